From an optimization exercise on the open Yosys and OpenROAD flow, aimed at small area; shortcuts taken in it are not production practice.
RTL that was checked went through simulation tests only; none was proved equivalent to the original.
Runs are listed by start time; runs that overlapped did not see each other's results, and the first one shown may already differ from the original design.
The series may have gaps, and a smaller design here may also do less where the tests do not look.
No functional check of the RTL was part of runs 2 to 4, 12, 13, 18, 19, 25 and 27 to 29.
The clock port is modelled as an ideal driver; clocking choices that lean on that would not hold on a real chip.

## config.mk

```make
export PLATFORM = sky130hd
export DESIGN_NAME = cordic_dds
export DESIGN_NICKNAME = cordic_dds
export VERILOG_FILES = /design/flow/design.v
export SDC_FILE = /design/flow/constraint.sdc
export NUM_CORES = 4
export LEC_CHECK = 0
export CAP_MARGIN = 20
export CORE_MARGIN = 2
export CORE_UTILIZATION = 40
export SLEW_MARGIN = 20
```

## constraint.sdc

```tcl
create_clock -name core_clock -period 5.0 [get_ports {clk}]
set_input_delay 1.0000 -clock core_clock [delete_from_list [all_inputs] [get_ports {clk}]]
set_output_delay 1.0000 -clock core_clock [all_outputs]
set_load 0.01 [all_outputs]
```

## design.v

```verilog
module cordic_dds # (
   parameter DW = 16,                
   parameter PIPE_DEPTH = 14,        
   parameter limP = 16'h4dba         
)
( 
   sin_o, cos_o, err_o,
   clk, phase_i
);
   input             clk;
   input [DW-1:0]    phase_i;        
   output [DW:0]     sin_o, cos_o;   
   output [DW:0]     err_o;          
   reg [DW:0] cos_r, sin_o_r;
   reg [DW:0] x[PIPE_DEPTH:0];
   reg [DW:0] y[PIPE_DEPTH:0];
   reg [DW:0] z[PIPE_DEPTH:0];
   reg [1:0] quadrant [PIPE_DEPTH:0];
   wire [DW:0] atan_rom[PIPE_DEPTH:0];
   assign atan_rom[0] = 8189;
   assign atan_rom[1] = 4834;
   assign atan_rom[2] = 2554;
   assign atan_rom[3] = 1296;
   assign atan_rom[4] = 650;
   assign atan_rom[5] = 325;
   assign atan_rom[6] = 162;
   assign atan_rom[7] = 81;
   assign atan_rom[8] = 40;
   assign atan_rom[9] = 20;
   assign atan_rom[10] = 10;
   assign atan_rom[11] = 5;
   assign atan_rom[12] = 2;
   assign atan_rom[13] = 1;
   assign atan_rom[14] = 0;
   always @ (posedge clk) begin  
      x[0] <= {1'b0, limP};
      y[0] <= 0;
      z[0] <= {3'b0, phase_i[DW-1-2:0]};  
   end
   always @ (posedge clk) begin  
      x[1] <= x[0] - y[0];
      y[1] <= x[0] + y[0];
      z[1] <= z[0] - atan_rom[0];  
   end
   generate
      genvar k;
      for(k=1; k<PIPE_DEPTH; k=k+1) begin
         always @ (posedge clk) begin
            if (z[k][DW]) begin  
               x[k+1] <= x[k] + {{k{y[k][DW]}},y[k][DW:k]};  
               y[k+1] <= y[k] - {{k{x[k][DW]}},x[k][DW:k]};  
               z[k+1] <= z[k] + atan_rom[k];
            end else begin
               x[k+1] <= x[k] - {{k{y[k][DW]}},y[k][DW:k]};
               y[k+1] <= y[k] + {{k{x[k][DW]}},x[k][DW:k]};
               z[k+1] <= z[k] - atan_rom[k];
            end
         end
      end
   endgenerate
   always @ (posedge clk) begin
      quadrant[0] <= phase_i[DW-1:DW-2];
   end
   generate
      genvar j;
      for(j=0; j<PIPE_DEPTH; j=j+1) begin
         always @ (posedge clk) begin
            quadrant[j+1] <= quadrant[j];
         end
      end
   endgenerate
   always @ (posedge clk)
      case(quadrant[PIPE_DEPTH])
         2'b00: begin
            cos_r <= x[PIPE_DEPTH];  
            sin_o_r <= y[PIPE_DEPTH];  
         end
         2'b01: begin
            cos_r <= ~(y[PIPE_DEPTH]) + 1'b1;  
            sin_o_r <= x[PIPE_DEPTH];  
         end
         2'b10: begin
            cos_r <= ~(x[PIPE_DEPTH]) + 1'b1;  
            sin_o_r <= ~(y[PIPE_DEPTH]) + 1'b1;  
         end
         2'b11: begin
            cos_r <= y[PIPE_DEPTH];  
            sin_o_r <= ~(x[PIPE_DEPTH]) + 1'b1;  
         end
      endcase
   assign cos_o = cos_r;
   assign sin_o = sin_o_r;
   assign err_o = z[PIPE_DEPTH];
endmodule
```

## run.sh

```bash
#!/bin/bash
# synth_recipe.tcl (not shown) runs the flow's synth.tcl, then flattens the netlist and writes it again
# the make line also repeats each setting of config.mk as NAME=value (left out here)
make -C /OpenROAD-flow-scripts/flow DESIGN_CONFIG=/design/flow/config.mk WORK_HOME=/design/flow/orfs CLKGATE_MAP_FILE= SYNTH_SCRIPT=/design/flow/synth_recipe.tcl finish
```

==> impl_metrics.py, run 1 <==
metrics = {
    "floorplanning": {
        "chipWidth_um": 334.5,
        "fp-row-count": 121,
        "core_area_um2": 108600,
        "initial_utilization_pct": 40.24,
        "die_height_um": 334.5,
        "floorplan.die_area_um2": 111900,
        "io_pins": 68,
    },
    "clock_tree": {
        "cts.sink_count": 718,
        "post_cts_repair_setup_buffers": 0,
        "cts-root-buf": "sky130_fd_sc_hd__clkbuf_16",
        "clock_tree.htree_level_count": 3,
        "cts_buffer_depth": 3,
        "cts_tree": "yes",
        "clk_latency_ns": 0.65,
        "holdBufCountCts": 0,
        "post_cts_resize_count": 0,
        "numCtsBuffers": 85,
        "clkTransAtPathRegs_ns": 0.06,
    },
    "sta": {
        "fin_crit_ns": 3.866,
        "count_of_final_max_slew_check_failures": 0,
        "setup_violations_final": 0,
        "max_slew.worst_pin.slew_ns": 1.014,
        "finClkSkew_ns": 0.02802,
        "final_min_period_over_clock_period_pct": 77.31,
        "final_hold_viol_count": 0,
        "grt_setup_unrepaired": "no",
        "maxSlewHeadroom_pct": 32.40,
        "final.hold.worst_slack_ns": 0.3084,
        "fmax_mhz": 258.7,
        "setup_total_negative_slack_ns": 0,
    },
    "synth": {
        "post_synthesis_instance_total": 4873,
        "syn-num-nets": 5522,
        "yosys_register_bits": 718,
        "sequential_to_total_area_share_from_yosys_stat_pct": 32.90,
        "synth.avg_cell_area_um2": 8.964,
        "ys_warn_count": 5,
        "synth_enable_flop_cells": 0,
        "postSynth.topFlopCell": "sky130_fd_sc_hd__dfxtp_1",
        "synthDistinctLibCells": 69,
        "async_reset_ff_share_pct": 0,
        "mappedNetlistArea_um2": 43680,
    },
    "routing": {
        "num_vias": 33330,
        "avgRoutedWirePerCell_um": 14.71,
        "post_drt_via_cell_ratio": 5.159,
        "drt_pre_antenna_iters": 5,
        "remaining_drcs": 0,
        "ant_nets": 0,
        "detail_route.iter0.violations": 1441,
        "route.final.wire_length_mm": 95.02,
    },
    "grt": {
        "antenna_found_initial": 0,
        "grt_pass1_vias": 32160,
        "global_route.overflow_total": 0,
        "grt_pass1_wl_mm": 157.7,
        "grt.total_usage_pct": 16.86,
        "pin_count_of_the_biggest_net_entering_global_routing": 65,
    },
    "critical_path": {
        "worst-endpoint-required_ns": 5.53,
        "arrival_time_at_the_worst_endpoint_ns": 4.40,
        "cp-startpoint": "z[11][16]$_DFF_P_",
        "timing.critical_path.fanout_max": 28,
        "regToRegStartpoint": "z[11][16]$_DFF_P_",
        "setup.worst_path.end_class": "register",
        "worst_setup_path_start_kind": "register",
        "setup.worst_path.class": "register to register",
    },
    "layout": {
        "antenna_cells_inserted": 0,
        "flow.area_growth_from_synthesis_pct": 12.04,
        "fin_area_um2": 48940,
        "fin_nets": 5630,
        "drive_gt1_share_pct": 4.102,
    },
    "placed_design": {
        "routabilityCongestion": 0.8793,
        "postPlaceCellArea_um2": 46010,
        "dpl.hpwl_mm": 75.23,
        "place.port_buffers": 67,
    },
    "worst_hold_path": {
        "hold_class": "register to register",
        "min_from": "quadrant[9][1]$_DFF_P_",
    },
    "run_status": {
        "run_status": "complete, no violations",
    },
    "job": {
        "max_cap_viols": 0,
    },
}
## kinds of logic (layout without fill, tap and decap cells)
group | after synthesis | count (layout) | synth area share [%]
xor+xnor | 660 | 660 | 13.23
fa+ha+maj | 632 | 632 | 18.70
flops | 718 | 718 | 32.90
mux | 44 | 44 | 1.117
simple gates | 1099 | 1099 | 11.70
buf+inv | 352 | 525 | 3.025
compound gates | 1368 | 1368 | 19.32
## synth_stat cells, types with 12 or more instances
library cell | number | area share [%]
sky130_fd_sc_hd__buf_1 | 14 | 0.12
sky130_fd_sc_hd__nor2b_1 | 48 | 0.69
sky130_fd_sc_hd__a31oi_1 | 50 | 0.72
sky130_fd_sc_hd__a21boi_0 | 12 | 0.21
sky130_fd_sc_hd__o41ai_1 | 16 | 0.32
sky130_fd_sc_hd__o21ai_0 | 279 | 3.2
sky130_fd_sc_hd__mux2_2 | 18 | 0.46
sky130_fd_sc_hd__or4_1 | 14 | 0.24
sky130_fd_sc_hd__clkbuf_1 | 47 | 0.40
sky130_fd_sc_hd__a21oi_1 | 495 | 5.7
sky130_fd_sc_hd__a211oi_1 | 40 | 0.69
sky130_fd_sc_hd__nor4_1 | 24 | 0.34
sky130_fd_sc_hd__or2_2 | 16 | 0.23
sky130_fd_sc_hd__or3_1 | 25 | 0.36
sky130_fd_sc_hd__nor3b_1 | 13 | 0.22
sky130_fd_sc_hd__a311oi_1 | 12 | 0.24
sky130_fd_sc_hd__inv_1 | 284 | 2.4
sky130_fd_sc_hd__nor2_1 | 406 | 3.5
sky130_fd_sc_hd__nand2_1 | 227 | 2.0
sky130_fd_sc_hd__and2_1 | 13 | 0.19
sky130_fd_sc_hd__mux2i_1 | 24 | 0.55
sky130_fd_sc_hd__a21o_1 | 189 | 3.2
sky130_fd_sc_hd__dfxtp_1 | 718 | 33
sky130_fd_sc_hd__fa_1 | 35 | 1.6
sky130_fd_sc_hd__xor2_1 | 218 | 4.4
sky130_fd_sc_hd__nand4_1 | 24 | 0.34
sky130_fd_sc_hd__o21bai_1 | 62 | 1.1
sky130_fd_sc_hd__o21a_1 | 72 | 1.2
sky130_fd_sc_hd__nand2b_1 | 63 | 0.90
sky130_fd_sc_hd__ha_1 | 597 | 17
sky130_fd_sc_hd__o31ai_1 | 24 | 0.41
sky130_fd_sc_hd__o211ai_1 | 15 | 0.26
sky130_fd_sc_hd__xnor2_1 | 442 | 8.9
sky130_fd_sc_hd__nand3_1 | 73 | 0.84
sky130_fd_sc_hd__and3_1 | 27 | 0.39
sky130_fd_sc_hd__nor3_1 | 116 | 1.3
## flip-flops by register name (all words and copies together) (netlist names)
signal and flops:
sin_o_r 17, x 203, cos_r 17, y 201, z 250, quadrant 30
## path summary, 6_finish.rpt
kind                             endpoint  slack, ns  cells past startpoint
setup / recovery        x[12][16]$_DFF_P_       1.13                     11
setup reg to reg        x[12][16]$_DFF_P_       1.13                     11
hold / removal    quadrant[10][1]$_DFF_P_       0.31                      0
hold reg to reg   quadrant[10][1]$_DFF_P_       0.31                      0
## critical path, cell delays in order (launching register included)
cell and delay (ns):
sky130_fd_sc_hd__dfxtp_1 0.74, sky130_fd_sc_hd__inv_1 0.61, sky130_fd_sc_hd__nor2_1 0.37, sky130_fd_sc_hd__a21oi_1 0.11
sky130_fd_sc_hd__ha_1 0.28, sky130_fd_sc_hd__or2_2 0.31, sky130_fd_sc_hd__nor4_1 0.45, sky130_fd_sc_hd__o21ai_0 0.18
sky130_fd_sc_hd__a31oi_1 0.32, sky130_fd_sc_hd__o21ai_0 0.15, sky130_fd_sc_hd__a21oi_1 0.18, sky130_fd_sc_hd__xnor2_1 0.08
## routing by layer
layer	up-vias	track usage, %	share of wire [%]
li1	17500	-	-
met1	15190	19.67	44
met2	467	31.53	50
met3	169	2.261	3.0
met4	0	5.444	2.8
met5	-	0	0
## metrics by stage
| step | instances | setup WS [ns] | utilization [%] |
|---|---|---|---|
| 3_3_place_gp | 6308 | 1.230 | 42.38 |
| 4_1_cts | 6460 | 1.157 | 45.09 |
| 3_5_place_dp | 6308 | 1.156 | 42.38 |
| 6_report | 6460 | 1.134 | 45.09 |
| 2_1_floorplan | 4873 | 1.498 | - |
| 5_1_grt | 6460 | 0.7599 | 45.09 |
## cell usage in the layout, fill, tap and decap left out, types with 14 or more instances in the layout
cell type                         synthesis  final
sky130_fd_sc_hd__a211oi_1                40     40
sky130_fd_sc_hd__mux2_2                  18     18
sky130_fd_sc_hd__o21a_1                  72     72
sky130_fd_sc_hd__or2_2                   16     16
sky130_fd_sc_hd__o21ai_0                279    279
sky130_fd_sc_hd__nand2_1                227    227
sky130_fd_sc_hd__dfxtp_1                718    717
sky130_fd_sc_hd__nand4_1                 24     24
sky130_fd_sc_hd__a21o_1                 189    189
sky130_fd_sc_hd__nor3_1                 116    116
sky130_fd_sc_hd__fa_1                    35     35
sky130_fd_sc_hd__or4_1                   14     14
sky130_fd_sc_hd__inv_1                  284    284
sky130_fd_sc_hd__clkdlybuf4s50_1          0     67
sky130_fd_sc_hd__nand3_1                 73     73
sky130_fd_sc_hd__nor2_1                 406    406
sky130_fd_sc_hd__o211ai_1                15     15
sky130_fd_sc_hd__nand2b_1                63     63
sky130_fd_sc_hd__o21bai_1                62     62
sky130_fd_sc_hd__a21oi_1                495    495
sky130_fd_sc_hd__clkinv_2                 0     14
sky130_fd_sc_hd__nor4_1                  24     24
sky130_fd_sc_hd__a31oi_1                 50     50
sky130_fd_sc_hd__xnor2_1                442    442
sky130_fd_sc_hd__nor2b_1                 48     48
sky130_fd_sc_hd__and3_1                  27     27
sky130_fd_sc_hd__o41ai_1                 16     16
sky130_fd_sc_hd__xor2_1                 218    218
sky130_fd_sc_hd__o31ai_1                 24     24
sky130_fd_sc_hd__clkbuf_16                0     86
sky130_fd_sc_hd__ha_1                   597    597
sky130_fd_sc_hd__mux2i_1                 24     24
sky130_fd_sc_hd__or3_1                   25     25
sky130_fd_sc_hd__buf_4                    0     15
## layout make-up
type                            count  area [um2]
Tap cell                         1414        1769
Fill cell                       10490       59610
Clock inverter                     45       614.3
Sequential cell                   718       14380
Timing Repair Buffer               82       783.3
Inverter                          291        1092
Multi-Input combinational cell   3803       27990
Clock buffer                      107        2321
Power of run 1 is left out: the tool's default activity adds up to more than one toggle a clock period on the data nets, which glitch-free logic cannot reach.
==> run 2: changes to the inputs <==
==> design.v (replaced) <==
module cordic_dds (clk, phase_i, sin_o, cos_o, err_o);
   input         clk;
   input  [15:0] phase_i;
   output [16:0] sin_o, cos_o, err_o;
   reg [1:0] q [0:14];
   always @(posedge clk) q[0] <= phase_i[15:14];
   genvar g;
   generate for (g = 1; g < 15; g = g + 1) begin : qp
      always @(posedge clk) q[g] <= q[g-1];
   end endgenerate
   reg [13:0] z0;
   always @(posedge clk) z0 <= phase_i[13:0];
   reg [14:0] z1;
   reg [13:0] z2;
   reg [12:0] z3;
   reg [11:0] z4;
   reg [10:0] z5;
   reg [9:0] z6;
   reg [8:0] z7;
   reg [7:0] z8;
   reg [6:0] z9;
   reg [5:0] z10;
   reg [4:0] z11;
   reg [3:0] z12;
   reg [3:0] z13;
   reg [2:0] z14;
   always @(posedge clk) z1 <= {1'b0, z0} - 15'd8189;
   always @(posedge clk) z2 <= z1[14] ? z1[13:0] + 14'd4834 : z1[13:0] - 14'd4834;
   always @(posedge clk) z3 <= z2[13] ? z2[12:0] + 13'd2554 : z2[12:0] - 13'd2554;
   always @(posedge clk) z4 <= z3[12] ? z3[11:0] + 12'd1296 : z3[11:0] - 12'd1296;
   always @(posedge clk) z5 <= z4[11] ? z4[10:0] + 11'd650 : z4[10:0] - 11'd650;
   always @(posedge clk) z6 <= z5[10] ? z5[9:0] + 10'd325 : z5[9:0] - 10'd325;
   always @(posedge clk) z7 <= z6[9] ? z6[8:0] + 9'd162 : z6[8:0] - 9'd162;
   always @(posedge clk) z8 <= z7[8] ? z7[7:0] + 8'd81 : z7[7:0] - 8'd81;
   always @(posedge clk) z9 <= z8[7] ? z8[6:0] + 7'd40 : z8[6:0] - 7'd40;
   always @(posedge clk) z10 <= z9[6] ? z9[5:0] + 6'd20 : z9[5:0] - 6'd20;
   always @(posedge clk) z11 <= z10[5] ? z10[4:0] + 5'd10 : z10[4:0] - 5'd10;
   always @(posedge clk) z12 <= z11[4] ? z11[3:0] + 4'd5 : z11[3:0] - 4'd5;
   always @(posedge clk) z13 <= z12[3] ? z12[3:0] + 4'd2 : z12[3:0] - 4'd2;
   always @(posedge clk) z14 <= z13[3] ? z13[2:0] + 3'd1 : z13[2:0] - 3'd1;
   assign err_o = {{14{z14[2]}}, z14};
   reg d1_2; always @(posedge clk) d1_2 <= z1[14];
   reg d1_3; always @(posedge clk) d1_3 <= d1_2;
   reg d1_4; always @(posedge clk) d1_4 <= d1_3;
   reg d1_5; always @(posedge clk) d1_5 <= d1_4;
   reg d1_6; always @(posedge clk) d1_6 <= d1_5;
   reg d1_7; always @(posedge clk) d1_7 <= d1_6;
   reg d2_3; always @(posedge clk) d2_3 <= z2[13];
   reg d2_4; always @(posedge clk) d2_4 <= d2_3;
   reg d2_5; always @(posedge clk) d2_5 <= d2_4;
   reg d2_6; always @(posedge clk) d2_6 <= d2_5;
   reg d2_7; always @(posedge clk) d2_7 <= d2_6;
   reg d3_4; always @(posedge clk) d3_4 <= z3[12];
   reg d3_5; always @(posedge clk) d3_5 <= d3_4;
   reg d3_6; always @(posedge clk) d3_6 <= d3_5;
   reg d3_7; always @(posedge clk) d3_7 <= d3_6;
   reg d4_5; always @(posedge clk) d4_5 <= z4[11];
   reg d4_6; always @(posedge clk) d4_6 <= d4_5;
   reg d4_7; always @(posedge clk) d4_7 <= d4_6;
   reg d5_6; always @(posedge clk) d5_6 <= z5[10];
   reg d5_7; always @(posedge clk) d5_7 <= d5_6;
   reg d6_7; always @(posedge clk) d6_7 <= z6[9];
   reg d7_8; always @(posedge clk) d7_8 <= z7[8];
   reg d8_9; always @(posedge clk) d8_9 <= z8[7];
   reg d9_10; always @(posedge clk) d9_10 <= z9[6];
   reg d10_11; always @(posedge clk) d10_11 <= z10[5];
   reg d11_12; always @(posedge clk) d11_12 <= z11[4];
   reg d12_13; always @(posedge clk) d12_13 <= z12[3];
   reg d13_14; always @(posedge clk) d13_14 <= z13[3];
   wire [5:0] tsel = {d6_7, d5_7, d4_7, d3_7, d2_7, d1_7};
   wire [15:0] tx, ty;
   wire [63:0] tx_t0 = 64'b1010011111110111101100111011110110100111111101111011001110111101;
   assign tx[0] = tx_t0[tsel];
   wire [63:0] tx_t1 = 64'b0011110011001101011000011001010100101111111000010110011101110011;
   assign tx[1] = tx_t1[tsel];
   wire [63:0] tx_t2 = 64'b0001001111111001000001111111000101111011110110110001110101010011;
   assign tx[2] = tx_t2[tsel];
   wire [63:0] tx_t3 = 64'b0100001010111111011110001010111100000010111100010100100000010101;
   assign tx[3] = tx_t3[tsel];
   wire [63:0] tx_t4 = 64'b0111110010011111011010100001011100100000111011110100010001010101;
   assign tx[4] = tx_t4[tsel];
   wire [63:0] tx_t5 = 64'b0010101110001101000111011101001100000111101100110000001100011011;
   assign tx[5] = tx_t5[tsel];
   wire [63:0] tx_t6 = 64'b1110101110101110100110111000001010010001111001001000101111001100;
   assign tx[6] = tx_t6[tsel];
   wire [63:0] tx_t7 = 64'b1110001110111101100000011101011110100111111100111011111110011101;
   assign tx[7] = tx_t7[tsel];
   wire [63:0] tx_t8 = 64'b1101110110010011100100011111111111111101100101011101101110111111;
   assign tx[8] = tx_t8[tsel];
   wire [63:0] tx_t9 = 64'b1101111110110001111110111011101110111101100100111101001111010001;
   assign tx[9] = tx_t9[tsel];
   wire [63:0] tx_t10 = 64'b1001100110011100111111111011010010101100110010101010100111100000;
   assign tx[10] = tx_t10[tsel];
   wire [63:0] tx_t11 = 64'b1110101010001001100111011111111111001110110010111001110110111111;
   assign tx[11] = tx_t11[tsel];
   wire [63:0] tx_t12 = 64'b1110100011111100111111011000101011101100101111101111110110001010;
   assign tx[12] = tx_t12[tsel];
   wire [63:0] tx_t13 = 64'b1011101010101110101011111010110010111110101011001010111110101100;
   assign tx[13] = tx_t13[tsel];
   wire [63:0] tx_t14 = 64'b1110111011101010111010111110101011101010111010101110101111101010;
   assign tx[14] = tx_t14[tsel];
   wire [63:0] tx_t15 = 64'b0000000000000000000000010000000000000000000000000000000100000000;
   assign tx[15] = tx_t15[tsel];
   wire [63:0] ty_t0 = 64'b1011110111001100111011111110010010111101110011001110111111100100;
   assign ty[0] = ty_t0[tsel];
   wire [63:0] ty_t1 = 64'b0100111011100111000001111111010100101001100001110011001100111101;
   assign ty[1] = ty_t1[tsel];
   wire [63:0] ty_t2 = 64'b1100101010111000110110111101111010001111111000001001111111001000;
   assign ty[2] = ty_t2[tsel];
   wire [63:0] ty_t3 = 64'b0010100000010010000011110100000001110101000111100111110101000010;
   assign ty[3] = ty_t3[tsel];
   wire [63:0] ty_t4 = 64'b0010101000100011011101110000010101101000010101110111100100111111;
   assign ty[4] = ty_t4[tsel];
   wire [63:0] ty_t5 = 64'b1101100011000001110011011110000111001011101110011011000111010101;
   assign ty[5] = ty_t5[tsel];
   wire [63:0] ty_t6 = 64'b1011001111010001101001111000100111000001110110011111010111010111;
   assign ty[6] = ty_t6[tsel];
   wire [63:0] ty_t7 = 64'b1011100111111100110011111110010011101011100000001011110111000110;
   assign ty[7] = ty_t7[tsel];
   wire [63:0] ty_t8 = 64'b1111110111011011101010011011111111111111100010011100100110111011;
   assign ty[8] = ty_t8[tsel];
   wire [63:0] ty_t9 = 64'b1000101111001011110010011011110111011101110111111000110111111011;
   assign ty[9] = ty_t9[tsel];
   wire [63:0] ty_t10 = 64'b1000011110010101110100110011010110101101111111111011100110011001;
   assign ty[10] = ty_t10[tsel];
   wire [63:0] ty_t11 = 64'b0111110110111001010100110111001101111111101110010001000101010111;
   assign ty[11] = ty_t11[tsel];
   wire [63:0] ty_t12 = 64'b0101000110111111011111010011011101010001101111110011111100010111;
   assign ty[12] = ty_t12[tsel];
   wire [63:0] ty_t13 = 64'b0011010111110101001101010111110100110101111101010111010101011101;
   assign ty[13] = ty_t13[tsel];
   wire [63:0] ty_t14 = 64'b0101011111010111010101110101011101010111110101110101011101110111;
   assign ty[14] = ty_t14[tsel];
   wire [63:0] ty_t15 = 64'b0000000010000000000000000000000000000000100000000000000000000000;
   assign ty[15] = ty_t15[tsel];
   reg [15:0] xr8, yr8;
   always @(posedge clk) begin xr8 <= tx; yr8 <= ty; end
   wire [16:0] wy7 = {(yr8[15] & yr8[14]), yr8};
   wire [16:0] wx7 = {(xr8[15] & xr8[14]), xr8};
   wire [15:0] sy7 = $signed(wy7) >>> 7;
   wire [15:0] sx7 = $signed(wx7) >>> 7;
   wire nd7 = ~d7_8;
   wire [15:0] nx8;
   wire [15:0] u1_b = sy7 ^ {16{nd7}};
   wire [15:0] u1_p = xr8 ^ u1_b, u1_g = xr8 & u1_b;
   wire u1_0_G = u1_g[1] | (u1_p[1] & (u1_g[0] | (u1_p[0] & nd7)));
   wire u1_1_G = u1_g[3] | (u1_p[3] & u1_g[2]);
   wire u1_1_P = u1_p[3] & u1_p[2];
   wire u1_2_G = u1_g[5] | (u1_p[5] & u1_g[4]);
   wire u1_2_P = u1_p[5] & u1_p[4];
   wire u1_3_G = u1_g[7] | (u1_p[7] & u1_g[6]);
   wire u1_3_P = u1_p[7] & u1_p[6];
   wire u1_4_G = u1_g[9] | (u1_p[9] & u1_g[8]);
   wire u1_4_P = u1_p[9] & u1_p[8];
   wire u1_5_G = u1_g[11] | (u1_p[11] & u1_g[10]);
   wire u1_5_P = u1_p[11] & u1_p[10];
   wire u1_6_G = u1_g[13] | (u1_p[13] & u1_g[12]);
   wire u1_6_P = u1_p[13] & u1_p[12];
   wire u1_7_G = u1_g[15] | (u1_p[15] & u1_g[14]);
   wire u1_7_P = u1_p[15] & u1_p[14];
   wire u1_8_G = u1_1_G | (u1_1_P & u1_0_G);
   wire u1_9_G = u1_3_G | (u1_3_P & u1_2_G);
   wire u1_9_P = u1_3_P & u1_2_P;
   wire u1_10_G = u1_5_G | (u1_5_P & u1_4_G);
   wire u1_10_P = u1_5_P & u1_4_P;
   wire u1_11_G = u1_7_G | (u1_7_P & u1_6_G);
   wire u1_11_P = u1_7_P & u1_6_P;
   wire u1_12_G = u1_9_G | (u1_9_P & u1_8_G);
   wire u1_13_G = u1_11_G | (u1_11_P & u1_10_G);
   wire u1_13_P = u1_11_P & u1_10_P;
   wire u1_14_G = u1_13_G | (u1_13_P & u1_12_G);
   wire u1_15_G = u1_10_G | (u1_10_P & u1_12_G);
   wire u1_16_G = u1_2_G | (u1_2_P & u1_8_G);
   wire u1_17_G = u1_4_G | (u1_4_P & u1_12_G);
   wire u1_18_G = u1_6_G | (u1_6_P & u1_15_G);
   wire u1_19_G = u1_g[2] | (u1_p[2] & u1_0_G);
   wire u1_20_G = u1_g[4] | (u1_p[4] & u1_8_G);
   wire u1_21_G = u1_g[6] | (u1_p[6] & u1_16_G);
   wire u1_22_G = u1_g[8] | (u1_p[8] & u1_12_G);
   wire u1_23_G = u1_g[10] | (u1_p[10] & u1_17_G);
   wire u1_24_G = u1_g[12] | (u1_p[12] & u1_15_G);
   wire u1_25_G = u1_g[14] | (u1_p[14] & u1_18_G);
   assign nx8 = u1_p ^ {u1_25_G, u1_18_G, u1_24_G, u1_15_G, u1_23_G, u1_17_G, u1_22_G, u1_12_G, u1_21_G, u1_16_G, u1_20_G, u1_8_G, u1_19_G, u1_0_G, (u1_g[0] | (u1_p[0] & nd7)), nd7};
   wire [15:0] ny8;
   wire [15:0] u2_b = sx7 ^ {16{d7_8}};
   wire [15:0] u2_p = yr8 ^ u2_b, u2_g = yr8 & u2_b;
   wire u2_0_G = u2_g[1] | (u2_p[1] & (u2_g[0] | (u2_p[0] & d7_8)));
   wire u2_1_G = u2_g[3] | (u2_p[3] & u2_g[2]);
   wire u2_1_P = u2_p[3] & u2_p[2];
   wire u2_2_G = u2_g[5] | (u2_p[5] & u2_g[4]);
   wire u2_2_P = u2_p[5] & u2_p[4];
   wire u2_3_G = u2_g[7] | (u2_p[7] & u2_g[6]);
   wire u2_3_P = u2_p[7] & u2_p[6];
   wire u2_4_G = u2_g[9] | (u2_p[9] & u2_g[8]);
   wire u2_4_P = u2_p[9] & u2_p[8];
   wire u2_5_G = u2_g[11] | (u2_p[11] & u2_g[10]);
   wire u2_5_P = u2_p[11] & u2_p[10];
   wire u2_6_G = u2_g[13] | (u2_p[13] & u2_g[12]);
   wire u2_6_P = u2_p[13] & u2_p[12];
   wire u2_7_G = u2_g[15] | (u2_p[15] & u2_g[14]);
   wire u2_7_P = u2_p[15] & u2_p[14];
   wire u2_8_G = u2_1_G | (u2_1_P & u2_0_G);
   wire u2_9_G = u2_3_G | (u2_3_P & u2_2_G);
   wire u2_9_P = u2_3_P & u2_2_P;
   wire u2_10_G = u2_5_G | (u2_5_P & u2_4_G);
   wire u2_10_P = u2_5_P & u2_4_P;
   wire u2_11_G = u2_7_G | (u2_7_P & u2_6_G);
   wire u2_11_P = u2_7_P & u2_6_P;
   wire u2_12_G = u2_9_G | (u2_9_P & u2_8_G);
   wire u2_13_G = u2_11_G | (u2_11_P & u2_10_G);
   wire u2_13_P = u2_11_P & u2_10_P;
   wire u2_14_G = u2_13_G | (u2_13_P & u2_12_G);
   wire u2_15_G = u2_10_G | (u2_10_P & u2_12_G);
   wire u2_16_G = u2_2_G | (u2_2_P & u2_8_G);
   wire u2_17_G = u2_4_G | (u2_4_P & u2_12_G);
   wire u2_18_G = u2_6_G | (u2_6_P & u2_15_G);
   wire u2_19_G = u2_g[2] | (u2_p[2] & u2_0_G);
   wire u2_20_G = u2_g[4] | (u2_p[4] & u2_8_G);
   wire u2_21_G = u2_g[6] | (u2_p[6] & u2_16_G);
   wire u2_22_G = u2_g[8] | (u2_p[8] & u2_12_G);
   wire u2_23_G = u2_g[10] | (u2_p[10] & u2_17_G);
   wire u2_24_G = u2_g[12] | (u2_p[12] & u2_15_G);
   wire u2_25_G = u2_g[14] | (u2_p[14] & u2_18_G);
   assign ny8 = u2_p ^ {u2_25_G, u2_18_G, u2_24_G, u2_15_G, u2_23_G, u2_17_G, u2_22_G, u2_12_G, u2_21_G, u2_16_G, u2_20_G, u2_8_G, u2_19_G, u2_0_G, (u2_g[0] | (u2_p[0] & d7_8)), d7_8};
   reg [15:0] xr9, yr9;
   always @(posedge clk) begin xr9 <= nx8; yr9 <= ny8; end
   wire [16:0] wy8 = {1'b0, yr9};
   wire [16:0] wx8 = {1'b0, xr9};
   wire [15:0] sy8 = $signed(wy8) >>> 8;
   wire [15:0] sx8 = $signed(wx8) >>> 8;
   wire nd8 = ~d8_9;
   wire [15:0] nx9;
   wire [15:0] u3_b = sy8 ^ {16{nd8}};
   wire [15:0] u3_p = xr9 ^ u3_b, u3_g = xr9 & u3_b;
   wire u3_0_G = u3_g[1] | (u3_p[1] & (u3_g[0] | (u3_p[0] & nd8)));
   wire u3_1_G = u3_g[3] | (u3_p[3] & u3_g[2]);
   wire u3_1_P = u3_p[3] & u3_p[2];
   wire u3_2_G = u3_g[5] | (u3_p[5] & u3_g[4]);
   wire u3_2_P = u3_p[5] & u3_p[4];
   wire u3_3_G = u3_g[7] | (u3_p[7] & u3_g[6]);
   wire u3_3_P = u3_p[7] & u3_p[6];
   wire u3_4_G = u3_g[9] | (u3_p[9] & u3_g[8]);
   wire u3_4_P = u3_p[9] & u3_p[8];
   wire u3_5_G = u3_g[11] | (u3_p[11] & u3_g[10]);
   wire u3_5_P = u3_p[11] & u3_p[10];
   wire u3_6_G = u3_g[13] | (u3_p[13] & u3_g[12]);
   wire u3_6_P = u3_p[13] & u3_p[12];
   wire u3_7_G = u3_g[15] | (u3_p[15] & u3_g[14]);
   wire u3_7_P = u3_p[15] & u3_p[14];
   wire u3_8_G = u3_1_G | (u3_1_P & u3_0_G);
   wire u3_9_G = u3_3_G | (u3_3_P & u3_2_G);
   wire u3_9_P = u3_3_P & u3_2_P;
   wire u3_10_G = u3_5_G | (u3_5_P & u3_4_G);
   wire u3_10_P = u3_5_P & u3_4_P;
   wire u3_11_G = u3_7_G | (u3_7_P & u3_6_G);
   wire u3_11_P = u3_7_P & u3_6_P;
   wire u3_12_G = u3_9_G | (u3_9_P & u3_8_G);
   wire u3_13_G = u3_11_G | (u3_11_P & u3_10_G);
   wire u3_13_P = u3_11_P & u3_10_P;
   wire u3_14_G = u3_13_G | (u3_13_P & u3_12_G);
   wire u3_15_G = u3_10_G | (u3_10_P & u3_12_G);
   wire u3_16_G = u3_2_G | (u3_2_P & u3_8_G);
   wire u3_17_G = u3_4_G | (u3_4_P & u3_12_G);
   wire u3_18_G = u3_6_G | (u3_6_P & u3_15_G);
   wire u3_19_G = u3_g[2] | (u3_p[2] & u3_0_G);
   wire u3_20_G = u3_g[4] | (u3_p[4] & u3_8_G);
   wire u3_21_G = u3_g[6] | (u3_p[6] & u3_16_G);
   wire u3_22_G = u3_g[8] | (u3_p[8] & u3_12_G);
   wire u3_23_G = u3_g[10] | (u3_p[10] & u3_17_G);
   wire u3_24_G = u3_g[12] | (u3_p[12] & u3_15_G);
   wire u3_25_G = u3_g[14] | (u3_p[14] & u3_18_G);
   assign nx9 = u3_p ^ {u3_25_G, u3_18_G, u3_24_G, u3_15_G, u3_23_G, u3_17_G, u3_22_G, u3_12_G, u3_21_G, u3_16_G, u3_20_G, u3_8_G, u3_19_G, u3_0_G, (u3_g[0] | (u3_p[0] & nd8)), nd8};
   wire [15:0] ny9;
   wire [15:0] u4_b = sx8 ^ {16{d8_9}};
   wire [15:0] u4_p = yr9 ^ u4_b, u4_g = yr9 & u4_b;
   wire u4_0_G = u4_g[1] | (u4_p[1] & (u4_g[0] | (u4_p[0] & d8_9)));
   wire u4_1_G = u4_g[3] | (u4_p[3] & u4_g[2]);
   wire u4_1_P = u4_p[3] & u4_p[2];
   wire u4_2_G = u4_g[5] | (u4_p[5] & u4_g[4]);
   wire u4_2_P = u4_p[5] & u4_p[4];
   wire u4_3_G = u4_g[7] | (u4_p[7] & u4_g[6]);
   wire u4_3_P = u4_p[7] & u4_p[6];
   wire u4_4_G = u4_g[9] | (u4_p[9] & u4_g[8]);
   wire u4_4_P = u4_p[9] & u4_p[8];
   wire u4_5_G = u4_g[11] | (u4_p[11] & u4_g[10]);
   wire u4_5_P = u4_p[11] & u4_p[10];
   wire u4_6_G = u4_g[13] | (u4_p[13] & u4_g[12]);
   wire u4_6_P = u4_p[13] & u4_p[12];
   wire u4_7_G = u4_g[15] | (u4_p[15] & u4_g[14]);
   wire u4_7_P = u4_p[15] & u4_p[14];
   wire u4_8_G = u4_1_G | (u4_1_P & u4_0_G);
   wire u4_9_G = u4_3_G | (u4_3_P & u4_2_G);
   wire u4_9_P = u4_3_P & u4_2_P;
   wire u4_10_G = u4_5_G | (u4_5_P & u4_4_G);
   wire u4_10_P = u4_5_P & u4_4_P;
   wire u4_11_G = u4_7_G | (u4_7_P & u4_6_G);
   wire u4_11_P = u4_7_P & u4_6_P;
   wire u4_12_G = u4_9_G | (u4_9_P & u4_8_G);
   wire u4_13_G = u4_11_G | (u4_11_P & u4_10_G);
   wire u4_13_P = u4_11_P & u4_10_P;
   wire u4_14_G = u4_13_G | (u4_13_P & u4_12_G);
   wire u4_15_G = u4_10_G | (u4_10_P & u4_12_G);
   wire u4_16_G = u4_2_G | (u4_2_P & u4_8_G);
   wire u4_17_G = u4_4_G | (u4_4_P & u4_12_G);
   wire u4_18_G = u4_6_G | (u4_6_P & u4_15_G);
   wire u4_19_G = u4_g[2] | (u4_p[2] & u4_0_G);
   wire u4_20_G = u4_g[4] | (u4_p[4] & u4_8_G);
   wire u4_21_G = u4_g[6] | (u4_p[6] & u4_16_G);
   wire u4_22_G = u4_g[8] | (u4_p[8] & u4_12_G);
   wire u4_23_G = u4_g[10] | (u4_p[10] & u4_17_G);
   wire u4_24_G = u4_g[12] | (u4_p[12] & u4_15_G);
   wire u4_25_G = u4_g[14] | (u4_p[14] & u4_18_G);
   assign ny9 = u4_p ^ {u4_25_G, u4_18_G, u4_24_G, u4_15_G, u4_23_G, u4_17_G, u4_22_G, u4_12_G, u4_21_G, u4_16_G, u4_20_G, u4_8_G, u4_19_G, u4_0_G, (u4_g[0] | (u4_p[0] & d8_9)), d8_9};
   reg [15:0] xr10, yr10;
   always @(posedge clk) begin xr10 <= nx9; yr10 <= ny9; end
   wire [16:0] wy9 = {1'b0, yr10};
   wire [16:0] wx9 = {1'b0, xr10};
   wire [15:0] sy9 = $signed(wy9) >>> 9;
   wire [15:0] sx9 = $signed(wx9) >>> 9;
   wire nd9 = ~d9_10;
   wire [15:0] nx10;
   wire [15:0] u5_b = sy9 ^ {16{nd9}};
   wire [15:0] u5_p = xr10 ^ u5_b, u5_g = xr10 & u5_b;
   wire u5_0_G = u5_g[1] | (u5_p[1] & (u5_g[0] | (u5_p[0] & nd9)));
   wire u5_1_G = u5_g[3] | (u5_p[3] & u5_g[2]);
   wire u5_1_P = u5_p[3] & u5_p[2];
   wire u5_2_G = u5_g[5] | (u5_p[5] & u5_g[4]);
   wire u5_2_P = u5_p[5] & u5_p[4];
   wire u5_3_G = u5_g[7] | (u5_p[7] & u5_g[6]);
   wire u5_3_P = u5_p[7] & u5_p[6];
   wire u5_4_G = u5_g[9] | (u5_p[9] & u5_g[8]);
   wire u5_4_P = u5_p[9] & u5_p[8];
   wire u5_5_G = u5_g[11] | (u5_p[11] & u5_g[10]);
   wire u5_5_P = u5_p[11] & u5_p[10];
   wire u5_6_G = u5_g[13] | (u5_p[13] & u5_g[12]);
   wire u5_6_P = u5_p[13] & u5_p[12];
   wire u5_7_G = u5_g[15] | (u5_p[15] & u5_g[14]);
   wire u5_7_P = u5_p[15] & u5_p[14];
   wire u5_8_G = u5_1_G | (u5_1_P & u5_0_G);
   wire u5_9_G = u5_3_G | (u5_3_P & u5_2_G);
   wire u5_9_P = u5_3_P & u5_2_P;
   wire u5_10_G = u5_5_G | (u5_5_P & u5_4_G);
   wire u5_10_P = u5_5_P & u5_4_P;
   wire u5_11_G = u5_7_G | (u5_7_P & u5_6_G);
   wire u5_11_P = u5_7_P & u5_6_P;
   wire u5_12_G = u5_9_G | (u5_9_P & u5_8_G);
   wire u5_13_G = u5_11_G | (u5_11_P & u5_10_G);
   wire u5_13_P = u5_11_P & u5_10_P;
   wire u5_14_G = u5_13_G | (u5_13_P & u5_12_G);
   wire u5_15_G = u5_10_G | (u5_10_P & u5_12_G);
   wire u5_16_G = u5_2_G | (u5_2_P & u5_8_G);
   wire u5_17_G = u5_4_G | (u5_4_P & u5_12_G);
   wire u5_18_G = u5_6_G | (u5_6_P & u5_15_G);
   wire u5_19_G = u5_g[2] | (u5_p[2] & u5_0_G);
   wire u5_20_G = u5_g[4] | (u5_p[4] & u5_8_G);
   wire u5_21_G = u5_g[6] | (u5_p[6] & u5_16_G);
   wire u5_22_G = u5_g[8] | (u5_p[8] & u5_12_G);
   wire u5_23_G = u5_g[10] | (u5_p[10] & u5_17_G);
   wire u5_24_G = u5_g[12] | (u5_p[12] & u5_15_G);
   wire u5_25_G = u5_g[14] | (u5_p[14] & u5_18_G);
   assign nx10 = u5_p ^ {u5_25_G, u5_18_G, u5_24_G, u5_15_G, u5_23_G, u5_17_G, u5_22_G, u5_12_G, u5_21_G, u5_16_G, u5_20_G, u5_8_G, u5_19_G, u5_0_G, (u5_g[0] | (u5_p[0] & nd9)), nd9};
   wire [15:0] ny10;
   wire [15:0] u6_b = sx9 ^ {16{d9_10}};
   wire [15:0] u6_p = yr10 ^ u6_b, u6_g = yr10 & u6_b;
   wire u6_0_G = u6_g[1] | (u6_p[1] & (u6_g[0] | (u6_p[0] & d9_10)));
   wire u6_1_G = u6_g[3] | (u6_p[3] & u6_g[2]);
   wire u6_1_P = u6_p[3] & u6_p[2];
   wire u6_2_G = u6_g[5] | (u6_p[5] & u6_g[4]);
   wire u6_2_P = u6_p[5] & u6_p[4];
   wire u6_3_G = u6_g[7] | (u6_p[7] & u6_g[6]);
   wire u6_3_P = u6_p[7] & u6_p[6];
   wire u6_4_G = u6_g[9] | (u6_p[9] & u6_g[8]);
   wire u6_4_P = u6_p[9] & u6_p[8];
   wire u6_5_G = u6_g[11] | (u6_p[11] & u6_g[10]);
   wire u6_5_P = u6_p[11] & u6_p[10];
   wire u6_6_G = u6_g[13] | (u6_p[13] & u6_g[12]);
   wire u6_6_P = u6_p[13] & u6_p[12];
   wire u6_7_G = u6_g[15] | (u6_p[15] & u6_g[14]);
   wire u6_7_P = u6_p[15] & u6_p[14];
   wire u6_8_G = u6_1_G | (u6_1_P & u6_0_G);
   wire u6_9_G = u6_3_G | (u6_3_P & u6_2_G);
   wire u6_9_P = u6_3_P & u6_2_P;
   wire u6_10_G = u6_5_G | (u6_5_P & u6_4_G);
   wire u6_10_P = u6_5_P & u6_4_P;
   wire u6_11_G = u6_7_G | (u6_7_P & u6_6_G);
   wire u6_11_P = u6_7_P & u6_6_P;
   wire u6_12_G = u6_9_G | (u6_9_P & u6_8_G);
   wire u6_13_G = u6_11_G | (u6_11_P & u6_10_G);
   wire u6_13_P = u6_11_P & u6_10_P;
   wire u6_14_G = u6_13_G | (u6_13_P & u6_12_G);
   wire u6_15_G = u6_10_G | (u6_10_P & u6_12_G);
   wire u6_16_G = u6_2_G | (u6_2_P & u6_8_G);
   wire u6_17_G = u6_4_G | (u6_4_P & u6_12_G);
   wire u6_18_G = u6_6_G | (u6_6_P & u6_15_G);
   wire u6_19_G = u6_g[2] | (u6_p[2] & u6_0_G);
   wire u6_20_G = u6_g[4] | (u6_p[4] & u6_8_G);
   wire u6_21_G = u6_g[6] | (u6_p[6] & u6_16_G);
   wire u6_22_G = u6_g[8] | (u6_p[8] & u6_12_G);
   wire u6_23_G = u6_g[10] | (u6_p[10] & u6_17_G);
   wire u6_24_G = u6_g[12] | (u6_p[12] & u6_15_G);
   wire u6_25_G = u6_g[14] | (u6_p[14] & u6_18_G);
   assign ny10 = u6_p ^ {u6_25_G, u6_18_G, u6_24_G, u6_15_G, u6_23_G, u6_17_G, u6_22_G, u6_12_G, u6_21_G, u6_16_G, u6_20_G, u6_8_G, u6_19_G, u6_0_G, (u6_g[0] | (u6_p[0] & d9_10)), d9_10};
   reg [15:0] xr11, yr11;
   always @(posedge clk) begin xr11 <= nx10; yr11 <= ny10; end
   wire [16:0] wy10 = {1'b0, yr11};
   wire [16:0] wx10 = {1'b0, xr11};
   wire [15:0] sy10 = $signed(wy10) >>> 10;
   wire [15:0] sx10 = $signed(wx10) >>> 10;
   wire nd10 = ~d10_11;
   wire [15:0] nx11;
   wire [15:0] u7_b = sy10 ^ {16{nd10}};
   wire [15:0] u7_p = xr11 ^ u7_b, u7_g = xr11 & u7_b;
   wire u7_0_G = u7_g[1] | (u7_p[1] & (u7_g[0] | (u7_p[0] & nd10)));
   wire u7_1_G = u7_g[3] | (u7_p[3] & u7_g[2]);
   wire u7_1_P = u7_p[3] & u7_p[2];
   wire u7_2_G = u7_g[5] | (u7_p[5] & u7_g[4]);
   wire u7_2_P = u7_p[5] & u7_p[4];
   wire u7_3_G = u7_g[7] | (u7_p[7] & u7_g[6]);
   wire u7_3_P = u7_p[7] & u7_p[6];
   wire u7_4_G = u7_g[9] | (u7_p[9] & u7_g[8]);
   wire u7_4_P = u7_p[9] & u7_p[8];
   wire u7_5_G = u7_g[11] | (u7_p[11] & u7_g[10]);
   wire u7_5_P = u7_p[11] & u7_p[10];
   wire u7_6_G = u7_g[13] | (u7_p[13] & u7_g[12]);
   wire u7_6_P = u7_p[13] & u7_p[12];
   wire u7_7_G = u7_g[15] | (u7_p[15] & u7_g[14]);
   wire u7_7_P = u7_p[15] & u7_p[14];
   wire u7_8_G = u7_1_G | (u7_1_P & u7_0_G);
   wire u7_9_G = u7_3_G | (u7_3_P & u7_2_G);
   wire u7_9_P = u7_3_P & u7_2_P;
   wire u7_10_G = u7_5_G | (u7_5_P & u7_4_G);
   wire u7_10_P = u7_5_P & u7_4_P;
   wire u7_11_G = u7_7_G | (u7_7_P & u7_6_G);
   wire u7_11_P = u7_7_P & u7_6_P;
   wire u7_12_G = u7_9_G | (u7_9_P & u7_8_G);
   wire u7_13_G = u7_11_G | (u7_11_P & u7_10_G);
   wire u7_13_P = u7_11_P & u7_10_P;
   wire u7_14_G = u7_13_G | (u7_13_P & u7_12_G);
   wire u7_15_G = u7_10_G | (u7_10_P & u7_12_G);
   wire u7_16_G = u7_2_G | (u7_2_P & u7_8_G);
   wire u7_17_G = u7_4_G | (u7_4_P & u7_12_G);
   wire u7_18_G = u7_6_G | (u7_6_P & u7_15_G);
   wire u7_19_G = u7_g[2] | (u7_p[2] & u7_0_G);
   wire u7_20_G = u7_g[4] | (u7_p[4] & u7_8_G);
   wire u7_21_G = u7_g[6] | (u7_p[6] & u7_16_G);
   wire u7_22_G = u7_g[8] | (u7_p[8] & u7_12_G);
   wire u7_23_G = u7_g[10] | (u7_p[10] & u7_17_G);
   wire u7_24_G = u7_g[12] | (u7_p[12] & u7_15_G);
   wire u7_25_G = u7_g[14] | (u7_p[14] & u7_18_G);
   assign nx11 = u7_p ^ {u7_25_G, u7_18_G, u7_24_G, u7_15_G, u7_23_G, u7_17_G, u7_22_G, u7_12_G, u7_21_G, u7_16_G, u7_20_G, u7_8_G, u7_19_G, u7_0_G, (u7_g[0] | (u7_p[0] & nd10)), nd10};
   wire [15:0] ny11;
   wire [15:0] u8_b = sx10 ^ {16{d10_11}};
   wire [15:0] u8_p = yr11 ^ u8_b, u8_g = yr11 & u8_b;
   wire u8_0_G = u8_g[1] | (u8_p[1] & (u8_g[0] | (u8_p[0] & d10_11)));
   wire u8_1_G = u8_g[3] | (u8_p[3] & u8_g[2]);
   wire u8_1_P = u8_p[3] & u8_p[2];
   wire u8_2_G = u8_g[5] | (u8_p[5] & u8_g[4]);
   wire u8_2_P = u8_p[5] & u8_p[4];
   wire u8_3_G = u8_g[7] | (u8_p[7] & u8_g[6]);
   wire u8_3_P = u8_p[7] & u8_p[6];
   wire u8_4_G = u8_g[9] | (u8_p[9] & u8_g[8]);
   wire u8_4_P = u8_p[9] & u8_p[8];
   wire u8_5_G = u8_g[11] | (u8_p[11] & u8_g[10]);
   wire u8_5_P = u8_p[11] & u8_p[10];
   wire u8_6_G = u8_g[13] | (u8_p[13] & u8_g[12]);
   wire u8_6_P = u8_p[13] & u8_p[12];
   wire u8_7_G = u8_g[15] | (u8_p[15] & u8_g[14]);
   wire u8_7_P = u8_p[15] & u8_p[14];
   wire u8_8_G = u8_1_G | (u8_1_P & u8_0_G);
   wire u8_9_G = u8_3_G | (u8_3_P & u8_2_G);
   wire u8_9_P = u8_3_P & u8_2_P;
   wire u8_10_G = u8_5_G | (u8_5_P & u8_4_G);
   wire u8_10_P = u8_5_P & u8_4_P;
   wire u8_11_G = u8_7_G | (u8_7_P & u8_6_G);
   wire u8_11_P = u8_7_P & u8_6_P;
   wire u8_12_G = u8_9_G | (u8_9_P & u8_8_G);
   wire u8_13_G = u8_11_G | (u8_11_P & u8_10_G);
   wire u8_13_P = u8_11_P & u8_10_P;
   wire u8_14_G = u8_13_G | (u8_13_P & u8_12_G);
   wire u8_15_G = u8_10_G | (u8_10_P & u8_12_G);
   wire u8_16_G = u8_2_G | (u8_2_P & u8_8_G);
   wire u8_17_G = u8_4_G | (u8_4_P & u8_12_G);
   wire u8_18_G = u8_6_G | (u8_6_P & u8_15_G);
   wire u8_19_G = u8_g[2] | (u8_p[2] & u8_0_G);
   wire u8_20_G = u8_g[4] | (u8_p[4] & u8_8_G);
   wire u8_21_G = u8_g[6] | (u8_p[6] & u8_16_G);
   wire u8_22_G = u8_g[8] | (u8_p[8] & u8_12_G);
   wire u8_23_G = u8_g[10] | (u8_p[10] & u8_17_G);
   wire u8_24_G = u8_g[12] | (u8_p[12] & u8_15_G);
   wire u8_25_G = u8_g[14] | (u8_p[14] & u8_18_G);
   assign ny11 = u8_p ^ {u8_25_G, u8_18_G, u8_24_G, u8_15_G, u8_23_G, u8_17_G, u8_22_G, u8_12_G, u8_21_G, u8_16_G, u8_20_G, u8_8_G, u8_19_G, u8_0_G, (u8_g[0] | (u8_p[0] & d10_11)), d10_11};
   reg [15:0] xr12, yr12;
   always @(posedge clk) begin xr12 <= nx11; yr12 <= ny11; end
   wire [16:0] wy11 = {1'b0, yr12};
   wire [16:0] wx11 = {1'b0, xr12};
   wire [15:0] sy11 = $signed(wy11) >>> 11;
   wire [15:0] sx11 = $signed(wx11) >>> 11;
   wire nd11 = ~d11_12;
   wire [15:0] nx12;
   wire [15:0] u9_b = sy11 ^ {16{nd11}};
   wire [15:0] u9_p = xr12 ^ u9_b, u9_g = xr12 & u9_b;
   wire u9_0_G = u9_g[1] | (u9_p[1] & (u9_g[0] | (u9_p[0] & nd11)));
   wire u9_1_G = u9_g[3] | (u9_p[3] & u9_g[2]);
   wire u9_1_P = u9_p[3] & u9_p[2];
   wire u9_2_G = u9_g[5] | (u9_p[5] & u9_g[4]);
   wire u9_2_P = u9_p[5] & u9_p[4];
   wire u9_3_G = u9_g[7] | (u9_p[7] & u9_g[6]);
   wire u9_3_P = u9_p[7] & u9_p[6];
   wire u9_4_G = u9_g[9] | (u9_p[9] & u9_g[8]);
   wire u9_4_P = u9_p[9] & u9_p[8];
   wire u9_5_G = u9_g[11] | (u9_p[11] & u9_g[10]);
   wire u9_5_P = u9_p[11] & u9_p[10];
   wire u9_6_G = u9_g[13] | (u9_p[13] & u9_g[12]);
   wire u9_6_P = u9_p[13] & u9_p[12];
   wire u9_7_G = u9_g[15] | (u9_p[15] & u9_g[14]);
   wire u9_7_P = u9_p[15] & u9_p[14];
   wire u9_8_G = u9_1_G | (u9_1_P & u9_0_G);
   wire u9_9_G = u9_3_G | (u9_3_P & u9_2_G);
   wire u9_9_P = u9_3_P & u9_2_P;
   wire u9_10_G = u9_5_G | (u9_5_P & u9_4_G);
   wire u9_10_P = u9_5_P & u9_4_P;
   wire u9_11_G = u9_7_G | (u9_7_P & u9_6_G);
   wire u9_11_P = u9_7_P & u9_6_P;
   wire u9_12_G = u9_9_G | (u9_9_P & u9_8_G);
   wire u9_13_G = u9_11_G | (u9_11_P & u9_10_G);
   wire u9_13_P = u9_11_P & u9_10_P;
   wire u9_14_G = u9_13_G | (u9_13_P & u9_12_G);
   wire u9_15_G = u9_10_G | (u9_10_P & u9_12_G);
   wire u9_16_G = u9_2_G | (u9_2_P & u9_8_G);
   wire u9_17_G = u9_4_G | (u9_4_P & u9_12_G);
   wire u9_18_G = u9_6_G | (u9_6_P & u9_15_G);
   wire u9_19_G = u9_g[2] | (u9_p[2] & u9_0_G);
   wire u9_20_G = u9_g[4] | (u9_p[4] & u9_8_G);
   wire u9_21_G = u9_g[6] | (u9_p[6] & u9_16_G);
   wire u9_22_G = u9_g[8] | (u9_p[8] & u9_12_G);
   wire u9_23_G = u9_g[10] | (u9_p[10] & u9_17_G);
   wire u9_24_G = u9_g[12] | (u9_p[12] & u9_15_G);
   wire u9_25_G = u9_g[14] | (u9_p[14] & u9_18_G);
   assign nx12 = u9_p ^ {u9_25_G, u9_18_G, u9_24_G, u9_15_G, u9_23_G, u9_17_G, u9_22_G, u9_12_G, u9_21_G, u9_16_G, u9_20_G, u9_8_G, u9_19_G, u9_0_G, (u9_g[0] | (u9_p[0] & nd11)), nd11};
   wire [15:0] ny12;
   wire [15:0] u10_b = sx11 ^ {16{d11_12}};
   wire [15:0] u10_p = yr12 ^ u10_b, u10_g = yr12 & u10_b;
   wire u10_0_G = u10_g[1] | (u10_p[1] & (u10_g[0] | (u10_p[0] & d11_12)));
   wire u10_1_G = u10_g[3] | (u10_p[3] & u10_g[2]);
   wire u10_1_P = u10_p[3] & u10_p[2];
   wire u10_2_G = u10_g[5] | (u10_p[5] & u10_g[4]);
   wire u10_2_P = u10_p[5] & u10_p[4];
   wire u10_3_G = u10_g[7] | (u10_p[7] & u10_g[6]);
   wire u10_3_P = u10_p[7] & u10_p[6];
   wire u10_4_G = u10_g[9] | (u10_p[9] & u10_g[8]);
   wire u10_4_P = u10_p[9] & u10_p[8];
   wire u10_5_G = u10_g[11] | (u10_p[11] & u10_g[10]);
   wire u10_5_P = u10_p[11] & u10_p[10];
   wire u10_6_G = u10_g[13] | (u10_p[13] & u10_g[12]);
   wire u10_6_P = u10_p[13] & u10_p[12];
   wire u10_7_G = u10_g[15] | (u10_p[15] & u10_g[14]);
   wire u10_7_P = u10_p[15] & u10_p[14];
   wire u10_8_G = u10_1_G | (u10_1_P & u10_0_G);
   wire u10_9_G = u10_3_G | (u10_3_P & u10_2_G);
   wire u10_9_P = u10_3_P & u10_2_P;
   wire u10_10_G = u10_5_G | (u10_5_P & u10_4_G);
   wire u10_10_P = u10_5_P & u10_4_P;
   wire u10_11_G = u10_7_G | (u10_7_P & u10_6_G);
   wire u10_11_P = u10_7_P & u10_6_P;
   wire u10_12_G = u10_9_G | (u10_9_P & u10_8_G);
   wire u10_13_G = u10_11_G | (u10_11_P & u10_10_G);
   wire u10_13_P = u10_11_P & u10_10_P;
   wire u10_14_G = u10_13_G | (u10_13_P & u10_12_G);
   wire u10_15_G = u10_10_G | (u10_10_P & u10_12_G);
   wire u10_16_G = u10_2_G | (u10_2_P & u10_8_G);
   wire u10_17_G = u10_4_G | (u10_4_P & u10_12_G);
   wire u10_18_G = u10_6_G | (u10_6_P & u10_15_G);
   wire u10_19_G = u10_g[2] | (u10_p[2] & u10_0_G);
   wire u10_20_G = u10_g[4] | (u10_p[4] & u10_8_G);
   wire u10_21_G = u10_g[6] | (u10_p[6] & u10_16_G);
   wire u10_22_G = u10_g[8] | (u10_p[8] & u10_12_G);
   wire u10_23_G = u10_g[10] | (u10_p[10] & u10_17_G);
   wire u10_24_G = u10_g[12] | (u10_p[12] & u10_15_G);
   wire u10_25_G = u10_g[14] | (u10_p[14] & u10_18_G);
   assign ny12 = u10_p ^ {u10_25_G, u10_18_G, u10_24_G, u10_15_G, u10_23_G, u10_17_G, u10_22_G, u10_12_G, u10_21_G, u10_16_G, u10_20_G, u10_8_G, u10_19_G, u10_0_G, (u10_g[0] | (u10_p[0] & d11_12)), d11_12};
   reg [15:0] xr13, yr13;
   always @(posedge clk) begin xr13 <= nx12; yr13 <= ny12; end
   wire [16:0] wy12 = {(yr13[15] & yr13[14]), yr13};
   wire [16:0] wx12 = {(xr13[15] & xr13[14]), xr13};
   wire [15:0] sy12 = $signed(wy12) >>> 12;
   wire [15:0] sx12 = $signed(wx12) >>> 12;
   wire nd12 = ~d12_13;
   wire [15:0] nx13;
   wire [15:0] u11_b = sy12 ^ {16{nd12}};
   wire [15:0] u11_p = xr13 ^ u11_b, u11_g = xr13 & u11_b;
   wire u11_0_G = u11_g[1] | (u11_p[1] & (u11_g[0] | (u11_p[0] & nd12)));
   wire u11_1_G = u11_g[3] | (u11_p[3] & u11_g[2]);
   wire u11_1_P = u11_p[3] & u11_p[2];
   wire u11_2_G = u11_g[5] | (u11_p[5] & u11_g[4]);
   wire u11_2_P = u11_p[5] & u11_p[4];
   wire u11_3_G = u11_g[7] | (u11_p[7] & u11_g[6]);
   wire u11_3_P = u11_p[7] & u11_p[6];
   wire u11_4_G = u11_g[9] | (u11_p[9] & u11_g[8]);
   wire u11_4_P = u11_p[9] & u11_p[8];
   wire u11_5_G = u11_g[11] | (u11_p[11] & u11_g[10]);
   wire u11_5_P = u11_p[11] & u11_p[10];
   wire u11_6_G = u11_g[13] | (u11_p[13] & u11_g[12]);
   wire u11_6_P = u11_p[13] & u11_p[12];
   wire u11_7_G = u11_g[15] | (u11_p[15] & u11_g[14]);
   wire u11_7_P = u11_p[15] & u11_p[14];
   wire u11_8_G = u11_1_G | (u11_1_P & u11_0_G);
   wire u11_9_G = u11_3_G | (u11_3_P & u11_2_G);
   wire u11_9_P = u11_3_P & u11_2_P;
   wire u11_10_G = u11_5_G | (u11_5_P & u11_4_G);
   wire u11_10_P = u11_5_P & u11_4_P;
   wire u11_11_G = u11_7_G | (u11_7_P & u11_6_G);
   wire u11_11_P = u11_7_P & u11_6_P;
   wire u11_12_G = u11_9_G | (u11_9_P & u11_8_G);
   wire u11_13_G = u11_11_G | (u11_11_P & u11_10_G);
   wire u11_13_P = u11_11_P & u11_10_P;
   wire u11_14_G = u11_13_G | (u11_13_P & u11_12_G);
   wire u11_15_G = u11_10_G | (u11_10_P & u11_12_G);
   wire u11_16_G = u11_2_G | (u11_2_P & u11_8_G);
   wire u11_17_G = u11_4_G | (u11_4_P & u11_12_G);
   wire u11_18_G = u11_6_G | (u11_6_P & u11_15_G);
   wire u11_19_G = u11_g[2] | (u11_p[2] & u11_0_G);
   wire u11_20_G = u11_g[4] | (u11_p[4] & u11_8_G);
   wire u11_21_G = u11_g[6] | (u11_p[6] & u11_16_G);
   wire u11_22_G = u11_g[8] | (u11_p[8] & u11_12_G);
   wire u11_23_G = u11_g[10] | (u11_p[10] & u11_17_G);
   wire u11_24_G = u11_g[12] | (u11_p[12] & u11_15_G);
   wire u11_25_G = u11_g[14] | (u11_p[14] & u11_18_G);
   assign nx13 = u11_p ^ {u11_25_G, u11_18_G, u11_24_G, u11_15_G, u11_23_G, u11_17_G, u11_22_G, u11_12_G, u11_21_G, u11_16_G, u11_20_G, u11_8_G, u11_19_G, u11_0_G, (u11_g[0] | (u11_p[0] & nd12)), nd12};
   wire [15:0] ny13;
   wire [15:0] u12_b = sx12 ^ {16{d12_13}};
   wire [15:0] u12_p = yr13 ^ u12_b, u12_g = yr13 & u12_b;
   wire u12_0_G = u12_g[1] | (u12_p[1] & (u12_g[0] | (u12_p[0] & d12_13)));
   wire u12_1_G = u12_g[3] | (u12_p[3] & u12_g[2]);
   wire u12_1_P = u12_p[3] & u12_p[2];
   wire u12_2_G = u12_g[5] | (u12_p[5] & u12_g[4]);
   wire u12_2_P = u12_p[5] & u12_p[4];
   wire u12_3_G = u12_g[7] | (u12_p[7] & u12_g[6]);
   wire u12_3_P = u12_p[7] & u12_p[6];
   wire u12_4_G = u12_g[9] | (u12_p[9] & u12_g[8]);
   wire u12_4_P = u12_p[9] & u12_p[8];
   wire u12_5_G = u12_g[11] | (u12_p[11] & u12_g[10]);
   wire u12_5_P = u12_p[11] & u12_p[10];
   wire u12_6_G = u12_g[13] | (u12_p[13] & u12_g[12]);
   wire u12_6_P = u12_p[13] & u12_p[12];
   wire u12_7_G = u12_g[15] | (u12_p[15] & u12_g[14]);
   wire u12_7_P = u12_p[15] & u12_p[14];
   wire u12_8_G = u12_1_G | (u12_1_P & u12_0_G);
   wire u12_9_G = u12_3_G | (u12_3_P & u12_2_G);
   wire u12_9_P = u12_3_P & u12_2_P;
   wire u12_10_G = u12_5_G | (u12_5_P & u12_4_G);
   wire u12_10_P = u12_5_P & u12_4_P;
   wire u12_11_G = u12_7_G | (u12_7_P & u12_6_G);
   wire u12_11_P = u12_7_P & u12_6_P;
   wire u12_12_G = u12_9_G | (u12_9_P & u12_8_G);
   wire u12_13_G = u12_11_G | (u12_11_P & u12_10_G);
   wire u12_13_P = u12_11_P & u12_10_P;
   wire u12_14_G = u12_13_G | (u12_13_P & u12_12_G);
   wire u12_15_G = u12_10_G | (u12_10_P & u12_12_G);
   wire u12_16_G = u12_2_G | (u12_2_P & u12_8_G);
   wire u12_17_G = u12_4_G | (u12_4_P & u12_12_G);
   wire u12_18_G = u12_6_G | (u12_6_P & u12_15_G);
   wire u12_19_G = u12_g[2] | (u12_p[2] & u12_0_G);
   wire u12_20_G = u12_g[4] | (u12_p[4] & u12_8_G);
   wire u12_21_G = u12_g[6] | (u12_p[6] & u12_16_G);
   wire u12_22_G = u12_g[8] | (u12_p[8] & u12_12_G);
   wire u12_23_G = u12_g[10] | (u12_p[10] & u12_17_G);
   wire u12_24_G = u12_g[12] | (u12_p[12] & u12_15_G);
   wire u12_25_G = u12_g[14] | (u12_p[14] & u12_18_G);
   assign ny13 = u12_p ^ {u12_25_G, u12_18_G, u12_24_G, u12_15_G, u12_23_G, u12_17_G, u12_22_G, u12_12_G, u12_21_G, u12_16_G, u12_20_G, u12_8_G, u12_19_G, u12_0_G, (u12_g[0] | (u12_p[0] & d12_13)), d12_13};
   reg [15:0] xr14, yr14;
   always @(posedge clk) begin xr14 <= nx13; yr14 <= ny13; end
   wire [16:0] X13 = {(xr14[15] & xr14[14]), xr14};
   wire [16:0] Y13 = {(yr14[15] & yr14[14]), yr14};
   wire [16:0] a13 = $signed(Y13) >>> 13;   
   wire [16:0] b13 = $signed(X13) >>> 13;   
   wire d13 = d13_14;
   wire [16:0] ta = d13 ? a13 : -a13;       
   wire [16:0] tb = d13 ? -b13 : b13;       
   wire [1:0] qq = q[14];
   wire cP = qq[0];
   wire cN = qq[1] ^ qq[0];
   wire sP = ~qq[0];
   wire sN = qq[1];
   wire [16:0] cA = cP ? Y13 : X13;
   wire [16:0] cT = cP ? tb : ta;
   wire [16:0] sA = sP ? Y13 : X13;
   wire [16:0] sT = sP ? tb : ta;
   reg [16:0] cos_r, sin_r;
   always @(posedge clk) begin
      cos_r <= (cA ^ {17{cN}}) + (cN ? -cT : cT) + {16'd0, cN};
      sin_r <= (sA ^ {17{sN}}) + (sN ? -sT : sT) + {16'd0, sN};
   end
   assign cos_o = cos_r;
   assign sin_o = sin_r;
endmodule
==> run 2 against run 1 <==
  * Non-clock buffer count up 8
  * Critical path type unchanged
  * Still clean on timing, DRC and antenna
  * Clock-buffer cell count shrank 50
  * Largest cell class unchanged
  * Maximum frequency is 8.2% lower
  * Hold slack better by 0.013 ns
  * Clock skew up 0.011 ns
==> impl_metrics.py, run 2 <==
metrics = {
    "routing": {
        "avgRoutedWirePerCell_um": 15.39,
        "ant_nets": 0,
        "route.final.wire_length_mm": 54.73,
        "detail_route.iter0.violations": 932,
        "drt_pre_antenna_iters": 7,
        "remaining_drcs": 0,
        "post_drt_via_cell_ratio": 5.073,
        "num_vias": 18050,
    },
    "floorplanning": {
        "io_pins": 68,
        "chipWidth_um": 255.8,
        "floorplan.die_area_um2": 65430,
        "die_height_um": 255.8,
        "core_area_um2": 62850,
        "fp-row-count": 92,
        "initial_utilization_pct": 40.35,
    },
    "sta": {
        "final_hold_viol_count": 0,
        "final_min_period_over_clock_period_pct": 84.17,
        "max_slew.worst_pin.slew_ns": 0.8269,
        "setup_violations_final": 0,
        "maxSlewHeadroom_pct": 44.88,
        "fmax_mhz": 237.6,
        "fin_crit_ns": 4.209,
        "finClkSkew_ns": 0.03878,
        "final.hold.worst_slack_ns": 0.3218,
        "count_of_final_max_slew_check_failures": 0,
        "setup_total_negative_slack_ns": 0,
        "grt_setup_unrepaired": "no",
    },
    "critical_path": {
        "setup.worst_path.class": "register to register",
        "arrival_time_at_the_worst_endpoint_ns": 4.68,
        "worst-endpoint-required_ns": 5.47,
        "worst_setup_path_start_kind": "register",
        "cp-startpoint": "xr14[15]$_DFF_P_",
        "timing.critical_path.fanout_max": 11,
        "setup.worst_path.end_class": "register",
        "regToRegStartpoint": "xr14[15]$_DFF_P_",
    },
    "job": {
        "max_cap_viols": 0,
    },
    "clock_tree": {
        "post_cts_repair_setup_buffers": 0,
        "cts-root-buf": "sky130_fd_sc_hd__clkbuf_16",
        "cts.sink_count": 451,
        "clkTransAtPathRegs_ns": 0.06,
        "holdBufCountCts": 0,
        "numCtsBuffers": 49,
        "clock_tree.htree_level_count": 2,
        "cts_buffer_depth": 3,
        "post_cts_resize_count": 0,
        "clk_latency_ns": 0.61,
        "cts_tree": "yes",
    },
    "synth": {
        "sequential_to_total_area_share_from_yosys_stat_pct": 35.60,
        "synth_enable_flop_cells": 0,
        "yosys_register_bits": 451,
        "synthDistinctLibCells": 82,
        "post_synthesis_instance_total": 2626,
        "synth.avg_cell_area_um2": 9.658,
        "yosys-top-cells-count": "451 x sky130_fd_sc_hd__dfxtp_1, 281 x sky130_fd_sc_hd__inv_1, 270 x sky130_fd_sc_hd__ha_1",
        "async_reset_ff_share_pct": 0,
        "yosysMostFrequentCell": "sky130_fd_sc_hd__dfxtp_1",
        "netlist_top_cells_area": "sky130_fd_sc_hd__dfxtp_1 36%, sky130_fd_sc_hd__ha_1 13%, sky130_fd_sc_hd__fa_1 8.8%",
        "syn-num-nets": 3024,
        "mappedNetlistArea_um2": 25360,
        "postSynth.topFlopCell": "sky130_fd_sc_hd__dfxtp_1",
        "synthDominantAreaCellType": "sky130_fd_sc_hd__dfxtp_1",
        "yosysTopAreaCellShare_pct": 35.60,
        "ys_warn_count": 2,
    },
    "run_status": {
        "run_status": "complete, no violations",
    },
    "placed_design": {
        "dpl.hpwl_mm": 42.10,
        "place.port_buffers": 67,
        "routabilityCongestion": 0.8966,
    },
    "grt": {
        "global_route.overflow_total": 0,
        "grt.total_usage_pct": 16.78,
        "pin_count_of_the_biggest_net_entering_global_routing": 87,
        "grt_pass1_vias": 18410,
        "antenna_found_initial": 0,
        "grt_pass1_wl_mm": 90.55,
    },
    "worst_hold_path": {
        "min_from": "z12[0]$_DFF_P_",
        "hold_class": "register to register",
    },
    "layout": {
        "layout.cells.most_common": "sky130_fd_sc_hd__dfxtp_1",
        "biggestRegsByFlops": "q (30), cos_r (17), sin_r (17)",
        "drive_gt1_share_pct": 5.496,
        "antenna_cells_inserted": 0,
        "nFillCells": 5979,
        "fin_nets": 3069,
        "post-route-util_pct": 45.57,
        "largest_register_ff_count": 30,
        "layout.cells.most_common_list": "446 x sky130_fd_sc_hd__dfxtp_1, 281 x sky130_fd_sc_hd__inv_1, 270 x sky130_fd_sc_hd__ha_1",
        "register_with_the_highest_flop_count": "q",
        "flow.area_growth_from_synthesis_pct": 12.92,
    },
}
-- run 2: metrics by stage --
step / setup slack [ns] / cells / instance area (um2)
final: 0.7913 / 3557 / 28640
after global routing: 0.4266 / 3557 / 28640
after CTS: 0.7772 / 3557 / 28640
after detailed placement: 0.7911 / 3466 / 26820
after global placement: 0.7988 / 3466 / 26820
after floorplan: 1.050 / 2626 / 25360
-- run 2: cell families after synthesis --
logic type	count (synthesis)	share of synthesized area (%)
compound gates	597	15.04
simple gates	477	8.954
flops	451	35.60
fa+ha+maj	381	22.08
buf+inv	379	5.969
xor+xnor	300	10.36
mux	41	1.998
-- run 2: worst max-delay path, cell delays in order (launching register included) --
cell	delay (ns)
sky130_fd_sc_hd__dfxtp_1	0.42
sky130_fd_sc_hd__or3_1	0.40
sky130_fd_sc_hd__ha_1	0.30
sky130_fd_sc_hd__mux4_2	0.54
sky130_fd_sc_hd__nand2_1	0.16
sky130_fd_sc_hd__o21ai_0	0.14
sky130_fd_sc_hd__xnor2_1	0.19
sky130_fd_sc_hd__ha_1	0.35
sky130_fd_sc_hd__and2_1	0.19
sky130_fd_sc_hd__a221o_1	0.37
sky130_fd_sc_hd__o32ai_1	0.36
sky130_fd_sc_hd__o21ai_2	0.14
sky130_fd_sc_hd__a21oi_1	0.26
sky130_fd_sc_hd__nor3_1	0.09
sky130_fd_sc_hd__nand3b_1	0.15
-- run 2: layout make-up --
cell class | instances | area [um2] | share of cell area (%)
Tap cell | 846 | 1059 | 3.696
Inverter | 283 | 1062 | 3.709
Multi-Input combinational cell | 1796 | 14820 | 51.75
Sequential cell | 451 | 9035 | 31.55
Clock buffer | 57 | 1296 | 4.526
Timing Repair Buffer | 90 | 843.3 | 2.945
Clock inverter | 34 | 524.3 | 1.831
-- run 2: final timing paths --
check,end,cells after the start,slack (ns)
worst max register to register,sin_r[15]$_DFF_P_,14,0.79
worst min-delay path,z13[0]$_DFF_P_,0,0.32
worst min register to register,z13[0]$_DFF_P_,0,0.32
worst max-delay path,sin_r[15]$_DFF_P_,14,0.79
-- run 2: metal layers --
layer	vias up	share of wire (%)	GRT usage, %
li1	9000	-	-
met1	8539	39	17.85
met2	353	53	31.98
met3	154	3.6	2.713
met4	0	4.8	8.073
met5	-	0	0
Power of run 2 is left out for the same reason.
==> run 3: changes to the inputs <==
--- a/config.mk
+++ b/config.mk
@@ -10,2 +10,3 @@
 export CORE_UTILIZATION = 40
+export CTS_BUF_LIST = sky130_fd_sc_hd__clkbuf_4
 export SLEW_MARGIN = 20
==> run 3 against run 2 <==
  * Critical endpoint unchanged
  * Critical path type unchanged
  * Core utilization is 0.49 points lower
  * Cell count rose by 3.2%
  * Final area decreased by 1.1%
==> impl_metrics.py, run 3 <==
metrics = {
    "routing": {
        "num_vias": 18400,
        "detail_route.iter0.violations": 886,
        "drt_pre_antenna_iters": 5,
        "route.final.wire_length_mm": 55.23,
        "post_drt_via_cell_ratio": 5.010,
        "remaining_drcs": 0,
        "ant_nets": 0,
        "avgRoutedWirePerCell_um": 15.04,
    },
    "critical_path": {
        "timing.reg2reg.worst_path_depth": 18,
        "critical-path-top-cell-by-count": "sky130_fd_sc_hd__ha_1",
        "worst-endpoint-required_ns": 5.70,
        "setup.worst_path.end_class": "register",
        "timing.critical_path.fanout_max": 9,
        "worst_path_cell_chain": "inv_1 -> ha_1 -> mux2i_1 -> and2_1 -> a21oi_1 -> inv_1 -> ha_1 -> nand2_1 -> o21ai_0 -> xnor2_1 -> ha_1 -> and2_1 -> a221o_1 -> o32ai_1 -> o21ai_2 -> a21oi_1 -> nor3_1 -> nand3b_1",
        "critPathTopFamily": "compound AO/OA/AOI/OAI gates",
        "crit_path_cell_count": 18,
        "arrival_time_at_the_worst_endpoint_ns": 4.93,
        "worst-path-buf-inv": 2,
        "setup.worst_path.class": "register to register",
        "worst_path_max_delay_cell": "sky130_fd_sc_hd__dfxtp_1",
        "worst_setup_path_start_kind": "register",
        "reg2reg_setup_slack_ns": 0.77,
        "critical-path-max-stage-delay_ns": 0.49,
    },
    "sta": {
        "maxSlewHeadroom_pct": 43.86,
        "fmax_mhz": 236.7,
        "setup_total_negative_slack_ns": 0,
        "final_hold_viol_count": 0,
        "max_slew.worst_pin.slew_ns": 0.8420,
        "grt_setup_unrepaired": "no",
        "finClkSkew_ns": 0.05808,
        "final_min_period_over_clock_period_pct": 84.50,
        "fin_crit_ns": 4.225,
        "count_of_final_max_slew_check_failures": 0,
        "setup_violations_final": 0,
    },
    "synth": {
        "postSynth.topFlopCell": "sky130_fd_sc_hd__dfxtp_1",
        "synthDistinctLibCells": 82,
        "yosysMostFrequentCell": "sky130_fd_sc_hd__dfxtp_1",
        "yosysTopAreaCellShare_pct": 35.60,
        "synthDominantAreaCellType": "sky130_fd_sc_hd__dfxtp_1",
        "syn-num-nets": 3024,
        "post_synthesis_instance_total": 2626,
        "mappedNetlistArea_um2": 25360,
        "netlist_top_cells_area": "sky130_fd_sc_hd__dfxtp_1 36%, sky130_fd_sc_hd__ha_1 13%, sky130_fd_sc_hd__fa_1 8.8%",
        "synth_enable_flop_cells": 0,
        "sequential_to_total_area_share_from_yosys_stat_pct": 35.60,
        "yosys_register_bits": 451,
        "ys_warn_count": 2,
        "synth.avg_cell_area_um2": 9.658,
        "yosys-top-cells-count": "451 x sky130_fd_sc_hd__dfxtp_1, 281 x sky130_fd_sc_hd__inv_1, 270 x sky130_fd_sc_hd__ha_1",
        "async_reset_ff_share_pct": 0,
    },
    "grt": {
        "global_route.overflow_total": 0,
        "grt_pass1_vias": 19030,
        "grt.total_usage_pct": 17.01,
        "antenna_found_initial": 1,
        "grt_pass1_wl_mm": 91.79,
        "pin_count_of_the_biggest_net_entering_global_routing": 87,
    },
    "layout": {
        "ff_latch_area_um2": 9035,
        "layout.cells.most_common_list": "446 x sky130_fd_sc_hd__dfxtp_1, 281 x sky130_fd_sc_hd__inv_1, 270 x sky130_fd_sc_hd__ha_1",
        "multiInputGateArea_um2": 14820,
        "nFillCells": 6087,
        "drive_gt1_share_pct": 8.743,
        "largest_register_ff_count": 30,
        "flow.area_growth_from_synthesis_pct": 11.71,
        "biggestRegsByFlops": "q (30), cos_r (17), sin_r (17)",
        "layout.cells.most_common": "sky130_fd_sc_hd__dfxtp_1",
        "fin_nets": 3140,
        "register_with_the_highest_flop_count": "q",
    },
    "worst_hold_path": {
        "hold-path-cell-count": 0,
        "hold_class": "register to register",
    },
    "clock_tree": {
        "cts_buffer_depth": 3,
        "cts-root-buf": "sky130_fd_sc_hd__clkbuf_4",
        "cts.sink_count": 451,
        "post_cts_resize_count": 0,
        "numCtsBuffers": 120,
        "clock_tree.htree_level_count": 3,
        "holdBufCountCts": 0,
        "clkTransAtPathRegs_ns": 0.07,
        "post_cts_repair_setup_buffers": 0,
        "cts_tree": "yes",
        "clk_latency_ns": 0.87,
    },
    "floorplanning": {
        "initial_utilization_pct": 40.35,
        "io_pins": 68,
        "fp-row-count": 92,
        "chipWidth_um": 255.8,
        "die_height_um": 255.8,
        "floorplan.die_area_um2": 65430,
        "core_area_um2": 62850,
    },
    "run_status": {
        "run_status": "complete, no violations",
    },
    "job": {
        "max_cap_viols": 0,
    },
    "placed_design": {
        "place.port_buffers": 67,
        "dpl.hpwl_mm": 42.10,
        "routabilityCongestion": 0.8966,
    },
}
==> run 3: changes by cell type in the layout (fill, tap and decap cells not counted), moves of 2 or more <==
cell                         before  now
sky130_fd_sc_hd__clkinv_1         1   21
sky130_fd_sc_hd__clkinvlp_4       5    0
sky130_fd_sc_hd__clkbuf_4         0  173
sky130_fd_sc_hd__clkbuf_16       49    0
sky130_fd_sc_hd__clkbuf_1         4    0
sky130_fd_sc_hd__clkbuf_8         4    0
sky130_fd_sc_hd__clkinv_4         3    1
sky130_fd_sc_hd__bufinv_16       11    1
sky130_fd_sc_hd__clkinv_2        11    4
==> run 3: path summary, 6_finish.rpt <==
kind                          from           endpoint
setup / recovery  xr14[14]$_DFF_P_  sin_r[15]$_DFF_P_
hold / removal     q[7][1]$_DFF_P_    q[8][1]$_DFF_P_
setup reg to reg  xr14[14]$_DFF_P_  sin_r[15]$_DFF_P_
hold reg to reg    q[7][1]$_DFF_P_    q[8][1]$_DFF_P_
==> run 3: cell families after synthesis <==
logic type / after synthesis / share of synthesized area (%)
AOI/OAI and AO/OA: 597 / 15.04
xor gates and xnor gates: 300 / 10.36
adders and majority gates: 381 / 22.08
buffers and inverters: 379 / 5.969
DFF: 451 / 35.60
muxes: 41 / 1.998
and+or+nand+nor: 477 / 8.954
==> run 3: final cells by class <==
type / count / area share [%]
Clock buffer: 173 / 4.584
Inverter: 283 / 3.750
Timing Repair Buffer: 90 / 2.977
Antenna cell: 1 / 0.008833
Sequential cell: 451 / 31.89
Tap cell: 846 / 3.736
Multi-Input combinational cell: 1796 / 52.31
Clock inverter: 32 / 0.7464
==> run 3: layer usage <==
metal / vias to the layer above / track usage, % / part of all wire (%)
li1: 9211 / - / -
met3: 162 / 2.951 / 3.8
met2: 399 / 32.00 / 53
met1: 8623 / 17.59 / 38
met5: - / 0 / 0
met4: 0 / 10.09 / 5.0
==> run 3: through the flow <==
step           cells  area (um2)  hold WS, ns  setup WS (ns)  util (%)
6_report        3672       28330       0.3149         0.7749     45.08
5_1_grt         3672       28330       0.3298         0.4032     45.08
4_1_cts         3671       28330       0.3135         0.7531     45.07
2_1_floorplan   2626       25360       0.3096          1.050         -
3_5_place_dp    3466       26820       0.3121         0.7911     42.67
3_3_place_gp    3466       26820       0.3096         0.7988     42.67
Power of run 3 is left out for the same reason.
==> run 4: changes to the inputs <==
--- a/design.v
+++ b/design.v
@@ -41,3 +41,3 @@
    assign err_o = {{14{z14[2]}}, z14};
-   reg d1_2; always @(posedge clk) d1_2 <= z1[14];
+   reg d1_2; always @(posedge clk) d1_2 <= (z1[14] ^ q[1][0]);
    reg d1_3; always @(posedge clk) d1_3 <= d1_2;
@@ -47,3 +47,3 @@
    reg d1_7; always @(posedge clk) d1_7 <= d1_6;
-   reg d2_3; always @(posedge clk) d2_3 <= z2[13];
+   reg d2_3; always @(posedge clk) d2_3 <= (z2[13] ^ q[2][0]);
    reg d2_4; always @(posedge clk) d2_4 <= d2_3;
@@ -52,3 +52,3 @@
    reg d2_7; always @(posedge clk) d2_7 <= d2_6;
-   reg d3_4; always @(posedge clk) d3_4 <= z3[12];
+   reg d3_4; always @(posedge clk) d3_4 <= (z3[12] ^ q[3][0]);
    reg d3_5; always @(posedge clk) d3_5 <= d3_4;
@@ -56,15 +56,15 @@
    reg d3_7; always @(posedge clk) d3_7 <= d3_6;
-   reg d4_5; always @(posedge clk) d4_5 <= z4[11];
+   reg d4_5; always @(posedge clk) d4_5 <= (z4[11] ^ q[4][0]);
    reg d4_6; always @(posedge clk) d4_6 <= d4_5;
    reg d4_7; always @(posedge clk) d4_7 <= d4_6;
-   reg d5_6; always @(posedge clk) d5_6 <= z5[10];
+   reg d5_6; always @(posedge clk) d5_6 <= (z5[10] ^ q[5][0]);
    reg d5_7; always @(posedge clk) d5_7 <= d5_6;
-   reg d6_7; always @(posedge clk) d6_7 <= z6[9];
-   reg d7_8; always @(posedge clk) d7_8 <= z7[8];
-   reg d8_9; always @(posedge clk) d8_9 <= z8[7];
-   reg d9_10; always @(posedge clk) d9_10 <= z9[6];
-   reg d10_11; always @(posedge clk) d10_11 <= z10[5];
-   reg d11_12; always @(posedge clk) d11_12 <= z11[4];
-   reg d12_13; always @(posedge clk) d12_13 <= z12[3];
-   reg d13_14; always @(posedge clk) d13_14 <= z13[3];
+   reg d6_7; always @(posedge clk) d6_7 <= (z6[9] ^ q[6][0]);
+   reg d7_8; always @(posedge clk) d7_8 <= (z7[8] ^ q[7][0]);
+   reg d8_9; always @(posedge clk) d8_9 <= (z8[7] ^ q[8][0]);
+   reg d9_10; always @(posedge clk) d9_10 <= (z9[6] ^ q[9][0]);
+   reg d10_11; always @(posedge clk) d10_11 <= (z10[5] ^ q[10][0]);
+   reg d11_12; always @(posedge clk) d11_12 <= (z11[4] ^ q[11][0]);
+   reg d12_13; always @(posedge clk) d12_13 <= (z12[3] ^ q[12][0]);
+   reg d13_14; always @(posedge clk) d13_14 <= (z13[3] ^ q[13][0]);
    wire [5:0] tsel = {d6_7, d5_7, d4_7, d3_7, d2_7, d1_7};
@@ -141,3 +141,4 @@
    wire [15:0] sx7 = $signed(wx7) >>> 7;
-   wire nd7 = ~d7_8;
+   wire dd7 = d7_8;
+   wire nd7 = ~dd7;
    wire [15:0] nx8;
@@ -184,5 +185,5 @@
    wire [15:0] ny8;
-   wire [15:0] u2_b = sx7 ^ {16{d7_8}};
+   wire [15:0] u2_b = sx7 ^ {16{dd7}};
    wire [15:0] u2_p = yr8 ^ u2_b, u2_g = yr8 & u2_b;
-   wire u2_0_G = u2_g[1] | (u2_p[1] & (u2_g[0] | (u2_p[0] & d7_8)));
+   wire u2_0_G = u2_g[1] | (u2_p[1] & (u2_g[0] | (u2_p[0] & dd7)));
    wire u2_1_G = u2_g[3] | (u2_p[3] & u2_g[2]);
@@ -223,3 +224,3 @@
    wire u2_25_G = u2_g[14] | (u2_p[14] & u2_18_G);
-   assign ny8 = u2_p ^ {u2_25_G, u2_18_G, u2_24_G, u2_15_G, u2_23_G, u2_17_G, u2_22_G, u2_12_G, u2_21_G, u2_16_G, u2_20_G, u2_8_G, u2_19_G, u2_0_G, (u2_g[0] | (u2_p[0] & d7_8)), d7_8};
+   assign ny8 = u2_p ^ {u2_25_G, u2_18_G, u2_24_G, u2_15_G, u2_23_G, u2_17_G, u2_22_G, u2_12_G, u2_21_G, u2_16_G, u2_20_G, u2_8_G, u2_19_G, u2_0_G, (u2_g[0] | (u2_p[0] & dd7)), dd7};
    reg [15:0] xr9, yr9;
@@ -230,3 +231,4 @@
    wire [15:0] sx8 = $signed(wx8) >>> 8;
-   wire nd8 = ~d8_9;
+   wire dd8 = d8_9;
+   wire nd8 = ~dd8;
    wire [15:0] nx9;
@@ -273,5 +275,5 @@
    wire [15:0] ny9;
-   wire [15:0] u4_b = sx8 ^ {16{d8_9}};
+   wire [15:0] u4_b = sx8 ^ {16{dd8}};
    wire [15:0] u4_p = yr9 ^ u4_b, u4_g = yr9 & u4_b;
-   wire u4_0_G = u4_g[1] | (u4_p[1] & (u4_g[0] | (u4_p[0] & d8_9)));
+   wire u4_0_G = u4_g[1] | (u4_p[1] & (u4_g[0] | (u4_p[0] & dd8)));
    wire u4_1_G = u4_g[3] | (u4_p[3] & u4_g[2]);
@@ -312,3 +314,3 @@
    wire u4_25_G = u4_g[14] | (u4_p[14] & u4_18_G);
-   assign ny9 = u4_p ^ {u4_25_G, u4_18_G, u4_24_G, u4_15_G, u4_23_G, u4_17_G, u4_22_G, u4_12_G, u4_21_G, u4_16_G, u4_20_G, u4_8_G, u4_19_G, u4_0_G, (u4_g[0] | (u4_p[0] & d8_9)), d8_9};
+   assign ny9 = u4_p ^ {u4_25_G, u4_18_G, u4_24_G, u4_15_G, u4_23_G, u4_17_G, u4_22_G, u4_12_G, u4_21_G, u4_16_G, u4_20_G, u4_8_G, u4_19_G, u4_0_G, (u4_g[0] | (u4_p[0] & dd8)), dd8};
    reg [15:0] xr10, yr10;
@@ -319,3 +321,4 @@
    wire [15:0] sx9 = $signed(wx9) >>> 9;
-   wire nd9 = ~d9_10;
+   wire dd9 = d9_10;
+   wire nd9 = ~dd9;
    wire [15:0] nx10;
@@ -362,5 +365,5 @@
    wire [15:0] ny10;
-   wire [15:0] u6_b = sx9 ^ {16{d9_10}};
+   wire [15:0] u6_b = sx9 ^ {16{dd9}};
    wire [15:0] u6_p = yr10 ^ u6_b, u6_g = yr10 & u6_b;
-   wire u6_0_G = u6_g[1] | (u6_p[1] & (u6_g[0] | (u6_p[0] & d9_10)));
+   wire u6_0_G = u6_g[1] | (u6_p[1] & (u6_g[0] | (u6_p[0] & dd9)));
    wire u6_1_G = u6_g[3] | (u6_p[3] & u6_g[2]);
@@ -401,3 +404,3 @@
    wire u6_25_G = u6_g[14] | (u6_p[14] & u6_18_G);
-   assign ny10 = u6_p ^ {u6_25_G, u6_18_G, u6_24_G, u6_15_G, u6_23_G, u6_17_G, u6_22_G, u6_12_G, u6_21_G, u6_16_G, u6_20_G, u6_8_G, u6_19_G, u6_0_G, (u6_g[0] | (u6_p[0] & d9_10)), d9_10};
+   assign ny10 = u6_p ^ {u6_25_G, u6_18_G, u6_24_G, u6_15_G, u6_23_G, u6_17_G, u6_22_G, u6_12_G, u6_21_G, u6_16_G, u6_20_G, u6_8_G, u6_19_G, u6_0_G, (u6_g[0] | (u6_p[0] & dd9)), dd9};
    reg [15:0] xr11, yr11;
@@ -408,3 +411,4 @@
    wire [15:0] sx10 = $signed(wx10) >>> 10;
-   wire nd10 = ~d10_11;
+   wire dd10 = d10_11;
+   wire nd10 = ~dd10;
    wire [15:0] nx11;
@@ -451,5 +455,5 @@
    wire [15:0] ny11;
-   wire [15:0] u8_b = sx10 ^ {16{d10_11}};
+   wire [15:0] u8_b = sx10 ^ {16{dd10}};
    wire [15:0] u8_p = yr11 ^ u8_b, u8_g = yr11 & u8_b;
-   wire u8_0_G = u8_g[1] | (u8_p[1] & (u8_g[0] | (u8_p[0] & d10_11)));
+   wire u8_0_G = u8_g[1] | (u8_p[1] & (u8_g[0] | (u8_p[0] & dd10)));
    wire u8_1_G = u8_g[3] | (u8_p[3] & u8_g[2]);
@@ -490,3 +494,3 @@
    wire u8_25_G = u8_g[14] | (u8_p[14] & u8_18_G);
-   assign ny11 = u8_p ^ {u8_25_G, u8_18_G, u8_24_G, u8_15_G, u8_23_G, u8_17_G, u8_22_G, u8_12_G, u8_21_G, u8_16_G, u8_20_G, u8_8_G, u8_19_G, u8_0_G, (u8_g[0] | (u8_p[0] & d10_11)), d10_11};
+   assign ny11 = u8_p ^ {u8_25_G, u8_18_G, u8_24_G, u8_15_G, u8_23_G, u8_17_G, u8_22_G, u8_12_G, u8_21_G, u8_16_G, u8_20_G, u8_8_G, u8_19_G, u8_0_G, (u8_g[0] | (u8_p[0] & dd10)), dd10};
    reg [15:0] xr12, yr12;
@@ -497,3 +501,4 @@
    wire [15:0] sx11 = $signed(wx11) >>> 11;
-   wire nd11 = ~d11_12;
+   wire dd11 = d11_12;
+   wire nd11 = ~dd11;
    wire [15:0] nx12;
@@ -540,5 +545,5 @@
    wire [15:0] ny12;
-   wire [15:0] u10_b = sx11 ^ {16{d11_12}};
+   wire [15:0] u10_b = sx11 ^ {16{dd11}};
    wire [15:0] u10_p = yr12 ^ u10_b, u10_g = yr12 & u10_b;
-   wire u10_0_G = u10_g[1] | (u10_p[1] & (u10_g[0] | (u10_p[0] & d11_12)));
+   wire u10_0_G = u10_g[1] | (u10_p[1] & (u10_g[0] | (u10_p[0] & dd11)));
    wire u10_1_G = u10_g[3] | (u10_p[3] & u10_g[2]);
@@ -579,3 +584,3 @@
    wire u10_25_G = u10_g[14] | (u10_p[14] & u10_18_G);
-   assign ny12 = u10_p ^ {u10_25_G, u10_18_G, u10_24_G, u10_15_G, u10_23_G, u10_17_G, u10_22_G, u10_12_G, u10_21_G, u10_16_G, u10_20_G, u10_8_G, u10_19_G, u10_0_G, (u10_g[0] | (u10_p[0] & d11_12)), d11_12};
+   assign ny12 = u10_p ^ {u10_25_G, u10_18_G, u10_24_G, u10_15_G, u10_23_G, u10_17_G, u10_22_G, u10_12_G, u10_21_G, u10_16_G, u10_20_G, u10_8_G, u10_19_G, u10_0_G, (u10_g[0] | (u10_p[0] & dd11)), dd11};
    reg [15:0] xr13, yr13;
@@ -586,3 +591,4 @@
    wire [15:0] sx12 = $signed(wx12) >>> 12;
-   wire nd12 = ~d12_13;
+   wire dd12 = d12_13;
+   wire nd12 = ~dd12;
    wire [15:0] nx13;
@@ -629,5 +635,5 @@
    wire [15:0] ny13;
-   wire [15:0] u12_b = sx12 ^ {16{d12_13}};
+   wire [15:0] u12_b = sx12 ^ {16{dd12}};
    wire [15:0] u12_p = yr13 ^ u12_b, u12_g = yr13 & u12_b;
-   wire u12_0_G = u12_g[1] | (u12_p[1] & (u12_g[0] | (u12_p[0] & d12_13)));
+   wire u12_0_G = u12_g[1] | (u12_p[1] & (u12_g[0] | (u12_p[0] & dd12)));
    wire u12_1_G = u12_g[3] | (u12_p[3] & u12_g[2]);
@@ -668,3 +674,3 @@
    wire u12_25_G = u12_g[14] | (u12_p[14] & u12_18_G);
-   assign ny13 = u12_p ^ {u12_25_G, u12_18_G, u12_24_G, u12_15_G, u12_23_G, u12_17_G, u12_22_G, u12_12_G, u12_21_G, u12_16_G, u12_20_G, u12_8_G, u12_19_G, u12_0_G, (u12_g[0] | (u12_p[0] & d12_13)), d12_13};
+   assign ny13 = u12_p ^ {u12_25_G, u12_18_G, u12_24_G, u12_15_G, u12_23_G, u12_17_G, u12_22_G, u12_12_G, u12_21_G, u12_16_G, u12_20_G, u12_8_G, u12_19_G, u12_0_G, (u12_g[0] | (u12_p[0] & dd12)), dd12};
    reg [15:0] xr14, yr14;
@@ -673,20 +679,13 @@
    wire [16:0] Y13 = {(yr14[15] & yr14[14]), yr14};
-   wire [16:0] a13 = $signed(Y13) >>> 13;   
-   wire [16:0] b13 = $signed(X13) >>> 13;   
+   wire [3:0] a13 = Y13[16:13];   
+   wire [3:0] b13 = X13[16:13];
    wire d13 = d13_14;
-   wire [16:0] ta = d13 ? a13 : -a13;       
-   wire [16:0] tb = d13 ? -b13 : b13;       
-   wire [1:0] qq = q[14];
-   wire cP = qq[0];
-   wire cN = qq[1] ^ qq[0];
-   wire sP = ~qq[0];
-   wire sN = qq[1];
-   wire [16:0] cA = cP ? Y13 : X13;
-   wire [16:0] cT = cP ? tb : ta;
-   wire [16:0] sA = sP ? Y13 : X13;
-   wire [16:0] sT = sP ? tb : ta;
+   wire cN = q[14][1] ^ q[14][0];
+   wire sN = q[14][1];
+   wire [4:0] ta = (d13 ? {a13[3], a13} : -{a13[3], a13}) - {4'd0, cN};
+   wire [4:0] tb = (d13 ? -{b13[3], b13} : {b13[3], b13}) - {4'd0, sN};
    reg [16:0] cos_r, sin_r;
    always @(posedge clk) begin
-      cos_r <= (cA ^ {17{cN}}) + (cN ? -cT : cT) + {16'd0, cN};
-      sin_r <= (sA ^ {17{sN}}) + (sN ? -sT : sT) + {16'd0, sN};
+      cos_r <= {17{cN}} ^ (X13 + {{12{ta[4]}}, ta});
+      sin_r <= {17{sN}} ^ (Y13 + {{12{tb[4]}}, tb});
    end
--- a/config.mk
+++ b/config.mk
@@ -10,3 +10,5 @@
 export CORE_UTILIZATION = 40
-export CTS_BUF_LIST = sky130_fd_sc_hd__clkbuf_4
+export CTS_BUF_LIST = sky130_fd_sc_hd__clkbuf_16
+export CTS_CLUSTER_DIAMETER = 120
+export CTS_CLUSTER_SIZE = 25
 export SLEW_MARGIN = 20
==> run 4 against run 3 <==
  * Global-route usage is 1.4 points lower
  * Area after synthesis decreased by 3.6%
  * Setup slack improved by 0.20 ns
  * Hold slack better by 0.014 ns
  * Still clean on timing, DRC and antenna
  * Highest routed layer unchanged
  * Maximum frequency increased by 4.9%
  * Critical path type unchanged
==> impl_metrics.py, run 4 <==
metrics = {
    "synth": {
        "syn-num-nets": 2878,
        "synth.avg_cell_area_um2": 9.859,
        "yosys_register_bits": 451,
        "ys_warn_count": 2,
        "async_reset_ff_share_pct": 0,
        "yosysTopAreaCellShare_pct": 36.93,
        "synthDominantAreaCellType": "sky130_fd_sc_hd__dfxtp_1",
        "sequential_to_total_area_share_from_yosys_stat_pct": 36.93,
        "netlist_top_cells_area": "sky130_fd_sc_hd__dfxtp_1 37%, sky130_fd_sc_hd__ha_1 14%, sky130_fd_sc_hd__fa_1 9.1%",
        "synth_enable_flop_cells": 0,
        "mappedNetlistArea_um2": 24450,
        "post_synthesis_instance_total": 2480,
        "synthDistinctLibCells": 67,
        "postSynth.topFlopCell": "sky130_fd_sc_hd__dfxtp_1",
        "yosys-top-cells-count": "451 x sky130_fd_sc_hd__dfxtp_1, 270 x sky130_fd_sc_hd__ha_1, 234 x sky130_fd_sc_hd__inv_1",
        "yosysMostFrequentCell": "sky130_fd_sc_hd__dfxtp_1",
    },
    "routing": {
        "num_vias": 16760,
        "drt_pre_antenna_iters": 5,
        "ant_nets": 0,
        "route.final.wire_length_mm": 48.89,
        "remaining_drcs": 0,
        "avgRoutedWirePerCell_um": 14.85,
        "detail_route.iter0.violations": 839,
        "post_drt_via_cell_ratio": 5.092,
    },
    "sta": {
        "fmax_mhz": 248.4,
        "final_hold_viol_count": 0,
        "maxSlewHeadroom_pct": 35.12,
        "setup_total_negative_slack_ns": 0,
        "finClkSkew_ns": 0.04040,
        "fin_crit_ns": 4.026,
        "grt_setup_unrepaired": "no",
        "finalWorstSetupSlack_ns": 0.9741,
        "setup_violations_final": 0,
        "final_min_period_over_clock_period_pct": 80.52,
        "count_of_final_max_slew_check_failures": 0,
        "max_slew.worst_pin.slew_ns": 0.9722,
    },
    "critical_path": {
        "regToRegStartpoint": "xr14[14]$_DFF_P_",
        "setup.worst_path.class": "register to register",
        "worst_setup_path_start_kind": "register",
        "critical-path-max-stage-delay_ns": 0.54,
        "timing.critical_path.fanout_max": 10,
        "worst-endpoint-required_ns": 5.45,
        "critical-path-top-cell-by-count": "sky130_fd_sc_hd__ha_1",
        "setup.worst_path.end_class": "register",
        "arrival_time_at_the_worst_endpoint_ns": 4.47,
        "worst_path_max_delay_cell": "sky130_fd_sc_hd__o221ai_1",
        "cp-startpoint": "xr14[14]$_DFF_P_",
        "worst_path_cell_chain": "inv_1 -> ha_1 -> mux2i_1 -> ha_1 -> a22oi_1 -> o221ai_1 -> buf_4 -> ha_1 -> nor2_1 -> o21ai_0 -> o21ai_1 -> nor4_1 -> o221ai_1 -> xnor2_1",
    },
    "layout": {
        "layout.cells.most_common": "sky130_fd_sc_hd__dfxtp_1",
        "antenna_cells_inserted": 0,
        "flow.area_growth_from_synthesis_pct": 8.326,
        "register_with_the_highest_flop_count": "q",
        "drive_gt1_share_pct": 2.669,
        "biggestRegsByFlops": "q (30), cos_r (17), sin_r (17)",
        "fin_nets": 2906,
        "largest_register_ff_count": 30,
        "layout.cells.most_common_list": "447 x sky130_fd_sc_hd__dfxtp_1, 270 x sky130_fd_sc_hd__ha_1, 236 x sky130_fd_sc_hd__inv_1",
    },
    "worst_hold_path": {
        "min_from": "d1_3$_DFF_P_",
        "hold_class": "register to register",
    },
    "clock_tree": {
        "post_cts_resize_count": 0,
        "post_cts_repair_setup_buffers": 0,
        "cts_tree": "yes",
        "clkTransAtPathRegs_ns": 0.10,
        "holdBufCountCts": 0,
        "cts_buffer_depth": 3,
        "numCtsBuffers": 22,
        "cts-root-buf": "sky130_fd_sc_hd__clkbuf_16",
        "clock_tree.htree_level_count": 1,
        "cts.sink_count": 451,
        "clk_latency_ns": 0.57,
    },
    "floorplanning": {
        "die_height_um": 251.2,
        "io_pins": 68,
        "core_area_um2": 60360,
        "fp-row-count": 90,
        "floorplan.die_area_um2": 63120,
        "initial_utilization_pct": 40.51,
        "chipWidth_um": 251.2,
    },
    "grt": {
        "antenna_found_initial": 0,
        "grt_pass1_vias": 17030,
        "grt_pass1_wl_mm": 82.08,
        "pin_count_of_the_biggest_net_entering_global_routing": 94,
        "grt.total_usage_pct": 15.59,
        "global_route.overflow_total": 0,
    },
    "job": {
        "max_cap_viols": 0,
    },
    "run_status": {
        "run_status": "complete, no violations",
    },
    "placed_design": {
        "pre_cts_ws_ns": 1.053,
        "dpl.hpwl_mm": 37.34,
        "place.port_buffers": 67,
        "routabilityCongestion": 0.8830,
    },
}
==> run 4: routing by layer <==
metal | routed length [um] | GRT usage (%) | vias to the layer above
met5 | 0 | 0 | -
met4 | 1457 | 5.306 | 0
met3 | 1700 | 1.688 | 99
met2 | 25930 | 30.61 | 325
met1 | 19800 | 17.25 | 7896
li1 | - | - | 8444
==> run 4: cell type report <==
| class | instances | area, um2 |
|---|---|---|
| clock buffers | 22 | 550.5 |
| clock inverters | 4 | 53.80 |
| fillers | 5676 | 33870 |
| inverters | 236 | 885.9 |
| multi-input cells | 1708 | 14150 |
| flip-flops and latches | 451 | 9036 |
| well taps | 782 | 978.4 |
| repair buffers | 89 | 835.8 |
==> run 4: worst paths after layout <==
path	end	slack, ns	cells past startpoint
setup / recovery	sin_r[16]$_DFF_P_	0.97	14
hold / removal	d1_4$_DFF_P_	0.33	0
hold reg to reg	d1_4$_DFF_P_	0.33	0
setup reg to reg	sin_r[16]$_DFF_P_	0.97	14
==> run 4: cell families after synthesis <==
family | count (synthesis) | synth area share, %
compound gates | 531 | 13.84
buf+inv | 321 | 5.220
xor+xnor | 312 | 11.25
flops | 451 | 36.93
fa+ha+maj | 381 | 22.90
mux | 17 | 0.9006
simple gates | 467 | 8.955
==> run 4: critical path: cells and delay by family (launching register included) <==
| family | cells | cell delay (ns) |
|---|---|---|
| AO/OA/AOI/OAI | 5 | 1.22 |
| XOR/XNOR | 1 | 0.18 |
| adder cells (fa/ha/maj) | 3 | 0.77 |
| buffers and inverters | 2 | 0.41 |
| flip-flops | 1 | 0.51 |
| multiplexers | 1 | 0.23 |
| AND/OR/NAND/NOR | 2 | 0.59 |
==> run 4: per-stage QoR <==
stage | instance area (um2) | cells | hold WS, ns | util, %
after CTS | 26490 | 3292 | 0.3327 | 43.88
after global placement | 25880 | 3266 | 0.3104 | 42.88
after detailed placement | 25880 | 3266 | 0.3121 | 42.88
after global routing | 26490 | 3292 | 0.3400 | 43.88
after floorplan | 24450 | 2480 | 0.3096 | -
final | 26490 | 3292 | 0.3288 | 43.88
Power of run 4 is left out for the same reason.
==> run 5: changes to the inputs <==
--- a/design.v
+++ b/design.v
@@ -139,4 +139,4 @@
    wire [16:0] wx7 = {(xr8[15] & xr8[14]), xr8};
-   wire [15:0] sy7 = $signed(wy7) >>> 7;
-   wire [15:0] sx7 = $signed(wx7) >>> 7;
+   wire [15:0] sy7 = {{6{wy7[16]}}, wy7[16:7]};   
+   wire [15:0] sx7 = {{6{wx7[16]}}, wx7[16:7]};   
    wire dd7 = d7_8;
@@ -229,4 +229,4 @@
    wire [16:0] wx8 = {1'b0, xr9};
-   wire [15:0] sy8 = $signed(wy8) >>> 8;
-   wire [15:0] sx8 = $signed(wx8) >>> 8;
+   wire [15:0] sy8 = {{7{wy8[16]}}, wy8[16:8]};   
+   wire [15:0] sx8 = {{7{wx8[16]}}, wx8[16:8]};   
    wire dd8 = d8_9;
@@ -319,4 +319,4 @@
    wire [16:0] wx9 = {1'b0, xr10};
-   wire [15:0] sy9 = $signed(wy9) >>> 9;
-   wire [15:0] sx9 = $signed(wx9) >>> 9;
+   wire [15:0] sy9 = {{8{wy9[16]}}, wy9[16:9]};   
+   wire [15:0] sx9 = {{8{wx9[16]}}, wx9[16:9]};   
    wire dd9 = d9_10;
@@ -409,4 +409,4 @@
    wire [16:0] wx10 = {1'b0, xr11};
-   wire [15:0] sy10 = $signed(wy10) >>> 10;
-   wire [15:0] sx10 = $signed(wx10) >>> 10;
+   wire [15:0] sy10 = {{9{wy10[16]}}, wy10[16:10]};   
+   wire [15:0] sx10 = {{9{wx10[16]}}, wx10[16:10]};   
    wire dd10 = d10_11;
@@ -499,4 +499,4 @@
    wire [16:0] wx11 = {1'b0, xr12};
-   wire [15:0] sy11 = $signed(wy11) >>> 11;
-   wire [15:0] sx11 = $signed(wx11) >>> 11;
+   wire [15:0] sy11 = {{10{wy11[16]}}, wy11[16:11]};   
+   wire [15:0] sx11 = {{10{wx11[16]}}, wx11[16:11]};   
    wire dd11 = d11_12;
@@ -589,4 +589,4 @@
    wire [16:0] wx12 = {(xr13[15] & xr13[14]), xr13};
-   wire [15:0] sy12 = $signed(wy12) >>> 12;
-   wire [15:0] sx12 = $signed(wx12) >>> 12;
+   wire [15:0] sy12 = {{11{wy12[16]}}, wy12[16:12]};   
+   wire [15:0] sx12 = {{11{wx12[16]}}, wx12[16:12]};   
    wire dd12 = d12_13;
@@ -686,6 +686,91 @@
    wire [4:0] tb = (d13 ? -{b13[3], b13} : {b13[3], b13}) - {4'd0, sN};
+   wire [16:0] tax = {{12{ta[4]}}, ta}, tbx = {{12{tb[4]}}, tb};
+   wire [16:0] cs;
+   wire [16:0] u13_b = tax ^ {17{1'b0}};
+   wire [16:0] u13_p = X13 ^ u13_b, u13_g = X13 & u13_b;
+   wire u13_0_G = u13_g[1] | (u13_p[1] & (u13_g[0] | (u13_p[0] & 1'b0)));
+   wire u13_1_G = u13_g[3] | (u13_p[3] & u13_g[2]);
+   wire u13_1_P = u13_p[3] & u13_p[2];
+   wire u13_2_G = u13_g[5] | (u13_p[5] & u13_g[4]);
+   wire u13_2_P = u13_p[5] & u13_p[4];
+   wire u13_3_G = u13_g[7] | (u13_p[7] & u13_g[6]);
+   wire u13_3_P = u13_p[7] & u13_p[6];
+   wire u13_4_G = u13_g[9] | (u13_p[9] & u13_g[8]);
+   wire u13_4_P = u13_p[9] & u13_p[8];
+   wire u13_5_G = u13_g[11] | (u13_p[11] & u13_g[10]);
+   wire u13_5_P = u13_p[11] & u13_p[10];
+   wire u13_6_G = u13_g[13] | (u13_p[13] & u13_g[12]);
+   wire u13_6_P = u13_p[13] & u13_p[12];
+   wire u13_7_G = u13_g[15] | (u13_p[15] & u13_g[14]);
+   wire u13_7_P = u13_p[15] & u13_p[14];
+   wire u13_8_G = u13_1_G | (u13_1_P & u13_0_G);
+   wire u13_9_G = u13_3_G | (u13_3_P & u13_2_G);
+   wire u13_9_P = u13_3_P & u13_2_P;
+   wire u13_10_G = u13_5_G | (u13_5_P & u13_4_G);
+   wire u13_10_P = u13_5_P & u13_4_P;
+   wire u13_11_G = u13_7_G | (u13_7_P & u13_6_G);
+   wire u13_11_P = u13_7_P & u13_6_P;
+   wire u13_12_G = u13_9_G | (u13_9_P & u13_8_G);
+   wire u13_13_G = u13_11_G | (u13_11_P & u13_10_G);
+   wire u13_13_P = u13_11_P & u13_10_P;
+   wire u13_14_G = u13_13_G | (u13_13_P & u13_12_G);
+   wire u13_15_G = u13_10_G | (u13_10_P & u13_12_G);
+   wire u13_16_G = u13_2_G | (u13_2_P & u13_8_G);
+   wire u13_17_G = u13_4_G | (u13_4_P & u13_12_G);
+   wire u13_18_G = u13_6_G | (u13_6_P & u13_15_G);
+   wire u13_19_G = u13_g[2] | (u13_p[2] & u13_0_G);
+   wire u13_20_G = u13_g[4] | (u13_p[4] & u13_8_G);
+   wire u13_21_G = u13_g[6] | (u13_p[6] & u13_16_G);
+   wire u13_22_G = u13_g[8] | (u13_p[8] & u13_12_G);
+   wire u13_23_G = u13_g[10] | (u13_p[10] & u13_17_G);
+   wire u13_24_G = u13_g[12] | (u13_p[12] & u13_15_G);
+   wire u13_25_G = u13_g[14] | (u13_p[14] & u13_18_G);
+   wire u13_26_G = u13_g[16] | (u13_p[16] & u13_14_G);
+   assign cs = u13_p ^ {u13_14_G, u13_25_G, u13_18_G, u13_24_G, u13_15_G, u13_23_G, u13_17_G, u13_22_G, u13_12_G, u13_21_G, u13_16_G, u13_20_G, u13_8_G, u13_19_G, u13_0_G, (u13_g[0] | (u13_p[0] & 1'b0)), 1'b0};
+   wire [16:0] ss;
+   wire [16:0] u14_b = tbx ^ {17{1'b0}};
+   wire [16:0] u14_p = Y13 ^ u14_b, u14_g = Y13 & u14_b;
+   wire u14_0_G = u14_g[1] | (u14_p[1] & (u14_g[0] | (u14_p[0] & 1'b0)));
+   wire u14_1_G = u14_g[3] | (u14_p[3] & u14_g[2]);
+   wire u14_1_P = u14_p[3] & u14_p[2];
+   wire u14_2_G = u14_g[5] | (u14_p[5] & u14_g[4]);
+   wire u14_2_P = u14_p[5] & u14_p[4];
+   wire u14_3_G = u14_g[7] | (u14_p[7] & u14_g[6]);
+   wire u14_3_P = u14_p[7] & u14_p[6];
+   wire u14_4_G = u14_g[9] | (u14_p[9] & u14_g[8]);
+   wire u14_4_P = u14_p[9] & u14_p[8];
+   wire u14_5_G = u14_g[11] | (u14_p[11] & u14_g[10]);
+   wire u14_5_P = u14_p[11] & u14_p[10];
+   wire u14_6_G = u14_g[13] | (u14_p[13] & u14_g[12]);
+   wire u14_6_P = u14_p[13] & u14_p[12];
+   wire u14_7_G = u14_g[15] | (u14_p[15] & u14_g[14]);
+   wire u14_7_P = u14_p[15] & u14_p[14];
+   wire u14_8_G = u14_1_G | (u14_1_P & u14_0_G);
+   wire u14_9_G = u14_3_G | (u14_3_P & u14_2_G);
+   wire u14_9_P = u14_3_P & u14_2_P;
+   wire u14_10_G = u14_5_G | (u14_5_P & u14_4_G);
+   wire u14_10_P = u14_5_P & u14_4_P;
+   wire u14_11_G = u14_7_G | (u14_7_P & u14_6_G);
+   wire u14_11_P = u14_7_P & u14_6_P;
+   wire u14_12_G = u14_9_G | (u14_9_P & u14_8_G);
+   wire u14_13_G = u14_11_G | (u14_11_P & u14_10_G);
+   wire u14_13_P = u14_11_P & u14_10_P;
+   wire u14_14_G = u14_13_G | (u14_13_P & u14_12_G);
+   wire u14_15_G = u14_10_G | (u14_10_P & u14_12_G);
+   wire u14_16_G = u14_2_G | (u14_2_P & u14_8_G);
+   wire u14_17_G = u14_4_G | (u14_4_P & u14_12_G);
+   wire u14_18_G = u14_6_G | (u14_6_P & u14_15_G);
+   wire u14_19_G = u14_g[2] | (u14_p[2] & u14_0_G);
+   wire u14_20_G = u14_g[4] | (u14_p[4] & u14_8_G);
+   wire u14_21_G = u14_g[6] | (u14_p[6] & u14_16_G);
+   wire u14_22_G = u14_g[8] | (u14_p[8] & u14_12_G);
+   wire u14_23_G = u14_g[10] | (u14_p[10] & u14_17_G);
+   wire u14_24_G = u14_g[12] | (u14_p[12] & u14_15_G);
+   wire u14_25_G = u14_g[14] | (u14_p[14] & u14_18_G);
+   wire u14_26_G = u14_g[16] | (u14_p[16] & u14_14_G);
+   assign ss = u14_p ^ {u14_14_G, u14_25_G, u14_18_G, u14_24_G, u14_15_G, u14_23_G, u14_17_G, u14_22_G, u14_12_G, u14_21_G, u14_16_G, u14_20_G, u14_8_G, u14_19_G, u14_0_G, (u14_g[0] | (u14_p[0] & 1'b0)), 1'b0};
    reg [16:0] cos_r, sin_r;
    always @(posedge clk) begin
-      cos_r <= {17{cN}} ^ (X13 + {{12{ta[4]}}, ta});
-      sin_r <= {17{sN}} ^ (Y13 + {{12{tb[4]}}, tb});
+      cos_r <= {17{cN}} ^ cs;
+      sin_r <= {17{sN}} ^ ss;
    end
--- a/config.mk
+++ b/config.mk
@@ -10,5 +10,2 @@
 export CORE_UTILIZATION = 40
-export CTS_BUF_LIST = sky130_fd_sc_hd__clkbuf_16
-export CTS_CLUSTER_DIAMETER = 120
-export CTS_CLUSTER_SIZE = 25
 export SLEW_MARGIN = 20
==> run 5 against run 4 <==
  * Clock-buffer cell count is 54 higher
  * Highest routed layer unchanged
  * Hold slack worse by 0.0061 ns
  * Routed wire length fell by 0.69%
  * Cell count increased by 2.8%
  * Critical endpoint is now cos_r[15]$_DFF_P_
  * Non-clock buffer count grew 5
  * Still clean on timing, DRC and antenna
  * Synthesized cell count grew 0.93%
  * Register-to-register slack lost 0.56 ns
  * Clock skew down 0.022 ns
  * Die area grew 0.75%
  * Maximum frequency decreased by 12%
==> impl_metrics.py, run 5 <==
metrics = {
    "layout": {
        "layout.cells.most_common": "sky130_fd_sc_hd__dfxtp_1",
        "flow.area_growth_from_synthesis_pct": 12.21,
        "nFillCells": 5638,
        "largest_register_ff_count": 30,
        "register_with_the_highest_flop_count": "q",
        "biggestRegsByFlops": "q (30), cos_r (17), sin_r (17)",
        "drive_gt1_share_pct": 5.073,
        "fin_nets": 2970,
        "layout.cells.most_common_list": "448 x sky130_fd_sc_hd__dfxtp_1, 318 x sky130_fd_sc_hd__inv_1, 265 x sky130_fd_sc_hd__ha_1",
        "antenna_cells_inserted": 0,
    },
    "synth": {
        "synth_enable_flop_cells": 0,
        "synth-xor-area-share_pct": 10.63,
        "synth.avg_cell_area_um2": 9.844,
        "ys_warn_count": 2,
        "async_reset_ff_share_pct": 0,
        "yosys-top-cells-count": "451 x sky130_fd_sc_hd__dfxtp_1, 319 x sky130_fd_sc_hd__inv_1, 265 x sky130_fd_sc_hd__ha_1",
        "combinational_family_with_the_most_area_after_synthesis": "adder cells",
        "mappedNetlistArea_um2": 24640,
        "yosys_register_bits": 451,
        "post_synthesis_instance_total": 2503,
        "synthDominantAreaCellType": "sky130_fd_sc_hd__dfxtp_1",
        "muxShareOfSynthArea_pct": 0.8582,
        "synth_compound_gate_area_share_pct": 13.53,
        "synthDistinctLibCells": 73,
        "netlist_top_cells_area": "sky130_fd_sc_hd__dfxtp_1 37%, sky130_fd_sc_hd__ha_1 13%, sky130_fd_sc_hd__fa_1 10%",
        "yosysTopAreaCellShare_pct": 36.64,
        "yosysMostFrequentCell": "sky130_fd_sc_hd__dfxtp_1",
        "synth-adder-area-share_pct": 23.61,
        "syn-num-nets": 2910,
        "postSynth.topFlopCell": "sky130_fd_sc_hd__dfxtp_1",
        "sequential_to_total_area_share_from_yosys_stat_pct": 36.64,
        "post_synth_and_or_nand_nor_area_fraction_pct": 7.886,
    },
    "floorplanning": {
        "fp-row-count": 90,
        "io_pins": 68,
        "die_height_um": 252.2,
        "initial_utilization_pct": 40.67,
        "floorplan.die_area_um2": 63600,
        "core_area_um2": 60580,
        "chipWidth_um": 252.2,
    },
    "routing": {
        "ant_nets": 0,
        "remaining_drcs": 0,
        "avgRoutedWirePerCell_um": 14.35,
        "route.final.wire_length_mm": 48.55,
        "post_drt_via_cell_ratio": 4.995,
        "detail_route.iter0.violations": 805,
        "num_vias": 16900,
        "drt_pre_antenna_iters": 6,
    },
    "sta": {
        "setup_violations_final": 0,
        "max_slew.worst_pin.slew_ns": 0.7633,
        "final_hold_viol_count": 0,
        "fmax_mhz": 218.0,
        "grt_setup_unrepaired": "no",
        "setup_total_negative_slack_ns": 0,
        "maxSlewHeadroom_pct": 49.11,
        "final_min_period_over_clock_period_pct": 91.73,
        "count_of_final_max_slew_check_failures": 0,
        "fin_crit_ns": 4.586,
        "finClkSkew_ns": 0.01842,
    },
    "clock_tree": {
        "clock_tree.htree_level_count": 2,
        "numCtsBuffers": 50,
        "cts.sink_count": 451,
        "clk_latency_ns": 0.59,
        "cts_tree": "yes",
        "cts-root-buf": "sky130_fd_sc_hd__clkbuf_16",
        "clkTransAtPathRegs_ns": 0.06,
        "holdBufCountCts": 0,
        "cts_buffer_depth": 3,
    },
    "critical_path": {
        "setup.worst_path.end_class": "register",
        "worst_setup_path_start_kind": "register",
        "setup.worst_path.class": "register to register",
        "worst_path_cell_chain": "inv_1 -> ha_1 -> mux2i_1 -> ha_1 -> nor2b_1 -> o22ai_1 -> o21ai_1 -> clkinvlp_4 -> buf_4 -> ha_1 -> o211ai_1 -> a21oi_1 -> o21ai_0 -> o21a_1 -> o21bai_1 -> a21oi_1 -> fa_1 -> xor2_1 -> xnor2_1",
        "arrival_time_at_the_worst_endpoint_ns": 5.05,
        "worst_path_max_delay_cell": "sky130_fd_sc_hd__o21ai_1",
        "worst-endpoint-required_ns": 5.46,
        "timing.critical_path.fanout_max": 12,
        "critical-path-max-stage-delay_ns": 0.52,
        "critical-path-top-cell-by-count": "sky130_fd_sc_hd__ha_1",
    },
    "placed_design": {
        "place.port_buffers": 67,
        "dpl.hpwl_mm": 36.93,
        "routabilityCongestion": 0.8688,
    },
    "worst_hold_path": {
        "hold_class": "register to register",
    },
    "grt": {
        "pin_count_of_the_biggest_net_entering_global_routing": 63,
        "grt.total_usage_pct": 15.59,
        "grt_pass1_wl_mm": 81.76,
        "antenna_found_initial": 0,
        "grt_pass1_vias": 17260,
        "global_route.overflow_total": 0,
    },
    "run_status": {
        "run_status": "complete, no violations",
    },
    "job": {
        "max_cap_viols": 0,
    },
}
==> run 5: changes by cell type after synthesis, moves of 14 or more <==
cell,before,now
sky130_fd_sc_hd__inv_1,234,319
sky130_fd_sc_hd__buf_2,9,40
sky130_fd_sc_hd__nand2b_1,26,40
sky130_fd_sc_hd__nand2_1,138,161
sky130_fd_sc_hd__fa_1,111,125
sky130_fd_sc_hd__clkbuf_1,48,20
sky130_fd_sc_hd__nor2_1,140,82
sky130_fd_sc_hd__xor2_1,115,93
==> run 5: path summary, 6_finish.rpt <==
| kind | from | end | slack, ns | depth (start not counted) |
|---|---|---|---|---|
| setup reg to reg | yr14[14]$_DFF_P_ | cos_r[15]$_DFF_P_ | 0.41 | 19 |
| hold / removal | q[8][1]$_DFF_P_ | q[9][1]$_DFF_P_ | 0.32 | 0 |
| setup / recovery | yr14[14]$_DFF_P_ | cos_r[15]$_DFF_P_ | 0.41 | 19 |
| hold reg to reg | q[8][1]$_DFF_P_ | q[9][1]$_DFF_P_ | 0.32 | 0 |
==> run 5: per-layer routing <==
layer	GRT usage, %	vias up	share of wire [%]
met5	0	-	0
li1	-	8461	-
met3	2.297	120	4.0
met2	29.93	367	52
met4	7.371	0	4.2
met1	16.62	7956	40
==> run 5: repair_timing <==
action,4_1_cts,5_1_grt
setup endpoints to repair,0,1
setup buffers,0,6
gates resized for setup,0,1
==> run 5: critical path: cells and delay by family, from the launching register on <==
family / cells / cell delay [ns]
buffers and inverters: 3 / 0.55
DFF: 1 / 0.49
muxes: 1 / 0.09
xor gates and xnor gates: 2 / 0.30
and+or+nand+nor: 1 / 0.17
adders and majority gates: 4 / 1.29
AOI/OAI and AO/OA: 8 / 1.56
==> run 5: cell type report <==
type | count | area (um2) | share of cell area (%)
clock inverters | 15 | 178.9 | 0.6472
inverters | 321 | 1209 | 4.372
multi-input cells | 1645 | 13930 | 50.37
flip-flops and latches | 451 | 9032 | 32.67
clock buffers | 76 | 1449 | 5.241
repair buffers | 94 | 873.3 | 3.159
well taps | 782 | 978.4 | 3.539
==> run 5: stage by stage <==
| stage | instances | setup WS (ns) | area, um2 | hold WS, ns | utilization [%] |
|---|---|---|---|---|---|
| 3_3_place_gp | 3287 | 0.5223 | 25970 | 0.3100 | 42.87 |
| 2_1_floorplan | 2503 | 0.8407 | 24640 | 0.3096 | - |
| 6_report | 3384 | 0.4136 | 27650 | 0.3228 | 45.63 |
| 4_1_cts | 3378 | 0.3192 | 27600 | 0.3232 | 45.55 |
| 5_1_grt | 3384 | 0.08788 | 27650 | 0.3285 | 45.63 |
| 3_5_place_dp | 3287 | 0.3397 | 25970 | 0.3121 | 42.87 |
==> run 5: logic make-up (layout without fill, tap and decap cells) <==
logic type | Yosys count | after routing
XOR/XNOR | 297 | 297
multiplexers | 16 | 16
AO/OA/AOI/OAI | 523 | 523
adder cells (fa/ha/maj) | 390 | 390
flip-flops | 451 | 451
buffers and inverters | 407 | 506
AND/OR/NAND/NOR | 419 | 419
Power of run 5 is left out for the same reason.
==> run 6: changes to the inputs <==
--- a/config.mk
+++ b/config.mk
@@ -10,2 +10,5 @@
 export CORE_UTILIZATION = 40
+export CTS_BUF_LIST = sky130_fd_sc_hd__clkbuf_16
+export CTS_CLUSTER_DIAMETER = 80
+export CTS_CLUSTER_SIZE = 35
 export SLEW_MARGIN = 20
==> run 6 against run 5 <==
  * Still clean
  * First-iteration DRC count grew 9.7%
  * Setup slack gained 0.0074 ns
  * Core utilization shrank 1.0 points
  * Via count shrank 1.4%
  * Sequential share of layout area grew 0.77 points
  * Area after synthesis is the same
  * Clock-buffer cell count shrank 49
  * Cell count shrank 1.2%
  * Global-route usage shrank 0.44 points
  * Final area shrank 2.3%
==> impl_metrics.py, run 6 <==
metrics = {
    "routing": {
        "route.final.wire_length_mm": 47.75,
        "remaining_drcs": 0,
        "avgRoutedWirePerCell_um": 14.28,
        "detail_route.iter0.violations": 883,
        "ant_nets": 0,
        "num_vias": 16670,
        "drt_pre_antenna_iters": 5,
        "post_drt_via_cell_ratio": 4.985,
    },
    "sta": {
        "fin_crit_ns": 4.579,
        "final_hold_viol_count": 0,
        "count_of_final_max_slew_check_failures": 0,
        "setup_violations_final": 0,
        "grt_setup_unrepaired": "no",
        "fmax_mhz": 218.4,
        "finClkSkew_ns": 0.02613,
        "setup_total_negative_slack_ns": 0,
        "final_min_period_over_clock_period_pct": 91.58,
        "maxSlewHeadroom_pct": 48.57,
        "max_slew.worst_pin.slew_ns": 0.7714,
    },
    "layout": {
        "largest_register_ff_count": 30,
        "nFillCells": 5685,
        "layout.cells.most_common": "sky130_fd_sc_hd__dfxtp_1",
        "flow.area_growth_from_synthesis_pct": 9.634,
        "post-route-util_pct": 44.59,
        "antenna_cells_inserted": 0,
        "drive_gt1_share_pct": 4.100,
        "multiInputGateArea_um2": 13930,
        "biggestRegsByFlops": "q (30), cos_r (17), sin_r (17)",
        "register_with_the_highest_flop_count": "q",
        "final_instance_count_without_filler_cells": 3343,
        "fin_nets": 2947,
        "layout.cells.most_common_list": "448 x sky130_fd_sc_hd__dfxtp_1, 319 x sky130_fd_sc_hd__inv_1, 265 x sky130_fd_sc_hd__ha_1",
        "ff_latch_area_um2": 9032,
    },
    "synth": {
        "mappedNetlistArea_um2": 24640,
        "yosys_register_bits": 451,
        "syn-num-nets": 2910,
        "yosys-top-cells-count": "451 x sky130_fd_sc_hd__dfxtp_1, 319 x sky130_fd_sc_hd__inv_1, 265 x sky130_fd_sc_hd__ha_1",
        "postSynth.topFlopCell": "sky130_fd_sc_hd__dfxtp_1",
        "synthDistinctLibCells": 73,
        "ys_warn_count": 2,
        "synth.avg_cell_area_um2": 9.844,
        "sequential_to_total_area_share_from_yosys_stat_pct": 36.64,
        "yosysTopAreaCellShare_pct": 36.64,
        "post_synthesis_instance_total": 2503,
        "netlist_top_cells_area": "sky130_fd_sc_hd__dfxtp_1 37%, sky130_fd_sc_hd__ha_1 13%, sky130_fd_sc_hd__fa_1 10%",
        "yosysMostFrequentCell": "sky130_fd_sc_hd__dfxtp_1",
        "synth_enable_flop_cells": 0,
        "synthDominantAreaCellType": "sky130_fd_sc_hd__dfxtp_1",
        "async_reset_ff_share_pct": 0,
    },
    "clock_tree": {
        "clkTransAtPathRegs_ns": 0.10,
        "clk_latency_ns": 0.60,
        "cts-root-buf": "sky130_fd_sc_hd__clkbuf_16",
        "numCtsBuffers": 27,
        "holdBufCountCts": 0,
        "cts_buffer_depth": 3,
        "cts.sink_count": 451,
        "clock_tree.htree_level_count": 1,
        "cts_tree": "yes",
    },
    "floorplanning": {
        "die_height_um": 252.2,
        "io_pins": 68,
        "floorplan.die_area_um2": 63600,
        "fp-row-count": 90,
        "core_area_um2": 60580,
        "chipWidth_um": 252.2,
        "initial_utilization_pct": 40.67,
    },
    "placed_design": {
        "routabilityCongestion": 0.8688,
        "dpl.hpwl_mm": 36.93,
        "place.detailed.instances": 3287,
        "place.port_buffers": 67,
    },
    "critical_path": {
        "worst-endpoint-required_ns": 5.49,
        "setup.worst_path.end_class": "register",
        "setup.worst_path.class": "register to register",
        "worst_setup_path_start_kind": "register",
        "arrival_time_at_the_worst_endpoint_ns": 5.07,
        "timing.critical_path.fanout_max": 12,
    },
    "grt": {
        "global_route.overflow_total": 0,
        "antenna_found_initial": 0,
        "pin_count_of_the_biggest_net_entering_global_routing": 63,
        "grt_pass1_wl_mm": 80.34,
        "grt.total_usage_pct": 15.15,
        "grt_pass1_vias": 16910,
    },
    "worst_hold_path": {
        "hold_class": "register to register",
    },
    "run_status": {
        "run_status": "complete, no violations",
    },
    "job": {
        "max_cap_viols": 0,
    },
}
-- run 6: cell count changes in the layout (fill, tap and decap cells not counted), moves of 2 or more --
cell                        before  now
sky130_fd_sc_hd__inv_8           0    7
sky130_fd_sc_hd__clkinv_4        0    2
sky130_fd_sc_hd__clkinv_8        1    3
sky130_fd_sc_hd__clkbuf_16      50   27
sky130_fd_sc_hd__inv_12          0    3
sky130_fd_sc_hd__clkinv_2        9    0
sky130_fd_sc_hd__clkbuf_1       16    0
sky130_fd_sc_hd__clkbuf_8       10    0
-- run 6: logic make-up after synthesis --
kind of cell	synth area share [%]
flip-flops	36.64
multiplexers	0.8582
AND/OR/NAND/NOR	7.887
adder cells (fa/ha/maj)	23.61
XOR/XNOR	10.63
buffers and inverters	6.835
AO/OA/AOI/OAI	13.53
-- run 6: path summary, 6_finish.rpt --
check / from / to / slack (ns) / depth (start not counted)
max: yr14[14]$_DFF_P_ / cos_r[15]$_DFF_P_ / 0.42 / 19
min: z6[0]$_DFF_P_ / z7[0]$_DFF_P_ / 0.32 / 0
min reg2reg: z6[0]$_DFF_P_ / z7[0]$_DFF_P_ / 0.32 / 0
max reg2reg: yr14[14]$_DFF_P_ / cos_r[15]$_DFF_P_ / 0.42 / 19
-- run 6: per-layer routing --
layer	vias to the layer above	part of all wire [%]	GRT usage [%]
met4	0	4.0	5.664
met5	-	0	0
met3	99	3.3	1.596
li1	8396	-	-
met2	329	52	29.74
met1	7842	40	16.59
-- run 6: repair_timing --
item / in CTS / in global routing
setup endpoints to repair: 0 / 1
setup buffers: 0 / 6
gates resized for setup: 0 / 1
-- run 6: final cells by class --
cell class / instances / share of cell area (%)
Multi-Input combinational cell: 1645 / 51.55
Sequential cell: 451 / 33.44
Inverter: 321 / 4.474
Tap cell: 782 / 3.622
Timing Repair Buffer: 94 / 3.233
Clock buffer: 27 / 2.501
Clock inverter: 23 / 1.177
-- run 6: per-stage QoR --
step           hold WS (ns)  area (um2)  worst slack (ns)
3_3_place_gp         0.3100       25970            0.5223
5_1_grt              0.3403       27010           0.08732
4_1_cts              0.3192       26960            0.3301
6_report             0.3160       27010            0.4210
3_5_place_dp         0.3121       25970            0.3397
2_1_floorplan        0.3096       24640            0.8407
-- run 6: worst max-delay path: stages (launching register included) --
cell                         delay (ns)
sky130_fd_sc_hd__dfxtp_1           0.50
sky130_fd_sc_hd__inv_1             0.15
sky130_fd_sc_hd__ha_1              0.30
sky130_fd_sc_hd__mux2i_1           0.09
sky130_fd_sc_hd__ha_1              0.27
sky130_fd_sc_hd__nor2b_1           0.17
sky130_fd_sc_hd__o22ai_1           0.11
sky130_fd_sc_hd__o21ai_1           0.51
sky130_fd_sc_hd__clkinvlp_4        0.19
sky130_fd_sc_hd__buf_4             0.21
sky130_fd_sc_hd__ha_1              0.34
sky130_fd_sc_hd__o211ai_1          0.10
sky130_fd_sc_hd__a21oi_1           0.16
sky130_fd_sc_hd__o21ai_0           0.16
sky130_fd_sc_hd__o21a_1            0.24
sky130_fd_sc_hd__o21bai_1          0.17
sky130_fd_sc_hd__a21oi_1           0.11
sky130_fd_sc_hd__fa_1              0.38
sky130_fd_sc_hd__xor2_1            0.18
sky130_fd_sc_hd__xnor2_1           0.12
Power of run 6 is left out for the same reason.
==> run 7: changes to the inputs <==
--- a/config.mk
+++ b/config.mk
@@ -9,6 +9,6 @@
 export CORE_MARGIN = 2
-export CORE_UTILIZATION = 40
+export CORE_UTILIZATION = 60
 export CTS_BUF_LIST = sky130_fd_sc_hd__clkbuf_16
-export CTS_CLUSTER_DIAMETER = 80
-export CTS_CLUSTER_SIZE = 35
+export CTS_CLUSTER_DIAMETER = 100
+export CTS_CLUSTER_SIZE = 30
 export SLEW_MARGIN = 20
==> run 7 against run 6 <==
  * Still clean
  * Setup slack improved by 0.048 ns
  * Flip-flop and latch count unchanged
  * Critical path depth fell by 3
  * Via count fell by 0.68%
  * Maximum frequency is 1.1% higher
  * First-iteration DRC count shrank 10%
==> impl_metrics.py, run 7 <==
metrics = {
    "routing": {
        "drt_pre_antenna_iters": 6,
        "route.final.wire_length_mm": 46.52,
        "ant_nets": 0,
        "avgRoutedWirePerCell_um": 15.19,
        "post_drt_via_cell_ratio": 5.406,
        "remaining_drcs": 0,
        "num_vias": 16550,
        "detail_route.iter0.violations": 794,
    },
    "synth": {
        "post_synthesis_instance_total": 2503,
        "yosys_register_bits": 451,
        "synth_enable_flop_cells": 0,
        "yosys-top-cells-count": "451 x sky130_fd_sc_hd__dfxtp_1, 319 x sky130_fd_sc_hd__inv_1, 265 x sky130_fd_sc_hd__ha_1",
        "synthDominantAreaCellType": "sky130_fd_sc_hd__dfxtp_1",
        "mappedNetlistArea_um2": 24640,
        "postSynth.topFlopCell": "sky130_fd_sc_hd__dfxtp_1",
        "yosysMostFrequentCell": "sky130_fd_sc_hd__dfxtp_1",
        "synthDistinctLibCells": 73,
        "async_reset_ff_share_pct": 0,
        "synth.avg_cell_area_um2": 9.844,
        "yosysTopAreaCellShare_pct": 36.64,
        "syn-num-nets": 2910,
        "sequential_to_total_area_share_from_yosys_stat_pct": 36.64,
        "netlist_top_cells_area": "sky130_fd_sc_hd__dfxtp_1 37%, sky130_fd_sc_hd__ha_1 13%, sky130_fd_sc_hd__fa_1 10%",
        "ys_warn_count": 2,
    },
    "layout": {
        "layout.cells.most_common_list": "448 x sky130_fd_sc_hd__dfxtp_1, 320 x sky130_fd_sc_hd__inv_1, 265 x sky130_fd_sc_hd__ha_1",
        "register_with_the_highest_flop_count": "q",
        "fin_nets": 2934,
        "biggestRegsByFlops": "q (30), cos_r (17), sin_r (17)",
        "fin_area_um2": 26200,
        "flow.area_growth_from_synthesis_pct": 6.322,
        "layout.cells.most_common": "sky130_fd_sc_hd__dfxtp_1",
        "drive_gt1_share_pct": 2.887,
        "largest_register_ff_count": 30,
    },
    "clock_tree": {
        "post_cts_resize_count": 0,
        "cts_tree": "yes",
        "holdBufCountCts": 0,
        "numCtsBuffers": 19,
        "cts_buffer_depth": 3,
        "cts.sink_count": 451,
        "clock_tree.htree_level_count": 1,
        "clk_latency_ns": 0.56,
        "clkTransAtPathRegs_ns": 0.11,
        "post_cts_repair_setup_buffers": 0,
        "cts-root-buf": "sky130_fd_sc_hd__clkbuf_16",
    },
    "grt": {
        "grt_pass1_vias": 16710,
        "global_route.overflow_total": 0,
        "antenna_found_initial": 0,
        "pin_count_of_the_biggest_net_entering_global_routing": 83,
        "grt_pass1_wl_mm": 78.23,
        "grt.total_usage_pct": 22.46,
    },
    "critical_path": {
        "timing.critical_path.fanout_max": 16,
        "setup.worst_path.end_class": "register",
        "setup.worst_path.class": "register to register",
        "cp-startpoint": "xr14[14]$_DFF_P_",
        "worst_setup_path_start_kind": "register",
        "worst-endpoint-required_ns": 5.43,
        "arrival_time_at_the_worst_endpoint_ns": 4.96,
        "regToRegStartpoint": "xr14[14]$_DFF_P_",
    },
    "placed_design": {
        "place.port_buffers": 67,
        "postPlaceCellArea_um2": 25670,
        "dpl.hpwl_mm": 36.51,
        "routabilityCongestion": 0.9418,
    },
    "sta": {
        "maxSlewHeadroom_pct": 48.33,
        "final_hold_viol_count": 0,
        "final_min_period_over_clock_period_pct": 90.61,
        "grt_setup_unrepaired": "no",
        "setup_total_negative_slack_ns": 0,
        "fin_crit_ns": 4.531,
        "final.hold.worst_slack_ns": 0.3324,
        "count_of_final_max_slew_check_failures": 0,
        "fmax_mhz": 220.7,
        "finClkSkew_ns": 0.01724,
        "setup_violations_final": 0,
        "max_slew.worst_pin.slew_ns": 0.7751,
    },
    "floorplanning": {
        "fp-row-count": 74,
        "floorplan.die_area_um2": 42700,
        "die_height_um": 206.6,
        "initial_utilization_pct": 60.62,
        "io_pins": 68,
        "core_area_um2": 40650,
        "chipWidth_um": 206.6,
    },
    "worst_hold_path": {
        "hold_class": "register to register",
        "min_from": "d4_6$_DFF_P_",
    },
    "job": {
        "max_cap_viols": 0,
    },
    "run_status": {
        "run_status": "complete, no violations",
    },
}
[run 7: per-layer routing]
metal | vias to the layer above | share of wire [%] | track usage, %
met5 | - | 0 | 0
met4 | 0 | 4.1 | 9.490
met3 | 109 | 3.4 | 2.151
met2 | 351 | 55 | 45.27
met1 | 7740 | 38 | 23.35
li1 | 8353 | - | -
[run 7: layout make-up]
class / instances / area [um2]
sequential: 451 / 9035
clock buffer: 19 / 475.5
tap: 532 / 665.6
fill: 3291 / 14450
antenna: 1 / 2.502
inverter: 321 / 1205
multi-input combinational: 1645 / 13930
timing repair buffer: 89 / 835.8
clock inverter: 4 / 51.30
[run 7: worst max-delay path, stage by stage, from the launching register on]
cell and delay [ns]:
sky130_fd_sc_hd__dfxtp_1 0.49, sky130_fd_sc_hd__inv_1 0.15, sky130_fd_sc_hd__ha_1 0.30, sky130_fd_sc_hd__mux2i_1 0.10
sky130_fd_sc_hd__ha_1 0.29, sky130_fd_sc_hd__a221o_1 0.32, sky130_fd_sc_hd__a21oi_2 0.30, sky130_fd_sc_hd__inv_1 0.40
sky130_fd_sc_hd__ha_1 0.46, sky130_fd_sc_hd__a21oi_1 0.19, sky130_fd_sc_hd__nand2_1 0.07, sky130_fd_sc_hd__o21ai_0 0.22
sky130_fd_sc_hd__o21a_1 0.24, sky130_fd_sc_hd__o21bai_1 0.09, sky130_fd_sc_hd__a21oi_1 0.20, sky130_fd_sc_hd__fa_1 0.46
sky130_fd_sc_hd__xnor2_1 0.14
[run 7: final timing paths]
check	endpoint	slack, ns	depth (start not counted)
worst min register to register	d4_7$_DFF_P_	0.33	0
worst max register to register	sin_r[14]$_DFF_P_	0.47	16
worst max-delay path	sin_r[14]$_DFF_P_	0.47	16
worst min-delay path	d4_7$_DFF_P_	0.33	0
[run 7: through the flow]
step	cells	setup WS, ns	util (%)
detailed placement	3038	0.4770	63.15
floorplan	2503	0.8407	-
CTS	3061	0.4730	64.44
global placement	3038	0.6086	63.15
global route	3061	0.1086	64.44
finish	3062	0.4693	64.45
[run 7: kinds of logic (layout without fill, tap and decap cells)]
family,Yosys count,in the layout,share of synthesized area [%]
AO/OA/AOI/OAI,523,523,13.53
flip-flops,451,451,36.64
AND/OR/NAND/NOR,419,419,7.887
buffers and inverters,407,433,6.835
adder cells (fa/ha/maj),390,390,23.61
XOR/XNOR,297,297,10.63
multiplexers,16,16,0.8582
other,0,1,0
Power of run 7 is left out for the same reason.
==> run 8: changes to the inputs <==
--- a/design.v
+++ b/design.v
@@ -70,67 +70,71 @@
    wire [5:0] tsel = {d6_7, d5_7, d4_7, d3_7, d2_7, d1_7};
-   wire [15:0] tx, ty;
-   wire [63:0] tx_t0 = 64'b1010011111110111101100111011110110100111111101111011001110111101;
-   assign tx[0] = tx_t0[tsel];
-   wire [63:0] tx_t1 = 64'b0011110011001101011000011001010100101111111000010110011101110011;
-   assign tx[1] = tx_t1[tsel];
-   wire [63:0] tx_t2 = 64'b0001001111111001000001111111000101111011110110110001110101010011;
-   assign tx[2] = tx_t2[tsel];
-   wire [63:0] tx_t3 = 64'b0100001010111111011110001010111100000010111100010100100000010101;
-   assign tx[3] = tx_t3[tsel];
-   wire [63:0] tx_t4 = 64'b0111110010011111011010100001011100100000111011110100010001010101;
-   assign tx[4] = tx_t4[tsel];
-   wire [63:0] tx_t5 = 64'b0010101110001101000111011101001100000111101100110000001100011011;
-   assign tx[5] = tx_t5[tsel];
-   wire [63:0] tx_t6 = 64'b1110101110101110100110111000001010010001111001001000101111001100;
-   assign tx[6] = tx_t6[tsel];
-   wire [63:0] tx_t7 = 64'b1110001110111101100000011101011110100111111100111011111110011101;
-   assign tx[7] = tx_t7[tsel];
-   wire [63:0] tx_t8 = 64'b1101110110010011100100011111111111111101100101011101101110111111;
-   assign tx[8] = tx_t8[tsel];
-   wire [63:0] tx_t9 = 64'b1101111110110001111110111011101110111101100100111101001111010001;
-   assign tx[9] = tx_t9[tsel];
-   wire [63:0] tx_t10 = 64'b1001100110011100111111111011010010101100110010101010100111100000;
-   assign tx[10] = tx_t10[tsel];
-   wire [63:0] tx_t11 = 64'b1110101010001001100111011111111111001110110010111001110110111111;
-   assign tx[11] = tx_t11[tsel];
-   wire [63:0] tx_t12 = 64'b1110100011111100111111011000101011101100101111101111110110001010;
-   assign tx[12] = tx_t12[tsel];
-   wire [63:0] tx_t13 = 64'b1011101010101110101011111010110010111110101011001010111110101100;
-   assign tx[13] = tx_t13[tsel];
-   wire [63:0] tx_t14 = 64'b1110111011101010111010111110101011101010111010101110101111101010;
-   assign tx[14] = tx_t14[tsel];
-   wire [63:0] tx_t15 = 64'b0000000000000000000000010000000000000000000000000000000100000000;
-   assign tx[15] = tx_t15[tsel];
-   wire [63:0] ty_t0 = 64'b1011110111001100111011111110010010111101110011001110111111100100;
-   assign ty[0] = ty_t0[tsel];
-   wire [63:0] ty_t1 = 64'b0100111011100111000001111111010100101001100001110011001100111101;
-   assign ty[1] = ty_t1[tsel];
-   wire [63:0] ty_t2 = 64'b1100101010111000110110111101111010001111111000001001111111001000;
-   assign ty[2] = ty_t2[tsel];
-   wire [63:0] ty_t3 = 64'b0010100000010010000011110100000001110101000111100111110101000010;
-   assign ty[3] = ty_t3[tsel];
-   wire [63:0] ty_t4 = 64'b0010101000100011011101110000010101101000010101110111100100111111;
-   assign ty[4] = ty_t4[tsel];
-   wire [63:0] ty_t5 = 64'b1101100011000001110011011110000111001011101110011011000111010101;
-   assign ty[5] = ty_t5[tsel];
-   wire [63:0] ty_t6 = 64'b1011001111010001101001111000100111000001110110011111010111010111;
-   assign ty[6] = ty_t6[tsel];
-   wire [63:0] ty_t7 = 64'b1011100111111100110011111110010011101011100000001011110111000110;
-   assign ty[7] = ty_t7[tsel];
-   wire [63:0] ty_t8 = 64'b1111110111011011101010011011111111111111100010011100100110111011;
-   assign ty[8] = ty_t8[tsel];
-   wire [63:0] ty_t9 = 64'b1000101111001011110010011011110111011101110111111000110111111011;
-   assign ty[9] = ty_t9[tsel];
-   wire [63:0] ty_t10 = 64'b1000011110010101110100110011010110101101111111111011100110011001;
-   assign ty[10] = ty_t10[tsel];
-   wire [63:0] ty_t11 = 64'b0111110110111001010100110111001101111111101110010001000101010111;
-   assign ty[11] = ty_t11[tsel];
-   wire [63:0] ty_t12 = 64'b0101000110111111011111010011011101010001101111110011111100010111;
-   assign ty[12] = ty_t12[tsel];
-   wire [63:0] ty_t13 = 64'b0011010111110101001101010111110100110101111101010111010101011101;
-   assign ty[13] = ty_t13[tsel];
-   wire [63:0] ty_t14 = 64'b0101011111010111010101110101011101010111110101110101011101110111;
-   assign ty[14] = ty_t14[tsel];
-   wire [63:0] ty_t15 = 64'b0000000010000000000000000000000000000000100000000000000000000000;
-   assign ty[15] = ty_t15[tsel];
+   wire hf = tsel[0];
+   wire [4:0] hsel = tsel[5:1] ^ {5{hf}};
+   wire [15:0] hx, hy;
+   wire [31:0] hx_t0 = 32'b00111110010101100011111001010110;
+   assign hx[0] = hx_t0[hsel];
+   wire [31:0] hx_t1 = 32'b01101011100101100011100110101100;
+   assign hx[1] = hx_t1[hsel];
+   wire [31:0] hx_t2 = 32'b01011101001111001101110001101101;
+   assign hx[2] = hx_t2[hsel];
+   wire [31:0] hx_t3 = 32'b10000111110000110000110010010110;
+   assign hx[3] = hx_t3[hsel];
+   wire [31:0] hx_t4 = 32'b11100110100001110000101110101110;
+   assign hx[4] = hx_t4[hsel];
+   wire [31:0] hx_t5 = 32'b00010011011111010011010100010100;
+   assign hx[5] = hx_t5[hsel];
+   wire [31:0] hx_t6 = 32'b10010011010100010101101100011010;
+   assign hx[6] = hx_t6[hsel];
+   wire [31:0] hx_t7 = 32'b10010111000111110011110101110110;
+   assign hx[7] = hx_t7[hsel];
+   wire [31:0] hx_t8 = 32'b11110101010111111111011111010110;
+   assign hx[8] = hx_t8[hsel];
+   wire [31:0] hx_t9 = 32'b11110101110101010111010111011100;
+   assign hx[9] = hx_t9[hsel];
+   wire [31:0] hx_t10 = 32'b01010111111101110010100000001001;
+   assign hx[10] = hx_t10[hsel];
+   wire [31:0] hx_t11 = 32'b10000000011111111010100001110111;
+   assign hx[11] = hx_t11[hsel];
+   wire [31:0] hx_t12 = 32'b10001111111100001010011111110000;
+   assign hx[12] = hx_t12[hsel];
+   wire [31:0] hx_t13 = 32'b01000011001100110110001100110011;
+   assign hx[13] = hx_t13[hsel];
+   wire [31:0] hx_t14 = 32'b10101001100110011000100110011001;
+   assign hx[14] = hx_t14[hsel];
+   wire [31:0] hx_t15 = 32'b00000001000100010000000100010001;
+   assign hx[15] = hx_t15[hsel];
+   wire [31:0] hy_t0 = 32'b01111011101110110111101110111011;
+   assign hy[0] = hy_t0[hsel];
+   wire [31:0] hy_t1 = 32'b10101010001111110001001101000110;
+   assign hy[1] = hy_t1[hsel];
+   wire [31:0] hy_t2 = 32'b10000101110111100011100001111000;
+   assign hy[2] = hy_t2[hsel];
+   wire [31:0] hy_t3 = 32'b00000101001110011111011111111001;
+   assign hy[3] = hy_t3[hsel];
+   wire [31:0] hy_t4 = 32'b00000001111100111000111011000110;
+   assign hy[4] = hy_t4[hsel];
+   wire [31:0] hy_t5 = 32'b11001001101110011001010101011111;
+   assign hy[5] = hy_t5[hsel];
+   wire [31:0] hy_t6 = 32'b01011100001100011001110111111111;
+   assign hy[6] = hy_t6[hsel];
+   wire [31:0] hy_t7 = 32'b01011111101110111001000001111010;
+   assign hy[7] = hy_t7[hsel];
+   wire [31:0] hy_t8 = 32'b11111101000101101111000110010100;
+   assign hy[8] = hy_t8[hsel];
+   wire [31:0] hy_t9 = 32'b00011001100101111111111100111101;
+   assign hy[9] = hy_t9[hsel];
+   wire [31:0] hy_t10 = 32'b00110111110101110011111101010101;
+   assign hy[10] = hy_t10[hsel];
+   wire [31:0] hy_t11 = 32'b11110101110111011111010101011111;
+   assign hy[11] = hy_t11[hsel];
+   wire [31:0] hy_t12 = 32'b11010111111101111101011101110111;
+   assign hy[12] = hy_t12[hsel];
+   wire [31:0] hy_t13 = 32'b01111111011111110111111111111111;
+   assign hy[13] = hy_t13[hsel];
+   wire [31:0] hy_t14 = 32'b11111111111111111111111111111111;
+   assign hy[14] = hy_t14[hsel];
+   wire [31:0] hy_t15 = 32'b00000000000000000000000000000000;
+   assign hy[15] = hy_t15[hsel];
+   wire [15:0] tx = hf ? hy : hx;
+   wire [15:0] ty = hf ? hx : hy;
    reg [15:0] xr8, yr8;
==> flow/run.sh (new file) <==
#!/bin/bash
# Own layout flow: the standard flow (standard synthesis unchanged), with
#  - the port buffers made from sky130_fd_sc_hd__buf_1 cells,
#  - clock tree options passed to clock_tree_synthesis,
#  - power recovery (cell down-sizing on paths with slack) after global routing.
# Each make run writes its full output to a log of its own in the work folder;
# ORFS's per-step logs are under orfs/logs/.
set -euo pipefail
cd "$(dirname "$0")/.."
source flow/knobs.sh
bash standard.sh finish \
  "BUFFER_PORTS_ARGS=$PORT_BUF_ARGS" \
  "CTS_ARGS=$CTS_ARGS" \
  "RECOVER_POWER=$RECOVER" > flow_standard.log 2>&1
==> flow/knobs.sh (new file) <==
PORT_BUF_ARGS="-buffer_cell sky130_fd_sc_hd__buf_1"
CTS_ARGS="-sink_clustering_enable -repair_clock_nets -dont_use_dummy_load -buf_list sky130_fd_sc_hd__clkbuf_16 -sink_clustering_size 25 -sink_clustering_max_diameter 120"
RECOVER=100
==> standard.sh (new file) <==
#!/bin/bash
# synth_recipe.tcl (not shown) runs the flow's synth.tcl, then flattens the netlist and writes it again
# the make line also repeats each setting of config.mk as NAME=value (left out here)
make -C /OpenROAD-flow-scripts/flow DESIGN_CONFIG=/design/flow/config.mk WORK_HOME=/design/flow/orfs CLKGATE_MAP_FILE= SYNTH_SCRIPT=/design/flow/synth_recipe.tcl "${@:-finish}"
--- a/config.mk
+++ b/config.mk
@@ -9,6 +9,3 @@
 export CORE_MARGIN = 2
-export CORE_UTILIZATION = 60
-export CTS_BUF_LIST = sky130_fd_sc_hd__clkbuf_16
-export CTS_CLUSTER_DIAMETER = 100
-export CTS_CLUSTER_SIZE = 30
+export CORE_UTILIZATION = 40
 export SLEW_MARGIN = 20
removed: run.sh
==> run 8 against run 7 <==
  * Sequential share of layout area is 0.27 points higher
  * Hold slack worse by 0.036 ns
  * Routed wire length is 0.79% higher
  * Highest routed layer unchanged
  * Core utilization is 21 points lower
  * Global-route usage is 7.5 points lower
  * The layout now fails its checks (capacitance limit, slew limit)
  * Via count is 2.2% lower
  * Cell count is 5.7% higher
  * Area after synthesis is 1.0% lower
==> impl_metrics.py, run 8 <==
metrics = {
    "routing": {
        "ant_nets": 0,
        "avgRoutedWirePerCell_um": 14.48,
        "drt_pre_antenna_iters": 11,
        "detail_route.iter0.violations": 548,
        "route.final.wire_length_mm": 46.89,
        "post_drt_via_cell_ratio": 5.002,
        "num_vias": 16200,
        "remaining_drcs": 0,
    },
    "synth": {
        "synth-xor-area-share_pct": 11.01,
        "yosys-top-cells-count": "451 x sky130_fd_sc_hd__dfxtp_1, 291 x sky130_fd_sc_hd__inv_1, 262 x sky130_fd_sc_hd__ha_1",
        "sequential_to_total_area_share_from_yosys_stat_pct": 37.01,
        "synth_enable_flop_cells": 0,
        "yosysMostFrequentCell": "sky130_fd_sc_hd__dfxtp_1",
        "combinational_family_with_the_most_area_after_synthesis": "adder cells",
        "yosys_register_bits": 451,
        "ys_warn_count": 2,
        "synthDominantAreaCellType": "sky130_fd_sc_hd__dfxtp_1",
        "post_synthesis_instance_total": 2411,
        "synth-adder-area-share_pct": 23.70,
        "syn-num-nets": 2815,
        "async_reset_ff_share_pct": 0,
        "muxShareOfSynthArea_pct": 1.446,
        "synth_compound_gate_area_share_pct": 13.17,
        "yosysTopAreaCellShare_pct": 37.01,
        "mappedNetlistArea_um2": 24390,
        "synthDistinctLibCells": 79,
        "postSynth.topFlopCell": "sky130_fd_sc_hd__dfxtp_1",
        "netlist_top_cells_area": "sky130_fd_sc_hd__dfxtp_1 37%, sky130_fd_sc_hd__ha_1 13%, sky130_fd_sc_hd__fa_1 10%",
        "synth.avg_cell_area_um2": 10.12,
        "post_synth_and_or_nand_nor_area_fraction_pct": 7.694,
    },
    "clock_tree": {
        "cts_tree": "yes",
        "clk_latency_ns": 0.55,
        "holdBufCountCts": 0,
        "numCtsBuffers": 22,
        "post_cts_repair_setup_buffers": 0,
        "clkTransAtPathRegs_ns": 0.09,
        "cts.sink_count": 451,
    },
    "layout": {
        "drive_gt1_share_pct": 2.606,
        "layout.cells.most_common": "sky130_fd_sc_hd__dfxtp_1",
        "biggestRegsByFlops": "q (30), cos_r (17), sin_r (17)",
        "flow.area_growth_from_synthesis_pct": 6.483,
        "fin_nets": 2862,
        "antenna_cells_inserted": 0,
        "largest_register_ff_count": 30,
        "register_with_the_highest_flop_count": "q",
        "layout.cells.most_common_list": "450 x sky130_fd_sc_hd__dfxtp_1, 291 x sky130_fd_sc_hd__inv_1, 262 x sky130_fd_sc_hd__ha_1",
    },
    "sta": {
        "finalWorstSetupSlack_ns": 0.5299,
        "grt_setup_unrepaired": "no",
        "count_of_final_max_slew_check_failures": 74,
        "maxSlewHeadroom_pct": -18.96,
        "fin_crit_ns": 4.470,
        "final_hold_viol_count": 0,
        "setup_total_negative_slack_ns": 0,
        "fmax_mhz": 223.7,
        "max_slew.worst_pin.slew_ns": 1.784,
        "final_min_period_over_clock_period_pct": 89.40,
        "setup_violations_final": 0,
        "finClkSkew_ns": 0.02585,
    },
    "critical_path": {
        "arrival_time_at_the_worst_endpoint_ns": 4.89,
        "worst_setup_path_start_kind": "register",
        "worst-endpoint-required_ns": 5.42,
        "reg2reg_setup_slack_ns": 0.53,
        "setup.worst_path.class": "register to register",
        "setup.worst_path.end_class": "register",
        "timing.critical_path.fanout_max": 16,
    },
    "floorplanning": {
        "die_height_um": 251.0,
        "io_pins": 68,
        "chipWidth_um": 251.0,
        "fp-row-count": 90,
        "core_area_um2": 60360,
        "floorplan.die_area_um2": 62980,
        "initial_utilization_pct": 40.41,
    },
    "run_status": {
        "failed_layout_checks": "capacitance limit, slew limit",
        "run_status": "complete, but fails checks",
    },
    "placed_design": {
        "pre_cts_ws_ns": 0.4590,
        "routabilityCongestion": 0.8530,
        "place.port_buffers": 67,
        "dpl.hpwl_mm": 37.26,
    },
    "grt": {
        "antenna_found_initial": 0,
        "grt_pass1_wl_mm": 79.07,
        "pin_count_of_the_biggest_net_entering_global_routing": 43,
        "global_route.overflow_total": 0,
        "grt.total_usage_pct": 14.99,
        "grt_pass1_vias": 16650,
    },
    "job": {
        "max_cap_viols": 3,
    },
    "worst_hold_path": {
        "hold_class": "register to register",
    },
}
run 8: worst paths after layout:
path / startpoint / to / cells after the start
max: yr14[14]$_DFF_P_ / cos_r[15]$_DFF_P_ / 18
min: d2_3$_DFF_P_ / d2_4$_DFF_P_ / 0
max reg2reg: yr14[14]$_DFF_P_ / cos_r[15]$_DFF_P_ / 18
min reg2reg: d2_3$_DFF_P_ / d2_4$_DFF_P_ / 0
run 8: critical path: stages (launching register included):
cell,delay (ns)
sky130_fd_sc_hd__dfxtp_1,0.47
sky130_fd_sc_hd__inv_1,0.14
sky130_fd_sc_hd__ha_1,0.30
sky130_fd_sc_hd__mux2i_1,0.23
sky130_fd_sc_hd__ha_1,0.28
sky130_fd_sc_hd__inv_1,0.07
sky130_fd_sc_hd__o211ai_1,0.16
sky130_fd_sc_hd__o31ai_1,0.10
sky130_fd_sc_hd__buf_4,0.17
sky130_fd_sc_hd__inv_1,0.46
sky130_fd_sc_hd__ha_1,0.29
sky130_fd_sc_hd__o21ai_0,0.16
sky130_fd_sc_hd__a211oi_1,0.27
sky130_fd_sc_hd__o21ai_0,0.16
sky130_fd_sc_hd__nor2b_1,0.18
sky130_fd_sc_hd__o21a_1,0.22
sky130_fd_sc_hd__fa_1,0.37
sky130_fd_sc_hd__xor2_1,0.18
sky130_fd_sc_hd__xnor2_1,0.13
run 8: logic make-up after synthesis:
kind of cell             count (synthesis)
multiplexers                            33
AO/OA/AOI/OAI                          494
adder cells (fa/ha/maj)                387
buffers and inverters                  363
AND/OR/NAND/NOR                        379
flip-flops                             451
XOR/XNOR                               304
run 8: metal layers:
| layer | global-route usage (%) | up-vias | share of wire (%) |
|---|---|---|---|
| met4 | 4.796 | 0 | 3.2 |
| met5 | 0 | - | 0 |
| met2 | 29.56 | 301 | 53 |
| met1 | 16.55 | 7660 | 40 |
| li1 | - | 8152 | - |
| met3 | 1.739 | 83 | 3.5 |
run 8: repair_timing:
| action | CTS | global route |
|---|---|---|
| resized for setup | 0 | 1 |
| setup endpoints to repair | 0 | 1 |
| hold endpoints to repair | 0 | 0 |
run 8: final cells by class:
class | instances | area, um2
sequential | 451 | 9030
inverter | 295 | 1107
timing repair buffer | 91 | 394.1
tap | 782 | 978.4
multi-input combinational | 1597 | 13910
clock buffer | 22 | 550.5
fill | 5741 | 34380
run 8: stage by stage:
stage | hold WS, ns | cell area, um2 | instances | utilization (%)
2_1_floorplan | 0.3096 | 24390 | 2411 | -
3_3_place_gp | 0.3104 | 25450 | 3216 | 42.17
3_5_place_dp | 0.3121 | 25450 | 3216 | 42.17
4_1_cts | 0.2998 | 26000 | 3238 | 43.08
5_1_grt | 0.3033 | 25970 | 3238 | 43.03
6_report | 0.2963 | 25970 | 3238 | 43.03
Power of run 8 is left out for the same reason.
==> run 9: changes to the inputs <==
==> run.sh (new file) <==
#!/bin/bash
# synth_recipe.tcl (not shown) runs the flow's synth.tcl, then flattens the netlist and writes it again
# the make line also repeats each setting of config.mk as NAME=value (left out here)
make -C /OpenROAD-flow-scripts/flow DESIGN_CONFIG=/design/flow/config.mk WORK_HOME=/design/flow/orfs CLKGATE_MAP_FILE= SYNTH_SCRIPT=/design/flow/synth_recipe.tcl finish
--- a/config.mk
+++ b/config.mk
@@ -10,2 +10,5 @@
 export CORE_UTILIZATION = 40
+export CTS_BUF_LIST = sky130_fd_sc_hd__clkbuf_16
+export CTS_CLUSTER_DIAMETER = 120
+export CTS_CLUSTER_SIZE = 25
 export SLEW_MARGIN = 20
removed: flow/run.sh
removed: flow/knobs.sh
removed: standard.sh
==> run 9 against run 8 <==
  * Now clean on timing, DRC and antenna
  * Sequential share of layout area shrank 0.64 points
  * Via count is 0.41% lower
  * Core utilization is 0.81 points higher
  * Maximum frequency fell by 1.9%
  * Global-route usage increased by 0.10 points
  * Non-clock buffer count decreased by 2
  * Clock-buffer cell count grew 1
  * Synthesized cell count unchanged
  * Critical path type unchanged
  * Critical endpoint is now sin_r[14]$_DFF_P_
==> impl_metrics.py, run 9 <==
metrics = {
    "placed_design": {
        "postPlaceCellArea_um2": 25860,
        "dpl.hpwl_mm": 37.34,
        "routabilityCongestion": 0.8826,
        "place.port_buffers": 67,
    },
    "sta": {
        "finClkSkew_ns": 0.01978,
        "maxSlewHeadroom_pct": 31.43,
        "final_min_period_over_clock_period_pct": 91.16,
        "final_hold_viol_count": 0,
        "count_of_final_max_slew_check_failures": 0,
        "final.hold.worst_slack_ns": 0.3272,
        "fin_crit_ns": 4.558,
        "fmax_mhz": 219.4,
        "grt_setup_unrepaired": "no",
        "setup_total_negative_slack_ns": 0,
        "setup_violations_final": 0,
        "max_slew.worst_pin.slew_ns": 1.021,
    },
    "floorplanning": {
        "floorplan.die_area_um2": 62980,
        "core_area_um2": 60360,
        "fp-row-count": 90,
        "initial_utilization_pct": 40.41,
        "io_pins": 68,
        "die_height_um": 251.0,
        "chipWidth_um": 251.0,
    },
    "clock_tree": {
        "clkTransAtPathRegs_ns": 0.10,
        "clock_tree.htree_level_count": 1,
        "cts.sink_count": 451,
        "post_cts_resize_count": 0,
        "clk_latency_ns": 0.55,
        "cts-root-buf": "sky130_fd_sc_hd__clkbuf_16",
        "holdBufCountCts": 0,
        "post_cts_repair_setup_buffers": 0,
        "numCtsBuffers": 22,
        "cts_tree": "yes",
        "cts_buffer_depth": 3,
    },
    "synth": {
        "netlist_top_cells_area": "sky130_fd_sc_hd__dfxtp_1 37%, sky130_fd_sc_hd__ha_1 13%, sky130_fd_sc_hd__fa_1 10%",
        "async_reset_ff_share_pct": 0,
        "combinational_family_with_the_most_area_after_synthesis": "adder cells",
        "yosys-top-cells-count": "451 x sky130_fd_sc_hd__dfxtp_1, 291 x sky130_fd_sc_hd__inv_1, 262 x sky130_fd_sc_hd__ha_1",
        "postSynth.topFlopCell": "sky130_fd_sc_hd__dfxtp_1",
        "syn-num-nets": 2815,
        "synth_compound_gate_area_share_pct": 13.17,
        "mappedNetlistArea_um2": 24390,
        "synthDominantAreaCellType": "sky130_fd_sc_hd__dfxtp_1",
        "post_synthesis_instance_total": 2411,
        "synth-xor-area-share_pct": 11.01,
        "synth.avg_cell_area_um2": 10.12,
        "yosysMostFrequentCell": "sky130_fd_sc_hd__dfxtp_1",
        "synth_enable_flop_cells": 0,
        "synthDistinctLibCells": 79,
        "post_synth_and_or_nand_nor_area_fraction_pct": 7.694,
        "yosys_register_bits": 451,
        "yosysTopAreaCellShare_pct": 37.01,
        "sequential_to_total_area_share_from_yosys_stat_pct": 37.01,
        "ys_warn_count": 2,
        "synth-adder-area-share_pct": 23.70,
        "muxShareOfSynthArea_pct": 1.446,
    },
    "layout": {
        "biggestRegsByFlops": "q (30), cos_r (17), sin_r (17)",
        "drive_gt1_share_pct": 3.092,
        "layout.cells.most_common_list": "450 x sky130_fd_sc_hd__dfxtp_1, 291 x sky130_fd_sc_hd__inv_1, 262 x sky130_fd_sc_hd__ha_1",
        "largest_register_ff_count": 30,
        "fin_area_um2": 26460,
        "fin_nets": 2860,
        "flow.area_growth_from_synthesis_pct": 8.484,
        "register_with_the_highest_flop_count": "q",
        "antenna_cells_inserted": 0,
        "layout.cells.most_common": "sky130_fd_sc_hd__dfxtp_1",
    },
    "critical_path": {
        "critical-path-max-stage-delay_ns": 0.50,
        "arrival_time_at_the_worst_endpoint_ns": 5.00,
        "timing.reg2reg.worst_path_depth": 16,
        "regToRegStartpoint": "xr14[14]$_DFF_P_",
        "regToRegEndpoint": "sin_r[14]$_DFF_P_",
        "worst_path_max_delay_cell": "sky130_fd_sc_hd__a21oi_1",
        "reg2reg_setup_slack_ns": 0.44,
        "worst-endpoint-required_ns": 5.44,
        "setup.worst_path.class": "register to register",
        "setup.worst_path.end_class": "register",
        "worst_setup_path_start_kind": "register",
        "timing.critical_path.fanout_max": 12,
        "worst_path_cell_chain": "inv_1 -> ha_1 -> mux2i_1 -> ha_1 -> inv_1 -> o311ai_0 -> a21oi_1 -> inv_1 -> ha_1 -> o21ai_0 -> a211oi_1 -> o21ai_0 -> nor2b_1 -> o21a_1 -> fa_1 -> xnor2_1",
    },
    "routing": {
        "drt_pre_antenna_iters": 6,
        "route.final.wire_length_mm": 46.80,
        "post_drt_via_cell_ratio": 4.978,
        "avgRoutedWirePerCell_um": 14.44,
        "num_vias": 16130,
        "remaining_drcs": 0,
        "detail_route.iter0.violations": 791,
        "ant_nets": 0,
    },
    "worst_hold_path": {
        "hold-path-cell-count": 0,
        "hold_class": "register to register",
        "min_from": "q[10][1]$_DFF_P_",
        "min_to": "q[11][1]$_DFF_P_",
    },
    "grt": {
        "grt_pass1_vias": 16760,
        "grt_pass1_wl_mm": 79.38,
        "grt.total_usage_pct": 15.09,
        "antenna_found_initial": 0,
        "pin_count_of_the_biggest_net_entering_global_routing": 61,
        "global_route.overflow_total": 0,
    },
    "run_status": {
        "run_status": "complete, no violations",
    },
    "job": {
        "max_cap_viols": 0,
    },
}
[run 9: cell counts after synthesis]
No cell type changed its count.
[run 9: how the worst max path moves through the flow]
stage                     cells after the start        startpoint  slack, ns           endpoint
after floorplan                              18  q[14][1]$_DFF_P_       0.42  cos_r[15]$_DFF_P_
after global placement                       16  xr14[14]$_DFF_P_       0.49  sin_r[14]$_DFF_P_
after detailed placement                     16  xr14[14]$_DFF_P_       0.43  sin_r[14]$_DFF_P_
after CTS                                    16  xr14[14]$_DFF_P_       0.39  sin_r[14]$_DFF_P_
after global routing                         16  xr14[14]$_DFF_P_       0.02  sin_r[14]$_DFF_P_
final                                        16  xr14[14]$_DFF_P_       0.44  sin_r[14]$_DFF_P_
[run 9: critical path: cells and delay by family (launching register included)]
kind / cells / cell delay (ns)
AOI/OAI and AO/OA: 6 / 1.38
DFF: 1 / 0.47
xor gates and xnor gates: 1 / 0.13
buffers and inverters: 3 / 0.64
and+or+nand+nor: 1 / 0.19
adders and majority gates: 4 / 1.52
muxes: 1 / 0.12
[run 9: layout make-up]
class,instances,area [um2]
sequential,451,9030
inverter,295,1107
fill,5679,33900
timing repair buffer,89,835.8
tap,782,978.4
multi-input combinational,1597,13910
clock buffer,23,575.6
clock inverter,3,28.78
[run 9: cell families (layout without fill, tap and decap cells)]
group	count (synthesis)	in the layout
DFF	451	451
muxes	33	33
buffers and inverters	363	410
and+or+nand+nor	379	379
adders and majority gates	387	387
xor gates and xnor gates	304	304
AOI/OAI and AO/OA	494	494
[run 9: metrics by stage]
| stage | utilization [%] | cells | setup slack, ns |
|---|---|---|---|
| 2_1_floorplan | - | 2411 | 0.4178 |
| 3_3_place_gp | 42.84 | 3214 | 0.4860 |
| 3_5_place_dp | 42.84 | 3214 | 0.4316 |
| 4_1_cts | 43.84 | 3240 | 0.3890 |
| 5_1_grt | 43.84 | 3240 | 0.02302 |
| 6_report | 43.84 | 3240 | 0.4421 |
[run 9: metal layers]
layer | GRT usage (%) | vias to the layer above | share of wire [%]
met5 | 0 | - | 0
met4 | 5.527 | 0 | 3.6
met3 | 1.791 | 89 | 3.4
met2 | 29.11 | 297 | 52
met1 | 16.90 | 7577 | 41
li1 | - | 8166 | -
Power of run 9 is left out for the same reason.
==> run 10: changes to the inputs <==
--- a/config.mk
+++ b/config.mk
@@ -7,2 +7,4 @@
 export LEC_CHECK = 0
+export ABC_AREA = 1
+export ABC_CLOCK_PERIOD_IN_PS = 5000
 export CAP_MARGIN = 20
==> run 10 against run 9 <==
  * Die area down 1.7%
  * Via count is 3.2% lower
  * Global-route usage fell by 1.3 points
  * Hold slack worse by 0.0063 ns
  * Non-clock buffer count shrank 11
  * Critical path depth decreased by 1
  * Register-to-register slack improved by 0.69 ns
  * Flip-flop and latch count did not move
==> impl_metrics.py, run 10 <==
metrics = {
    "critical_path": {
        "cp-startpoint": "q[14][1]$_DFF_P_",
        "worst-path-buf-inv": 1,
        "regToRegEndpoint": "cos_r[14]$_DFF_P_",
        "setup.worst_path.end_class": "register",
        "critical-path-max-stage-delay_ns": 0.56,
        "timing.reg2reg.worst_path_depth": 15,
        "worst_path_cell_chain": "xor2_4 -> buf_4 -> ha_1 -> ha_1 -> nand3_1 -> nand2_1 -> ha_1 -> a21o_1 -> nand2_1 -> nand3_1 -> nand2_1 -> nand3_1 -> a21oi_1 -> fa_1 -> xnor2_1",
        "regToRegStartpoint": "q[14][1]$_DFF_P_",
        "worst_path_max_delay_cell": "sky130_fd_sc_hd__nand2_1",
        "arrival_time_at_the_worst_endpoint_ns": 4.32,
        "setup.worst_path.class": "register to register",
        "crit_path_cell_count": 15,
        "timing.critical_path.fanout_max": 18,
        "capture_point_of_the_critical_path": "cos_r[14]$_DFF_P_",
        "reg2reg_setup_slack_ns": 1.13,
        "critPathTopFamily": "adder cells",
        "worst-endpoint-required_ns": 5.45,
        "worst_setup_path_start_kind": "register",
    },
    "synth": {
        "post_synthesis_instance_total": 2579,
        "sequential_to_total_area_share_from_yosys_stat_pct": 37.66,
        "ys_warn_count": 2,
        "yosysTopAreaCellShare_pct": 37.66,
        "synthDominantAreaCellType": "sky130_fd_sc_hd__dfxtp_1",
        "yosys-top-cells-count": "451 x sky130_fd_sc_hd__dfxtp_1, 430 x sky130_fd_sc_hd__inv_1, 421 x sky130_fd_sc_hd__nand2_1",
        "netlist_top_cells_area": "sky130_fd_sc_hd__dfxtp_1 38%, sky130_fd_sc_hd__ha_1 14%, sky130_fd_sc_hd__fa_1 10%",
        "synth_enable_flop_cells": 0,
        "mappedNetlistArea_um2": 23970,
        "postSynth.topFlopCell": "sky130_fd_sc_hd__dfxtp_1",
        "syn-num-nets": 2983,
        "synthDistinctLibCells": 43,
        "yosys_register_bits": 451,
        "async_reset_ff_share_pct": 0,
        "yosysMostFrequentCell": "sky130_fd_sc_hd__dfxtp_1",
        "synth.avg_cell_area_um2": 9.296,
    },
    "placed_design": {
        "routabilityCongestion": 0.8621,
        "place.detailed.instances": 3385,
        "place.port_buffers": 67,
        "dpl.hpwl_mm": 33.26,
    },
    "layout": {
        "drive_gt1_share_pct": 3.069,
        "antenna_cells_inserted": 0,
        "ff_latch_area_um2": 9030,
        "nFillCells": 5594,
        "multiInputGateArea_um2": 13010,
        "largest_register_ff_count": 30,
        "flow.area_growth_from_synthesis_pct": 8.507,
        "layout.cells.most_common": "sky130_fd_sc_hd__dfxtp_1",
        "biggestRegsByFlops": "q (30), cos_r (17), sin_r (17)",
        "final_instance_count_without_filler_cells": 3412,
        "layout.cells.most_common_list": "450 x sky130_fd_sc_hd__dfxtp_1, 431 x sky130_fd_sc_hd__inv_1, 421 x sky130_fd_sc_hd__nand2_1",
        "register_with_the_highest_flop_count": "q",
        "fin_nets": 3040,
    },
    "floorplanning": {
        "chipWidth_um": 248.8,
        "die_height_um": 248.8,
        "core_area_um2": 59130,
        "initial_utilization_pct": 40.54,
        "floorplan.die_area_um2": 61910,
        "fp-row-count": 89,
        "io_pins": 68,
    },
    "clock_tree": {
        "cts.sink_count": 451,
        "clk_latency_ns": 0.56,
        "cts_tree": "yes",
        "cts_buffer_depth": 3,
        "holdBufCountCts": 0,
        "numCtsBuffers": 22,
        "post_cts_resize_count": 0,
        "post_cts_repair_setup_buffers": 0,
        "cts-root-buf": "sky130_fd_sc_hd__clkbuf_16",
        "clkTransAtPathRegs_ns": 0.09,
        "clock_tree.htree_level_count": 1,
    },
    "routing": {
        "remaining_drcs": 0,
        "route.final.wire_length_mm": 41.76,
        "detail_route.iter0.violations": 579,
        "ant_nets": 0,
        "avgRoutedWirePerCell_um": 12.24,
        "post_drt_via_cell_ratio": 4.576,
        "drt_pre_antenna_iters": 6,
        "num_vias": 15620,
    },
    "sta": {
        "fmax_mhz": 258.7,
        "final_min_period_over_clock_period_pct": 77.32,
        "grt_setup_unrepaired": "no",
        "setup_total_negative_slack_ns": 0,
        "maxSlewHeadroom_pct": 32.29,
        "setup_violations_final": 0,
        "max_slew.worst_pin.slew_ns": 1.013,
        "fin_crit_ns": 3.866,
        "finClkSkew_ns": 0.01349,
        "count_of_final_max_slew_check_failures": 0,
        "final_hold_viol_count": 0,
    },
    "grt": {
        "grt_pass1_wl_mm": 72.96,
        "grt_pass1_vias": 16080,
        "grt.total_usage_pct": 13.79,
        "global_route.overflow_total": 0,
        "antenna_found_initial": 1,
        "pin_count_of_the_biggest_net_entering_global_routing": 41,
    },
    "job": {
        "max_cap_viols": 0,
    },
    "run_status": {
        "run_status": "complete, no violations",
    },
    "worst_hold_path": {
        "hold_class": "register to register",
        "min_from": "q[3][1]$_DFF_P_",
    },
}
-- run 10: how the worst min path moves through the flow --
stage | to | cells past startpoint
after floorplan | d1_3$_DFF_P_ | 0
after global placement | z3[0]$_DFF_P_ | 0
after detailed placement | d1_5$_DFF_P_ | 0
after CTS | q[4][1]$_DFF_P_ | 0
after global routing | z4[0]$_DFF_P_ | 0
final | q[4][1]$_DFF_P_ | 0
-- run 10: kinds of logic after synthesis --
logic type      Yosys count  synth area share (%)
flops                   451                 37.66
mux                       2               0.08351
fa+ha+maj               387                 24.11
simple gates            692                 12.25
xor+xnor                294                 11.04
buf+inv                 482                 8.068
compound gates          271                 6.790
-- run 10: per-layer routing --
| metal | track usage [%] | wire length, um | up-vias |
|---|---|---|---|
| met1 | 15.59 | 17950 | 7149 |
| met5 | 0 | 0 | - |
| li1 | - | - | 8184 |
| met2 | 26.86 | 21540 | 206 |
| met3 | 1.609 | 1164 | 76 |
| met4 | 4.087 | 1098 | 0 |
-- run 10: final cells by class --
type / count / share of cell area [%]
Multi-Input combinational cell: 1646 / 50.02
Sequential cell: 451 / 34.71
Clock buffer: 23 / 2.212
Inverter: 437 / 6.306
Tap cell: 773 / 3.718
Timing Repair Buffer: 78 / 2.895
Clock inverter: 4 / 0.1395
-- run 10: per-stage QoR --
step           setup WS (ns)  hold slack (ns)  util [%]  instance area, um2
2_1_floorplan          1.261           0.3096         -               23970
3_3_place_gp           1.252           0.3102     42.96               25400
3_5_place_dp           1.137           0.3121     42.96               25400
4_1_cts                1.097           0.3262     43.99               26010
5_1_grt               0.8428           0.3351     43.99               26010
6_report               1.134           0.3209     43.99               26010
Power of run 10 is left out for the same reason.
==> run 11: changes to the inputs <==
==> flow/run.sh (new file) <==
#!/bin/bash
# Own layout flow: the standard flow (standard synthesis unchanged), with
#  - the port buffers made from sky130_fd_sc_hd__buf_1 cells,
#  - clock tree options passed to clock_tree_synthesis,
#  - power recovery (cell down-sizing on paths with slack) after global routing.
# Each make run writes its full output to a log of its own in the work folder;
# ORFS's per-step logs are under orfs/logs/.
set -euo pipefail
cd "$(dirname "$0")/.."
source flow/knobs.sh
bash standard.sh finish \
  "BUFFER_PORTS_ARGS=$PORT_BUF_ARGS" \
  "CTS_ARGS=$CTS_ARGS" \
  "RECOVER_POWER=$RECOVER" > flow_standard.log 2>&1
==> flow/knobs.sh (new file) <==
PORT_BUF_ARGS="-buffer_cell sky130_fd_sc_hd__buf_1"
CTS_ARGS="-sink_clustering_enable -repair_clock_nets -dont_use_dummy_load -buf_list sky130_fd_sc_hd__clkbuf_16 -sink_clustering_size 25 -sink_clustering_max_diameter 120"
RECOVER=0
==> standard.sh (new file) <==
#!/bin/bash
# synth_recipe.tcl (not shown) runs the flow's synth.tcl, then flattens the netlist and writes it again
# the make line also repeats each setting of config.mk as NAME=value (left out here)
make -C /OpenROAD-flow-scripts/flow DESIGN_CONFIG=/design/flow/config.mk WORK_HOME=/design/flow/orfs CLKGATE_MAP_FILE= SYNTH_SCRIPT=/design/flow/synth_recipe.tcl "${@:-finish}"
--- a/config.mk
+++ b/config.mk
@@ -12,5 +12,2 @@
 export CORE_UTILIZATION = 40
-export CTS_BUF_LIST = sky130_fd_sc_hd__clkbuf_16
-export CTS_CLUSTER_DIAMETER = 120
-export CTS_CLUSTER_SIZE = 25
 export SLEW_MARGIN = 20
removed: run.sh
==> run 11 against run 10 <==
  * Final area decreased by 1.8%
  * Flip-flop and latch count is the same
  * Setup slack lost 0.19 ns
  * First-iteration DRC count rose by 0.86%
  * Global-route usage fell by 0.30 points
  * Cell count is 0.12% lower
  * Routed wire length decreased by 0.99%
  * Synthesized cell count unchanged
  * Sequential share of layout area up 0.65 points
  * Hold slack lost 0.010 ns
  * Still clean
  * Register-to-register slack lost 0.19 ns
==> impl_metrics.py, run 11 <==
metrics = {
    "grt": {
        "grt_pass1_vias": 15930,
        "top_usage_layer": "met2",
        "global_route.overflow_total": 0,
        "pin_count_of_the_biggest_net_entering_global_routing": 41,
        "grt.met3_usage_pct": 1.693,
        "grt_pass1_wl_mm": 71.73,
        "grt_util_met1_pct": 15.34,
        "grt.met2_usage_pct": 26.19,
        "antenna_found_initial": 1,
        "grt.total_usage_pct": 13.49,
    },
    "synth": {
        "yosysMostFrequentCell": "sky130_fd_sc_hd__dfxtp_1",
        "synthDistinctLibCells": 43,
        "sequential_to_total_area_share_from_yosys_stat_pct": 37.66,
        "synth_enable_flop_cells": 0,
        "yosysTopAreaCellShare_pct": 37.66,
        "synthDominantAreaCellType": "sky130_fd_sc_hd__dfxtp_1",
        "yosys-top-cells-count": "451 x sky130_fd_sc_hd__dfxtp_1, 430 x sky130_fd_sc_hd__inv_1, 421 x sky130_fd_sc_hd__nand2_1",
        "ys_warn_count": 2,
        "yosys_register_bits": 451,
        "synth.avg_cell_area_um2": 9.296,
        "post_synthesis_instance_total": 2579,
        "mappedNetlistArea_um2": 23970,
        "netlist_top_cells_area": "sky130_fd_sc_hd__dfxtp_1 38%, sky130_fd_sc_hd__ha_1 14%, sky130_fd_sc_hd__fa_1 10%",
        "async_reset_ff_share_pct": 0,
        "syn-num-nets": 2983,
        "postSynth.topFlopCell": "sky130_fd_sc_hd__dfxtp_1",
    },
    "worst_hold_path": {
        "min_to": "z4[0]$_DFF_P_",
        "min_from": "z3[0]$_DFF_P_",
        "hold_class": "register to register",
        "hold-path-cell-count": 0,
    },
    "critical_path": {
        "timing.reg2reg.worst_path_depth": 16,
        "worst-endpoint-required_ns": 5.45,
        "worst_setup_path_start_kind": "register",
        "reg2reg_setup_slack_ns": 0.94,
        "timing.critical_path.fanout_max": 18,
        "setup.worst_path.end_class": "register",
        "arrival_time_at_the_worst_endpoint_ns": 4.51,
        "regToRegEndpoint": "cos_r[14]$_DFF_P_",
        "regToRegStartpoint": "q[14][1]$_DFF_P_",
        "setup.worst_path.class": "register to register",
    },
    "sta": {
        "fin_crit_ns": 4.055,
        "final_hold_viol_count": 0,
        "finClkSkew_ns": 0.04319,
        "count_of_final_max_slew_check_failures": 0,
        "grt_setup_unrepaired": "no",
        "setup_total_negative_slack_ns": 0,
        "maxSlewHeadroom_pct": 32.13,
        "max_slew.worst_pin.slew_ns": 1.016,
        "setup_violations_final": 0,
        "fmax_mhz": 246.6,
        "final_min_period_over_clock_period_pct": 81.11,
    },
    "floorplanning": {
        "floorplan.die_area_um2": 61910,
        "initial_utilization_pct": 40.54,
        "die_height_um": 248.8,
        "chipWidth_um": 248.8,
        "io_pins": 68,
        "fp-row-count": 89,
        "core_area_um2": 59130,
    },
    "layout": {
        "layout.cells.most_common_list": "450 x sky130_fd_sc_hd__dfxtp_1, 430 x sky130_fd_sc_hd__inv_1, 421 x sky130_fd_sc_hd__nand2_1",
        "drive_gt1_share_pct": 2.923,
        "flow.area_growth_from_synthesis_pct": 6.513,
        "register_with_the_highest_flop_count": "q",
        "layout.cells.most_common": "sky130_fd_sc_hd__dfxtp_1",
        "biggestRegsByFlops": "q (30), cos_r (17), sin_r (17)",
        "fin_nets": 3040,
        "largest_register_ff_count": 30,
    },
    "clock_tree": {
        "clkTransAtPathRegs_ns": 0.10,
        "clk_latency_ns": 0.54,
        "numCtsBuffers": 22,
        "cts_tree": "yes",
        "holdBufCountCts": 0,
        "cts.sink_count": 451,
        "post_cts_repair_setup_buffers": 0,
        "post_cts_resize_count": 0,
    },
    "routing": {
        "num_vias": 15570,
        "drt_pre_antenna_iters": 5,
        "detail_route.iter0.violations": 584,
        "avgRoutedWirePerCell_um": 12.13,
        "ant_nets": 0,
        "route.final.wire_length_mm": 41.34,
        "remaining_drcs": 0,
        "post_drt_via_cell_ratio": 4.569,
    },
    "placed_design": {
        "dpl.hpwl_mm": 33.01,
        "routabilityCongestion": 0.8591,
        "place.port_buffers": 67,
    },
    "job": {
        "max_cap_viols": 0,
    },
    "run_status": {
        "run_status": "complete, no violations",
    },
}
==> run 11: changes by cell type in the layout (fill, tap and decap cells not counted) <==
cell and change:
sky130_fd_sc_hd__buf_1 +67, sky130_fd_sc_hd__clkdlybuf4s50_1 -67, sky130_fd_sc_hd__clkbuf_16 -1, sky130_fd_sc_hd__clkinv_8 -1, sky130_fd_sc_hd__clkinvlp_4 -1, sky130_fd_sc_hd__diode_2 +1, sky130_fd_sc_hd__inv_1 -1, sky130_fd_sc_hd__inv_6 -1
==> run 11: final cells by class <==
| cell class | instances | area [um2] |
|---|---|---|
| antenna | 1 | 2.502 |
| clock buffer | 22 | 550.5 |
| fill | 5651 | 33590 |
| inverter | 437 | 1640 |
| multi-input combinational | 1646 | 13010 |
| sequential | 451 | 9030 |
| tap | 773 | 967.2 |
| timing repair buffer | 78 | 334.1 |
==> run 11: cell families (layout without fill, tap and decap cells) <==
kind of cell / count (synthesis) / in the layout / synth area share, %
other: 0 / 1 / 0
AND/OR/NAND/NOR: 692 / 692 / 12.25
buffers and inverters: 482 / 537 / 8.068
XOR/XNOR: 294 / 294 / 11.04
multiplexers: 2 / 2 / 0.08351
AO/OA/AOI/OAI: 271 / 271 / 6.790
flip-flops: 451 / 451 / 37.66
adder cells (fa/ha/maj): 387 / 387 / 24.11
==> run 11: how the worst max path moves through the flow <==
stage | from | to | slack (ns) | cells past startpoint
3_5_place_dp | q[14][1]$_DFF_P_ | cos_r[14]$_DFF_P_ | 0.92 | 16
6_report | q[14][1]$_DFF_P_ | cos_r[14]$_DFF_P_ | 0.94 | 16
3_3_place_gp | q[14][1]$_DFF_P_ | cos_r[14]$_DFF_P_ | 1.07 | 16
5_1_grt | q[14][1]$_DFF_P_ | cos_r[14]$_DFF_P_ | 0.59 | 16
2_1_floorplan | d12_13$_DFF_P_ | yr14[15]$_DFF_P_ | 1.26 | 14
4_1_cts | q[14][1]$_DFF_P_ | cos_r[14]$_DFF_P_ | 0.90 | 16
==> run 11: critical path: stages (launching register included) <==
cell                      delay, ns
sky130_fd_sc_hd__dfxtp_1       0.32
sky130_fd_sc_hd__buf_4         0.28
sky130_fd_sc_hd__xor2_4        0.15
sky130_fd_sc_hd__buf_4         0.27
sky130_fd_sc_hd__ha_1          0.23
sky130_fd_sc_hd__ha_1          0.19
sky130_fd_sc_hd__nand3_1       0.11
sky130_fd_sc_hd__nand2_1       0.56
sky130_fd_sc_hd__ha_1          0.41
sky130_fd_sc_hd__a21o_1        0.19
sky130_fd_sc_hd__nand2_1       0.06
sky130_fd_sc_hd__nand3_1       0.16
sky130_fd_sc_hd__nand2_1       0.10
sky130_fd_sc_hd__nand3_1       0.09
sky130_fd_sc_hd__a21oi_1       0.20
sky130_fd_sc_hd__fa_1          0.46
sky130_fd_sc_hd__xnor2_1       0.14
==> run 11: through the flow <==
step | setup WS (ns) | util, % | hold slack [ns] | std cells | cell area (um2)
final | 0.9446 | 43.19 | 0.3109 | 3408 | 25540
after detailed placement | 0.9236 | 42.25 | 0.3121 | 3385 | 24980
after CTS | 0.9008 | 43.18 | 0.3040 | 3407 | 25530
after floorplan | 1.261 | - | 0.3096 | 2579 | 23970
after global routing | 0.5866 | 43.18 | 0.3254 | 3407 | 25530
after global placement | 1.073 | 42.25 | 0.3102 | 3385 | 24980
==> run 11: layer usage <==
layer  vias to the layer above  share of wire [%]
met5                         -                  0
met4                         0                2.3
met3                        51                2.8
met2                       206                 51
met1                      7128                 44
li1                       8187                  -
Power of run 11 is left out for the same reason.
==> run 12: changes to the inputs <==
--- a/design.v
+++ b/design.v
@@ -47,2 +47,4 @@
    reg d1_7; always @(posedge clk) d1_7 <= d1_6;
+   reg d1_8; always @(posedge clk) d1_8 <= d1_7;
+   reg d1_9; always @(posedge clk) d1_9 <= d1_8;
    reg d2_3; always @(posedge clk) d2_3 <= (z2[13] ^ q[2][0]);
@@ -52,2 +54,4 @@
    reg d2_7; always @(posedge clk) d2_7 <= d2_6;
+   reg d2_8; always @(posedge clk) d2_8 <= d2_7;
+   reg d2_9; always @(posedge clk) d2_9 <= d2_8;
    reg d3_4; always @(posedge clk) d3_4 <= (z3[12] ^ q[3][0]);
@@ -56,2 +60,4 @@
    reg d3_7; always @(posedge clk) d3_7 <= d3_6;
+   reg d3_8; always @(posedge clk) d3_8 <= d3_7;
+   reg d3_9; always @(posedge clk) d3_9 <= d3_8;
    reg d4_5; always @(posedge clk) d4_5 <= (z4[11] ^ q[4][0]);
@@ -59,6 +65,13 @@
    reg d4_7; always @(posedge clk) d4_7 <= d4_6;
+   reg d4_8; always @(posedge clk) d4_8 <= d4_7;
+   reg d4_9; always @(posedge clk) d4_9 <= d4_8;
    reg d5_6; always @(posedge clk) d5_6 <= (z5[10] ^ q[5][0]);
    reg d5_7; always @(posedge clk) d5_7 <= d5_6;
+   reg d5_8; always @(posedge clk) d5_8 <= d5_7;
+   reg d5_9; always @(posedge clk) d5_9 <= d5_8;
    reg d6_7; always @(posedge clk) d6_7 <= (z6[9] ^ q[6][0]);
+   reg d6_8; always @(posedge clk) d6_8 <= d6_7;
+   reg d6_9; always @(posedge clk) d6_9 <= d6_8;
    reg d7_8; always @(posedge clk) d7_8 <= (z7[8] ^ q[7][0]);
+   reg d7_9; always @(posedge clk) d7_9 <= d7_8;
    reg d8_9; always @(posedge clk) d8_9 <= (z8[7] ^ q[8][0]);
@@ -69,69 +82,69 @@
    reg d13_14; always @(posedge clk) d13_14 <= (z13[3] ^ q[13][0]);
-   wire [5:0] tsel = {d6_7, d5_7, d4_7, d3_7, d2_7, d1_7};
+   wire [7:0] tsel = {d8_9, d7_9, d6_9, d5_9, d4_9, d3_9, d2_9, d1_9};
    wire hf = tsel[0];
-   wire [4:0] hsel = tsel[5:1] ^ {5{hf}};
+   wire [6:0] hsel = tsel[7:1] ^ {7{hf}};
    wire [15:0] hx, hy;
-   wire [31:0] hx_t0 = 32'b00111110010101100011111001010110;
+   wire [127:0] hx_t0 = 128'b00111100101011100011010100111000110101000101001111011111110100100011110010101110001101010011100011010100010100111101111111010010;
    assign hx[0] = hx_t0[hsel];
-   wire [31:0] hx_t1 = 32'b01101011100101100011100110101100;
+   wire [127:0] hx_t1 = 128'b11010000000101001010011101010011101001110001001000010111000000011000110101010111001111000100011100010010101011000110011011111111;
    assign hx[1] = hx_t1[hsel];
-   wire [31:0] hx_t2 = 32'b01011101001111001101110001101101;
+   wire [127:0] hx_t2 = 128'b00000101111110011111010110111101111111111111100000110100001010010001000101111101000110001000010010111110110000110010101111101010;
    assign hx[2] = hx_t2[hsel];
-   wire [31:0] hx_t3 = 32'b10000111110000110000110010010110;
+   wire [127:0] hx_t3 = 128'b00100011010010000010000111100101110001011100110111001110110110000000110110001000000001101011010011101010100111010001101001110011;
    assign hx[3] = hx_t3[hsel];
-   wire [31:0] hx_t4 = 32'b11100110100001110000101110101110;
+   wire [127:0] hx_t4 = 128'b00101110111011011100101011001101110001001010110100101011100000001100011010100111001000011000011000001011111001111110010110101000;
    assign hx[4] = hx_t4[hsel];
-   wire [31:0] hx_t5 = 32'b00010011011111010011010100010100;
+   wire [127:0] hx_t5 = 128'b10011001101101010111011111110101101110011111111110111101101110101001101111010101100101011001010001010101110111111001111110110010;
    assign hx[5] = hx_t5[hsel];
-   wire [31:0] hx_t6 = 32'b10010011010100010101101100011010;
+   wire [127:0] hx_t6 = 128'b10110011011110010011000101110011100100010101000101011011000111100001101111010001110110111001101010111001111110011111001110010110;
    assign hx[6] = hx_t6[hsel];
-   wire [31:0] hx_t7 = 32'b10010111000111110011110101110110;
+   wire [127:0] hx_t7 = 128'b11000000010010000110001001101000011010101110000011000010100010010110000001100000010000100000100111101010111000001100101010000001;
    assign hx[7] = hx_t7[hsel];
-   wire [31:0] hx_t8 = 32'b11110101010111111111011111010110;
+   wire [127:0] hx_t8 = 128'b00011101101101110001010100111111100111011011111100110101010111110110001001000000110010101010000001100010010000001100101010101000;
    assign hx[8] = hx_t8[hsel];
-   wire [31:0] hx_t9 = 32'b11110101110101010111010111011100;
+   wire [127:0] hx_t9 = 128'b00000010100010101000101000001010111111010111010101110101110101010110000011001010010000001000101010011111001101011011111101110101;
    assign hx[9] = hx_t9[hsel];
-   wire [31:0] hx_t10 = 32'b01010111111101110010100000001001;
+   wire [127:0] hx_t10 = 128'b10100010101000100101110111011101010111111101011100101000000010001100001011100010000111010101110101011101110101111010001000101000;
    assign hx[10] = hx_t10[hsel];
-   wire [31:0] hx_t11 = 32'b10000000011111111010100001110111;
+   wire [127:0] hx_t11 = 128'b11010101001010101000100001110111100010000111111110101000011101111001010101101010100010000111011110001000011111110010101001010111;
    assign hx[11] = hx_t11[hsel];
-   wire [31:0] hx_t12 = 32'b10001111111100001010011111110000;
+   wire [127:0] hx_t12 = 128'b10001111101001011000011111110000100001111111000010100111111100001000111111100101100001111111000010000111111100001010010111110000;
    assign hx[12] = hx_t12[hsel];
-   wire [31:0] hx_t13 = 32'b01000011001100110110001100110011;
+   wire [127:0] hx_t13 = 128'b01000011011000110100001100110011010000110011001101100011001100110100001100100011010000110011001101000011001100110110001100110011;
    assign hx[13] = hx_t13[hsel];
-   wire [31:0] hx_t14 = 32'b10101001100110011000100110011001;
+   wire [127:0] hx_t14 = 128'b10101001100010011010100110011001101010011001100110001001100110011010100110001001101010011001100110101001100110011000100110011001;
    assign hx[14] = hx_t14[hsel];
-   wire [31:0] hx_t15 = 32'b00000001000100010000000100010001;
+   wire [127:0] hx_t15 = 128'b00000001000000010000000100010001000000010001000100000001000100010000000100000001000000010001000100000001000100010000000100010001;
    assign hx[15] = hx_t15[hsel];
-   wire [31:0] hy_t0 = 32'b01111011101110110111101110111011;
+   wire [127:0] hy_t0 = 128'b11001110100001001100111001100100011001000000010001000110111001001100111010000100110011100110010001100100000001000100011011100100;
    assign hy[0] = hy_t0[hsel];
-   wire [31:0] hy_t1 = 32'b10101010001111110001001101000110;
+   wire [127:0] hy_t1 = 128'b11111001111011100110101001111110101100010000111010101000011101111101101111001110111000101101011100111001101011101010100001011110;
    assign hy[1] = hy_t1[hsel];
-   wire [31:0] hy_t2 = 32'b10000101110111100011100001111000;
+   wire [127:0] hy_t2 = 128'b00000111011001111111111000000111001011011100011101110110101011110000011111001101111101001010010101010000101100100000001101111011;
    assign hy[2] = hy_t2[hsel];
-   wire [31:0] hy_t3 = 32'b00000101001110011111011111111001;
+   wire [127:0] hy_t3 = 128'b01110000000000111110110001011100010100101010100101100110110101101101001010000011101110110000101110100000001110110011101001011011;
    assign hy[3] = hy_t3[hsel];
-   wire [31:0] hy_t4 = 32'b00000001111100111000111011000110;
+   wire [127:0] hy_t4 = 128'b10101001110011000100010100011010000010110110110010010000010011110101110011000100100000010011000111011100110101100101110010111100;
    assign hy[4] = hy_t4[hsel];
-   wire [31:0] hy_t5 = 32'b11001001101110011001010101011111;
+   wire [127:0] hy_t5 = 128'b01111010110000011001110011110011000011110110100101011001100111000101010001001110010101110101110110000011111101000101111000101011;
    assign hy[5] = hy_t5[hsel];
-   wire [31:0] hy_t6 = 32'b01011100001100011001110111111111;
+   wire [127:0] hy_t6 = 128'b01001011001011001011100010010110001101000000101110110011000101011010001111101110011101110101011101111000010100010111000111110010;
    assign hy[6] = hy_t6[hsel];
-   wire [31:0] hy_t7 = 32'b01011111101110111001000001111010;
+   wire [127:0] hy_t7 = 128'b00011111110011001101001101010001100101110000101100011100100100001111110101100100111100100111101000111001101110010011011000011100;
    assign hy[7] = hy_t7[hsel];
-   wire [31:0] hy_t8 = 32'b11111101000101101111000110010100;
+   wire [127:0] hy_t8 = 128'b01010111110010110001101100010100101101011010011001110001111111100101110101000011100100111001010000110011101111001111100101111110;
    assign hy[8] = hy_t8[hsel];
-   wire [31:0] hy_t9 = 32'b00011001100101111111111100111101;
+   wire [127:0] hy_t9 = 128'b00011011010011111111010100111101010100011000011101111111001111010001100111000111111111010011110111010101100101010111111110111101;
    assign hy[9] = hy_t9[hsel];
-   wire [31:0] hy_t10 = 32'b00110111110101110011111101010101;
+   wire [127:0] hy_t10 = 128'b00110101100011110011111101010101001111111100011110111111010101010011011110000111001111110101010100111111110101011011111101010101;
    assign hy[10] = hy_t10[hsel];
-   wire [31:0] hy_t11 = 32'b11110101110111011111010101011111;
+   wire [127:0] hy_t11 = 128'b11110101110001011111010101011111111101011100110111110101010111111111010111001101111101010101111111110101110111111111010101011111;
    assign hy[11] = hy_t11[hsel];
-   wire [31:0] hy_t12 = 32'b11010111111101111101011101110111;
+   wire [127:0] hy_t12 = 128'b11010111111001111101011101110111110101111110011111010111011101111101011111100111110101110111011111010111111101111101011101110111;
    assign hy[12] = hy_t12[hsel];
-   wire [31:0] hy_t13 = 32'b01111111011111110111111111111111;
+   wire [127:0] hy_t13 = 128'b01111111011011110111111111111111011111110110111101111111111111110111111101101111011111111111111101111111011111110111111111111111;
    assign hy[13] = hy_t13[hsel];
-   wire [31:0] hy_t14 = 32'b11111111111111111111111111111111;
+   wire [127:0] hy_t14 = 128'b11111111111011111111111111111111111111111110111111111111111111111111111111101111111111111111111111111111111111111111111111111111;
    assign hy[14] = hy_t14[hsel];
-   wire [31:0] hy_t15 = 32'b00000000000000000000000000000000;
+   wire [127:0] hy_t15 = 128'b00000000000100000000000000000000000000000001000000000000000000000000000000010000000000000000000000000000000000000000000000000000;
    assign hy[15] = hy_t15[hsel];
@@ -139,14 +152,14 @@
    wire [15:0] ty = hf ? hx : hy;
-   reg [15:0] xr8, yr8;
-   always @(posedge clk) begin xr8 <= tx; yr8 <= ty; end
-   wire [16:0] wy7 = {(yr8[15] & yr8[14]), yr8};
-   wire [16:0] wx7 = {(xr8[15] & xr8[14]), xr8};
-   wire [15:0] sy7 = {{6{wy7[16]}}, wy7[16:7]};   
-   wire [15:0] sx7 = {{6{wx7[16]}}, wx7[16:7]};   
-   wire dd7 = d7_8;
-   wire nd7 = ~dd7;
-   wire [15:0] nx8;
-   wire [15:0] u1_b = sy7 ^ {16{nd7}};
-   wire [15:0] u1_p = xr8 ^ u1_b, u1_g = xr8 & u1_b;
-   wire u1_0_G = u1_g[1] | (u1_p[1] & (u1_g[0] | (u1_p[0] & nd7)));
+   reg [15:0] xr10, yr10;
+   always @(posedge clk) begin xr10 <= tx; yr10 <= ty; end
+   wire [16:0] wy9 = {1'b0, yr10};
+   wire [16:0] wx9 = {1'b0, xr10};
+   wire [15:0] sy9 = {{8{wy9[16]}}, wy9[16:9]};   
+   wire [15:0] sx9 = {{8{wx9[16]}}, wx9[16:9]};   
+   wire dd9 = d9_10;
+   wire nd9 = ~dd9;
+   wire [15:0] nx10;
+   wire [15:0] u1_b = sy9 ^ {16{nd9}};
+   wire [15:0] u1_p = xr10 ^ u1_b, u1_g = xr10 & u1_b;
+   wire u1_0_G = u1_g[1] | (u1_p[1] & (u1_g[0] | (u1_p[0] & nd9)));
    wire u1_1_G = u1_g[3] | (u1_p[3] & u1_g[2]);
@@ -187,7 +200,7 @@
    wire u1_25_G = u1_g[14] | (u1_p[14] & u1_18_G);
-   assign nx8 = u1_p ^ {u1_25_G, u1_18_G, u1_24_G, u1_15_G, u1_23_G, u1_17_G, u1_22_G, u1_12_G, u1_21_G, u1_16_G, u1_20_G, u1_8_G, u1_19_G, u1_0_G, (u1_g[0] | (u1_p[0] & nd7)), nd7};
-   wire [15:0] ny8;
-   wire [15:0] u2_b = sx7 ^ {16{dd7}};
-   wire [15:0] u2_p = yr8 ^ u2_b, u2_g = yr8 & u2_b;
-   wire u2_0_G = u2_g[1] | (u2_p[1] & (u2_g[0] | (u2_p[0] & dd7)));
+   assign nx10 = u1_p ^ {u1_25_G, u1_18_G, u1_24_G, u1_15_G, u1_23_G, u1_17_G, u1_22_G, u1_12_G, u1_21_G, u1_16_G, u1_20_G, u1_8_G, u1_19_G, u1_0_G, (u1_g[0] | (u1_p[0] & nd9)), nd9};
+   wire [15:0] ny10;
+   wire [15:0] u2_b = sx9 ^ {16{dd9}};
+   wire [15:0] u2_p = yr10 ^ u2_b, u2_g = yr10 & u2_b;
+   wire u2_0_G = u2_g[1] | (u2_p[1] & (u2_g[0] | (u2_p[0] & dd9)));
    wire u2_1_G = u2_g[3] | (u2_p[3] & u2_g[2]);
@@ -228,15 +241,15 @@
    wire u2_25_G = u2_g[14] | (u2_p[14] & u2_18_G);
-   assign ny8 = u2_p ^ {u2_25_G, u2_18_G, u2_24_G, u2_15_G, u2_23_G, u2_17_G, u2_22_G, u2_12_G, u2_21_G, u2_16_G, u2_20_G, u2_8_G, u2_19_G, u2_0_G, (u2_g[0] | (u2_p[0] & dd7)), dd7};
-   reg [15:0] xr9, yr9;
-   always @(posedge clk) begin xr9 <= nx8; yr9 <= ny8; end
-   wire [16:0] wy8 = {1'b0, yr9};
-   wire [16:0] wx8 = {1'b0, xr9};
-   wire [15:0] sy8 = {{7{wy8[16]}}, wy8[16:8]};   
-   wire [15:0] sx8 = {{7{wx8[16]}}, wx8[16:8]};   
-   wire dd8 = d8_9;
-   wire nd8 = ~dd8;
-   wire [15:0] nx9;
-   wire [15:0] u3_b = sy8 ^ {16{nd8}};
-   wire [15:0] u3_p = xr9 ^ u3_b, u3_g = xr9 & u3_b;
-   wire u3_0_G = u3_g[1] | (u3_p[1] & (u3_g[0] | (u3_p[0] & nd8)));
+   assign ny10 = u2_p ^ {u2_25_G, u2_18_G, u2_24_G, u2_15_G, u2_23_G, u2_17_G, u2_22_G, u2_12_G, u2_21_G, u2_16_G, u2_20_G, u2_8_G, u2_19_G, u2_0_G, (u2_g[0] | (u2_p[0] & dd9)), dd9};
+   reg [15:0] xr11, yr11;
+   always @(posedge clk) begin xr11 <= nx10; yr11 <= ny10; end
+   wire [16:0] wy10 = {1'b0, yr11};
+   wire [16:0] wx10 = {1'b0, xr11};
+   wire [15:0] sy10 = {{9{wy10[16]}}, wy10[16:10]};   
+   wire [15:0] sx10 = {{9{wx10[16]}}, wx10[16:10]};   
+   wire dd10 = d10_11;
+   wire nd10 = ~dd10;
+   wire [15:0] nx11;
+   wire [15:0] u3_b = sy10 ^ {16{nd10}};
+   wire [15:0] u3_p = xr11 ^ u3_b, u3_g = xr11 & u3_b;
+   wire u3_0_G = u3_g[1] | (u3_p[1] & (u3_g[0] | (u3_p[0] & nd10)));
    wire u3_1_G = u3_g[3] | (u3_p[3] & u3_g[2]);
@@ -277,7 +290,7 @@
    wire u3_25_G = u3_g[14] | (u3_p[14] & u3_18_G);
-   assign nx9 = u3_p ^ {u3_25_G, u3_18_G, u3_24_G, u3_15_G, u3_23_G, u3_17_G, u3_22_G, u3_12_G, u3_21_G, u3_16_G, u3_20_G, u3_8_G, u3_19_G, u3_0_G, (u3_g[0] | (u3_p[0] & nd8)), nd8};
-   wire [15:0] ny9;
-   wire [15:0] u4_b = sx8 ^ {16{dd8}};
-   wire [15:0] u4_p = yr9 ^ u4_b, u4_g = yr9 & u4_b;
-   wire u4_0_G = u4_g[1] | (u4_p[1] & (u4_g[0] | (u4_p[0] & dd8)));
+   assign nx11 = u3_p ^ {u3_25_G, u3_18_G, u3_24_G, u3_15_G, u3_23_G, u3_17_G, u3_22_G, u3_12_G, u3_21_G, u3_16_G, u3_20_G, u3_8_G, u3_19_G, u3_0_G, (u3_g[0] | (u3_p[0] & nd10)), nd10};
+   wire [15:0] ny11;
+   wire [15:0] u4_b = sx10 ^ {16{dd10}};
+   wire [15:0] u4_p = yr11 ^ u4_b, u4_g = yr11 & u4_b;
+   wire u4_0_G = u4_g[1] | (u4_p[1] & (u4_g[0] | (u4_p[0] & dd10)));
    wire u4_1_G = u4_g[3] | (u4_p[3] & u4_g[2]);
@@ -318,15 +331,15 @@
    wire u4_25_G = u4_g[14] | (u4_p[14] & u4_18_G);
-   assign ny9 = u4_p ^ {u4_25_G, u4_18_G, u4_24_G, u4_15_G, u4_23_G, u4_17_G, u4_22_G, u4_12_G, u4_21_G, u4_16_G, u4_20_G, u4_8_G, u4_19_G, u4_0_G, (u4_g[0] | (u4_p[0] & dd8)), dd8};
-   reg [15:0] xr10, yr10;
-   always @(posedge clk) begin xr10 <= nx9; yr10 <= ny9; end
-   wire [16:0] wy9 = {1'b0, yr10};
-   wire [16:0] wx9 = {1'b0, xr10};
-   wire [15:0] sy9 = {{8{wy9[16]}}, wy9[16:9]};   
-   wire [15:0] sx9 = {{8{wx9[16]}}, wx9[16:9]};   
-   wire dd9 = d9_10;
-   wire nd9 = ~dd9;
-   wire [15:0] nx10;
-   wire [15:0] u5_b = sy9 ^ {16{nd9}};
-   wire [15:0] u5_p = xr10 ^ u5_b, u5_g = xr10 & u5_b;
-   wire u5_0_G = u5_g[1] | (u5_p[1] & (u5_g[0] | (u5_p[0] & nd9)));
+   assign ny11 = u4_p ^ {u4_25_G, u4_18_G, u4_24_G, u4_15_G, u4_23_G, u4_17_G, u4_22_G, u4_12_G, u4_21_G, u4_16_G, u4_20_G, u4_8_G, u4_19_G, u4_0_G, (u4_g[0] | (u4_p[0] & dd10)), dd10};
+   reg [15:0] xr12, yr12;
+   always @(posedge clk) begin xr12 <= nx11; yr12 <= ny11; end
+   wire [16:0] wy11 = {1'b0, yr12};
+   wire [16:0] wx11 = {1'b0, xr12};
+   wire [15:0] sy11 = {{10{wy11[16]}}, wy11[16:11]};   
+   wire [15:0] sx11 = {{10{wx11[16]}}, wx11[16:11]};   
+   wire dd11 = d11_12;
+   wire nd11 = ~dd11;
+   wire [15:0] nx12;
+   wire [15:0] u5_b = sy11 ^ {16{nd11}};
+   wire [15:0] u5_p = xr12 ^ u5_b, u5_g = xr12 & u5_b;
+   wire u5_0_G = u5_g[1] | (u5_p[1] & (u5_g[0] | (u5_p[0] & nd11)));
    wire u5_1_G = u5_g[3] | (u5_p[3] & u5_g[2]);
@@ -367,7 +380,7 @@
    wire u5_25_G = u5_g[14] | (u5_p[14] & u5_18_G);
-   assign nx10 = u5_p ^ {u5_25_G, u5_18_G, u5_24_G, u5_15_G, u5_23_G, u5_17_G, u5_22_G, u5_12_G, u5_21_G, u5_16_G, u5_20_G, u5_8_G, u5_19_G, u5_0_G, (u5_g[0] | (u5_p[0] & nd9)), nd9};
-   wire [15:0] ny10;
-   wire [15:0] u6_b = sx9 ^ {16{dd9}};
-   wire [15:0] u6_p = yr10 ^ u6_b, u6_g = yr10 & u6_b;
-   wire u6_0_G = u6_g[1] | (u6_p[1] & (u6_g[0] | (u6_p[0] & dd9)));
+   assign nx12 = u5_p ^ {u5_25_G, u5_18_G, u5_24_G, u5_15_G, u5_23_G, u5_17_G, u5_22_G, u5_12_G, u5_21_G, u5_16_G, u5_20_G, u5_8_G, u5_19_G, u5_0_G, (u5_g[0] | (u5_p[0] & nd11)), nd11};
+   wire [15:0] ny12;
+   wire [15:0] u6_b = sx11 ^ {16{dd11}};
+   wire [15:0] u6_p = yr12 ^ u6_b, u6_g = yr12 & u6_b;
+   wire u6_0_G = u6_g[1] | (u6_p[1] & (u6_g[0] | (u6_p[0] & dd11)));
    wire u6_1_G = u6_g[3] | (u6_p[3] & u6_g[2]);
@@ -408,15 +421,15 @@
    wire u6_25_G = u6_g[14] | (u6_p[14] & u6_18_G);
-   assign ny10 = u6_p ^ {u6_25_G, u6_18_G, u6_24_G, u6_15_G, u6_23_G, u6_17_G, u6_22_G, u6_12_G, u6_21_G, u6_16_G, u6_20_G, u6_8_G, u6_19_G, u6_0_G, (u6_g[0] | (u6_p[0] & dd9)), dd9};
-   reg [15:0] xr11, yr11;
-   always @(posedge clk) begin xr11 <= nx10; yr11 <= ny10; end
-   wire [16:0] wy10 = {1'b0, yr11};
-   wire [16:0] wx10 = {1'b0, xr11};
-   wire [15:0] sy10 = {{9{wy10[16]}}, wy10[16:10]};   
-   wire [15:0] sx10 = {{9{wx10[16]}}, wx10[16:10]};   
-   wire dd10 = d10_11;
-   wire nd10 = ~dd10;
-   wire [15:0] nx11;
-   wire [15:0] u7_b = sy10 ^ {16{nd10}};
-   wire [15:0] u7_p = xr11 ^ u7_b, u7_g = xr11 & u7_b;
-   wire u7_0_G = u7_g[1] | (u7_p[1] & (u7_g[0] | (u7_p[0] & nd10)));
+   assign ny12 = u6_p ^ {u6_25_G, u6_18_G, u6_24_G, u6_15_G, u6_23_G, u6_17_G, u6_22_G, u6_12_G, u6_21_G, u6_16_G, u6_20_G, u6_8_G, u6_19_G, u6_0_G, (u6_g[0] | (u6_p[0] & dd11)), dd11};
+   reg [15:0] xr13, yr13;
+   always @(posedge clk) begin xr13 <= nx12; yr13 <= ny12; end
+   wire [16:0] wy12 = {(yr13[15] & yr13[14]), yr13};
+   wire [16:0] wx12 = {(xr13[15] & xr13[14]), xr13};
+   wire [15:0] sy12 = {{11{wy12[16]}}, wy12[16:12]};   
+   wire [15:0] sx12 = {{11{wx12[16]}}, wx12[16:12]};   
+   wire dd12 = d12_13;
+   wire nd12 = ~dd12;
+   wire [15:0] nx13;
+   wire [15:0] u7_b = sy12 ^ {16{nd12}};
+   wire [15:0] u7_p = xr13 ^ u7_b, u7_g = xr13 & u7_b;
+   wire u7_0_G = u7_g[1] | (u7_p[1] & (u7_g[0] | (u7_p[0] & nd12)));
    wire u7_1_G = u7_g[3] | (u7_p[3] & u7_g[2]);
@@ -457,7 +470,7 @@
    wire u7_25_G = u7_g[14] | (u7_p[14] & u7_18_G);
-   assign nx11 = u7_p ^ {u7_25_G, u7_18_G, u7_24_G, u7_15_G, u7_23_G, u7_17_G, u7_22_G, u7_12_G, u7_21_G, u7_16_G, u7_20_G, u7_8_G, u7_19_G, u7_0_G, (u7_g[0] | (u7_p[0] & nd10)), nd10};
-   wire [15:0] ny11;
-   wire [15:0] u8_b = sx10 ^ {16{dd10}};
-   wire [15:0] u8_p = yr11 ^ u8_b, u8_g = yr11 & u8_b;
-   wire u8_0_G = u8_g[1] | (u8_p[1] & (u8_g[0] | (u8_p[0] & dd10)));
+   assign nx13 = u7_p ^ {u7_25_G, u7_18_G, u7_24_G, u7_15_G, u7_23_G, u7_17_G, u7_22_G, u7_12_G, u7_21_G, u7_16_G, u7_20_G, u7_8_G, u7_19_G, u7_0_G, (u7_g[0] | (u7_p[0] & nd12)), nd12};
+   wire [15:0] ny13;
+   wire [15:0] u8_b = sx12 ^ {16{dd12}};
+   wire [15:0] u8_p = yr13 ^ u8_b, u8_g = yr13 & u8_b;
+   wire u8_0_G = u8_g[1] | (u8_p[1] & (u8_g[0] | (u8_p[0] & dd12)));
    wire u8_1_G = u8_g[3] | (u8_p[3] & u8_g[2]);
@@ -498,15 +511,19 @@
    wire u8_25_G = u8_g[14] | (u8_p[14] & u8_18_G);
-   assign ny11 = u8_p ^ {u8_25_G, u8_18_G, u8_24_G, u8_15_G, u8_23_G, u8_17_G, u8_22_G, u8_12_G, u8_21_G, u8_16_G, u8_20_G, u8_8_G, u8_19_G, u8_0_G, (u8_g[0] | (u8_p[0] & dd10)), dd10};
-   reg [15:0] xr12, yr12;
-   always @(posedge clk) begin xr12 <= nx11; yr12 <= ny11; end
-   wire [16:0] wy11 = {1'b0, yr12};
-   wire [16:0] wx11 = {1'b0, xr12};
-   wire [15:0] sy11 = {{10{wy11[16]}}, wy11[16:11]};   
-   wire [15:0] sx11 = {{10{wx11[16]}}, wx11[16:11]};   
-   wire dd11 = d11_12;
-   wire nd11 = ~dd11;
-   wire [15:0] nx12;
-   wire [15:0] u9_b = sy11 ^ {16{nd11}};
-   wire [15:0] u9_p = xr12 ^ u9_b, u9_g = xr12 & u9_b;
-   wire u9_0_G = u9_g[1] | (u9_p[1] & (u9_g[0] | (u9_p[0] & nd11)));
+   assign ny13 = u8_p ^ {u8_25_G, u8_18_G, u8_24_G, u8_15_G, u8_23_G, u8_17_G, u8_22_G, u8_12_G, u8_21_G, u8_16_G, u8_20_G, u8_8_G, u8_19_G, u8_0_G, (u8_g[0] | (u8_p[0] & dd12)), dd12};
+   reg [15:0] xr14, yr14;
+   always @(posedge clk) begin xr14 <= nx13; yr14 <= ny13; end
+   wire [16:0] X13 = {(xr14[15] & xr14[14]), xr14};
+   wire [16:0] Y13 = {(yr14[15] & yr14[14]), yr14};
+   wire [3:0] a13 = Y13[16:13];   
+   wire [3:0] b13 = X13[16:13];
+   wire d13 = d13_14;
+   wire cN = q[14][1] ^ q[14][0];
+   wire sN = q[14][1];
+   wire [4:0] ta = (d13 ? {a13[3], a13} : -{a13[3], a13}) - {4'd0, cN};
+   wire [4:0] tb = (d13 ? -{b13[3], b13} : {b13[3], b13}) - {4'd0, sN};
+   wire [16:0] tax = {{12{ta[4]}}, ta}, tbx = {{12{tb[4]}}, tb};
+   wire [16:0] cs;
+   wire [16:0] u9_b = tax ^ {17{1'b0}};
+   wire [16:0] u9_p = X13 ^ u9_b, u9_g = X13 & u9_b;
+   wire u9_0_G = u9_g[1] | (u9_p[1] & (u9_g[0] | (u9_p[0] & 1'b0)));
    wire u9_1_G = u9_g[3] | (u9_p[3] & u9_g[2]);
@@ -547,7 +564,8 @@
    wire u9_25_G = u9_g[14] | (u9_p[14] & u9_18_G);
-   assign nx12 = u9_p ^ {u9_25_G, u9_18_G, u9_24_G, u9_15_G, u9_23_G, u9_17_G, u9_22_G, u9_12_G, u9_21_G, u9_16_G, u9_20_G, u9_8_G, u9_19_G, u9_0_G, (u9_g[0] | (u9_p[0] & nd11)), nd11};
-   wire [15:0] ny12;
-   wire [15:0] u10_b = sx11 ^ {16{dd11}};
-   wire [15:0] u10_p = yr12 ^ u10_b, u10_g = yr12 & u10_b;
-   wire u10_0_G = u10_g[1] | (u10_p[1] & (u10_g[0] | (u10_p[0] & dd11)));
+   wire u9_26_G = u9_g[16] | (u9_p[16] & u9_14_G);
+   assign cs = u9_p ^ {u9_14_G, u9_25_G, u9_18_G, u9_24_G, u9_15_G, u9_23_G, u9_17_G, u9_22_G, u9_12_G, u9_21_G, u9_16_G, u9_20_G, u9_8_G, u9_19_G, u9_0_G, (u9_g[0] | (u9_p[0] & 1'b0)), 1'b0};
+   wire [16:0] ss;
+   wire [16:0] u10_b = tbx ^ {17{1'b0}};
+   wire [16:0] u10_p = Y13 ^ u10_b, u10_g = Y13 & u10_b;
+   wire u10_0_G = u10_g[1] | (u10_p[1] & (u10_g[0] | (u10_p[0] & 1'b0)));
    wire u10_1_G = u10_g[3] | (u10_p[3] & u10_g[2]);
@@ -588,189 +606,4 @@
    wire u10_25_G = u10_g[14] | (u10_p[14] & u10_18_G);
-   assign ny12 = u10_p ^ {u10_25_G, u10_18_G, u10_24_G, u10_15_G, u10_23_G, u10_17_G, u10_22_G, u10_12_G, u10_21_G, u10_16_G, u10_20_G, u10_8_G, u10_19_G, u10_0_G, (u10_g[0] | (u10_p[0] & dd11)), dd11};
-   reg [15:0] xr13, yr13;
-   always @(posedge clk) begin xr13 <= nx12; yr13 <= ny12; end
-   wire [16:0] wy12 = {(yr13[15] & yr13[14]), yr13};
-   wire [16:0] wx12 = {(xr13[15] & xr13[14]), xr13};
-   wire [15:0] sy12 = {{11{wy12[16]}}, wy12[16:12]};   
-   wire [15:0] sx12 = {{11{wx12[16]}}, wx12[16:12]};   
-   wire dd12 = d12_13;
-   wire nd12 = ~dd12;
-   wire [15:0] nx13;
-   wire [15:0] u11_b = sy12 ^ {16{nd12}};
-   wire [15:0] u11_p = xr13 ^ u11_b, u11_g = xr13 & u11_b;
-   wire u11_0_G = u11_g[1] | (u11_p[1] & (u11_g[0] | (u11_p[0] & nd12)));
-   wire u11_1_G = u11_g[3] | (u11_p[3] & u11_g[2]);
-   wire u11_1_P = u11_p[3] & u11_p[2];
-   wire u11_2_G = u11_g[5] | (u11_p[5] & u11_g[4]);
-   wire u11_2_P = u11_p[5] & u11_p[4];
-   wire u11_3_G = u11_g[7] | (u11_p[7] & u11_g[6]);
-   wire u11_3_P = u11_p[7] & u11_p[6];
-   wire u11_4_G = u11_g[9] | (u11_p[9] & u11_g[8]);
-   wire u11_4_P = u11_p[9] & u11_p[8];
-   wire u11_5_G = u11_g[11] | (u11_p[11] & u11_g[10]);
-   wire u11_5_P = u11_p[11] & u11_p[10];
-   wire u11_6_G = u11_g[13] | (u11_p[13] & u11_g[12]);
-   wire u11_6_P = u11_p[13] & u11_p[12];
-   wire u11_7_G = u11_g[15] | (u11_p[15] & u11_g[14]);
-   wire u11_7_P = u11_p[15] & u11_p[14];
-   wire u11_8_G = u11_1_G | (u11_1_P & u11_0_G);
-   wire u11_9_G = u11_3_G | (u11_3_P & u11_2_G);
-   wire u11_9_P = u11_3_P & u11_2_P;
-   wire u11_10_G = u11_5_G | (u11_5_P & u11_4_G);
-   wire u11_10_P = u11_5_P & u11_4_P;
-   wire u11_11_G = u11_7_G | (u11_7_P & u11_6_G);
-   wire u11_11_P = u11_7_P & u11_6_P;
-   wire u11_12_G = u11_9_G | (u11_9_P & u11_8_G);
-   wire u11_13_G = u11_11_G | (u11_11_P & u11_10_G);
-   wire u11_13_P = u11_11_P & u11_10_P;
-   wire u11_14_G = u11_13_G | (u11_13_P & u11_12_G);
-   wire u11_15_G = u11_10_G | (u11_10_P & u11_12_G);
-   wire u11_16_G = u11_2_G | (u11_2_P & u11_8_G);
-   wire u11_17_G = u11_4_G | (u11_4_P & u11_12_G);
-   wire u11_18_G = u11_6_G | (u11_6_P & u11_15_G);
-   wire u11_19_G = u11_g[2] | (u11_p[2] & u11_0_G);
-   wire u11_20_G = u11_g[4] | (u11_p[4] & u11_8_G);
-   wire u11_21_G = u11_g[6] | (u11_p[6] & u11_16_G);
-   wire u11_22_G = u11_g[8] | (u11_p[8] & u11_12_G);
-   wire u11_23_G = u11_g[10] | (u11_p[10] & u11_17_G);
-   wire u11_24_G = u11_g[12] | (u11_p[12] & u11_15_G);
-   wire u11_25_G = u11_g[14] | (u11_p[14] & u11_18_G);
-   assign nx13 = u11_p ^ {u11_25_G, u11_18_G, u11_24_G, u11_15_G, u11_23_G, u11_17_G, u11_22_G, u11_12_G, u11_21_G, u11_16_G, u11_20_G, u11_8_G, u11_19_G, u11_0_G, (u11_g[0] | (u11_p[0] & nd12)), nd12};
-   wire [15:0] ny13;
-   wire [15:0] u12_b = sx12 ^ {16{dd12}};
-   wire [15:0] u12_p = yr13 ^ u12_b, u12_g = yr13 & u12_b;
-   wire u12_0_G = u12_g[1] | (u12_p[1] & (u12_g[0] | (u12_p[0] & dd12)));
-   wire u12_1_G = u12_g[3] | (u12_p[3] & u12_g[2]);
-   wire u12_1_P = u12_p[3] & u12_p[2];
-   wire u12_2_G = u12_g[5] | (u12_p[5] & u12_g[4]);
-   wire u12_2_P = u12_p[5] & u12_p[4];
-   wire u12_3_G = u12_g[7] | (u12_p[7] & u12_g[6]);
-   wire u12_3_P = u12_p[7] & u12_p[6];
-   wire u12_4_G = u12_g[9] | (u12_p[9] & u12_g[8]);
-   wire u12_4_P = u12_p[9] & u12_p[8];
-   wire u12_5_G = u12_g[11] | (u12_p[11] & u12_g[10]);
-   wire u12_5_P = u12_p[11] & u12_p[10];
-   wire u12_6_G = u12_g[13] | (u12_p[13] & u12_g[12]);
-   wire u12_6_P = u12_p[13] & u12_p[12];
-   wire u12_7_G = u12_g[15] | (u12_p[15] & u12_g[14]);
-   wire u12_7_P = u12_p[15] & u12_p[14];
-   wire u12_8_G = u12_1_G | (u12_1_P & u12_0_G);
-   wire u12_9_G = u12_3_G | (u12_3_P & u12_2_G);
-   wire u12_9_P = u12_3_P & u12_2_P;
-   wire u12_10_G = u12_5_G | (u12_5_P & u12_4_G);
-   wire u12_10_P = u12_5_P & u12_4_P;
-   wire u12_11_G = u12_7_G | (u12_7_P & u12_6_G);
-   wire u12_11_P = u12_7_P & u12_6_P;
-   wire u12_12_G = u12_9_G | (u12_9_P & u12_8_G);
-   wire u12_13_G = u12_11_G | (u12_11_P & u12_10_G);
-   wire u12_13_P = u12_11_P & u12_10_P;
-   wire u12_14_G = u12_13_G | (u12_13_P & u12_12_G);
-   wire u12_15_G = u12_10_G | (u12_10_P & u12_12_G);
-   wire u12_16_G = u12_2_G | (u12_2_P & u12_8_G);
-   wire u12_17_G = u12_4_G | (u12_4_P & u12_12_G);
-   wire u12_18_G = u12_6_G | (u12_6_P & u12_15_G);
-   wire u12_19_G = u12_g[2] | (u12_p[2] & u12_0_G);
-   wire u12_20_G = u12_g[4] | (u12_p[4] & u12_8_G);
-   wire u12_21_G = u12_g[6] | (u12_p[6] & u12_16_G);
-   wire u12_22_G = u12_g[8] | (u12_p[8] & u12_12_G);
-   wire u12_23_G = u12_g[10] | (u12_p[10] & u12_17_G);
-   wire u12_24_G = u12_g[12] | (u12_p[12] & u12_15_G);
-   wire u12_25_G = u12_g[14] | (u12_p[14] & u12_18_G);
-   assign ny13 = u12_p ^ {u12_25_G, u12_18_G, u12_24_G, u12_15_G, u12_23_G, u12_17_G, u12_22_G, u12_12_G, u12_21_G, u12_16_G, u12_20_G, u12_8_G, u12_19_G, u12_0_G, (u12_g[0] | (u12_p[0] & dd12)), dd12};
-   reg [15:0] xr14, yr14;
-   always @(posedge clk) begin xr14 <= nx13; yr14 <= ny13; end
-   wire [16:0] X13 = {(xr14[15] & xr14[14]), xr14};
-   wire [16:0] Y13 = {(yr14[15] & yr14[14]), yr14};
-   wire [3:0] a13 = Y13[16:13];   
-   wire [3:0] b13 = X13[16:13];
-   wire d13 = d13_14;
-   wire cN = q[14][1] ^ q[14][0];
-   wire sN = q[14][1];
-   wire [4:0] ta = (d13 ? {a13[3], a13} : -{a13[3], a13}) - {4'd0, cN};
-   wire [4:0] tb = (d13 ? -{b13[3], b13} : {b13[3], b13}) - {4'd0, sN};
-   wire [16:0] tax = {{12{ta[4]}}, ta}, tbx = {{12{tb[4]}}, tb};
-   wire [16:0] cs;
-   wire [16:0] u13_b = tax ^ {17{1'b0}};
-   wire [16:0] u13_p = X13 ^ u13_b, u13_g = X13 & u13_b;
-   wire u13_0_G = u13_g[1] | (u13_p[1] & (u13_g[0] | (u13_p[0] & 1'b0)));
-   wire u13_1_G = u13_g[3] | (u13_p[3] & u13_g[2]);
-   wire u13_1_P = u13_p[3] & u13_p[2];
-   wire u13_2_G = u13_g[5] | (u13_p[5] & u13_g[4]);
-   wire u13_2_P = u13_p[5] & u13_p[4];
-   wire u13_3_G = u13_g[7] | (u13_p[7] & u13_g[6]);
-   wire u13_3_P = u13_p[7] & u13_p[6];
-   wire u13_4_G = u13_g[9] | (u13_p[9] & u13_g[8]);
-   wire u13_4_P = u13_p[9] & u13_p[8];
-   wire u13_5_G = u13_g[11] | (u13_p[11] & u13_g[10]);
-   wire u13_5_P = u13_p[11] & u13_p[10];
-   wire u13_6_G = u13_g[13] | (u13_p[13] & u13_g[12]);
-   wire u13_6_P = u13_p[13] & u13_p[12];
-   wire u13_7_G = u13_g[15] | (u13_p[15] & u13_g[14]);
-   wire u13_7_P = u13_p[15] & u13_p[14];
-   wire u13_8_G = u13_1_G | (u13_1_P & u13_0_G);
-   wire u13_9_G = u13_3_G | (u13_3_P & u13_2_G);
-   wire u13_9_P = u13_3_P & u13_2_P;
-   wire u13_10_G = u13_5_G | (u13_5_P & u13_4_G);
-   wire u13_10_P = u13_5_P & u13_4_P;
-   wire u13_11_G = u13_7_G | (u13_7_P & u13_6_G);
-   wire u13_11_P = u13_7_P & u13_6_P;
-   wire u13_12_G = u13_9_G | (u13_9_P & u13_8_G);
-   wire u13_13_G = u13_11_G | (u13_11_P & u13_10_G);
-   wire u13_13_P = u13_11_P & u13_10_P;
-   wire u13_14_G = u13_13_G | (u13_13_P & u13_12_G);
-   wire u13_15_G = u13_10_G | (u13_10_P & u13_12_G);
-   wire u13_16_G = u13_2_G | (u13_2_P & u13_8_G);
-   wire u13_17_G = u13_4_G | (u13_4_P & u13_12_G);
-   wire u13_18_G = u13_6_G | (u13_6_P & u13_15_G);
-   wire u13_19_G = u13_g[2] | (u13_p[2] & u13_0_G);
-   wire u13_20_G = u13_g[4] | (u13_p[4] & u13_8_G);
-   wire u13_21_G = u13_g[6] | (u13_p[6] & u13_16_G);
-   wire u13_22_G = u13_g[8] | (u13_p[8] & u13_12_G);
-   wire u13_23_G = u13_g[10] | (u13_p[10] & u13_17_G);
-   wire u13_24_G = u13_g[12] | (u13_p[12] & u13_15_G);
-   wire u13_25_G = u13_g[14] | (u13_p[14] & u13_18_G);
-   wire u13_26_G = u13_g[16] | (u13_p[16] & u13_14_G);
-   assign cs = u13_p ^ {u13_14_G, u13_25_G, u13_18_G, u13_24_G, u13_15_G, u13_23_G, u13_17_G, u13_22_G, u13_12_G, u13_21_G, u13_16_G, u13_20_G, u13_8_G, u13_19_G, u13_0_G, (u13_g[0] | (u13_p[0] & 1'b0)), 1'b0};
-   wire [16:0] ss;
-   wire [16:0] u14_b = tbx ^ {17{1'b0}};
-   wire [16:0] u14_p = Y13 ^ u14_b, u14_g = Y13 & u14_b;
-   wire u14_0_G = u14_g[1] | (u14_p[1] & (u14_g[0] | (u14_p[0] & 1'b0)));
-   wire u14_1_G = u14_g[3] | (u14_p[3] & u14_g[2]);
-   wire u14_1_P = u14_p[3] & u14_p[2];
-   wire u14_2_G = u14_g[5] | (u14_p[5] & u14_g[4]);
-   wire u14_2_P = u14_p[5] & u14_p[4];
-   wire u14_3_G = u14_g[7] | (u14_p[7] & u14_g[6]);
-   wire u14_3_P = u14_p[7] & u14_p[6];
-   wire u14_4_G = u14_g[9] | (u14_p[9] & u14_g[8]);
-   wire u14_4_P = u14_p[9] & u14_p[8];
-   wire u14_5_G = u14_g[11] | (u14_p[11] & u14_g[10]);
-   wire u14_5_P = u14_p[11] & u14_p[10];
-   wire u14_6_G = u14_g[13] | (u14_p[13] & u14_g[12]);
-   wire u14_6_P = u14_p[13] & u14_p[12];
-   wire u14_7_G = u14_g[15] | (u14_p[15] & u14_g[14]);
-   wire u14_7_P = u14_p[15] & u14_p[14];
-   wire u14_8_G = u14_1_G | (u14_1_P & u14_0_G);
-   wire u14_9_G = u14_3_G | (u14_3_P & u14_2_G);
-   wire u14_9_P = u14_3_P & u14_2_P;
-   wire u14_10_G = u14_5_G | (u14_5_P & u14_4_G);
-   wire u14_10_P = u14_5_P & u14_4_P;
-   wire u14_11_G = u14_7_G | (u14_7_P & u14_6_G);
-   wire u14_11_P = u14_7_P & u14_6_P;
-   wire u14_12_G = u14_9_G | (u14_9_P & u14_8_G);
-   wire u14_13_G = u14_11_G | (u14_11_P & u14_10_G);
-   wire u14_13_P = u14_11_P & u14_10_P;
-   wire u14_14_G = u14_13_G | (u14_13_P & u14_12_G);
-   wire u14_15_G = u14_10_G | (u14_10_P & u14_12_G);
-   wire u14_16_G = u14_2_G | (u14_2_P & u14_8_G);
-   wire u14_17_G = u14_4_G | (u14_4_P & u14_12_G);
-   wire u14_18_G = u14_6_G | (u14_6_P & u14_15_G);
-   wire u14_19_G = u14_g[2] | (u14_p[2] & u14_0_G);
-   wire u14_20_G = u14_g[4] | (u14_p[4] & u14_8_G);
-   wire u14_21_G = u14_g[6] | (u14_p[6] & u14_16_G);
-   wire u14_22_G = u14_g[8] | (u14_p[8] & u14_12_G);
-   wire u14_23_G = u14_g[10] | (u14_p[10] & u14_17_G);
-   wire u14_24_G = u14_g[12] | (u14_p[12] & u14_15_G);
-   wire u14_25_G = u14_g[14] | (u14_p[14] & u14_18_G);
-   wire u14_26_G = u14_g[16] | (u14_p[16] & u14_14_G);
-   assign ss = u14_p ^ {u14_14_G, u14_25_G, u14_18_G, u14_24_G, u14_15_G, u14_23_G, u14_17_G, u14_22_G, u14_12_G, u14_21_G, u14_16_G, u14_20_G, u14_8_G, u14_19_G, u14_0_G, (u14_g[0] | (u14_p[0] & 1'b0)), 1'b0};
+   wire u10_26_G = u10_g[16] | (u10_p[16] & u10_14_G);
+   assign ss = u10_p ^ {u10_14_G, u10_25_G, u10_18_G, u10_24_G, u10_15_G, u10_23_G, u10_17_G, u10_22_G, u10_12_G, u10_21_G, u10_16_G, u10_20_G, u10_8_G, u10_19_G, u10_0_G, (u10_g[0] | (u10_p[0] & 1'b0)), 1'b0};
    reg [16:0] cos_r, sin_r;
==> run 12 against run 11 <==
  * Still clean on timing, DRC and antenna
  * Clock-buffer cell count down 2
  * Clock skew grew 0.040 ns
  * Via count grew 16%
  * Routed wire length rose by 53%
  * Area after synthesis is 4.2% lower
  * Synthesized cell count increased by 7.3%
  * Maximum frequency is 0.98% lower
  * Setup slack got worse by 0.040 ns
  * Sequential share of layout area decreased by 2.5 points
  * Flip-flop and latch count shrank 51
  * Highest routed layer unchanged
==> impl_metrics.py, run 12 <==
metrics = {
    "run_status": {
        "run_status": "complete, no violations",
    },
    "critical_path": {
        "setup.worst_path.class": "register to register",
        "regToRegEndpoint": "cos_r[15]$_DFF_P_",
        "regToRegStartpoint": "q[14][1]$_DFF_P_",
        "setup.worst_path.end_class": "register",
        "worst_setup_path_start_kind": "register",
        "timing.reg2reg.worst_path_depth": 19,
        "arrival_time_at_the_worst_endpoint_ns": 4.53,
        "reg2reg_setup_slack_ns": 0.90,
        "timing.critical_path.fanout_max": 17,
        "worst-endpoint-required_ns": 5.44,
    },
    "sta": {
        "count_of_final_max_slew_check_failures": 0,
        "setup_violations_final": 0,
        "setup_total_negative_slack_ns": 0,
        "maxSlewHeadroom_pct": 32.87,
        "max_slew.worst_pin.slew_ns": 1.006,
        "final_hold_viol_count": 0,
        "fin_crit_ns": 4.096,
        "final_min_period_over_clock_period_pct": 81.91,
        "finClkSkew_ns": 0.08279,
        "fmax_mhz": 244.2,
        "grt_setup_unrepaired": "no",
    },
    "layout": {
        "flow.area_growth_from_synthesis_pct": 6.223,
        "largest_register_ff_count": 30,
        "nFillCells": 5718,
        "drive_gt1_share_pct": 3.718,
        "register_with_the_highest_flop_count": "q",
        "layout.cells.most_common_list": "627 x sky130_fd_sc_hd__nand2_1, 399 x sky130_fd_sc_hd__dfxtp_1, 321 x sky130_fd_sc_hd__inv_1",
        "multiInputGateArea_um2": 13150,
        "layout.cells.most_common": "sky130_fd_sc_hd__nand2_1",
        "antenna_cells_inserted": 0,
        "ff_latch_area_um2": 8009,
        "fin_nets": 3124,
        "final_instance_count_without_filler_cells": 3553,
        "biggestRegsByFlops": "q (30), cos_r (17), sin_r (17)",
    },
    "synth": {
        "mappedNetlistArea_um2": 22960,
        "synthDistinctLibCells": 45,
        "ys_warn_count": 2,
        "synth.avg_cell_area_um2": 8.302,
        "async_reset_ff_share_pct": 0,
        "yosysMostFrequentCell": "sky130_fd_sc_hd__nand2_1",
        "synth_enable_flop_cells": 0,
        "yosys_register_bits": 400,
        "post_synthesis_instance_total": 2766,
        "synthDominantAreaCellType": "sky130_fd_sc_hd__dfxtp_1",
        "yosys-top-cells-count": "627 x sky130_fd_sc_hd__nand2_1, 400 x sky130_fd_sc_hd__dfxtp_1, 321 x sky130_fd_sc_hd__inv_1",
        "yosysTopAreaCellShare_pct": 34.87,
        "netlist_top_cells_area": "sky130_fd_sc_hd__dfxtp_1 35%, sky130_fd_sc_hd__ha_1 12%, sky130_fd_sc_hd__nand2_1 10%",
        "syn-num-nets": 3091,
        "sequential_to_total_area_share_from_yosys_stat_pct": 34.87,
        "postSynth.topFlopCell": "sky130_fd_sc_hd__dfxtp_1",
    },
    "floorplanning": {
        "fp-row-count": 87,
        "initial_utilization_pct": 40.57,
        "chipWidth_um": 243.6,
        "floorplan.die_area_um2": 59340,
        "io_pins": 68,
        "core_area_um2": 56600,
        "die_height_um": 243.6,
    },
    "placed_design": {
        "routabilityCongestion": 0.9990,
        "place.port_buffers": 67,
        "place.detailed.instances": 3533,
        "dpl.hpwl_mm": 48.63,
    },
    "job": {
        "max_cap_viols": 0,
    },
    "clock_tree": {
        "clkTransAtPathRegs_ns": 0.09,
        "clk_latency_ns": 0.55,
        "post_cts_repair_setup_buffers": 0,
        "cts_tree": "yes",
        "post_cts_resize_count": 0,
        "holdBufCountCts": 0,
        "numCtsBuffers": 20,
        "cts.sink_count": 400,
    },
    "routing": {
        "ant_nets": 0,
        "remaining_drcs": 0,
        "avgRoutedWirePerCell_um": 17.84,
        "drt_pre_antenna_iters": 6,
        "num_vias": 18100,
        "detail_route.iter0.violations": 1029,
        "post_drt_via_cell_ratio": 5.095,
        "route.final.wire_length_mm": 63.37,
    },
    "grt": {
        "grt_pass1_wl_mm": 99.79,
        "antenna_found_initial": 0,
        "grt.total_usage_pct": 21.31,
        "grt_pass1_vias": 18230,
        "pin_count_of_the_biggest_net_entering_global_routing": 49,
        "global_route.overflow_total": 0,
    },
    "worst_hold_path": {
        "hold-path-cell-count": 0,
        "min_to": "d1_9$_DFF_P_",
        "hold_class": "register to register",
        "min_from": "d1_8$_DFF_P_",
    },
}
-- run 12: changes by cell type in the layout (fill, tap and decap cells not counted), sizes merged, moves of 15 or more --
cell / previous run / this run
a21oi: 111 / 134
nand3: 130 / 282
o21ai: 53 / 68
inv: 436 / 326
xor2: 155 / 136
dfxtp: 451 / 400
nor2: 89 / 115
buf: 78 / 100
fa: 125 / 93
nand2: 434 / 654
xnor2: 139 / 102
ha: 262 / 215
-- run 12: worst max-delay path by stage --
stage	start	end	slack, ns	depth (start not counted)
4_1_cts	q[14][1]$_DFF_P_	cos_r[15]$_DFF_P_	0.88	19
3_3_place_gp	q[14][1]$_DFF_P_	cos_r[15]$_DFF_P_	1.05	20
3_5_place_dp	q[14][1]$_DFF_P_	cos_r[15]$_DFF_P_	0.89	19
5_1_grt	q[14][1]$_DFF_P_	cos_r[15]$_DFF_P_	0.52	20
6_report	q[14][1]$_DFF_P_	cos_r[15]$_DFF_P_	0.90	19
2_1_floorplan	q[14][1]$_DFF_P_	cos_r[14]$_DFF_P_	0.86	18
-- run 12: layout make-up --
class,instances,share of cell area (%)
sequential,400,32.84
inverter,327,5.073
tap,756,3.878
timing repair buffer,100,2.252
clock buffer,20,2.052
multi-input combinational,1950,53.91
-- run 12: kinds of logic (layout without fill, tap and decap cells) --
group | after synthesis | count (layout) | synth area share, %
and+or+nand+nor | 1101 | 1101 | 20.55
buffers and inverters | 416 | 447 | 7.874
DFF | 400 | 400 | 34.87
adders and majority gates | 308 | 308 | 19.82
AOI/OAI and AO/OA | 303 | 303 | 7.640
xor gates and xnor gates | 238 | 238 | 9.241
-- run 12: layer usage --
metal | vias to the layer above | wire length [um] | global-route usage, %
met5 | - | 0 | 0
met4 | 0 | 3402 | 10.03
met3 | 146 | 3160 | 2.423
met2 | 520 | 31450 | 39.29
met1 | 8488 | 25360 | 24.47
li1 | 8947 | - | -
-- run 12: worst max-delay path, stage by stage, from the launching register on --
cell and delay [ns]:
sky130_fd_sc_hd__dfxtp_1 0.33, sky130_fd_sc_hd__buf_4 0.25, sky130_fd_sc_hd__nand2_1 0.08, sky130_fd_sc_hd__nand2_1 0.08, sky130_fd_sc_hd__buf_4 0.27, sky130_fd_sc_hd__inv_1 0.08, sky130_fd_sc_hd__ha_1 0.22, sky130_fd_sc_hd__ha_1 0.22
sky130_fd_sc_hd__nand3_1 0.11, sky130_fd_sc_hd__nand2_1 0.31, sky130_fd_sc_hd__buf_4 0.31, sky130_fd_sc_hd__ha_1 0.30, sky130_fd_sc_hd__nand4_1 0.10, sky130_fd_sc_hd__nand3_1 0.14, sky130_fd_sc_hd__nand3_1 0.12, sky130_fd_sc_hd__o21bai_1 0.22
sky130_fd_sc_hd__a21boi_0 0.16, sky130_fd_sc_hd__fa_1 0.40, sky130_fd_sc_hd__xnor2_1 0.20, sky130_fd_sc_hd__xnor2_1 0.09
-- run 12: per-stage QoR --
stage / hold slack [ns] / setup WS (ns) / utilization (%) / area (um2)
floorplan: 0.3096 / 0.8584 / - / 22960
global placement: 0.3099 / 1.047 / 42.21 / 23890
detailed placement: 0.3121 / 0.8880 / 42.21 / 23890
CTS: 0.2683 / 0.8787 / 43.09 / 24390
global route: 0.2566 / 0.5205 / 43.09 / 24390
finish: 0.2658 / 0.9043 / 43.09 / 24390
Power of run 12 is left out for the same reason.
==> run 13: changes to the inputs <==
--- a/design.v
+++ b/design.v
@@ -48,3 +48,2 @@
    reg d1_8; always @(posedge clk) d1_8 <= d1_7;
-   reg d1_9; always @(posedge clk) d1_9 <= d1_8;
    reg d2_3; always @(posedge clk) d2_3 <= (z2[13] ^ q[2][0]);
@@ -55,3 +54,2 @@
    reg d2_8; always @(posedge clk) d2_8 <= d2_7;
-   reg d2_9; always @(posedge clk) d2_9 <= d2_8;
    reg d3_4; always @(posedge clk) d3_4 <= (z3[12] ^ q[3][0]);
@@ -61,3 +59,2 @@
    reg d3_8; always @(posedge clk) d3_8 <= d3_7;
-   reg d3_9; always @(posedge clk) d3_9 <= d3_8;
    reg d4_5; always @(posedge clk) d4_5 <= (z4[11] ^ q[4][0]);
@@ -66,3 +63,2 @@
    reg d4_8; always @(posedge clk) d4_8 <= d4_7;
-   reg d4_9; always @(posedge clk) d4_9 <= d4_8;
    reg d5_6; always @(posedge clk) d5_6 <= (z5[10] ^ q[5][0]);
@@ -70,8 +66,5 @@
    reg d5_8; always @(posedge clk) d5_8 <= d5_7;
-   reg d5_9; always @(posedge clk) d5_9 <= d5_8;
    reg d6_7; always @(posedge clk) d6_7 <= (z6[9] ^ q[6][0]);
    reg d6_8; always @(posedge clk) d6_8 <= d6_7;
-   reg d6_9; always @(posedge clk) d6_9 <= d6_8;
    reg d7_8; always @(posedge clk) d7_8 <= (z7[8] ^ q[7][0]);
-   reg d7_9; always @(posedge clk) d7_9 <= d7_8;
    reg d8_9; always @(posedge clk) d8_9 <= (z8[7] ^ q[8][0]);
@@ -82,69 +75,69 @@
    reg d13_14; always @(posedge clk) d13_14 <= (z13[3] ^ q[13][0]);
-   wire [7:0] tsel = {d8_9, d7_9, d6_9, d5_9, d4_9, d3_9, d2_9, d1_9};
+   wire [6:0] tsel = {d7_8, d6_8, d5_8, d4_8, d3_8, d2_8, d1_8};
    wire hf = tsel[0];
-   wire [6:0] hsel = tsel[7:1] ^ {7{hf}};
+   wire [5:0] hsel = tsel[6:1] ^ {6{hf}};
    wire [15:0] hx, hy;
-   wire [127:0] hx_t0 = 128'b00111100101011100011010100111000110101000101001111011111110100100011110010101110001101010011100011010100010100111101111111010010;
+   wire [63:0] hx_t0 = 64'b0110000111101101101011100010110001100001111011011010111000101100;
    assign hx[0] = hx_t0[hsel];
-   wire [127:0] hx_t1 = 128'b11010000000101001010011101010011101001110001001000010111000000011000110101010111001111000100011100010010101011000110011011111111;
+   wire [63:0] hx_t1 = 64'b1000100010010010110110000110101011010111001010010100100000010000;
    assign hx[1] = hx_t1[hsel];
-   wire [127:0] hx_t2 = 128'b00000101111110011111010110111101111111111111100000110100001010010001000101111101000110001000010010111110110000110010101111101010;
+   wire [63:0] hx_t2 = 64'b0011101110111101000100101100010010010001100000101110001101000000;
    assign hx[2] = hx_t2[hsel];
-   wire [127:0] hx_t3 = 128'b00100011010010000010000111100101110001011100110111001110110110000000110110001000000001101011010011101010100111010001101001110011;
+   wire [63:0] hx_t3 = 64'b1110110100000010110011101111111000100001100101111101000011010011;
    assign hx[3] = hx_t3[hsel];
-   wire [127:0] hx_t4 = 128'b00101110111011011100101011001101110001001010110100101011100000001100011010100111001000011000011000001011111001111110010110101000;
+   wire [63:0] hx_t4 = 64'b0000010010001101110000111110010000100010110011010000110110100000;
    assign hx[4] = hx_t4[hsel];
-   wire [127:0] hx_t5 = 128'b10011001101101010111011111110101101110011111111110111101101110101001101111010101100101011001010001010101110111111001111110110010;
+   wire [63:0] hx_t5 = 64'b0011001101011101110111110111110011110101010101110001011100110010;
    assign hx[5] = hx_t5[hsel];
-   wire [127:0] hx_t6 = 128'b10110011011110010011000101110011100100010101000101011011000111100001101111010001110110111001101010111001111110011111001110010110;
+   wire [63:0] hx_t6 = 64'b0011101111011001000100011111001000011001111110011111001110010110;
    assign hx[6] = hx_t6[hsel];
-   wire [127:0] hx_t7 = 128'b11000000010010000110001001101000011010101110000011000010100010010110000001100000010000100000100111101010111000001100101010000001;
+   wire [63:0] hx_t7 = 64'b1011111110010111101111011001011000010101000111110011010101111110;
    assign hx[7] = hx_t7[hsel];
-   wire [127:0] hx_t8 = 128'b00011101101101110001010100111111100111011011111100110101010111110110001001000000110010101010000001100010010000001100101010101000;
+   wire [63:0] hx_t8 = 64'b0010001000100000100010001010100110001000101000000000000000101001;
    assign hx[8] = hx_t8[hsel];
-   wire [127:0] hx_t9 = 128'b00000010100010101000101000001010111111010111010101110101110101010110000011001010010000001000101010011111001101011011111101110101;
+   wire [63:0] hx_t9 = 64'b0010000010001010000000101000101011111101011101010111010111110101;
    assign hx[9] = hx_t9[hsel];
-   wire [127:0] hx_t10 = 128'b10100010101000100101110111011101010111111101011100101000000010001100001011100010000111010101110101011101110101111010001000101000;
+   wire [63:0] hx_t10 = 64'b1000001010100010010111010101110101011111110101110010100000101000;
    assign hx[10] = hx_t10[hsel];
-   wire [127:0] hx_t11 = 128'b11010101001010101000100001110111100010000111111110101000011101111001010101101010100010000111011110001000011111110010101001010111;
+   wire [63:0] hx_t11 = 64'b1101010100101010100010000111011110001000011111111010100001010111;
    assign hx[11] = hx_t11[hsel];
-   wire [127:0] hx_t12 = 128'b10001111101001011000011111110000100001111111000010100111111100001000111111100101100001111111000010000111111100001010010111110000;
+   wire [63:0] hx_t12 = 64'b1000111110100101100001111111000010000111111100001010011111110000;
    assign hx[12] = hx_t12[hsel];
-   wire [127:0] hx_t13 = 128'b01000011011000110100001100110011010000110011001101100011001100110100001100100011010000110011001101000011001100110110001100110011;
+   wire [63:0] hx_t13 = 64'b0100001101100011010000110011001101000011001100110110001100110011;
    assign hx[13] = hx_t13[hsel];
-   wire [127:0] hx_t14 = 128'b10101001100010011010100110011001101010011001100110001001100110011010100110001001101010011001100110101001100110011000100110011001;
+   wire [63:0] hx_t14 = 64'b1010100110001001101010011001100110101001100110011000100110011001;
    assign hx[14] = hx_t14[hsel];
-   wire [127:0] hx_t15 = 128'b00000001000000010000000100010001000000010001000100000001000100010000000100000001000000010001000100000001000100010000000100010001;
+   wire [63:0] hx_t15 = 64'b0000000100000001000000010001000100000001000100010000000100010001;
    assign hx[15] = hx_t15[hsel];
-   wire [127:0] hy_t0 = 128'b11001110100001001100111001100100011001000000010001000110111001001100111010000100110011100110010001100100000001000100011011100100;
+   wire [63:0] hy_t0 = 64'b1110110010100100010001101100110111101100101001000100011011001101;
    assign hy[0] = hy_t0[hsel];
-   wire [127:0] hy_t1 = 128'b11111001111011100110101001111110101100010000111010101000011101111101101111001110111000101101011100111001101011101010100001011110;
+   wire [63:0] hy_t1 = 64'b1101101101100100111000001101010001001100011110111101110110100010;
    assign hy[1] = hy_t1[hsel];
-   wire [127:0] hy_t2 = 128'b00000111011001111111111000000111001011011100011101110110101011110000011111001101111101001010010101010000101100100000001101111011;
+   wire [63:0] hy_t2 = 64'b1010010101001111101010010111000011000011000101000111111011110010;
    assign hy[2] = hy_t2[hsel];
-   wire [127:0] hy_t3 = 128'b01110000000000111110110001011100010100101010100101100110110101101101001010000011101110110000101110100000001110110011101001011011;
+   wire [63:0] hy_t3 = 64'b1010011110001011001110100010010011100111000100011110111010101100;
    assign hy[3] = hy_t3[hsel];
-   wire [127:0] hy_t4 = 128'b10101001110011000100010100011010000010110110110010010000010011110101110011000100100000010011000111011100110101100101110010111100;
+   wire [63:0] hy_t4 = 64'b0111011001001011000011101011010110010100011100110001011111101000;
    assign hy[4] = hy_t4[hsel];
-   wire [127:0] hy_t5 = 128'b01111010110000011001110011110011000011110110100101011001100111000101010001001110010101110101110110000011111101000101111000101011;
+   wire [63:0] hy_t5 = 64'b1011000000000110000110101001101001000111101101101001101011111000;
    assign hy[5] = hy_t5[hsel];
-   wire [127:0] hy_t6 = 128'b01001011001011001011100010010110001101000000101110110011000101011010001111101110011101110101011101111000010100010111000111110010;
+   wire [63:0] hy_t6 = 64'b1010100101000100110101000111110010010110111110110101101110011011;
    assign hy[6] = hy_t6[hsel];
-   wire [127:0] hy_t7 = 128'b00011111110011001101001101010001100101110000101100011100100100001111110101100100111100100111101000111001101110010011011000011100;
+   wire [63:0] hy_t7 = 64'b0101010101100100011110111101001110111111000100111011110010010100;
    assign hy[7] = hy_t7[hsel];
-   wire [127:0] hy_t8 = 128'b01010111110010110001101100010100101101011010011001110001111111100101110101000011100100111001010000110011101111001111100101111110;
+   wire [63:0] hy_t8 = 64'b0101110101000011100110110001010010110101101111100111000111111110;
    assign hy[8] = hy_t8[hsel];
-   wire [127:0] hy_t9 = 128'b00011011010011111111010100111101010100011000011101111111001111010001100111000111111111010011110111010101100101010111111110111101;
+   wire [63:0] hy_t9 = 64'b0001100111000111111101010011110101010001100101110111111100111101;
    assign hy[9] = hy_t9[hsel];
-   wire [127:0] hy_t10 = 128'b00110101100011110011111101010101001111111100011110111111010101010011011110000111001111110101010100111111110101011011111101010101;
+   wire [63:0] hy_t10 = 64'b0011011110000111001111110101010100111111110101111011111101010101;
    assign hy[10] = hy_t10[hsel];
-   wire [127:0] hy_t11 = 128'b11110101110001011111010101011111111101011100110111110101010111111111010111001101111101010101111111110101110111111111010101011111;
+   wire [63:0] hy_t11 = 64'b1111010111001101111101010101111111110101110111011111010101011111;
    assign hy[11] = hy_t11[hsel];
-   wire [127:0] hy_t12 = 128'b11010111111001111101011101110111110101111110011111010111011101111101011111100111110101110111011111010111111101111101011101110111;
+   wire [63:0] hy_t12 = 64'b1101011111100111110101110111011111010111111101111101011101110111;
    assign hy[12] = hy_t12[hsel];
-   wire [127:0] hy_t13 = 128'b01111111011011110111111111111111011111110110111101111111111111110111111101101111011111111111111101111111011111110111111111111111;
+   wire [63:0] hy_t13 = 64'b0111111101101111011111111111111101111111011111110111111111111111;
    assign hy[13] = hy_t13[hsel];
-   wire [127:0] hy_t14 = 128'b11111111111011111111111111111111111111111110111111111111111111111111111111101111111111111111111111111111111111111111111111111111;
+   wire [63:0] hy_t14 = 64'b1111111111101111111111111111111111111111111111111111111111111111;
    assign hy[14] = hy_t14[hsel];
-   wire [127:0] hy_t15 = 128'b00000000000100000000000000000000000000000001000000000000000000000000000000010000000000000000000000000000000000000000000000000000;
+   wire [63:0] hy_t15 = 64'b0000000000010000000000000000000000000000000000000000000000000000;
    assign hy[15] = hy_t15[hsel];
@@ -152,14 +145,14 @@
    wire [15:0] ty = hf ? hx : hy;
-   reg [15:0] xr10, yr10;
-   always @(posedge clk) begin xr10 <= tx; yr10 <= ty; end
-   wire [16:0] wy9 = {1'b0, yr10};
-   wire [16:0] wx9 = {1'b0, xr10};
-   wire [15:0] sy9 = {{8{wy9[16]}}, wy9[16:9]};   
-   wire [15:0] sx9 = {{8{wx9[16]}}, wx9[16:9]};   
-   wire dd9 = d9_10;
-   wire nd9 = ~dd9;
-   wire [15:0] nx10;
-   wire [15:0] u1_b = sy9 ^ {16{nd9}};
-   wire [15:0] u1_p = xr10 ^ u1_b, u1_g = xr10 & u1_b;
-   wire u1_0_G = u1_g[1] | (u1_p[1] & (u1_g[0] | (u1_p[0] & nd9)));
+   reg [15:0] xr9, yr9;
+   always @(posedge clk) begin xr9 <= tx; yr9 <= ty; end
+   wire [16:0] wy8 = {1'b0, yr9};
+   wire [16:0] wx8 = {1'b0, xr9};
+   wire [15:0] sy8 = {{7{wy8[16]}}, wy8[16:8]};   
+   wire [15:0] sx8 = {{7{wx8[16]}}, wx8[16:8]};   
+   wire dd8 = d8_9;
+   wire nd8 = ~dd8;
+   wire [15:0] nx9;
+   wire [15:0] u1_b = sy8 ^ {16{nd8}};
+   wire [15:0] u1_p = xr9 ^ u1_b, u1_g = xr9 & u1_b;
+   wire u1_0_G = u1_g[1] | (u1_p[1] & (u1_g[0] | (u1_p[0] & nd8)));
    wire u1_1_G = u1_g[3] | (u1_p[3] & u1_g[2]);
@@ -200,7 +193,7 @@
    wire u1_25_G = u1_g[14] | (u1_p[14] & u1_18_G);
-   assign nx10 = u1_p ^ {u1_25_G, u1_18_G, u1_24_G, u1_15_G, u1_23_G, u1_17_G, u1_22_G, u1_12_G, u1_21_G, u1_16_G, u1_20_G, u1_8_G, u1_19_G, u1_0_G, (u1_g[0] | (u1_p[0] & nd9)), nd9};
-   wire [15:0] ny10;
-   wire [15:0] u2_b = sx9 ^ {16{dd9}};
-   wire [15:0] u2_p = yr10 ^ u2_b, u2_g = yr10 & u2_b;
-   wire u2_0_G = u2_g[1] | (u2_p[1] & (u2_g[0] | (u2_p[0] & dd9)));
+   assign nx9 = u1_p ^ {u1_25_G, u1_18_G, u1_24_G, u1_15_G, u1_23_G, u1_17_G, u1_22_G, u1_12_G, u1_21_G, u1_16_G, u1_20_G, u1_8_G, u1_19_G, u1_0_G, (u1_g[0] | (u1_p[0] & nd8)), nd8};
+   wire [15:0] ny9;
+   wire [15:0] u2_b = sx8 ^ {16{dd8}};
+   wire [15:0] u2_p = yr9 ^ u2_b, u2_g = yr9 & u2_b;
+   wire u2_0_G = u2_g[1] | (u2_p[1] & (u2_g[0] | (u2_p[0] & dd8)));
    wire u2_1_G = u2_g[3] | (u2_p[3] & u2_g[2]);
@@ -241,15 +234,15 @@
    wire u2_25_G = u2_g[14] | (u2_p[14] & u2_18_G);
-   assign ny10 = u2_p ^ {u2_25_G, u2_18_G, u2_24_G, u2_15_G, u2_23_G, u2_17_G, u2_22_G, u2_12_G, u2_21_G, u2_16_G, u2_20_G, u2_8_G, u2_19_G, u2_0_G, (u2_g[0] | (u2_p[0] & dd9)), dd9};
-   reg [15:0] xr11, yr11;
-   always @(posedge clk) begin xr11 <= nx10; yr11 <= ny10; end
-   wire [16:0] wy10 = {1'b0, yr11};
-   wire [16:0] wx10 = {1'b0, xr11};
-   wire [15:0] sy10 = {{9{wy10[16]}}, wy10[16:10]};   
-   wire [15:0] sx10 = {{9{wx10[16]}}, wx10[16:10]};   
-   wire dd10 = d10_11;
-   wire nd10 = ~dd10;
-   wire [15:0] nx11;
-   wire [15:0] u3_b = sy10 ^ {16{nd10}};
-   wire [15:0] u3_p = xr11 ^ u3_b, u3_g = xr11 & u3_b;
-   wire u3_0_G = u3_g[1] | (u3_p[1] & (u3_g[0] | (u3_p[0] & nd10)));
+   assign ny9 = u2_p ^ {u2_25_G, u2_18_G, u2_24_G, u2_15_G, u2_23_G, u2_17_G, u2_22_G, u2_12_G, u2_21_G, u2_16_G, u2_20_G, u2_8_G, u2_19_G, u2_0_G, (u2_g[0] | (u2_p[0] & dd8)), dd8};
+   reg [15:0] xr10, yr10;
+   always @(posedge clk) begin xr10 <= nx9; yr10 <= ny9; end
+   wire [16:0] wy9 = {1'b0, yr10};
+   wire [16:0] wx9 = {1'b0, xr10};
+   wire [15:0] sy9 = {{8{wy9[16]}}, wy9[16:9]};   
+   wire [15:0] sx9 = {{8{wx9[16]}}, wx9[16:9]};   
+   wire dd9 = d9_10;
+   wire nd9 = ~dd9;
+   wire [15:0] nx10;
+   wire [15:0] u3_b = sy9 ^ {16{nd9}};
+   wire [15:0] u3_p = xr10 ^ u3_b, u3_g = xr10 & u3_b;
+   wire u3_0_G = u3_g[1] | (u3_p[1] & (u3_g[0] | (u3_p[0] & nd9)));
    wire u3_1_G = u3_g[3] | (u3_p[3] & u3_g[2]);
@@ -290,7 +283,7 @@
    wire u3_25_G = u3_g[14] | (u3_p[14] & u3_18_G);
-   assign nx11 = u3_p ^ {u3_25_G, u3_18_G, u3_24_G, u3_15_G, u3_23_G, u3_17_G, u3_22_G, u3_12_G, u3_21_G, u3_16_G, u3_20_G, u3_8_G, u3_19_G, u3_0_G, (u3_g[0] | (u3_p[0] & nd10)), nd10};
-   wire [15:0] ny11;
-   wire [15:0] u4_b = sx10 ^ {16{dd10}};
-   wire [15:0] u4_p = yr11 ^ u4_b, u4_g = yr11 & u4_b;
-   wire u4_0_G = u4_g[1] | (u4_p[1] & (u4_g[0] | (u4_p[0] & dd10)));
+   assign nx10 = u3_p ^ {u3_25_G, u3_18_G, u3_24_G, u3_15_G, u3_23_G, u3_17_G, u3_22_G, u3_12_G, u3_21_G, u3_16_G, u3_20_G, u3_8_G, u3_19_G, u3_0_G, (u3_g[0] | (u3_p[0] & nd9)), nd9};
+   wire [15:0] ny10;
+   wire [15:0] u4_b = sx9 ^ {16{dd9}};
+   wire [15:0] u4_p = yr10 ^ u4_b, u4_g = yr10 & u4_b;
+   wire u4_0_G = u4_g[1] | (u4_p[1] & (u4_g[0] | (u4_p[0] & dd9)));
    wire u4_1_G = u4_g[3] | (u4_p[3] & u4_g[2]);
@@ -331,15 +324,15 @@
    wire u4_25_G = u4_g[14] | (u4_p[14] & u4_18_G);
-   assign ny11 = u4_p ^ {u4_25_G, u4_18_G, u4_24_G, u4_15_G, u4_23_G, u4_17_G, u4_22_G, u4_12_G, u4_21_G, u4_16_G, u4_20_G, u4_8_G, u4_19_G, u4_0_G, (u4_g[0] | (u4_p[0] & dd10)), dd10};
-   reg [15:0] xr12, yr12;
-   always @(posedge clk) begin xr12 <= nx11; yr12 <= ny11; end
-   wire [16:0] wy11 = {1'b0, yr12};
-   wire [16:0] wx11 = {1'b0, xr12};
-   wire [15:0] sy11 = {{10{wy11[16]}}, wy11[16:11]};   
-   wire [15:0] sx11 = {{10{wx11[16]}}, wx11[16:11]};   
-   wire dd11 = d11_12;
-   wire nd11 = ~dd11;
-   wire [15:0] nx12;
-   wire [15:0] u5_b = sy11 ^ {16{nd11}};
-   wire [15:0] u5_p = xr12 ^ u5_b, u5_g = xr12 & u5_b;
-   wire u5_0_G = u5_g[1] | (u5_p[1] & (u5_g[0] | (u5_p[0] & nd11)));
+   assign ny10 = u4_p ^ {u4_25_G, u4_18_G, u4_24_G, u4_15_G, u4_23_G, u4_17_G, u4_22_G, u4_12_G, u4_21_G, u4_16_G, u4_20_G, u4_8_G, u4_19_G, u4_0_G, (u4_g[0] | (u4_p[0] & dd9)), dd9};
+   reg [15:0] xr11, yr11;
+   always @(posedge clk) begin xr11 <= nx10; yr11 <= ny10; end
+   wire [16:0] wy10 = {1'b0, yr11};
+   wire [16:0] wx10 = {1'b0, xr11};
+   wire [15:0] sy10 = {{9{wy10[16]}}, wy10[16:10]};   
+   wire [15:0] sx10 = {{9{wx10[16]}}, wx10[16:10]};   
+   wire dd10 = d10_11;
+   wire nd10 = ~dd10;
+   wire [15:0] nx11;
+   wire [15:0] u5_b = sy10 ^ {16{nd10}};
+   wire [15:0] u5_p = xr11 ^ u5_b, u5_g = xr11 & u5_b;
+   wire u5_0_G = u5_g[1] | (u5_p[1] & (u5_g[0] | (u5_p[0] & nd10)));
    wire u5_1_G = u5_g[3] | (u5_p[3] & u5_g[2]);
@@ -380,7 +373,7 @@
    wire u5_25_G = u5_g[14] | (u5_p[14] & u5_18_G);
-   assign nx12 = u5_p ^ {u5_25_G, u5_18_G, u5_24_G, u5_15_G, u5_23_G, u5_17_G, u5_22_G, u5_12_G, u5_21_G, u5_16_G, u5_20_G, u5_8_G, u5_19_G, u5_0_G, (u5_g[0] | (u5_p[0] & nd11)), nd11};
-   wire [15:0] ny12;
-   wire [15:0] u6_b = sx11 ^ {16{dd11}};
-   wire [15:0] u6_p = yr12 ^ u6_b, u6_g = yr12 & u6_b;
-   wire u6_0_G = u6_g[1] | (u6_p[1] & (u6_g[0] | (u6_p[0] & dd11)));
+   assign nx11 = u5_p ^ {u5_25_G, u5_18_G, u5_24_G, u5_15_G, u5_23_G, u5_17_G, u5_22_G, u5_12_G, u5_21_G, u5_16_G, u5_20_G, u5_8_G, u5_19_G, u5_0_G, (u5_g[0] | (u5_p[0] & nd10)), nd10};
+   wire [15:0] ny11;
+   wire [15:0] u6_b = sx10 ^ {16{dd10}};
+   wire [15:0] u6_p = yr11 ^ u6_b, u6_g = yr11 & u6_b;
+   wire u6_0_G = u6_g[1] | (u6_p[1] & (u6_g[0] | (u6_p[0] & dd10)));
    wire u6_1_G = u6_g[3] | (u6_p[3] & u6_g[2]);
@@ -421,15 +414,15 @@
    wire u6_25_G = u6_g[14] | (u6_p[14] & u6_18_G);
-   assign ny12 = u6_p ^ {u6_25_G, u6_18_G, u6_24_G, u6_15_G, u6_23_G, u6_17_G, u6_22_G, u6_12_G, u6_21_G, u6_16_G, u6_20_G, u6_8_G, u6_19_G, u6_0_G, (u6_g[0] | (u6_p[0] & dd11)), dd11};
-   reg [15:0] xr13, yr13;
-   always @(posedge clk) begin xr13 <= nx12; yr13 <= ny12; end
-   wire [16:0] wy12 = {(yr13[15] & yr13[14]), yr13};
-   wire [16:0] wx12 = {(xr13[15] & xr13[14]), xr13};
-   wire [15:0] sy12 = {{11{wy12[16]}}, wy12[16:12]};   
-   wire [15:0] sx12 = {{11{wx12[16]}}, wx12[16:12]};   
-   wire dd12 = d12_13;
-   wire nd12 = ~dd12;
-   wire [15:0] nx13;
-   wire [15:0] u7_b = sy12 ^ {16{nd12}};
-   wire [15:0] u7_p = xr13 ^ u7_b, u7_g = xr13 & u7_b;
-   wire u7_0_G = u7_g[1] | (u7_p[1] & (u7_g[0] | (u7_p[0] & nd12)));
+   assign ny11 = u6_p ^ {u6_25_G, u6_18_G, u6_24_G, u6_15_G, u6_23_G, u6_17_G, u6_22_G, u6_12_G, u6_21_G, u6_16_G, u6_20_G, u6_8_G, u6_19_G, u6_0_G, (u6_g[0] | (u6_p[0] & dd10)), dd10};
+   reg [15:0] xr12, yr12;
+   always @(posedge clk) begin xr12 <= nx11; yr12 <= ny11; end
+   wire [16:0] wy11 = {1'b0, yr12};
+   wire [16:0] wx11 = {1'b0, xr12};
+   wire [15:0] sy11 = {{10{wy11[16]}}, wy11[16:11]};   
+   wire [15:0] sx11 = {{10{wx11[16]}}, wx11[16:11]};   
+   wire dd11 = d11_12;
+   wire nd11 = ~dd11;
+   wire [15:0] nx12;
+   wire [15:0] u7_b = sy11 ^ {16{nd11}};
+   wire [15:0] u7_p = xr12 ^ u7_b, u7_g = xr12 & u7_b;
+   wire u7_0_G = u7_g[1] | (u7_p[1] & (u7_g[0] | (u7_p[0] & nd11)));
    wire u7_1_G = u7_g[3] | (u7_p[3] & u7_g[2]);
@@ -470,7 +463,7 @@
    wire u7_25_G = u7_g[14] | (u7_p[14] & u7_18_G);
-   assign nx13 = u7_p ^ {u7_25_G, u7_18_G, u7_24_G, u7_15_G, u7_23_G, u7_17_G, u7_22_G, u7_12_G, u7_21_G, u7_16_G, u7_20_G, u7_8_G, u7_19_G, u7_0_G, (u7_g[0] | (u7_p[0] & nd12)), nd12};
-   wire [15:0] ny13;
-   wire [15:0] u8_b = sx12 ^ {16{dd12}};
-   wire [15:0] u8_p = yr13 ^ u8_b, u8_g = yr13 & u8_b;
-   wire u8_0_G = u8_g[1] | (u8_p[1] & (u8_g[0] | (u8_p[0] & dd12)));
+   assign nx12 = u7_p ^ {u7_25_G, u7_18_G, u7_24_G, u7_15_G, u7_23_G, u7_17_G, u7_22_G, u7_12_G, u7_21_G, u7_16_G, u7_20_G, u7_8_G, u7_19_G, u7_0_G, (u7_g[0] | (u7_p[0] & nd11)), nd11};
+   wire [15:0] ny12;
+   wire [15:0] u8_b = sx11 ^ {16{dd11}};
+   wire [15:0] u8_p = yr12 ^ u8_b, u8_g = yr12 & u8_b;
+   wire u8_0_G = u8_g[1] | (u8_p[1] & (u8_g[0] | (u8_p[0] & dd11)));
    wire u8_1_G = u8_g[3] | (u8_p[3] & u8_g[2]);
@@ -511,19 +504,15 @@
    wire u8_25_G = u8_g[14] | (u8_p[14] & u8_18_G);
-   assign ny13 = u8_p ^ {u8_25_G, u8_18_G, u8_24_G, u8_15_G, u8_23_G, u8_17_G, u8_22_G, u8_12_G, u8_21_G, u8_16_G, u8_20_G, u8_8_G, u8_19_G, u8_0_G, (u8_g[0] | (u8_p[0] & dd12)), dd12};
-   reg [15:0] xr14, yr14;
-   always @(posedge clk) begin xr14 <= nx13; yr14 <= ny13; end
-   wire [16:0] X13 = {(xr14[15] & xr14[14]), xr14};
-   wire [16:0] Y13 = {(yr14[15] & yr14[14]), yr14};
-   wire [3:0] a13 = Y13[16:13];   
-   wire [3:0] b13 = X13[16:13];
-   wire d13 = d13_14;
-   wire cN = q[14][1] ^ q[14][0];
-   wire sN = q[14][1];
-   wire [4:0] ta = (d13 ? {a13[3], a13} : -{a13[3], a13}) - {4'd0, cN};
-   wire [4:0] tb = (d13 ? -{b13[3], b13} : {b13[3], b13}) - {4'd0, sN};
-   wire [16:0] tax = {{12{ta[4]}}, ta}, tbx = {{12{tb[4]}}, tb};
-   wire [16:0] cs;
-   wire [16:0] u9_b = tax ^ {17{1'b0}};
-   wire [16:0] u9_p = X13 ^ u9_b, u9_g = X13 & u9_b;
-   wire u9_0_G = u9_g[1] | (u9_p[1] & (u9_g[0] | (u9_p[0] & 1'b0)));
+   assign ny12 = u8_p ^ {u8_25_G, u8_18_G, u8_24_G, u8_15_G, u8_23_G, u8_17_G, u8_22_G, u8_12_G, u8_21_G, u8_16_G, u8_20_G, u8_8_G, u8_19_G, u8_0_G, (u8_g[0] | (u8_p[0] & dd11)), dd11};
+   reg [15:0] xr13, yr13;
+   always @(posedge clk) begin xr13 <= nx12; yr13 <= ny12; end
+   wire [16:0] wy12 = {(yr13[15] & yr13[14]), yr13};
+   wire [16:0] wx12 = {(xr13[15] & xr13[14]), xr13};
+   wire [15:0] sy12 = {{11{wy12[16]}}, wy12[16:12]};   
+   wire [15:0] sx12 = {{11{wx12[16]}}, wx12[16:12]};   
+   wire dd12 = d12_13;
+   wire nd12 = ~dd12;
+   wire [15:0] nx13;
+   wire [15:0] u9_b = sy12 ^ {16{nd12}};
+   wire [15:0] u9_p = xr13 ^ u9_b, u9_g = xr13 & u9_b;
+   wire u9_0_G = u9_g[1] | (u9_p[1] & (u9_g[0] | (u9_p[0] & nd12)));
    wire u9_1_G = u9_g[3] | (u9_p[3] & u9_g[2]);
@@ -564,8 +553,7 @@
    wire u9_25_G = u9_g[14] | (u9_p[14] & u9_18_G);
-   wire u9_26_G = u9_g[16] | (u9_p[16] & u9_14_G);
-   assign cs = u9_p ^ {u9_14_G, u9_25_G, u9_18_G, u9_24_G, u9_15_G, u9_23_G, u9_17_G, u9_22_G, u9_12_G, u9_21_G, u9_16_G, u9_20_G, u9_8_G, u9_19_G, u9_0_G, (u9_g[0] | (u9_p[0] & 1'b0)), 1'b0};
-   wire [16:0] ss;
-   wire [16:0] u10_b = tbx ^ {17{1'b0}};
-   wire [16:0] u10_p = Y13 ^ u10_b, u10_g = Y13 & u10_b;
-   wire u10_0_G = u10_g[1] | (u10_p[1] & (u10_g[0] | (u10_p[0] & 1'b0)));
+   assign nx13 = u9_p ^ {u9_25_G, u9_18_G, u9_24_G, u9_15_G, u9_23_G, u9_17_G, u9_22_G, u9_12_G, u9_21_G, u9_16_G, u9_20_G, u9_8_G, u9_19_G, u9_0_G, (u9_g[0] | (u9_p[0] & nd12)), nd12};
+   wire [15:0] ny13;
+   wire [15:0] u10_b = sx12 ^ {16{dd12}};
+   wire [15:0] u10_p = yr13 ^ u10_b, u10_g = yr13 & u10_b;
+   wire u10_0_G = u10_g[1] | (u10_p[1] & (u10_g[0] | (u10_p[0] & dd12)));
    wire u10_1_G = u10_g[3] | (u10_p[3] & u10_g[2]);
@@ -606,4 +594,99 @@
    wire u10_25_G = u10_g[14] | (u10_p[14] & u10_18_G);
-   wire u10_26_G = u10_g[16] | (u10_p[16] & u10_14_G);
-   assign ss = u10_p ^ {u10_14_G, u10_25_G, u10_18_G, u10_24_G, u10_15_G, u10_23_G, u10_17_G, u10_22_G, u10_12_G, u10_21_G, u10_16_G, u10_20_G, u10_8_G, u10_19_G, u10_0_G, (u10_g[0] | (u10_p[0] & 1'b0)), 1'b0};
+   assign ny13 = u10_p ^ {u10_25_G, u10_18_G, u10_24_G, u10_15_G, u10_23_G, u10_17_G, u10_22_G, u10_12_G, u10_21_G, u10_16_G, u10_20_G, u10_8_G, u10_19_G, u10_0_G, (u10_g[0] | (u10_p[0] & dd12)), dd12};
+   reg [15:0] xr14, yr14;
+   always @(posedge clk) begin xr14 <= nx13; yr14 <= ny13; end
+   wire [16:0] X13 = {(xr14[15] & xr14[14]), xr14};
+   wire [16:0] Y13 = {(yr14[15] & yr14[14]), yr14};
+   wire [3:0] a13 = Y13[16:13];   
+   wire [3:0] b13 = X13[16:13];
+   wire d13 = d13_14;
+   wire cN = q[14][1] ^ q[14][0];
+   wire sN = q[14][1];
+   wire [4:0] ta = (d13 ? {a13[3], a13} : -{a13[3], a13}) - {4'd0, cN};
+   wire [4:0] tb = (d13 ? -{b13[3], b13} : {b13[3], b13}) - {4'd0, sN};
+   wire [16:0] tax = {{12{ta[4]}}, ta}, tbx = {{12{tb[4]}}, tb};
+   wire [16:0] cs;
+   wire [16:0] u11_b = tax ^ {17{1'b0}};
+   wire [16:0] u11_p = X13 ^ u11_b, u11_g = X13 & u11_b;
+   wire u11_0_G = u11_g[1] | (u11_p[1] & (u11_g[0] | (u11_p[0] & 1'b0)));
+   wire u11_1_G = u11_g[3] | (u11_p[3] & u11_g[2]);
+   wire u11_1_P = u11_p[3] & u11_p[2];
+   wire u11_2_G = u11_g[5] | (u11_p[5] & u11_g[4]);
+   wire u11_2_P = u11_p[5] & u11_p[4];
+   wire u11_3_G = u11_g[7] | (u11_p[7] & u11_g[6]);
+   wire u11_3_P = u11_p[7] & u11_p[6];
+   wire u11_4_G = u11_g[9] | (u11_p[9] & u11_g[8]);
+   wire u11_4_P = u11_p[9] & u11_p[8];
+   wire u11_5_G = u11_g[11] | (u11_p[11] & u11_g[10]);
+   wire u11_5_P = u11_p[11] & u11_p[10];
+   wire u11_6_G = u11_g[13] | (u11_p[13] & u11_g[12]);
+   wire u11_6_P = u11_p[13] & u11_p[12];
+   wire u11_7_G = u11_g[15] | (u11_p[15] & u11_g[14]);
+   wire u11_7_P = u11_p[15] & u11_p[14];
+   wire u11_8_G = u11_1_G | (u11_1_P & u11_0_G);
+   wire u11_9_G = u11_3_G | (u11_3_P & u11_2_G);
+   wire u11_9_P = u11_3_P & u11_2_P;
+   wire u11_10_G = u11_5_G | (u11_5_P & u11_4_G);
+   wire u11_10_P = u11_5_P & u11_4_P;
+   wire u11_11_G = u11_7_G | (u11_7_P & u11_6_G);
+   wire u11_11_P = u11_7_P & u11_6_P;
+   wire u11_12_G = u11_9_G | (u11_9_P & u11_8_G);
+   wire u11_13_G = u11_11_G | (u11_11_P & u11_10_G);
+   wire u11_13_P = u11_11_P & u11_10_P;
+   wire u11_14_G = u11_13_G | (u11_13_P & u11_12_G);
+   wire u11_15_G = u11_10_G | (u11_10_P & u11_12_G);
+   wire u11_16_G = u11_2_G | (u11_2_P & u11_8_G);
+   wire u11_17_G = u11_4_G | (u11_4_P & u11_12_G);
+   wire u11_18_G = u11_6_G | (u11_6_P & u11_15_G);
+   wire u11_19_G = u11_g[2] | (u11_p[2] & u11_0_G);
+   wire u11_20_G = u11_g[4] | (u11_p[4] & u11_8_G);
+   wire u11_21_G = u11_g[6] | (u11_p[6] & u11_16_G);
+   wire u11_22_G = u11_g[8] | (u11_p[8] & u11_12_G);
+   wire u11_23_G = u11_g[10] | (u11_p[10] & u11_17_G);
+   wire u11_24_G = u11_g[12] | (u11_p[12] & u11_15_G);
+   wire u11_25_G = u11_g[14] | (u11_p[14] & u11_18_G);
+   wire u11_26_G = u11_g[16] | (u11_p[16] & u11_14_G);
+   assign cs = u11_p ^ {u11_14_G, u11_25_G, u11_18_G, u11_24_G, u11_15_G, u11_23_G, u11_17_G, u11_22_G, u11_12_G, u11_21_G, u11_16_G, u11_20_G, u11_8_G, u11_19_G, u11_0_G, (u11_g[0] | (u11_p[0] & 1'b0)), 1'b0};
+   wire [16:0] ss;
+   wire [16:0] u12_b = tbx ^ {17{1'b0}};
+   wire [16:0] u12_p = Y13 ^ u12_b, u12_g = Y13 & u12_b;
+   wire u12_0_G = u12_g[1] | (u12_p[1] & (u12_g[0] | (u12_p[0] & 1'b0)));
+   wire u12_1_G = u12_g[3] | (u12_p[3] & u12_g[2]);
+   wire u12_1_P = u12_p[3] & u12_p[2];
+   wire u12_2_G = u12_g[5] | (u12_p[5] & u12_g[4]);
+   wire u12_2_P = u12_p[5] & u12_p[4];
+   wire u12_3_G = u12_g[7] | (u12_p[7] & u12_g[6]);
+   wire u12_3_P = u12_p[7] & u12_p[6];
+   wire u12_4_G = u12_g[9] | (u12_p[9] & u12_g[8]);
+   wire u12_4_P = u12_p[9] & u12_p[8];
+   wire u12_5_G = u12_g[11] | (u12_p[11] & u12_g[10]);
+   wire u12_5_P = u12_p[11] & u12_p[10];
+   wire u12_6_G = u12_g[13] | (u12_p[13] & u12_g[12]);
+   wire u12_6_P = u12_p[13] & u12_p[12];
+   wire u12_7_G = u12_g[15] | (u12_p[15] & u12_g[14]);
+   wire u12_7_P = u12_p[15] & u12_p[14];
+   wire u12_8_G = u12_1_G | (u12_1_P & u12_0_G);
+   wire u12_9_G = u12_3_G | (u12_3_P & u12_2_G);
+   wire u12_9_P = u12_3_P & u12_2_P;
+   wire u12_10_G = u12_5_G | (u12_5_P & u12_4_G);
+   wire u12_10_P = u12_5_P & u12_4_P;
+   wire u12_11_G = u12_7_G | (u12_7_P & u12_6_G);
+   wire u12_11_P = u12_7_P & u12_6_P;
+   wire u12_12_G = u12_9_G | (u12_9_P & u12_8_G);
+   wire u12_13_G = u12_11_G | (u12_11_P & u12_10_G);
+   wire u12_13_P = u12_11_P & u12_10_P;
+   wire u12_14_G = u12_13_G | (u12_13_P & u12_12_G);
+   wire u12_15_G = u12_10_G | (u12_10_P & u12_12_G);
+   wire u12_16_G = u12_2_G | (u12_2_P & u12_8_G);
+   wire u12_17_G = u12_4_G | (u12_4_P & u12_12_G);
+   wire u12_18_G = u12_6_G | (u12_6_P & u12_15_G);
+   wire u12_19_G = u12_g[2] | (u12_p[2] & u12_0_G);
+   wire u12_20_G = u12_g[4] | (u12_p[4] & u12_8_G);
+   wire u12_21_G = u12_g[6] | (u12_p[6] & u12_16_G);
+   wire u12_22_G = u12_g[8] | (u12_p[8] & u12_12_G);
+   wire u12_23_G = u12_g[10] | (u12_p[10] & u12_17_G);
+   wire u12_24_G = u12_g[12] | (u12_p[12] & u12_15_G);
+   wire u12_25_G = u12_g[14] | (u12_p[14] & u12_18_G);
+   wire u12_26_G = u12_g[16] | (u12_p[16] & u12_14_G);
+   assign ss = u12_p ^ {u12_14_G, u12_25_G, u12_18_G, u12_24_G, u12_15_G, u12_23_G, u12_17_G, u12_22_G, u12_12_G, u12_21_G, u12_16_G, u12_20_G, u12_8_G, u12_19_G, u12_0_G, (u12_g[0] | (u12_p[0] & 1'b0)), 1'b0};
    reg [16:0] cos_r, sin_r;
==> run 13 against run 12 <==
  * Still clean
  * Routed wire length shrank 22%
  * Maximum frequency grew 2.8%
  * Hold slack gained 0.065 ns
  * Final area grew 0.31%
  * Flip-flop and latch count grew 25
  * Register-to-register slack gained 0.11 ns
  * First-iteration DRC count shrank 36%
  * Via count shrank 10%
  * Clock-buffer cell count grew 1
  * Core utilization grew 0.052 points
  * Global-route usage shrank 4.4 points
  * Critical endpoint is now cos_r[14]$_DFF_P_
  * Largest cell class unchanged
==> impl_metrics.py, run 13 <==
metrics = {
    "routing": {
        "route.final.wire_length_mm": 49.22,
        "detail_route.iter0.violations": 662,
        "post_drt_via_cell_ratio": 4.754,
        "num_vias": 16240,
        "avgRoutedWirePerCell_um": 14.41,
        "remaining_drcs": 0,
        "ant_nets": 0,
        "drt_pre_antenna_iters": 5,
    },
    "critical_path": {
        "worst_path_cell_chain": "xor2_4 -> buf_4 -> ha_1 -> ha_1 -> inv_1 -> a21oi_1 -> nand2_1 -> nand2_1 -> ha_1 -> a21o_1 -> nand2_1 -> nand3_1 -> a21o_1 -> a21oi_1 -> fa_1 -> xnor2_1",
        "capture_point_of_the_critical_path": "cos_r[14]$_DFF_P_",
        "cp-startpoint": "q[14][1]$_DFF_P_",
        "worst_path_max_delay_cell": "sky130_fd_sc_hd__nand2_1",
        "critPathTopFamily": "adder cells",
        "setup.worst_path.end_class": "register",
        "worst-path-buf-inv": 2,
        "timing.critical_path.fanout_max": 18,
        "regToRegStartpoint": "q[14][1]$_DFF_P_",
        "crit_path_cell_count": 16,
        "arrival_time_at_the_worst_endpoint_ns": 4.42,
        "worst-endpoint-required_ns": 5.44,
        "worst_setup_path_start_kind": "register",
        "regToRegEndpoint": "cos_r[14]$_DFF_P_",
        "critical-path-max-stage-delay_ns": 0.56,
        "timing.reg2reg.worst_path_depth": 16,
        "setup.worst_path.class": "register to register",
        "reg2reg_setup_slack_ns": 1.02,
    },
    "sta": {
        "grt_setup_unrepaired": "no",
        "finClkSkew_ns": 0.04316,
        "final_hold_viol_count": 0,
        "setup_violations_final": 0,
        "max_slew.worst_pin.slew_ns": 0.7749,
        "fmax_mhz": 251.1,
        "final_min_period_over_clock_period_pct": 79.65,
        "maxSlewHeadroom_pct": 48.21,
        "fin_crit_ns": 3.983,
        "count_of_final_max_slew_check_failures": 0,
        "setup_total_negative_slack_ns": 0,
    },
    "job": {
        "max_cap_viols": 0,
    },
    "synth": {
        "yosys_register_bits": 425,
        "mappedNetlistArea_um2": 23030,
        "netlist_top_cells_area": "sky130_fd_sc_hd__dfxtp_1 37%, sky130_fd_sc_hd__ha_1 13%, sky130_fd_sc_hd__fa_1 9.5%",
        "synth.avg_cell_area_um2": 8.798,
        "synthDominantAreaCellType": "sky130_fd_sc_hd__dfxtp_1",
        "post_synth_and_or_nand_nor_area_fraction_pct": 16.47,
        "yosysTopAreaCellShare_pct": 36.94,
        "post_synthesis_instance_total": 2618,
        "sequential_to_total_area_share_from_yosys_stat_pct": 36.94,
        "synth_enable_flop_cells": 0,
        "syn-num-nets": 2982,
        "synth_compound_gate_area_share_pct": 6.720,
        "async_reset_ff_share_pct": 0,
        "combinational_family_with_the_most_area_after_synthesis": "adder cells",
        "synth-xor-area-share_pct": 9.778,
        "muxShareOfSynthArea_pct": 0,
        "postSynth.topFlopCell": "sky130_fd_sc_hd__dfxtp_1",
        "yosysMostFrequentCell": "sky130_fd_sc_hd__nand2_1",
        "synth-adder-area-share_pct": 22.40,
        "ys_warn_count": 2,
        "synthDistinctLibCells": 43,
        "yosys-top-cells-count": "555 x sky130_fd_sc_hd__nand2_1, 425 x sky130_fd_sc_hd__dfxtp_1, 363 x sky130_fd_sc_hd__inv_1",
    },
    "placed_design": {
        "place.detailed.instances": 3395,
        "dpl.hpwl_mm": 38.41,
        "routabilityCongestion": 0.8956,
        "place.port_buffers": 67,
    },
    "layout": {
        "drive_gt1_share_pct": 3.120,
        "layout.cells.most_common": "sky130_fd_sc_hd__nand2_1",
        "biggestRegsByFlops": "q (30), cos_r (17), sin_r (17)",
        "layout.cells.most_common_list": "555 x sky130_fd_sc_hd__nand2_1, 425 x sky130_fd_sc_hd__dfxtp_1, 363 x sky130_fd_sc_hd__inv_1",
        "flow.area_growth_from_synthesis_pct": 6.231,
        "final_instance_count_without_filler_cells": 3416,
        "largest_register_ff_count": 30,
        "antenna_cells_inserted": 0,
        "register_with_the_highest_flop_count": "q",
        "fin_nets": 3026,
    },
    "floorplanning": {
        "initial_utilization_pct": 40.61,
        "fp-row-count": 87,
        "io_pins": 68,
        "floorplan.die_area_um2": 59520,
        "die_height_um": 244.0,
        "chipWidth_um": 244.0,
        "core_area_um2": 56710,
    },
    "grt": {
        "pin_count_of_the_biggest_net_entering_global_routing": 46,
        "antenna_found_initial": 1,
        "global_route.overflow_total": 0,
        "grt_pass1_wl_mm": 81.94,
        "grt_pass1_vias": 16790,
        "grt.total_usage_pct": 16.91,
    },
    "clock_tree": {
        "clkTransAtPathRegs_ns": 0.09,
        "post_cts_repair_setup_buffers": 0,
        "clk_latency_ns": 0.55,
        "cts.sink_count": 425,
        "numCtsBuffers": 21,
        "cts_tree": "yes",
        "holdBufCountCts": 0,
        "post_cts_resize_count": 0,
    },
    "run_status": {
        "run_status": "complete, no violations",
    },
    "worst_hold_path": {
        "hold-path-cell-count": 0,
        "hold_class": "register to register",
    },
}
==> run 13: routing by layer <==
layer / wire, um / share of wire, % / track usage (%)
met1: 19830 / 40 / 18.33
met2: 25430 / 52 / 32.90
met3: 1842 / 3.7 / 2.074
met4: 2094 / 4.3 / 6.833
met5: 13 / 0.026 / 0
==> run 13: how the worst min path moves through the flow <==
| stage | start | to | slack, ns |
|---|---|---|---|
| after CTS | z9[0]$_DFF_P_ | z10[0]$_DFF_P_ | 0.33 |
| after floorplan | d1_2$_DFF_P_ | d1_3$_DFF_P_ | 0.31 |
| after global routing | z9[0]$_DFF_P_ | z10[0]$_DFF_P_ | 0.33 |
| after detailed placement | d2_4$_DFF_P_ | d2_5$_DFF_P_ | 0.31 |
| final | z9[0]$_DFF_P_ | z10[0]$_DFF_P_ | 0.33 |
| after global placement | d2_4$_DFF_P_ | d2_5$_DFF_P_ | 0.31 |
==> run 13: area by class of cell <==
cell class              count  area (um2)
clock buffers              21       525.5
fillers                  5558       32250
well taps                 756       945.9
repair buffers             77       326.6
flip-flops and latches    425        8508
inverters                 374        1409
multi-input cells        1763       12750
==> run 13: cells by family after synthesis <==
logic type	after synthesis
xor+xnor	255
simple gates	892
compound gates	269
buf+inv	430
fa+ha+maj	347
flops	425
==> run 13: metrics by stage <==
step | setup slack [ns] | hold WS (ns) | util (%) | cell area (um2)
floorplan | 1.168 | 0.3096 | - | 23030
global placement | 1.142 | 0.3098 | 42.22 | 23940
detailed placement | 1.028 | 0.3121 | 42.22 | 23940
CTS | 1.013 | 0.3326 | 43.14 | 24470
global route | 0.6806 | 0.3332 | 43.14 | 24470
finish | 1.017 | 0.3307 | 43.14 | 24470
Power of run 13 is left out for the same reason.
==> run 14: changes to the inputs <==
==> design.v (replaced) <==
module cordic_dds (clk, phase_i, sin_o, cos_o, err_o);
   input         clk;
   input  [15:0] phase_i;
   output [16:0] sin_o, cos_o, err_o;
   reg [1:0] q [0:14];
   always @(posedge clk) q[0] <= phase_i[15:14];
   genvar g;
   generate for (g = 1; g < 15; g = g + 1) begin : qp
      always @(posedge clk) q[g] <= q[g-1];
   end endgenerate
   reg [13:0] z0;
   always @(posedge clk) z0 <= phase_i[13:0];
   reg [14:0] z1;
   reg [13:0] z2;
   reg [12:0] z3;
   reg [11:0] z4;
   reg [10:0] z5;
   reg [9:0] z6;
   reg [8:0] z7;
   reg [7:0] z8;
   reg [6:0] z9;
   reg [5:0] z10;
   reg [4:0] z11;
   reg [3:0] z12;
   reg [3:0] z13;
   reg [2:0] z14;
   always @(posedge clk) z1 <= {1'b0, z0} - 15'd8189;
   always @(posedge clk) z2 <= z1[14] ? z1[13:0] + 14'd4834 : z1[13:0] - 14'd4834;
   always @(posedge clk) z3 <= z2[13] ? z2[12:0] + 13'd2554 : z2[12:0] - 13'd2554;
   always @(posedge clk) z4 <= z3[12] ? z3[11:0] + 12'd1296 : z3[11:0] - 12'd1296;
   always @(posedge clk) z5 <= z4[11] ? z4[10:0] + 11'd650 : z4[10:0] - 11'd650;
   always @(posedge clk) z6 <= z5[10] ? z5[9:0] + 10'd325 : z5[9:0] - 10'd325;
   always @(posedge clk) z7 <= z6[9] ? z6[8:0] + 9'd162 : z6[8:0] - 9'd162;
   always @(posedge clk) z8 <= z7[8] ? z7[7:0] + 8'd81 : z7[7:0] - 8'd81;
   always @(posedge clk) z9 <= z8[7] ? z8[6:0] + 7'd40 : z8[6:0] - 7'd40;
   always @(posedge clk) z10 <= z9[6] ? z9[5:0] + 6'd20 : z9[5:0] - 6'd20;
   always @(posedge clk) z11 <= z10[5] ? z10[4:0] + 5'd10 : z10[4:0] - 5'd10;
   always @(posedge clk) z12 <= z11[4] ? z11[3:0] + 4'd5 : z11[3:0] - 4'd5;
   always @(posedge clk) z13 <= z12[3] ? z12[3:0] + 4'd2 : z12[3:0] - 4'd2;
   always @(posedge clk) z14 <= z13[3] ? z13[2:0] + 3'd1 : z13[2:0] - 3'd1;
   assign err_o = {{14{z14[2]}}, z14};
   reg d1_2; always @(posedge clk) d1_2 <= (z1[14] ^ q[1][0]);
   reg d1_3; always @(posedge clk) d1_3 <= d1_2;
   reg d1_4; always @(posedge clk) d1_4 <= d1_3;
   reg d1_5; always @(posedge clk) d1_5 <= d1_4;
   reg d1_6; always @(posedge clk) d1_6 <= d1_5;
   reg d1_7; always @(posedge clk) d1_7 <= d1_6;
   reg d1_8; always @(posedge clk) d1_8 <= d1_7;
   reg d1_9; always @(posedge clk) d1_9 <= d1_8;
   reg d2_3; always @(posedge clk) d2_3 <= (z2[13] ^ q[2][0]);
   reg d2_4; always @(posedge clk) d2_4 <= d2_3;
   reg d2_5; always @(posedge clk) d2_5 <= d2_4;
   reg d2_6; always @(posedge clk) d2_6 <= d2_5;
   reg d2_7; always @(posedge clk) d2_7 <= d2_6;
   reg d2_8; always @(posedge clk) d2_8 <= d2_7;
   reg d2_9; always @(posedge clk) d2_9 <= d2_8;
   reg d3_4; always @(posedge clk) d3_4 <= (z3[12] ^ q[3][0]);
   reg d3_5; always @(posedge clk) d3_5 <= d3_4;
   reg d3_6; always @(posedge clk) d3_6 <= d3_5;
   reg d3_7; always @(posedge clk) d3_7 <= d3_6;
   reg d3_8; always @(posedge clk) d3_8 <= d3_7;
   reg d3_9; always @(posedge clk) d3_9 <= d3_8;
   reg d4_5; always @(posedge clk) d4_5 <= (z4[11] ^ q[4][0]);
   reg d4_6; always @(posedge clk) d4_6 <= d4_5;
   reg d4_7; always @(posedge clk) d4_7 <= d4_6;
   reg d4_8; always @(posedge clk) d4_8 <= d4_7;
   reg d4_9; always @(posedge clk) d4_9 <= d4_8;
   reg d5_6; always @(posedge clk) d5_6 <= (z5[10] ^ q[5][0]);
   reg d5_7; always @(posedge clk) d5_7 <= d5_6;
   reg d5_8; always @(posedge clk) d5_8 <= d5_7;
   reg d5_9; always @(posedge clk) d5_9 <= d5_8;
   reg d6_7; always @(posedge clk) d6_7 <= (z6[9] ^ q[6][0]);
   reg d6_8; always @(posedge clk) d6_8 <= d6_7;
   reg d6_9; always @(posedge clk) d6_9 <= d6_8;
   reg d7_8; always @(posedge clk) d7_8 <= (z7[8] ^ q[7][0]);
   reg d7_9; always @(posedge clk) d7_9 <= d7_8;
   reg d8_9; always @(posedge clk) d8_9 <= (z8[7] ^ q[8][0]);
   reg d9_10; always @(posedge clk) d9_10 <= (z9[6] ^ q[9][0]);
   reg d10_11; always @(posedge clk) d10_11 <= (z10[5] ^ q[10][0]);
   reg d11_12; always @(posedge clk) d11_12 <= (z11[4] ^ q[11][0]);
   reg d12_13; always @(posedge clk) d12_13 <= (z12[3] ^ q[12][0]);
   reg d13_14; always @(posedge clk) d13_14 <= (z13[3] ^ q[13][0]);
   wire [7:0] tsel = {d8_9, d7_9, d6_9, d5_9, d4_9, d3_9, d2_9, d1_9};
   wire hf = tsel[0];
   wire [6:0] hsel = tsel[7:1] ^ {7{hf}};
   wire [15:0] hx, hy;
   wire [127:0] hx_t0 = 128'b00111100101011100011010100111000110101000101001111011111110100100011110010101110001101010011100011010100010100111101111111010010;
   assign hx[0] = hx_t0[hsel];
   wire [127:0] hx_t1 = 128'b11010000000101001010011101010011101001110001001000010111000000011000110101010111001111000100011100010010101011000110011011111111;
   assign hx[1] = hx_t1[hsel];
   wire [127:0] hx_t2 = 128'b00000101111110011111010110111101111111111111100000110100001010010001000101111101000110001000010010111110110000110010101111101010;
   assign hx[2] = hx_t2[hsel];
   wire [127:0] hx_t3 = 128'b00100011010010000010000111100101110001011100110111001110110110000000110110001000000001101011010011101010100111010001101001110011;
   assign hx[3] = hx_t3[hsel];
   wire [127:0] hx_t4 = 128'b00101110111011011100101011001101110001001010110100101011100000001100011010100111001000011000011000001011111001111110010110101000;
   assign hx[4] = hx_t4[hsel];
   wire [127:0] hx_t5 = 128'b10011001101101010111011111110101101110011111111110111101101110101001101111010101100101011001010001010101110111111001111110110010;
   assign hx[5] = hx_t5[hsel];
   wire [127:0] hx_t6 = 128'b10110011011110010011000101110011100100010101000101011011000111100001101111010001110110111001101010111001111110011111001110010110;
   assign hx[6] = hx_t6[hsel];
   wire [127:0] hx_t7 = 128'b11000000010010000110001001101000011010101110000011000010100010010110000001100000010000100000100111101010111000001100101010000001;
   assign hx[7] = hx_t7[hsel];
   wire [127:0] hx_t8 = 128'b00011101101101110001010100111111100111011011111100110101010111110110001001000000110010101010000001100010010000001100101010101000;
   assign hx[8] = hx_t8[hsel];
   wire [127:0] hx_t9 = 128'b00000010100010101000101000001010111111010111010101110101110101010110000011001010010000001000101010011111001101011011111101110101;
   assign hx[9] = hx_t9[hsel];
   wire [127:0] hx_t10 = 128'b10100010101000100101110111011101010111111101011100101000000010001100001011100010000111010101110101011101110101111010001000101000;
   assign hx[10] = hx_t10[hsel];
   wire [127:0] hx_t11 = 128'b11010101001010101000100001110111100010000111111110101000011101111001010101101010100010000111011110001000011111110010101001010111;
   assign hx[11] = hx_t11[hsel];
   wire [127:0] hx_t12 = 128'b10001111101001011000011111110000100001111111000010100111111100001000111111100101100001111111000010000111111100001010010111110000;
   assign hx[12] = hx_t12[hsel];
   wire [127:0] hx_t13 = 128'b01000011011000110100001100110011010000110011001101100011001100110100001100100011010000110011001101000011001100110110001100110011;
   assign hx[13] = hx_t13[hsel];
   wire [127:0] hx_t14 = 128'b10101001100010011010100110011001101010011001100110001001100110011010100110001001101010011001100110101001100110011000100110011001;
   assign hx[14] = hx_t14[hsel];
   wire [127:0] hx_t15 = 128'b00000001000000010000000100010001000000010001000100000001000100010000000100000001000000010001000100000001000100010000000100010001;
   assign hx[15] = hx_t15[hsel];
   wire [127:0] hy_t0 = 128'b11001110100001001100111001100100011001000000010001000110111001001100111010000100110011100110010001100100000001000100011011100100;
   assign hy[0] = hy_t0[hsel];
   wire [127:0] hy_t1 = 128'b11111001111011100110101001111110101100010000111010101000011101111101101111001110111000101101011100111001101011101010100001011110;
   assign hy[1] = hy_t1[hsel];
   wire [127:0] hy_t2 = 128'b00000111011001111111111000000111001011011100011101110110101011110000011111001101111101001010010101010000101100100000001101111011;
   assign hy[2] = hy_t2[hsel];
   wire [127:0] hy_t3 = 128'b01110000000000111110110001011100010100101010100101100110110101101101001010000011101110110000101110100000001110110011101001011011;
   assign hy[3] = hy_t3[hsel];
   wire [127:0] hy_t4 = 128'b10101001110011000100010100011010000010110110110010010000010011110101110011000100100000010011000111011100110101100101110010111100;
   assign hy[4] = hy_t4[hsel];
   wire [127:0] hy_t5 = 128'b01111010110000011001110011110011000011110110100101011001100111000101010001001110010101110101110110000011111101000101111000101011;
   assign hy[5] = hy_t5[hsel];
   wire [127:0] hy_t6 = 128'b01001011001011001011100010010110001101000000101110110011000101011010001111101110011101110101011101111000010100010111000111110010;
   assign hy[6] = hy_t6[hsel];
   wire [127:0] hy_t7 = 128'b00011111110011001101001101010001100101110000101100011100100100001111110101100100111100100111101000111001101110010011011000011100;
   assign hy[7] = hy_t7[hsel];
   wire [127:0] hy_t8 = 128'b01010111110010110001101100010100101101011010011001110001111111100101110101000011100100111001010000110011101111001111100101111110;
   assign hy[8] = hy_t8[hsel];
   wire [127:0] hy_t9 = 128'b00011011010011111111010100111101010100011000011101111111001111010001100111000111111111010011110111010101100101010111111110111101;
   assign hy[9] = hy_t9[hsel];
   wire [127:0] hy_t10 = 128'b00110101100011110011111101010101001111111100011110111111010101010011011110000111001111110101010100111111110101011011111101010101;
   assign hy[10] = hy_t10[hsel];
   wire [127:0] hy_t11 = 128'b11110101110001011111010101011111111101011100110111110101010111111111010111001101111101010101111111110101110111111111010101011111;
   assign hy[11] = hy_t11[hsel];
   wire [127:0] hy_t12 = 128'b11010111111001111101011101110111110101111110011111010111011101111101011111100111110101110111011111010111111101111101011101110111;
   assign hy[12] = hy_t12[hsel];
   wire [127:0] hy_t13 = 128'b01111111011011110111111111111111011111110110111101111111111111110111111101101111011111111111111101111111011111110111111111111111;
   assign hy[13] = hy_t13[hsel];
   wire [127:0] hy_t14 = 128'b11111111111011111111111111111111111111111110111111111111111111111111111111101111111111111111111111111111111111111111111111111111;
   assign hy[14] = hy_t14[hsel];
   wire [127:0] hy_t15 = 128'b00000000000100000000000000000000000000000001000000000000000000000000000000010000000000000000000000000000000000000000000000000000;
   assign hy[15] = hy_t15[hsel];
   wire [15:0] tx = hf ? hy : hx;
   wire [15:0] ty = hf ? hx : hy;
   reg [15:0] xr10, yr10;
   always @(posedge clk) begin xr10 <= tx; yr10 <= ty; end
   wire [16:0] wy9 = {1'b0, yr10};
   wire [16:0] wx9 = {1'b0, xr10};
   wire [15:0] sy9 = {{8{wy9[16]}}, wy9[16:9]};   
   wire [15:0] sx9 = {{8{wx9[16]}}, wx9[16:9]};   
   wire dd9 = d9_10;
   wire nd9 = ~dd9;
   wire [15:0] nx10;
   wire [15:0] u1_b = sy9 ^ {16{nd9}};
   wire [15:0] u1_p = xr10 ^ u1_b, u1_g = xr10 & u1_b;
   wire u1_G0 = u1_g[1] | (u1_p[1] & (u1_g[0] | (u1_p[0] & nd9)));
   wire u1_G1 = u1_g[3] | (u1_p[3] & u1_g[2]);
   wire u1_P1 = u1_p[3] & u1_p[2];
   wire u1_G2 = u1_g[5] | (u1_p[5] & u1_g[4]);
   wire u1_P2 = u1_p[5] & u1_p[4];
   wire u1_G3 = u1_g[7] | (u1_p[7] & u1_g[6]);
   wire u1_P3 = u1_p[7] & u1_p[6];
   wire u1_G4 = u1_g[9] | (u1_p[9] & u1_g[8]);
   wire u1_P4 = u1_p[9] & u1_p[8];
   wire u1_G5 = u1_g[11] | (u1_p[11] & u1_g[10]);
   wire u1_P5 = u1_p[11] & u1_p[10];
   wire u1_G6 = u1_g[13] | (u1_p[13] & u1_g[12]);
   wire u1_P6 = u1_p[13] & u1_p[12];
   wire u1_G7 = u1_g[15] | (u1_p[15] & u1_g[14]);
   wire u1_P7 = u1_p[15] & u1_p[14];
   wire u1_0_G = u1_G1 | (u1_P1 & u1_G0);
   wire u1_1_G = u1_G3 | (u1_P3 & u1_G2);
   wire u1_1_P = u1_P3 & u1_P2;
   wire u1_2_G = u1_G5 | (u1_P5 & u1_G4);
   wire u1_2_P = u1_P5 & u1_P4;
   wire u1_3_G = u1_G7 | (u1_P7 & u1_G6);
   wire u1_3_P = u1_P7 & u1_P6;
   wire u1_4_G = u1_1_G | (u1_1_P & u1_0_G);
   wire u1_5_G = u1_3_G | (u1_3_P & u1_2_G);
   wire u1_5_P = u1_3_P & u1_2_P;
   wire u1_6_G = u1_5_G | (u1_5_P & u1_4_G);
   wire u1_7_G = u1_2_G | (u1_2_P & u1_4_G);
   wire u1_8_G = u1_G2 | (u1_P2 & u1_0_G);
   wire u1_9_G = u1_G4 | (u1_P4 & u1_4_G);
   wire u1_10_G = u1_G6 | (u1_P6 & u1_7_G);
   assign nx10 = u1_p ^ {(u1_g[14] | (u1_p[14] & u1_10_G)), u1_10_G, (u1_g[12] | (u1_p[12] & u1_7_G)), u1_7_G, (u1_g[10] | (u1_p[10] & u1_9_G)), u1_9_G, (u1_g[8] | (u1_p[8] & u1_4_G)), u1_4_G, (u1_g[6] | (u1_p[6] & u1_8_G)), u1_8_G, (u1_g[4] | (u1_p[4] & u1_0_G)), u1_0_G, (u1_g[2] | (u1_p[2] & u1_G0)), u1_G0, (u1_g[0] | (u1_p[0] & nd9)), nd9};
   wire [15:0] ny10;
   wire [15:0] u2_b = sx9 ^ {16{dd9}};
   wire [15:0] u2_p = yr10 ^ u2_b, u2_g = yr10 & u2_b;
   wire u2_G0 = u2_g[1] | (u2_p[1] & (u2_g[0] | (u2_p[0] & dd9)));
   wire u2_G1 = u2_g[3] | (u2_p[3] & u2_g[2]);
   wire u2_P1 = u2_p[3] & u2_p[2];
   wire u2_G2 = u2_g[5] | (u2_p[5] & u2_g[4]);
   wire u2_P2 = u2_p[5] & u2_p[4];
   wire u2_G3 = u2_g[7] | (u2_p[7] & u2_g[6]);
   wire u2_P3 = u2_p[7] & u2_p[6];
   wire u2_G4 = u2_g[9] | (u2_p[9] & u2_g[8]);
   wire u2_P4 = u2_p[9] & u2_p[8];
   wire u2_G5 = u2_g[11] | (u2_p[11] & u2_g[10]);
   wire u2_P5 = u2_p[11] & u2_p[10];
   wire u2_G6 = u2_g[13] | (u2_p[13] & u2_g[12]);
   wire u2_P6 = u2_p[13] & u2_p[12];
   wire u2_G7 = u2_g[15] | (u2_p[15] & u2_g[14]);
   wire u2_P7 = u2_p[15] & u2_p[14];
   wire u2_0_G = u2_G1 | (u2_P1 & u2_G0);
   wire u2_1_G = u2_G3 | (u2_P3 & u2_G2);
   wire u2_1_P = u2_P3 & u2_P2;
   wire u2_2_G = u2_G5 | (u2_P5 & u2_G4);
   wire u2_2_P = u2_P5 & u2_P4;
   wire u2_3_G = u2_G7 | (u2_P7 & u2_G6);
   wire u2_3_P = u2_P7 & u2_P6;
   wire u2_4_G = u2_1_G | (u2_1_P & u2_0_G);
   wire u2_5_G = u2_3_G | (u2_3_P & u2_2_G);
   wire u2_5_P = u2_3_P & u2_2_P;
   wire u2_6_G = u2_5_G | (u2_5_P & u2_4_G);
   wire u2_7_G = u2_2_G | (u2_2_P & u2_4_G);
   wire u2_8_G = u2_G2 | (u2_P2 & u2_0_G);
   wire u2_9_G = u2_G4 | (u2_P4 & u2_4_G);
   wire u2_10_G = u2_G6 | (u2_P6 & u2_7_G);
   assign ny10 = u2_p ^ {(u2_g[14] | (u2_p[14] & u2_10_G)), u2_10_G, (u2_g[12] | (u2_p[12] & u2_7_G)), u2_7_G, (u2_g[10] | (u2_p[10] & u2_9_G)), u2_9_G, (u2_g[8] | (u2_p[8] & u2_4_G)), u2_4_G, (u2_g[6] | (u2_p[6] & u2_8_G)), u2_8_G, (u2_g[4] | (u2_p[4] & u2_0_G)), u2_0_G, (u2_g[2] | (u2_p[2] & u2_G0)), u2_G0, (u2_g[0] | (u2_p[0] & dd9)), dd9};
   reg [15:0] xr11, yr11;
   always @(posedge clk) begin xr11 <= nx10; yr11 <= ny10; end
   wire [16:0] wy10 = {1'b0, yr11};
   wire [16:0] wx10 = {1'b0, xr11};
   wire [15:0] sy10 = {{9{wy10[16]}}, wy10[16:10]};   
   wire [15:0] sx10 = {{9{wx10[16]}}, wx10[16:10]};   
   wire dd10 = d10_11;
   wire nd10 = ~dd10;
   wire [15:0] nx11;
   wire [15:0] u3_b = sy10 ^ {16{nd10}};
   wire [15:0] u3_p = xr11 ^ u3_b, u3_g = xr11 & u3_b;
   wire u3_G0 = u3_g[1] | (u3_p[1] & (u3_g[0] | (u3_p[0] & nd10)));
   wire u3_G1 = u3_g[3] | (u3_p[3] & u3_g[2]);
   wire u3_P1 = u3_p[3] & u3_p[2];
   wire u3_G2 = u3_g[5] | (u3_p[5] & u3_g[4]);
   wire u3_P2 = u3_p[5] & u3_p[4];
   wire u3_G3 = u3_g[7] | (u3_p[7] & u3_g[6]);
   wire u3_P3 = u3_p[7] & u3_p[6];
   wire u3_G4 = u3_g[9] | (u3_p[9] & u3_g[8]);
   wire u3_P4 = u3_p[9] & u3_p[8];
   wire u3_G5 = u3_g[11] | (u3_p[11] & u3_g[10]);
   wire u3_P5 = u3_p[11] & u3_p[10];
   wire u3_G6 = u3_g[13] | (u3_p[13] & u3_g[12]);
   wire u3_P6 = u3_p[13] & u3_p[12];
   wire u3_G7 = u3_g[15] | (u3_p[15] & u3_g[14]);
   wire u3_P7 = u3_p[15] & u3_p[14];
   wire u3_0_G = u3_G1 | (u3_P1 & u3_G0);
   wire u3_1_G = u3_G3 | (u3_P3 & u3_G2);
   wire u3_1_P = u3_P3 & u3_P2;
   wire u3_2_G = u3_G5 | (u3_P5 & u3_G4);
   wire u3_2_P = u3_P5 & u3_P4;
   wire u3_3_G = u3_G7 | (u3_P7 & u3_G6);
   wire u3_3_P = u3_P7 & u3_P6;
   wire u3_4_G = u3_1_G | (u3_1_P & u3_0_G);
   wire u3_5_G = u3_3_G | (u3_3_P & u3_2_G);
   wire u3_5_P = u3_3_P & u3_2_P;
   wire u3_6_G = u3_5_G | (u3_5_P & u3_4_G);
   wire u3_7_G = u3_2_G | (u3_2_P & u3_4_G);
   wire u3_8_G = u3_G2 | (u3_P2 & u3_0_G);
   wire u3_9_G = u3_G4 | (u3_P4 & u3_4_G);
   wire u3_10_G = u3_G6 | (u3_P6 & u3_7_G);
   assign nx11 = u3_p ^ {(u3_g[14] | (u3_p[14] & u3_10_G)), u3_10_G, (u3_g[12] | (u3_p[12] & u3_7_G)), u3_7_G, (u3_g[10] | (u3_p[10] & u3_9_G)), u3_9_G, (u3_g[8] | (u3_p[8] & u3_4_G)), u3_4_G, (u3_g[6] | (u3_p[6] & u3_8_G)), u3_8_G, (u3_g[4] | (u3_p[4] & u3_0_G)), u3_0_G, (u3_g[2] | (u3_p[2] & u3_G0)), u3_G0, (u3_g[0] | (u3_p[0] & nd10)), nd10};
   wire [15:0] ny11;
   wire [15:0] u4_b = sx10 ^ {16{dd10}};
   wire [15:0] u4_p = yr11 ^ u4_b, u4_g = yr11 & u4_b;
   wire u4_G0 = u4_g[1] | (u4_p[1] & (u4_g[0] | (u4_p[0] & dd10)));
   wire u4_G1 = u4_g[3] | (u4_p[3] & u4_g[2]);
   wire u4_P1 = u4_p[3] & u4_p[2];
   wire u4_G2 = u4_g[5] | (u4_p[5] & u4_g[4]);
   wire u4_P2 = u4_p[5] & u4_p[4];
   wire u4_G3 = u4_g[7] | (u4_p[7] & u4_g[6]);
   wire u4_P3 = u4_p[7] & u4_p[6];
   wire u4_G4 = u4_g[9] | (u4_p[9] & u4_g[8]);
   wire u4_P4 = u4_p[9] & u4_p[8];
   wire u4_G5 = u4_g[11] | (u4_p[11] & u4_g[10]);
   wire u4_P5 = u4_p[11] & u4_p[10];
   wire u4_G6 = u4_g[13] | (u4_p[13] & u4_g[12]);
   wire u4_P6 = u4_p[13] & u4_p[12];
   wire u4_G7 = u4_g[15] | (u4_p[15] & u4_g[14]);
   wire u4_P7 = u4_p[15] & u4_p[14];
   wire u4_0_G = u4_G1 | (u4_P1 & u4_G0);
   wire u4_1_G = u4_G3 | (u4_P3 & u4_G2);
   wire u4_1_P = u4_P3 & u4_P2;
   wire u4_2_G = u4_G5 | (u4_P5 & u4_G4);
   wire u4_2_P = u4_P5 & u4_P4;
   wire u4_3_G = u4_G7 | (u4_P7 & u4_G6);
   wire u4_3_P = u4_P7 & u4_P6;
   wire u4_4_G = u4_1_G | (u4_1_P & u4_0_G);
   wire u4_5_G = u4_3_G | (u4_3_P & u4_2_G);
   wire u4_5_P = u4_3_P & u4_2_P;
   wire u4_6_G = u4_5_G | (u4_5_P & u4_4_G);
   wire u4_7_G = u4_2_G | (u4_2_P & u4_4_G);
   wire u4_8_G = u4_G2 | (u4_P2 & u4_0_G);
   wire u4_9_G = u4_G4 | (u4_P4 & u4_4_G);
   wire u4_10_G = u4_G6 | (u4_P6 & u4_7_G);
   assign ny11 = u4_p ^ {(u4_g[14] | (u4_p[14] & u4_10_G)), u4_10_G, (u4_g[12] | (u4_p[12] & u4_7_G)), u4_7_G, (u4_g[10] | (u4_p[10] & u4_9_G)), u4_9_G, (u4_g[8] | (u4_p[8] & u4_4_G)), u4_4_G, (u4_g[6] | (u4_p[6] & u4_8_G)), u4_8_G, (u4_g[4] | (u4_p[4] & u4_0_G)), u4_0_G, (u4_g[2] | (u4_p[2] & u4_G0)), u4_G0, (u4_g[0] | (u4_p[0] & dd10)), dd10};
   reg [15:0] xr12, yr12;
   always @(posedge clk) begin xr12 <= nx11; yr12 <= ny11; end
   wire [16:0] wy11 = {1'b0, yr12};
   wire [16:0] wx11 = {1'b0, xr12};
   wire [15:0] sy11 = {{10{wy11[16]}}, wy11[16:11]};   
   wire [15:0] sx11 = {{10{wx11[16]}}, wx11[16:11]};   
   wire dd11 = d11_12;
   wire nd11 = ~dd11;
   wire [15:0] nx12;
   wire [15:0] u5_b = sy11 ^ {16{nd11}};
   wire [15:0] u5_p = xr12 ^ u5_b, u5_g = xr12 & u5_b;
   wire u5_G0 = u5_g[1] | (u5_p[1] & (u5_g[0] | (u5_p[0] & nd11)));
   wire u5_G1 = u5_g[3] | (u5_p[3] & u5_g[2]);
   wire u5_P1 = u5_p[3] & u5_p[2];
   wire u5_G2 = u5_g[5] | (u5_p[5] & u5_g[4]);
   wire u5_P2 = u5_p[5] & u5_p[4];
   wire u5_G3 = u5_g[7] | (u5_p[7] & u5_g[6]);
   wire u5_P3 = u5_p[7] & u5_p[6];
   wire u5_G4 = u5_g[9] | (u5_p[9] & u5_g[8]);
   wire u5_P4 = u5_p[9] & u5_p[8];
   wire u5_G5 = u5_g[11] | (u5_p[11] & u5_g[10]);
   wire u5_P5 = u5_p[11] & u5_p[10];
   wire u5_G6 = u5_g[13] | (u5_p[13] & u5_g[12]);
   wire u5_P6 = u5_p[13] & u5_p[12];
   wire u5_G7 = u5_g[15] | (u5_p[15] & u5_g[14]);
   wire u5_P7 = u5_p[15] & u5_p[14];
   wire u5_0_G = u5_G1 | (u5_P1 & u5_G0);
   wire u5_1_G = u5_G3 | (u5_P3 & u5_G2);
   wire u5_1_P = u5_P3 & u5_P2;
   wire u5_2_G = u5_G5 | (u5_P5 & u5_G4);
   wire u5_2_P = u5_P5 & u5_P4;
   wire u5_3_G = u5_G7 | (u5_P7 & u5_G6);
   wire u5_3_P = u5_P7 & u5_P6;
   wire u5_4_G = u5_1_G | (u5_1_P & u5_0_G);
   wire u5_5_G = u5_3_G | (u5_3_P & u5_2_G);
   wire u5_5_P = u5_3_P & u5_2_P;
   wire u5_6_G = u5_5_G | (u5_5_P & u5_4_G);
   wire u5_7_G = u5_2_G | (u5_2_P & u5_4_G);
   wire u5_8_G = u5_G2 | (u5_P2 & u5_0_G);
   wire u5_9_G = u5_G4 | (u5_P4 & u5_4_G);
   wire u5_10_G = u5_G6 | (u5_P6 & u5_7_G);
   assign nx12 = u5_p ^ {(u5_g[14] | (u5_p[14] & u5_10_G)), u5_10_G, (u5_g[12] | (u5_p[12] & u5_7_G)), u5_7_G, (u5_g[10] | (u5_p[10] & u5_9_G)), u5_9_G, (u5_g[8] | (u5_p[8] & u5_4_G)), u5_4_G, (u5_g[6] | (u5_p[6] & u5_8_G)), u5_8_G, (u5_g[4] | (u5_p[4] & u5_0_G)), u5_0_G, (u5_g[2] | (u5_p[2] & u5_G0)), u5_G0, (u5_g[0] | (u5_p[0] & nd11)), nd11};
   wire [15:0] ny12;
   wire [15:0] u6_b = sx11 ^ {16{dd11}};
   wire [15:0] u6_p = yr12 ^ u6_b, u6_g = yr12 & u6_b;
   wire u6_G0 = u6_g[1] | (u6_p[1] & (u6_g[0] | (u6_p[0] & dd11)));
   wire u6_G1 = u6_g[3] | (u6_p[3] & u6_g[2]);
   wire u6_P1 = u6_p[3] & u6_p[2];
   wire u6_G2 = u6_g[5] | (u6_p[5] & u6_g[4]);
   wire u6_P2 = u6_p[5] & u6_p[4];
   wire u6_G3 = u6_g[7] | (u6_p[7] & u6_g[6]);
   wire u6_P3 = u6_p[7] & u6_p[6];
   wire u6_G4 = u6_g[9] | (u6_p[9] & u6_g[8]);
   wire u6_P4 = u6_p[9] & u6_p[8];
   wire u6_G5 = u6_g[11] | (u6_p[11] & u6_g[10]);
   wire u6_P5 = u6_p[11] & u6_p[10];
   wire u6_G6 = u6_g[13] | (u6_p[13] & u6_g[12]);
   wire u6_P6 = u6_p[13] & u6_p[12];
   wire u6_G7 = u6_g[15] | (u6_p[15] & u6_g[14]);
   wire u6_P7 = u6_p[15] & u6_p[14];
   wire u6_0_G = u6_G1 | (u6_P1 & u6_G0);
   wire u6_1_G = u6_G3 | (u6_P3 & u6_G2);
   wire u6_1_P = u6_P3 & u6_P2;
   wire u6_2_G = u6_G5 | (u6_P5 & u6_G4);
   wire u6_2_P = u6_P5 & u6_P4;
   wire u6_3_G = u6_G7 | (u6_P7 & u6_G6);
   wire u6_3_P = u6_P7 & u6_P6;
   wire u6_4_G = u6_1_G | (u6_1_P & u6_0_G);
   wire u6_5_G = u6_3_G | (u6_3_P & u6_2_G);
   wire u6_5_P = u6_3_P & u6_2_P;
   wire u6_6_G = u6_5_G | (u6_5_P & u6_4_G);
   wire u6_7_G = u6_2_G | (u6_2_P & u6_4_G);
   wire u6_8_G = u6_G2 | (u6_P2 & u6_0_G);
   wire u6_9_G = u6_G4 | (u6_P4 & u6_4_G);
   wire u6_10_G = u6_G6 | (u6_P6 & u6_7_G);
   assign ny12 = u6_p ^ {(u6_g[14] | (u6_p[14] & u6_10_G)), u6_10_G, (u6_g[12] | (u6_p[12] & u6_7_G)), u6_7_G, (u6_g[10] | (u6_p[10] & u6_9_G)), u6_9_G, (u6_g[8] | (u6_p[8] & u6_4_G)), u6_4_G, (u6_g[6] | (u6_p[6] & u6_8_G)), u6_8_G, (u6_g[4] | (u6_p[4] & u6_0_G)), u6_0_G, (u6_g[2] | (u6_p[2] & u6_G0)), u6_G0, (u6_g[0] | (u6_p[0] & dd11)), dd11};
   reg [15:0] xr13, yr13;
   always @(posedge clk) begin xr13 <= nx12; yr13 <= ny12; end
   wire [16:0] wy12 = {(yr13[15] & yr13[14]), yr13};
   wire [16:0] wx12 = {(xr13[15] & xr13[14]), xr13};
   wire [15:0] sy12 = {{11{wy12[16]}}, wy12[16:12]};   
   wire [15:0] sx12 = {{11{wx12[16]}}, wx12[16:12]};   
   wire dd12 = d12_13;
   wire nd12 = ~dd12;
   wire [15:0] nx13;
   wire [15:0] u7_b = sy12 ^ {16{nd12}};
   wire [15:0] u7_p = xr13 ^ u7_b, u7_g = xr13 & u7_b;
   wire u7_G0 = u7_g[1] | (u7_p[1] & (u7_g[0] | (u7_p[0] & nd12)));
   wire u7_G1 = u7_g[3] | (u7_p[3] & u7_g[2]);
   wire u7_P1 = u7_p[3] & u7_p[2];
   wire u7_G2 = u7_g[5] | (u7_p[5] & u7_g[4]);
   wire u7_P2 = u7_p[5] & u7_p[4];
   wire u7_G3 = u7_g[7] | (u7_p[7] & u7_g[6]);
   wire u7_P3 = u7_p[7] & u7_p[6];
   wire u7_G4 = u7_g[9] | (u7_p[9] & u7_g[8]);
   wire u7_P4 = u7_p[9] & u7_p[8];
   wire u7_G5 = u7_g[11] | (u7_p[11] & u7_g[10]);
   wire u7_P5 = u7_p[11] & u7_p[10];
   wire u7_G6 = u7_g[13] | (u7_p[13] & u7_g[12]);
   wire u7_P6 = u7_p[13] & u7_p[12];
   wire u7_G7 = u7_g[15] | (u7_p[15] & u7_g[14]);
   wire u7_P7 = u7_p[15] & u7_p[14];
   wire u7_0_G = u7_G1 | (u7_P1 & u7_G0);
   wire u7_1_G = u7_G3 | (u7_P3 & u7_G2);
   wire u7_1_P = u7_P3 & u7_P2;
   wire u7_2_G = u7_G5 | (u7_P5 & u7_G4);
   wire u7_2_P = u7_P5 & u7_P4;
   wire u7_3_G = u7_G7 | (u7_P7 & u7_G6);
   wire u7_3_P = u7_P7 & u7_P6;
   wire u7_4_G = u7_1_G | (u7_1_P & u7_0_G);
   wire u7_5_G = u7_3_G | (u7_3_P & u7_2_G);
   wire u7_5_P = u7_3_P & u7_2_P;
   wire u7_6_G = u7_5_G | (u7_5_P & u7_4_G);
   wire u7_7_G = u7_2_G | (u7_2_P & u7_4_G);
   wire u7_8_G = u7_G2 | (u7_P2 & u7_0_G);
   wire u7_9_G = u7_G4 | (u7_P4 & u7_4_G);
   wire u7_10_G = u7_G6 | (u7_P6 & u7_7_G);
   assign nx13 = u7_p ^ {(u7_g[14] | (u7_p[14] & u7_10_G)), u7_10_G, (u7_g[12] | (u7_p[12] & u7_7_G)), u7_7_G, (u7_g[10] | (u7_p[10] & u7_9_G)), u7_9_G, (u7_g[8] | (u7_p[8] & u7_4_G)), u7_4_G, (u7_g[6] | (u7_p[6] & u7_8_G)), u7_8_G, (u7_g[4] | (u7_p[4] & u7_0_G)), u7_0_G, (u7_g[2] | (u7_p[2] & u7_G0)), u7_G0, (u7_g[0] | (u7_p[0] & nd12)), nd12};
   wire [15:0] ny13;
   wire [15:0] u8_b = sx12 ^ {16{dd12}};
   wire [15:0] u8_p = yr13 ^ u8_b, u8_g = yr13 & u8_b;
   wire u8_G0 = u8_g[1] | (u8_p[1] & (u8_g[0] | (u8_p[0] & dd12)));
   wire u8_G1 = u8_g[3] | (u8_p[3] & u8_g[2]);
   wire u8_P1 = u8_p[3] & u8_p[2];
   wire u8_G2 = u8_g[5] | (u8_p[5] & u8_g[4]);
   wire u8_P2 = u8_p[5] & u8_p[4];
   wire u8_G3 = u8_g[7] | (u8_p[7] & u8_g[6]);
   wire u8_P3 = u8_p[7] & u8_p[6];
   wire u8_G4 = u8_g[9] | (u8_p[9] & u8_g[8]);
   wire u8_P4 = u8_p[9] & u8_p[8];
   wire u8_G5 = u8_g[11] | (u8_p[11] & u8_g[10]);
   wire u8_P5 = u8_p[11] & u8_p[10];
   wire u8_G6 = u8_g[13] | (u8_p[13] & u8_g[12]);
   wire u8_P6 = u8_p[13] & u8_p[12];
   wire u8_G7 = u8_g[15] | (u8_p[15] & u8_g[14]);
   wire u8_P7 = u8_p[15] & u8_p[14];
   wire u8_0_G = u8_G1 | (u8_P1 & u8_G0);
   wire u8_1_G = u8_G3 | (u8_P3 & u8_G2);
   wire u8_1_P = u8_P3 & u8_P2;
   wire u8_2_G = u8_G5 | (u8_P5 & u8_G4);
   wire u8_2_P = u8_P5 & u8_P4;
   wire u8_3_G = u8_G7 | (u8_P7 & u8_G6);
   wire u8_3_P = u8_P7 & u8_P6;
   wire u8_4_G = u8_1_G | (u8_1_P & u8_0_G);
   wire u8_5_G = u8_3_G | (u8_3_P & u8_2_G);
   wire u8_5_P = u8_3_P & u8_2_P;
   wire u8_6_G = u8_5_G | (u8_5_P & u8_4_G);
   wire u8_7_G = u8_2_G | (u8_2_P & u8_4_G);
   wire u8_8_G = u8_G2 | (u8_P2 & u8_0_G);
   wire u8_9_G = u8_G4 | (u8_P4 & u8_4_G);
   wire u8_10_G = u8_G6 | (u8_P6 & u8_7_G);
   assign ny13 = u8_p ^ {(u8_g[14] | (u8_p[14] & u8_10_G)), u8_10_G, (u8_g[12] | (u8_p[12] & u8_7_G)), u8_7_G, (u8_g[10] | (u8_p[10] & u8_9_G)), u8_9_G, (u8_g[8] | (u8_p[8] & u8_4_G)), u8_4_G, (u8_g[6] | (u8_p[6] & u8_8_G)), u8_8_G, (u8_g[4] | (u8_p[4] & u8_0_G)), u8_0_G, (u8_g[2] | (u8_p[2] & u8_G0)), u8_G0, (u8_g[0] | (u8_p[0] & dd12)), dd12};
   reg [15:0] xr14, yr14;
   always @(posedge clk) begin xr14 <= nx13; yr14 <= ny13; end
   wire [16:0] X13 = {(xr14[15] & xr14[14]), xr14};
   wire [16:0] Y13 = {(yr14[15] & yr14[14]), yr14};
   wire [3:0] a13 = Y13[16:13];   
   wire [3:0] b13 = X13[16:13];
   wire d13 = d13_14;
   wire cN = q[14][1] ^ q[14][0];
   wire sN = q[14][1];
   wire [4:0] ta = (d13 ? {a13[3], a13} : -{a13[3], a13}) - {4'd0, cN};
   wire [4:0] tb = (d13 ? -{b13[3], b13} : {b13[3], b13}) - {4'd0, sN};
   wire [16:0] tax = {{12{ta[4]}}, ta}, tbx = {{12{tb[4]}}, tb};
   wire [16:0] cs;
   wire [16:0] u9_b = tax ^ {17{1'b0}};
   wire [16:0] u9_p = X13 ^ u9_b, u9_g = X13 & u9_b;
   wire u9_0_G = u9_g[1] | (u9_p[1] & (u9_g[0] | (u9_p[0] & 1'b0)));
   wire u9_1_G = u9_g[3] | (u9_p[3] & u9_g[2]);
   wire u9_1_P = u9_p[3] & u9_p[2];
   wire u9_2_G = u9_g[5] | (u9_p[5] & u9_g[4]);
   wire u9_2_P = u9_p[5] & u9_p[4];
   wire u9_3_G = u9_g[7] | (u9_p[7] & u9_g[6]);
   wire u9_3_P = u9_p[7] & u9_p[6];
   wire u9_4_G = u9_g[9] | (u9_p[9] & u9_g[8]);
   wire u9_4_P = u9_p[9] & u9_p[8];
   wire u9_5_G = u9_g[11] | (u9_p[11] & u9_g[10]);
   wire u9_5_P = u9_p[11] & u9_p[10];
   wire u9_6_G = u9_g[13] | (u9_p[13] & u9_g[12]);
   wire u9_6_P = u9_p[13] & u9_p[12];
   wire u9_7_G = u9_g[15] | (u9_p[15] & u9_g[14]);
   wire u9_7_P = u9_p[15] & u9_p[14];
   wire u9_8_G = u9_1_G | (u9_1_P & u9_0_G);
   wire u9_9_G = u9_3_G | (u9_3_P & u9_2_G);
   wire u9_9_P = u9_3_P & u9_2_P;
   wire u9_10_G = u9_5_G | (u9_5_P & u9_4_G);
   wire u9_10_P = u9_5_P & u9_4_P;
   wire u9_11_G = u9_7_G | (u9_7_P & u9_6_G);
   wire u9_11_P = u9_7_P & u9_6_P;
   wire u9_12_G = u9_9_G | (u9_9_P & u9_8_G);
   wire u9_13_G = u9_11_G | (u9_11_P & u9_10_G);
   wire u9_13_P = u9_11_P & u9_10_P;
   wire u9_14_G = u9_13_G | (u9_13_P & u9_12_G);
   wire u9_15_G = u9_10_G | (u9_10_P & u9_12_G);
   wire u9_16_G = u9_2_G | (u9_2_P & u9_8_G);
   wire u9_17_G = u9_4_G | (u9_4_P & u9_12_G);
   wire u9_18_G = u9_6_G | (u9_6_P & u9_15_G);
   wire u9_19_G = u9_g[2] | (u9_p[2] & u9_0_G);
   wire u9_20_G = u9_g[4] | (u9_p[4] & u9_8_G);
   wire u9_21_G = u9_g[6] | (u9_p[6] & u9_16_G);
   wire u9_22_G = u9_g[8] | (u9_p[8] & u9_12_G);
   wire u9_23_G = u9_g[10] | (u9_p[10] & u9_17_G);
   wire u9_24_G = u9_g[12] | (u9_p[12] & u9_15_G);
   wire u9_25_G = u9_g[14] | (u9_p[14] & u9_18_G);
   wire u9_26_G = u9_g[16] | (u9_p[16] & u9_14_G);
   assign cs = u9_p ^ {u9_14_G, u9_25_G, u9_18_G, u9_24_G, u9_15_G, u9_23_G, u9_17_G, u9_22_G, u9_12_G, u9_21_G, u9_16_G, u9_20_G, u9_8_G, u9_19_G, u9_0_G, (u9_g[0] | (u9_p[0] & 1'b0)), 1'b0};
   wire [16:0] ss;
   wire [16:0] u10_b = tbx ^ {17{1'b0}};
   wire [16:0] u10_p = Y13 ^ u10_b, u10_g = Y13 & u10_b;
   wire u10_0_G = u10_g[1] | (u10_p[1] & (u10_g[0] | (u10_p[0] & 1'b0)));
   wire u10_1_G = u10_g[3] | (u10_p[3] & u10_g[2]);
   wire u10_1_P = u10_p[3] & u10_p[2];
   wire u10_2_G = u10_g[5] | (u10_p[5] & u10_g[4]);
   wire u10_2_P = u10_p[5] & u10_p[4];
   wire u10_3_G = u10_g[7] | (u10_p[7] & u10_g[6]);
   wire u10_3_P = u10_p[7] & u10_p[6];
   wire u10_4_G = u10_g[9] | (u10_p[9] & u10_g[8]);
   wire u10_4_P = u10_p[9] & u10_p[8];
   wire u10_5_G = u10_g[11] | (u10_p[11] & u10_g[10]);
   wire u10_5_P = u10_p[11] & u10_p[10];
   wire u10_6_G = u10_g[13] | (u10_p[13] & u10_g[12]);
   wire u10_6_P = u10_p[13] & u10_p[12];
   wire u10_7_G = u10_g[15] | (u10_p[15] & u10_g[14]);
   wire u10_7_P = u10_p[15] & u10_p[14];
   wire u10_8_G = u10_1_G | (u10_1_P & u10_0_G);
   wire u10_9_G = u10_3_G | (u10_3_P & u10_2_G);
   wire u10_9_P = u10_3_P & u10_2_P;
   wire u10_10_G = u10_5_G | (u10_5_P & u10_4_G);
   wire u10_10_P = u10_5_P & u10_4_P;
   wire u10_11_G = u10_7_G | (u10_7_P & u10_6_G);
   wire u10_11_P = u10_7_P & u10_6_P;
   wire u10_12_G = u10_9_G | (u10_9_P & u10_8_G);
   wire u10_13_G = u10_11_G | (u10_11_P & u10_10_G);
   wire u10_13_P = u10_11_P & u10_10_P;
   wire u10_14_G = u10_13_G | (u10_13_P & u10_12_G);
   wire u10_15_G = u10_10_G | (u10_10_P & u10_12_G);
   wire u10_16_G = u10_2_G | (u10_2_P & u10_8_G);
   wire u10_17_G = u10_4_G | (u10_4_P & u10_12_G);
   wire u10_18_G = u10_6_G | (u10_6_P & u10_15_G);
   wire u10_19_G = u10_g[2] | (u10_p[2] & u10_0_G);
   wire u10_20_G = u10_g[4] | (u10_p[4] & u10_8_G);
   wire u10_21_G = u10_g[6] | (u10_p[6] & u10_16_G);
   wire u10_22_G = u10_g[8] | (u10_p[8] & u10_12_G);
   wire u10_23_G = u10_g[10] | (u10_p[10] & u10_17_G);
   wire u10_24_G = u10_g[12] | (u10_p[12] & u10_15_G);
   wire u10_25_G = u10_g[14] | (u10_p[14] & u10_18_G);
   wire u10_26_G = u10_g[16] | (u10_p[16] & u10_14_G);
   assign ss = u10_p ^ {u10_14_G, u10_25_G, u10_18_G, u10_24_G, u10_15_G, u10_23_G, u10_17_G, u10_22_G, u10_12_G, u10_21_G, u10_16_G, u10_20_G, u10_8_G, u10_19_G, u10_0_G, (u10_g[0] | (u10_p[0] & 1'b0)), 1'b0};
   reg [16:0] cos_r, sin_r;
   always @(posedge clk) begin
      cos_r <= {17{cN}} ^ cs;
      sin_r <= {17{sN}} ^ ss;
   end
   assign cos_o = cos_r;
   assign sin_o = sin_r;
endmodule
==> run 14 against run 13 <==
  * Still clean
  * Hold slack worse by 0.029 ns
  * Area after synthesis down 0.39%
  * Maximum frequency down 6.1%
  * Clock skew is 0.0028 ns higher
  * Clock-buffer cell count down 2
  * Via count grew 11%
  * Setup slack worse by 0.26 ns
  * Core utilization about the same
  * Die area down 0.38%
  * Global-route usage rose by 3.9 points
  * Final area down 0.43%
  * Largest cell class unchanged
==> impl_metrics.py, run 14 <==
metrics = {
    "layout": {
        "biggestRegsByFlops": "q (30), cos_r (17), sin_r (17)",
        "antenna_cells_inserted": 0,
        "fin_nets": 3138,
        "largest_register_ff_count": 30,
        "flow.area_growth_from_synthesis_pct": 6.184,
        "layout.cells.most_common_list": "624 x sky130_fd_sc_hd__nand2_1, 399 x sky130_fd_sc_hd__dfxtp_1, 323 x sky130_fd_sc_hd__inv_1",
        "register_with_the_highest_flop_count": "q",
        "layout.cells.most_common": "sky130_fd_sc_hd__nand2_1",
        "drive_gt1_share_pct": 3.486,
    },
    "run_status": {
        "run_status": "complete, no violations",
    },
    "grt": {
        "grt_pass1_wl_mm": 97.15,
        "pin_count_of_the_biggest_net_entering_global_routing": 61,
        "top_usage_layer": "met2",
        "grt.met2_usage_pct": 37.76,
        "grt_util_met1_pct": 23.56,
        "grt_pass1_vias": 17950,
        "antenna_found_initial": 0,
        "global_route.overflow_total": 0,
        "grt.total_usage_pct": 20.79,
        "grt.met3_usage_pct": 2.985,
    },
    "clock_tree": {
        "post_cts_repair_setup_buffers": 0,
        "numCtsBuffers": 19,
        "holdBufCountCts": 0,
        "post_cts_resize_count": 0,
        "cts_tree": "yes",
        "cts.sink_count": 400,
        "clkTransAtPathRegs_ns": 0.09,
        "clk_latency_ns": 0.54,
    },
    "synth": {
        "post_synthesis_instance_total": 2783,
        "sequential_to_total_area_share_from_yosys_stat_pct": 34.90,
        "synthDistinctLibCells": 46,
        "netlist_top_cells_area": "sky130_fd_sc_hd__dfxtp_1 35%, sky130_fd_sc_hd__ha_1 12%, sky130_fd_sc_hd__nand2_1 10%",
        "yosys_register_bits": 400,
        "synth_enable_flop_cells": 0,
        "yosysMostFrequentCell": "sky130_fd_sc_hd__nand2_1",
        "synthDominantAreaCellType": "sky130_fd_sc_hd__dfxtp_1",
        "postSynth.topFlopCell": "sky130_fd_sc_hd__dfxtp_1",
        "yosys-top-cells-count": "626 x sky130_fd_sc_hd__nand2_1, 400 x sky130_fd_sc_hd__dfxtp_1, 323 x sky130_fd_sc_hd__inv_1",
        "async_reset_ff_share_pct": 0,
        "yosysTopAreaCellShare_pct": 34.90,
        "syn-num-nets": 3108,
        "mappedNetlistArea_um2": 22940,
        "synth.avg_cell_area_um2": 8.244,
        "ys_warn_count": 2,
    },
    "floorplanning": {
        "io_pins": 68,
        "chipWidth_um": 243.5,
        "die_height_um": 243.5,
        "fp-row-count": 87,
        "core_area_um2": 56500,
        "floorplan.die_area_um2": 59290,
        "initial_utilization_pct": 40.61,
    },
    "routing": {
        "detail_route.iter0.violations": 1269,
        "avgRoutedWirePerCell_um": 17.34,
        "route.final.wire_length_mm": 61.87,
        "num_vias": 18020,
        "drt_pre_antenna_iters": 6,
        "remaining_drcs": 0,
        "post_drt_via_cell_ratio": 5.052,
        "ant_nets": 0,
    },
    "placed_design": {
        "place.port_buffers": 67,
        "dpl.hpwl_mm": 47.58,
        "routabilityCongestion": 0.9798,
    },
    "sta": {
        "setup_total_negative_slack_ns": 0,
        "finClkSkew_ns": 0.04592,
        "grt_setup_unrepaired": "no",
        "max_slew.worst_pin.slew_ns": 1.023,
        "maxSlewHeadroom_pct": 31.49,
        "final_min_period_over_clock_period_pct": 84.83,
        "setup_violations_final": 0,
        "fmax_mhz": 235.8,
        "final_hold_viol_count": 0,
        "fin_crit_ns": 4.241,
        "count_of_final_max_slew_check_failures": 0,
    },
    "critical_path": {
        "setup.worst_path.class": "register to register",
        "setup.worst_path.end_class": "register",
        "worst_setup_path_start_kind": "register",
        "worst-endpoint-required_ns": 5.43,
        "arrival_time_at_the_worst_endpoint_ns": 4.67,
        "timing.critical_path.fanout_max": 17,
    },
    "worst_hold_path": {
        "hold_class": "register to register",
    },
    "job": {
        "max_cap_viols": 0,
    },
}
[run 14: cell types whose count changed after synthesis, sizes merged, moves of 26 or more]
cell   delta
a21oi    +26
nor2     +37
nand2    +76
nand3   +117
inv      -44
buf      +27
[run 14: worst max-delay path, cell delays in order, from the launching register on]
cell and delay (ns):
sky130_fd_sc_hd__dfxtp_1 0.34, sky130_fd_sc_hd__buf_4 0.26, sky130_fd_sc_hd__nand2_1 0.07, sky130_fd_sc_hd__nand2_1 0.09, sky130_fd_sc_hd__inv_1 0.05, sky130_fd_sc_hd__ha_1 0.19, sky130_fd_sc_hd__ha_1 0.21, sky130_fd_sc_hd__a21oi_1 0.49
sky130_fd_sc_hd__inv_1 0.49, sky130_fd_sc_hd__ha_1 0.49, sky130_fd_sc_hd__a21o_1 0.20, sky130_fd_sc_hd__nand2_1 0.06, sky130_fd_sc_hd__nand3_1 0.14, sky130_fd_sc_hd__nand3_1 0.13, sky130_fd_sc_hd__o21bai_1 0.08, sky130_fd_sc_hd__a21boi_0 0.22
sky130_fd_sc_hd__fa_1 0.47, sky130_fd_sc_hd__xor2_1 0.17
[run 14: path summary, 6_finish.rpt]
path,start,endpoint,slack [ns],depth (start not counted)
max reg2reg,q[14][1]$_DFF_P_,cos_r[14]$_DFF_P_,0.76,17
max,q[14][1]$_DFF_P_,cos_r[14]$_DFF_P_,0.76,17
min,z8[2]$_DFF_P_,z9[2]$_DFF_P_,0.30,0
min reg2reg,z8[2]$_DFF_P_,z9[2]$_DFF_P_,0.30,0
[run 14: kinds of logic after synthesis]
kind of cell,after synthesis,share of synthesized area [%]
AND/OR/NAND/NOR,1125,21.18
adder cells (fa/ha/maj),308,19.84
flip-flops,400,34.90
buffers and inverters,418,7.711
AO/OA/AOI/OAI,294,7.171
XOR/XNOR,238,9.200
[run 14: final cells by class]
cell class	count	area [um2]
clock buffer	19	475.5
fill	5593	32130
inverter	330	1244
multi-input combinational	1965	13190
sequential	400	8009
tap	756	945.9
timing repair buffer	97	501.7
[run 14: through the flow]
step                      utilization, %  setup slack, ns  hold WS [ns]  std cells  area [um2]
after global routing               43.12           0.2286        0.3190       3567       24360
after floorplan                        -           0.6872        0.3096       2783       22940
after CTS                          43.12           0.7135        0.2893       3567       24360
after global placement             42.28           0.7799        0.3097       3548       23890
after detailed placement           42.28           0.7427        0.3121       3548       23890
final                              43.12           0.7586        0.3019       3567       24360
[run 14: metal layers]
metal	share of wire, %	vias up
met1	39	8373
met3	5.8	151
met5	0	-
met2	49	557
li1	-	8939
met4	5.8	0
Power of run 14 is left out for the same reason.
==> run 15: too many edits to list; what changed since run 14 <==
design.v: 560 -> 430 lines; modules unchanged: 0
  cordic_dds: edited, 560 -> 430 lines, shown in part
==> module cordic_dds, changes in run 15, first 37 of 803 lines <==
@@ -49,2 +49,4 @@
    reg d1_9; always @(posedge clk) d1_9 <= d1_8;
+   reg d1_10; always @(posedge clk) d1_10 <= d1_9;
+   reg d1_11; always @(posedge clk) d1_11 <= d1_10;
    reg d2_3; always @(posedge clk) d2_3 <= (z2[13] ^ q[2][0]);
@@ -56,2 +58,4 @@
    reg d2_9; always @(posedge clk) d2_9 <= d2_8;
+   reg d2_10; always @(posedge clk) d2_10 <= d2_9;
+   reg d2_11; always @(posedge clk) d2_11 <= d2_10;
    reg d3_4; always @(posedge clk) d3_4 <= (z3[12] ^ q[3][0]);
@@ -62,2 +66,4 @@
    reg d3_9; always @(posedge clk) d3_9 <= d3_8;
+   reg d3_10; always @(posedge clk) d3_10 <= d3_9;
+   reg d3_11; always @(posedge clk) d3_11 <= d3_10;
    reg d4_5; always @(posedge clk) d4_5 <= (z4[11] ^ q[4][0]);
@@ -67,2 +73,4 @@
    reg d4_9; always @(posedge clk) d4_9 <= d4_8;
+   reg d4_10; always @(posedge clk) d4_10 <= d4_9;
+   reg d4_11; always @(posedge clk) d4_11 <= d4_10;
    reg d5_6; always @(posedge clk) d5_6 <= (z5[10] ^ q[5][0]);
@@ -71,2 +79,4 @@
    reg d5_9; always @(posedge clk) d5_9 <= d5_8;
+   reg d5_10; always @(posedge clk) d5_10 <= d5_9;
+   reg d5_11; always @(posedge clk) d5_11 <= d5_10;
    reg d6_7; always @(posedge clk) d6_7 <= (z6[9] ^ q[6][0]);
@@ -74,77 +84,90 @@
    reg d6_9; always @(posedge clk) d6_9 <= d6_8;
+   reg d6_10; always @(posedge clk) d6_10 <= d6_9;
+   reg d6_11; always @(posedge clk) d6_11 <= d6_10;
    reg d7_8; always @(posedge clk) d7_8 <= (z7[8] ^ q[7][0]);
    reg d7_9; always @(posedge clk) d7_9 <= d7_8;
+   reg d7_10; always @(posedge clk) d7_10 <= d7_9;
+   reg d7_11; always @(posedge clk) d7_11 <= d7_10;
    reg d8_9; always @(posedge clk) d8_9 <= (z8[7] ^ q[8][0]);
+   reg d8_10; always @(posedge clk) d8_10 <= d8_9;
+   reg d8_11; always @(posedge clk) d8_11 <= d8_10;
+   reg d8_12; always @(posedge clk) d8_12 <= d8_11;
==> run 15 against run 14 <==
  * Final area shrank 5.5%
  * Still clean on timing, DRC and antenna
  * Highest routed layer unchanged
  * Flip-flop and latch count is 41 lower
  * Maximum frequency decreased by 6.1%
  * Clock-buffer cell count is the same
  * First-iteration DRC count decreased by 12%
  * Setup slack got worse by 0.28 ns
  * Sequential share of layout area is 1.7 points lower
  * Core utilization rose by 0.52 points
  * Critical path depth up 8
  * Die area decreased by 6.6%
  * Global-route usage fell by 1.6 points
  * Area after synthesis decreased by 6.7%
==> impl_metrics.py, run 15 <==
metrics = {
    "floorplanning": {
        "io_pins": 68,
        "fp-row-count": 84,
        "die_height_um": 235.3,
        "core_area_um2": 52760,
        "chipWidth_um": 235.3,
        "initial_utilization_pct": 40.55,
        "floorplan.die_area_um2": 55360,
    },
    "clock_tree": {
        "clk_latency_ns": 0.54,
        "clkTransAtPathRegs_ns": 0.10,
        "numCtsBuffers": 19,
        "cts.sink_count": 359,
        "post_cts_repair_setup_buffers": 0,
        "holdBufCountCts": 0,
        "cts_tree": "yes",
        "post_cts_resize_count": 0,
    },
    "placed_design": {
        "routabilityCongestion": 0.9784,
        "dpl.hpwl_mm": 43.58,
        "place.detailed.instances": 3551,
        "place.port_buffers": 67,
    },
    "synth": {
        "yosysMostFrequentCell": "sky130_fd_sc_hd__nand2_1",
        "async_reset_ff_share_pct": 0,
        "synthDominantAreaCellType": "sky130_fd_sc_hd__dfxtp_1",
        "ys_warn_count": 2,
        "sequential_to_total_area_share_from_yosys_stat_pct": 33.59,
        "mappedNetlistArea_um2": 21400,
        "netlist_top_cells_area": "sky130_fd_sc_hd__dfxtp_1 34%, sky130_fd_sc_hd__nand2_1 11%, sky130_fd_sc_hd__ha_1 9.2%",
        "yosysTopAreaCellShare_pct": 33.59,
        "syn-num-nets": 3003,
        "yosys-top-cells-count": "619 x sky130_fd_sc_hd__nand2_1, 359 x sky130_fd_sc_hd__dfxtp_1, 352 x sky130_fd_sc_hd__inv_1",
        "synth_enable_flop_cells": 0,
        "post_synthesis_instance_total": 2815,
        "postSynth.topFlopCell": "sky130_fd_sc_hd__dfxtp_1",
        "synthDistinctLibCells": 61,
        "synth.avg_cell_area_um2": 7.601,
        "yosys_register_bits": 359,
    },
    "layout": {
        "largest_register_ff_count": 30,
        "post-route-util_pct": 43.64,
        "final_instance_count_without_filler_cells": 3570,
        "layout.cells.most_common": "sky130_fd_sc_hd__nand2_1",
        "drive_gt1_share_pct": 6.523,
        "register_with_the_highest_flop_count": "q",
        "layout.cells.most_common_list": "619 x sky130_fd_sc_hd__nand2_1, 358 x sky130_fd_sc_hd__dfxtp_1, 352 x sky130_fd_sc_hd__inv_1",
        "fin_nets": 3072,
        "biggestRegsByFlops": "q (30), cos_r (17), sin_r (17)",
        "antenna_cells_inserted": 0,
        "flow.area_growth_from_synthesis_pct": 7.602,
    },
    "run_status": {
        "run_status": "complete, no violations",
    },
    "critical_path": {
        "timing.critical_path.fanout_max": 28,
        "setup.worst_path.end_class": "register",
        "critical-path-max-stage-delay_ns": 0.38,
        "reg2reg_setup_slack_ns": 0.48,
        "regToRegStartpoint": "d8_12$_DFF_P_",
        "setup.worst_path.class": "register to register",
        "worst-endpoint-required_ns": 5.39,
        "timing.reg2reg.worst_path_depth": 25,
        "critical-path-top-cell-by-count": "sky130_fd_sc_hd__a21oi_1",
        "arrival_time_at_the_worst_endpoint_ns": 4.91,
        "worst_setup_path_start_kind": "register",
        "worst_path_max_delay_cell": "sky130_fd_sc_hd__dfxtp_1",
        "regToRegEndpoint": "yr13[14]$_DFF_P_",
    },
    "sta": {
        "count_of_final_max_slew_check_failures": 0,
        "fin_crit_ns": 4.518,
        "setup_violations_final": 0,
        "max_slew.worst_pin.slew_ns": 1.034,
        "finClkSkew_ns": 0.04703,
        "maxSlewHeadroom_pct": 30.94,
        "fmax_mhz": 221.3,
        "final_min_period_over_clock_period_pct": 90.36,
        "final_hold_viol_count": 0,
        "grt_setup_unrepaired": "no",
        "setup_total_negative_slack_ns": 0,
    },
    "grt": {
        "antenna_found_initial": 0,
        "pin_count_of_the_biggest_net_entering_global_routing": 37,
        "top_usage_layer": "met2",
        "grt.total_usage_pct": 19.18,
        "grt_pass1_wl_mm": 87.42,
        "grt_util_met1_pct": 22.02,
        "global_route.overflow_total": 0,
        "grt_pass1_vias": 17780,
        "grt.met2_usage_pct": 36.25,
        "grt.met3_usage_pct": 2.029,
    },
    "routing": {
        "detail_route.iter0.violations": 1115,
        "num_vias": 18270,
        "ant_nets": 0,
        "route.final.wire_length_mm": 54.72,
        "remaining_drcs": 0,
        "avgRoutedWirePerCell_um": 15.33,
        "drt_pre_antenna_iters": 6,
        "post_drt_via_cell_ratio": 5.117,
    },
    "worst_hold_path": {
        "min_from": "d8_10$_DFF_P_",
        "hold-path-cell-count": 0,
        "min_to": "d8_11$_DFF_P_",
        "hold_class": "register to register",
    },
    "job": {
        "max_cap_viols": 0,
    },
}
## run 15: cell count changes in the layout (fill, tap and decap cells not counted), sizes merged, moves of 29 or more
| cell | previous run | this run |
|---|---|---|
| inv | 329 | 370 |
| ha | 215 | 158 |
| nor2 | 128 | 181 |
| xor2 | 135 | 216 |
| dfxtp | 400 | 359 |
| o21ai | 76 | 134 |
| buf | 97 | 126 |
| nand3 | 294 | 185 |
| fa | 93 | 13 |
| nand4 | 16 | 46 |
## run 15: through the flow
stage | worst slack [ns] | hold WS, ns | instance area (um2)
after detailed placement | 0.4202 | 0.3121 | 22540
after floorplan | 0.3225 | 0.3096 | 21400
final | 0.4822 | 0.3208 | 23020
after global routing | 0.01921 | 0.3379 | 23020
after CTS | 0.3649 | 0.3335 | 23020
after global placement | 0.5207 | 0.3096 | 22540
## run 15: cell type report
cell class,count,area (um2)
flip-flops and latches,359,7188
multi-input cells,2005,12390
well taps,688,860.8
fillers,5344,29740
clock buffers,19,475.5
inverters,373,1400
repair buffers,126,706.9
## run 15: how the worst max path moves through the flow
| stage | startpoint | end | slack (ns) | cells after the start |
|---|---|---|---|---|
| after floorplan | d8_12$_DFF_P_ | yr13[10]$_DFF_P_ | 0.32 | 26 |
| after global placement | d10_13$_DFF_P_ | xr14[13]$_DFF_P_ | 0.52 | 27 |
| after detailed placement | d10_13$_DFF_P_ | yr14[7]$_DFF_P_ | 0.42 | 25 |
| after CTS | d10_13$_DFF_P_ | yr14[7]$_DFF_P_ | 0.36 | 25 |
| after global routing | d8_12$_DFF_P_ | yr13[14]$_DFF_P_ | 0.02 | 27 |
| final | d8_12$_DFF_P_ | yr13[14]$_DFF_P_ | 0.48 | 25 |
## run 15: cells by family after synthesis
family	share of synthesized area (%)
buf+inv	8.555
fa+ha+maj	10.46
compound gates	10.95
xor+xnor	12.53
flops	33.59
simple gates	23.93
## run 15: per-layer routing
metal	share of wire, %	up-vias
met5	0	-
met4	4.2	0
met3	3.7	131
met2	50	447
met1	42	8466
li1	-	9225
## run 15: worst max-delay path: cells and delay by family (launching register included)
kind	cells	cell delay, ns
compound gates	8	1.40
xor+xnor	3	0.42
fa+ha+maj	2	0.68
buf+inv	4	0.60
flops	1	0.38
simple gates	8	0.85
Power of run 15 is left out for the same reason.
==> run 16: changes to the inputs <==
==> flow/knobs.sh (replaced) <==
PORT_BUF_ARGS="-buffer_cell sky130_fd_sc_hd__buf_1"
CTS_ARGS="-sink_clustering_enable -repair_clock_nets -dont_use_dummy_load -buf_list sky130_fd_sc_hd__clkbuf_8 -root_buf sky130_fd_sc_hd__clkbuf_16 -sink_clustering_size 20 -sink_clustering_max_diameter 100"
RECOVER=0
==> run 16 against run 15 <==
  * Non-clock buffer count did not move
  * Clock-buffer cell count rose by 3
  * Sequential share of layout area rose by 0.19 points
  * Final area fell by 0.60%
  * Critical endpoint is now xr13[11]$_DFF_P_
==> impl_metrics.py, run 16 <==
metrics = {
    "floorplanning": {
        "fp-row-count": 84,
        "initial_utilization_pct": 40.55,
        "floorplan.die_area_um2": 55360,
        "io_pins": 68,
        "core_area_um2": 52760,
        "die_height_um": 235.3,
        "chipWidth_um": 235.3,
    },
    "synth": {
        "yosysMostFrequentCell": "sky130_fd_sc_hd__nand2_1",
        "yosysTopAreaCellShare_pct": 33.59,
        "post_synthesis_instance_total": 2815,
        "async_reset_ff_share_pct": 0,
        "sequential_to_total_area_share_from_yosys_stat_pct": 33.59,
        "yosys-top-cells-count": "619 x sky130_fd_sc_hd__nand2_1, 359 x sky130_fd_sc_hd__dfxtp_1, 352 x sky130_fd_sc_hd__inv_1",
        "synth_enable_flop_cells": 0,
        "synthDominantAreaCellType": "sky130_fd_sc_hd__dfxtp_1",
        "synth.avg_cell_area_um2": 7.601,
        "ys_warn_count": 2,
        "synthDistinctLibCells": 61,
        "yosys_register_bits": 359,
        "syn-num-nets": 3003,
        "mappedNetlistArea_um2": 21400,
        "netlist_top_cells_area": "sky130_fd_sc_hd__dfxtp_1 34%, sky130_fd_sc_hd__nand2_1 11%, sky130_fd_sc_hd__ha_1 9.2%",
        "postSynth.topFlopCell": "sky130_fd_sc_hd__dfxtp_1",
    },
    "layout": {
        "drive_gt1_share_pct": 6.620,
        "post-route-util_pct": 43.37,
        "flow.area_growth_from_synthesis_pct": 6.953,
        "largest_register_ff_count": 30,
        "nFillCells": 5361,
        "register_with_the_highest_flop_count": "q",
        "layout.cells.most_common_list": "619 x sky130_fd_sc_hd__nand2_1, 358 x sky130_fd_sc_hd__dfxtp_1, 352 x sky130_fd_sc_hd__inv_1",
        "layout.cells.most_common": "sky130_fd_sc_hd__nand2_1",
        "biggestRegsByFlops": "q (30), cos_r (17), sin_r (17)",
        "antenna_cells_inserted": 0,
        "fin_nets": 3075,
    },
    "critical_path": {
        "worst_setup_path_start_kind": "register",
        "setup.worst_path.end_class": "register",
        "crit_path_cell_count": 25,
        "regToRegStartpoint": "d8_12$_DFF_P_",
        "worst_path_max_delay_cell": "sky130_fd_sc_hd__ha_1",
        "worst-endpoint-required_ns": 5.43,
        "critical-path-max-stage-delay_ns": 0.38,
        "critical-path-top-cell-by-count": "sky130_fd_sc_hd__nand2_1",
        "cp-startpoint": "d8_12$_DFF_P_",
        "setup.worst_path.class": "register to register",
        "worst-path-buf-inv": 2,
        "timing.critical_path.fanout_max": 28,
        "arrival_time_at_the_worst_endpoint_ns": 4.96,
        "critPathTopFamily": "compound AO/OA/AOI/OAI gates",
        "timing.reg2reg.worst_path_depth": 25,
    },
    "clock_tree": {
        "post_cts_repair_setup_buffers": 0,
        "cts_tree": "yes",
        "clk_latency_ns": 0.52,
        "numCtsBuffers": 22,
        "cts.sink_count": 359,
        "post_cts_resize_count": 0,
        "holdBufCountCts": 0,
        "clkTransAtPathRegs_ns": 0.12,
    },
    "routing": {
        "ant_nets": 0,
        "avgRoutedWirePerCell_um": 15.29,
        "detail_route.iter0.violations": 1207,
        "remaining_drcs": 0,
        "route.final.wire_length_mm": 54.63,
        "num_vias": 18170,
        "post_drt_via_cell_ratio": 5.086,
        "drt_pre_antenna_iters": 6,
    },
    "placed_design": {
        "routabilityCongestion": 0.9784,
        "place.port_buffers": 67,
        "dpl.hpwl_mm": 43.58,
    },
    "sta": {
        "final_min_period_over_clock_period_pct": 90.46,
        "final_hold_viol_count": 0,
        "setup_total_negative_slack_ns": 0,
        "fmax_mhz": 221.1,
        "grt_setup_unrepaired": "no",
        "finClkSkew_ns": 0.02734,
        "setup_violations_final": 0,
        "fin_crit_ns": 4.523,
        "count_of_final_max_slew_check_failures": 0,
        "maxSlewHeadroom_pct": 30.12,
        "max_slew.worst_pin.slew_ns": 1.047,
    },
    "grt": {
        "grt.met3_usage_pct": 1.782,
        "grt_pass1_vias": 17800,
        "top_usage_layer": "met2",
        "grt_util_met1_pct": 22.00,
        "grt_pass1_wl_mm": 87.29,
        "antenna_found_initial": 0,
        "grt.total_usage_pct": 19.15,
        "global_route.overflow_total": 0,
        "grt.met2_usage_pct": 36.17,
        "pin_count_of_the_biggest_net_entering_global_routing": 37,
    },
    "worst_hold_path": {
        "min_from": "d10_12$_DFF_P_",
        "hold_class": "register to register",
        "hold-path-cell-count": 0,
    },
    "run_status": {
        "run_status": "complete, no violations",
    },
    "job": {
        "max_cap_viols": 0,
    },
}
## run 16: cell counts after synthesis
No cell type changed its count.
## run 16: cells by family after synthesis
logic type / after synthesis / share of synthesized area (%)
flops: 359 / 33.59
simple gates: 1126 / 23.93
fa+ha+maj: 171 / 10.46
compound gates: 402 / 10.95
xor+xnor: 306 / 12.53
buf+inv: 451 / 8.555
## run 16: layout make-up
| class | instances | area (um2) | area share, % |
|---|---|---|---|
| clock buffer | 22 | 336.6 | 1.471 |
| inverter | 373 | 1400 | 6.118 |
| multi-input combinational | 2005 | 12390 | 54.15 |
| sequential | 359 | 7188 | 31.41 |
| tap | 688 | 860.8 | 3.762 |
| timing repair buffer | 126 | 706.9 | 3.089 |
## run 16: final timing paths
path / slack, ns / endpoint
worst min register to register: 0.33 / d10_13$_DFF_P_
worst min-delay path: 0.33 / d10_13$_DFF_P_
worst max-delay path: 0.48 / xr13[11]$_DFF_P_
worst max register to register: 0.48 / xr13[11]$_DFF_P_
## run 16: per-stage QoR
step | worst slack (ns) | area [um2] | cells | hold WS, ns
final | 0.4772 | 22880 | 3573 | 0.3262
after global routing | 0.008522 | 22880 | 3573 | 0.3426
after CTS | 0.3469 | 22880 | 3573 | 0.3348
after detailed placement | 0.4202 | 22540 | 3551 | 0.3121
after global placement | 0.5207 | 22540 | 3551 | 0.3096
after floorplan | 0.3225 | 21400 | 2815 | 0.3096
## run 16: layer usage
layer	vias up	routed length [um]
li1	9222	-
met3	140	2001
met4	0	2407
met1	8354	22890
met5	-	0
met2	456	27330
Power of run 16 is left out for the same reason.
==> run 17: too many edits to list; what changed since run 16 <==
design.v: 430 -> 449 lines; modules unchanged: 0
  cordic_dds: edited, 430 -> 449 lines, shown in part
==> module cordic_dds, changes in run 17, first 43 of 620 lines <==
@@ -12,32 +12,48 @@
    always @(posedge clk) z0 <= phase_i[13:0];
-   reg [14:0] z1;
-   reg [13:0] z2;
-   reg [12:0] z3;
-   reg [11:0] z4;
-   reg [10:0] z5;
-   reg [9:0] z6;
-   reg [8:0] z7;
-   reg [7:0] z8;
-   reg [6:0] z9;
-   reg [5:0] z10;
-   reg [4:0] z11;
-   reg [3:0] z12;
-   reg [3:0] z13;
-   reg [2:0] z14;
-   always @(posedge clk) z1 <= {1'b0, z0} - 15'd8189;
-   always @(posedge clk) z2 <= z1[14] ? z1[13:0] + 14'd4834 : z1[13:0] - 14'd4834;
-   always @(posedge clk) z3 <= z2[13] ? z2[12:0] + 13'd2554 : z2[12:0] - 13'd2554;
-   always @(posedge clk) z4 <= z3[12] ? z3[11:0] + 12'd1296 : z3[11:0] - 12'd1296;
-   always @(posedge clk) z5 <= z4[11] ? z4[10:0] + 11'd650 : z4[10:0] - 11'd650;
-   always @(posedge clk) z6 <= z5[10] ? z5[9:0] + 10'd325 : z5[9:0] - 10'd325;
-   always @(posedge clk) z7 <= z6[9] ? z6[8:0] + 9'd162 : z6[8:0] - 9'd162;
-   always @(posedge clk) z8 <= z7[8] ? z7[7:0] + 8'd81 : z7[7:0] - 8'd81;
-   always @(posedge clk) z9 <= z8[7] ? z8[6:0] + 7'd40 : z8[6:0] - 7'd40;
-   always @(posedge clk) z10 <= z9[6] ? z9[5:0] + 6'd20 : z9[5:0] - 6'd20;
-   always @(posedge clk) z11 <= z10[5] ? z10[4:0] + 5'd10 : z10[4:0] - 5'd10;
-   always @(posedge clk) z12 <= z11[4] ? z11[3:0] + 4'd5 : z11[3:0] - 4'd5;
-   always @(posedge clk) z13 <= z12[3] ? z12[3:0] + 4'd2 : z12[3:0] - 4'd2;
-   always @(posedge clk) z14 <= z13[3] ? z13[2:0] + 3'd1 : z13[2:0] - 3'd1;
+   reg [13:0] u1; reg sd1;
+   reg [12:0] u2; reg sd2;
+   reg [11:0] u3; reg sd3;
+   reg [10:0] u4; reg sd4;
+   reg [9:0] u5; reg sd5;
+   reg [8:0] u6; reg sd6;
+   reg [7:0] u7; reg sd7;
+   reg [6:0] u8; reg sd8;
+   reg [5:0] u9; reg sd9;
+   reg [4:0] u10; reg sd10;
+   reg [3:0] u11; reg sd11;
+   reg [2:0] u12; reg sd12;
+   reg [2:0] u13; reg sd13;
==> flow/knobs.sh (replaced) <==
PORT_BUF_ARGS="-buffer_cell sky130_fd_sc_hd__buf_1"
CTS_ARGS="-sink_clustering_enable -repair_clock_nets -dont_use_dummy_load -buf_list sky130_fd_sc_hd__clkbuf_16 -sink_clustering_size 25 -sink_clustering_max_diameter 120"
RECOVER=0
==> run 17 against run 16 <==
  * Maximum frequency shrank 1.5%
  * Via count shrank 2.2%
  * Critical path depth did not move
  * Core utilization grew 0.097 points
  * Register-to-register slack got worse by 0.07 ns
  * Still clean on timing, DRC and antenna
  * Largest cell class unchanged
  * Cell count fell by 0.87%
  * Sequential share of layout area rose by 0.76 points
  * Non-clock buffer count down 17
  * Flip-flop and latch count is the same
  * Hold slack worse by 0.032 ns
==> impl_metrics.py, run 17 <==
metrics = {
    "layout": {
        "antenna_cells_inserted": 0,
        "ff_latch_area_um2": 7188,
        "drive_gt1_share_pct": 5.695,
        "fin_nets": 2987,
        "layout.cells.most_common": "sky130_fd_sc_hd__nand2_1",
        "nFillCells": 5219,
        "largest_register_ff_count": 30,
        "layout.cells.most_common_list": "683 x sky130_fd_sc_hd__nand2_1, 358 x sky130_fd_sc_hd__dfxtp_1, 342 x sky130_fd_sc_hd__inv_1",
        "biggestRegsByFlops": "q (30), cos_r (17), sin_r (17)",
        "register_with_the_highest_flop_count": "q",
        "flow.area_growth_from_synthesis_pct": 7.158,
        "multiInputGateArea_um2": 11910,
    },
    "clock_tree": {
        "clkTransAtPathRegs_ns": 0.11,
        "cts_tree": "yes",
        "clk_latency_ns": 0.54,
        "cts.sink_count": 359,
        "numCtsBuffers": 19,
    },
    "synth": {
        "ys_warn_count": 2,
        "mappedNetlistArea_um2": 20850,
        "yosys-top-cells-count": "683 x sky130_fd_sc_hd__nand2_1, 359 x sky130_fd_sc_hd__dfxtp_1, 342 x sky130_fd_sc_hd__inv_1",
        "yosysTopAreaCellShare_pct": 34.46,
        "synth_enable_flop_cells": 0,
        "synthDominantAreaCellType": "sky130_fd_sc_hd__dfxtp_1",
        "synth.avg_cell_area_um2": 7.411,
        "netlist_top_cells_area": "sky130_fd_sc_hd__dfxtp_1 34%, sky130_fd_sc_hd__nand2_1 12%, sky130_fd_sc_hd__xor2_1 8.8%",
        "syn-num-nets": 2937,
        "postSynth.topFlopCell": "sky130_fd_sc_hd__dfxtp_1",
        "async_reset_ff_share_pct": 0,
        "sequential_to_total_area_share_from_yosys_stat_pct": 34.46,
        "synthDistinctLibCells": 62,
        "yosys_register_bits": 359,
        "post_synthesis_instance_total": 2814,
        "yosysMostFrequentCell": "sky130_fd_sc_hd__nand2_1",
    },
    "floorplanning": {
        "fp-row-count": 83,
        "floorplan.die_area_um2": 53980,
        "io_pins": 68,
        "die_height_um": 232.3,
        "chipWidth_um": 232.3,
        "core_area_um2": 51410,
        "initial_utilization_pct": 40.57,
    },
    "grt": {
        "grt_pass1_wl_mm": 83.36,
        "grt_pass1_vias": 16880,
        "antenna_found_initial": 0,
        "pin_count_of_the_biggest_net_entering_global_routing": 42,
        "grt.total_usage_pct": 18.76,
        "global_route.overflow_total": 0,
    },
    "sta": {
        "maxSlewHeadroom_pct": 34.04,
        "setup_total_negative_slack_ns": 0,
        "max_slew.worst_pin.slew_ns": 0.9860,
        "grt_setup_unrepaired": "no",
        "finClkSkew_ns": 0.05728,
        "fin_crit_ns": 4.593,
        "final_min_period_over_clock_period_pct": 91.87,
        "final_hold_viol_count": 0,
        "count_of_final_max_slew_check_failures": 0,
        "setup_violations_final": 0,
        "fmax_mhz": 217.7,
    },
    "routing": {
        "route.final.wire_length_mm": 51.35,
        "remaining_drcs": 0,
        "num_vias": 17770,
        "detail_route.iter0.violations": 1217,
        "post_drt_via_cell_ratio": 5.016,
        "drt_pre_antenna_iters": 6,
        "avgRoutedWirePerCell_um": 14.50,
        "ant_nets": 0,
    },
    "critical_path": {
        "cp-startpoint": "d8_12$_DFF_P_",
        "regToRegStartpoint": "d8_12$_DFF_P_",
        "worst-endpoint-required_ns": 5.42,
        "setup.worst_path.end_class": "register",
        "timing.critical_path.fanout_max": 28,
        "worst_setup_path_start_kind": "register",
        "setup.worst_path.class": "register to register",
        "arrival_time_at_the_worst_endpoint_ns": 5.01,
    },
    "job": {
        "max_cap_viols": 0,
    },
    "worst_hold_path": {
        "hold_class": "register to register",
        "min_from": "d8_10$_DFF_P_",
    },
    "placed_design": {
        "dpl.hpwl_mm": 40.52,
        "routabilityCongestion": 0.9506,
        "place.port_buffers": 67,
    },
    "run_status": {
        "run_status": "complete, no violations",
    },
}
run 17: cell types whose count changed in the layout (fill, tap and decap cells not counted), sizes merged, moves of 16 or more:
cell,delta
ha,-52
nand2,+67
buf,-17
xnor2,+57
a21oi,-48
inv,-16
run 17: repair_timing:
| item | 4_1_cts | 5_1_grt |
|---|---|---|
| gates resized for setup | 0 | 1 |
| buffers inserted | 0 | 0 |
| hold buffers | 0 | 0 |
| setup endpoints to repair | 0 | 20 |
run 17: path summary, 6_finish.rpt:
path	to	depth (start not counted)	slack, ns
max	yr13[13]$_DFF_P_	25	0.41
max reg2reg	yr13[13]$_DFF_P_	25	0.41
min reg2reg	d8_11$_DFF_P_	0	0.29
min	d8_11$_DFF_P_	0	0.29
run 17: critical path, stage by stage (launching register included):
cell                      delay [ns]
sky130_fd_sc_hd__dfxtp_1        0.37
sky130_fd_sc_hd__buf_12         0.20
sky130_fd_sc_hd__xnor2_1        0.15
sky130_fd_sc_hd__ha_1           0.30
sky130_fd_sc_hd__a21oi_1        0.19
sky130_fd_sc_hd__o21ai_0        0.12
sky130_fd_sc_hd__a21oi_1        0.18
sky130_fd_sc_hd__nand3_2        0.24
sky130_fd_sc_hd__inv_1          0.26
sky130_fd_sc_hd__nand2_1        0.13
sky130_fd_sc_hd__o22ai_1        0.16
sky130_fd_sc_hd__xor2_1         0.16
sky130_fd_sc_hd__inv_1          0.06
sky130_fd_sc_hd__ha_1           0.34
sky130_fd_sc_hd__a21o_1         0.19
sky130_fd_sc_hd__nand3_1        0.07
sky130_fd_sc_hd__o211a_1        0.18
sky130_fd_sc_hd__o21ai_0        0.13
sky130_fd_sc_hd__a21oi_1        0.17
sky130_fd_sc_hd__nor2_1         0.06
sky130_fd_sc_hd__nor2_1         0.13
sky130_fd_sc_hd__xor2_1         0.16
sky130_fd_sc_hd__buf_4          0.18
sky130_fd_sc_hd__nand3_1        0.11
sky130_fd_sc_hd__nand3_1        0.10
sky130_fd_sc_hd__nand2_1        0.08
run 17: logic make-up (layout without fill, tap and decap cells):
logic type | Yosys count | count (layout) | synth area share [%]
flip-flops | 359 | 359 | 34.46
adder cells (fa/ha/maj) | 106 | 106 | 6.360
AO/OA/AOI/OAI | 353 | 353 | 10.04
XOR/XNOR | 356 | 356 | 14.99
buffers and inverters | 437 | 485 | 8.412
AND/OR/NAND/NOR | 1203 | 1203 | 25.73
run 17: stage by stage:
stage	util (%)	cells	hold WS [ns]	worst slack, ns	area, um2
5_1_grt	43.47	3542	0.3024	0.05751	22350
3_3_place_gp	42.54	3523	0.3099	0.5145	21870
3_5_place_dp	42.54	3523	0.3121	0.4061	21870
2_1_floorplan	-	2814	0.3096	0.4094	20850
4_1_cts	43.47	3542	0.2994	0.3559	22350
6_report	43.47	3542	0.2940	0.4066	22350
run 17: layout make-up:
cell class	instances	share of cell area, %
clock buffer	19	2.128
inverter	357	5.997
multi-input combinational	2018	53.31
sequential	359	32.17
tap	680	3.807
timing repair buffer	109	2.592
run 17: per-layer routing:
metal | GRT usage [%] | wire length [um] | up-vias
met5 | 0 | 0 | -
met4 | 6.991 | 1985 | 0
li1 | - | - | 9100
met1 | 22.71 | 22090 | 8124
met3 | 2.001 | 2049 | 109
met2 | 33.99 | 25220 | 433
Power of run 17 is left out for the same reason.
==> run 18: changes to the inputs <==
--- a/design.v
+++ b/design.v
@@ -28,27 +28,263 @@
    always @(posedge clk) begin u1 <= v0[13:0] ^ {14{v0[14]}}; sd1 <= v0[14] ^ q[0][0]; end
-   wire [14:0] v1 = {1'd0, u1} - 15'd4834;
+   wire [14:0] v1; wire [14:0] br1;
+   assign br1[0] = 1'b0;
+   assign v1[0] = u1[0] ^ br1[0];
+   assign br1[1] = ~u1[0] & br1[0];
+   assign v1[1] = ~(u1[1] ^ br1[1]);
+   assign br1[2] = ~u1[1] | br1[1];
+   assign v1[2] = u1[2] ^ br1[2];
+   assign br1[3] = ~u1[2] & br1[2];
+   assign v1[3] = u1[3] ^ br1[3];
+   assign br1[4] = ~u1[3] & br1[3];
+   assign v1[4] = u1[4] ^ br1[4];
+   assign br1[5] = ~u1[4] & br1[4];
+   assign v1[5] = ~(u1[5] ^ br1[5]);
+   assign br1[6] = ~u1[5] | br1[5];
+   assign v1[6] = ~(u1[6] ^ br1[6]);
+   assign br1[7] = ~u1[6] | br1[6];
+   assign v1[7] = ~(u1[7] ^ br1[7]);
+   assign br1[8] = ~u1[7] | br1[7];
+   assign v1[8] = u1[8] ^ br1[8];
+   assign br1[9] = ~u1[8] & br1[8];
+   assign v1[9] = ~(u1[9] ^ br1[9]);
+   assign br1[10] = ~u1[9] | br1[9];
+   assign v1[10] = u1[10] ^ br1[10];
+   assign br1[11] = ~u1[10] & br1[10];
+   assign v1[11] = u1[11] ^ br1[11];
+   assign br1[12] = ~u1[11] & br1[11];
+   assign v1[12] = ~(u1[12] ^ br1[12]);
+   assign br1[13] = ~u1[12] | br1[12];
+   assign v1[13] = u1[13] ^ br1[13];
+   assign br1[14] = ~u1[13] & br1[13];
+   assign v1[14] = 1'b0 ^ br1[14];
    always @(posedge clk) begin u2 <= v1[12:0] ^ {13{v1[14]}}; sd2 <= sd1 ^ v1[14]; end
-   wire [13:0] v2 = {1'd0, u2} - 14'd2554;
+   wire [13:0] v2; wire [13:0] br2;
+   assign br2[0] = 1'b0;
+   assign v2[0] = u2[0] ^ br2[0];
+   assign br2[1] = ~u2[0] & br2[0];
+   assign v2[1] = ~(u2[1] ^ br2[1]);
+   assign br2[2] = ~u2[1] | br2[1];
+   assign v2[2] = u2[2] ^ br2[2];
+   assign br2[3] = ~u2[2] & br2[2];
+   assign v2[3] = ~(u2[3] ^ br2[3]);
+   assign br2[4] = ~u2[3] | br2[3];
+   assign v2[4] = ~(u2[4] ^ br2[4]);
+   assign br2[5] = ~u2[4] | br2[4];
+   assign v2[5] = ~(u2[5] ^ br2[5]);
+   assign br2[6] = ~u2[5] | br2[5];
+   assign v2[6] = ~(u2[6] ^ br2[6]);
+   assign br2[7] = ~u2[6] | br2[6];
+   assign v2[7] = ~(u2[7] ^ br2[7]);
+   assign br2[8] = ~u2[7] | br2[7];
+   assign v2[8] = ~(u2[8] ^ br2[8]);
+   assign br2[9] = ~u2[8] | br2[8];
+   assign v2[9] = u2[9] ^ br2[9];
+   assign br2[10] = ~u2[9] & br2[9];
+   assign v2[10] = u2[10] ^ br2[10];
+   assign br2[11] = ~u2[10] & br2[10];
+   assign v2[11] = ~(u2[11] ^ br2[11]);
+   assign br2[12] = ~u2[11] | br2[11];
+   assign v2[12] = u2[12] ^ br2[12];
+   assign br2[13] = ~u2[12] & br2[12];
+   assign v2[13] = 1'b0 ^ br2[13];
    always @(posedge clk) begin u3 <= v2[11:0] ^ {12{v2[13]}}; sd3 <= sd2 ^ v2[13]; end
-   wire [12:0] v3 = {1'd0, u3} - 13'd1296;
+   wire [12:0] v3; wire [12:0] br3;
+   assign br3[0] = 1'b0;
+   assign v3[0] = u3[0] ^ br3[0];
+   assign br3[1] = ~u3[0] & br3[0];
+   assign v3[1] = u3[1] ^ br3[1];
+   assign br3[2] = ~u3[1] & br3[1];
+   assign v3[2] = u3[2] ^ br3[2];
+   assign br3[3] = ~u3[2] & br3[2];
+   assign v3[3] = u3[3] ^ br3[3];
+   assign br3[4] = ~u3[3] & br3[3];
+   assign v3[4] = ~(u3[4] ^ br3[4]);
+   assign br3[5] = ~u3[4] | br3[4];
+   assign v3[5] = u3[5] ^ br3[5];
+   assign br3[6] = ~u3[5] & br3[5];
+   assign v3[6] = u3[6] ^ br3[6];
+   assign br3[7] = ~u3[6] & br3[6];
+   assign v3[7] = u3[7] ^ br3[7];
+   assign br3[8] = ~u3[7] & br3[7];
+   assign v3[8] = ~(u3[8] ^ br3[8]);
+   assign br3[9] = ~u3[8] | br3[8];
+   assign v3[9] = u3[9] ^ br3[9];
+   assign br3[10] = ~u3[9] & br3[9];
+   assign v3[10] = ~(u3[10] ^ br3[10]);
+   assign br3[11] = ~u3[10] | br3[10];
+   assign v3[11] = u3[11] ^ br3[11];
+   assign br3[12] = ~u3[11] & br3[11];
+   assign v3[12] = 1'b0 ^ br3[12];
    always @(posedge clk) begin u4 <= v3[10:0] ^ {11{v3[12]}}; sd4 <= sd3 ^ v3[12]; end
-   wire [11:0] v4 = {1'd0, u4} - 12'd650;
+   wire [11:0] v4; wire [11:0] br4;
+   assign br4[0] = 1'b0;
+   assign v4[0] = u4[0] ^ br4[0];
+   assign br4[1] = ~u4[0] & br4[0];
+   assign v4[1] = ~(u4[1] ^ br4[1]);
+   assign br4[2] = ~u4[1] | br4[1];
+   assign v4[2] = u4[2] ^ br4[2];
+   assign br4[3] = ~u4[2] & br4[2];
+   assign v4[3] = ~(u4[3] ^ br4[3]);
+   assign br4[4] = ~u4[3] | br4[3];
+   assign v4[4] = u4[4] ^ br4[4];
+   assign br4[5] = ~u4[4] & br4[4];
+   assign v4[5] = u4[5] ^ br4[5];
+   assign br4[6] = ~u4[5] & br4[5];
+   assign v4[6] = u4[6] ^ br4[6];
+   assign br4[7] = ~u4[6] & br4[6];
+   assign v4[7] = ~(u4[7] ^ br4[7]);
+   assign br4[8] = ~u4[7] | br4[7];
+   assign v4[8] = u4[8] ^ br4[8];
+   assign br4[9] = ~u4[8] & br4[8];
+   assign v4[9] = ~(u4[9] ^ br4[9]);
+   assign br4[10] = ~u4[9] | br4[9];
+   assign v4[10] = u4[10] ^ br4[10];
+   assign br4[11] = ~u4[10] & br4[10];
+   assign v4[11] = 1'b0 ^ br4[11];
    always @(posedge clk) begin u5 <= v4[9:0] ^ {10{v4[11]}}; sd5 <= sd4 ^ v4[11]; end
-   wire [10:0] v5 = {1'd0, u5} - 11'd325;
+   wire [10:0] v5; wire [10:0] br5;
+   assign br5[0] = 1'b0;
+   assign v5[0] = ~(u5[0] ^ br5[0]);
+   assign br5[1] = ~u5[0] | br5[0];
+   assign v5[1] = u5[1] ^ br5[1];
+   assign br5[2] = ~u5[1] & br5[1];
+   assign v5[2] = ~(u5[2] ^ br5[2]);
+   assign br5[3] = ~u5[2] | br5[2];
+   assign v5[3] = u5[3] ^ br5[3];
+   assign br5[4] = ~u5[3] & br5[3];
+   assign v5[4] = u5[4] ^ br5[4];
+   assign br5[5] = ~u5[4] & br5[4];
+   assign v5[5] = u5[5] ^ br5[5];
+   assign br5[6] = ~u5[5] & br5[5];
+   assign v5[6] = ~(u5[6] ^ br5[6]);
+   assign br5[7] = ~u5[6] | br5[6];
+   assign v5[7] = u5[7] ^ br5[7];
+   assign br5[8] = ~u5[7] & br5[7];
+   assign v5[8] = ~(u5[8] ^ br5[8]);
+   assign br5[9] = ~u5[8] | br5[8];
+   assign v5[9] = u5[9] ^ br5[9];
+   assign br5[10] = ~u5[9] & br5[9];
+   assign v5[10] = 1'b0 ^ br5[10];
    always @(posedge clk) begin u6 <= v5[8:0] ^ {9{v5[10]}}; sd6 <= sd5 ^ v5[10]; end
-   wire [9:0] v6 = {1'd0, u6} - 10'd162;
+   wire [9:0] v6; wire [9:0] br6;
+   assign br6[0] = 1'b0;
+   assign v6[0] = u6[0] ^ br6[0];
+   assign br6[1] = ~u6[0] & br6[0];
+   assign v6[1] = ~(u6[1] ^ br6[1]);
+   assign br6[2] = ~u6[1] | br6[1];
+   assign v6[2] = u6[2] ^ br6[2];
+   assign br6[3] = ~u6[2] & br6[2];
+   assign v6[3] = u6[3] ^ br6[3];
+   assign br6[4] = ~u6[3] & br6[3];
+   assign v6[4] = u6[4] ^ br6[4];
+   assign br6[5] = ~u6[4] & br6[4];
+   assign v6[5] = ~(u6[5] ^ br6[5]);
+   assign br6[6] = ~u6[5] | br6[5];
+   assign v6[6] = u6[6] ^ br6[6];
+   assign br6[7] = ~u6[6] & br6[6];
+   assign v6[7] = ~(u6[7] ^ br6[7]);
+   assign br6[8] = ~u6[7] | br6[7];
+   assign v6[8] = u6[8] ^ br6[8];
+   assign br6[9] = ~u6[8] & br6[8];
+   assign v6[9] = 1'b0 ^ br6[9];
    always @(posedge clk) begin u7 <= v6[7:0] ^ {8{v6[9]}}; sd7 <= sd6 ^ v6[9]; end
-   wire [8:0] v7 = {1'd0, u7} - 9'd81;
+   wire [8:0] v7; wire [8:0] br7;
+   assign br7[0] = 1'b0;
+   assign v7[0] = ~(u7[0] ^ br7[0]);
+   assign br7[1] = ~u7[0] | br7[0];
+   assign v7[1] = u7[1] ^ br7[1];
+   assign br7[2] = ~u7[1] & br7[1];
+   assign v7[2] = u7[2] ^ br7[2];
+   assign br7[3] = ~u7[2] & br7[2];
+   assign v7[3] = u7[3] ^ br7[3];
+   assign br7[4] = ~u7[3] & br7[3];
+   assign v7[4] = ~(u7[4] ^ br7[4]);
+   assign br7[5] = ~u7[4] | br7[4];
+   assign v7[5] = u7[5] ^ br7[5];
+   assign br7[6] = ~u7[5] & br7[5];
+   assign v7[6] = ~(u7[6] ^ br7[6]);
+   assign br7[7] = ~u7[6] | br7[6];
+   assign v7[7] = u7[7] ^ br7[7];
+   assign br7[8] = ~u7[7] & br7[7];
+   assign v7[8] = 1'b0 ^ br7[8];
    always @(posedge clk) begin u8 <= v7[6:0] ^ {7{v7[8]}}; sd8 <= sd7 ^ v7[8]; end
-   wire [7:0] v8 = {1'd0, u8} - 8'd40;
+   wire [7:0] v8; wire [7:0] br8;
+   assign br8[0] = 1'b0;
+   assign v8[0] = u8[0] ^ br8[0];
+   assign br8[1] = ~u8[0] & br8[0];
+   assign v8[1] = u8[1] ^ br8[1];
+   assign br8[2] = ~u8[1] & br8[1];
+   assign v8[2] = u8[2] ^ br8[2];
+   assign br8[3] = ~u8[2] & br8[2];
+   assign v8[3] = ~(u8[3] ^ br8[3]);
+   assign br8[4] = ~u8[3] | br8[3];
+   assign v8[4] = u8[4] ^ br8[4];
+   assign br8[5] = ~u8[4] & br8[4];
+   assign v8[5] = ~(u8[5] ^ br8[5]);
+   assign br8[6] = ~u8[5] | br8[5];
+   assign v8[6] = u8[6] ^ br8[6];
+   assign br8[7] = ~u8[6] & br8[6];
+   assign v8[7] = 1'b0 ^ br8[7];
    always @(posedge clk) begin u9 <= v8[5:0] ^ {6{v8[7]}}; sd9 <= sd8 ^ v8[7]; end
-   wire [6:0] v9 = {1'd0, u9} - 7'd20;
+   wire [6:0] v9; wire [6:0] br9;
+   assign br9[0] = 1'b0;
+   assign v9[0] = u9[0] ^ br9[0];
+   assign br9[1] = ~u9[0] & br9[0];
+   assign v9[1] = u9[1] ^ br9[1];
+   assign br9[2] = ~u9[1] & br9[1];
+   assign v9[2] = ~(u9[2] ^ br9[2]);
+   assign br9[3] = ~u9[2] | br9[2];
+   assign v9[3] = u9[3] ^ br9[3];
+   assign br9[4] = ~u9[3] & br9[3];
+   assign v9[4] = ~(u9[4] ^ br9[4]);
+   assign br9[5] = ~u9[4] | br9[4];
+   assign v9[5] = u9[5] ^ br9[5];
+   assign br9[6] = ~u9[5] & br9[5];
+   assign v9[6] = 1'b0 ^ br9[6];
    always @(posedge clk) begin u10 <= v9[4:0] ^ {5{v9[6]}}; sd10 <= sd9 ^ v9[6]; end
-   wire [5:0] v10 = {1'd0, u10} - 6'd10;
+   wire [5:0] v10; wire [5:0] br10;
+   assign br10[0] = 1'b0;
+   assign v10[0] = u10[0] ^ br10[0];
+   assign br10[1] = ~u10[0] & br10[0];
+   assign v10[1] = ~(u10[1] ^ br10[1]);
+   assign br10[2] = ~u10[1] | br10[1];
+   assign v10[2] = u10[2] ^ br10[2];
+   assign br10[3] = ~u10[2] & br10[2];
+   assign v10[3] = ~(u10[3] ^ br10[3]);
+   assign br10[4] = ~u10[3] | br10[3];
+   assign v10[4] = u10[4] ^ br10[4];
+   assign br10[5] = ~u10[4] & br10[4];
+   assign v10[5] = 1'b0 ^ br10[5];
    always @(posedge clk) begin u11 <= v10[3:0] ^ {4{v10[5]}}; sd11 <= sd10 ^ v10[5]; end
-   wire [4:0] v11 = {1'd0, u11} - 5'd5;
+   wire [4:0] v11; wire [4:0] br11;
+   assign br11[0] = 1'b0;
+   assign v11[0] = ~(u11[0] ^ br11[0]);
+   assign br11[1] = ~u11[0] | br11[0];
+   assign v11[1] = u11[1] ^ br11[1];
+   assign br11[2] = ~u11[1] & br11[1];
+   assign v11[2] = ~(u11[2] ^ br11[2]);
+   assign br11[3] = ~u11[2] | br11[2];
+   assign v11[3] = u11[3] ^ br11[3];
+   assign br11[4] = ~u11[3] & br11[3];
+   assign v11[4] = 1'b0 ^ br11[4];
    always @(posedge clk) begin u12 <= v11[2:0] ^ {3{v11[4]}}; sd12 <= sd11 ^ v11[4]; end
-   wire [3:0] v12 = {1'd0, u12} - 4'd2;
+   wire [3:0] v12; wire [3:0] br12;
+   assign br12[0] = 1'b0;
+   assign v12[0] = u12[0] ^ br12[0];
+   assign br12[1] = ~u12[0] & br12[0];
+   assign v12[1] = ~(u12[1] ^ br12[1]);
+   assign br12[2] = ~u12[1] | br12[1];
+   assign v12[2] = u12[2] ^ br12[2];
+   assign br12[3] = ~u12[2] & br12[2];
+   assign v12[3] = 1'b0 ^ br12[3];
    always @(posedge clk) begin u13 <= v12[2:0] ^ {3{v12[3]}}; sd13 <= sd12 ^ v12[3]; end
-   wire [3:0] v13 = {1'd0, u13} - 4'd1;
+   wire [3:0] v13; wire [3:0] br13;
+   assign br13[0] = 1'b0;
+   assign v13[0] = ~(u13[0] ^ br13[0]);
+   assign br13[1] = ~u13[0] | br13[0];
+   assign v13[1] = u13[1] ^ br13[1];
+   assign br13[2] = ~u13[1] & br13[1];
+   assign v13[2] = u13[2] ^ br13[2];
+   assign br13[3] = ~u13[2] & br13[2];
+   assign v13[3] = 1'b0 ^ br13[3];
    always @(posedge clk) begin u14 <= v13[1:0] ^ {2{v13[3]}}; sd14 <= sd13 ^ v13[3]; end
--- a/config.mk
+++ b/config.mk
@@ -11,3 +11,3 @@
 export CORE_MARGIN = 2
-export CORE_UTILIZATION = 40
+export CORE_UTILIZATION = 65
 export SLEW_MARGIN = 20
==> run 18 against run 17 <==
  * Still clean
  * Cell count is 9.7% lower
  * Clock skew is 0.017 ns lower
  * Core utilization increased by 27 points
  * Largest cell class unchanged
==> impl_metrics.py, run 18 <==
metrics = {
    "run_status": {
        "run_status": "complete, no violations",
    },
    "layout": {
        "antenna_cells_inserted": 0,
        "register_with_the_highest_flop_count": "q",
        "nFillCells": 2467,
        "final_instance_count_without_filler_cells": 3198,
        "fin_nets": 2972,
        "layout.cells.most_common_list": "595 x sky130_fd_sc_hd__nand2_1, 374 x sky130_fd_sc_hd__inv_1, 355 x sky130_fd_sc_hd__dfxtp_1",
        "layout.cells.most_common": "sky130_fd_sc_hd__nand2_1",
        "drive_gt1_share_pct": 6.259,
        "multiInputGateArea_um2": 11640,
        "ff_latch_area_um2": 7194,
        "flow.area_growth_from_synthesis_pct": 6.618,
        "biggestRegsByFlops": "q (30), cos_r (17), sin_r (17)",
        "largest_register_ff_count": 30,
    },
    "sta": {
        "grt_setup_unrepaired": "no",
        "finClkSkew_ns": 0.04005,
        "final.hold.worst_slack_ns": 0.3060,
        "final_min_period_over_clock_period_pct": 90.01,
        "fin_crit_ns": 4.501,
        "finalWorstSetupSlack_ns": 0.4995,
        "max_slew.worst_pin.slew_ns": 0.9845,
        "maxSlewHeadroom_pct": 34.12,
        "setup_total_negative_slack_ns": 0,
        "count_of_final_max_slew_check_failures": 0,
        "fmax_mhz": 222.2,
        "setup_violations_final": 0,
        "final_hold_viol_count": 0,
    },
    "floorplanning": {
        "die_height_um": 182.5,
        "initial_utilization_pct": 65.78,
        "fp-row-count": 65,
        "floorplan.die_area_um2": 33290,
        "chipWidth_um": 182.5,
        "io_pins": 68,
        "core_area_um2": 31470,
    },
    "grt": {
        "grt.total_usage_pct": 31.65,
        "grt_pass1_vias": 17750,
        "pin_count_of_the_biggest_net_entering_global_routing": 34,
        "antenna_found_initial": 0,
        "grt_pass1_wl_mm": 85.49,
        "global_route.overflow_total": 0,
    },
    "routing": {
        "detail_route.iter0.violations": 1225,
        "drt_pre_antenna_iters": 8,
        "ant_nets": 0,
        "route.final.wire_length_mm": 52.98,
        "num_vias": 17970,
        "avgRoutedWirePerCell_um": 16.57,
        "post_drt_via_cell_ratio": 5.619,
        "remaining_drcs": 0,
    },
    "clock_tree": {
        "numCtsBuffers": 18,
        "cts.sink_count": 359,
        "clk_latency_ns": 0.53,
        "cts_tree": "yes",
        "holdBufCountCts": 0,
        "clkTransAtPathRegs_ns": 0.11,
    },
    "synth": {
        "yosysMostFrequentCell": "sky130_fd_sc_hd__nand2_1",
        "ys_warn_count": 2,
        "yosysTopAreaCellShare_pct": 34.72,
        "synth_enable_flop_cells": 0,
        "netlist_top_cells_area": "sky130_fd_sc_hd__dfxtp_1 35%, sky130_fd_sc_hd__nand2_1 11%, sky130_fd_sc_hd__ha_1 9.5%",
        "synthDistinctLibCells": 58,
        "synthDominantAreaCellType": "sky130_fd_sc_hd__dfxtp_1",
        "syn-num-nets": 2893,
        "yosys_register_bits": 359,
        "synth.avg_cell_area_um2": 7.614,
        "post_synthesis_instance_total": 2719,
        "sequential_to_total_area_share_from_yosys_stat_pct": 34.72,
        "async_reset_ff_share_pct": 0,
        "mappedNetlistArea_um2": 20700,
        "postSynth.topFlopCell": "sky130_fd_sc_hd__dfxtp_1",
        "yosys-top-cells-count": "597 x sky130_fd_sc_hd__nand2_1, 375 x sky130_fd_sc_hd__inv_1, 359 x sky130_fd_sc_hd__dfxtp_1",
    },
    "critical_path": {
        "worst-path-buf-inv": 4,
        "cp-startpoint": "d8_12$_DFF_P_",
        "arrival_time_at_the_worst_endpoint_ns": 4.92,
        "worst_path_max_delay_cell": "sky130_fd_sc_hd__dfxtp_4",
        "reg2reg_setup_slack_ns": 0.50,
        "critical-path-max-stage-delay_ns": 0.42,
        "setup.worst_path.class": "register to register",
        "critical-path-top-cell-by-count": "sky130_fd_sc_hd__nand2_1",
        "crit_path_cell_count": 30,
        "worst-endpoint-required_ns": 5.42,
        "regToRegEndpoint": "yr13[15]$_DFF_P_",
        "timing.critical_path.fanout_max": 13,
        "setup.worst_path.end_class": "register",
        "critPathTopFamily": "simple AND/OR/NAND/NOR gates",
        "worst_setup_path_start_kind": "register",
        "regToRegStartpoint": "d8_12$_DFF_P_",
        "timing.reg2reg.worst_path_depth": 30,
    },
    "worst_hold_path": {
        "min_from": "d12_13$_DFF_P_",
        "min_to": "d12_14$_DFF_P_",
        "hold_class": "register to register",
        "hold-path-cell-count": 0,
    },
    "placed_design": {
        "place.port_buffers": 67,
        "pre_cts_ws_ns": 0.1750,
        "place.detailed.instances": 3180,
        "routabilityCongestion": 1.036,
        "dpl.hpwl_mm": 41.42,
    },
    "job": {
        "max_cap_viols": 0,
    },
}
## run 18: cell families after synthesis
logic type                 after synthesis  synth area share, %
and+or+nand+nor                       1069                22.83
xor gates and xnor gates               337                14.35
buffers and inverters                  470                9.168
DFF                                    359                34.72
AOI/OAI and AO/OA                      327                9.446
adders and majority gates              157                9.489
## run 18: area by class of cell
type,count,area share (%)
well taps,402,2.279
inverters,390,6.632
flip-flops and latches,359,32.59
clock buffers,18,2.041
repair buffers,139,3.719
multi-input cells,1890,52.74
## run 18: worst max path at each step
| stage | slack [ns] | endpoint |
|---|---|---|
| after floorplan | 0.47 | yr13[11]$_DFF_P_ |
| after global placement | 0.38 | xr13[9]$_DFF_P_ |
| after detailed placement | 0.17 | xr13[9]$_DFF_P_ |
| after CTS | 0.16 | xr13[9]$_DFF_P_ |
| after global routing | 0.06 | xr13[9]$_DFF_P_ |
| final | 0.50 | yr13[15]$_DFF_P_ |
## run 18: metrics by stage
step / util (%) / instance area [um2]
after floorplan: - / 20700
after global placement: 68.61 / 21590
after detailed placement: 68.63 / 21600
after CTS: 70.06 / 22050
after global routing: 70.13 / 22070
final: 70.13 / 22070
## run 18: timing repair
action	4_1_cts	5_1_grt
setup endpoints to repair	0	16
resized for setup	0	12
buffers inserted	0	0
## run 18: per-layer routing
metal,GRT usage (%),vias up,routed length [um]
met4,17.81,0,3236
met2,59.51,662,26830
li1,-,8864,-
met5,0,-,0
met1,34.34,8233,20240
met3,3.652,210,2677
Power of run 18 is left out for the same reason.
==> run 19: changes to the inputs <==
--- a/config.mk
+++ b/config.mk
@@ -11,3 +11,3 @@
 export CORE_MARGIN = 2
-export CORE_UTILIZATION = 65
+export CORE_UTILIZATION = 40
 export SLEW_MARGIN = 20
==> run 19 against run 18 <==
  * Final area rose by 1.8%
  * Clock skew is 0.016 ns higher
  * Setup slack got worse by 0.042 ns
  * Still clean on timing, DRC and antenna
  * Routed wire length decreased by 3.6%
  * Synthesized cell count is the same
  * Via count fell by 2.5%
==> impl_metrics.py, run 19 <==
metrics = {
    "layout": {
        "register_with_the_highest_flop_count": "q",
        "layout.cells.most_common_list": "595 x sky130_fd_sc_hd__nand2_1, 374 x sky130_fd_sc_hd__inv_1, 358 x sky130_fd_sc_hd__dfxtp_1",
        "biggestRegsByFlops": "q (30), cos_r (17), sin_r (17)",
        "nFillCells": 5184,
        "drive_gt1_share_pct": 6.384,
        "flow.area_growth_from_synthesis_pct": 8.552,
        "fin_nets": 2980,
        "antenna_cells_inserted": 0,
        "largest_register_ff_count": 30,
        "layout.cells.most_common": "sky130_fd_sc_hd__nand2_1",
    },
    "floorplanning": {
        "io_pins": 68,
        "floorplan.die_area_um2": 53590,
        "fp-row-count": 83,
        "core_area_um2": 51200,
        "die_height_um": 231.5,
        "initial_utilization_pct": 40.44,
        "chipWidth_um": 231.5,
    },
    "critical_path": {
        "critPathTopFamily": "simple AND/OR/NAND/NOR gates",
        "arrival_time_at_the_worst_endpoint_ns": 4.95,
        "worst-endpoint-required_ns": 5.41,
        "setup.worst_path.end_class": "register",
        "worst-path-buf-inv": 3,
        "critical-path-max-stage-delay_ns": 0.40,
        "setup.worst_path.class": "register to register",
        "reg2reg_setup_slack_ns": 0.46,
        "worst_setup_path_start_kind": "register",
        "timing.critical_path.fanout_max": 23,
        "worst_path_max_delay_cell": "sky130_fd_sc_hd__dfxtp_2",
        "critical-path-top-cell-by-count": "sky130_fd_sc_hd__nand2_1",
    },
    "job": {
        "max_cap_viols": 0,
    },
    "synth": {
        "netlist_top_cells_area": "sky130_fd_sc_hd__dfxtp_1 35%, sky130_fd_sc_hd__nand2_1 11%, sky130_fd_sc_hd__ha_1 9.5%",
        "mappedNetlistArea_um2": 20700,
        "async_reset_ff_share_pct": 0,
        "syn-num-nets": 2893,
        "post_synthesis_instance_total": 2719,
        "synth.avg_cell_area_um2": 7.614,
        "synthDistinctLibCells": 58,
        "yosysMostFrequentCell": "sky130_fd_sc_hd__nand2_1",
        "sequential_to_total_area_share_from_yosys_stat_pct": 34.72,
        "synth_enable_flop_cells": 0,
        "ys_warn_count": 2,
        "yosys-top-cells-count": "597 x sky130_fd_sc_hd__nand2_1, 375 x sky130_fd_sc_hd__inv_1, 359 x sky130_fd_sc_hd__dfxtp_1",
        "synthDominantAreaCellType": "sky130_fd_sc_hd__dfxtp_1",
        "yosys_register_bits": 359,
        "yosysTopAreaCellShare_pct": 34.72,
        "postSynth.topFlopCell": "sky130_fd_sc_hd__dfxtp_1",
    },
    "grt": {
        "antenna_found_initial": 0,
        "grt_pass1_wl_mm": 83.23,
        "grt.total_usage_pct": 18.91,
        "pin_count_of_the_biggest_net_entering_global_routing": 39,
        "global_route.overflow_total": 0,
        "grt_pass1_vias": 16780,
    },
    "routing": {
        "route.final.wire_length_mm": 51.06,
        "remaining_drcs": 0,
        "num_vias": 17530,
        "dr_wl_met2_mm": 25.41,
        "total_met3_wirelength_after_detailed_routing_mm": 2.364,
        "ant_nets": 0,
        "post_drt_via_cell_ratio": 5.030,
        "drt_pre_antenna_iters": 5,
        "avgRoutedWirePerCell_um": 14.65,
        "maxUsedRoutingLayer": "met4",
        "detail_route.iter0.violations": 1162,
        "route.layer.met1.wl_mm": 21.18,
    },
    "sta": {
        "grt_setup_unrepaired": "no",
        "count_of_final_max_slew_check_failures": 0,
        "finClkSkew_ns": 0.05609,
        "fin_crit_ns": 4.543,
        "setup_total_negative_slack_ns": 0,
        "max_slew.worst_pin.slew_ns": 1.049,
        "setup_violations_final": 0,
        "fmax_mhz": 220.1,
        "maxSlewHeadroom_pct": 29.81,
        "final_min_period_over_clock_period_pct": 90.85,
        "final_hold_viol_count": 0,
    },
    "clock_tree": {
        "post_cts_resize_count": 0,
        "cts_tree": "yes",
        "cts.sink_count": 359,
        "post_cts_repair_setup_buffers": 0,
        "clkTransAtPathRegs_ns": 0.09,
        "holdBufCountCts": 0,
        "clk_latency_ns": 0.53,
        "numCtsBuffers": 19,
    },
    "worst_hold_path": {
        "hold_class": "register to register",
    },
    "placed_design": {
        "dpl.hpwl_mm": 40.58,
        "routabilityCongestion": 0.9535,
        "place.port_buffers": 67,
    },
    "run_status": {
        "run_status": "complete, no violations",
    },
}
[run 19: final timing paths]
check	startpoint	end	cells after the start
setup / recovery	d8_12$_DFF_P_	yr13[11]$_DFF_P_	29
hold / removal	d7_8$_DFF_P_	d7_9$_DFF_P_	0
setup reg to reg	d8_12$_DFF_P_	yr13[11]$_DFF_P_	29
hold reg to reg	d7_8$_DFF_P_	d7_9$_DFF_P_	0
[run 19: cell type report]
class	instances	area [um2]	area share, %
multi-input cells	1890	11640	51.78
flip-flops and latches	359	7188	31.99
inverters	390	1464	6.514
repair buffers	146	857.1	3.814
well taps	680	850.8	3.786
clock buffers	19	475.5	2.116
[run 19: through the flow]
step           std cells  util, %  cell area [um2]  hold WS (ns)  worst slack [ns]
5_1_grt             3484    43.89            22470        0.3393           0.01112
4_1_cts             3484    43.88            22460        0.3220            0.3496
3_3_place_gp        3465    42.95            21990        0.3097            0.5180
6_report            3484    43.89            22470        0.3264            0.4573
3_5_place_dp        3465    42.95            21990        0.3121            0.4185
2_1_floorplan       2719        -            20700        0.3096            0.4672
[run 19: logic make-up (layout without fill, tap and decap cells)]
| family | count (synthesis) | in the layout | synth area share (%) |
|---|---|---|---|
| xor+xnor | 337 | 337 | 14.35 |
| flops | 359 | 359 | 34.72 |
| compound gates | 327 | 327 | 9.446 |
| fa+ha+maj | 157 | 157 | 9.489 |
| simple gates | 1069 | 1069 | 22.83 |
| buf+inv | 470 | 555 | 9.168 |
[run 19: layer usage]
layer	global-route usage (%)	vias up
met5	0	-
met4	7.278	0
met3	2.301	129
met2	35.19	481
met1	21.89	8047
li1	-	8868
[run 19: worst reg2reg max path, delay by kind of cell, from the launching register on]
| kind | cells | cell delay (ns) |
|---|---|---|
| XOR/XNOR | 1 | 0.10 |
| AND/OR/NAND/NOR | 15 | 1.63 |
| adder cells (fa/ha/maj) | 2 | 0.59 |
| AO/OA/AOI/OAI | 8 | 1.39 |
| flip-flops | 1 | 0.40 |
| buffers and inverters | 3 | 0.31 |
Power of run 19 is left out for the same reason.
==> run 20: changes to the inputs <==
==> design.v: back to that of run 17 <==
==> flow/knobs.sh (replaced) <==
PORT_BUF_ARGS="-buffer_cell sky130_fd_sc_hd__buf_1"
CTS_ARGS="-sink_clustering_enable -repair_clock_nets -dont_use_dummy_load -buf_list sky130_fd_sc_hd__clkbuf_8 -root_buf sky130_fd_sc_hd__clkbuf_16 -sink_clustering_size 15 -sink_clustering_max_diameter 60"
RECOVER=0
==> run 20 against run 19 <==
  * Sequential share of layout area is 0.071 points higher
  * Still clean on timing, DRC and antenna
  * Flip-flop and latch count stayed put
  * Largest cell class unchanged
  * Global-route usage is 0.16 points higher
  * Setup slack better by 0.0014 ns
  * Register-to-register slack about the same
  * Maximum frequency is essentially flat
  * Non-clock buffer count is 37 lower
==> impl_metrics.py, run 20 <==
metrics = {
    "run_status": {
        "run_status": "complete, no violations",
    },
    "clock_tree": {
        "cts.sink_count": 359,
        "numCtsBuffers": 36,
        "clkTransAtPathRegs_ns": 0.09,
        "holdBufCountCts": 0,
        "clk_latency_ns": 0.53,
        "cts_tree": "yes",
        "post_cts_repair_setup_buffers": 0,
        "post_cts_resize_count": 0,
    },
    "critical_path": {
        "arrival_time_at_the_worst_endpoint_ns": 4.93,
        "setup.worst_path.end_class": "register",
        "worst_setup_path_start_kind": "register",
        "timing.reg2reg.worst_path_depth": 24,
        "setup.worst_path.class": "register to register",
        "reg2reg_setup_slack_ns": 0.46,
        "worst-endpoint-required_ns": 5.39,
        "regToRegStartpoint": "yr12[14]$_DFF_P_",
        "regToRegEndpoint": "yr13[13]$_DFF_P_",
        "timing.critical_path.fanout_max": 9,
    },
    "layout": {
        "layout.cells.most_common": "sky130_fd_sc_hd__nand2_1",
        "largest_register_ff_count": 30,
        "nFillCells": 5223,
        "layout.cells.most_common_list": "683 x sky130_fd_sc_hd__nand2_1, 358 x sky130_fd_sc_hd__dfxtp_1, 342 x sky130_fd_sc_hd__inv_1",
        "biggestRegsByFlops": "q (30), cos_r (17), sin_r (17)",
        "antenna_cells_inserted": 0,
        "register_with_the_highest_flop_count": "q",
        "final_instance_count_without_filler_cells": 3559,
        "post-route-util_pct": 43.62,
        "fin_nets": 3004,
        "drive_gt1_share_pct": 6.252,
        "flow.area_growth_from_synthesis_pct": 7.524,
    },
    "sta": {
        "setup_total_negative_slack_ns": 0,
        "finClkSkew_ns": 0.06915,
        "setup_violations_final": 0,
        "count_of_final_max_slew_check_failures": 0,
        "fmax_mhz": 220.2,
        "maxSlewHeadroom_pct": 35.25,
        "finalWorstSetupSlack_ns": 0.4587,
        "final_hold_viol_count": 0,
        "fin_crit_ns": 4.541,
        "max_slew.worst_pin.slew_ns": 0.9680,
        "final_min_period_over_clock_period_pct": 90.83,
        "grt_setup_unrepaired": "no",
    },
    "synth": {
        "yosys_register_bits": 359,
        "postSynth.topFlopCell": "sky130_fd_sc_hd__dfxtp_1",
        "async_reset_ff_share_pct": 0,
        "synth.avg_cell_area_um2": 7.411,
        "sequential_to_total_area_share_from_yosys_stat_pct": 34.46,
        "synthDistinctLibCells": 62,
        "synthDominantAreaCellType": "sky130_fd_sc_hd__dfxtp_1",
        "post_synthesis_instance_total": 2814,
        "mappedNetlistArea_um2": 20850,
        "synth_enable_flop_cells": 0,
        "ys_warn_count": 2,
        "yosysTopAreaCellShare_pct": 34.46,
        "netlist_top_cells_area": "sky130_fd_sc_hd__dfxtp_1 34%, sky130_fd_sc_hd__nand2_1 12%, sky130_fd_sc_hd__xor2_1 8.8%",
        "yosysMostFrequentCell": "sky130_fd_sc_hd__nand2_1",
        "yosys-top-cells-count": "683 x sky130_fd_sc_hd__nand2_1, 359 x sky130_fd_sc_hd__dfxtp_1, 342 x sky130_fd_sc_hd__inv_1",
        "syn-num-nets": 2937,
    },
    "floorplanning": {
        "core_area_um2": 51410,
        "chipWidth_um": 232.3,
        "floorplan.die_area_um2": 53980,
        "initial_utilization_pct": 40.57,
        "fp-row-count": 83,
        "die_height_um": 232.3,
        "io_pins": 68,
    },
    "grt": {
        "grt.total_usage_pct": 19.06,
        "pin_count_of_the_biggest_net_entering_global_routing": 42,
        "grt_pass1_wl_mm": 83.88,
        "antenna_found_initial": 0,
        "global_route.overflow_total": 0,
        "grt_pass1_vias": 17020,
    },
    "worst_hold_path": {
        "min_to": "d1_9$_DFF_P_",
        "min_from": "d1_8$_DFF_P_",
        "hold_class": "register to register",
        "hold-path-cell-count": 0,
    },
    "routing": {
        "route.final.wire_length_mm": 51.69,
        "detail_route.iter0.violations": 1254,
        "post_drt_via_cell_ratio": 5.021,
        "avgRoutedWirePerCell_um": 14.52,
        "ant_nets": 0,
        "remaining_drcs": 0,
        "num_vias": 17870,
        "drt_pre_antenna_iters": 8,
    },
    "placed_design": {
        "routabilityCongestion": 0.9506,
        "place.detailed.instances": 3523,
        "place.port_buffers": 67,
        "dpl.hpwl_mm": 40.52,
        "pre_cts_ws_ns": 0.4061,
    },
    "job": {
        "max_cap_viols": 0,
    },
}
## run 20: cell count changes after synthesis, sizes merged, moves of 7 or more
cell | previous run | this run
or2 | 5 | 13
nand2 | 617 | 712
ha | 157 | 106
a21oi | 96 | 108
o21ai | 117 | 132
xnor2 | 122 | 147
nor2 | 159 | 187
nand4 | 37 | 44
inv | 383 | 354
## run 20: cell families (layout without fill, tap and decap cells)
group / after synthesis / count (layout) / share of synthesized area (%)
buf+inv: 437 / 502 / 8.412
xor+xnor: 356 / 356 / 14.99
compound gates: 353 / 353 / 10.04
flops: 359 / 359 / 34.46
simple gates: 1203 / 1203 / 25.73
fa+ha+maj: 106 / 106 / 6.360
## run 20: worst max-delay path by stage
stage | start | endpoint | cells past startpoint
floorplan | d8_12$_DFF_P_ | yr13[12]$_DFF_P_ | 26
global placement | d10_13$_DFF_P_ | yr14[10]$_DFF_P_ | 26
detailed placement | d10_13$_DFF_P_ | yr14[10]$_DFF_P_ | 26
CTS | d10_13$_DFF_P_ | yr14[13]$_DFF_P_ | 26
global route | d10_13$_DFF_P_ | yr14[10]$_DFF_P_ | 27
finish | yr12[14]$_DFF_P_ | yr13[13]$_DFF_P_ | 24
## run 20: area by class of cell
type	count	area (um2)	area share, %
Timing Repair Buffer	109	579.3	2.584
Multi-Input combinational cell	2018	11910	53.13
Tap cell	680	850.8	3.794
Clock buffer	36	551.8	2.461
Sequential cell	359	7188	32.06
Inverter	357	1340	5.976
## run 20: metrics by stage
stage          hold WS (ns)  instance area, um2
2_1_floorplan        0.3096               20850
3_3_place_gp         0.3099               21870
3_5_place_dp         0.3121               21870
4_1_cts              0.3046               22420
5_1_grt              0.3068               22420
6_report             0.2995               22420
## run 20: routing by layer
| layer | GRT usage (%) | up-vias | routed length (um) |
|---|---|---|---|
| li1 | - | 9123 | - |
| met1 | 22.59 | 8142 | 21950 |
| met2 | 33.81 | 471 | 24970 |
| met3 | 2.959 | 134 | 2481 |
| met4 | 8.413 | 0 | 2291 |
| met5 | 0 | - | 0 |
## run 20: critical path: stages, from the launching register on
cell	delay, ns
sky130_fd_sc_hd__dfxtp_1	0.53
sky130_fd_sc_hd__xnor2_1	0.17
sky130_fd_sc_hd__ha_1	0.31
sky130_fd_sc_hd__a21oi_1	0.22
sky130_fd_sc_hd__o22ai_1	0.10
sky130_fd_sc_hd__a21oi_1	0.16
sky130_fd_sc_hd__nand3_2	0.24
sky130_fd_sc_hd__inv_1	0.26
sky130_fd_sc_hd__nand2_1	0.13
sky130_fd_sc_hd__o22ai_1	0.16
sky130_fd_sc_hd__xor2_1	0.16
sky130_fd_sc_hd__inv_1	0.06
sky130_fd_sc_hd__ha_1	0.34
sky130_fd_sc_hd__a21o_1	0.20
sky130_fd_sc_hd__nand3_1	0.07
sky130_fd_sc_hd__o211a_1	0.18
sky130_fd_sc_hd__o21ai_0	0.13
sky130_fd_sc_hd__a21oi_1	0.18
sky130_fd_sc_hd__nor2_1	0.06
sky130_fd_sc_hd__nor2_1	0.13
sky130_fd_sc_hd__xor2_1	0.16
sky130_fd_sc_hd__buf_4	0.18
sky130_fd_sc_hd__nand3_1	0.10
sky130_fd_sc_hd__nand3_1	0.09
sky130_fd_sc_hd__nand2_1	0.08
Power of run 20 is left out for the same reason.
==> run 21: changes to the inputs <==
==> flow/knobs.sh (replaced) <==
PORT_BUF_ARGS="-buffer_cell sky130_fd_sc_hd__buf_1"
CTS_ARGS="-sink_clustering_enable -repair_clock_nets -dont_use_dummy_load -buf_list sky130_fd_sc_hd__clkbuf_16 -sink_clustering_size 25 -sink_clustering_max_diameter 120"
RECOVER=0
--- a/config.mk
+++ b/config.mk
@@ -9,5 +9,5 @@
 export ABC_CLOCK_PERIOD_IN_PS = 5000
-export CAP_MARGIN = 20
+export CAP_MARGIN = 5
 export CORE_MARGIN = 2
 export CORE_UTILIZATION = 40
-export SLEW_MARGIN = 20
+export SLEW_MARGIN = 5
==> run 21 against run 20 <==
  * Still clean
  * Via count fell by 0.58%
  * Flip-flop and latch count did not move
  * Hold slack got worse by 0.0055 ns
  * Global-route usage fell by 0.30 points
  * Core utilization fell by 0.15 points
  * Final area fell by 0.34%
  * Clock skew fell by 0.012 ns
  * Largest cell class unchanged
==> impl_metrics.py, run 21 <==
metrics = {
    "run_status": {
        "run_status": "complete, no violations",
    },
    "routing": {
        "route.final.wire_length_mm": 51.35,
        "drt_pre_antenna_iters": 6,
        "num_vias": 17770,
        "detail_route.iter0.violations": 1217,
        "avgRoutedWirePerCell_um": 14.50,
        "post_drt_via_cell_ratio": 5.016,
        "ant_nets": 0,
        "remaining_drcs": 0,
    },
    "synth": {
        "yosysMostFrequentCell": "sky130_fd_sc_hd__nand2_1",
        "yosys-top-cells-count": "683 x sky130_fd_sc_hd__nand2_1, 359 x sky130_fd_sc_hd__dfxtp_1, 342 x sky130_fd_sc_hd__inv_1",
        "synthDominantAreaCellType": "sky130_fd_sc_hd__dfxtp_1",
        "yosys_register_bits": 359,
        "postSynth.topFlopCell": "sky130_fd_sc_hd__dfxtp_1",
        "mappedNetlistArea_um2": 20850,
        "netlist_top_cells_area": "sky130_fd_sc_hd__dfxtp_1 34%, sky130_fd_sc_hd__nand2_1 12%, sky130_fd_sc_hd__xor2_1 8.8%",
        "ys_warn_count": 2,
        "syn-num-nets": 2937,
        "sequential_to_total_area_share_from_yosys_stat_pct": 34.46,
        "synthDistinctLibCells": 62,
        "synth_enable_flop_cells": 0,
        "post_synthesis_instance_total": 2814,
        "synth.avg_cell_area_um2": 7.411,
        "async_reset_ff_share_pct": 0,
        "yosysTopAreaCellShare_pct": 34.46,
    },
    "layout": {
        "flow.area_growth_from_synthesis_pct": 7.158,
        "fin_nets": 2987,
        "drive_gt1_share_pct": 5.695,
        "layout.cells.most_common_list": "683 x sky130_fd_sc_hd__nand2_1, 358 x sky130_fd_sc_hd__dfxtp_1, 342 x sky130_fd_sc_hd__inv_1",
        "final_instance_count_without_filler_cells": 3542,
        "layout.cells.most_common": "sky130_fd_sc_hd__nand2_1",
        "largest_register_ff_count": 30,
        "antenna_cells_inserted": 0,
        "nFillCells": 5219,
        "register_with_the_highest_flop_count": "q",
        "biggestRegsByFlops": "q (30), cos_r (17), sin_r (17)",
    },
    "floorplanning": {
        "initial_utilization_pct": 40.57,
        "io_pins": 68,
        "chipWidth_um": 232.3,
        "fp-row-count": 83,
        "floorplan.die_area_um2": 53980,
        "die_height_um": 232.3,
        "core_area_um2": 51410,
    },
    "placed_design": {
        "place.detailed.instances": 3523,
        "dpl.hpwl_mm": 40.52,
        "place.port_buffers": 67,
        "routabilityCongestion": 0.9506,
    },
    "clock_tree": {
        "cts_tree": "yes",
        "clk_latency_ns": 0.54,
        "clkTransAtPathRegs_ns": 0.11,
        "numCtsBuffers": 19,
        "cts.sink_count": 359,
        "post_cts_repair_setup_buffers": 0,
    },
    "grt": {
        "grt.total_usage_pct": 18.76,
        "grt_pass1_vias": 16880,
        "antenna_found_initial": 0,
        "pin_count_of_the_biggest_net_entering_global_routing": 42,
        "grt_pass1_wl_mm": 83.36,
        "global_route.overflow_total": 0,
    },
    "sta": {
        "setup_violations_final": 0,
        "finClkSkew_ns": 0.05728,
        "setup_total_negative_slack_ns": 0,
        "fmax_mhz": 217.7,
        "max_slew.worst_pin.slew_ns": 0.9860,
        "grt_setup_unrepaired": "no",
        "final_min_period_over_clock_period_pct": 91.87,
        "fin_crit_ns": 4.593,
        "count_of_final_max_slew_check_failures": 0,
        "final_hold_viol_count": 0,
        "maxSlewHeadroom_pct": 34.04,
    },
    "critical_path": {
        "worst-endpoint-required_ns": 5.42,
        "reg2reg_setup_slack_ns": 0.41,
        "worst_setup_path_start_kind": "register",
        "setup.worst_path.class": "register to register",
        "setup.worst_path.end_class": "register",
        "arrival_time_at_the_worst_endpoint_ns": 5.01,
        "timing.critical_path.fanout_max": 28,
    },
    "worst_hold_path": {
        "hold_class": "register to register",
    },
    "job": {
        "max_cap_viols": 0,
    },
}
-- run 21: cell types whose count changed in the layout (fill, tap and decap cells not counted) --
cell,previous run,this run
sky130_fd_sc_hd__clkbuf_16,5,19
sky130_fd_sc_hd__clkbuf_8,31,0
-- run 21: cell families after synthesis --
family,share of synthesized area (%)
AND/OR/NAND/NOR,25.73
buffers and inverters,8.412
flip-flops,34.46
XOR/XNOR,14.99
AO/OA/AOI/OAI,10.04
adder cells (fa/ha/maj),6.360
-- run 21: cell type report --
class,instances,area (um2),share of cell area [%]
Inverter,357,1340,5.997
Tap cell,680,850.8,3.807
Clock buffer,19,475.5,2.128
Multi-Input combinational cell,2018,11910,53.31
Sequential cell,359,7188,32.17
Timing Repair Buffer,109,579.3,2.592
-- run 21: per-layer routing --
layer,GRT usage (%),routed length (um)
met1,22.71,22090
met2,33.99,25220
met3,2.001,2049
met4,6.991,1985
met5,0,0
-- run 21: what timing repair did --
| item | 4_1_cts | 5_1_grt |
|---|---|---|
| hold buffers | 0 | 0 |
| resized for setup | 0 | 1 |
| endpoints found under the setup margin | 0 | 20 |
-- run 21: through the flow --
stage / hold slack (ns) / instance area [um2] / worst slack [ns] / util (%)
6_report: 0.2940 / 22350 / 0.4066 / 43.47
5_1_grt: 0.3024 / 22350 / 0.05751 / 43.47
4_1_cts: 0.2994 / 22350 / 0.3559 / 43.47
3_5_place_dp: 0.3121 / 21870 / 0.4061 / 42.54
3_3_place_gp: 0.3099 / 21870 / 0.5145 / 42.54
2_1_floorplan: 0.3096 / 20850 / 0.4094 / -
-- run 21: critical path, cell delays in order, from the launching register on --
cell and delay, ns:
sky130_fd_sc_hd__dfxtp_1 0.37, sky130_fd_sc_hd__buf_12 0.20, sky130_fd_sc_hd__xnor2_1 0.15, sky130_fd_sc_hd__ha_1 0.30, sky130_fd_sc_hd__a21oi_1 0.19, sky130_fd_sc_hd__o21ai_0 0.12, sky130_fd_sc_hd__a21oi_1 0.18, sky130_fd_sc_hd__nand3_2 0.24
sky130_fd_sc_hd__inv_1 0.26, sky130_fd_sc_hd__nand2_1 0.13, sky130_fd_sc_hd__o22ai_1 0.16, sky130_fd_sc_hd__xor2_1 0.16, sky130_fd_sc_hd__inv_1 0.06, sky130_fd_sc_hd__ha_1 0.34, sky130_fd_sc_hd__a21o_1 0.19, sky130_fd_sc_hd__nand3_1 0.07
sky130_fd_sc_hd__o211a_1 0.18, sky130_fd_sc_hd__o21ai_0 0.13, sky130_fd_sc_hd__a21oi_1 0.17, sky130_fd_sc_hd__nor2_1 0.06, sky130_fd_sc_hd__nor2_1 0.13, sky130_fd_sc_hd__xor2_1 0.16, sky130_fd_sc_hd__buf_4 0.18, sky130_fd_sc_hd__nand3_1 0.11
sky130_fd_sc_hd__nand3_1 0.10, sky130_fd_sc_hd__nand2_1 0.08
-- run 21: final timing paths --
check | start | end | depth (start not counted)
worst max-delay path | d8_12$_DFF_P_ | yr13[13]$_DFF_P_ | 25
worst min-delay path | d8_10$_DFF_P_ | d8_11$_DFF_P_ | 0
worst max register to register | d8_12$_DFF_P_ | yr13[13]$_DFF_P_ | 25
worst min register to register | d8_10$_DFF_P_ | d8_11$_DFF_P_ | 0
Power of run 21 is left out for the same reason.
==> run 22: changes to the inputs <==
--- a/config.mk
+++ b/config.mk
@@ -9,5 +9,6 @@
 export ABC_CLOCK_PERIOD_IN_PS = 5000
-export CAP_MARGIN = 5
+export CAP_MARGIN = 20
 export CORE_MARGIN = 2
 export CORE_UTILIZATION = 40
-export SLEW_MARGIN = 5
+export GPL_TIMING_DRIVEN = 0
+export SLEW_MARGIN = 20
==> run 22 against run 21 <==
  * Cell count up 1.2%
  * Setup slack worse by 0.16 ns
  * Final area up 1.5%
  * Die area unchanged
  * Maximum frequency down 3.3%
  * Area after synthesis unchanged
  * Core utilization up 0.65 points
  * Hold slack better by 0.031 ns
  * Clock skew down 0.00098 ns
  * Register-to-register slack worse by 0.16 ns
  * Clock-buffer cell count unchanged
  * Largest cell class unchanged
  * Synthesized cell count unchanged
==> impl_metrics.py, run 22 <==
metrics = {
    "grt": {
        "global_route.overflow_total": 0,
        "pin_count_of_the_biggest_net_entering_global_routing": 26,
        "grt_pass1_vias": 17250,
        "antenna_found_initial": 0,
        "grt_pass1_wl_mm": 88.20,
        "grt.total_usage_pct": 20.39,
    },
    "sta": {
        "fmax_mhz": 210.5,
        "final_min_period_over_clock_period_pct": 95.01,
        "max_slew.worst_pin.slew_ns": 1.095,
        "fin_crit_ns": 4.751,
        "count_of_final_max_slew_check_failures": 0,
        "maxSlewHeadroom_pct": 26.73,
        "finalWorstSetupSlack_ns": 0.2495,
        "final_hold_viol_count": 0,
        "finClkSkew_ns": 0.05630,
        "setup_violations_final": 0,
    },
    "synth": {
        "netlist_top_cells_area": "sky130_fd_sc_hd__dfxtp_1 34%, sky130_fd_sc_hd__nand2_1 12%, sky130_fd_sc_hd__xor2_1 8.8%",
        "synthDominantAreaCellType": "sky130_fd_sc_hd__dfxtp_1",
        "ys_warn_count": 2,
        "post_synthesis_instance_total": 2814,
        "synth_enable_flop_cells": 0,
        "postSynth.topFlopCell": "sky130_fd_sc_hd__dfxtp_1",
        "yosysTopAreaCellShare_pct": 34.46,
        "synth.avg_cell_area_um2": 7.411,
        "yosys_register_bits": 359,
        "syn-num-nets": 2937,
        "synthDistinctLibCells": 62,
        "sequential_to_total_area_share_from_yosys_stat_pct": 34.46,
        "mappedNetlistArea_um2": 20850,
        "async_reset_ff_share_pct": 0,
        "yosysMostFrequentCell": "sky130_fd_sc_hd__nand2_1",
        "yosys-top-cells-count": "683 x sky130_fd_sc_hd__nand2_1, 359 x sky130_fd_sc_hd__dfxtp_1, 342 x sky130_fd_sc_hd__inv_1",
    },
    "critical_path": {
        "worst-path-buf-inv": 4,
        "timing.critical_path.fanout_max": 10,
        "setup.worst_path.class": "register to register",
        "critical-path-top-cell-by-count": "sky130_fd_sc_hd__inv_1",
        "reg2reg_setup_slack_ns": 0.25,
        "critPathTopFamily": "buffers and inverters",
        "arrival_time_at_the_worst_endpoint_ns": 5.10,
        "worst_path_cell_chain": "buf_2 -> xnor2_1 -> inv_1 -> ha_1 -> inv_1 -> nor2_1 -> inv_1 -> a31oi_1 -> nand3_1 -> a221oi_1 -> o21ai_0",
        "worst_setup_path_start_kind": "register",
        "worst_path_max_delay_cell": "sky130_fd_sc_hd__xnor2_1",
        "setup.worst_path.end_class": "register",
        "critical-path-max-stage-delay_ns": 0.89,
        "worst-endpoint-required_ns": 5.35,
    },
    "clock_tree": {
        "clkTransAtPathRegs_ns": 0.09,
        "cts.sink_count": 359,
        "cts_tree": "yes",
        "clk_latency_ns": 0.54,
        "holdBufCountCts": 0,
        "numCtsBuffers": 19,
    },
    "layout": {
        "biggestRegsByFlops": "q (30), cos_r (17), sin_r (17)",
        "layout.cells.most_common_list": "679 x sky130_fd_sc_hd__nand2_1, 358 x sky130_fd_sc_hd__dfxtp_1, 341 x sky130_fd_sc_hd__inv_1",
        "antenna_cells_inserted": 0,
        "largest_register_ff_count": 30,
        "final_instance_count_without_filler_cells": 3585,
        "drive_gt1_share_pct": 6.437,
        "layout.cells.most_common": "sky130_fd_sc_hd__nand2_1",
        "fin_nets": 3030,
        "register_with_the_highest_flop_count": "q",
        "flow.area_growth_from_synthesis_pct": 8.760,
    },
    "floorplanning": {
        "initial_utilization_pct": 40.57,
        "fp-row-count": 83,
        "core_area_um2": 51410,
        "floorplan.die_area_um2": 53980,
        "die_height_um": 232.3,
        "chipWidth_um": 232.3,
        "io_pins": 68,
    },
    "placed_design": {
        "routabilityCongestion": 0.9519,
        "place.detailed.instances": 3561,
        "place.port_buffers": 67,
        "dpl.hpwl_mm": 44.50,
        "pre_cts_ws_ns": -0.7153,
    },
    "worst_hold_path": {
        "hold_class": "register to register",
    },
    "routing": {
        "route.final.wire_length_mm": 56.04,
        "remaining_drcs": 0,
        "post_drt_via_cell_ratio": 5.031,
        "detail_route.iter0.violations": 1224,
        "num_vias": 18040,
        "avgRoutedWirePerCell_um": 15.63,
        "ant_nets": 0,
        "drt_pre_antenna_iters": 5,
    },
    "job": {
        "max_cap_viols": 0,
    },
    "run_status": {
        "run_status": "complete, no violations",
    },
}
run 22: cell count changes in the layout (fill, tap and decap cells not counted), sizes merged:
cell    previous run  this run
clkbuf            19        52
xor2             209       210
buf              109       118
run 22: cell families (layout without fill, tap and decap cells):
logic type	after synthesis	count (layout)	share of synthesized area [%]
AO/OA/AOI/OAI	353	353	10.04
XOR/XNOR	356	357	14.99
adder cells (fa/ha/maj)	106	106	6.360
buffers and inverters	437	527	8.412
flip-flops	359	359	34.46
AND/OR/NAND/NOR	1203	1203	25.73
run 22: repair_timing:
| action | CTS | global route |
|---|---|---|
| cloned | 0 | 1 |
| gates resized for setup | 12 | 40 |
| pin swaps | 1 | 2 |
| buffers inserted | 2 | 2 |
| endpoints found under the setup margin | 44 | 46 |
run 22: area by class of cell:
cell class              instances  area (um2)
plain buffers                  80       450.4
flip-flops and latches        359        7191
clock buffers                  19       475.5
fillers                      5223       28730
inverters                     357        1343
repair buffers                 71       294.0
well taps                     680       850.8
multi-input cells            2019       12080
run 22: final timing paths:
| path | from | end | cells after the start |
|---|---|---|---|
| setup reg to reg | d1_11$_DFF_P_ | yr12[1]$_DFF_P_ | 11 |
| setup / recovery | d1_11$_DFF_P_ | yr12[1]$_DFF_P_ | 11 |
| hold / removal | q[0][1]$_DFF_P_ | q[1][1]$_DFF_P_ | 0 |
| hold reg to reg | q[0][1]$_DFF_P_ | q[1][1]$_DFF_P_ | 0 |
run 22: routing by layer:
metal,up-vias,wire [um],track usage [%]
met1,8271,22960,23.29
met3,139,2282,2.222
li1,9191,-,-
met4,0,2544,8.213
met5,-,0,0
met2,435,28250,38.30
run 22: metrics by stage:
step	hold WS [ns]	TNS (ns)	area (um2)	utilization (%)
finish	0.3249	0	22680	44.12
global placement	0.3098	-17.39	21960	42.71
floorplan	0.3096	0	20850	-
CTS	0.3325	0	22520	43.80
global route	0.3350	-0.06108	22680	44.12
detailed placement	0.3121	-20.15	21960	42.71
Power of run 22 is left out for the same reason.
==> run 23: changes to the inputs <==
--- a/config.mk
+++ b/config.mk
@@ -11,4 +11,5 @@
 export CORE_MARGIN = 2
-export CORE_UTILIZATION = 40
-export GPL_TIMING_DRIVEN = 0
+export CORE_UTILIZATION = 50
+export PLACE_DENSITY = 0.6
 export SLEW_MARGIN = 20
+export TNS_END_PERCENT = 0
==> run 23 against run 22 <==
  * Setup slack improved by 0.12 ns
  * Highest routed layer unchanged
  * Via count decreased by 0.48%
  * Cell count decreased by 5.0%
  * Die area decreased by 20%
  * Global-route usage increased by 3.4 points
  * Maximum frequency increased by 2.5%
==> impl_metrics.py, run 23 <==
metrics = {
    "layout": {
        "antenna_cells_inserted": 0,
        "biggestRegsByFlops": "q (30), cos_r (17), sin_r (17)",
        "layout.cells.most_common_list": "683 x sky130_fd_sc_hd__nand2_1, 359 x sky130_fd_sc_hd__dfxtp_1, 342 x sky130_fd_sc_hd__inv_1",
        "fin_area_um2": 22250,
        "flow.area_growth_from_synthesis_pct": 6.690,
        "fin_nets": 3000,
        "largest_register_ff_count": 30,
        "layout.cells.most_common": "sky130_fd_sc_hd__nand2_1",
        "register_with_the_highest_flop_count": "q",
        "multiInputGateArea_um2": 11910,
        "drive_gt1_share_pct": 6.087,
        "final_instance_count_without_filler_cells": 3407,
        "post-route-util_pct": 54.24,
        "ff_latch_area_um2": 7187,
        "nFillCells": 3946,
    },
    "synth": {
        "mappedNetlistArea_um2": 20850,
        "synthDistinctLibCells": 62,
        "synthDominantAreaCellType": "sky130_fd_sc_hd__dfxtp_1",
        "yosys-top-cells-count": "683 x sky130_fd_sc_hd__nand2_1, 359 x sky130_fd_sc_hd__dfxtp_1, 342 x sky130_fd_sc_hd__inv_1",
        "synth.avg_cell_area_um2": 7.411,
        "post_synth_and_or_nand_nor_area_fraction_pct": 25.73,
        "yosys_register_bits": 359,
        "ys_warn_count": 2,
        "sequential_to_total_area_share_from_yosys_stat_pct": 34.46,
        "synth_enable_flop_cells": 0,
        "yosysTopAreaCellShare_pct": 34.46,
        "combinational_family_with_the_most_area_after_synthesis": "simple AND/OR/NAND/NOR gates",
        "syn-num-nets": 2937,
        "yosysMostFrequentCell": "sky130_fd_sc_hd__nand2_1",
        "netlist_top_cells_area": "sky130_fd_sc_hd__dfxtp_1 34%, sky130_fd_sc_hd__nand2_1 12%, sky130_fd_sc_hd__xor2_1 8.8%",
        "muxShareOfSynthArea_pct": 0,
        "postSynth.topFlopCell": "sky130_fd_sc_hd__dfxtp_1",
        "synth-xor-area-share_pct": 14.99,
        "post_synthesis_instance_total": 2814,
        "synth-adder-area-share_pct": 6.360,
        "async_reset_ff_share_pct": 0,
        "synth_compound_gate_area_share_pct": 10.04,
    },
    "floorplanning": {
        "chipWidth_um": 208.2,
        "floorplan.die_area_um2": 43360,
        "io_pins": 68,
        "fp-row-count": 74,
        "die_height_um": 208.2,
        "initial_utilization_pct": 50.84,
        "core_area_um2": 41020,
    },
    "run_status": {
        "run_status": "complete, no violations",
    },
    "placed_design": {
        "place.port_buffers": 67,
        "dpl.hpwl_mm": 41.50,
        "routabilityCongestion": 0.9724,
        "postPlaceCellArea_um2": 21770,
        "place.detailed.instances": 3388,
    },
    "critical_path": {
        "setup.worst_path.end_class": "register",
        "timing.critical_path.fanout_max": 28,
        "critical-path-max-stage-delay_ns": 0.36,
        "worst-endpoint-required_ns": 5.41,
        "worst_setup_path_start_kind": "register",
        "critical-path-top-cell-by-count": "sky130_fd_sc_hd__nand2_1",
        "arrival_time_at_the_worst_endpoint_ns": 5.04,
        "setup.worst_path.class": "register to register",
        "worst_path_max_delay_cell": "sky130_fd_sc_hd__ha_1",
    },
    "sta": {
        "maxSlewHeadroom_pct": 37.31,
        "fin_crit_ns": 4.633,
        "max_slew.worst_pin.slew_ns": 0.9372,
        "fmax_mhz": 215.9,
        "finClkSkew_ns": 0.03716,
        "setup_total_negative_slack_ns": 0,
        "final_hold_viol_count": 0,
        "setup_violations_final": 0,
        "count_of_final_max_slew_check_failures": 0,
        "final_min_period_over_clock_period_pct": 92.65,
        "grt_setup_unrepaired": "no",
    },
    "clock_tree": {
        "holdBufCountCts": 0,
        "clk_latency_ns": 0.52,
        "cts_tree": "yes",
        "post_cts_repair_setup_buffers": 0,
        "numCtsBuffers": 19,
        "clkTransAtPathRegs_ns": 0.10,
        "cts.sink_count": 359,
    },
    "routing": {
        "drt_pre_antenna_iters": 8,
        "dr_wl_met2_mm": 26.83,
        "route.layer.met1.wl_mm": 21.08,
        "num_vias": 17950,
        "post_drt_via_cell_ratio": 5.269,
        "detail_route.iter0.violations": 1276,
        "total_met3_wirelength_after_detailed_routing_mm": 2.032,
        "maxUsedRoutingLayer": "met4",
        "ant_nets": 0,
        "avgRoutedWirePerCell_um": 15.30,
        "route.final.wire_length_mm": 52.13,
        "remaining_drcs": 0,
    },
    "grt": {
        "pin_count_of_the_biggest_net_entering_global_routing": 35,
        "grt_pass1_wl_mm": 84.81,
        "grt_pass1_vias": 17410,
        "global_route.overflow_total": 0,
        "antenna_found_initial": 0,
        "grt.total_usage_pct": 23.75,
    },
    "worst_hold_path": {
        "hold_class": "register to register",
    },
    "job": {
        "max_cap_viols": 0,
    },
}
[run 23: cell count changes in the layout (fill, tap and decap cells not counted), moves of 5 or more]
cell,before,now
sky130_fd_sc_hd__buf_4,23,54
sky130_fd_sc_hd__buf_1,76,67
sky130_fd_sc_hd__buf_2,11,0
sky130_fd_sc_hd__buf_6,7,1
sky130_fd_sc_hd__clkbuf_1,30,0
sky130_fd_sc_hd__o21ai_0,118,123
sky130_fd_sc_hd__xor2_1,204,209
[run 23: timing repair]
action,4_1_cts,5_1_grt
endpoints found under the setup margin,0,4
gates resized for setup,0,1
endpoints found under the hold margin,0,0
[run 23: cells by family (layout without fill, tap and decap cells)]
| group | Yosys count | in the layout |
|---|---|---|
| AND/OR/NAND/NOR | 1203 | 1203 |
| buffers and inverters | 437 | 498 |
| flip-flops | 359 | 359 |
| XOR/XNOR | 356 | 356 |
| AO/OA/AOI/OAI | 353 | 353 |
| adder cells (fa/ha/maj) | 106 | 106 |
[run 23: final timing paths]
kind	startpoint	to	slack, ns	cells after the start
worst max-delay path	d8_12$_DFF_P_	yr13[10]$_DFF_P_	0.37	25
worst min-delay path	d8_10$_DFF_P_	d8_11$_DFF_P_	0.31	0
worst max register to register	d8_12$_DFF_P_	yr13[10]$_DFF_P_	0.37	25
worst min register to register	d8_10$_DFF_P_	d8_11$_DFF_P_	0.31	0
[run 23: layer usage]
layer / global-route usage (%) / up-vias
li1: - / 9133
met1: 26.65 / 8250
met2: 45.58 / 426
met3: 2.596 / 141
met4: 9.228 / 0
met5: 0 / -
[run 23: area by class of cell]
type / count / area share [%]
Clock buffer: 19 / 2.137
Inverter: 357 / 6.023
Multi-Input combinational cell: 2018 / 53.54
Sequential cell: 359 / 32.30
Tap cell: 532 / 2.992
Timing Repair Buffer: 122 / 3.003
[run 23: metrics by stage]
stage               hold slack (ns)  setup WS, ns
floorplan                    0.3096        0.4094
global placement             0.3096        0.4857
detailed placement           0.3121        0.4811
CTS                          0.3161        0.4455
global route                 0.3307       0.03017
finish                       0.3119        0.3675
[run 23: critical path: cells and delay by family (launching register included)]
kind	cells	cell delay, ns
AOI/OAI and AO/OA	7	1.41
and+or+nand+nor	9	0.85
buffers and inverters	4	0.78
xor gates and xnor gates	3	0.42
DFF	1	0.33
adders and majority gates	2	0.70
Power of run 23 is left out for the same reason.
==> run 24: changes to the inputs <==
==> flow/knobs.sh (replaced) <==
PORT_BUF_ARGS="-buffer_cell sky130_fd_sc_hd__buf_1"
CTS_ARGS="-sink_clustering_enable -repair_clock_nets -dont_use_dummy_load -buf_list sky130_fd_sc_hd__clkbuf_16 -sink_clustering_size 30 -sink_clustering_max_diameter 150"
RECOVER=0
--- a/config.mk
+++ b/config.mk
@@ -11,5 +11,3 @@
 export CORE_MARGIN = 2
-export CORE_UTILIZATION = 50
-export PLACE_DENSITY = 0.6
+export CORE_UTILIZATION = 40
 export SLEW_MARGIN = 20
-export TNS_END_PERCENT = 0
==> run 24 against run 23 <==
  * Clock skew fell by 0.0032 ns
  * Core utilization fell by 11 points
  * Maximum frequency rose by 0.81%
  * Largest cell class unchanged
  * Hold slack improved by 0.011 ns
  * Via count fell by 1.1%
  * First-iteration DRC count fell by 11%
==> impl_metrics.py, run 24 <==
metrics = {
    "clock_tree": {
        "cts_tree": "yes",
        "numCtsBuffers": 15,
        "clk_latency_ns": 0.53,
        "clkTransAtPathRegs_ns": 0.12,
        "cts.sink_count": 359,
    },
    "critical_path": {
        "setup.worst_path.class": "register to register",
        "timing.critical_path.fanout_max": 28,
        "arrival_time_at_the_worst_endpoint_ns": 5.00,
        "setup.worst_path.end_class": "register",
        "critical-path-max-stage-delay_ns": 0.37,
        "worst_setup_path_start_kind": "register",
        "critPathTopFamily": "compound AO/OA/AOI/OAI gates",
        "worst-path-buf-inv": 4,
        "worst_path_max_delay_cell": "sky130_fd_sc_hd__dfxtp_1",
        "worst-endpoint-required_ns": 5.41,
    },
    "routing": {
        "num_vias": 17750,
        "ant_nets": 0,
        "detail_route.iter0.violations": 1134,
        "drt_pre_antenna_iters": 8,
        "remaining_drcs": 0,
        "post_drt_via_cell_ratio": 5.017,
        "avgRoutedWirePerCell_um": 14.51,
        "route.final.wire_length_mm": 51.32,
    },
    "run_status": {
        "run_status": "complete, no violations",
    },
    "floorplanning": {
        "die_height_um": 232.3,
        "core_area_um2": 51410,
        "floorplan.die_area_um2": 53980,
        "io_pins": 68,
        "chipWidth_um": 232.3,
        "fp-row-count": 83,
        "initial_utilization_pct": 40.57,
    },
    "sta": {
        "max_slew.worst_pin.slew_ns": 0.9797,
        "count_of_final_max_slew_check_failures": 0,
        "finClkSkew_ns": 0.03398,
        "final_hold_viol_count": 0,
        "grt_setup_unrepaired": "no",
        "setup_total_negative_slack_ns": 0,
        "final_min_period_over_clock_period_pct": 91.90,
        "maxSlewHeadroom_pct": 34.46,
        "final.hold.worst_slack_ns": 0.3228,
        "setup_violations_final": 0,
        "fin_crit_ns": 4.595,
        "fmax_mhz": 217.6,
    },
    "placed_design": {
        "routabilityCongestion": 0.9506,
        "place.port_buffers": 67,
        "dpl.hpwl_mm": 40.52,
    },
    "grt": {
        "pin_count_of_the_biggest_net_entering_global_routing": 42,
        "global_route.overflow_total": 0,
        "grt.total_usage_pct": 18.75,
        "antenna_found_initial": 0,
        "grt_pass1_vias": 16900,
        "grt_pass1_wl_mm": 83.41,
    },
    "synth": {
        "syn-num-nets": 2937,
        "postSynth.topFlopCell": "sky130_fd_sc_hd__dfxtp_1",
        "synthDominantAreaCellType": "sky130_fd_sc_hd__dfxtp_1",
        "mappedNetlistArea_um2": 20850,
        "ys_warn_count": 2,
        "synth_enable_flop_cells": 0,
        "yosys_register_bits": 359,
        "synthDistinctLibCells": 62,
        "post_synthesis_instance_total": 2814,
        "synth.avg_cell_area_um2": 7.411,
        "async_reset_ff_share_pct": 0,
        "yosysMostFrequentCell": "sky130_fd_sc_hd__nand2_1",
        "sequential_to_total_area_share_from_yosys_stat_pct": 34.46,
        "netlist_top_cells_area": "sky130_fd_sc_hd__dfxtp_1 34%, sky130_fd_sc_hd__nand2_1 12%, sky130_fd_sc_hd__xor2_1 8.8%",
        "yosysTopAreaCellShare_pct": 34.46,
        "yosys-top-cells-count": "683 x sky130_fd_sc_hd__nand2_1, 359 x sky130_fd_sc_hd__dfxtp_1, 342 x sky130_fd_sc_hd__inv_1",
    },
    "layout": {
        "nFillCells": 5233,
        "register_with_the_highest_flop_count": "q",
        "layout.cells.most_common_list": "683 x sky130_fd_sc_hd__nand2_1, 358 x sky130_fd_sc_hd__dfxtp_1, 342 x sky130_fd_sc_hd__inv_1",
        "largest_register_ff_count": 30,
        "post-route-util_pct": 43.28,
        "fin_nets": 2983,
        "layout.cells.most_common": "sky130_fd_sc_hd__nand2_1",
        "antenna_cells_inserted": 0,
        "biggestRegsByFlops": "q (30), cos_r (17), sin_r (17)",
        "flow.area_growth_from_synthesis_pct": 6.678,
        "drive_gt1_share_pct": 5.563,
    },
    "worst_hold_path": {
        "hold_class": "register to register",
    },
    "job": {
        "max_cap_viols": 0,
    },
}
==> run 24: cell counts after synthesis <==
No cell type changed its count.
==> run 24: kinds of logic after synthesis <==
family / Yosys count / share of synthesized area (%)
simple gates: 1203 / 25.73
buf+inv: 437 / 8.412
flops: 359 / 34.46
xor+xnor: 356 / 14.99
compound gates: 353 / 10.04
fa+ha+maj: 106 / 6.360
==> run 24: worst register-to-register path, cell delays in order (launching register included) <==
cell and delay (ns):
sky130_fd_sc_hd__dfxtp_1 0.37, sky130_fd_sc_hd__buf_12 0.20, sky130_fd_sc_hd__xnor2_1 0.16, sky130_fd_sc_hd__ha_1 0.30, sky130_fd_sc_hd__a21oi_1 0.19, sky130_fd_sc_hd__o21ai_0 0.12
sky130_fd_sc_hd__a21oi_1 0.19, sky130_fd_sc_hd__nand3_2 0.25, sky130_fd_sc_hd__inv_1 0.26, sky130_fd_sc_hd__nand2_1 0.13, sky130_fd_sc_hd__o22ai_1 0.16, sky130_fd_sc_hd__xor2_1 0.16
sky130_fd_sc_hd__inv_1 0.06, sky130_fd_sc_hd__ha_1 0.34, sky130_fd_sc_hd__a21o_1 0.20, sky130_fd_sc_hd__nand3_1 0.07, sky130_fd_sc_hd__o211a_1 0.18, sky130_fd_sc_hd__o21ai_0 0.13
sky130_fd_sc_hd__a21oi_1 0.18, sky130_fd_sc_hd__nor2_1 0.06, sky130_fd_sc_hd__nor2_1 0.14, sky130_fd_sc_hd__xor2_1 0.16, sky130_fd_sc_hd__buf_4 0.18, sky130_fd_sc_hd__nand3_1 0.11
sky130_fd_sc_hd__nand3_1 0.09, sky130_fd_sc_hd__nand2_1 0.08
==> run 24: stage by stage <==
step / instance area [um2] / setup WS, ns / cells
after floorplan: 20850 / 0.4094 / 2814
after global placement: 21870 / 0.5145 / 3523
after detailed placement: 21870 / 0.4061 / 3523
after CTS: 22250 / 0.3453 / 3538
after global routing: 22250 / 0.06392 / 3538
final: 22250 / 0.4049 / 3538
==> run 24: final timing paths <==
path         cells past startpoint               to  slack, ns      startpoint
min reg2reg                      0   d10_13$_DFF_P_       0.32  d10_12$_DFF_P_
max reg2reg                     25  yr13[9]$_DFF_P_       0.40   d8_12$_DFF_P_
min                              0   d10_13$_DFF_P_       0.32  d10_12$_DFF_P_
max                             25  yr13[9]$_DFF_P_       0.40   d8_12$_DFF_P_
==> run 24: timing repair <==
action / in CTS / in global routing
hold buffers: 0 / 0
setup buffers: 0 / 0
resized for setup: 0 / 1
setup endpoints to repair: 0 / 20
==> run 24: area by class of cell <==
| type | count | area (um2) | area share (%) |
|---|---|---|---|
| clock buffers | 15 | 375.4 | 1.687 |
| inverters | 357 | 1340 | 6.024 |
| multi-input cells | 2018 | 11910 | 53.55 |
| flip-flops and latches | 359 | 7188 | 32.31 |
| well taps | 680 | 850.8 | 3.825 |
| repair buffers | 109 | 579.3 | 2.604 |
==> run 24: layer usage <==
layer / wire (um) / global-route usage, % / vias to the layer above
met1: 21990 / 22.64 / 8099
met3: 2109 / 1.891 / 122
met5: 0 / 0 / -
met2: 25110 / 34.10 / 447
met4: 2106 / 7.051 / 0
li1: - / - / 9082
Power of run 24 is left out for the same reason.
==> run 25: changes to the inputs <==
--- a/design.v
+++ b/design.v
@@ -4,6 +4,6 @@
    output [16:0] sin_o, cos_o, err_o;
-   reg [1:0] q [0:14];
+   reg [1:0] q [0:15];
    always @(posedge clk) q[0] <= phase_i[15:14];
    genvar g;
-   generate for (g = 1; g < 15; g = g + 1) begin : qp
+   generate for (g = 1; g < 16; g = g + 1) begin : qp
       always @(posedge clk) q[g] <= q[g-1];
@@ -67,2 +67,3 @@
    reg d1_11; always @(posedge clk) d1_11 <= d1_10;
+   reg d1_12; always @(posedge clk) d1_12 <= d1_11;
    reg d2_3; always @(posedge clk) d2_3 <= sd2;
@@ -76,2 +77,3 @@
    reg d2_11; always @(posedge clk) d2_11 <= d2_10;
+   reg d2_12; always @(posedge clk) d2_12 <= d2_11;
    reg d3_4; always @(posedge clk) d3_4 <= sd3;
@@ -84,2 +86,3 @@
    reg d3_11; always @(posedge clk) d3_11 <= d3_10;
+   reg d3_12; always @(posedge clk) d3_12 <= d3_11;
    reg d4_5; always @(posedge clk) d4_5 <= sd4;
@@ -91,2 +94,3 @@
    reg d4_11; always @(posedge clk) d4_11 <= d4_10;
+   reg d4_12; always @(posedge clk) d4_12 <= d4_11;
    reg d5_6; always @(posedge clk) d5_6 <= sd5;
@@ -97,2 +101,3 @@
    reg d5_11; always @(posedge clk) d5_11 <= d5_10;
+   reg d5_12; always @(posedge clk) d5_12 <= d5_11;
    reg d6_7; always @(posedge clk) d6_7 <= sd6;
@@ -102,2 +107,3 @@
    reg d6_11; always @(posedge clk) d6_11 <= d6_10;
+   reg d6_12; always @(posedge clk) d6_12 <= d6_11;
    reg d7_8; always @(posedge clk) d7_8 <= sd7;
@@ -106,2 +112,3 @@
    reg d7_11; always @(posedge clk) d7_11 <= d7_10;
+   reg d7_12; always @(posedge clk) d7_12 <= d7_11;
    reg d8_9; always @(posedge clk) d8_9 <= sd8;
@@ -110,2 +117,3 @@
    reg d8_12; always @(posedge clk) d8_12 <= d8_11;
+   reg d8_13; always @(posedge clk) d8_13 <= d8_12;
    reg d9_10; always @(posedge clk) d9_10 <= sd9;
@@ -113,2 +121,3 @@
    reg d9_12; always @(posedge clk) d9_12 <= d9_11;
+   reg d9_13; always @(posedge clk) d9_13 <= d9_12;
    reg d10_11; always @(posedge clk) d10_11 <= sd10;
@@ -116,8 +125,12 @@
    reg d10_13; always @(posedge clk) d10_13 <= d10_12;
+   reg d10_14; always @(posedge clk) d10_14 <= d10_13;
    reg d11_12; always @(posedge clk) d11_12 <= sd11;
    reg d11_13; always @(posedge clk) d11_13 <= d11_12;
+   reg d11_14; always @(posedge clk) d11_14 <= d11_13;
    reg d12_13; always @(posedge clk) d12_13 <= sd12;
    reg d12_14; always @(posedge clk) d12_14 <= d12_13;
+   reg d12_15; always @(posedge clk) d12_15 <= d12_14;
    reg d13_14; always @(posedge clk) d13_14 <= sd13;
-   wire [6:0] tsel = {d7_11, d6_11, d5_11, d4_11, d3_11, d2_11, d1_11};
+   reg d13_15; always @(posedge clk) d13_15 <= d13_14;
+   wire [6:0] tsel = {d7_12, d6_12, d5_12, d4_12, d3_12, d2_12, d1_12};
    wire hf = tsel[0];
@@ -191,9 +204,9 @@
    wire [15:0] ty = hf ? hx : hy;
-   reg [15:0] xr12, yr12;
-   always @(posedge clk) begin xr12 <= tx; yr12 <= ty; end
-   wire cN = q[14][1] ^ q[14][0];
-   wire sN = q[14][1];
-   wire [16:0] X8 = {1'b0, xr12};
-   wire [16:0] Y8 = {1'b0, yr12};
-   wire dg8 = d8_12;
+   reg [15:0] xr13, yr13;
+   always @(posedge clk) begin xr13 <= tx; yr13 <= ty; end
+   wire cN = q[15][1] ^ q[15][0];
+   wire sN = q[15][1];
+   wire [16:0] X8 = {1'b0, xr13};
+   wire [16:0] Y8 = {1'b0, yr13};
+   wire dg8 = d8_13;
    wire [8:0] g8_wy0 = Y8[16:8], g8_wx0 = X8[16:8];
@@ -232,3 +245,3 @@
    wire [16:0] g8_x1 = {g8_xh1, g8_xl1[7:0]}, g8_y1 = {g8_yh1, g8_yl1[7:0]};
-   wire dg9 = d9_12;
+   wire dg9 = d9_13;
    wire [7:0] g8_wy1 = g8_y1[16:9], g8_wx1 = g8_x1[16:9];
@@ -267,7 +280,7 @@
    wire [16:0] g8_x2 = {g8_xh2, g8_xl2[7:0]}, g8_y2 = {g8_yh2, g8_yl2[7:0]};
-   reg [15:0] xr13, yr13;
-   always @(posedge clk) begin xr13 <= g8_x2[15:0]; yr13 <= g8_y2[15:0]; end
-   wire [16:0] X10 = {1'b0, xr13};
-   wire [16:0] Y10 = {1'b0, yr13};
-   wire dg10 = d10_13;
+   reg [15:0] xr14, yr14;
+   always @(posedge clk) begin xr14 <= g8_x2[15:0]; yr14 <= g8_y2[15:0]; end
+   wire [16:0] X10 = {1'b0, xr14};
+   wire [16:0] Y10 = {1'b0, yr14};
+   wire dg10 = d10_14;
    wire [6:0] g10_wy0 = Y10[16:10], g10_wx0 = X10[16:10];
@@ -310,3 +323,3 @@
    wire [16:0] g10_x1 = {g10_xh1, g10_xl1[5:0]}, g10_y1 = {g10_yh1, g10_yl1[5:0]};
-   wire dg11 = d11_13;
+   wire dg11 = d11_14;
    wire [5:0] g10_wy1 = g10_y1[16:11], g10_wx1 = g10_x1[16:11];
@@ -349,7 +362,7 @@
    wire [16:0] g10_x2 = {g10_xh2, g10_xl2[5:0]}, g10_y2 = {g10_yh2, g10_yl2[5:0]};
-   reg [15:0] xr14, yr14;
-   always @(posedge clk) begin xr14 <= g10_x2[15:0]; yr14 <= g10_y2[15:0]; end
-   wire [16:0] X12 = {(xr14[15] & xr14[14]), xr14};
-   wire [16:0] Y12 = {(yr14[15] & yr14[14]), yr14};
-   wire dg12 = d12_14;
+   reg [15:0] xr15, yr15;
+   always @(posedge clk) begin xr15 <= g10_x2[15:0]; yr15 <= g10_y2[15:0]; end
+   wire [16:0] X12 = {(xr15[15] & xr15[14]), xr15};
+   wire [16:0] Y12 = {(yr15[15] & yr15[14]), yr15};
+   wire dg12 = d12_15;
    wire [4:0] g12_wy0 = Y12[16:12], g12_wx0 = X12[16:12];
@@ -396,3 +409,3 @@
    wire [16:0] g12_x1 = {g12_xh1, g12_xl1[3:0]}, g12_y1 = {g12_yh1, g12_yl1[3:0]};
-   wire dg13 = d13_14;
+   wire dg13 = d13_15;
    wire [3:0] g12_wy1 = g12_y1[16:13], g12_wx1 = g12_x1[16:13];
@@ -441,9 +454,4 @@
    wire [16:0] g12_x2 = {g12_xh2, g12_xl2[3:0]}, g12_y2 = {g12_yh2, g12_yl2[3:0]};
-   reg [16:0] cos_r, sin_r;
-   always @(posedge clk) begin
-      cos_r <= {17{cN}} ^ g12_x2;
-      sin_r <= {17{sN}} ^ g12_y2;
-   end
-   assign cos_o = cos_r;
-   assign sin_o = sin_r;
+   assign cos_o = {17{cN}} ^ g12_x2;
+   assign sin_o = {17{sN}} ^ g12_y2;
 endmodule
==> flow/knobs.sh (replaced) <==
PORT_BUF_ARGS="-buffer_cell sky130_fd_sc_hd__buf_1"
CTS_ARGS="-sink_clustering_enable -repair_clock_nets -dont_use_dummy_load -buf_list sky130_fd_sc_hd__clkbuf_16 -sink_clustering_size 25 -sink_clustering_max_diameter 120"
RECOVER=0
==> run 25 against run 24 <==
  * Now fails the layout checks on setup timing
  * Hold slack got worse by 0.057 ns
  * Clock skew rose by 0.041 ns
  * Core utilization up 1.6 points
  * Sequential share of layout area down 2.6 points
  * First-iteration DRC count about the same
  * Cell count up 1.6%
  * Synthesized cell count down 0.60%
  * Final area grew 3.0%
  * Register-to-register slack hardly changed
==> impl_metrics.py, run 25 <==
metrics = {
    "layout": {
        "largest_register_ff_count": 32,
        "post-route-util_pct": 44.92,
        "layout.cells.most_common_list": "648 x sky130_fd_sc_hd__nand2_1, 351 x sky130_fd_sc_hd__inv_1, 337 x sky130_fd_sc_hd__dfxtp_1",
        "antenna_cells_inserted": 0,
        "drive_gt1_share_pct": 10.92,
        "flow.area_growth_from_synthesis_pct": 11.61,
        "register_with_the_highest_flop_count": "q",
        "ff_latch_area_um2": 6810,
        "fin_nets": 3038,
        "multiInputGateArea_um2": 12220,
        "nFillCells": 5127,
        "layout.cells.most_common": "sky130_fd_sc_hd__nand2_1",
    },
    "synth": {
        "sequential_to_total_area_share_from_yosys_stat_pct": 33.16,
        "yosys-top-cells-count": "666 x sky130_fd_sc_hd__nand2_1, 354 x sky130_fd_sc_hd__inv_1, 340 x sky130_fd_sc_hd__dfxtp_1",
        "post_synthesis_instance_total": 2797,
        "yosysTopAreaCellShare_pct": 33.16,
        "synth_enable_flop_cells": 0,
        "yosys_register_bits": 340,
        "ys_warn_count": 2,
        "yosysMostFrequentCell": "sky130_fd_sc_hd__nand2_1",
        "postSynth.topFlopCell": "sky130_fd_sc_hd__dfxtp_1",
        "synth.avg_cell_area_um2": 7.338,
        "async_reset_ff_share_pct": 0,
        "mappedNetlistArea_um2": 20520,
        "synthDistinctLibCells": 60,
        "synthDominantAreaCellType": "sky130_fd_sc_hd__dfxtp_1",
        "syn-num-nets": 2920,
        "netlist_top_cells_area": "sky130_fd_sc_hd__dfxtp_1 33%, sky130_fd_sc_hd__nand2_1 12%, sky130_fd_sc_hd__xor2_1 9.2%",
    },
    "grt": {
        "grt.total_usage_pct": 19.51,
        "grt_pass1_wl_mm": 84.90,
        "pin_count_of_the_biggest_net_entering_global_routing": 34,
        "global_route.overflow_total": 0,
        "antenna_found_initial": 0,
        "grt_pass1_vias": 17050,
    },
    "sta": {
        "maxSlewHeadroom_pct": 31.04,
        "grt_setup_unrepaired": "yes",
        "fmax_mhz": 187.8,
        "setup_violations_final": 26,
        "fin_crit_ns": 5.326,
        "max_slew.worst_pin.slew_ns": 1.031,
        "finClkSkew_ns": 0.07462,
        "setup_total_negative_slack_ns": -6.706,
        "final_min_period_over_clock_period_pct": 106.5,
        "final_hold_viol_count": 0,
        "finalWorstSetupSlack_ns": -0.3257,
        "count_of_final_max_slew_check_failures": 0,
    },
    "critical_path": {
        "worst_setup_path_start_kind": "register",
        "critical-path-top-cell-by-count": "sky130_fd_sc_hd__nand2_2",
        "critical-path-max-stage-delay_ns": 0.36,
        "crit_path_cell_count": 30,
        "reg2reg_setup_slack_ns": 0.41,
        "timing.critical_path.fanout_max": 7,
        "worst-endpoint-required_ns": 4.00,
        "setup.worst_path.class": "register to output pin",
        "capture_point_of_the_critical_path": "cos_o[16]",
        "worst_path_max_delay_cell": "sky130_fd_sc_hd__ha_1",
        "timing.reg2reg.worst_path_depth": 25,
        "worst-path-buf-inv": 6,
        "setup.worst_path.end_class": "output pin",
        "regToRegEndpoint": "yr14[10]$_DFF_P_",
        "cp-startpoint": "d12_15$_DFF_P_",
        "regToRegStartpoint": "d8_13$_DFF_P_",
        "critPathTopFamily": "simple AND/OR/NAND/NOR gates",
        "arrival_time_at_the_worst_endpoint_ns": 4.33,
    },
    "clock_tree": {
        "cts.sink_count": 340,
        "cts_tree": "yes",
        "clkTransAtPathRegs_ns": 0.09,
        "clk_latency_ns": 0.53,
        "numCtsBuffers": 18,
    },
    "floorplanning": {
        "io_pins": 68,
        "fp-row-count": 83,
        "chipWidth_um": 230.5,
        "floorplan.die_area_um2": 53140,
        "initial_utilization_pct": 40.25,
        "core_area_um2": 50990,
        "die_height_um": 230.5,
    },
    "routing": {
        "post_drt_via_cell_ratio": 5.023,
        "detail_route.iter0.violations": 1133,
        "drt_pre_antenna_iters": 9,
        "route.final.wire_length_mm": 53.52,
        "num_vias": 18050,
        "ant_nets": 0,
        "avgRoutedWirePerCell_um": 14.90,
        "remaining_drcs": 0,
    },
    "worst_hold_path": {
        "hold_class": "register to register",
    },
    "placed_design": {
        "routabilityCongestion": 0.9630,
        "place.port_buffers": 67,
        "dpl.hpwl_mm": 42.07,
    },
    "run_status": {
        "run_status": "complete, but fails checks",
        "failed_layout_checks": "setup timing",
    },
    "job": {
        "max_cap_viols": 0,
    },
}
==> run 25: changes by cell type in the layout (fill, tap and decap cells not counted), sizes merged, moves of 7 or more <==
cell and delta:
a21oi +12, buf +58, clkbuf +10, dfxtp -19
inv +13, nand2 -18, nand3 -20, nand4 +11
nor2 +7
==> run 25: cell families after synthesis <==
group	share of synthesized area [%]
fa+ha+maj	6.462
simple gates	25.70
xor+xnor	15.27
compound gates	10.45
flops	33.16
buf+inv	8.956
==> run 25: worst min-delay path by stage <==
stage	start	slack, ns	cells after the start	end
after detailed placement	d8_9$_DFF_P_	0.31	0	d8_10$_DFF_P_
after global placement	d8_9$_DFF_P_	0.31	0	d8_10$_DFF_P_
after global routing	d3_11$_DFF_P_	0.25	0	d3_12$_DFF_P_
after CTS	d3_11$_DFF_P_	0.26	0	d3_12$_DFF_P_
after floorplan	d10_11$_DFF_P_	0.31	0	d10_12$_DFF_P_
final	d3_11$_DFF_P_	0.27	0	d3_12$_DFF_P_
==> run 25: timing repair <==
action                                 4_1_cts  5_1_grt
gates cloned                                 4        1
hold buffers                                 0        0
setup endpoints to repair                   26       61
pin swaps                                   22       22
endpoints found under the hold margin        0        0
resized for setup                           59       48
setup buffers                                6        3
==> run 25: metal layers <==
layer	global-route usage [%]	wire length, um
met1	22.55	22160
met2	36.73	27050
met3	1.791	2131
met4	7.863	2172
met5	0	0
==> run 25: area by class of cell <==
class,instances,share of cell area [%]
Timing Repair Buffer,175,5.167
Tap cell,680,3.714
Multi-Input combinational cell,2010,53.35
Inverter,370,6.074
Sequential cell,340,29.73
Clock buffer,18,1.966
==> run 25: worst register-to-register path: cells and delay by family (launching register included) <==
kind | cells | cell delay, ns
AO/OA/AOI/OAI | 8 | 1.44
AND/OR/NAND/NOR | 8 | 0.90
buffers and inverters | 4 | 0.66
XOR/XNOR | 3 | 0.44
adder cells (fa/ha/maj) | 2 | 0.67
flip-flops | 1 | 0.37
==> run 25: metrics by stage <==
| step | hold slack (ns) | setup slack (ns) | instances | cell area, um2 |
|---|---|---|---|---|
| 2_1_floorplan | 0.3096 | 0.09492 | 2797 | 20520 |
| 3_3_place_gp | 0.3108 | 0.1829 | 3561 | 21960 |
| 3_5_place_dp | 0.3121 | 0.05565 | 3561 | 21960 |
| 4_1_cts | 0.2562 | -0.3558 | 3589 | 22710 |
| 5_1_grt | 0.2542 | -0.6872 | 3593 | 22910 |
| 6_report | 0.2654 | -0.3257 | 3593 | 22910 |
Power of run 25 is left out for the same reason.
==> run 26: changes to the inputs <==
==> design.v: back to that of run 17 <==
==> run.sh (new file) <==
#!/bin/bash
# synth_recipe.tcl (not shown) runs the flow's synth.tcl, then flattens the netlist and writes it again
# the make line also repeats each setting of config.mk as NAME=value (left out here)
make -C /OpenROAD-flow-scripts/flow DESIGN_CONFIG=/design/flow/config.mk WORK_HOME=/design/flow/orfs CLKGATE_MAP_FILE= SYNTH_SCRIPT=/design/flow/synth_recipe.tcl finish
--- a/config.mk
+++ b/config.mk
@@ -12,2 +12,5 @@
 export CORE_UTILIZATION = 40
+export CTS_BUF_LIST = sky130_fd_sc_hd__clkbuf_16
+export CTS_CLUSTER_DIAMETER = 120
+export CTS_CLUSTER_SIZE = 25
 export SLEW_MARGIN = 20
removed: flow/run.sh
removed: flow/knobs.sh
removed: standard.sh
==> run 26 against run 25 <==
  * Now clean on timing, DRC and antenna
  * Area after synthesis up 1.6%
  * Highest routed layer unchanged
  * Final area hardly changed
  * Clock-buffer cell count is 2 higher
  * Non-clock buffer count is 65 lower
  * Clock skew shrank 0.040 ns
  * Hold slack better by 0.056 ns
  * Largest cell class unchanged
  * Critical path depth fell by 5
  * Global-route usage is 0.26 points lower
  * Register-to-register slack about the same
  * Routed wire length down 2.3%
  * Die area increased by 1.6%
==> impl_metrics.py, run 26 <==
metrics = {
    "floorplanning": {
        "io_pins": 68,
        "initial_utilization_pct": 40.57,
        "chipWidth_um": 232.3,
        "fp-row-count": 83,
        "die_height_um": 232.3,
        "floorplan.die_area_um2": 53980,
        "core_area_um2": 51410,
    },
    "critical_path": {
        "critical-path-max-stage-delay_ns": 0.36,
        "worst-endpoint-required_ns": 5.44,
        "setup.worst_path.class": "register to register",
        "timing.reg2reg.worst_path_depth": 25,
        "timing.critical_path.fanout_max": 28,
        "arrival_time_at_the_worst_endpoint_ns": 5.02,
        "worst-path-buf-inv": 4,
        "worst_setup_path_start_kind": "register",
        "critPathTopFamily": "compound AO/OA/AOI/OAI gates",
        "worst_path_max_delay_cell": "sky130_fd_sc_hd__ha_1",
        "setup.worst_path.end_class": "register",
        "crit_path_cell_count": 25,
        "reg2reg_setup_slack_ns": 0.42,
    },
    "synth": {
        "syn-num-nets": 2937,
        "postSynth.topFlopCell": "sky130_fd_sc_hd__dfxtp_1",
        "async_reset_ff_share_pct": 0,
        "yosysMostFrequentCell": "sky130_fd_sc_hd__nand2_1",
        "yosys-top-cells-count": "683 x sky130_fd_sc_hd__nand2_1, 359 x sky130_fd_sc_hd__dfxtp_1, 342 x sky130_fd_sc_hd__inv_1",
        "ys_warn_count": 2,
        "mappedNetlistArea_um2": 20850,
        "synthDominantAreaCellType": "sky130_fd_sc_hd__dfxtp_1",
        "yosysTopAreaCellShare_pct": 34.46,
        "post_synthesis_instance_total": 2814,
        "synthDistinctLibCells": 62,
        "yosys_register_bits": 359,
        "netlist_top_cells_area": "sky130_fd_sc_hd__dfxtp_1 34%, sky130_fd_sc_hd__nand2_1 12%, sky130_fd_sc_hd__xor2_1 8.8%",
        "synth_enable_flop_cells": 0,
        "sequential_to_total_area_share_from_yosys_stat_pct": 34.46,
        "synth.avg_cell_area_um2": 7.411,
    },
    "clock_tree": {
        "clock_tree.htree_level_count": 1,
        "clk_latency_ns": 0.56,
        "cts_buffer_depth": 3,
        "holdBufCountCts": 0,
        "cts-root-buf": "sky130_fd_sc_hd__clkbuf_16",
        "cts.sink_count": 359,
        "numCtsBuffers": 20,
        "cts_tree": "yes",
        "clkTransAtPathRegs_ns": 0.10,
    },
    "sta": {
        "fin_crit_ns": 4.577,
        "maxSlewHeadroom_pct": 45.97,
        "setup_violations_final": 0,
        "grt_setup_unrepaired": "no",
        "count_of_final_max_slew_check_failures": 0,
        "final_min_period_over_clock_period_pct": 91.53,
        "max_slew.worst_pin.slew_ns": 0.8093,
        "fmax_mhz": 218.5,
        "setup_total_negative_slack_ns": 0,
        "finClkSkew_ns": 0.03504,
        "finalWorstSetupSlack_ns": 0.4234,
        "final_hold_viol_count": 0,
    },
    "grt": {
        "antenna_found_initial": 0,
        "grt.total_usage_pct": 19.25,
        "pin_count_of_the_biggest_net_entering_global_routing": 42,
        "global_route.overflow_total": 0,
        "grt_pass1_vias": 17240,
        "grt_pass1_wl_mm": 85.11,
    },
    "worst_hold_path": {
        "hold_class": "register to register",
        "hold-path-cell-count": 0,
    },
    "routing": {
        "route.final.wire_length_mm": 52.30,
        "post_drt_via_cell_ratio": 5.010,
        "detail_route.iter0.violations": 1097,
        "remaining_drcs": 0,
        "num_vias": 17790,
        "drt_pre_antenna_iters": 6,
        "avgRoutedWirePerCell_um": 14.73,
        "ant_nets": 0,
    },
    "layout": {
        "largest_register_ff_count": 30,
        "layout.cells.most_common_list": "683 x sky130_fd_sc_hd__nand2_1, 359 x sky130_fd_sc_hd__dfxtp_1, 342 x sky130_fd_sc_hd__inv_1",
        "antenna_cells_inserted": 0,
        "flow.area_growth_from_synthesis_pct": 9.852,
        "final_instance_count_without_filler_cells": 3551,
        "drive_gt1_share_pct": 5.991,
        "fin_area_um2": 22910,
        "register_with_the_highest_flop_count": "q",
        "fin_nets": 2989,
        "biggestRegsByFlops": "q (30), cos_r (17), sin_r (17)",
        "layout.cells.most_common": "sky130_fd_sc_hd__nand2_1",
    },
    "placed_design": {
        "routabilityCongestion": 0.9990,
        "place.port_buffers": 67,
        "pre_cts_ws_ns": 0.4420,
        "postPlaceCellArea_um2": 22280,
        "place.detailed.instances": 3524,
        "dpl.hpwl_mm": 41.29,
    },
    "job": {
        "max_cap_viols": 0,
    },
    "run_status": {
        "run_status": "complete, no violations",
    },
}
-- run 26: changes by cell type after synthesis, sizes merged, moves of 11 or more --
cell,delta
dfxtp,+19
nand4,-11
a21oi,-12
nand3,+20
nand2,+21
inv,-13
-- run 26: metrics by stage --
stage	hold WS (ns)	utilization, %
finish	0.3209	44.56
global route	0.3372	44.56
CTS	0.3255	44.52
detailed placement	0.3121	43.35
global placement	0.3098	43.35
floorplan	0.3096	-
-- run 26: logic make-up after synthesis --
group                    after synthesis  share of synthesized area, %
flip-flops                           359                         34.46
AND/OR/NAND/NOR                     1203                         25.73
XOR/XNOR                             356                         14.99
buffers and inverters                437                         8.412
AO/OA/AOI/OAI                        353                         10.04
adder cells (fa/ha/maj)              106                         6.360
-- run 26: layer usage --
metal | global-route usage [%] | vias up | routed length (um)
li1 | - | 9111 | -
met4 | 7.833 | 0 | 2034
met1 | 23.00 | 8121 | 22540
met3 | 2.444 | 124 | 2229
met2 | 34.63 | 436 | 25490
met5 | 0 | - | 0
-- run 26: worst paths after layout --
kind / from / end
setup reg to reg: d8_12$_DFF_P_ / yr13[10]$_DFF_P_
setup / recovery: d8_12$_DFF_P_ / yr13[10]$_DFF_P_
hold / removal: q[12][1]$_DFF_P_ / q[13][1]$_DFF_P_
hold reg to reg: q[12][1]$_DFF_P_ / q[13][1]$_DFF_P_
-- run 26: cell type report --
class / instances / area [um2]
clock buffer: 20 / 500.5
clock inverter: 7 / 100.1
fill: 5133 / 28500
inverter: 357 / 1340
multi-input combinational: 2018 / 11930
sequential: 359 / 7187
tap: 680 / 850.8
timing repair buffer: 110 / 1001
-- run 26: repair_timing --
item / CTS / global route
gates resized for setup: 0 / 3
endpoints found under the setup margin: 0 / 24
setup buffers: 0 / 0
Power of run 26 is left out for the same reason.
## Run 27: large edit since run 26, in outline
design.v: 449 -> 448 lines; modules unchanged: 0
  cordic_dds: edited, 449 -> 448 lines, shown in part
==> module cordic_dds, changes in run 27, first 41 of 451 lines <==
@@ -109,3 +109,2 @@
    reg d8_11; always @(posedge clk) d8_11 <= d8_10;
-   reg d8_12; always @(posedge clk) d8_12 <= d8_11;
    reg d9_10; always @(posedge clk) d9_10 <= sd9;
@@ -115,3 +114,2 @@
    reg d10_12; always @(posedge clk) d10_12 <= d10_11;
-   reg d10_13; always @(posedge clk) d10_13 <= d10_12;
    reg d11_12; always @(posedge clk) d11_12 <= sd11;
@@ -119,3 +117,2 @@
    reg d12_13; always @(posedge clk) d12_13 <= sd12;
-   reg d12_14; always @(posedge clk) d12_14 <= d12_13;
    reg d13_14; always @(posedge clk) d13_14 <= sd13;
@@ -191,9 +188,7 @@
    wire [15:0] ty = hf ? hx : hy;
-   reg [15:0] xr12, yr12;
-   always @(posedge clk) begin xr12 <= tx; yr12 <= ty; end
    wire cN = q[14][1] ^ q[14][0];
    wire sN = q[14][1];
-   wire [16:0] X8 = {1'b0, xr12};
-   wire [16:0] Y8 = {1'b0, yr12};
-   wire dg8 = d8_12;
+   wire [16:0] X8 = {1'b0, tx};
+   wire [16:0] Y8 = {1'b0, ty};
+   wire dg8 = d8_11;
    wire [8:0] g8_wy0 = Y8[16:8], g8_wx0 = X8[16:8];
@@ -232,215 +227,219 @@
    wire [16:0] g8_x1 = {g8_xh1, g8_xl1[7:0]}, g8_y1 = {g8_yh1, g8_yl1[7:0]};
+   reg [15:0] xr12, yr12;
+   always @(posedge clk) begin xr12 <= g8_x1[15:0]; yr12 <= g8_y1[15:0]; end
+   wire [16:0] X9 = {1'b0, xr12};
+   wire [16:0] Y9 = {1'b0, yr12};
    wire dg9 = d9_12;
-   wire [7:0] g8_wy1 = g8_y1[16:9], g8_wx1 = g8_x1[16:9];
-   wire [10:0] g8_xl2_c = {g8_xl1, 1'b1} + {{{2{g8_wy1[7]}}, g8_wy1} ^ {10{~dg9}}, ~dg9};
-   wire [9:0] g8_xl2 = g8_xl2_c[10:1];
-   wire [10:0] g8_yl2_c = {g8_yl1, 1'b1} + {{{2{g8_wx1[7]}}, g8_wx1} ^ {10{dg9}}, dg9};
-   wire [9:0] g8_yl2 = g8_yl2_c[10:1];
-   wire [8:0] g8_xh2_h = X8[16:8];
-   wire [1:0] g8_xh2_c = g8_xl2[9:8];
-   wire g8_xh2_i = g8_xh2_c[0] & ~g8_xh2_c[1], g8_xh2_d = g8_xh2_c[1];
-   wire [8:0] g8_xh2_p1, g8_xh2_p0;
removed: run.sh
==> flow/run.sh (new file) <==
#!/bin/bash
# Own layout flow: the standard flow (standard synthesis unchanged), with
#  - the port buffers made from sky130_fd_sc_hd__buf_1 cells,
#  - clock tree options passed to clock_tree_synthesis,
#  - power recovery (cell down-sizing on paths with slack) after global routing.
# Each make run writes its full output to a log of its own in the work folder;
# ORFS's per-step logs are under orfs/logs/.
set -euo pipefail
cd "$(dirname "$0")/.."
source flow/knobs.sh
bash standard.sh finish \
  "BUFFER_PORTS_ARGS=$PORT_BUF_ARGS" \
  "CTS_ARGS=$CTS_ARGS" \
  "RECOVER_POWER=$RECOVER" > flow_standard.log 2>&1
==> flow/knobs.sh (new file) <==
PORT_BUF_ARGS="-buffer_cell sky130_fd_sc_hd__buf_1"
CTS_ARGS="-sink_clustering_enable -repair_clock_nets -dont_use_dummy_load -buf_list sky130_fd_sc_hd__clkbuf_16 -sink_clustering_size 25 -sink_clustering_max_diameter 120"
RECOVER=0
==> standard.sh (new file) <==
#!/bin/bash
# synth_recipe.tcl (not shown) runs the flow's synth.tcl, then flattens the netlist and writes it again
# the make line also repeats each setting of config.mk as NAME=value (left out here)
make -C /OpenROAD-flow-scripts/flow DESIGN_CONFIG=/design/flow/config.mk WORK_HOME=/design/flow/orfs CLKGATE_MAP_FILE= SYNTH_SCRIPT=/design/flow/synth_recipe.tcl "${@:-finish}"
--- a/config.mk
+++ b/config.mk
@@ -12,5 +12,2 @@
 export CORE_UTILIZATION = 40
-export CTS_BUF_LIST = sky130_fd_sc_hd__clkbuf_16
-export CTS_CLUSTER_DIAMETER = 120
-export CTS_CLUSTER_SIZE = 25
 export SLEW_MARGIN = 20
==> run 27 against run 26 <==
  * Routed wire length fell by 2.8%
  * Critical endpoint is now xr12[11]$_DFF_P_
  * Hold slack got worse by 0.012 ns
  * Critical path depth rose by 5
  * Sequential share of layout area rose by 0.20 points
==> impl_metrics.py, run 27 <==
metrics = {
    "routing": {
        "post_drt_via_cell_ratio": 4.948,
        "ant_nets": 0,
        "route.layer.met1.wl_mm": 20.60,
        "detail_route.iter0.violations": 1090,
        "total_met3_wirelength_after_detailed_routing_mm": 1.763,
        "drt_pre_antenna_iters": 6,
        "maxUsedRoutingLayer": "met4",
        "avgRoutedWirePerCell_um": 14.28,
        "dr_wl_met2_mm": 26.20,
        "remaining_drcs": 0,
        "num_vias": 17620,
        "route.final.wire_length_mm": 50.85,
    },
    "placed_design": {
        "place.port_buffers": 67,
        "dpl.hpwl_mm": 41.11,
        "routabilityCongestion": 0.9687,
    },
    "synth": {
        "async_reset_ff_share_pct": 0,
        "syn-num-nets": 2873,
        "sequential_to_total_area_share_from_yosys_stat_pct": 34.86,
        "postSynth.topFlopCell": "sky130_fd_sc_hd__dfxtp_1",
        "yosysMostFrequentCell": "sky130_fd_sc_hd__nand2_1",
        "yosysTopAreaCellShare_pct": 34.86,
        "synth_enable_flop_cells": 0,
        "yosys-top-cells-count": "660 x sky130_fd_sc_hd__nand2_1, 356 x sky130_fd_sc_hd__dfxtp_1, 328 x sky130_fd_sc_hd__inv_1",
        "synth.avg_cell_area_um2": 7.428,
        "yosys_register_bits": 356,
        "synthDistinctLibCells": 52,
        "synthDominantAreaCellType": "sky130_fd_sc_hd__dfxtp_1",
        "mappedNetlistArea_um2": 20440,
        "ys_warn_count": 2,
        "netlist_top_cells_area": "sky130_fd_sc_hd__dfxtp_1 35%, sky130_fd_sc_hd__nand2_1 12%, sky130_fd_sc_hd__xor2_1 10%",
        "post_synthesis_instance_total": 2752,
    },
    "sta": {
        "max_slew.worst_pin.slew_ns": 0.9440,
        "fmax_mhz": 217.0,
        "final_min_period_over_clock_period_pct": 92.15,
        "count_of_final_max_slew_check_failures": 0,
        "setup_total_negative_slack_ns": 0,
        "final_hold_viol_count": 0,
        "fin_crit_ns": 4.607,
        "finClkSkew_ns": 0.04240,
        "setup_violations_final": 0,
        "maxSlewHeadroom_pct": 36.86,
    },
    "grt": {
        "pin_count_of_the_biggest_net_entering_global_routing": 37,
        "grt_pass1_vias": 16680,
        "grt_pass1_wl_mm": 81.95,
        "antenna_found_initial": 0,
        "grt.total_usage_pct": 18.86,
        "global_route.overflow_total": 0,
    },
    "run_status": {
        "run_status": "complete, no violations",
    },
    "floorplanning": {
        "die_height_um": 230.1,
        "io_pins": 68,
        "initial_utilization_pct": 40.66,
        "core_area_um2": 50270,
        "chipWidth_um": 230.1,
        "floorplan.die_area_um2": 52930,
        "fp-row-count": 82,
    },
    "layout": {
        "flow.area_growth_from_synthesis_pct": 10.45,
        "fin_nets": 3012,
        "nFillCells": 5088,
        "register_with_the_highest_flop_count": "q",
        "biggestRegsByFlops": "q (30), cos_r (17), sin_r (17)",
        "antenna_cells_inserted": 0,
        "largest_register_ff_count": 30,
        "drive_gt1_share_pct": 7.684,
        "layout.cells.most_common_list": "658 x sky130_fd_sc_hd__nand2_1, 354 x sky130_fd_sc_hd__dfxtp_1, 327 x sky130_fd_sc_hd__inv_1",
        "layout.cells.most_common": "sky130_fd_sc_hd__nand2_1",
    },
    "critical_path": {
        "critical-path-top-cell-by-count": "sky130_fd_sc_hd__nand2_1",
        "arrival_time_at_the_worst_endpoint_ns": 5.00,
        "timing.critical_path.fanout_max": 6,
        "worst_path_max_delay_cell": "sky130_fd_sc_hd__dfxtp_2",
        "critical-path-max-stage-delay_ns": 0.38,
        "worst-endpoint-required_ns": 5.39,
        "timing.reg2reg.worst_path_depth": 30,
        "setup.worst_path.end_class": "register",
        "setup.worst_path.class": "register to register",
        "worst_setup_path_start_kind": "register",
    },
    "clock_tree": {
        "cts.sink_count": 356,
        "numCtsBuffers": 18,
        "clk_latency_ns": 0.54,
        "clkTransAtPathRegs_ns": 0.09,
        "cts_tree": "yes",
    },
    "job": {
        "max_cap_viols": 0,
    },
    "worst_hold_path": {
        "hold-path-cell-count": 0,
        "hold_class": "register to register",
    },
}
==> run 27: routing by layer <==
metal  GRT usage [%]  vias up
met4           7.681        0
met5               0        -
met2           36.50      419
li1                -     9093
met3           1.984      121
met1           20.74     7986
==> run 27: what timing repair did <==
item,4_1_cts,5_1_grt
endpoints found under the setup margin,0,42
setup buffers,0,1
gates resized for setup,0,18
hold buffers,0,0
==> run 27: cells by family (layout without fill, tap and decap cells) <==
logic type / after synthesis / count (layout) / synth area share (%)
adder cells (fa/ha/maj): 104 / 104 / 6.366
AND/OR/NAND/NOR: 1156 / 1156 / 24.38
AO/OA/AOI/OAI: 342 / 342 / 9.622
XOR/XNOR: 379 / 379 / 16.46
flip-flops: 356 / 356 / 34.86
buffers and inverters: 415 / 552 / 8.312
==> run 27: worst paths after layout <==
kind | startpoint | endpoint | slack [ns]
setup / recovery | d1_11$_DFF_P_ | xr12[11]$_DFF_P_ | 0.39
hold reg to reg | q[7][0]$_DFF_P_ | q[8][0]$_DFF_P_ | 0.31
hold / removal | q[7][0]$_DFF_P_ | q[8][0]$_DFF_P_ | 0.31
setup reg to reg | d1_11$_DFF_P_ | xr12[11]$_DFF_P_ | 0.39
==> run 27: area by class of cell <==
class / instances / area (um2) / share of cell area, %
well taps: 672 / 840.8 / 3.724
clock buffers: 18 / 450.4 / 1.995
flip-flops and latches: 356 / 7129 / 31.58
inverters: 344 / 1294 / 5.730
multi-input cells: 1981 / 11660 / 51.63
repair buffers: 190 / 1207 / 5.348
==> run 27: worst max-delay path: cells and delay by family (launching register included) <==
family	cells	cell delay, ns
AOI/OAI and AO/OA	9	1.42
and+or+nand+nor	12	0.99
buffers and inverters	6	0.78
adders and majority gates	2	0.64
DFF	1	0.38
xor gates and xnor gates	1	0.26
==> run 27: per-stage QoR <==
stage | instances | util, % | instance area (um2) | hold WS [ns] | setup WS [ns]
detailed placement | 3542 | 43.90 | 22070 | 0.3120 | 0.1461
global route | 3561 | 44.91 | 22580 | 0.3369 | -0.001357
finish | 3561 | 44.91 | 22580 | 0.3088 | 0.3926
global placement | 3542 | 43.90 | 22070 | 0.3097 | 0.2548
CTS | 3560 | 44.79 | 22520 | 0.3031 | 0.1196
floorplan | 2752 | - | 20440 | 0.3096 | 0.4862
Power of run 27 is left out for the same reason.
==> run 28: changes to the inputs <==
==> design.v (replaced) <==
module cordic_dds (clk, phase_i, sin_o, cos_o, err_o);
   input         clk;
   input  [15:0] phase_i;
   output [16:0] sin_o, cos_o, err_o;
   reg [1:0] q [0:14];
   always @(posedge clk) q[0] <= phase_i[15:14];
   genvar g;
   generate for (g = 1; g < 15; g = g + 1) begin : qp
      always @(posedge clk) q[g] <= q[g-1];
   end endgenerate
   reg [13:0] z0;
   always @(posedge clk) z0 <= phase_i[13:0];
   reg [13:0] u1; reg sd1;
   reg [12:0] u2; reg sd2;
   reg [11:0] u3; reg sd3;
   reg [10:0] u4; reg sd4;
   reg [9:0] u5; reg sd5;
   reg [8:0] u6; reg sd6;
   reg [7:0] u7; reg sd7;
   reg [6:0] u8; reg sd8;
   reg [5:0] u9; reg sd9;
   reg [4:0] u10; reg sd10;
   reg [3:0] u11; reg sd11;
   reg [2:0] u12; reg sd12;
   reg [2:0] u13; reg sd13;
   reg [1:0] u14; reg sd14;
   wire [14:0] v0 = {1'b0, z0} - 15'd8189;
   always @(posedge clk) begin u1 <= v0[13:0] ^ {14{v0[14]}}; sd1 <= v0[14] ^ q[0][0]; end
   wire [14:0] v1 = {1'd0, u1} - 15'd4834;
   always @(posedge clk) begin u2 <= v1[12:0] ^ {13{v1[14]}}; sd2 <= sd1 ^ v1[14]; end
   wire [13:0] v2 = {1'd0, u2} - 14'd2554;
   always @(posedge clk) begin u3 <= v2[11:0] ^ {12{v2[13]}}; sd3 <= sd2 ^ v2[13]; end
   wire [12:0] v3 = {1'd0, u3} - 13'd1296;
   always @(posedge clk) begin u4 <= v3[10:0] ^ {11{v3[12]}}; sd4 <= sd3 ^ v3[12]; end
   wire [11:0] v4 = {1'd0, u4} - 12'd650;
   always @(posedge clk) begin u5 <= v4[9:0] ^ {10{v4[11]}}; sd5 <= sd4 ^ v4[11]; end
   wire [10:0] v5 = {1'd0, u5} - 11'd325;
   always @(posedge clk) begin u6 <= v5[8:0] ^ {9{v5[10]}}; sd6 <= sd5 ^ v5[10]; end
   wire [9:0] v6 = {1'd0, u6} - 10'd162;
   always @(posedge clk) begin u7 <= v6[7:0] ^ {8{v6[9]}}; sd7 <= sd6 ^ v6[9]; end
   wire [8:0] v7 = {1'd0, u7} - 9'd81;
   always @(posedge clk) begin u8 <= v7[6:0] ^ {7{v7[8]}}; sd8 <= sd7 ^ v7[8]; end
   wire [7:0] v8 = {1'd0, u8} - 8'd40;
   always @(posedge clk) begin u9 <= v8[5:0] ^ {6{v8[7]}}; sd9 <= sd8 ^ v8[7]; end
   wire [6:0] v9 = {1'd0, u9} - 7'd20;
   always @(posedge clk) begin u10 <= v9[4:0] ^ {5{v9[6]}}; sd10 <= sd9 ^ v9[6]; end
   wire [5:0] v10 = {1'd0, u10} - 6'd10;
   always @(posedge clk) begin u11 <= v10[3:0] ^ {4{v10[5]}}; sd11 <= sd10 ^ v10[5]; end
   wire [4:0] v11 = {1'd0, u11} - 5'd5;
   always @(posedge clk) begin u12 <= v11[2:0] ^ {3{v11[4]}}; sd12 <= sd11 ^ v11[4]; end
   wire [3:0] v12 = {1'd0, u12} - 4'd2;
   always @(posedge clk) begin u13 <= v12[2:0] ^ {3{v12[3]}}; sd13 <= sd12 ^ v12[3]; end
   wire [3:0] v13 = {1'd0, u13} - 4'd1;
   always @(posedge clk) begin u14 <= v13[1:0] ^ {2{v13[3]}}; sd14 <= sd13 ^ v13[3]; end
   wire zsg = sd14 ^ q[14][0];
   wire [2:0] z14 = {zsg, u14 ^ {2{zsg}}};
   assign err_o = {{14{z14[2]}}, z14};
   reg d1_2; always @(posedge clk) d1_2 <= sd1;
   reg d1_3; always @(posedge clk) d1_3 <= d1_2;
   reg d1_4; always @(posedge clk) d1_4 <= d1_3;
   reg d1_5; always @(posedge clk) d1_5 <= d1_4;
   reg d1_6; always @(posedge clk) d1_6 <= d1_5;
   reg d1_7; always @(posedge clk) d1_7 <= d1_6;
   reg d1_8; always @(posedge clk) d1_8 <= d1_7;
   reg d1_9; always @(posedge clk) d1_9 <= d1_8;
   reg d1_10; always @(posedge clk) d1_10 <= d1_9;
   reg d1_11; always @(posedge clk) d1_11 <= d1_10;
   reg d1_12; always @(posedge clk) d1_12 <= d1_11;
   reg d2_3; always @(posedge clk) d2_3 <= sd2;
   reg d2_4; always @(posedge clk) d2_4 <= d2_3;
   reg d2_5; always @(posedge clk) d2_5 <= d2_4;
   reg d2_6; always @(posedge clk) d2_6 <= d2_5;
   reg d2_7; always @(posedge clk) d2_7 <= d2_6;
   reg d2_8; always @(posedge clk) d2_8 <= d2_7;
   reg d2_9; always @(posedge clk) d2_9 <= d2_8;
   reg d2_10; always @(posedge clk) d2_10 <= d2_9;
   reg d2_11; always @(posedge clk) d2_11 <= d2_10;
   reg d2_12; always @(posedge clk) d2_12 <= d2_11;
   reg d3_4; always @(posedge clk) d3_4 <= sd3;
   reg d3_5; always @(posedge clk) d3_5 <= d3_4;
   reg d3_6; always @(posedge clk) d3_6 <= d3_5;
   reg d3_7; always @(posedge clk) d3_7 <= d3_6;
   reg d3_8; always @(posedge clk) d3_8 <= d3_7;
   reg d3_9; always @(posedge clk) d3_9 <= d3_8;
   reg d3_10; always @(posedge clk) d3_10 <= d3_9;
   reg d3_11; always @(posedge clk) d3_11 <= d3_10;
   reg d3_12; always @(posedge clk) d3_12 <= d3_11;
   reg d4_5; always @(posedge clk) d4_5 <= sd4;
   reg d4_6; always @(posedge clk) d4_6 <= d4_5;
   reg d4_7; always @(posedge clk) d4_7 <= d4_6;
   reg d4_8; always @(posedge clk) d4_8 <= d4_7;
   reg d4_9; always @(posedge clk) d4_9 <= d4_8;
   reg d4_10; always @(posedge clk) d4_10 <= d4_9;
   reg d4_11; always @(posedge clk) d4_11 <= d4_10;
   reg d4_12; always @(posedge clk) d4_12 <= d4_11;
   reg d5_6; always @(posedge clk) d5_6 <= sd5;
   reg d5_7; always @(posedge clk) d5_7 <= d5_6;
   reg d5_8; always @(posedge clk) d5_8 <= d5_7;
   reg d5_9; always @(posedge clk) d5_9 <= d5_8;
   reg d5_10; always @(posedge clk) d5_10 <= d5_9;
   reg d5_11; always @(posedge clk) d5_11 <= d5_10;
   reg d5_12; always @(posedge clk) d5_12 <= d5_11;
   reg d6_7; always @(posedge clk) d6_7 <= sd6;
   reg d6_8; always @(posedge clk) d6_8 <= d6_7;
   reg d6_9; always @(posedge clk) d6_9 <= d6_8;
   reg d6_10; always @(posedge clk) d6_10 <= d6_9;
   reg d6_11; always @(posedge clk) d6_11 <= d6_10;
   reg d6_12; always @(posedge clk) d6_12 <= d6_11;
   reg d7_8; always @(posedge clk) d7_8 <= sd7;
   reg d7_9; always @(posedge clk) d7_9 <= d7_8;
   reg d7_10; always @(posedge clk) d7_10 <= d7_9;
   reg d7_11; always @(posedge clk) d7_11 <= d7_10;
   reg d7_12; always @(posedge clk) d7_12 <= d7_11;
   reg d8_9; always @(posedge clk) d8_9 <= sd8;
   reg d8_10; always @(posedge clk) d8_10 <= d8_9;
   reg d8_11; always @(posedge clk) d8_11 <= d8_10;
   reg d8_12; always @(posedge clk) d8_12 <= d8_11;
   reg d9_10; always @(posedge clk) d9_10 <= sd9;
   reg d9_11; always @(posedge clk) d9_11 <= d9_10;
   reg d9_12; always @(posedge clk) d9_12 <= d9_11;
   reg d10_11; always @(posedge clk) d10_11 <= sd10;
   reg d10_12; always @(posedge clk) d10_12 <= d10_11;
   reg d10_13; always @(posedge clk) d10_13 <= d10_12;
   reg d11_12; always @(posedge clk) d11_12 <= sd11;
   reg d11_13; always @(posedge clk) d11_13 <= d11_12;
   reg d12_13; always @(posedge clk) d12_13 <= sd12;
   reg d12_14; always @(posedge clk) d12_14 <= d12_13;
   reg d13_14; always @(posedge clk) d13_14 <= sd13;
   wire [7:0] tsel = {d8_12, d7_12, d6_12, d5_12, d4_12, d3_12, d2_12, d1_12};
   wire hf = tsel[0];
   wire [6:0] hsel = tsel[7:1] ^ {7{hf}};
   wire [15:0] hx, hy;
   wire [127:0] hx_t0 = 128'b00111100101011100011010100111000110101000101001111011111110100100011110010101110001101010011100011010100010100111101111111010010;
   assign hx[0] = hx_t0[hsel];
   wire [127:0] hx_t1 = 128'b11010000000101001010011101010011101001110001001000010111000000011000110101010111001111000100011100010010101011000110011011111111;
   assign hx[1] = hx_t1[hsel];
   wire [127:0] hx_t2 = 128'b00000101111110011111010110111101111111111111100000110100001010010001000101111101000110001000010010111110110000110010101111101010;
   assign hx[2] = hx_t2[hsel];
   wire [127:0] hx_t3 = 128'b00100011010010000010000111100101110001011100110111001110110110000000110110001000000001101011010011101010100111010001101001110011;
   assign hx[3] = hx_t3[hsel];
   wire [127:0] hx_t4 = 128'b00101110111011011100101011001101110001001010110100101011100000001100011010100111001000011000011000001011111001111110010110101000;
   assign hx[4] = hx_t4[hsel];
   wire [127:0] hx_t5 = 128'b10011001101101010111011111110101101110011111111110111101101110101001101111010101100101011001010001010101110111111001111110110010;
   assign hx[5] = hx_t5[hsel];
   wire [127:0] hx_t6 = 128'b10110011011110010011000101110011100100010101000101011011000111100001101111010001110110111001101010111001111110011111001110010110;
   assign hx[6] = hx_t6[hsel];
   wire [127:0] hx_t7 = 128'b11000000010010000110001001101000011010101110000011000010100010010110000001100000010000100000100111101010111000001100101010000001;
   assign hx[7] = hx_t7[hsel];
   wire [127:0] hx_t8 = 128'b00011101101101110001010100111111100111011011111100110101010111110110001001000000110010101010000001100010010000001100101010101000;
   assign hx[8] = hx_t8[hsel];
   wire [127:0] hx_t9 = 128'b00000010100010101000101000001010111111010111010101110101110101010110000011001010010000001000101010011111001101011011111101110101;
   assign hx[9] = hx_t9[hsel];
   wire [127:0] hx_t10 = 128'b10100010101000100101110111011101010111111101011100101000000010001100001011100010000111010101110101011101110101111010001000101000;
   assign hx[10] = hx_t10[hsel];
   wire [127:0] hx_t11 = 128'b11010101001010101000100001110111100010000111111110101000011101111001010101101010100010000111011110001000011111110010101001010111;
   assign hx[11] = hx_t11[hsel];
   wire [127:0] hx_t12 = 128'b10001111101001011000011111110000100001111111000010100111111100001000111111100101100001111111000010000111111100001010010111110000;
   assign hx[12] = hx_t12[hsel];
   wire [127:0] hx_t13 = 128'b01000011011000110100001100110011010000110011001101100011001100110100001100100011010000110011001101000011001100110110001100110011;
   assign hx[13] = hx_t13[hsel];
   wire [127:0] hx_t14 = 128'b10101001100010011010100110011001101010011001100110001001100110011010100110001001101010011001100110101001100110011000100110011001;
   assign hx[14] = hx_t14[hsel];
   wire [127:0] hx_t15 = 128'b00000001000000010000000100010001000000010001000100000001000100010000000100000001000000010001000100000001000100010000000100010001;
   assign hx[15] = hx_t15[hsel];
   wire [127:0] hy_t0 = 128'b11001110100001001100111001100100011001000000010001000110111001001100111010000100110011100110010001100100000001000100011011100100;
   assign hy[0] = hy_t0[hsel];
   wire [127:0] hy_t1 = 128'b11111001111011100110101001111110101100010000111010101000011101111101101111001110111000101101011100111001101011101010100001011110;
   assign hy[1] = hy_t1[hsel];
   wire [127:0] hy_t2 = 128'b00000111011001111111111000000111001011011100011101110110101011110000011111001101111101001010010101010000101100100000001101111011;
   assign hy[2] = hy_t2[hsel];
   wire [127:0] hy_t3 = 128'b01110000000000111110110001011100010100101010100101100110110101101101001010000011101110110000101110100000001110110011101001011011;
   assign hy[3] = hy_t3[hsel];
   wire [127:0] hy_t4 = 128'b10101001110011000100010100011010000010110110110010010000010011110101110011000100100000010011000111011100110101100101110010111100;
   assign hy[4] = hy_t4[hsel];
   wire [127:0] hy_t5 = 128'b01111010110000011001110011110011000011110110100101011001100111000101010001001110010101110101110110000011111101000101111000101011;
   assign hy[5] = hy_t5[hsel];
   wire [127:0] hy_t6 = 128'b01001011001011001011100010010110001101000000101110110011000101011010001111101110011101110101011101111000010100010111000111110010;
   assign hy[6] = hy_t6[hsel];
   wire [127:0] hy_t7 = 128'b00011111110011001101001101010001100101110000101100011100100100001111110101100100111100100111101000111001101110010011011000011100;
   assign hy[7] = hy_t7[hsel];
   wire [127:0] hy_t8 = 128'b01010111110010110001101100010100101101011010011001110001111111100101110101000011100100111001010000110011101111001111100101111110;
   assign hy[8] = hy_t8[hsel];
   wire [127:0] hy_t9 = 128'b00011011010011111111010100111101010100011000011101111111001111010001100111000111111111010011110111010101100101010111111110111101;
   assign hy[9] = hy_t9[hsel];
   wire [127:0] hy_t10 = 128'b00110101100011110011111101010101001111111100011110111111010101010011011110000111001111110101010100111111110101011011111101010101;
   assign hy[10] = hy_t10[hsel];
   wire [127:0] hy_t11 = 128'b11110101110001011111010101011111111101011100110111110101010111111111010111001101111101010101111111110101110111111111010101011111;
   assign hy[11] = hy_t11[hsel];
   wire [127:0] hy_t12 = 128'b11010111111001111101011101110111110101111110011111010111011101111101011111100111110101110111011111010111111101111101011101110111;
   assign hy[12] = hy_t12[hsel];
   wire [127:0] hy_t13 = 128'b01111111011011110111111111111111011111110110111101111111111111110111111101101111011111111111111101111111011111110111111111111111;
   assign hy[13] = hy_t13[hsel];
   wire [127:0] hy_t14 = 128'b11111111111011111111111111111111111111111110111111111111111111111111111111101111111111111111111111111111111111111111111111111111;
   assign hy[14] = hy_t14[hsel];
   wire [127:0] hy_t15 = 128'b00000000000100000000000000000000000000000001000000000000000000000000000000010000000000000000000000000000000000000000000000000000;
   assign hy[15] = hy_t15[hsel];
   wire [15:0] tx = hf ? hy : hx;
   wire [15:0] ty = hf ? hx : hy;
   wire cN = q[14][1] ^ q[14][0];
   wire sN = q[14][1];
   wire [16:0] X9 = {1'b0, tx};
   wire [16:0] Y9 = {1'b0, ty};
   wire dg9 = d9_12;
   wire [7:0] g9_wy0 = Y9[16:9], g9_wx0 = X9[16:9];
   wire [9:0] g9_xl1_c = {{2'b00, X9[6:0]}, 1'b1} + {{{1{g9_wy0[7]}}, g9_wy0} ^ {9{~dg9}}, ~dg9};
   wire [8:0] g9_xl1 = g9_xl1_c[9:1];
   wire [9:0] g9_yl1_c = {{2'b00, Y9[6:0]}, 1'b1} + {{{1{g9_wx0[7]}}, g9_wx0} ^ {9{dg9}}, dg9};
   wire [8:0] g9_yl1 = g9_yl1_c[9:1];
   wire [9:0] g9_xh1_h = X9[16:7];
   wire [1:0] g9_xh1_c = g9_xl1[8:7];
   wire g9_xh1_i = g9_xh1_c[0] & ~g9_xh1_c[1], g9_xh1_d = g9_xh1_c[1];
   wire [9:0] g9_xh1_p1, g9_xh1_p0;
   assign g9_xh1_p1[0] = 1'b1; assign g9_xh1_p0[0] = 1'b1;
   assign g9_xh1_p1[1] = g9_xh1_p1[0] & g9_xh1_h[0]; assign g9_xh1_p0[1] = g9_xh1_p0[0] & ~g9_xh1_h[0];
   assign g9_xh1_p1[2] = g9_xh1_p1[1] & g9_xh1_h[1]; assign g9_xh1_p0[2] = g9_xh1_p0[1] & ~g9_xh1_h[1];
   assign g9_xh1_p1[3] = g9_xh1_p1[2] & g9_xh1_h[2]; assign g9_xh1_p0[3] = g9_xh1_p0[2] & ~g9_xh1_h[2];
   assign g9_xh1_p1[4] = g9_xh1_p1[3] & g9_xh1_h[3]; assign g9_xh1_p0[4] = g9_xh1_p0[3] & ~g9_xh1_h[3];
   assign g9_xh1_p1[5] = g9_xh1_p1[4] & g9_xh1_h[4]; assign g9_xh1_p0[5] = g9_xh1_p0[4] & ~g9_xh1_h[4];
   assign g9_xh1_p1[6] = g9_xh1_p1[5] & g9_xh1_h[5]; assign g9_xh1_p0[6] = g9_xh1_p0[5] & ~g9_xh1_h[5];
   assign g9_xh1_p1[7] = g9_xh1_p1[6] & g9_xh1_h[6]; assign g9_xh1_p0[7] = g9_xh1_p0[6] & ~g9_xh1_h[6];
   assign g9_xh1_p1[8] = g9_xh1_p1[7] & g9_xh1_h[7]; assign g9_xh1_p0[8] = g9_xh1_p0[7] & ~g9_xh1_h[7];
   assign g9_xh1_p1[9] = g9_xh1_p1[8] & g9_xh1_h[8]; assign g9_xh1_p0[9] = g9_xh1_p0[8] & ~g9_xh1_h[8];
   wire [9:0] g9_xh1 = g9_xh1_h ^ (({10{g9_xh1_i}} & g9_xh1_p1) | ({10{g9_xh1_d}} & g9_xh1_p0));
   wire [9:0] g9_yh1_h = Y9[16:7];
   wire [1:0] g9_yh1_c = g9_yl1[8:7];
   wire g9_yh1_i = g9_yh1_c[0] & ~g9_yh1_c[1], g9_yh1_d = g9_yh1_c[1];
   wire [9:0] g9_yh1_p1, g9_yh1_p0;
   assign g9_yh1_p1[0] = 1'b1; assign g9_yh1_p0[0] = 1'b1;
   assign g9_yh1_p1[1] = g9_yh1_p1[0] & g9_yh1_h[0]; assign g9_yh1_p0[1] = g9_yh1_p0[0] & ~g9_yh1_h[0];
   assign g9_yh1_p1[2] = g9_yh1_p1[1] & g9_yh1_h[1]; assign g9_yh1_p0[2] = g9_yh1_p0[1] & ~g9_yh1_h[1];
   assign g9_yh1_p1[3] = g9_yh1_p1[2] & g9_yh1_h[2]; assign g9_yh1_p0[3] = g9_yh1_p0[2] & ~g9_yh1_h[2];
   assign g9_yh1_p1[4] = g9_yh1_p1[3] & g9_yh1_h[3]; assign g9_yh1_p0[4] = g9_yh1_p0[3] & ~g9_yh1_h[3];
   assign g9_yh1_p1[5] = g9_yh1_p1[4] & g9_yh1_h[4]; assign g9_yh1_p0[5] = g9_yh1_p0[4] & ~g9_yh1_h[4];
   assign g9_yh1_p1[6] = g9_yh1_p1[5] & g9_yh1_h[5]; assign g9_yh1_p0[6] = g9_yh1_p0[5] & ~g9_yh1_h[5];
   assign g9_yh1_p1[7] = g9_yh1_p1[6] & g9_yh1_h[6]; assign g9_yh1_p0[7] = g9_yh1_p0[6] & ~g9_yh1_h[6];
   assign g9_yh1_p1[8] = g9_yh1_p1[7] & g9_yh1_h[7]; assign g9_yh1_p0[8] = g9_yh1_p0[7] & ~g9_yh1_h[7];
   assign g9_yh1_p1[9] = g9_yh1_p1[8] & g9_yh1_h[8]; assign g9_yh1_p0[9] = g9_yh1_p0[8] & ~g9_yh1_h[8];
   wire [9:0] g9_yh1 = g9_yh1_h ^ (({10{g9_yh1_i}} & g9_yh1_p1) | ({10{g9_yh1_d}} & g9_yh1_p0));
   wire [16:0] g9_x1 = {g9_xh1, g9_xl1[6:0]}, g9_y1 = {g9_yh1, g9_yl1[6:0]};
   reg [15:0] xr13, yr13;
   always @(posedge clk) begin xr13 <= g9_x1[15:0]; yr13 <= g9_y1[15:0]; end
   wire [16:0] X10 = {1'b0, xr13};
   wire [16:0] Y10 = {1'b0, yr13};
   wire dg10 = d10_13;
   wire [6:0] g10_wy0 = Y10[16:10], g10_wx0 = X10[16:10];
   wire [8:0] g10_xl1_c = {{2'b00, X10[5:0]}, 1'b1} + {{{1{g10_wy0[6]}}, g10_wy0} ^ {8{~dg10}}, ~dg10};
   wire [7:0] g10_xl1 = g10_xl1_c[8:1];
   wire [8:0] g10_yl1_c = {{2'b00, Y10[5:0]}, 1'b1} + {{{1{g10_wx0[6]}}, g10_wx0} ^ {8{dg10}}, dg10};
   wire [7:0] g10_yl1 = g10_yl1_c[8:1];
   wire [10:0] g10_xh1_h = X10[16:6];
   wire [1:0] g10_xh1_c = g10_xl1[7:6];
   wire g10_xh1_i = g10_xh1_c[0] & ~g10_xh1_c[1], g10_xh1_d = g10_xh1_c[1];
   wire [10:0] g10_xh1_p1, g10_xh1_p0;
   assign g10_xh1_p1[0] = 1'b1; assign g10_xh1_p0[0] = 1'b1;
   assign g10_xh1_p1[1] = g10_xh1_p1[0] & g10_xh1_h[0]; assign g10_xh1_p0[1] = g10_xh1_p0[0] & ~g10_xh1_h[0];
   assign g10_xh1_p1[2] = g10_xh1_p1[1] & g10_xh1_h[1]; assign g10_xh1_p0[2] = g10_xh1_p0[1] & ~g10_xh1_h[1];
   assign g10_xh1_p1[3] = g10_xh1_p1[2] & g10_xh1_h[2]; assign g10_xh1_p0[3] = g10_xh1_p0[2] & ~g10_xh1_h[2];
   assign g10_xh1_p1[4] = g10_xh1_p1[3] & g10_xh1_h[3]; assign g10_xh1_p0[4] = g10_xh1_p0[3] & ~g10_xh1_h[3];
   assign g10_xh1_p1[5] = g10_xh1_p1[4] & g10_xh1_h[4]; assign g10_xh1_p0[5] = g10_xh1_p0[4] & ~g10_xh1_h[4];
   assign g10_xh1_p1[6] = g10_xh1_p1[5] & g10_xh1_h[5]; assign g10_xh1_p0[6] = g10_xh1_p0[5] & ~g10_xh1_h[5];
   assign g10_xh1_p1[7] = g10_xh1_p1[6] & g10_xh1_h[6]; assign g10_xh1_p0[7] = g10_xh1_p0[6] & ~g10_xh1_h[6];
   assign g10_xh1_p1[8] = g10_xh1_p1[7] & g10_xh1_h[7]; assign g10_xh1_p0[8] = g10_xh1_p0[7] & ~g10_xh1_h[7];
   assign g10_xh1_p1[9] = g10_xh1_p1[8] & g10_xh1_h[8]; assign g10_xh1_p0[9] = g10_xh1_p0[8] & ~g10_xh1_h[8];
   assign g10_xh1_p1[10] = g10_xh1_p1[9] & g10_xh1_h[9]; assign g10_xh1_p0[10] = g10_xh1_p0[9] & ~g10_xh1_h[9];
   wire [10:0] g10_xh1 = g10_xh1_h ^ (({11{g10_xh1_i}} & g10_xh1_p1) | ({11{g10_xh1_d}} & g10_xh1_p0));
   wire [10:0] g10_yh1_h = Y10[16:6];
   wire [1:0] g10_yh1_c = g10_yl1[7:6];
   wire g10_yh1_i = g10_yh1_c[0] & ~g10_yh1_c[1], g10_yh1_d = g10_yh1_c[1];
   wire [10:0] g10_yh1_p1, g10_yh1_p0;
   assign g10_yh1_p1[0] = 1'b1; assign g10_yh1_p0[0] = 1'b1;
   assign g10_yh1_p1[1] = g10_yh1_p1[0] & g10_yh1_h[0]; assign g10_yh1_p0[1] = g10_yh1_p0[0] & ~g10_yh1_h[0];
   assign g10_yh1_p1[2] = g10_yh1_p1[1] & g10_yh1_h[1]; assign g10_yh1_p0[2] = g10_yh1_p0[1] & ~g10_yh1_h[1];
   assign g10_yh1_p1[3] = g10_yh1_p1[2] & g10_yh1_h[2]; assign g10_yh1_p0[3] = g10_yh1_p0[2] & ~g10_yh1_h[2];
   assign g10_yh1_p1[4] = g10_yh1_p1[3] & g10_yh1_h[3]; assign g10_yh1_p0[4] = g10_yh1_p0[3] & ~g10_yh1_h[3];
   assign g10_yh1_p1[5] = g10_yh1_p1[4] & g10_yh1_h[4]; assign g10_yh1_p0[5] = g10_yh1_p0[4] & ~g10_yh1_h[4];
   assign g10_yh1_p1[6] = g10_yh1_p1[5] & g10_yh1_h[5]; assign g10_yh1_p0[6] = g10_yh1_p0[5] & ~g10_yh1_h[5];
   assign g10_yh1_p1[7] = g10_yh1_p1[6] & g10_yh1_h[6]; assign g10_yh1_p0[7] = g10_yh1_p0[6] & ~g10_yh1_h[6];
   assign g10_yh1_p1[8] = g10_yh1_p1[7] & g10_yh1_h[7]; assign g10_yh1_p0[8] = g10_yh1_p0[7] & ~g10_yh1_h[7];
   assign g10_yh1_p1[9] = g10_yh1_p1[8] & g10_yh1_h[8]; assign g10_yh1_p0[9] = g10_yh1_p0[8] & ~g10_yh1_h[8];
   assign g10_yh1_p1[10] = g10_yh1_p1[9] & g10_yh1_h[9]; assign g10_yh1_p0[10] = g10_yh1_p0[9] & ~g10_yh1_h[9];
   wire [10:0] g10_yh1 = g10_yh1_h ^ (({11{g10_yh1_i}} & g10_yh1_p1) | ({11{g10_yh1_d}} & g10_yh1_p0));
   wire [16:0] g10_x1 = {g10_xh1, g10_xl1[5:0]}, g10_y1 = {g10_yh1, g10_yl1[5:0]};
   wire dg11 = d11_13;
   wire [5:0] g10_wy1 = g10_y1[16:11], g10_wx1 = g10_x1[16:11];
   wire [8:0] g10_xl2_c = {g10_xl1, 1'b1} + {{{2{g10_wy1[5]}}, g10_wy1} ^ {8{~dg11}}, ~dg11};
   wire [7:0] g10_xl2 = g10_xl2_c[8:1];
   wire [8:0] g10_yl2_c = {g10_yl1, 1'b1} + {{{2{g10_wx1[5]}}, g10_wx1} ^ {8{dg11}}, dg11};
   wire [7:0] g10_yl2 = g10_yl2_c[8:1];
   wire [10:0] g10_xh2_h = X10[16:6];
   wire [1:0] g10_xh2_c = g10_xl2[7:6];
   wire g10_xh2_i = g10_xh2_c[0] & ~g10_xh2_c[1], g10_xh2_d = g10_xh2_c[1];
   wire [10:0] g10_xh2_p1, g10_xh2_p0;
   assign g10_xh2_p1[0] = 1'b1; assign g10_xh2_p0[0] = 1'b1;
   assign g10_xh2_p1[1] = g10_xh2_p1[0] & g10_xh2_h[0]; assign g10_xh2_p0[1] = g10_xh2_p0[0] & ~g10_xh2_h[0];
   assign g10_xh2_p1[2] = g10_xh2_p1[1] & g10_xh2_h[1]; assign g10_xh2_p0[2] = g10_xh2_p0[1] & ~g10_xh2_h[1];
   assign g10_xh2_p1[3] = g10_xh2_p1[2] & g10_xh2_h[2]; assign g10_xh2_p0[3] = g10_xh2_p0[2] & ~g10_xh2_h[2];
   assign g10_xh2_p1[4] = g10_xh2_p1[3] & g10_xh2_h[3]; assign g10_xh2_p0[4] = g10_xh2_p0[3] & ~g10_xh2_h[3];
   assign g10_xh2_p1[5] = g10_xh2_p1[4] & g10_xh2_h[4]; assign g10_xh2_p0[5] = g10_xh2_p0[4] & ~g10_xh2_h[4];
   assign g10_xh2_p1[6] = g10_xh2_p1[5] & g10_xh2_h[5]; assign g10_xh2_p0[6] = g10_xh2_p0[5] & ~g10_xh2_h[5];
   assign g10_xh2_p1[7] = g10_xh2_p1[6] & g10_xh2_h[6]; assign g10_xh2_p0[7] = g10_xh2_p0[6] & ~g10_xh2_h[6];
   assign g10_xh2_p1[8] = g10_xh2_p1[7] & g10_xh2_h[7]; assign g10_xh2_p0[8] = g10_xh2_p0[7] & ~g10_xh2_h[7];
   assign g10_xh2_p1[9] = g10_xh2_p1[8] & g10_xh2_h[8]; assign g10_xh2_p0[9] = g10_xh2_p0[8] & ~g10_xh2_h[8];
   assign g10_xh2_p1[10] = g10_xh2_p1[9] & g10_xh2_h[9]; assign g10_xh2_p0[10] = g10_xh2_p0[9] & ~g10_xh2_h[9];
   wire [10:0] g10_xh2 = g10_xh2_h ^ (({11{g10_xh2_i}} & g10_xh2_p1) | ({11{g10_xh2_d}} & g10_xh2_p0));
   wire [10:0] g10_yh2_h = Y10[16:6];
   wire [1:0] g10_yh2_c = g10_yl2[7:6];
   wire g10_yh2_i = g10_yh2_c[0] & ~g10_yh2_c[1], g10_yh2_d = g10_yh2_c[1];
   wire [10:0] g10_yh2_p1, g10_yh2_p0;
   assign g10_yh2_p1[0] = 1'b1; assign g10_yh2_p0[0] = 1'b1;
   assign g10_yh2_p1[1] = g10_yh2_p1[0] & g10_yh2_h[0]; assign g10_yh2_p0[1] = g10_yh2_p0[0] & ~g10_yh2_h[0];
   assign g10_yh2_p1[2] = g10_yh2_p1[1] & g10_yh2_h[1]; assign g10_yh2_p0[2] = g10_yh2_p0[1] & ~g10_yh2_h[1];
   assign g10_yh2_p1[3] = g10_yh2_p1[2] & g10_yh2_h[2]; assign g10_yh2_p0[3] = g10_yh2_p0[2] & ~g10_yh2_h[2];
   assign g10_yh2_p1[4] = g10_yh2_p1[3] & g10_yh2_h[3]; assign g10_yh2_p0[4] = g10_yh2_p0[3] & ~g10_yh2_h[3];
   assign g10_yh2_p1[5] = g10_yh2_p1[4] & g10_yh2_h[4]; assign g10_yh2_p0[5] = g10_yh2_p0[4] & ~g10_yh2_h[4];
   assign g10_yh2_p1[6] = g10_yh2_p1[5] & g10_yh2_h[5]; assign g10_yh2_p0[6] = g10_yh2_p0[5] & ~g10_yh2_h[5];
   assign g10_yh2_p1[7] = g10_yh2_p1[6] & g10_yh2_h[6]; assign g10_yh2_p0[7] = g10_yh2_p0[6] & ~g10_yh2_h[6];
   assign g10_yh2_p1[8] = g10_yh2_p1[7] & g10_yh2_h[7]; assign g10_yh2_p0[8] = g10_yh2_p0[7] & ~g10_yh2_h[7];
   assign g10_yh2_p1[9] = g10_yh2_p1[8] & g10_yh2_h[8]; assign g10_yh2_p0[9] = g10_yh2_p0[8] & ~g10_yh2_h[8];
   assign g10_yh2_p1[10] = g10_yh2_p1[9] & g10_yh2_h[9]; assign g10_yh2_p0[10] = g10_yh2_p0[9] & ~g10_yh2_h[9];
   wire [10:0] g10_yh2 = g10_yh2_h ^ (({11{g10_yh2_i}} & g10_yh2_p1) | ({11{g10_yh2_d}} & g10_yh2_p0));
   wire [16:0] g10_x2 = {g10_xh2, g10_xl2[5:0]}, g10_y2 = {g10_yh2, g10_yl2[5:0]};
   reg [15:0] xr14, yr14;
   always @(posedge clk) begin xr14 <= g10_x2[15:0]; yr14 <= g10_y2[15:0]; end
   wire [16:0] X12 = {(xr14[15] & xr14[14]), xr14};
   wire [16:0] Y12 = {(yr14[15] & yr14[14]), yr14};
   wire dg12 = d12_14;
   wire [4:0] g12_wy0 = Y12[16:12], g12_wx0 = X12[16:12];
   wire [6:0] g12_xl1_c = {{2'b00, X12[3:0]}, 1'b1} + {{{1{g12_wy0[4]}}, g12_wy0} ^ {6{~dg12}}, ~dg12};
   wire [5:0] g12_xl1 = g12_xl1_c[6:1];
   wire [6:0] g12_yl1_c = {{2'b00, Y12[3:0]}, 1'b1} + {{{1{g12_wx0[4]}}, g12_wx0} ^ {6{dg12}}, dg12};
   wire [5:0] g12_yl1 = g12_yl1_c[6:1];
   wire [12:0] g12_xh1_h = X12[16:4];
   wire [1:0] g12_xh1_c = g12_xl1[5:4];
   wire g12_xh1_i = g12_xh1_c[0] & ~g12_xh1_c[1], g12_xh1_d = g12_xh1_c[1];
   wire [12:0] g12_xh1_p1, g12_xh1_p0;
   assign g12_xh1_p1[0] = 1'b1; assign g12_xh1_p0[0] = 1'b1;
   assign g12_xh1_p1[1] = g12_xh1_p1[0] & g12_xh1_h[0]; assign g12_xh1_p0[1] = g12_xh1_p0[0] & ~g12_xh1_h[0];
   assign g12_xh1_p1[2] = g12_xh1_p1[1] & g12_xh1_h[1]; assign g12_xh1_p0[2] = g12_xh1_p0[1] & ~g12_xh1_h[1];
   assign g12_xh1_p1[3] = g12_xh1_p1[2] & g12_xh1_h[2]; assign g12_xh1_p0[3] = g12_xh1_p0[2] & ~g12_xh1_h[2];
   assign g12_xh1_p1[4] = g12_xh1_p1[3] & g12_xh1_h[3]; assign g12_xh1_p0[4] = g12_xh1_p0[3] & ~g12_xh1_h[3];
   assign g12_xh1_p1[5] = g12_xh1_p1[4] & g12_xh1_h[4]; assign g12_xh1_p0[5] = g12_xh1_p0[4] & ~g12_xh1_h[4];
   assign g12_xh1_p1[6] = g12_xh1_p1[5] & g12_xh1_h[5]; assign g12_xh1_p0[6] = g12_xh1_p0[5] & ~g12_xh1_h[5];
   assign g12_xh1_p1[7] = g12_xh1_p1[6] & g12_xh1_h[6]; assign g12_xh1_p0[7] = g12_xh1_p0[6] & ~g12_xh1_h[6];
   assign g12_xh1_p1[8] = g12_xh1_p1[7] & g12_xh1_h[7]; assign g12_xh1_p0[8] = g12_xh1_p0[7] & ~g12_xh1_h[7];
   assign g12_xh1_p1[9] = g12_xh1_p1[8] & g12_xh1_h[8]; assign g12_xh1_p0[9] = g12_xh1_p0[8] & ~g12_xh1_h[8];
   assign g12_xh1_p1[10] = g12_xh1_p1[9] & g12_xh1_h[9]; assign g12_xh1_p0[10] = g12_xh1_p0[9] & ~g12_xh1_h[9];
   assign g12_xh1_p1[11] = g12_xh1_p1[10] & g12_xh1_h[10]; assign g12_xh1_p0[11] = g12_xh1_p0[10] & ~g12_xh1_h[10];
   assign g12_xh1_p1[12] = g12_xh1_p1[11] & g12_xh1_h[11]; assign g12_xh1_p0[12] = g12_xh1_p0[11] & ~g12_xh1_h[11];
   wire [12:0] g12_xh1 = g12_xh1_h ^ (({13{g12_xh1_i}} & g12_xh1_p1) | ({13{g12_xh1_d}} & g12_xh1_p0));
   wire [12:0] g12_yh1_h = Y12[16:4];
   wire [1:0] g12_yh1_c = g12_yl1[5:4];
   wire g12_yh1_i = g12_yh1_c[0] & ~g12_yh1_c[1], g12_yh1_d = g12_yh1_c[1];
   wire [12:0] g12_yh1_p1, g12_yh1_p0;
   assign g12_yh1_p1[0] = 1'b1; assign g12_yh1_p0[0] = 1'b1;
   assign g12_yh1_p1[1] = g12_yh1_p1[0] & g12_yh1_h[0]; assign g12_yh1_p0[1] = g12_yh1_p0[0] & ~g12_yh1_h[0];
   assign g12_yh1_p1[2] = g12_yh1_p1[1] & g12_yh1_h[1]; assign g12_yh1_p0[2] = g12_yh1_p0[1] & ~g12_yh1_h[1];
   assign g12_yh1_p1[3] = g12_yh1_p1[2] & g12_yh1_h[2]; assign g12_yh1_p0[3] = g12_yh1_p0[2] & ~g12_yh1_h[2];
   assign g12_yh1_p1[4] = g12_yh1_p1[3] & g12_yh1_h[3]; assign g12_yh1_p0[4] = g12_yh1_p0[3] & ~g12_yh1_h[3];
   assign g12_yh1_p1[5] = g12_yh1_p1[4] & g12_yh1_h[4]; assign g12_yh1_p0[5] = g12_yh1_p0[4] & ~g12_yh1_h[4];
   assign g12_yh1_p1[6] = g12_yh1_p1[5] & g12_yh1_h[5]; assign g12_yh1_p0[6] = g12_yh1_p0[5] & ~g12_yh1_h[5];
   assign g12_yh1_p1[7] = g12_yh1_p1[6] & g12_yh1_h[6]; assign g12_yh1_p0[7] = g12_yh1_p0[6] & ~g12_yh1_h[6];
   assign g12_yh1_p1[8] = g12_yh1_p1[7] & g12_yh1_h[7]; assign g12_yh1_p0[8] = g12_yh1_p0[7] & ~g12_yh1_h[7];
   assign g12_yh1_p1[9] = g12_yh1_p1[8] & g12_yh1_h[8]; assign g12_yh1_p0[9] = g12_yh1_p0[8] & ~g12_yh1_h[8];
   assign g12_yh1_p1[10] = g12_yh1_p1[9] & g12_yh1_h[9]; assign g12_yh1_p0[10] = g12_yh1_p0[9] & ~g12_yh1_h[9];
   assign g12_yh1_p1[11] = g12_yh1_p1[10] & g12_yh1_h[10]; assign g12_yh1_p0[11] = g12_yh1_p0[10] & ~g12_yh1_h[10];
   assign g12_yh1_p1[12] = g12_yh1_p1[11] & g12_yh1_h[11]; assign g12_yh1_p0[12] = g12_yh1_p0[11] & ~g12_yh1_h[11];
   wire [12:0] g12_yh1 = g12_yh1_h ^ (({13{g12_yh1_i}} & g12_yh1_p1) | ({13{g12_yh1_d}} & g12_yh1_p0));
   wire [16:0] g12_x1 = {g12_xh1, g12_xl1[3:0]}, g12_y1 = {g12_yh1, g12_yl1[3:0]};
   wire dg13 = d13_14;
   wire [3:0] g12_wy1 = g12_y1[16:13], g12_wx1 = g12_x1[16:13];
   wire [5:0] g12_xm = g12_xl1 - {5'd0, cN};
   wire [5:0] g12_ym = g12_yl1 - {5'd0, sN};
   wire [6:0] g12_xl2_c = {g12_xm, 1'b1} + {{{2{g12_wy1[3]}}, g12_wy1} ^ {6{~dg13}}, ~dg13};
   wire [5:0] g12_xl2 = g12_xl2_c[6:1];
   wire [6:0] g12_yl2_c = {g12_ym, 1'b1} + {{{2{g12_wx1[3]}}, g12_wx1} ^ {6{dg13}}, dg13};
   wire [5:0] g12_yl2 = g12_yl2_c[6:1];
   wire [12:0] g12_xh2_h = X12[16:4];
   wire [1:0] g12_xh2_c = g12_xl2[5:4];
   wire g12_xh2_i = g12_xh2_c[0] & ~g12_xh2_c[1], g12_xh2_d = g12_xh2_c[1];
   wire [12:0] g12_xh2_p1, g12_xh2_p0;
   assign g12_xh2_p1[0] = 1'b1; assign g12_xh2_p0[0] = 1'b1;
   assign g12_xh2_p1[1] = g12_xh2_p1[0] & g12_xh2_h[0]; assign g12_xh2_p0[1] = g12_xh2_p0[0] & ~g12_xh2_h[0];
   assign g12_xh2_p1[2] = g12_xh2_p1[1] & g12_xh2_h[1]; assign g12_xh2_p0[2] = g12_xh2_p0[1] & ~g12_xh2_h[1];
   assign g12_xh2_p1[3] = g12_xh2_p1[2] & g12_xh2_h[2]; assign g12_xh2_p0[3] = g12_xh2_p0[2] & ~g12_xh2_h[2];
   assign g12_xh2_p1[4] = g12_xh2_p1[3] & g12_xh2_h[3]; assign g12_xh2_p0[4] = g12_xh2_p0[3] & ~g12_xh2_h[3];
   assign g12_xh2_p1[5] = g12_xh2_p1[4] & g12_xh2_h[4]; assign g12_xh2_p0[5] = g12_xh2_p0[4] & ~g12_xh2_h[4];
   assign g12_xh2_p1[6] = g12_xh2_p1[5] & g12_xh2_h[5]; assign g12_xh2_p0[6] = g12_xh2_p0[5] & ~g12_xh2_h[5];
   assign g12_xh2_p1[7] = g12_xh2_p1[6] & g12_xh2_h[6]; assign g12_xh2_p0[7] = g12_xh2_p0[6] & ~g12_xh2_h[6];
   assign g12_xh2_p1[8] = g12_xh2_p1[7] & g12_xh2_h[7]; assign g12_xh2_p0[8] = g12_xh2_p0[7] & ~g12_xh2_h[7];
   assign g12_xh2_p1[9] = g12_xh2_p1[8] & g12_xh2_h[8]; assign g12_xh2_p0[9] = g12_xh2_p0[8] & ~g12_xh2_h[8];
   assign g12_xh2_p1[10] = g12_xh2_p1[9] & g12_xh2_h[9]; assign g12_xh2_p0[10] = g12_xh2_p0[9] & ~g12_xh2_h[9];
   assign g12_xh2_p1[11] = g12_xh2_p1[10] & g12_xh2_h[10]; assign g12_xh2_p0[11] = g12_xh2_p0[10] & ~g12_xh2_h[10];
   assign g12_xh2_p1[12] = g12_xh2_p1[11] & g12_xh2_h[11]; assign g12_xh2_p0[12] = g12_xh2_p0[11] & ~g12_xh2_h[11];
   wire [12:0] g12_xh2 = g12_xh2_h ^ (({13{g12_xh2_i}} & g12_xh2_p1) | ({13{g12_xh2_d}} & g12_xh2_p0));
   wire [12:0] g12_yh2_h = Y12[16:4];
   wire [1:0] g12_yh2_c = g12_yl2[5:4];
   wire g12_yh2_i = g12_yh2_c[0] & ~g12_yh2_c[1], g12_yh2_d = g12_yh2_c[1];
   wire [12:0] g12_yh2_p1, g12_yh2_p0;
   assign g12_yh2_p1[0] = 1'b1; assign g12_yh2_p0[0] = 1'b1;
   assign g12_yh2_p1[1] = g12_yh2_p1[0] & g12_yh2_h[0]; assign g12_yh2_p0[1] = g12_yh2_p0[0] & ~g12_yh2_h[0];
   assign g12_yh2_p1[2] = g12_yh2_p1[1] & g12_yh2_h[1]; assign g12_yh2_p0[2] = g12_yh2_p0[1] & ~g12_yh2_h[1];
   assign g12_yh2_p1[3] = g12_yh2_p1[2] & g12_yh2_h[2]; assign g12_yh2_p0[3] = g12_yh2_p0[2] & ~g12_yh2_h[2];
   assign g12_yh2_p1[4] = g12_yh2_p1[3] & g12_yh2_h[3]; assign g12_yh2_p0[4] = g12_yh2_p0[3] & ~g12_yh2_h[3];
   assign g12_yh2_p1[5] = g12_yh2_p1[4] & g12_yh2_h[4]; assign g12_yh2_p0[5] = g12_yh2_p0[4] & ~g12_yh2_h[4];
   assign g12_yh2_p1[6] = g12_yh2_p1[5] & g12_yh2_h[5]; assign g12_yh2_p0[6] = g12_yh2_p0[5] & ~g12_yh2_h[5];
   assign g12_yh2_p1[7] = g12_yh2_p1[6] & g12_yh2_h[6]; assign g12_yh2_p0[7] = g12_yh2_p0[6] & ~g12_yh2_h[6];
   assign g12_yh2_p1[8] = g12_yh2_p1[7] & g12_yh2_h[7]; assign g12_yh2_p0[8] = g12_yh2_p0[7] & ~g12_yh2_h[7];
   assign g12_yh2_p1[9] = g12_yh2_p1[8] & g12_yh2_h[8]; assign g12_yh2_p0[9] = g12_yh2_p0[8] & ~g12_yh2_h[8];
   assign g12_yh2_p1[10] = g12_yh2_p1[9] & g12_yh2_h[9]; assign g12_yh2_p0[10] = g12_yh2_p0[9] & ~g12_yh2_h[9];
   assign g12_yh2_p1[11] = g12_yh2_p1[10] & g12_yh2_h[10]; assign g12_yh2_p0[11] = g12_yh2_p0[10] & ~g12_yh2_h[10];
   assign g12_yh2_p1[12] = g12_yh2_p1[11] & g12_yh2_h[11]; assign g12_yh2_p0[12] = g12_yh2_p0[11] & ~g12_yh2_h[11];
   wire [12:0] g12_yh2 = g12_yh2_h ^ (({13{g12_yh2_i}} & g12_yh2_p1) | ({13{g12_yh2_d}} & g12_yh2_p0));
   wire [16:0] g12_x2 = {g12_xh2, g12_xl2[3:0]}, g12_y2 = {g12_yh2, g12_yl2[3:0]};
   reg [16:0] cos_r, sin_r;
   always @(posedge clk) begin
      cos_r <= {17{cN}} ^ g12_x2;
      sin_r <= {17{sN}} ^ g12_y2;
   end
   assign cos_o = cos_r;
   assign sin_o = sin_r;
endmodule
==> run 28 against run 27 <==
  * Critical path depth fell by 1
  * Register-to-register slack got worse by 0.07 ns
  * Flip-flop and latch count fell by 22
  * Largest cell class unchanged
  * First-iteration DRC count rose by 40%
  * Still clean
  * Hold slack improved by 0.020 ns
  * Die area barely moved
  * Cell count rose by 8.1%
  * Core utilization rose by 1.8 points
==> impl_metrics.py, run 28 <==
metrics = {
    "critical_path": {
        "worst-path-buf-inv": 8,
        "critical-path-top-cell-by-count": "sky130_fd_sc_hd__nand2_1",
        "timing.critical_path.fanout_max": 9,
        "worst_setup_path_start_kind": "register",
        "worst_path_max_delay_cell": "sky130_fd_sc_hd__dfxtp_2",
        "capture_point_of_the_critical_path": "xr13[14]$_DFF_P_",
        "critPathTopFamily": "simple AND/OR/NAND/NOR gates",
        "regToRegEndpoint": "xr13[14]$_DFF_P_",
        "timing.reg2reg.worst_path_depth": 29,
        "cp-startpoint": "d1_12$_DFF_P_",
        "regToRegStartpoint": "d1_12$_DFF_P_",
        "setup.worst_path.end_class": "register",
        "worst-endpoint-required_ns": 5.37,
        "crit_path_cell_count": 29,
        "reg2reg_setup_slack_ns": 0.33,
        "critical-path-max-stage-delay_ns": 0.45,
        "setup.worst_path.class": "register to register",
        "arrival_time_at_the_worst_endpoint_ns": 5.04,
    },
    "sta": {
        "fmax_mhz": 213.9,
        "maxSlewHeadroom_pct": 37.41,
        "fin_crit_ns": 4.675,
        "max_slew.worst_pin.slew_ns": 0.9357,
        "setup_violations_final": 0,
        "final_min_period_over_clock_period_pct": 93.49,
        "final.hold.worst_slack_ns": 0.3285,
        "count_of_final_max_slew_check_failures": 0,
        "grt_setup_unrepaired": "yes",
        "finClkSkew_ns": 0.04687,
        "final_hold_viol_count": 0,
    },
    "floorplanning": {
        "die_height_um": 230.2,
        "fp-row-count": 82,
        "initial_utilization_pct": 40.62,
        "io_pins": 68,
        "chipWidth_um": 230.2,
        "core_area_um2": 50380,
        "floorplan.die_area_um2": 52980,
    },
    "clock_tree": {
        "numCtsBuffers": 17,
        "post_cts_repair_setup_buffers": 0,
        "clkTransAtPathRegs_ns": 0.09,
        "cts.sink_count": 334,
        "holdBufCountCts": 0,
        "clk_latency_ns": 0.52,
        "cts_tree": "yes",
    },
    "synth": {
        "synthDominantAreaCellType": "sky130_fd_sc_hd__dfxtp_1",
        "yosysMostFrequentCell": "sky130_fd_sc_hd__nand2_1",
        "netlist_top_cells_area": "sky130_fd_sc_hd__dfxtp_1 33%, sky130_fd_sc_hd__nand2_1 15%, sky130_fd_sc_hd__xor2_1 8.4%",
        "synth_enable_flop_cells": 0,
        "post_synthesis_instance_total": 2927,
        "yosys-top-cells-count": "820 x sky130_fd_sc_hd__nand2_1, 334 x sky130_fd_sc_hd__dfxtp_1, 319 x sky130_fd_sc_hd__inv_1",
        "sequential_to_total_area_share_from_yosys_stat_pct": 32.68,
        "async_reset_ff_share_pct": 0,
        "ys_warn_count": 2,
        "postSynth.topFlopCell": "sky130_fd_sc_hd__dfxtp_1",
        "synth.avg_cell_area_um2": 6.991,
        "syn-num-nets": 3029,
        "yosysTopAreaCellShare_pct": 32.68,
        "synthDistinctLibCells": 60,
        "yosys_register_bits": 334,
        "mappedNetlistArea_um2": 20460,
    },
    "layout": {
        "drive_gt1_share_pct": 12.25,
        "layout.cells.most_common_list": "818 x sky130_fd_sc_hd__nand2_1, 332 x sky130_fd_sc_hd__dfxtp_1, 319 x sky130_fd_sc_hd__inv_1",
        "register_with_the_highest_flop_count": "q",
        "biggestRegsByFlops": "q (30), cos_r (17), sin_r (17)",
        "layout.cells.most_common": "sky130_fd_sc_hd__nand2_1",
        "fin_nets": 3279,
        "largest_register_ff_count": 30,
        "flow.area_growth_from_synthesis_pct": 15.02,
    },
    "placed_design": {
        "dpl.hpwl_mm": 61.29,
        "routabilityCongestion": 1.004,
        "place.port_buffers": 67,
    },
    "routing": {
        "route.final.wire_length_mm": 75.42,
        "remaining_drcs": 0,
        "detail_route.iter0.violations": 1523,
        "post_drt_via_cell_ratio": 5.262,
        "ant_nets": 0,
        "avgRoutedWirePerCell_um": 19.59,
        "num_vias": 20250,
        "drt_pre_antenna_iters": 5,
    },
    "job": {
        "max_cap_viols": 0,
    },
    "grt": {
        "grt.total_usage_pct": 28.01,
        "pin_count_of_the_biggest_net_entering_global_routing": 36,
        "global_route.overflow_total": 0,
        "grt_pass1_vias": 19790,
        "grt_pass1_wl_mm": 114.1,
        "antenna_found_initial": 2,
    },
    "run_status": {
        "run_status": "complete, no violations",
    },
    "worst_hold_path": {
        "hold-path-cell-count": 0,
        "hold_class": "register to register",
    },
}
run 28: cells by family after synthesis:
logic type / Yosys count / synth area share, %
XOR/XNOR: 306 / 13.10
flip-flops: 334 / 32.68
adder cells (fa/ha/maj): 85 / 5.197
AO/OA/AOI/OAI: 333 / 9.551
AND/OR/NAND/NOR: 1436 / 30.60
buffers and inverters: 432 / 8.835
multiplexers: 1 / 0.04892
run 28: worst min-delay path by stage:
stage                     startpoint                to  slack [ns]
floorplan             d10_11$_DFF_P_    d10_12$_DFF_P_        0.31
global placement    q[10][0]$_DFF_P_  q[11][0]$_DFF_P_        0.31
detailed placement      d5_6$_DFF_P_      d5_7$_DFF_P_        0.31
CTS                     d4_8$_DFF_P_      d4_9$_DFF_P_        0.33
global route            d1_2$_DFF_P_      d1_3$_DFF_P_        0.34
finish                  d4_8$_DFF_P_      d4_9$_DFF_P_        0.33
run 28: metrics by stage:
step | setup TNS, ns | util (%) | instances | area (um2) | setup slack [ns]
4_1_cts | 0 | 46.60 | 3847 | 23470 | 0.03819
5_1_grt | -0.02291 | 46.71 | 3847 | 23530 | -0.02291
2_1_floorplan | 0 | - | 2927 | 20460 | 0.6569
3_3_place_gp | 0 | 45.75 | 3830 | 23050 | 0.2098
6_report | 0 | 46.72 | 3849 | 23540 | 0.3253
3_5_place_dp | 0 | 45.75 | 3830 | 23050 | 0.1021
run 28: area by class of cell:
| type | instances | area (um2) |
|---|---|---|
| timing repair buffer | 322 | 2261 |
| inverter | 341 | 1287 |
| tap | 672 | 840.8 |
| clock buffer | 17 | 425.4 |
| antenna | 2 | 5.005 |
| multi-input combinational | 2161 | 12030 |
| fill | 5203 | 26840 |
| sequential | 334 | 6689 |
run 28: layer usage:
metal / vias to the layer above / GRT usage [%] / wire (um)
li1: 9870 / - / -
met1: 9451 / 33.95 / 31160
met2: 745 / 49.57 / 36090
met3: 186 / 4.080 / 4521
met4: 0 / 11.27 / 3644
met5: - / 0 / 0
run 28: what timing repair did:
item,in CTS,in global routing
setup endpoints to repair,0,39
gates resized for setup,0,18
hold endpoints to repair,0,0
Power of run 28 is left out for the same reason.
==> run 29: changes to the inputs <==
==> design.v: back to that of run 27 <==
--- a/config.mk
+++ b/config.mk
@@ -12,2 +12,3 @@
 export CORE_UTILIZATION = 40
+export GPL_TIMING_DRIVEN = 0
 export SLEW_MARGIN = 20
==> run 29 against run 28 <==
  * Final area decreased by 3.5%
  * Still clean
  * Global-route usage decreased by 7.9 points
  * Critical path type unchanged
  * Synthesized cell count decreased by 6.0%
  * Via count decreased by 12%
  * Setup slack got worse by 0.031 ns
  * Sequential share of layout area increased by 3.0 points
  * Cell count decreased by 8.0%
  * Non-clock buffer count decreased by 150
  * Core utilization decreased by 1.6 points
  * Routed wire length decreased by 28%
==> impl_metrics.py, run 29 <==
metrics = {
    "sta": {
        "finClkSkew_ns": 0.03088,
        "max_slew.worst_pin.slew_ns": 1.116,
        "setup_violations_final": 0,
        "final_hold_viol_count": 0,
        "fmax_mhz": 212.5,
        "maxSlewHeadroom_pct": 25.30,
        "fin_crit_ns": 4.705,
        "count_of_final_max_slew_check_failures": 0,
        "final_min_period_over_clock_period_pct": 94.10,
    },
    "synth": {
        "synthDominantAreaCellType": "sky130_fd_sc_hd__dfxtp_1",
        "async_reset_ff_share_pct": 0,
        "postSynth.topFlopCell": "sky130_fd_sc_hd__dfxtp_1",
        "sequential_to_total_area_share_from_yosys_stat_pct": 34.86,
        "syn-num-nets": 2873,
        "post_synthesis_instance_total": 2752,
        "yosysMostFrequentCell": "sky130_fd_sc_hd__nand2_1",
        "synth.avg_cell_area_um2": 7.428,
        "netlist_top_cells_area": "sky130_fd_sc_hd__dfxtp_1 35%, sky130_fd_sc_hd__nand2_1 12%, sky130_fd_sc_hd__xor2_1 10%",
        "ys_warn_count": 2,
        "synth_enable_flop_cells": 0,
        "yosys_register_bits": 356,
        "yosysTopAreaCellShare_pct": 34.86,
        "yosys-top-cells-count": "660 x sky130_fd_sc_hd__nand2_1, 356 x sky130_fd_sc_hd__dfxtp_1, 328 x sky130_fd_sc_hd__inv_1",
        "synthDistinctLibCells": 52,
        "mappedNetlistArea_um2": 20440,
    },
    "critical_path": {
        "timing.critical_path.fanout_max": 10,
        "critical-path-top-cell-by-count": "sky130_fd_sc_hd__nand2_1",
        "timing.reg2reg.worst_path_depth": 31,
        "reg2reg_setup_slack_ns": 0.29,
        "worst_setup_path_start_kind": "register",
        "capture_point_of_the_critical_path": "yr13[9]$_DFF_P_",
        "regToRegStartpoint": "d9_12$_DFF_P_",
        "cp-startpoint": "d9_12$_DFF_P_",
        "setup.worst_path.end_class": "register",
        "critical-path-max-stage-delay_ns": 0.39,
        "worst-endpoint-required_ns": 5.41,
        "worst-path-buf-inv": 7,
        "critPathTopFamily": "simple AND/OR/NAND/NOR gates",
        "regToRegEndpoint": "yr13[9]$_DFF_P_",
        "worst_path_max_delay_cell": "sky130_fd_sc_hd__dfxtp_1",
        "arrival_time_at_the_worst_endpoint_ns": 5.11,
        "crit_path_cell_count": 31,
        "setup.worst_path.class": "register to register",
    },
    "grt": {
        "top_usage_layer": "met2",
        "grt_pass1_wl_mm": 85.73,
        "grt.total_usage_pct": 20.08,
        "grt_util_met1_pct": 22.06,
        "global_route.overflow_total": 0,
        "grt.met3_usage_pct": 2.133,
        "pin_count_of_the_biggest_net_entering_global_routing": 26,
        "antenna_found_initial": 0,
        "grt.met2_usage_pct": 37.68,
        "grt_pass1_vias": 16890,
    },
    "floorplanning": {
        "fp-row-count": 82,
        "chipWidth_um": 230.1,
        "core_area_um2": 50270,
        "floorplan.die_area_um2": 52930,
        "die_height_um": 230.1,
        "initial_utilization_pct": 40.66,
        "io_pins": 68,
    },
    "layout": {
        "post-route-util_pct": 45.17,
        "layout.cells.most_common": "sky130_fd_sc_hd__nand2_1",
        "biggestRegsByFlops": "q (30), cos_r (17), sin_r (17)",
        "drive_gt1_share_pct": 8.464,
        "antenna_cells_inserted": 0,
        "register_with_the_highest_flop_count": "q",
        "largest_register_ff_count": 30,
        "layout.cells.most_common_list": "638 x sky130_fd_sc_hd__nand2_1, 355 x sky130_fd_sc_hd__dfxtp_1, 324 x sky130_fd_sc_hd__inv_1",
        "flow.area_growth_from_synthesis_pct": 11.08,
        "nFillCells": 5101,
        "fin_nets": 2994,
    },
    "routing": {
        "drt_pre_antenna_iters": 6,
        "post_drt_via_cell_ratio": 5.016,
        "num_vias": 17770,
        "detail_route.iter0.violations": 1134,
        "remaining_drcs": 0,
        "route.final.wire_length_mm": 54.22,
        "avgRoutedWirePerCell_um": 15.30,
        "ant_nets": 0,
    },
    "run_status": {
        "run_status": "complete, no violations",
    },
    "clock_tree": {
        "cts.sink_count": 356,
        "clk_latency_ns": 0.53,
        "cts_tree": "yes",
        "clkTransAtPathRegs_ns": 0.10,
        "holdBufCountCts": 0,
        "numCtsBuffers": 18,
    },
    "placed_design": {
        "place.port_buffers": 67,
        "dpl.hpwl_mm": 42.56,
        "routabilityCongestion": 0.9987,
    },
    "job": {
        "max_cap_viols": 0,
    },
    "worst_hold_path": {
        "hold_class": "register to register",
    },
}
## run 29: worst min-delay path by stage
| stage | end | slack (ns) | cells after the start | from |
|---|---|---|---|---|
| after detailed placement | d3_5$_DFF_P_ | 0.31 | 0 | d3_4$_DFF_P_ |
| after global routing | d6_8$_DFF_P_ | 0.33 | 0 | d6_7$_DFF_P_ |
| final | d6_8$_DFF_P_ | 0.32 | 0 | d6_7$_DFF_P_ |
| after global placement | q[4][1]$_DFF_P_ | 0.31 | 0 | q[3][1]$_DFF_P_ |
| after CTS | q[8][0]$_DFF_P_ | 0.33 | 0 | q[7][0]$_DFF_P_ |
| after floorplan | d10_12$_DFF_P_ | 0.31 | 0 | d10_11$_DFF_P_ |
## run 29: cell type report
class                      instances  area, um2  share of cell area, %
inverter                         344       1296                  5.709
clock buffer                      18      450.4                  1.984
timing repair buffer             101      523.0                  2.303
sequential                       356       7131                  31.40
tap                              672      840.8                  3.703
buffer                            71      479.2                  2.110
multi-input combinational       1981      11990                  52.79
## run 29: logic make-up (layout without fill, tap and decap cells)
kind of cell / Yosys count / in the layout / synth area share (%)
xor gates and xnor gates: 379 / 379 / 16.46
adders and majority gates: 104 / 104 / 6.366
AOI/OAI and AO/OA: 342 / 342 / 9.622
and+or+nand+nor: 1156 / 1156 / 24.38
DFF: 356 / 356 / 34.86
buffers and inverters: 415 / 534 / 8.312
## run 29: per-stage QoR
step                setup TNS [ns]  hold slack [ns]  setup WS [ns]  instances  area, um2
CTS                              0           0.3280      0.0009757       3523      22210
global route              -0.07190           0.3346       -0.02104       3543      22710
floorplan                        0           0.3096         0.4862       2752      20440
finish                           0           0.3245         0.2948       3543      22710
global placement            -34.54           0.3096         -1.118       3491      21530
detailed placement          -34.30           0.3121        -0.8968       3491      21530
## run 29: per-layer routing
metal,share of wire [%],wire [um]
met5,0,0
met4,6.2,3354
met3,4.1,2230
met2,50,27240
met1,39,21400
## run 29: worst register-to-register path, delay by kind of cell (launching register included)
family	cells	cell delay [ns]
simple gates	18	1.96
xor+xnor	3	0.44
buf+inv	7	0.92
compound gates	1	0.19
flops	1	0.39
fa+ha+maj	2	0.71
## run 29: what timing repair did
action | 4_1_cts | 5_1_grt
pin swaps | 5 | 18
endpoints found under the setup margin | 61 | 57
gates resized for setup | 37 | 105
setup buffers | 14 | 20
Power of run 29 is left out for the same reason.

[port drivers added, routing unchanged]
How much do the figures lean on ideal ports? The routed layouts below were timed once more, with nothing changed but the port constraints.
Step 1: set_driving_cell puts a clkbuf_16 on clk and a buf_2 on each other input, an assumption about the parent block.
Step 2 also shifts input and output timing later by t, the mid clock arrival at the registers, as if the neighbouring blocks saw the same clock.
Three values: ideal, step 1, step 2; two values: the first two.
| run | t (ns) | slack for setup (ns) | cell pins on the clock port's net |
|---|---|---|---|
| run 1 | 0.710 | 1.134 / 1.134 / 1.134 | 1 |
| run 2 | 0.651 | 0.791 / 0.791 / 0.791 | 1 |
| run 3 | 0.890 | 0.775 / 0.775 / 0.775 | 1 |
| run 4 | 0.610 | 0.974 / 0.974 / 0.974 | 1 |
| run 5 | 0.639 | 0.414 / 0.414 / 0.414 | 1 |
| run 6 | 0.644 | 0.421 / 0.421 / 0.421 | 1 |
| run 7 | 0.601 | 0.469 / 0.469 / 0.469 | 1 |
| run 8 | 0.595 | 0.530 / 0.530 / 0.530 | 1 |
| run 9 | 0.606 | 0.442 / 0.442 / 0.442 | 1 |
| run 10 | 0.613 | 1.134 / 1.134 / 1.134 | 1 |
| run 11 | 0.589 | 0.945 / 0.945 / 0.945 | 1 |
| run 12 | 0.571 | 0.904 / 0.904 / 0.904 | 1 |
| run 13 | 0.589 | 1.017 / 1.017 / 1.017 | 1 |
| run 14 | 0.577 | 0.759 / 0.759 / 0.759 | 1 |
| run 15 | 0.571 | 0.482 / 0.482 / 0.482 | 1 |
| run 16 | 0.567 | 0.477 / 0.477 / 0.477 | 1 |
| run 17 | 0.563 | 0.407 / 0.407 / 0.407 | 1 |
| run 18 | 0.559 | 0.499 / 0.499 / 0.499 | 1 |
| run 19 | 0.555 | 0.457 / 0.457 / 0.457 | 1 |
| run 20 | 0.548 | 0.459 / 0.459 / 0.459 | 1 |
| run 21 | 0.563 | 0.407 / 0.407 / 0.407 | 1 |
| run 22 | 0.567 | 0.249 / 0.249 / 0.249 | 1 |
| run 23 | 0.559 | 0.367 / 0.367 / 0.367 | 1 |
| run 24 | 0.567 | 0.405 / 0.405 / 0.405 | 1 |
| run 25 | 0.548 | -0.326 / -0.379 / 0.170 | 1 |
| run 26 | 0.598 | 0.423 / 0.423 / 0.423 | 1 |
| run 27 | 0.566 | 0.393 / 0.393 / 0.393 | 1 |
| run 28 | 0.551 | 0.325 / 0.325 / 0.325 | 1 |
| run 29 | 0.564 | 0.295 / 0.295 / 0.295 | 1 |
